Context: an optimization exercise on an open-source flow, tuned for small area, a short achievable clock period and few clock cycles per item. The choices shown serve that exercise and are no tape-out recipe. Where RTL was checked, it was by simulation tests only, not by an equivalence proof against the original. Order is by start time. A run may have started before the one above it ended, and the first run may already hold edits. The series may have gaps, and a smaller design here may also do less where the tests do not look. For runs 3 to 8, 21 to 23, 25, 30 and 36, only the layout was checked, not whether the RTL still works. Power figures rest on the tool's default switching activity, not on a simulated workload.

`design.v`:
```
module rom #(
    parameter   NUM_TAPS   = 8,
                COEFF_WIDTH = 8,
                FILE_NAME  = "fir_coeffs.mem"
)(
    input    [$clog2(NUM_TAPS)-1:0] addr,
    output reg  signed [COEFF_WIDTH-1:0] coeff
);
    reg signed [COEFF_WIDTH-1:0] memory [0:NUM_TAPS-1];
    initial begin
        $readmemh("fir_coeffs.mem", memory);
    end
    always @(*) begin
        coeff <= memory[addr];
    end
endmodule
module shift_register #(
    parameter   DATA_WIDTH = 8,
                NUM_TAPS   = 8
)(
    input                                    clk,
    input                                    rst,
    input                                    shift_en,
    input  signed [DATA_WIDTH-1:0]          data_in,
    output signed [NUM_TAPS*DATA_WIDTH-1:0] taps_out
);
    reg signed [DATA_WIDTH-1:0] reg_mem [0:NUM_TAPS-1];
    integer i;
    always @(posedge clk) begin
        if (rst) begin
            for (i = 0; i < NUM_TAPS; i = i + 1)
                reg_mem[i] <= {DATA_WIDTH{1'b0}};
        end else if (shift_en) begin
            for (i = NUM_TAPS-1; i > 0; i = i - 1)
                reg_mem[i] <= reg_mem[i-1];
            reg_mem[0] <= data_in;  
        end
    end
    genvar k;
    generate
        for (k = 0; k < NUM_TAPS; k = k + 1) begin : gen_taps_out
            assign taps_out[(k+1)*DATA_WIDTH-1 : k*DATA_WIDTH] = reg_mem[k];
        end
    endgenerate
endmodule
module mux_taps #(
    parameter   DATA_WIDTH = 8,
                NUM_TAPS   = 8
)(
    input    [NUM_TAPS*DATA_WIDTH-1:0] taps_in,
    input    [$clog2(NUM_TAPS)-1:0]    tap_index,
    output reg  signed [DATA_WIDTH-1:0]   data_out
);
    always @(*) begin
        data_out = taps_in[(tap_index+1)*DATA_WIDTH-1 -: DATA_WIDTH];
    end
endmodule
module mac #(
    parameter DW = 8,
    parameter CW = 8,
    parameter AW = DW + CW + 4
)(
    input  wire clk,
    input  wire rst,
    input  wire signed [DW-1:0] data_in,
    input  wire signed [CW-1:0] coeff_in,
    input  wire ps,
    input  wire l_acc,
    input  wire signed [AW-1:0] load_value,
    output reg  signed [AW-1:0] acc_out,
    output wire signed [AW-1:0] sum_out
);
    wire signed [DW+CW-1:0] product;
    assign product = data_in * coeff_in;
    wire signed [AW-1:0] product_ext;
    assign product_ext = {{(AW-(DW+CW)){product[DW+CW-1]}}, product};
    wire signed [AW-1:0] sum;
    assign sum = acc_out + product_ext;
    assign sum_out = sum;
    always @(posedge clk or posedge rst) begin
        if (rst)
            acc_out <= 0;
        else if (l_acc)
            acc_out <= 0;
        else if (ps)
            acc_out <= sum;
    end
endmodule
module fir_control #(
    parameter K = 8
  )(
    input  wire clk,
    input  wire rst,
    input  wire start,
    output reg  shift_en,
    output reg  acc_clear,
    output reg  mac_en,
    output reg  data_valid,
    output reg  [$clog2(K)-1:0] tap_index
  );
  localparam IDLE    = 3'd0;
  localparam CAPTURE = 3'd1;
  localparam SHIFT   = 3'd2;
  localparam PROCESS = 3'd3;
  localparam DONE    = 3'd4;
  reg [2:0] state, next_state;
  always @(posedge clk or posedge rst)
  begin
    if (rst)
      state <= IDLE;
    else
      state <= next_state;
  end
  always @(*)
  begin
    next_state = state;
    case (state)
      IDLE:
        if (start)
          next_state = CAPTURE;
      CAPTURE:
        next_state = SHIFT;
      SHIFT:
        next_state = PROCESS;
      PROCESS:
        if (tap_index == K-1)
          next_state = DONE;
      DONE:
        next_state = IDLE;
    endcase
  end
  always @(posedge clk or posedge rst)
  begin
    if (rst)
      tap_index <= 0;
    else
    begin
      case (state)
        CAPTURE: tap_index <= 0;
        PROCESS:
          if (tap_index < K-1)
            tap_index <= tap_index + 1;
        default: ;
      endcase
    end
  end
  always @(state)
  begin
    shift_en   = 1'b0;
    mac_en     = 1'b0;
    acc_clear  = 1'b0;
    data_valid = 1'b0;
    case (state)
      CAPTURE: acc_clear  = 1'b1;
      SHIFT:   shift_en   = 1'b1;
      PROCESS: mac_en     = 1'b1;
      DONE:    data_valid = 1'b1;
      default: ;
    endcase
  end
endmodule
module fir_datapath #(
    parameter K  = 8,
    parameter DW = 8,
    parameter CW = 8
)(
    input  wire clk,
    input  wire rst,
    input  wire shift_en,
    input  wire mac_en,
    input  wire acc_clear,
    input  wire [$clog2(K)-1:0] tap_index,
    input  wire signed [DW-1:0] x_in,
    output reg  signed [DW+CW+$clog2(K):0] y_out
);
    localparam PW = DW + CW;
    localparam AW = PW + $clog2(K) + 1;
    wire signed [K*DW-1:0] taps_bus;
    shift_register #(
        .DATA_WIDTH(DW),
        .NUM_TAPS  (K)
    ) u_shift_register (
        .clk      (clk),
        .rst      (rst),
        .shift_en (shift_en),
        .data_in  (x_in),
        .taps_out (taps_bus)
    );
    wire signed [DW-1:0] sample;
    mux_taps #(
        .DATA_WIDTH(DW),
        .NUM_TAPS  (K)
    ) u_mux_taps (
        .taps_in  (taps_bus),
        .tap_index(tap_index),
        .data_out (sample)
    );
    wire signed [CW-1:0] coeff_rom;
    rom #(
        .NUM_TAPS   (K),
        .COEFF_WIDTH(CW),
        .FILE_NAME  ("fir_coeffs.mem")
    ) u_rom (
        .addr (tap_index),
        .coeff(coeff_rom)
    );
    wire signed [AW-1:0] mac_out;
    wire signed [AW-1:0] mac_sum;
    mac #(
        .DW(DW),
        .CW(CW),
        .AW(AW)
    ) u_mac (
        .clk        (clk),
        .rst        (rst),
        .data_in    (sample),
        .coeff_in   (coeff_rom),
        .ps         (mac_en),      
        .l_acc      (acc_clear),   
        .load_value ({AW{1'b0}}),  
        .acc_out    (mac_out),
        .sum_out    (mac_sum)
    );
    always @(posedge clk or posedge rst) begin
        if (rst)
            y_out <= 0;
        else if (mac_en && (tap_index == K-1))
            y_out <= mac_sum;
    end
endmodule
module fir_top #(
    parameter K  = 8,
    parameter DW = 8,
    parameter CW = 8
)(
    input  wire clk,
    input  wire rst,
    input  wire start,
    input  wire signed [DW-1:0] x_in,
    output wire signed [DW+CW+$clog2(K):0] y_out,
    output wire data_valid
);
    wire shift_en;
    wire mac_en;
    wire acc_clear;
    wire [$clog2(K)-1:0] tap_index;
    fir_control #(
        .K(K)
    ) u_fir_control (
        .clk        (clk),
        .rst        (rst),
        .start      (start),
        .shift_en   (shift_en),
        .acc_clear  (acc_clear),
        .mac_en     (mac_en),
        .tap_index  (tap_index),
        .data_valid (data_valid)
    );
    fir_datapath #(
        .K (K),
        .DW(DW),
        .CW(CW)
    ) u_fir_datapath (
        .clk       (clk),
        .rst       (rst),
        .shift_en  (shift_en),
        .mac_en    (mac_en),
        .acc_clear (acc_clear),
        .x_in      (x_in),
        .tap_index (tap_index),
        .y_out     (y_out)
    );
endmodule
```
`fir_coeffs.mem`:
```
04
01
01
01
01
01
02
05
```
`run.sh`:
```
#!/bin/bash
# synth_recipe.tcl (not shown) runs the flow's synth.tcl, then flattens the netlist and writes it again
# the make line also repeats each setting of config.mk as NAME=value (left out here)
make -C /OpenROAD-flow-scripts/flow DESIGN_CONFIG=/design/flow/config.mk WORK_HOME=/design/flow/orfs CLKGATE_MAP_FILE= SYNTH_SCRIPT=/design/flow/synth_recipe.tcl finish
```
`config.mk`:
```
export PLATFORM = sky130hd
export DESIGN_NAME = fir_top
export DESIGN_NICKNAME = fir_top
export VERILOG_FILES = /design/flow/design.v
export SDC_FILE = /design/flow/constraint.sdc
export NUM_CORES = 4
export LEC_CHECK = 0
export CAP_MARGIN = 20
export CORE_MARGIN = 2
export CORE_UTILIZATION = 40
export SLEW_MARGIN = 20
```
`constraint.sdc`:
```
create_clock -name core_clock -period 6.0 [get_ports {clk}]
set_input_delay 1.2000 -clock core_clock [delete_from_list [all_inputs] [get_ports {clk}]]
set_output_delay 1.2000 -clock core_clock [all_outputs]
set_load 0.01 [all_outputs]
```
==> results of run 1 <==
## cell usage after synthesis (5+ instances only)
master and count:
fa_1 35, clkbuf_1 25, buf_1 7, a21oi_1 78, a22o_1 5, o21ai_0 24
nand3_1 11, dfxtp_1 64, ha_1 60, o22ai_1 10, inv_1 114, mux4_2 13
nor2_1 33, a21o_1 8, xnor2_1 9, nor2b_1 5, xor2_1 10, dfrtp_1 46
mux2_2 5, nand2_1 179
## kinds of logic (layout without fill, tap and decap cells)
| group | after synthesis | in the layout | share of synthesized area (%) |
|---|---|---|---|
| compound gates | 157 | 157 | 13.4 |
| mux | 19 | 19 | 5.12 |
| fa+ha+maj | 95 | 95 | 20.7 |
| simple gates | 251 | 251 | 14.8 |
| xor+xnor | 21 | 21 | 2.93 |
| flops | 110 | 110 | 34.7 |
| buf+inv | 152 | 182 | 8.37 |
## timing repair
action	in CTS	in global routing
buffers inserted	0	1
endpoints found under the setup margin	0	17
gates resized for setup	0	15
## cell usage in the layout (no fill, tap or decap), drive strengths merged, types with 4 or more instances in the layout
cell and count:
dfrtp 46, a21oi 78, ha 60, nor2b 5, xor2 11, a31oi 5, inv 117, o21ai 28
mux2 5, nand3 11, nor2 34, clkdlybuf4s50 30, a21o 8, clkbuf 10, o22ai 10, a22o 5
nand2 179, o21a 4, buf 22, xnor2 9, fa 35, dfxtp 64, o211ai 4, mux4 13
## sequential cells by signal, summed over array words and instances, names as in the netlist
signal	cells
u_fir_datapath.y_out	20
u_fir_control.state	3
u_fir_control.tap_index	3
u_fir_datapath.u_mac.acc_out	20
u_fir_datapath.u_shift_register.reg_mem	64
## power by group through the flow
stage | clock network [uW] | registers [uW] | logic [uW]
after global routing | 727 | 984 | 1710
after global placement | 0 | 976 | 1450
after detailed placement | 0 | 979 | 1460
after floorplan | 0 | 995 | 992
after CTS | 699 | 964 | 1470
final | 678 | 963 | 1500
## through the flow
stage                     instances  utilization (%)  instance area [sq um]  worst slack (ps)  hold WS, ps
after detailed placement       1043             44.1                   7590              51.6          446
after global placement         1043             44.1                   7590               173          440
after CTS                      1059             46.0                   7930              33.6          458
final                          1060             46.4                   8000               360          455
after floorplan                 805                -                   7010               106          433
after global routing           1060             46.4                   8000              6.63          486
## routing by layer
layer	share of wire, %	global-route usage (%)
met5	0	0
met4	1.8	5.21
met3	2.1	3.09
met2	47	26.3
met1	50	22.8
## worst max-delay path, cell delays in order, from the launching register on
cell and delay (ps):
dfrtp_1 410, inv_1 70, ha_1 350, buf_4 190
buf_6 170, mux4_2 550, a22o_1 250, nand2_1 110
nor2_1 70, fa_1 460, ha_1 310, ha_1 280
inv_1 50, fa_1 520, inv_1 40, ha_1 320
o211ai_1 210, a21oi_2 80, o31ai_2 280, a31oi_1 140
a211oi_1 260, xnor3_1 280, o21ai_1 140
## layout make-up
| type | instances | area share [%] |
|---|---|---|
| Timing Repair Buffer | 52 | 5.83 |
| Sequential cell | 110 | 30.4 |
| Multi-Input combinational cell | 543 | 50.7 |
| Clock buffer | 10 | 2.99 |
| Clock inverter | 6 | 1.22 |
| Inverter | 114 | 5.37 |
| Tap cell | 225 | 3.52 |
## worst min-delay path by stage
stage | cells after the start | slack, ps | to | start
floorplan | 2 | 430 | u_fir_datapath.u_shift_register.reg_mem[7][4]$_SDFFE_PP0P_ | u_fir_datapath.u_shift_register.reg_mem[7][4]$_SDFFE_PP0P_
global placement | 2 | 440 | u_fir_datapath.u_shift_register.reg_mem[7][0]$_SDFFE_PP0P_ | u_fir_datapath.u_shift_register.reg_mem[7][0]$_SDFFE_PP0P_
detailed placement | 2 | 450 | u_fir_datapath.u_shift_register.reg_mem[7][5]$_SDFFE_PP0P_ | u_fir_datapath.u_shift_register.reg_mem[7][5]$_SDFFE_PP0P_
CTS | 2 | 460 | u_fir_datapath.u_shift_register.reg_mem[7][5]$_SDFFE_PP0P_ | u_fir_datapath.u_shift_register.reg_mem[7][5]$_SDFFE_PP0P_
global route | 2 | 490 | u_fir_datapath.u_shift_register.reg_mem[7][3]$_SDFFE_PP0P_ | u_fir_datapath.u_shift_register.reg_mem[7][3]$_SDFFE_PP0P_
finish | 2 | 450 | u_fir_datapath.u_shift_register.reg_mem[7][2]$_SDFFE_PP0P_ | u_fir_datapath.u_shift_register.reg_mem[7][2]$_SDFFE_PP0P_
==> impl_metrics.tcl, run 1 <==
set metrics [dict create \
    insertedDiodeCount 0 \
    p_sw_share_pct 38.7 \
    tightest_slew_ps 899 \
    synth-main-ff-cell "dfxtp_1" \
    r2r-end "u_fir_datapath.y_out[19]$_DFFE_PP0P_" \
    ctsHoldBuffers 0 \
    netlist.area_leader.share_pct 18.3 \
    nFillCells 1684 \
    hold_viol 0 \
    status "timing/DRC/antenna clean" \
    hpwl_mm 10.2 \
    rr_worst_depth 22 \
    vias 5123 \
    critPathLaunchType "register" \
    syn_inst 805 \
    synth_top_area_cell "dfxtp_1" \
    detail-route-antenna-nets 0 \
    io_pins 32 \
    crit_required_ps 6260 \
    ir_drop_uv 215 \
    grt_pass1_vias 4901 \
    async_reset_ff_share_pct 41.8 \
    p_sw_uw 1220 \
    die_w_um 136 \
    p_leak_uw 0.00359 \
    power_density_nw_per_um2 393 \
    relSlewSlack_pct 39.9 \
    hp-class "reg2reg" \
    synth.cell_area_sq_um 7010 \
    yosys_warnings 7 \
    drv_cap 0 \
    numCtsBuffers 9 \
    slew_violations 0 \
    die-area_sq_um 18600 \
    clk_path_buf_depth 2 \
    synth.area.top_cells "dfxtp_1 18%, dfrtp_1 16%, ha_1 11%" \
    startpoint "u_fir_control.tap_index[0]$_DFFE_PP0P_" \
    root_buffer "clkbuf_16" \
    power.total_uw 3140 \
    syn_avg_cell_area_sq_um 8.71 \
    num_rows 48 \
    ff_latch_area_sq_um 2430 \
    fin_skew_ps 14.9 \
    combPwrFrac_pct 47.7 \
    io_buffers 31 \
    drtIter0Drc 222 \
    clkSinkCount 110 \
    synth-edff-count 0 \
    synth-seq-area-share_pct 34.7 \
    clkTransAtPathRegs_ps 80 \
    grt_overflow 0 \
    vias_per_cell 4.83 \
    coreArea_sq_um 17200 \
    cp.arrival_ps 5900 \
    firstDrtPassIters 4 \
    gp_congestion 0.866 \
    end_kind "register" \
    ys_ff_latch 110 \
    p_clk_share_pct 21.6 \
    drt_wl_total_mm 14.3 \
    post-route-drc-count 0 \
    setup_viol 0 \
    die_h_um 136 \
    layout_worst_path_cycle_share_pct 94.0 \
    grt_pass1_wl_mm 24.1 \
    reg2reg_from "u_fir_control.tap_index[0]$_DFFE_PP0P_" \
    post-route-min-period_ps 5640 \
    drive_gt1_share_pct 9.34 \
    setup_tns_ps 0 \
    intPower_uw 1920 \
    rsz0062_at_grt "false" \
    cp_max_fo 10 \
    critPathCapture "u_fir_datapath.y_out[19]$_DFFE_PP0P_" \
    yosysUniqueCellTypes 54 \
    multi_input_area_sq_um 4050 \
    insertion_delay_ps 360 \
    antenna_found_initial 0 \
    grt_max_degree 66 \
    max_freq_mhz 177 \
    path_class "reg2reg" \
    cts.htree.levels 3 \
    area_growth_pct 14.1 \
    grt_usage_pct 16.5 \
    tritoncts "done" \
    wire_per_inst_um 13.5 \
    start_util_pct 40.7 \
    pwr-share-seq_pct 30.7 \
    ff2ff_setup_slack_ps 360 \
    finalNetCount 936 \
]
Testbench counts, summed over its fixed seeds: cycles 96,000, items 8,000.
==> run 2, diff against run 1 <==
==> design.v (replaced) <==
module fir_top #(
    parameter K  = 8,
    parameter DW = 8,
    parameter CW = 8
)(
    input  wire clk,
    input  wire rst,
    input  wire start,
    input  wire signed [DW-1:0] x_in,
    output wire signed [DW+CW+$clog2(K):0] y_out,
    output wire data_valid
);
    reg [7:0] u1, u2, u3, u4, u5, u6, u7;
    reg [11:0] p;
    reg [11:0] y;
    reg dv;
    wire [7:0]  u_in = {~x_in[7], x_in[6:0]};
    wire [11:0] psum = u1 + u2 + u3 + u4 + u5 + {u6, 1'b0} + {u7, 2'b00} + u7;
    wire [11:0] s    = {u_in, 2'b00} + p;
    wire ld = start & ~rst;
    wire hd = ~start & ~rst;
    always @(posedge clk) begin
        u1 <= ({8{ld}} & u_in) | ({8{hd}} & u1) | {rst, 7'b0};
        u2 <= ({8{ld}} & u1)   | ({8{hd}} & u2) | {rst, 7'b0};
        u3 <= ({8{ld}} & u2)   | ({8{hd}} & u3) | {rst, 7'b0};
        u4 <= ({8{ld}} & u3)   | ({8{hd}} & u4) | {rst, 7'b0};
        u5 <= ({8{ld}} & u4)   | ({8{hd}} & u5) | {rst, 7'b0};
        u6 <= ({8{ld}} & u5)   | ({8{hd}} & u6) | {rst, 7'b0};
        u7 <= ({8{ld}} & u6)   | ({8{hd}} & u7) | {rst, 7'b0};
    end
    always @(posedge clk) begin
        if (rst) p <= 12'd1536;
        else     p <= psum;
    end
    always @(posedge clk)
        y <= {~s[11], s[10:0]};
    always @(posedge clk or posedge rst) begin
        if (rst) dv <= 1'b0;
        else     dv <= start;
    end
    assign y_out = {{8{y[11]}}, y};
    assign data_valid = dv;
endmodule
removed: fir_coeffs.mem
==> impl_metrics.tcl, run 2 <==
set metrics [dict create \
    status "timing/DRC/antenna clean" \
    io_pins 32 \
    detail-route-antenna-nets 0 \
    power_density_nw_per_um2 272 \
    root_buffer "clkbuf_16" \
    hpwl_mm 5.51 \
    clkSinkCount 81 \
    max_freq_mhz 254 \
    clkTransAtPathRegs_ps 60 \
    dp.cells 610 \
    tritoncts "done" \
    grt_pass1_wl_mm 13.3 \
    wl_met3_um 246 \
    fin_area_sq_um 5250 \
    top_layer_used "met4" \
    cp.arrival_ps 4140 \
    wire_per_inst_um 12.0 \
    grt_overflow 0 \
    yosys_warnings 1 \
    ctsHoldBuffers 0 \
    antenna_found_initial 0 \
    ir_drop_uv 229 \
    hp-class "reg2reg" \
    synth-seq-area-share_pct 35.4 \
    insertion_delay_ps 340 \
    end_kind "register" \
    post-route-drc-count 0 \
    die-area_sq_um 12400 \
    die_w_um 111 \
    rr_worst_depth 14 \
    num_rows 39 \
    syn_avg_cell_area_sq_um 10.1 \
    cts.htree.levels 3 \
    drive_gt1_share_pct 5.18 \
    cpPeakStageDelay_ps 530 \
    slew_violations 0 \
    vias_per_cell 4.56 \
    cts-resized-gates 0 \
    synthTopCellsByCount "93 x inv_1, 80 x dfxtp_1, 62 x nor2_1, 54 x mux2i_1, 47 x fa_1" \
    crit_required_ps 6200 \
    combPwrFrac_pct 20.4 \
    p_clk_share_pct 38.0 \
    nFillCells 1053 \
    stdcell_count 626 \
    multi_input_area_sq_um 2490 \
    cp_slowest_cell "fa_1" \
    postCtsSetupBuffers 0 \
    pwr-share-seq_pct 41.6 \
    synth-edff-count 0 \
    wl_met1_mm 3.22 \
    synth_top_area_cell "dfxtp_1" \
    mostFrequentLayoutCell "inv_1" \
    critPathLaunchType "register" \
    path_cells "fa_1 > inv_1 > fa_1 > fa_1 > fa_1 > inv_1 > ha_1 > inv_1 > fa_1 > nor2b_1 > o2111ai_1 > nand4_1 > a21o_1 > a21oi_1" \
    hold_depth 0 \
    ff2ff_setup_slack_ps 2060 \
    syn_inst 457 \
    gp_congestion 0.781 \
    insertedDiodeCount 0 \
    cp_max_fo 3 \
    coreArea_sq_um 11300 \
    grt_usage_pct 13.4 \
    tightest_slew_ps 931 \
    setup_tns_ps 0 \
    p_sw_uw 373 \
    postPlaceCellArea_sq_um 4950 \
    post-route-min-period_ps 3940 \
    yosysMostFrequentCell "inv_1" \
    setup_viol 0 \
    hold_viol 0 \
    start_util_pct 40.6 \
    ff_latch_area_sq_um 1630 \
    drv_cap 0 \
    whs_ps 326 \
    p_leak_uw 0.00239 \
    ys_ff_latch 81 \
    area_growth_pct 14.3 \
    power.total_uw 1430 \
    numCtsBuffers 9 \
    layout_worst_path_cycle_share_pct 65.6 \
    synth.cell_area_sq_um 4590 \
    crit_path_frequent_cell "fa_1" \
    grt_max_degree 62 \
    path_class "reg2reg" \
    rsz0062_at_grt "false" \
    firstDrtPassIters 4 \
    die_h_um 111 \
    p_sw_share_pct 26.0 \
    io_buffers 31 \
    cp_num_cells 14 \
    intPower_uw 1060 \
    synth-main-ff-cell "dfxtp_1" \
    grt_pass1_vias 2932 \
    drtIter0Drc 110 \
    fin_skew_ps 7.15 \
    mostFrequentLayoutCells "93 x inv_1, 80 x dfxtp_1, 62 x nor2_1" \
    netlist.area_leader.share_pct 34.9 \
    critPathBufInv 3 \
    finalNetCount 560 \
    met2_length_mm 3.90 \
    yosysUniqueCellTypes 35 \
    synth.area.top_cells "dfxtp_1 35%, fa_1 20%, mux2i_1 12%" \
    async_reset_ff_share_pct 1.23 \
    clk_path_buf_depth 2 \
    cp_top_family "adder cells" \
    vias 2852 \
    relSlewSlack_pct 37.9 \
    drt_wl_total_mm 7.50 \
]
run 2: changes by cell type after synthesis, moves of 13 or more:
| cell | previous run | this run |
|---|---|---|
| dfrtp_1 | 46 | 1 |
| ha_1 | 60 | 24 |
| nand2_1 | 179 | 14 |
| dfxtp_1 | 64 | 80 |
| mux2i_1 | 1 | 54 |
| o21ai_0 | 24 | 8 |
| a21oi_1 | 78 | 8 |
| nor2_1 | 33 | 62 |
| clkbuf_1 | 25 | 5 |
| inv_1 | 114 | 93 |
| mux4_2 | 13 | 0 |
run 2: power by group through the flow:
stage / Clock (uW) / Combinational [uW] / Sequential (uW)
finish: 544 / 292 / 595
global route: 582 / 327 / 599
CTS: 562 / 297 / 596
detailed placement: 0 / 295 / 608
global placement: 0 / 291 / 606
floorplan: 0 / 193 / 616
run 2: final timing paths:
check	start	endpoint
setup reg to reg	u1[3]$_DFF_P_	p[11]$_SDFF_PP0_
hold reg to reg	p[0]$_SDFF_PP0_	y[0]$_DFF_P_
setup / recovery	u1[3]$_DFF_P_	p[11]$_SDFF_PP0_
hold / removal	p[0]$_SDFF_PP0_	y[0]$_DFF_P_
min in group asynchronous	rst	dv$_DFF_PP0_
max in group asynchronous	rst	dv$_DFF_PP0_
run 2: per-stage QoR:
step / utilization, % / setup WS (ps)
2_1_floorplan: - / 2210
3_3_place_gp: 43.8 / 2070
3_5_place_dp: 43.8 / 2060
4_1_cts: 46.4 / 2040
5_1_grt: 46.4 / 1760
6_report: 46.4 / 2060
run 2: cell type report:
cell class / instances / area share (%)
repair buffers: 32 / 5.91
multi-input cells: 260 / 47.3
clock inverters: 5 / 1.05
clock buffers: 11 / 4.62
well taps: 143 / 3.41
inverters: 94 / 6.72
flip-flops and latches: 81 / 31.0
run 2: layer usage:
metal	up-vias	track usage (%)
met5	-	0
met3	10	3.50
met1	1361	16.1
met4	0	4.94
li1	1445	-
met2	36	23.3
run 2: kinds of logic (layout without fill, tap and decap cells):
kind of cell / Yosys count / in the layout / synth area share (%)
AOI/OAI and AO/OA: 28 / 28 / 4.25
xor gates and xnor gates: 10 / 10 / 1.91
adders and majority gates: 71 / 71 / 27.0
buffers and inverters: 116 / 142 / 10.5
DFF: 81 / 81 / 35.4
muxes: 54 / 54 / 11.8
and+or+nand+nor: 97 / 97 / 9.18
Testbench counts for the RTL of run 2, summed over its fixed seeds: cycles 16,000, items 8,000.
==> run 3, diff against run 2 <==
==> design.v (replaced) <==
module fa_cell (input wire a, input wire b, input wire c, output wire s, output wire co);
    assign s  = a ^ b ^ c;
    assign co = (a & b) | (a & c) | (b & c);
endmodule
module ha_cell (input wire a, input wire b, output wire s, output wire co);
    assign s  = a ^ b;
    assign co = a & b;
endmodule
module hold_cell (input wire ld, input wire hd, input wire d, input wire q, output wire o);
    assign o = (ld & d) | (hd & q);
endmodule
module hold1_cell (input wire ld, input wire hd, input wire r, input wire d, input wire q, output wire o);
    assign o = (ld & d) | (hd & q) | r;
endmodule
module fir_top #(
    parameter K  = 8,
    parameter DW = 8,
    parameter CW = 8
)(
    input  wire clk,
    input  wire rst,
    input  wire start,
    input  wire signed [DW-1:0] x_in,
    output wire signed [DW+CW+$clog2(K):0] y_out,
    output wire data_valid
);
    reg [7:0] u1, u2, u3, u4, u5, u6, u7;
    reg [11:0] ra, rb;
    reg [11:0] y;
    reg dv;
    wire [7:0]  u_in = {~x_in[7], x_in[6:0]};
    wire s1, c1;
    ha_cell u_ha1 (.a(u1[1]), .b(u2[1]), .s(s1), .co(c1));
    wire s2, c2;
    fa_cell u_fa2 (.a(u1[2]), .b(u2[2]), .c(u3[2]), .s(s2), .co(c2));
    wire s3, c3;
    ha_cell u_ha3 (.a(u4[2]), .b(u5[2]), .s(s3), .co(c3));
    wire s4, c4;
    fa_cell u_fa4 (.a(u1[3]), .b(u2[3]), .c(u3[3]), .s(s4), .co(c4));
    wire s5, c5;
    fa_cell u_fa5 (.a(u4[3]), .b(u5[3]), .c(u6[2]), .s(s5), .co(c5));
    wire s6, c6;
    fa_cell u_fa6 (.a(u1[4]), .b(u2[4]), .c(u3[4]), .s(s6), .co(c6));
    wire s7, c7;
    fa_cell u_fa7 (.a(u4[4]), .b(u5[4]), .c(u6[3]), .s(s7), .co(c7));
    wire s8, c8;
    fa_cell u_fa8 (.a(u1[5]), .b(u2[5]), .c(u3[5]), .s(s8), .co(c8));
    wire s9, c9;
    fa_cell u_fa9 (.a(u4[5]), .b(u5[5]), .c(u6[4]), .s(s9), .co(c9));
    wire s10, c10;
    fa_cell u_fa10 (.a(u1[6]), .b(u2[6]), .c(u3[6]), .s(s10), .co(c10));
    wire s11, c11;
    fa_cell u_fa11 (.a(u4[6]), .b(u5[6]), .c(u6[5]), .s(s11), .co(c11));
    wire s12, c12;
    fa_cell u_fa12 (.a(u1[7]), .b(u2[7]), .c(u3[7]), .s(s12), .co(c12));
    wire s13, c13;
    fa_cell u_fa13 (.a(u4[7]), .b(u5[7]), .c(u6[6]), .s(s13), .co(c13));
    wire s14, c14;
    fa_cell u_fa14 (.a(u1[0]), .b(u2[0]), .c(u3[0]), .s(s14), .co(c14));
    wire s15, c15;
    fa_cell u_fa15 (.a(u3[1]), .b(u4[1]), .c(u5[1]), .s(s15), .co(c15));
    wire s16, c16;
    ha_cell u_ha16 (.a(u6[0]), .b(u7[1]), .s(s16), .co(c16));
    wire s17, c17;
    fa_cell u_fa17 (.a(u6[1]), .b(u7[0]), .c(u7[2]), .s(s17), .co(c17));
    wire s18, c18;
    fa_cell u_fa18 (.a(s2), .b(s3), .c(c1), .s(s18), .co(c18));
    wire s19, c19;
    fa_cell u_fa19 (.a(u7[1]), .b(u7[3]), .c(s4), .s(s19), .co(c19));
    wire s20, c20;
    fa_cell u_fa20 (.a(s5), .b(c2), .c(c3), .s(s20), .co(c20));
    wire s21, c21;
    fa_cell u_fa21 (.a(u7[2]), .b(u7[4]), .c(s6), .s(s21), .co(c21));
    wire s22, c22;
    fa_cell u_fa22 (.a(s7), .b(c4), .c(c5), .s(s22), .co(c22));
    wire s23, c23;
    fa_cell u_fa23 (.a(u7[3]), .b(u7[5]), .c(s8), .s(s23), .co(c23));
    wire s24, c24;
    fa_cell u_fa24 (.a(s9), .b(c6), .c(c7), .s(s24), .co(c24));
    wire s25, c25;
    fa_cell u_fa25 (.a(u7[4]), .b(u7[6]), .c(s10), .s(s25), .co(c25));
    wire s26, c26;
    fa_cell u_fa26 (.a(s11), .b(c8), .c(c9), .s(s26), .co(c26));
    wire s27, c27;
    fa_cell u_fa27 (.a(u7[5]), .b(u7[7]), .c(s12), .s(s27), .co(c27));
    wire s28, c28;
    fa_cell u_fa28 (.a(s13), .b(c10), .c(c11), .s(s28), .co(c28));
    wire s29, c29;
    fa_cell u_fa29 (.a(u6[7]), .b(u7[6]), .c(c12), .s(s29), .co(c29));
    wire s30, c30;
    ha_cell u_ha30 (.a(u4[0]), .b(u5[0]), .s(s30), .co(c30));
    wire s31, c31;
    fa_cell u_fa31 (.a(s1), .b(s15), .c(s16), .s(s31), .co(c31));
    wire s32, c32;
    fa_cell u_fa32 (.a(s17), .b(s18), .c(c15), .s(s32), .co(c32));
    wire s33, c33;
    fa_cell u_fa33 (.a(s19), .b(s20), .c(c17), .s(s33), .co(c33));
    wire s34, c34;
    fa_cell u_fa34 (.a(s21), .b(s22), .c(c19), .s(s34), .co(c34));
    wire s35, c35;
    fa_cell u_fa35 (.a(s23), .b(s24), .c(c21), .s(s35), .co(c35));
    wire s36, c36;
    fa_cell u_fa36 (.a(s25), .b(s26), .c(c23), .s(s36), .co(c36));
    wire s37, c37;
    fa_cell u_fa37 (.a(s27), .b(s28), .c(c25), .s(s37), .co(c37));
    wire s38, c38;
    fa_cell u_fa38 (.a(c13), .b(s29), .c(c27), .s(s38), .co(c38));
    wire s39, c39;
    ha_cell u_ha39 (.a(u7[0]), .b(s14), .s(s39), .co(c39));
    wire s40, c40;
    fa_cell u_fa40 (.a(c14), .b(s31), .c(c30), .s(s40), .co(c40));
    wire s41, c41;
    fa_cell u_fa41 (.a(c16), .b(s32), .c(c31), .s(s41), .co(c41));
    wire s42, c42;
    fa_cell u_fa42 (.a(c18), .b(s33), .c(c32), .s(s42), .co(c42));
    wire s43, c43;
    fa_cell u_fa43 (.a(c20), .b(s34), .c(c33), .s(s43), .co(c43));
    wire s44, c44;
    fa_cell u_fa44 (.a(c22), .b(s35), .c(c34), .s(s44), .co(c44));
    wire s45, c45;
    fa_cell u_fa45 (.a(c24), .b(s36), .c(c35), .s(s45), .co(c45));
    wire s46, c46;
    fa_cell u_fa46 (.a(c26), .b(s37), .c(c36), .s(s46), .co(c46));
    wire s47, c47;
    fa_cell u_fa47 (.a(c28), .b(s38), .c(c37), .s(s47), .co(c47));
    wire s48, c48;
    fa_cell u_fa48 (.a(u7[7]), .b(c29), .c(c38), .s(s48), .co(c48));
    wire [11:0] pr0 = {1'b0, c48, s48, s47, s46, s45, s44, s43, s42, s41, s40, s30};
    wire [11:0] pr1 = {1'b0, 1'b0, c47, c46, c45, c44, c43, c42, c41, c40, c39, s39};
    wire [11:0] p = ra + rb;
    wire [11:0] s = {u_in, 2'b00} + p;
    wire ld = start & ~rst;
    wire hd = ~start & ~rst;
    wire [55:0] hist = {u7, u6, u5, u4, u3, u2, u1};
    wire [55:0] hin  = {u6, u5, u4, u3, u2, u1, u_in};
    wire [55:0] hnx;
    genvar gi;
    generate
        for (gi = 0; gi < 56; gi = gi + 1) begin : g_hist
            if (gi % 8 == 7) begin : g_msb
                hold1_cell u_h (.ld(ld), .hd(hd), .r(rst), .d(hin[gi]), .q(hist[gi]), .o(hnx[gi]));
            end else begin : g_low
                hold_cell u_h (.ld(ld), .hd(hd), .d(hin[gi]), .q(hist[gi]), .o(hnx[gi]));
            end
        end
    endgenerate
    always @(posedge clk)
        {u7, u6, u5, u4, u3, u2, u1} <= hnx;
    always @(posedge clk) begin
        if (rst) begin
            ra <= 12'd1536;
            rb <= 12'd0;
        end else begin
            ra <= pr0;
            rb <= pr1;
        end
    end
    always @(posedge clk)
        y <= {~s[11], s[10:0]};
    always @(posedge clk or posedge rst) begin
        if (rst) dv <= 1'b0;
        else     dv <= start;
    end
    assign y_out = {{8{y[11]}}, y};
    assign data_valid = dv;
endmodule
--- a/config.mk
+++ b/config.mk
@@ -10,2 +10,3 @@
 export CORE_UTILIZATION = 40
 export SLEW_MARGIN = 20
+export SYNTH_HIERARCHICAL = 1
==> impl_metrics.tcl, run 3 <==
set metrics [dict create \
    status "timing/DRC/antenna clean" \
    synthTopCellsByCount "89 x dfxtp_1, 52 x fa_1, 49 x a22o_1, 22 x nor2b_1, 17 x ha_1" \
    num_rows 36 \
    mostFrequentLayoutCells "89 x dfxtp_1, 52 x fa_1, 49 x a22o_1" \
    clk_path_buf_depth 2 \
    clkTransAtPathRegs_ps 80 \
    syn_inst 300 \
    cts-resized-gates 0 \
    layout_worst_path_cycle_share_pct 55.4 \
    slew_violations 0 \
    drive_gt1_share_pct 7.96 \
    io_buffers 31 \
    critPathLaunchType "input port" \
    postCtsSetupBuffers 0 \
    synth.area.top_cells "dfxtp_1 43%, fa_1 25%, a22o_1 10%" \
    netlist.area_leader.share_pct 43.5 \
    tightest_slew_ps 981 \
    whs_ps 465 \
    p_sw_share_pct 26.2 \
    root_buffer "clkbuf_8" \
    path_class "in2reg" \
    relSlewSlack_pct 34.4 \
    tritoncts "done" \
    gp_congestion 0.734 \
    top_register "y" \
    yosys_warnings 7 \
    intPower_uw 1050 \
    rsz0062_at_grt "false" \
    hpwl_mm 4.85 \
    detail-route-antenna-nets 0 \
    ir_drop_uv 179 \
    synth.cell_area_sq_um 4100 \
    grt_max_degree 44 \
    firstDrtPassIters 4 \
    ctsHoldBuffers 0 \
    drt_wl_total_mm 6.65 \
    coreArea_sq_um 9860 \
    die-area_sq_um 11100 \
    finalNetCount 414 \
    clkSinkCount 90 \
    hold_viol 0 \
    wire_per_inst_um 14.1 \
    setup_tns_ps 0 \
    grt_pass1_vias 2520 \
    synth_top_area_cell "dfxtp_1" \
    hold_depth 1 \
    p_leak_uw 0.00208 \
    vias_per_cell 4.98 \
    combPwrFrac_pct 20.9 \
    p_clk_share_pct 31.9 \
    syn_avg_cell_area_sq_um 13.7 \
    cp.arrival_ps 3560 \
    ys_ff_latch 90 \
    yosysMostFrequentCell "dfxtp_1" \
    insertedDiodeCount 0 \
    grt_pass1_wl_mm 12.2 \
    top_usage_layer "met2" \
    crit_required_ps 6240 \
    synth-main-ff-cell "dfxtp_1" \
    area_growth_pct 16.4 \
    fin_skew_ps 9.42 \
    insertion_delay_ps 370 \
    vias 2352 \
    grt_overflow 0 \
    pwr-share-seq_pct 47.2 \
    antenna_found_initial 0 \
    hp-class "reg2reg" \
    drtIter0Drc 73 \
    synth-edff-count 0 \
    post-route-min-period_ps 3320 \
    grt_use_met1_pct 18.4 \
    end_kind "register" \
    p_sw_uw 372 \
    max_freq_mhz 301 \
    power_density_nw_per_um2 297 \
    rr_worst_depth 5 \
    io_pins 32 \
    start_util_pct 41.6 \
    die_w_um 105 \
    yosysUniqueCellTypes 38 \
    use_met2_pct 22.0 \
    synth-seq-area-share_pct 44.1 \
    gr-usage-met3_pct 5.19 \
    die_h_um 105 \
    largest_reg_flops 12 \
    drv_cap 0 \
    setup_viol 0 \
    async_reset_ff_share_pct 1.11 \
    grt_usage_pct 14.1 \
    post-route-drc-count 0 \
    cts.htree.levels 3 \
    cp_max_fo 4 \
    numCtsBuffers 9 \
    mostFrequentLayoutCell "dfxtp_1" \
]
[run 3: path summary, 6_finish.rpt]
kind	start	end	slack, ps
max in group asynchronous	rst	dv$_DFF_PP0_	4660
min in group asynchronous	rst	dv$_DFF_PP0_	1240
worst min-delay path	ra[0]$_SDFF_PP0_	y[0]$_DFF_P_	460
worst max-delay path	x_in[0]	y[9]$_DFF_P_	2680
worst min register to register	ra[0]$_SDFF_PP0_	y[0]$_DFF_P_	460
worst max register to register	u1[2]$_DFF_P_	ra[2]$_SDFF_PP0_	3390
[run 3: per-layer routing]
layer  vias up  share of wire (%)
met5         -                  0
met4         0                1.1
met3        12                4.0
met2        26                 49
met1      1180                 46
li1       1134                  -
[run 3: area by class of cell]
type	instances	area, sq um
clock buffers	11	141
clock inverters	5	77.6
fillers	877	5090
inverters	9	33.8
multi-input cells	190	2200
flip-flops and latches	90	1810
well taps	133	166
repair buffers	34	345
[run 3: through the flow]
step / power, uW / setup slack [ps] / util, % / cell area, sq um / instances
after CTS: 1440 / 2690 / 48.4 / 4770 / 472
after detailed placement: 985 / 2310 / 46.2 / 4550 / 456
after global placement: 981 / 2310 / 46.0 / 4530 / 455
after global routing: 1510 / 2510 / 48.4 / 4770 / 472
after floorplan: 876 / 2310 / - / 4100 / 300
final: 1420 / 2680 / 48.4 / 4770 / 472
[run 3: critical path: stages]
cell             delay [ps]
clkdlybuf4s50_1         480
inv_1                    70
fa_1                    530
inv_1                    70
fa_1                    450
a21o_1                  210
a21oi_2                 220
o221ai_1                170
xor2_1                  170
[run 3: cell families after synthesis]
logic type	Yosys count	share of synthesized area, %
adders and majority gates	69	30.6
AOI/OAI and AO/OA	76	15.9
buffers and inverters	20	2.59
xor gates and xnor gates	6	1.28
and+or+nand+nor	39	5.55
DFF	90	44.1
[run 3: power groups by stage]
stage | clock (uW) | sequential, uW | combinational [uW]
after floorplan | 0 | 691 | 185
after global placement | 0 | 683 | 298
after detailed placement | 0 | 686 | 300
after CTS | 470 | 672 | 302
after global routing | 495 | 678 | 334
final | 452 | 670 | 297
[run 3: per-module statistics from Yosys (local to each module, per instance)]
module	flip-flops and latches	times used	cells	area, sq um
hold1_cell	0	7	1	10.0
fa_cell	0	43	1	20.0
fir_top	90	1	196	2680
ha_cell	0	5	1	12.5
hold_cell	0	49	1	8.76
==> run 4, diff against run 3 <==
--- a/design.v
+++ b/design.v
@@ -12,4 +12,10 @@
 module hold1_cell (input wire ld, input wire hd, input wire r, input wire d, input wire q, output wire o);
     assign o = (ld & d) | (hd & q) | r;
+endmodule
+module add12 (input wire [11:0] a, input wire [11:0] b, output wire [11:0] s);
+    assign s = a + b;
+endmodule
+module add10 (input wire [9:0] a, input wire [7:0] b, output wire [9:0] s);
+    assign s = a + {2'b00, b};
 endmodule
 module fir_top #(
@@ -128,6 +134,8 @@
     wire [11:0] pr0 = {1'b0, c48, s48, s47, s46, s45, s44, s43, s42, s41, s40, s30};
     wire [11:0] pr1 = {1'b0, 1'b0, c47, c46, c45, c44, c43, c42, c41, c40, c39, s39};
-    wire [11:0] p = ra + rb;
-    wire [11:0] s = {u_in, 2'b00} + p;
+    wire [11:0] p, s;
+    add12 u_add_p (.a(ra), .b(rb), .s(p));
+    add10 u_add_s (.a(p[11:2]), .b(u_in), .s(s[11:2]));
+    assign s[1:0] = p[1:0];
     wire ld = start & ~rst;
     wire hd = ~start & ~rst;
==> flow/run.sh (new file) <==
#!/bin/bash
# Standard layout, except that the port buffers are buf_1 cells instead of
# the flow's default pick (clkdlybuf4s50_1, a slow delay cell).
set -euo pipefail
export BUFFER_PORTS_ARGS="-buffer_cell sky130_fd_sc_hd__buf_1"
bash standard.sh > standard.log 2>&1
==> standard.sh (new file) <==
#!/bin/bash
# synth_recipe.tcl (not shown) runs the flow's synth.tcl, then flattens the netlist and writes it again
# the make line also repeats each setting of config.mk as NAME=value (left out here)
make -C /OpenROAD-flow-scripts/flow DESIGN_CONFIG=/design/flow/config.mk WORK_HOME=/design/flow/orfs CLKGATE_MAP_FILE= SYNTH_SCRIPT=/design/flow/synth_recipe.tcl "${@:-finish}"
removed: run.sh
==> impl_metrics.tcl, run 4 <==
set metrics [dict create \
    synth_top_family_by_area "adder cells" \
    numCtsBuffers 9 \
    detail-route-antenna-nets 0 \
    yosysMostFrequentCell "dfxtp_1" \
    synth-edff-count 0 \
    synthMuxAreaShare_pct 0 \
    netlist.area_leader.share_pct 40.8 \
    syn_inst 342 \
    start_util_pct 40.6 \
    mostFrequentLayoutCells "89 x dfxtp_1, 49 x a22o_1, 45 x fa_1" \
    yosys_warnings 7 \
    mostFrequentLayoutCell "dfxtp_1" \
    grt_usage_pct 14.3 \
    syn_avg_cell_area_sq_um 12.8 \
    async_reset_ff_share_pct 1.11 \
    coreArea_sq_um 10700 \
    ir_drop_uv 164 \
    synth-seq-area-share_pct 41.4 \
    ff2ff_setup_slack_ps 2720 \
    slew_violations 0 \
    gr-usage-met3_pct 4.22 \
    crit_required_ps 6260 \
    relSlewSlack_pct 60.5 \
    status "timing/DRC/antenna clean" \
    synth_xor_xnor_area_share_pct 3.41 \
    root_buffer "clkbuf_8" \
    vias_per_cell 5.05 \
    synth-compound-area-share_pct 18.4 \
    postCtsSetupBuffers 0 \
    synth_top_area_cell "dfxtp_1" \
    power_density_nw_per_um2 281 \
    cp.arrival_ps 3540 \
    clkSinkCount 90 \
    setup_tns_ps 0 \
    gp_congestion 0.785 \
    p_leak_uw 0.00211 \
    startpoint "ra[0]$_SDFF_PP0_" \
    die-area_sq_um 11800 \
    drt_wl_total_mm 7.53 \
    max_freq_mhz 305 \
    synth-simple-area-share_pct 6.73 \
    rr_worst_depth 13 \
    reg2reg_from "ra[0]$_SDFF_PP0_" \
    critPathCapture "y[11]$_DFF_P_" \
    top_usage_layer "met2" \
    grt_pass1_wl_mm 13.0 \
    antenna_found_initial 0 \
    vias 2647 \
    die_h_um 108 \
    end_kind "register" \
    use_met2_pct 23.6 \
    cts-resized-gates 0 \
    hp-class "reg2reg" \
    cts.htree.levels 3 \
    wire_per_inst_um 14.4 \
    synthTopCellsByCount "89 x dfxtp_1, 49 x a22o_1, 45 x fa_1, 24 x ha_1, 18 x nor2b_1" \
    synth-adder-area-share_pct 27.5 \
    io_buffers 31 \
    insertedDiodeCount 0 \
    rsz0062_at_grt "false" \
    insertion_delay_ps 360 \
    fin_skew_ps 9.80 \
    finalNetCount 459 \
    nFillCells 1038 \
    area_growth_pct 10.3 \
    largest_reg_flops 12 \
    yosysUniqueCellTypes 46 \
    io_pins 32 \
    num_rows 38 \
    ys_ff_latch 90 \
    ctsHoldBuffers 0 \
    hold_viol 0 \
    cp_max_fo 4 \
    setup_ws_ps 2720 \
    grt_use_met1_pct 18.1 \
    clk_path_buf_depth 2 \
    hpwl_mm 5.49 \
    synth.area.top_cells "dfxtp_1 41%, fa_1 21%, a22o_1 9.8%" \
    path_class "reg2reg" \
    grt_overflow 0 \
    clkTransAtPathRegs_ps 80 \
    tightest_slew_ps 593 \
    grt_pass1_vias 2742 \
    synth-main-ff-cell "dfxtp_1" \
    grt_max_degree 57 \
    post-route-min-period_ps 3280 \
    r2r-end "y[11]$_DFF_P_" \
    synth.cell_area_sq_um 4370 \
    setup_viol 0 \
    die_w_um 108 \
    critPathLaunchType "register" \
    drtIter0Drc 128 \
    top_register "y" \
    drv_cap 0 \
    post-route-drc-count 0 \
    firstDrtPassIters 4 \
    layout_worst_path_cycle_share_pct 54.6 \
    dp_slack_ps 2770 \
    tritoncts "done" \
    drive_gt1_share_pct 7.03 \
]
run 4: changes by cell type in the layout (fill, tap and decap cells not counted), moves of 7 or more:
cell             before  now
xnor2_1               3   12
a21oi_1               2   10
fa_1                 52   45
ha_1                 17   24
clkdlybuf4s50_1      31    0
buf_1                 0   31
run 4: where the power goes:
part	switching [uW]	internal (uW)
clock	207	193
sequential	25.2	644
combinational	164	122
total	396	958
run 4: routing by layer:
layer,up-vias,part of all wire (%)
met5,-,0
met4,0,1.2
met3,7,2.9
met2,36,50
met1,1303,46
li1,1301,-
run 4: how the worst min path moves through the flow:
stage	startpoint	end	slack, ps	depth (start not counted)
floorplan	rb[0]$_SDFF_PP0_	y[0]$_DFF_P_	420	1
global placement	rb[0]$_SDFF_PP0_	y[0]$_DFF_P_	440	1
detailed placement	rb[0]$_SDFF_PP0_	y[0]$_DFF_P_	440	1
CTS	rb[0]$_SDFF_PP0_	y[0]$_DFF_P_	470	1
global route	ra[0]$_SDFF_PP0_	y[0]$_DFF_P_	500	1
finish	rb[0]$_SDFF_PP0_	y[0]$_DFF_P_	460	1
run 4: cell families after synthesis:
logic type / Yosys count
AO/OA/AOI/OAI: 95
flip-flops: 90
adder cells (fa/ha/maj): 69
AND/OR/NAND/NOR: 51
buffers and inverters: 19
XOR/XNOR: 17
other: 1
run 4: worst max-delay path, cell delays in order (launching register included):
cell and delay, ps:
dfxtp_1 310, ha_1 220, fa_1 430, a211oi_1 360
nor2_1 120, o21a_1 200, o41a_1 320, xor2_1 150
ha_1 360, a21oi_2 160, o21ai_0 130, a211o_1 320
o211ai_2 70, inv_1 50
run 4: per-module statistics from Yosys (local to each module, per instance):
module,flip-flops and latches,cells,area [sq um],times used
add10,0,52,399,1
hold_cell,0,1,8.76,49
ha_cell,0,1,12.5,5
hold1_cell,0,1,10.0,7
fa_cell,0,1,20.0,43
fir_top,90,127,2040,1
add12,0,59,503,1
run 4: cell type report:
type / instances / area (sq um) / share of cell area [%]
Clock buffer: 12 / 135 / 2.81
Clock inverter: 4 / 52.6 / 1.09
Sequential cell: 90 / 1810 / 37.5
Timing Repair Buffer: 34 / 139 / 2.88
Multi-Input combinational cell: 235 / 2470 / 51.4
Tap cell: 140 / 175 / 3.64
Inverter: 9 / 33.8 / 0.702
run 4: stage by stage:
stage / instances / total power [uW] / hold WS, ps / area [sq um] / util (%)
global route: 524 / 1440 / 504 / 4810 / 44.8
finish: 524 / 1350 / 463 / 4810 / 44.8
detailed placement: 508 / 972 / 440 / 4630 / 43.1
floorplan: 344 / 925 / 420 / 4370 / -
global placement: 508 / 966 / 440 / 4630 / 43.1
CTS: 524 / 1380 / 466 / 4810 / 44.8
==> run 5, diff against run 4 <==
==> flow/run.sh (replaced) <==
#!/bin/bash
# Standard layout, except: port buffers are buf_1 cells instead of the flow's
# default pick (clkdlybuf4s50_1, a slow delay cell), and synthesis leaves the
# adders to abc (no fa_1/ha_1 extraction), so that they map for speed.
set -euo pipefail
export BUFFER_PORTS_ARGS="-buffer_cell sky130_fd_sc_hd__buf_1"
export ADDER_MAP_FILE=
bash standard.sh > standard.log 2>&1
--- a/config.mk
+++ b/config.mk
@@ -6,7 +6,8 @@
 export NUM_CORES = 4
 export LEC_CHECK = 0
+export ABC_CLOCK_PERIOD_IN_PS = 2000
 export CAP_MARGIN = 20
 export CORE_MARGIN = 2
 export CORE_UTILIZATION = 40
 export SLEW_MARGIN = 20
-export SYNTH_HIERARCHICAL = 1
+export SYNTH_HIERARCHICAL = 0
==> impl_metrics.tcl, run 5 <==
set metrics [dict create \
    relSlewSlack_pct 36.5 \
    critPathCapture "y[11]$_DFF_P_" \
    critPathBufInv 1 \
    vias 3540 \
    largest_reg_flops 12 \
    area_growth_pct 10.3 \
    ctsHoldBuffers 0 \
    setup_viol 0 \
    start_util_pct 41.0 \
    slew_violations 0 \
    drv_cap 0 \
    path_cells "buf_1 > maj3_1 > a21oi_1 > o21ai_0 > o211a_1 > maj3_2 > a221o_1 > o31a_1 > o31a_4 > o21a_1 > o31a_1 > nand2_1" \
    grt_pass1_wl_mm 14.0 \
    postCtsSetupBuffers 0 \
    io_pins 32 \
    vias_per_cell 4.82 \
    path_class "in2reg" \
    max_freq_mhz 266 \
    num_rows 40 \
    insertedDiodeCount 0 \
    end_kind "register" \
    cp_num_cells 12 \
    drt_wl_total_mm 8.22 \
    syn_avg_cell_area_sq_um 8.99 \
    yosysMostFrequentCell "dfxtp_1" \
    cp_max_fo 8 \
    top_register "y" \
    grt_max_degree 70 \
    grt_overflow 0 \
    ir_drop_uv 158 \
    hpwl_mm 5.91 \
    die-area_sq_um 13300 \
    synth-edff-count 0 \
    post-route-drc-count 0 \
    cts.htree.levels 3 \
    stdcell_count 734 \
    async_reset_ff_share_pct 1.11 \
    hold_viol 0 \
    wire_per_inst_um 11.2 \
    status "timing/DRC/antenna clean" \
    crit_path_frequent_cell "o31a_1" \
    die_w_um 115 \
    grt_pass1_vias 3157 \
    r2r-end "y[11]$_DFF_P_" \
    power_density_nw_per_um2 258 \
    crit_required_ps 6280 \
    fin_skew_ps 7.83 \
    cp_top_family "compound AO/OA/AOI/OAI gates" \
    tritoncts "done" \
    setup_ws_ps 2240 \
    post-route-min-period_ps 3760 \
    dp_slack_ps 1920 \
    die_h_um 115 \
    cts-resized-gates 0 \
    drtIter0Drc 164 \
    synth-seq-area-share_pct 36.5 \
    detail-route-antenna-nets 0 \
    critPathLaunchType "input port" \
    reg2reg_from "rb[1]$_SDFF_PP0_" \
    netlist.area_leader.share_pct 36.0 \
    gp_congestion 0.819 \
    layout_worst_path_cycle_share_pct 62.7 \
    rr_worst_depth 11 \
    antenna_found_initial 0 \
    cp.arrival_ps 4050 \
    insertion_delay_ps 340 \
    drive_gt1_share_pct 4.95 \
    ff2ff_setup_slack_ps 2700 \
    yosys_warnings 1 \
    synth.cell_area_sq_um 4940 \
    syn_inst 550 \
    setup_tns_ps 0 \
    nFillCells 1145 \
    mostFrequentLayoutCell "dfxtp_1" \
    clkTransAtPathRegs_ps 60 \
    dp.cells 718 \
    whs_ps 481 \
    grt_usage_pct 13.2 \
    ys_ff_latch 90 \
    synthTopCellsByCount "89 x dfxtp_1, 87 x nor2_1, 84 x xnor2_1, 55 x mux2i_1, 41 x nand2_1" \
    finalNetCount 572 \
    io_buffers 31 \
    power.total_uw 1410 \
    hp-class "reg2reg" \
    coreArea_sq_um 12100 \
    root_buffer "clkbuf_16" \
    synth.area.top_cells "dfxtp_1 36%, xnor2_1 15%, mux2i_1 11%" \
    numCtsBuffers 9 \
    startpoint "x_in[0]" \
    synth-main-ff-cell "dfxtp_1" \
    yosysUniqueCellTypes 44 \
    clk_path_buf_depth 2 \
    tightest_slew_ps 953 \
    clkSinkCount 90 \
    firstDrtPassIters 4 \
    cpPeakStageDelay_ps 410 \
    rsz0062_at_grt "false" \
    cp_slowest_cell "maj3_1" \
    synth_top_area_cell "dfxtp_1" \
    p_leak_uw 0.00217 \
    mostFrequentLayoutCells "89 x dfxtp_1, 87 x nor2_1, 84 x xnor2_1" \
]
[run 5: routing by layer]
| layer | global-route usage, % | vias up | part of all wire [%] |
|---|---|---|---|
| li1 | - | 1855 | - |
| met1 | 16.9 | 1618 | 51 |
| met2 | 20.8 | 54 | 44 |
| met3 | 4.22 | 13 | 3.3 |
| met4 | 4.66 | 0 | 1.8 |
| met5 | 0 | - | 0 |
[run 5: how the worst min path moves through the flow]
stage / start / end / slack (ps) / depth (start not counted)
floorplan: ra[10]$_SDFF_PP1_ / y[10]$_DFF_P_ / 430 / 1
global placement: ra[10]$_SDFF_PP1_ / y[10]$_DFF_P_ / 460 / 1
detailed placement: ra[10]$_SDFF_PP1_ / y[10]$_DFF_P_ / 480 / 1
CTS: ra[10]$_SDFF_PP1_ / y[10]$_DFF_P_ / 480 / 1
global route: ra[10]$_SDFF_PP1_ / y[10]$_DFF_P_ / 500 / 1
finish: ra[10]$_SDFF_PP1_ / y[10]$_DFF_P_ / 480 / 1
[run 5: area by class of cell]
| class | instances | area (sq um) | area share [%] |
|---|---|---|---|
| multi-input combinational | 423 | 2970 | 54.4 |
| sequential | 90 | 1810 | 33.1 |
| clock buffer | 11 | 243 | 4.45 |
| tap | 168 | 210 | 3.85 |
| timing repair buffer | 33 | 134 | 2.46 |
| clock inverter | 5 | 77.6 | 1.42 |
| inverter | 4 | 15.0 | 0.275 |
[run 5: cells by family (layout without fill, tap and decap cells)]
| kind of cell | Yosys count | count (layout) | synth area share [%] |
|---|---|---|---|
| multiplexers | 55 | 55 | 11.1 |
| adder cells (fa/ha/maj) | 26 | 26 | 5.31 |
| AO/OA/AOI/OAI | 69 | 69 | 9.36 |
| buffers and inverters | 37 | 53 | 3.47 |
| AND/OR/NAND/NOR | 150 | 150 | 12.4 |
| XOR/XNOR | 123 | 123 | 21.8 |
| flip-flops | 90 | 90 | 36.5 |
[run 5: stage by stage]
| stage | utilization, % | area (sq um) |
|---|---|---|
| floorplan | - | 4940 |
| global placement | 42.6 | 5130 |
| detailed placement | 42.6 | 5130 |
| CTS | 45.2 | 5450 |
| global route | 45.2 | 5450 |
| finish | 45.2 | 5450 |
[run 5: power by group]
part	internal, uW	total [uW]	switching [uW]
clock	375	602	227
sequential	624	643	18.9
combinational	73.6	164	90.4
==> run 6, diff against run 5 <==
==> flow/run.sh (replaced) <==
#!/bin/bash
# Standard layout, except that the port buffers are buf_1 cells instead of
# the flow's default pick (clkdlybuf4s50_1, a slow delay cell).
set -euo pipefail
export BUFFER_PORTS_ARGS="-buffer_cell sky130_fd_sc_hd__buf_1"
bash standard.sh > standard.log 2>&1
--- a/config.mk
+++ b/config.mk
@@ -6,8 +6,8 @@
 export NUM_CORES = 4
 export LEC_CHECK = 0
-export ABC_CLOCK_PERIOD_IN_PS = 2000
 export CAP_MARGIN = 20
 export CORE_MARGIN = 2
 export CORE_UTILIZATION = 40
+export SETUP_SLACK_MARGIN = 3.6
 export SLEW_MARGIN = 20
-export SYNTH_HIERARCHICAL = 0
+export SYNTH_HIERARCHICAL = 1
==> impl_metrics.tcl, run 6 <==
set metrics [dict create \
    status "timing/DRC/antenna clean" \
    die-area_sq_um 11800 \
    num_rows 38 \
    netlist.area_leader.share_pct 40.8 \
    io_buffers 31 \
    cts.htree.levels 3 \
    rsz0062_at_grt "true" \
    ir_drop_uv 192 \
    hp-class "reg2reg" \
    setup_tns_ps 0 \
    syn_avg_cell_area_sq_um 12.8 \
    relSlewSlack_pct 61.7 \
    power_density_nw_per_um2 262 \
    gp_congestion 0.781 \
    slew_violations 0 \
    area_growth_pct 18.3 \
    tightest_slew_ps 574 \
    synth_top_area_cell "dfxtp_1" \
    cp.arrival_ps 3250 \
    post-route-drc-count 0 \
    root_buffer "clkbuf_8" \
    setup_viol 0 \
    post-route-min-period_ps 2990 \
    yosys_warnings 7 \
    mostFrequentLayoutCells "68 x dfxtp_1, 49 x a22o_1, 31 x buf_1" \
    critPathLaunchType "register" \
    p_leak_uw 0.00223 \
    tritoncts "done" \
    firstDrtPassIters 4 \
    drtIter0Drc 121 \
    numCtsBuffers 9 \
    detail-route-antenna-nets 0 \
    clkTransAtPathRegs_ps 90 \
    hold_viol 0 \
    clk_path_buf_depth 2 \
    io_pins 32 \
    async_reset_ff_share_pct 1.11 \
    die_w_um 108 \
    drt_wl_total_mm 8.08 \
    synth-main-ff-cell "dfxtp_1" \
    die_h_um 108 \
    max_freq_mhz 335 \
    hpwl_mm 5.46 \
    ys_ff_latch 90 \
    synth-edff-count 0 \
    synthTopCellsByCount "89 x dfxtp_1, 49 x a22o_1, 45 x fa_1, 24 x ha_1, 18 x nor2b_1" \
    grt_pass1_wl_mm 13.6 \
    power.total_uw 1350 \
    synth.area.top_cells "dfxtp_1 41%, fa_1 21%, a22o_1 9.8%" \
    crit_required_ps 6270 \
    yosysMostFrequentCell "dfxtp_1" \
    end_kind "register" \
    path_class "reg2reg" \
    top_register "y" \
    largest_reg_flops 12 \
    wire_per_inst_um 14.8 \
    vias_per_cell 5.06 \
    cp_max_fo 4 \
    grt_usage_pct 15.0 \
    fin_skew_ps 12.3 \
    insertion_delay_ps 370 \
    mostFrequentLayoutCell "dfxtp_1" \
    grt_pass1_vias 2906 \
    start_util_pct 40.6 \
    grt_max_degree 57 \
    layout_worst_path_cycle_share_pct 49.8 \
    grt_overflow 0 \
    ctsHoldBuffers 0 \
    drv_cap 0 \
    syn_inst 342 \
    antenna_found_initial 0 \
    drive_gt1_share_pct 25.0 \
    synth.cell_area_sq_um 4370 \
    synth-seq-area-share_pct 41.4 \
    coreArea_sq_um 10700 \
    yosysUniqueCellTypes 46 \
    vias 2771 \
    insertedDiodeCount 0 \
    clkSinkCount 90 \
    finalNetCount 483 \
]
## run 6: cell count changes after synthesis, sizes merged, moves of 17 or more
cell	delta
nor2	-77
nand2	-38
o21ai	-17
xnor2	-72
maj3	-26
a22o	+48
xor2	-34
nor2b	+18
ha	+24
clkbuf	-19
mux2i	-55
fa	+45
## run 6: layout make-up
cell class / instances / area, sq um
fillers: 991 / 5580
clock inverters: 6 / 43.8
inverters: 9 / 33.8
multi-input cells: 235 / 2610
well taps: 140 / 175
flip-flops and latches: 90 / 1830
clock buffers: 10 / 128
repair buffers: 58 / 338
## run 6: logic make-up (layout without fill, tap and decap cells)
kind of cell	Yosys count	count (layout)	synth area share, %
other	1	3	0.0859
DFF	90	90	41.4
adders and majority gates	69	69	27.5
buffers and inverters	19	83	2.52
xor gates and xnor gates	17	17	3.41
AOI/OAI and AO/OA	95	95	18.4
and+or+nand+nor	51	51	6.73
## run 6: per-module statistics from Yosys (local to each module, per instance)
module,flops+latches,copies in the design,cells
ha_cell,0,5,1
hold_cell,0,49,1
hold1_cell,0,7,1
fir_top,90,1,127
add10,0,1,52
add12,0,1,59
fa_cell,0,43,1
## run 6: power by group
part	switching, uW	internal (uW)
Sequential	25.7	645
Combinational	173	142
Clock	218	151
## run 6: timing repair
| item | in CTS | in global routing |
|---|---|---|
| buffers inserted | 21 | 3 |
| endpoints found under the hold margin | 0 | 0 |
| resized for setup | 35 | 16 |
| setup endpoints to repair | 21 | 22 |
| pin swaps | 17 | 10 |
## run 6: worst max-delay path: stages (launching register included)
cell and delay [ps]:
dfxtp_2 340, ha_4 160, fa_2 370, a211oi_4 260, nor2_2 80, o21a_1 190, o41a_1 320, xor2_1 150
ha_1 330, a21oi_2 160, o211ai_1 120, a211o_1 290, o211ai_2 70, inv_1 50
## run 6: metal layers
layer  routed length, um  part of all wire (%)  vias to the layer above  GRT usage, %
li1                    -                     -                     1343             -
met1                3580                    44                     1394          18.3
met2                4170                    52                       26          25.1
met3                 220                   2.7                        8          4.16
met4                 115                   1.4                        0          5.95
met5                   0                     0                        -             0
## run 6: path summary, 6_finish.rpt
check	slack, ps	end	cells past startpoint	startpoint
hold reg to reg	500	y[0]$_DFF_P_	1	ra[0]$_SDFF_PP0_
setup / recovery	3010	y[11]$_DFF_P_	13	rb[0]$_SDFF_PP0_
hold / removal	500	y[0]$_DFF_P_	1	ra[0]$_SDFF_PP0_
setup reg to reg	3010	y[11]$_DFF_P_	13	rb[0]$_SDFF_PP0_
max in group asynchronous	4990	dv$_DFF_PP0_	3	rst
min in group asynchronous	910	dv$_DFF_PP0_	3	rst
## run 6: stage by stage
step	cells	setup slack [ps]	cell area (sq um)	hold WS (ps)	util, %
2_1_floorplan	344	3160	4410	446	-
3_3_place_gp	508	3070	4650	464	43.3
3_5_place_dp	508	2950	4650	465	43.3
4_1_cts	545	2980	5080	490	47.3
5_1_grt	548	2860	5160	508	48.1
6_report	548	3010	5160	502	48.1
==> run 7, diff against run 6 <==
--- a/design.v
+++ b/design.v
@@ -12,10 +12,4 @@
 module hold1_cell (input wire ld, input wire hd, input wire r, input wire d, input wire q, output wire o);
     assign o = (ld & d) | (hd & q) | r;
-endmodule
-module add12 (input wire [11:0] a, input wire [11:0] b, output wire [11:0] s);
-    assign s = a + b;
-endmodule
-module add10 (input wire [9:0] a, input wire [7:0] b, output wire [9:0] s);
-    assign s = a + {2'b00, b};
 endmodule
 module fir_top #(
@@ -132,10 +126,9 @@
     wire s48, c48;
     fa_cell u_fa48 (.a(u7[7]), .b(c29), .c(c38), .s(s48), .co(c48));
+    localparam [11:0] RA0 = 12'd1536;
+    localparam [11:0] RB0 = 12'd0;
     wire [11:0] pr0 = {1'b0, c48, s48, s47, s46, s45, s44, s43, s42, s41, s40, s30};
     wire [11:0] pr1 = {1'b0, 1'b0, c47, c46, c45, c44, c43, c42, c41, c40, c39, s39};
-    wire [11:0] p, s;
-    add12 u_add_p (.a(ra), .b(rb), .s(p));
-    add10 u_add_s (.a(p[11:2]), .b(u_in), .s(s[11:2]));
-    assign s[1:0] = p[1:0];
+    wire [11:0] s = ra + rb + {2'b00, u_in, 2'b00};
     wire ld = start & ~rst;
     wire hd = ~start & ~rst;
@@ -157,6 +150,6 @@
     always @(posedge clk) begin
         if (rst) begin
-            ra <= 12'd1536;
-            rb <= 12'd0;
+            ra <= RA0;
+            rb <= RB0;
         end else begin
             ra <= pr0;
==> flow/run.sh (replaced) <==
#!/bin/bash
# The standard layout (standard.sh) with two changes:
#  - port buffers are buf_1 cells instead of the flow's default pick
#    (clkdlybuf4s50_1, a slow delay cell);
#  - synthesis is the standard flow's script, except that Yosys's full/half adder
#    extraction runs only inside the fa_cell and ha_cell modules, so that the
#    final adder is left to abc as plain gates (the extracted fa_1/ha_1 cells
#    are slow on its carry path). Registers are untouched.
set -euo pipefail
W=$(pwd)
export BUFFER_PORTS_ARGS="-buffer_cell sky130_fd_sc_hd__buf_1"
sed 's|extract_fa {\*}\[dont_use_extract_fa_args\]|extract_fa {*}[dont_use_extract_fa_args] fa_cell ha_cell|' \
    "$FLOW_HOME/scripts/synth.tcl" > "$W/flow_synth_core.tcl"
grep -q 'dont_use_extract_fa_args\] fa_cell ha_cell' "$W/flow_synth_core.tcl"
sed "s|source \$::env(SCRIPTS_DIR)/synth.tcl|source $W/flow_synth_core.tcl|" synth_recipe.tcl > "$W/flow_synth.tcl"
grep -q "flow_synth_core.tcl" "$W/flow_synth.tcl"
sed "s|SYNTH_SCRIPT=[^ ]*|SYNTH_SCRIPT=$W/flow_synth.tcl|" standard.sh > "$W/flow_standard.sh"
grep -q "SYNTH_SCRIPT=$W/flow_synth.tcl" "$W/flow_standard.sh"
bash "$W/flow_standard.sh" > "$W/standard.log" 2>&1
--- a/config.mk
+++ b/config.mk
@@ -9,5 +9,4 @@
 export CORE_MARGIN = 2
 export CORE_UTILIZATION = 40
-export SETUP_SLACK_MARGIN = 3.6
 export SLEW_MARGIN = 20
 export SYNTH_HIERARCHICAL = 1
==> impl_metrics.tcl, run 7 <==
set metrics [dict create \
    status "timing/DRC/antenna clean" \
    mostFrequentLayoutCell "dfxtp_1" \
    drt_wl_total_mm 7.94 \
    grt_usage_pct 13.4 \
    grt_max_degree 57 \
    vias 2896 \
    slew_violations 0 \
    yosys_warnings 7 \
    yosysMostFrequentCell "dfxtp_1" \
    ff2ff_setup_slack_ps 3390 \
    cp_max_fo 8 \
    dp_slack_ps 2750 \
    critPathLaunchType "input port" \
    top_register "y" \
    post-route-drc-count 0 \
    setup_tns_ps 0 \
    setup_viol 0 \
    grt_overflow 0 \
    fin_skew_ps 5.77 \
    hold_viol 0 \
    power_density_nw_per_um2 307 \
    die_w_um 111 \
    end_kind "register" \
    async_reset_ff_share_pct 1.11 \
    insertion_delay_ps 340 \
    synth.area.top_cells "dfxtp_1 39%, fa_1 19%, a22o_1 9.6%" \
    hp-class "reg2reg" \
    root_buffer "clkbuf_16" \
    clk_path_buf_depth 2 \
    syn_inst 382 \
    vias_per_cell 5.23 \
    cts.htree.levels 3 \
    synthTopCellsByCount "89 x dfxtp_1, 50 x a22o_1, 43 x fa_1, 20 x nor2b_1, 17 x xnor2_1" \
    die_h_um 111 \
    io_pins 32 \
    ir_drop_uv 176 \
    gp_congestion 0.873 \
    synth-main-ff-cell "dfxtp_1" \
    wire_per_inst_um 14.3 \
    synth.cell_area_sq_um 4580 \
    clkTransAtPathRegs_ps 60 \
    synth-edff-count 0 \
    die-area_sq_um 12300 \
    top_layer_used "met4" \
    netlist.area_leader.share_pct 38.9 \
    syn_avg_cell_area_sq_um 12.0 \
    relSlewSlack_pct 60.6 \
    setup_ws_ps 3090 \
    max_freq_mhz 343 \
    post-route-min-period_ps 2910 \
    detail-route-antenna-nets 0 \
    cts-resized-gates 0 \
    num_rows 39 \
    cp.arrival_ps 3140 \
    ctsHoldBuffers 0 \
    wl_met1_mm 4.11 \
    hpwl_mm 5.72 \
    yosysUniqueCellTypes 48 \
    drv_cap 0 \
    layout_worst_path_cycle_share_pct 48.5 \
    drtIter0Drc 106 \
    antenna_found_initial 0 \
    numCtsBuffers 9 \
    nFillCells 1028 \
    largest_reg_flops 12 \
    wl_met3_um 223 \
    firstDrtPassIters 4 \
    crit_required_ps 6230 \
    synth_top_area_cell "dfxtp_1" \
    grt_pass1_vias 2770 \
    start_util_pct 40.6 \
    tritoncts "done" \
    area_growth_pct 11.0 \
    grt_pass1_wl_mm 13.3 \
    synth-seq-area-share_pct 39.5 \
    insertedDiodeCount 0 \
    met2_length_mm 3.49 \
    path_class "in2reg" \
    drive_gt1_share_pct 8.52 \
    stdcell_count 554 \
    p_leak_uw 0.00214 \
    ys_ff_latch 90 \
    postCtsSetupBuffers 0 \
    post-route-util_pct 45.1 \
    rsz0062_at_grt "false" \
    coreArea_sq_um 11300 \
    mostFrequentLayoutCells "89 x dfxtp_1, 50 x a22o_1, 43 x fa_1" \
    clkSinkCount 90 \
    tightest_slew_ps 591 \
    finalNetCount 465 \
    io_buffers 31 \
    dp.cells 538 \
]
## run 7: modules after synthesis (local to each module, per instance)
module / cells / copies in the design
fir_top: 278 / 1
fa_cell: 1 / 43
ha_cell: 1 / 5
hold1_cell: 1 / 7
hold_cell: 1 / 49
## run 7: final cells by class
cell class	count	area, sq um	area share, %
Clock buffer	15	288	5.66
Timing Repair Buffer	34	139	2.73
Sequential cell	90	1810	35.5
Inverter	6	22.5	0.443
Clock inverter	1	30.0	0.591
Multi-Input combinational cell	265	2620	51.5
Tap cell	143	179	3.52
## run 7: worst paths after layout
check,from,endpoint,cells past startpoint
min in group asynchronous,rst,dv$_DFF_PP0_,3
hold / removal,u5[2]$_DFF_P_,u5[2]$_DFF_P_,1
max in group asynchronous,rst,dv$_DFF_PP0_,3
setup / recovery,x_in[1],y[9]$_DFF_P_,8
hold reg to reg,u5[2]$_DFF_P_,u5[2]$_DFF_P_,1
setup reg to reg,u1[2]$_DFF_P_,ra[2]$_SDFF_PP0_,5
## run 7: metal layers
| metal | up-vias | track usage, % |
|---|---|---|
| met5 | - | 0 |
| met4 | 0 | 5.00 |
| met3 | 8 | 3.50 |
| met1 | 1422 | 19.4 |
| li1 | 1424 | - |
| met2 | 42 | 19.3 |
## run 7: where the power goes
group	total (uW)	internal (uW)	switching, uW
sequential	678	644	34.9
combinational	292	135	158
clock	589	369	220
## run 7: metrics by stage
step / hold slack [ps] / power (uW) / area, sq um
finish: 506 / 1560 / 5080
global route: 528 / 1640 / 5080
CTS: 509 / 1580 / 5080
detailed placement: 489 / 986 / 4770
global placement: 481 / 985 / 4770
floorplan: 464 / 936 / 4580
## run 7: cells by family (layout without fill, tap and decap cells)
| logic type | Yosys count | count (layout) | synth area share, % |
|---|---|---|---|
| buffers and inverters | 27 | 56 | 3.66 |
| DFF | 90 | 90 | 39.5 |
| and+or+nand+nor | 68 | 68 | 7.76 |
| adders and majority gates | 56 | 56 | 22.0 |
| xor gates and xnor gates | 33 | 33 | 8.31 |
| AOI/OAI and AO/OA | 108 | 108 | 18.8 |
## run 7: worst max-delay path: stages
cell      delay [ps]
buf_1            340
xor3_1           450
a31oi_1          210
o22ai_1          120
a211oi_1         430
o21ai_0          160
nand4_1          140
xnor2_1           80
==> run 8, diff against run 7 <==
--- a/config.mk
+++ b/config.mk
@@ -6,7 +6,9 @@
 export NUM_CORES = 4
 export LEC_CHECK = 0
+export ABC_AREA = 1
 export CAP_MARGIN = 20
 export CORE_MARGIN = 2
 export CORE_UTILIZATION = 40
+export SETUP_SLACK_MARGIN = 3.6
 export SLEW_MARGIN = 20
 export SYNTH_HIERARCHICAL = 1
==> impl_metrics.tcl, run 8 <==
set metrics [dict create \
    path_cells "fa_1 > fa_1 > fa_1 > fa_1 > inv_1 > nor2_1" \
    async_reset_ff_share_pct 1.11 \
    hold_viol 0 \
    area_growth_pct 14.0 \
    largest_reg_flops 12 \
    critPathLaunchType "register" \
    yosysUniqueCellTypes 30 \
    clkSinkCount 90 \
    die_w_um 110 \
    hp-class "reg2reg" \
    yosysMostFrequentCell "nand2_1" \
    coreArea_sq_um 10900 \
    nFillCells 1067 \
    clkTransAtPathRegs_ps 60 \
    root_buffer "clkbuf_16" \
    die_h_um 110 \
    cts.htree.levels 3 \
    io_pins 32 \
    synth-main-ff-cell "dfxtp_1" \
    layout_worst_path_cycle_share_pct 42.1 \
    finalNetCount 636 \
    ir_drop_uv 166 \
    p_sw_uw 403 \
    crit_path_frequent_cell "fa_1" \
    cp_max_fo 3 \
    drtIter0Drc 100 \
    yosys_warnings 7 \
    setup_tns_ps 0 \
    netlist.area_leader.share_pct 39.4 \
    tritoncts "done" \
    synth.area.top_cells "dfxtp_1 39%, nand2_1 19%, fa_1 19%" \
    min-delay-start "u6[3]$_DFF_P_" \
    post-route-util_pct 47.2 \
    hpwl_mm 5.85 \
    setup_viol 0 \
    drv_cap 0 \
    reg2reg_from "u4[3]$_DFF_P_" \
    drt_wl_total_mm 7.80 \
    wire_per_inst_um 10.8 \
    antenna_found_initial 0 \
    firstDrtPassIters 4 \
    synthTopCellsByCount "233 x nand2_1, 89 x dfxtp_1, 58 x inv_1, 43 x fa_1, 29 x nor2_1" \
    cp_slowest_cell "fa_1" \
    syn_inst 541 \
    rsz0062_at_grt "true" \
    synth-edff-count 0 \
    num_rows 38 \
    startpoint "u4[3]$_DFF_P_" \
    top_register "y" \
    numCtsBuffers 9 \
    syn_avg_cell_area_sq_um 8.37 \
    gp_congestion 0.785 \
    vias 3201 \
    start_util_pct 41.4 \
    relSlewSlack_pct 66.3 \
    drive_gt1_share_pct 14.8 \
    combPwrFrac_pct 17.1 \
    path_class "reg2reg" \
    insertion_delay_ps 340 \
    synth-seq-area-share_pct 39.9 \
    crit_required_ps 6210 \
    intPower_uw 1090 \
    grt_overflow 0 \
    io_buffers 31 \
    synth.cell_area_sq_um 4530 \
    cpPeakStageDelay_ps 560 \
    cp.arrival_ps 2740 \
    detail-route-antenna-nets 0 \
    vias_per_cell 4.43 \
    synth_top_area_cell "dfxtp_1" \
    max_freq_mhz 396 \
    grt_pass1_wl_mm 14.6 \
    grt_max_degree 47 \
    slew_violations 0 \
    pwr-share-seq_pct 44.4 \
    p_sw_share_pct 26.9 \
    post-route-min-period_ps 2530 \
    grt_usage_pct 15.5 \
    end_kind "register" \
    ys_ff_latch 90 \
    clk_path_buf_depth 2 \
    die-area_sq_um 12200 \
    tightest_slew_ps 504 \
    mostFrequentLayoutCells "233 x nand2_1, 75 x dfxtp_1, 56 x inv_1" \
    power.total_uw 1500 \
    power_density_nw_per_um2 290 \
    insertedDiodeCount 0 \
    p_leak_uw 0.00258 \
    post-route-drc-count 0 \
    fin_skew_ps 4.46 \
    p_clk_share_pct 38.6 \
    grt_pass1_vias 3351 \
    mostFrequentLayoutCell "nand2_1" \
    status "timing/DRC/antenna clean" \
]
-- run 8: Yosys stat by module (local to each module, per instance) --
module      flip-flops and latches  copies in the design  cells
fa_cell                          0                    43      1
fir_top                         90                     1    318
ha_cell                          0                     5      1
hold1_cell                       0                     7      4
hold_cell                        0                    49      3
-- run 8: layer usage --
metal / GRT usage [%] / vias to the layer above / part of all wire [%]
met5: 0 / - / 0
met4: 5.98 / 0 / 1.9
met2: 27.4 / 42 / 50
met1: 17.9 / 1463 / 45
met3: 4.00 / 12 / 3.2
li1: - / 1684 / -
-- run 8: repair_timing --
item	4_1_cts	5_1_grt
endpoints found under the hold margin	0	0
hold buffers	0	0
endpoints found under the setup margin	14	17
buffers inserted	0	1
gates resized for setup	7	13
pin swaps	3	2
-- run 8: cell families (layout without fill, tap and decap cells) --
kind of cell	after synthesis	after routing	share of synthesized area (%)
AND/OR/NAND/NOR	313	313	30.1
flip-flops	90	90	39.9
buffers and inverters	72	113	6.64
adder cells (fa/ha/maj)	48	48	20.4
AO/OA/AOI/OAI	12	12	1.77
XOR/XNOR	6	6	1.16
-- run 8: power by group through the flow --
| stage | Clock, uW | Sequential [uW] | Combinational, uW |
|---|---|---|---|
| 6_report | 577 | 664 | 255 |
| 3_5_place_dp | 0 | 678 | 258 |
| 4_1_cts | 593 | 665 | 260 |
| 5_1_grt | 613 | 671 | 301 |
| 3_3_place_gp | 0 | 676 | 253 |
| 2_1_floorplan | 0 | 685 | 203 |
-- run 8: stage by stage --
stage	cell area [sq um]	setup WS (ps)	hold WS [ps]	std cells
floorplan	4550	3580	432	541
global placement	4790	3210	446	704
detailed placement	4810	3400	458	705
CTS	5130	3480	464	721
global route	5160	3390	486	722
finish	5160	3470	462	722
-- run 8: cell type report --
| class | count | area, sq um | share of cell area [%] |
|---|---|---|---|
| Multi-Input combinational cell | 379 | 2450 | 47.6 |
| Timing Repair Buffer | 35 | 160 | 3.11 |
| Sequential cell | 90 | 1830 | 35.4 |
| Clock buffer | 14 | 274 | 5.31 |
| Inverter | 62 | 233 | 4.51 |
| Clock inverter | 2 | 35.0 | 0.679 |
| Tap cell | 140 | 175 | 3.40 |
-- run 8: final timing paths --
path | endpoint | slack [ps] | cells past startpoint
hold reg to reg | u6[3]$_DFF_P_ | 460 | 2
setup / recovery | ra[3]$_SDFF_PP0_ | 3470 | 6
hold / removal | u6[3]$_DFF_P_ | 460 | 2
setup reg to reg | ra[3]$_SDFF_PP0_ | 3470 | 6
max in group asynchronous | dv$_DFF_PP0_ | 4960 | 3
min in group asynchronous | dv$_DFF_PP0_ | 940 | 3
-- run 8: critical path, delay by kind of cell (launching register included) --
kind / cells / cell delay (ps)
fa+ha+maj: 4 / 1960
simple gates: 1 / 40
flops: 1 / 330
buf+inv: 1 / 70
==> run 9, diff against run 8 <==
==> design.v (replaced) <==
module fa_cell (input wire a, input wire b, input wire c, output wire s, output wire co);
    assign s  = a ^ b ^ c;
    assign co = (a & b) | (a & c) | (b & c);
endmodule
module ha_cell (input wire a, input wire b, output wire s, output wire co);
    assign s  = a ^ b;
    assign co = a & b;
endmodule
module hold_cell (input wire ld, input wire hd, input wire d, input wire q, output wire o);
    assign o = (ld & d) | (hd & q);
endmodule
module hold1_cell (input wire ld, input wire hd, input wire r, input wire d, input wire q, output wire o);
    assign o = (ld & d) | (hd & q) | r;
endmodule
module fir_top #(
    parameter K  = 8,
    parameter DW = 8,
    parameter CW = 8
)(
    input  wire clk,
    input  wire rst,
    input  wire start,
    input  wire signed [DW-1:0] x_in,
    output wire signed [DW+CW+$clog2(K):0] y_out,
    output wire data_valid
);
    reg [7:0] u1, u2, u3, u4, u5, u6;
    reg [10:0] w;
    reg [11:0] ra, rb;
    reg [11:0] y;
    reg dv;
    wire [7:0] u_in = {~x_in[7], x_in[6:0]};
    wire [10:0] w_nx = {2'b00, u5, 1'b0} + {1'b0, u6, 2'b00} + {3'b000, u6};
    wire ld = start & ~rst;
    wire hd = ~start & ~rst;
    wire [58:0] hist = {w, u6, u5, u4, u3, u2, u1};
    wire [58:0] hin  = {w_nx, u5, u4, u3, u2, u1, u_in};
    localparam [58:0] RST1 = {11'd896, {6{8'h80}}};
    wire [58:0] hnx;
    genvar gi;
    generate
        for (gi = 0; gi < 59; gi = gi + 1) begin : g_hist
            if (RST1[gi]) begin : g_one
                hold1_cell u_h (.ld(ld), .hd(hd), .r(rst), .d(hin[gi]), .q(hist[gi]), .o(hnx[gi]));
            end else begin : g_zero
                hold_cell u_h (.ld(ld), .hd(hd), .d(hin[gi]), .q(hist[gi]), .o(hnx[gi]));
            end
        end
    endgenerate
    always @(posedge clk)
        {w, u6, u5, u4, u3, u2, u1} <= hnx;
    wire s1, c1;
    fa_cell u_fa1 (.a(u1[0]), .b(u2[0]), .c(u3[0]), .s(s1), .co(c1));
    wire s2, c2;
    fa_cell u_fa2 (.a(u1[1]), .b(u2[1]), .c(u3[1]), .s(s2), .co(c2));
    wire s3, c3;
    ha_cell u_ha3 (.a(u4[1]), .b(u5[1]), .s(s3), .co(c3));
    wire s4, c4;
    fa_cell u_fa4 (.a(u1[2]), .b(u2[2]), .c(u3[2]), .s(s4), .co(c4));
    wire s5, c5;
    fa_cell u_fa5 (.a(u4[2]), .b(u5[2]), .c(w[2]), .s(s5), .co(c5));
    wire s6, c6;
    fa_cell u_fa6 (.a(u1[3]), .b(u2[3]), .c(u3[3]), .s(s6), .co(c6));
    wire s7, c7;
    fa_cell u_fa7 (.a(u4[3]), .b(u5[3]), .c(w[3]), .s(s7), .co(c7));
    wire s8, c8;
    fa_cell u_fa8 (.a(u1[4]), .b(u2[4]), .c(u3[4]), .s(s8), .co(c8));
    wire s9, c9;
    fa_cell u_fa9 (.a(u4[4]), .b(u5[4]), .c(w[4]), .s(s9), .co(c9));
    wire s10, c10;
    fa_cell u_fa10 (.a(u1[5]), .b(u2[5]), .c(u3[5]), .s(s10), .co(c10));
    wire s11, c11;
    fa_cell u_fa11 (.a(u4[5]), .b(u5[5]), .c(w[5]), .s(s11), .co(c11));
    wire s12, c12;
    fa_cell u_fa12 (.a(u1[6]), .b(u2[6]), .c(u3[6]), .s(s12), .co(c12));
    wire s13, c13;
    fa_cell u_fa13 (.a(u4[6]), .b(u5[6]), .c(w[6]), .s(s13), .co(c13));
    wire s14, c14;
    fa_cell u_fa14 (.a(u1[7]), .b(u2[7]), .c(u3[7]), .s(s14), .co(c14));
    wire s15, c15;
    fa_cell u_fa15 (.a(u4[7]), .b(u5[7]), .c(w[7]), .s(s15), .co(c15));
    wire s16, c16;
    ha_cell u_ha16 (.a(u4[0]), .b(u5[0]), .s(s16), .co(c16));
    wire s17, c17;
    fa_cell u_fa17 (.a(w[1]), .b(s2), .c(s3), .s(s17), .co(c17));
    wire s18, c18;
    fa_cell u_fa18 (.a(s4), .b(s5), .c(c2), .s(s18), .co(c18));
    wire s19, c19;
    fa_cell u_fa19 (.a(s6), .b(s7), .c(c4), .s(s19), .co(c19));
    wire s20, c20;
    fa_cell u_fa20 (.a(s8), .b(s9), .c(c6), .s(s20), .co(c20));
    wire s21, c21;
    fa_cell u_fa21 (.a(s10), .b(s11), .c(c8), .s(s21), .co(c21));
    wire s22, c22;
    fa_cell u_fa22 (.a(s12), .b(s13), .c(c10), .s(s22), .co(c22));
    wire s23, c23;
    fa_cell u_fa23 (.a(s14), .b(s15), .c(c12), .s(s23), .co(c23));
    wire s24, c24;
    ha_cell u_ha24 (.a(w[8]), .b(c14), .s(s24), .co(c24));
    wire s25, c25;
    ha_cell u_ha25 (.a(w[0]), .b(s1), .s(s25), .co(c25));
    wire s26, c26;
    fa_cell u_fa26 (.a(c1), .b(s17), .c(c16), .s(s26), .co(c26));
    wire s27, c27;
    fa_cell u_fa27 (.a(c3), .b(s18), .c(c17), .s(s27), .co(c27));
    wire s28, c28;
    fa_cell u_fa28 (.a(c5), .b(s19), .c(c18), .s(s28), .co(c28));
    wire s29, c29;
    fa_cell u_fa29 (.a(c7), .b(s20), .c(c19), .s(s29), .co(c29));
    wire s30, c30;
    fa_cell u_fa30 (.a(c9), .b(s21), .c(c20), .s(s30), .co(c30));
    wire s31, c31;
    fa_cell u_fa31 (.a(c11), .b(s22), .c(c21), .s(s31), .co(c31));
    wire s32, c32;
    fa_cell u_fa32 (.a(c13), .b(s23), .c(c22), .s(s32), .co(c32));
    wire s33, c33;
    fa_cell u_fa33 (.a(c15), .b(s24), .c(c23), .s(s33), .co(c33));
    wire s34, c34;
    ha_cell u_ha34 (.a(w[9]), .b(c24), .s(s34), .co(c34));
    wire [11:0] pr0 = {1'b0, w[10], s34, s33, s32, s31, s30, s29, s28, s27, s26, s16};
    wire [11:0] pr1 = {1'b0, c34, c33, c32, c31, c30, c29, c28, c27, c26, c25, s25};
    localparam [11:0] RA0 = 12'd0;
    localparam [11:0] RB0 = 12'd1536;
    always @(posedge clk) begin
        if (rst) begin
            ra <= RA0;
            rb <= RB0;
        end else begin
            ra <= pr0;
            rb <= pr1;
        end
    end
    wire [11:0] s = ra + rb + {2'b00, u_in, 2'b00};
    always @(posedge clk)
        y <= {~s[11], s[10:0]};
    always @(posedge clk or posedge rst) begin
        if (rst) dv <= 1'b0;
        else     dv <= start;
    end
    assign y_out = {{8{y[11]}}, y};
    assign data_valid = dv;
endmodule
--- a/config.mk
+++ b/config.mk
@@ -10,5 +10,5 @@
 export CORE_MARGIN = 2
 export CORE_UTILIZATION = 40
-export SETUP_SLACK_MARGIN = 3.6
+export SETUP_SLACK_MARGIN = 3.5
 export SLEW_MARGIN = 20
 export SYNTH_HIERARCHICAL = 1
==> impl_metrics.tcl, run 9 <==
set metrics [dict create \
    hold_viol 0 \
    tightest_slew_ps 632 \
    clkSinkCount 94 \
    vias 4089 \
    gp_congestion 0.908 \
    drt_wl_total_mm 9.37 \
    wire_per_inst_um 10.0 \
    hpwl_mm 6.81 \
    grt_overflow 0 \
    drive_gt1_share_pct 7.74 \
    io_pins 32 \
    start_util_pct 40.8 \
    die_h_um 117 \
    combPwrFrac_pct 14.2 \
    relSlewSlack_pct 57.9 \
    grt_max_degree 60 \
    dp_slack_ps 3460 \
    cts.htree.levels 3 \
    antenna_found_initial 0 \
    area_growth_pct 13.5 \
    crit_path_frequent_cell "nand2_1" \
    pwr-share-seq_pct 41.4 \
    vias_per_cell 4.38 \
    power_density_nw_per_um2 287 \
    p_leak_uw 0.00305 \
    path_cells "buf_1 > inv_1 > nand2_1 > nand2_1 > nand2_1 > nand3_1 > nand2_1 > nor2_1 > nand2_1 > nand2_1 > nand2_1 > nand2_1 > nand2_1 > nand2_1" \
    synthMuxAreaShare_pct 0 \
    synth_top_family_by_area "simple AND/OR/NAND/NOR gates" \
    insertedDiodeCount 0 \
    ir_drop_uv 132 \
    syn_avg_cell_area_sq_um 7.06 \
    coreArea_sq_um 12500 \
    cp_slowest_cell "buf_1" \
    num_rows 41 \
    mostFrequentLayoutCell "nand2_1" \
    mostFrequentLayoutCells "325 x nand2_1, 95 x inv_1, 93 x dfxtp_1" \
    post-route-min-period_ps 2200 \
    synthTopCellsByCount "325 x nand2_1, 95 x inv_1, 93 x dfxtp_1, 54 x nor2_1, 34 x nand3_1" \
    clkTransAtPathRegs_ps 70 \
    grt_usage_pct 14.9 \
    hp-class "reg2reg" \
    yosys_warnings 7 \
    synth-compound-area-share_pct 2.38 \
    tritoncts "done" \
    clk_path_buf_depth 2 \
    intPower_uw 1240 \
    power.total_uw 1660 \
    synth-main-ff-cell "dfxtp_1" \
    fin_skew_ps 8.60 \
    yosysUniqueCellTypes 29 \
    root_buffer "clkbuf_16" \
    post-route-drc-count 0 \
    ctsHoldBuffers 0 \
    netlist.area_leader.share_pct 36.5 \
    synth.area.top_cells "dfxtp_1 36%, nand2_1 24%, fa_1 11%" \
    yosysMostFrequentCell "nand2_1" \
    max_freq_mhz 455 \
    largest_reg_flops 12 \
    p_sw_share_pct 25.2 \
    status "timing/DRC/antenna clean" \
    p_sw_uw 418 \
    finalNetCount 802 \
    synth_xor_xnor_area_share_pct 1.89 \
    firstDrtPassIters 6 \
    io_buffers 31 \
    cp_max_fo 4 \
    detail-route-antenna-nets 0 \
    synth.cell_area_sq_um 5100 \
    end_kind "register" \
    ys_ff_latch 94 \
    synth_top_area_cell "dfxtp_1" \
    postCtsSetupBuffers 0 \
    syn_inst 723 \
    grt_pass1_vias 3727 \
    synth-adder-area-share_pct 12.6 \
    die_w_um 117 \
    rsz0062_at_grt "false" \
    drv_cap 0 \
    insertion_delay_ps 340 \
    setup_tns_ps 0 \
    setup_ws_ps 3800 \
    slew_violations 0 \
    synth-simple-area-share_pct 37.5 \
    setup_viol 0 \
    p_clk_share_pct 44.4 \
    synth-edff-count 0 \
    cp.arrival_ps 2420 \
    cpPeakStageDelay_ps 180 \
    async_reset_ff_share_pct 1.06 \
    crit_required_ps 6230 \
    synth-seq-area-share_pct 37.0 \
    grt_pass1_wl_mm 16.3 \
    path_class "in2reg" \
    drtIter0Drc 232 \
    top_register "y" \
    cts-resized-gates 0 \
    die-area_sq_um 13700 \
    critPathLaunchType "input port" \
    numCtsBuffers 9 \
    layout_worst_path_cycle_share_pct 36.6 \
]
run 9: cell count changes in the layout (fill, tap and decap cells not counted), sizes merged, moves of 6 or more:
cell    delta
clkbuf     -6
fa        -14
inv       +38
nand2     +86
nand3     +28
nor2      +26
o21ai     +10
run 9: final cells by class:
class	instances	area (sq um)
fillers	1252	6730
multi-input cells	519	2790
flip-flops and latches	94	1890
inverters	99	372
clock buffers	9	225
well taps	172	215
clock inverters	7	168
repair buffers	34	139
run 9: metrics by stage:
stage                     area [sq um]  util [%]  std cells  hold slack (ps)
after CTS                         5790      46.3        934              441
after global placement            5400      43.1        918              430
after detailed placement          5400      43.1        918              432
final                             5790      46.3        934              442
after floorplan                   5130         -        723              403
after global routing              5790      46.3        934              459
run 9: critical path, delay by kind of cell:
family                 cells  cell delay, ps
buffers and inverters      2             240
and+or+nand+nor           12             980
run 9: per-layer routing:
metal	up-vias	wire length [um]	GRT usage, %	share of wire, %
met2	48	4110	23.2	44
met5	-	0	0	0
met1	1785	4780	20.1	51
met4	0	227	6.90	2.4
li1	2238	-	-	-
met3	18	255	2.94	2.7
run 9: power groups by stage:
stage          registers [uW]  logic (uW)  clock network (uW)
2_1_floorplan             708         185                   0
3_3_place_gp              701         235                   0
3_5_place_dp              702         237                   0
4_1_cts                   688         239                 751
5_1_grt                   694         276                 783
6_report                  687         235                 737
run 9: worst paths after layout:
| kind | endpoint | slack [ps] | from | depth (start not counted) |
|---|---|---|---|---|
| max | y[9]$_DFF_P_ | 3800 | x_in[2] | 14 |
| min | w[10]$_DFF_P_ | 440 | w[10]$_DFF_P_ | 2 |
| max reg2reg | rb[9]$_SDFF_PP1_ | 3840 | u5[7]$_DFF_P_ | 4 |
| min reg2reg | w[10]$_DFF_P_ | 440 | w[10]$_DFF_P_ | 2 |
| max in group asynchronous | dv$_DFF_PP0_ | 4950 | rst | 3 |
| min in group asynchronous | dv$_DFF_PP0_ | 950 | rst | 3 |
run 9: logic make-up after synthesis:
group	after synthesis
simple gates	452
buf+inv	110
compound gates	22
xor+xnor	11
flops	94
fa+ha+maj	34
run 9: per-module statistics from Yosys, one instance, submodules excluded:
module / cell area (sq um) / copies in the design
hold1_cell: 21.3 / 9
ha_cell: 12.5 / 5
fir_top: 3700 / 1
fa_cell: 20.0 / 29
hold_cell: 11.3 / 50
Testbench counts for the RTL of run 9, summed over its fixed seeds: cycles 16,000, items 8,000.
==> run 10, diff against run 9 <==
--- a/config.mk
+++ b/config.mk
@@ -6,9 +6,8 @@
 export NUM_CORES = 4
 export LEC_CHECK = 0
-export ABC_AREA = 1
 export CAP_MARGIN = 20
 export CORE_MARGIN = 2
 export CORE_UTILIZATION = 40
-export SETUP_SLACK_MARGIN = 3.5
+export SETUP_SLACK_MARGIN = 3.6
 export SLEW_MARGIN = 20
 export SYNTH_HIERARCHICAL = 1
==> impl_metrics.tcl, run 10 <==
set metrics [dict create \
    status "timing/DRC/antenna clean" \
    path_cells "buf_8 > maj3_4 > xor2_1 > nor2_4 > o211ai_1 > a21oi_2 > a21oi_2 > maj3_2 > xnor2_1" \
    grt_pass1_wl_mm 16.6 \
    ff2ff_setup_slack_ps 3670 \
    syn_avg_cell_area_sq_um 10.7 \
    r2r-end "w[9]$_DFF_P_" \
    hp-class "reg2reg" \
    whs_ps 479 \
    grt_max_degree 60 \
    tritoncts "done" \
    finalNetCount 557 \
    max_freq_mhz 382 \
    num_rows 40 \
    end_kind "register" \
    cp.arrival_ps 2850 \
    synth-seq-area-share_pct 38.3 \
    coreArea_sq_um 12000 \
    cts.htree.levels 3 \
    nFillCells 1062 \
    synth-edff-count 0 \
    synth_top_area_cell "dfxtp_1" \
    grt_pass1_vias 3381 \
    layout_worst_path_cycle_share_pct 43.6 \
    power.total_uw 1620 \
    gp_congestion 0.809 \
    path_class "in2reg" \
    crit_required_ps 6230 \
    ir_drop_uv 158 \
    drive_gt1_share_pct 22.2 \
    reg2reg_from "u5[2]$_DFF_P_" \
    hold_path_end "w[10]$_DFF_P_" \
    post-route-drc-count 0 \
    synth.cell_area_sq_um 4920 \
    setup_viol 0 \
    top_register "y" \
    drv_cap 0 \
    area_growth_pct 22.0 \
    critPathBufInv 1 \
    vias_per_cell 5.37 \
    insertion_delay_ps 340 \
    grt_overflow 0 \
    vias 3566 \
    antenna_found_initial 0 \
    yosysUniqueCellTypes 57 \
    root_buffer "clkbuf_16" \
    setup_ws_ps 3380 \
    p_sw_share_pct 27.2 \
    tightest_slew_ps 639 \
    yosys_warnings 7 \
    setup_tns_ps 0 \
    post-route-util_pct 50.0 \
    numCtsBuffers 9 \
    p_clk_share_pct 38.4 \
    start_util_pct 41.0 \
    netlist.area_leader.share_pct 37.8 \
    async_reset_ff_share_pct 1.06 \
    drtIter0Drc 246 \
    slew_violations 0 \
    post-route-min-period_ps 2620 \
    synth.area.top_cells "dfxtp_1 38%, fa_1 12%, a22o_1 9.1%" \
    power_density_nw_per_um2 270 \
    clk_path_buf_depth 2 \
    mostFrequentLayoutCell "dfxtp_1" \
    hold_depth 1 \
    pwr-share-seq_pct 43.1 \
    hpwl_mm 6.35 \
    synth-main-ff-cell "dfxtp_1" \
    cpPeakStageDelay_ps 380 \
    synthTopCellsByCount "93 x dfxtp_1, 51 x a22o_1, 36 x xnor2_1, 29 x fa_1, 26 x nand2_1" \
    wire_per_inst_um 14.8 \
    hold_viol 0 \
    yosysMostFrequentCell "dfxtp_1" \
    clkTransAtPathRegs_ps 70 \
    critPathLaunchType "input port" \
    die_w_um 115 \
    firstDrtPassIters 4 \
    drt_wl_total_mm 9.81 \
    intPower_uw 1180 \
    die-area_sq_um 13200 \
    io_pins 32 \
    combPwrFrac_pct 18.5 \
    p_leak_uw 0.00242 \
    io_buffers 31 \
    rsz0062_at_grt "true" \
    rr_worst_depth 9 \
    grt_usage_pct 15.7 \
    cp_max_fo 9 \
    fin_skew_ps 6.99 \
    syn_inst 459 \
    p_sw_uw 442 \
    min-delay-start "w[10]$_DFF_P_" \
    insertedDiodeCount 0 \
    largest_reg_flops 12 \
    crit_path_frequent_cell "a21oi_2" \
    dp_slack_ps 2810 \
    cp_slowest_cell "maj3_4" \
    ys_ff_latch 94 \
    cp_top_family "adder cells" \
    mostFrequentLayoutCells "83 x dfxtp_1, 51 x a22o_1, 32 x xnor2_1" \
    clkSinkCount 94 \
    relSlewSlack_pct 57.4 \
    ctsHoldBuffers 0 \
    die_h_um 115 \
    detail-route-antenna-nets 0 \
]
run 10: cell count changes after synthesis, sizes merged, moves of 12 or more:
| cell | before | now |
|---|---|---|
| a21oi | 6 | 24 |
| xnor2 | 5 | 36 |
| inv | 99 | 9 |
| a22o | 0 | 51 |
| nor2 | 58 | 20 |
| nor2b | 0 | 22 |
| nand2 | 335 | 26 |
| maj3 | 0 | 12 |
| nand3 | 51 | 6 |
run 10: kinds of logic (layout without fill, tap and decap cells):
| group | Yosys count | after routing | synth area share [%] |
|---|---|---|---|
| compound gates | 137 | 137 | 21.2 |
| simple gates | 92 | 92 | 9.38 |
| mux | 1 | 1 | 0.203 |
| buf+inv | 30 | 88 | 2.95 |
| flops | 94 | 94 | 38.3 |
| fa+ha+maj | 46 | 46 | 15.6 |
| xor+xnor | 59 | 59 | 12.4 |
run 10: final cells by class:
cell class	instances	area, sq um	area share (%)
timing repair buffer	63	415	6.92
sequential	94	1910	31.8
multi-input combinational	335	3130	52.2
clock buffer	9	225	3.75
tap	147	184	3.06
clock inverter	7	103	1.71
inverter	9	33.8	0.563
run 10: power by group through the flow:
stage	Sequential, uW	Combinational, uW	Clock (uW)
6_report	700	300	624
3_3_place_gp	714	254	0
5_1_grt	707	334	667
4_1_cts	701	289	638
2_1_floorplan	720	200	0
3_5_place_dp	715	257	0
run 10: worst max path at each step:
| stage | cells past startpoint | end | start | slack [ps] |
|---|---|---|---|---|
| 6_report | 9 | y[10]$_DFF_P_ | x_in[4] | 3380 |
| 2_1_floorplan | 8 | y[10]$_DFF_P_ | x_in[4] | 3230 |
| 5_1_grt | 9 | y[11]$_DFF_P_ | x_in[1] | 3320 |
| 3_5_place_dp | 9 | y[10]$_DFF_P_ | x_in[3] | 2810 |
| 3_3_place_gp | 9 | y[11]$_DFF_P_ | x_in[1] | 2910 |
| 4_1_cts | 9 | y[10]$_DFF_P_ | x_in[3] | 3340 |
run 10: repair_timing:
item                       in CTS  in global routing
gates resized for setup        49                 24
hold endpoints to repair        0                  0
pin swaps                      29                 24
setup endpoints to repair      10                 14
buffers inserted               15                 14
run 10: stage by stage:
step,cells,area [sq um]
2_1_floorplan,459,4970
3_3_place_gp,619,5180
3_5_place_dp,619,5180
4_1_cts,650,5810
5_1_grt,664,6000
6_report,664,6000
run 10: per-module statistics from Yosys, one instance, submodules excluded:
module	cells inside	times used
hold1_cell	1	9
fir_top	366	1
ha_cell	1	5
fa_cell	1	29
hold_cell	1	50
run 10: per-layer routing:
layer	vias up	routed length [um]	global-route usage [%]
met2	54	4580	24.4
li1	1758	-	-
met5	-	0	0
met1	1741	4850	21.9
met3	13	177	2.53
met4	0	201	6.51
==> run 11, diff against run 10 <==
--- a/config.mk
+++ b/config.mk
@@ -9,5 +9,5 @@
 export CORE_MARGIN = 2
 export CORE_UTILIZATION = 40
-export SETUP_SLACK_MARGIN = 3.6
+export SETUP_SLACK_MARGIN = 3.8
 export SLEW_MARGIN = 20
 export SYNTH_HIERARCHICAL = 1
==> impl_metrics.tcl, run 11 <==
set metrics [dict create \
    syn_inst 459 \
    synth_top_area_cell "dfxtp_1" \
    yosysMostFrequentCell "dfxtp_1" \
    firstDrtPassIters 4 \
    nFillCells 1047 \
    clk_path_buf_depth 2 \
    postPlaceCellArea_sq_um 5180 \
    detail-route-antenna-nets 0 \
    ys_ff_latch 94 \
    post-route-drc-count 0 \
    end_kind "register" \
    io_buffers 31 \
    synth.area.top_cells "dfxtp_1 38%, fa_1 12%, a22o_1 9.1%" \
    start_util_pct 41.0 \
    yosys_warnings 7 \
    vias_per_cell 5.38 \
    post-route-min-period_ps 2680 \
    drt_wl_total_mm 9.72 \
    hpwl_mm 6.31 \
    post-route-util_pct 50.1 \
    synth-edff-count 0 \
    cp.arrival_ps 2890 \
    num_rows 40 \
    drv_cap 0 \
    cp_slowest_cell "xor3_2" \
    top_register "y" \
    synth-seq-area-share_pct 38.3 \
    mostFrequentLayoutCell "dfxtp_1" \
    io_pins 32 \
    vias 3575 \
    setup_viol 0 \
    synth-main-ff-cell "dfxtp_1" \
    root_buffer "clkbuf_16" \
    netlist.area_leader.share_pct 37.8 \
    drive_gt1_share_pct 23.0 \
    die_h_um 115 \
    insertion_delay_ps 330 \
    antenna_found_initial 0 \
    setup_tns_ps 0 \
    clkSinkCount 94 \
    power_density_nw_per_um2 267 \
    crit_required_ps 6210 \
    hp-class "reg2reg" \
    rsz0062_at_grt "true" \
    die-area_sq_um 13200 \
    status "timing/DRC/antenna clean" \
    p_leak_uw 0.00243 \
    path_class "in2reg" \
    grt_usage_pct 15.4 \
    yosysUniqueCellTypes 57 \
    synth.cell_area_sq_um 4920 \
    power.total_uw 1610 \
    area_growth_pct 22.3 \
    synthTopCellsByCount "93 x dfxtp_1, 51 x a22o_1, 36 x xnor2_1, 29 x fa_1, 26 x nand2_1" \
    multi_input_area_sq_um 3130 \
    grt_max_degree 60 \
    syn_avg_cell_area_sq_um 10.7 \
    largest_reg_flops 12 \
    grt_pass1_wl_mm 16.3 \
    path_cells "buf_6 > xor3_2 > xnor2_4 > nor2_4 > o211ai_1 > a21oi_1 > a21oi_2 > maj3_2 > xnor2_1" \
    tightest_slew_ps 521 \
    relSlewSlack_pct 65.3 \
    drtIter0Drc 244 \
    ir_drop_uv 116 \
    cts.htree.levels 3 \
    async_reset_ff_share_pct 1.06 \
    critPathLaunchType "input port" \
    slew_violations 0 \
    fin_area_sq_um 6020 \
    tritoncts "done" \
    clkTransAtPathRegs_ps 60 \
    finalNetCount 557 \
    insertedDiodeCount 0 \
    cpPeakStageDelay_ps 470 \
    gp_congestion 0.787 \
    ff_latch_area_sq_um 1920 \
    max_freq_mhz 373 \
    numCtsBuffers 9 \
    grt_pass1_vias 3401 \
    cp_max_fo 5 \
    mostFrequentLayoutCells "80 x dfxtp_1, 51 x a22o_1, 32 x xnor2_1" \
    wire_per_inst_um 14.6 \
    whs_ps 486 \
    fin_skew_ps 7.88 \
    die_w_um 115 \
    grt_overflow 0 \
    hold_viol 0 \
    layout_worst_path_cycle_share_pct 44.7 \
    coreArea_sq_um 12000 \
]
## run 11: what timing repair did
item	CTS	global route
gates resized for setup	48	36
setup endpoints to repair	27	80
gates cloned	0	0
pin swaps	25	24
hold endpoints to repair	0	0
setup buffers	16	13
hold buffers	0	0
## run 11: modules after synthesis, one instance, submodules excluded
module / flops+latches / area, sq um
fir_top: 94 / 3750
hold1_cell: 0 / 10.0
ha_cell: 0 / 12.5
fa_cell: 0 / 20.0
hold_cell: 0 / 8.76
## run 11: report_power, final
group | internal, uW | leakage, uW | switching [uW]
logic | 146 | 0.00149 | 155
clock network | 366 | 0.000156 | 241
registers | 667 | 0.000780 | 32.4
total | 1180 | 0.00243 | 428
## run 11: worst paths after layout
kind	startpoint	depth (start not counted)	slack (ps)	endpoint
worst max-delay path	x_in[4]	9	3320	y[10]$_DFF_P_
max in group asynchronous	rst	3	4940	dv$_DFF_PP0_
worst min-delay path	w[10]$_DFF_P_	1	490	w[10]$_DFF_P_
min in group asynchronous	rst	3	960	dv$_DFF_PP0_
worst max register to register	u5[2]$_DFF_P_	10	3710	w[9]$_DFF_P_
worst min register to register	w[10]$_DFF_P_	1	490	w[10]$_DFF_P_
## run 11: final cells by class
cell class,count,area share (%)
Sequential cell,94,31.9
Clock buffer,9,3.74
Inverter,9,0.561
Tap cell,147,3.05
Timing Repair Buffer,63,7.11
Multi-Input combinational cell,335,52.0
Clock inverter,7,1.64
## run 11: worst max-delay path, delay by kind of cell
family          cells  cell delay (ps)
xor+xnor            3              780
simple gates        1              110
compound gates      3              390
fa+ha+maj           1              310
buf+inv             1              100
## run 11: through the flow
stage,std cells,worst slack [ps]
global route,664,3260
floorplan,459,3230
finish,664,3320
global placement,619,2910
detailed placement,619,2830
CTS,651,3290
## run 11: metal layers
metal,track usage [%],vias up,part of all wire (%)
li1,-,1767,-
met1,21.1,1743,50
met2,24.5,50,46
met3,2.69,15,2.5
met4,5.62,0,1.8
met5,0,-,0
## run 11: logic make-up (layout without fill, tap and decap cells)
logic type                 count (synthesis)  after routing  synth area share, %
AOI/OAI and AO/OA                        137            137                 21.2
buffers and inverters                     30             88                 2.95
and+or+nand+nor                           92             92                 9.38
muxes                                      1              1                0.203
adders and majority gates                 46             46                 15.6
xor gates and xnor gates                  59             59                 12.4
DFF                                       94             94                 38.3
==> run 12, diff against run 11 <==
--- a/config.mk
+++ b/config.mk
@@ -6,4 +6,6 @@
 export NUM_CORES = 4
 export LEC_CHECK = 0
+export ABC_AREA = 1
+export ABC_CLOCK_PERIOD_IN_PS = 1000
 export CAP_MARGIN = 20
 export CORE_MARGIN = 2
==> impl_metrics.tcl, run 12 <==
set metrics [dict create \
    status "timing/DRC/antenna clean" \
    die-area_sq_um 13700 \
    io_pins 32 \
    relSlewSlack_pct 70.0 \
    power.total_uw 1460 \
    async_reset_ff_share_pct 1.06 \
    ctsHoldBuffers 0 \
    root_buffer "clkbuf_16" \
    power_density_nw_per_um2 250 \
    antenna_found_initial 0 \
    mostFrequentLayoutCell "nand2_1" \
    grt_max_degree 60 \
    cp_top_family "simple AND/OR/NAND/NOR gates" \
    grt_usage_pct 14.7 \
    cp_max_fo 4 \
    yosys_warnings 7 \
    cp.arrival_ps 2360 \
    cts.htree.levels 3 \
    largest_reg_flops 12 \
    synth_top_area_cell "dfxtp_1" \
    wire_per_inst_um 10.3 \
    clkTransAtPathRegs_ps 60 \
    firstDrtPassIters 4 \
    p_sw_uw 414 \
    clkSinkCount 94 \
    coreArea_sq_um 12500 \
    mostFrequentLayoutCells "299 x nand2_1, 94 x inv_1, 92 x dfxtp_1" \
    combPwrFrac_pct 17.6 \
    io_buffers 31 \
    synth-seq-area-share_pct 37.0 \
    clk_path_buf_depth 2 \
    start_util_pct 40.8 \
    whs_ps 452 \
    top_register "y" \
    setup_viol 0 \
    numCtsBuffers 9 \
    synthTopCellsByCount "325 x nand2_1, 95 x inv_1, 93 x dfxtp_1, 54 x nor2_1, 34 x nand3_1" \
    p_leak_uw 0.00304 \
    p_sw_share_pct 28.3 \
    synth.area.top_cells "dfxtp_1 36%, nand2_1 24%, fa_1 11%" \
    drt_wl_total_mm 9.69 \
    tightest_slew_ps 449 \
    hpwl_mm 7.00 \
    area_growth_pct 14.7 \
    hold_viol 0 \
    die_w_um 117 \
    crit_path_frequent_cell "nand2_1" \
    drv_cap 0 \
    insertion_delay_ps 330 \
    drive_gt1_share_pct 14.8 \
    path_class "in2reg" \
    yosysUniqueCellTypes 29 \
    netlist.area_leader.share_pct 36.5 \
    ys_ff_latch 94 \
    grt_pass1_vias 3750 \
    die_h_um 117 \
    slew_violations 0 \
    post-route-min-period_ps 2130 \
    synth-main-ff-cell "dfxtp_1" \
    post-route-drc-count 0 \
    insertedDiodeCount 0 \
    finalNetCount 806 \
    vias 4180 \
    rsz0062_at_grt "true" \
    vias_per_cell 4.46 \
    grt_overflow 0 \
    max_freq_mhz 469 \
    layout_worst_path_cycle_share_pct 35.5 \
    intPower_uw 1050 \
    fin_skew_ps 5.89 \
    synth.cell_area_sq_um 5100 \
    syn_inst 723 \
    ir_drop_uv 157 \
    setup_tns_ps 0 \
    tritoncts "done" \
    pwr-share-seq_pct 47.1 \
    gp_congestion 0.872 \
    detail-route-antenna-nets 0 \
    synth-edff-count 0 \
    drtIter0Drc 199 \
    crit_required_ps 6230 \
    critPathLaunchType "input port" \
    path_cells "clkbuf_2 > inv_1 > nand2_1 > nand2_1 > nand2_1 > nand3_2 > nand2_2 > nor2_2 > nand2_1 > nand3_2 > nand2_2 > nand2_1 > nand2_1 > nand2_1" \
    syn_avg_cell_area_sq_um 7.06 \
    grt_pass1_wl_mm 16.1 \
    cp_slowest_cell "nand3_2" \
    hp-class "reg2reg" \
    num_rows 41 \
    cpPeakStageDelay_ps 150 \
    critPathBufInv 2 \
    yosysMostFrequentCell "nand2_1" \
    end_kind "register" \
    p_clk_share_pct 35.3 \
]
[run 12: cell types whose count changed after synthesis, sizes merged, moves of 12 or more]
cell / delta
nor2: +38
xnor2: -31
maj3: -12
nand3: +45
inv: +90
a21oi: -18
a22o: -51
nor2b: -22
nand2: +309
[run 12: layout make-up]
| class | instances | area (sq um) |
|---|---|---|
| Clock buffer | 12 | 246 |
| Clock inverter | 4 | 22.5 |
| Fill cell | 1259 | 6660 |
| Inverter | 99 | 372 |
| Multi-Input combinational cell | 519 | 2920 |
| Sequential cell | 94 | 1890 |
| Tap cell | 172 | 215 |
| Timing Repair Buffer | 38 | 185 |
[run 12: cells by family after synthesis]
kind of cell	Yosys count	share of synthesized area, %
AO/OA/AOI/OAI	22	2.38
flip-flops	94	37.0
adder cells (fa/ha/maj)	34	12.6
buffers and inverters	110	8.68
XOR/XNOR	11	1.89
AND/OR/NAND/NOR	452	37.5
[run 12: repair_timing]
action / in CTS / in global routing
gates resized for setup: 0 / 56
setup endpoints to repair: 0 / 44
setup buffers: 0 / 4
[run 12: worst paths after layout]
path                       slack, ps          endpoint  cells past startpoint           from
max                             3870     y[10]$_DFF_P_                     14        x_in[3]
min                              450     w[10]$_DFF_P_                      2  w[10]$_DFF_P_
max reg2reg                     3890  rb[9]$_SDFF_PP1_                      4  u5[7]$_DFF_P_
min reg2reg                      450     w[10]$_DFF_P_                      2  w[10]$_DFF_P_
max in group asynchronous       4950      dv$_DFF_PP0_                      3            rst
min in group asynchronous        950      dv$_DFF_PP0_                      3            rst
[run 12: power by group through the flow]
stage / clock network (uW) / logic (uW) / registers, uW
after detailed placement: 0 / 239 / 703
final: 516 / 258 / 690
after global routing: 558 / 299 / 697
after floorplan: 0 / 188 / 709
after CTS: 532 / 240 / 689
after global placement: 0 / 235 / 702
[run 12: per-stage QoR]
stage,instance area [sq um],util [%],worst slack [ps],std cells
floorplan,5150,-,3580,723
global placement,5410,43.2,3480,918
detailed placement,5410,43.2,3440,918
CTS,5680,45.3,3800,934
global route,5850,46.8,3720,938
finish,5850,46.8,3870,938
[run 12: worst min-delay path, delay by kind of cell, from the launching register on]
family           cells  cell delay, ps
flip-flops           1             310
AND/OR/NAND/NOR      2             100
[run 12: layer usage]
metal / vias up / global-route usage, % / routed length, um
met5: - / 0 / 0
met4: 0 / 5.73 / 189
met3: 16 / 2.78 / 248
met2: 53 / 23.5 / 4410
met1: 1865 / 19.7 / 4840
li1: 2246 / - / -
[run 12: modules after synthesis (local to each module, per instance)]
module / flip-flops and latches / cell area, sq um / cells / copies in the design
fir_top: 94 / 3700 / 503 / 1
fa_cell: 0 / 20.0 / 1 / 29
ha_cell: 0 / 12.5 / 1 / 5
hold_cell: 0 / 11.3 / 3 / 50
hold1_cell: 0 / 21.3 / 4 / 9
==> run 13, diff against run 12 <==
--- a/config.mk
+++ b/config.mk
@@ -7,5 +7,5 @@
 export LEC_CHECK = 0
 export ABC_AREA = 1
-export ABC_CLOCK_PERIOD_IN_PS = 1000
+export ABC_CLOCK_PERIOD_IN_PS = 1600
 export CAP_MARGIN = 20
 export CORE_MARGIN = 2
==> impl_metrics.tcl, run 13 <==
set metrics [dict create \
    status "timing/DRC/antenna clean" \
    io_pins 32 \
    cp_max_fo 4 \
    io_buffers 31 \
    synth.cell_area_sq_um 5100 \
    setup_tns_ps 0 \
    clk_path_buf_depth 2 \
    synth.area.top_cells "dfxtp_1 36%, nand2_1 24%, fa_1 11%" \
    ctsHoldBuffers 0 \
    min-delay-start "w[10]$_DFF_P_" \
    vias 4180 \
    wire_per_inst_um 10.3 \
    netlist.area_leader.share_pct 36.5 \
    num_rows 41 \
    path_class "in2reg" \
    coreArea_sq_um 12500 \
    root_buffer "clkbuf_16" \
    r2r-end "rb[9]$_SDFF_PP1_" \
    firstDrtPassIters 4 \
    tightest_slew_ps 449 \
    grt_pass1_vias 3750 \
    layout_worst_path_cycle_share_pct 35.5 \
    post-route-drc-count 0 \
    grt_usage_pct 14.7 \
    cp.arrival_ps 2360 \
    hold_depth 2 \
    cp_top_family "simple AND/OR/NAND/NOR gates" \
    drtIter0Drc 199 \
    clkTransAtPathRegs_ps 60 \
    reg2reg_from "u5[7]$_DFF_P_" \
    synth-main-ff-cell "dfxtp_1" \
    drive_gt1_share_pct 14.8 \
    hp-class "reg2reg" \
    end_kind "register" \
    syn_avg_cell_area_sq_um 7.06 \
    ir_drop_uv 157 \
    hold_viol 0 \
    start_util_pct 40.8 \
    numCtsBuffers 9 \
    crit_required_ps 6230 \
    relSlewSlack_pct 70.0 \
    path_cells "clkbuf_2 > inv_1 > nand2_1 > nand2_1 > nand2_1 > nand3_2 > nand2_2 > nor2_2 > nand2_1 > nand3_2 > nand2_2 > nand2_1 > nand2_1 > nand2_1" \
    rsz0062_at_grt "true" \
    mostFrequentLayoutCell "nand2_1" \
    detail-route-antenna-nets 0 \
    max_freq_mhz 469 \
    synth_top_area_cell "dfxtp_1" \
    power.total_uw 1460 \
    synth-edff-count 0 \
    gp_congestion 0.872 \
    ff2ff_setup_slack_ps 3890 \
    critPathLaunchType "input port" \
    antenna_found_initial 0 \
    critPathBufInv 2 \
    yosys_warnings 7 \
    drt_wl_total_mm 9.69 \
    clkSinkCount 94 \
    power_density_nw_per_um2 250 \
    post-route-min-period_ps 2130 \
    synth-seq-area-share_pct 37.0 \
    rr_worst_depth 4 \
    cp_slowest_cell "nand3_2" \
    vias_per_cell 4.46 \
    cts.htree.levels 3 \
    p_leak_uw 0.00304 \
    synthTopCellsByCount "325 x nand2_1, 95 x inv_1, 93 x dfxtp_1, 54 x nor2_1, 34 x nand3_1" \
    drv_cap 0 \
    hpwl_mm 7.00 \
    die-area_sq_um 13700 \
    crit_path_frequent_cell "nand2_1" \
    insertedDiodeCount 0 \
    yosysMostFrequentCell "nand2_1" \
    slew_violations 0 \
    insertion_delay_ps 330 \
    hold_path_end "w[10]$_DFF_P_" \
    grt_max_degree 60 \
    die_w_um 117 \
    syn_inst 723 \
    grt_pass1_wl_mm 16.1 \
    cpPeakStageDelay_ps 150 \
    area_growth_pct 14.7 \
    finalNetCount 806 \
    tritoncts "done" \
    top_register "y" \
    mostFrequentLayoutCells "299 x nand2_1, 94 x inv_1, 92 x dfxtp_1" \
    largest_reg_flops 12 \
    fin_skew_ps 5.89 \
    ys_ff_latch 94 \
    setup_viol 0 \
    async_reset_ff_share_pct 1.06 \
    yosysUniqueCellTypes 29 \
    die_h_um 117 \
    grt_overflow 0 \
]
## run 13: cell counts after synthesis
Identical to the previous run, type by type.
## run 13: per-stage QoR
| step | setup WS (ps) | instances | hold WS, ps | instance area [sq um] | util [%] |
|---|---|---|---|---|---|
| after floorplan | 3580 | 723 | 403 | 5150 | - |
| after global routing | 3720 | 938 | 473 | 5850 | 46.8 |
| after CTS | 3800 | 934 | 454 | 5680 | 45.3 |
| final | 3870 | 938 | 452 | 5850 | 46.8 |
| after global placement | 3480 | 918 | 434 | 5410 | 43.2 |
| after detailed placement | 3440 | 918 | 443 | 5410 | 43.2 |
## run 13: cells by family (layout without fill, tap and decap cells)
logic type,Yosys count,count (layout),share of synthesized area [%]
buffers and inverters,110,153,8.68
adder cells (fa/ha/maj),34,34,12.6
AND/OR/NAND/NOR,452,452,37.5
XOR/XNOR,11,11,1.89
flip-flops,94,94,37.0
AO/OA/AOI/OAI,22,22,2.38
## run 13: layout make-up
| cell class | count | area, sq um |
|---|---|---|
| multi-input cells | 519 | 2920 |
| repair buffers | 38 | 185 |
| inverters | 99 | 372 |
| fillers | 1259 | 6660 |
| flip-flops and latches | 94 | 1890 |
| clock inverters | 4 | 22.5 |
| well taps | 172 | 215 |
| clock buffers | 12 | 246 |
## run 13: tightest hold or removal path, stage by stage (launching register included)
cell     delay [ps]
dfxtp_1         310
nand2_1          60
nand2_1          40
## run 13: how the worst max path moves through the flow
stage,start,end,slack [ps],cells after the start
after floorplan,rst,u1[7]$_DFF_P_,3580,5
after global placement,x_in[4],y[10]$_DFF_P_,3480,12
after detailed placement,x_in[2],y[8]$_DFF_P_,3440,12
after CTS,x_in[2],y[8]$_DFF_P_,3800,12
after global routing,x_in[2],y[9]$_DFF_P_,3720,14
final,x_in[3],y[10]$_DFF_P_,3870,14
## run 13: modules after synthesis (local to each module, per instance)
module      area [sq um]  times used  flip-flops and latches  cells
fir_top             3700           1                      94    503
hold1_cell          21.3           9                       0      4
fa_cell             20.0          29                       0      1
ha_cell             12.5           5                       0      1
hold_cell           11.3          50                       0      3
## run 13: timing repair
action,CTS,global route
gates resized for setup,0,56
buffers inserted,0,4
endpoints found under the setup margin,0,44
## run 13: power by group
part | internal, uW | switching (uW) | leakage, uW
registers | 665 | 25.0 | 0.000772
logic | 95.0 | 163 | 0.00214
clock network | 290 | 226 | 0.000132
## run 13: per-layer routing
metal / track usage (%) / up-vias / wire, um
li1: - / 2246 / -
met1: 19.7 / 1865 / 4840
met2: 23.5 / 53 / 4410
met3: 2.78 / 16 / 248
met4: 5.73 / 0 / 189
met5: 0 / - / 0
==> run 14, diff against run 13 <==
--- a/config.mk
+++ b/config.mk
@@ -7,5 +7,4 @@
 export LEC_CHECK = 0
 export ABC_AREA = 1
-export ABC_CLOCK_PERIOD_IN_PS = 1600
 export CAP_MARGIN = 20
 export CORE_MARGIN = 2
==> impl_metrics.tcl, run 14 <==
set metrics [dict create \
    mostFrequentLayoutCell "nand2_1" \
    post-route-min-period_ps 2130 \
    hp-class "reg2reg" \
    insertion_delay_ps 330 \
    path_class "in2reg" \
    gp_congestion 0.872 \
    p_leak_uw 0.00304 \
    antenna_found_initial 0 \
    async_reset_ff_share_pct 1.06 \
    synth-main-ff-cell "dfxtp_1" \
    grt_pass1_wl_mm 16.1 \
    root_buffer "clkbuf_16" \
    status "timing/DRC/antenna clean" \
    syn_inst 723 \
    vias 4180 \
    mostFrequentLayoutCells "299 x nand2_1, 94 x inv_1, 92 x dfxtp_1" \
    drtIter0Drc 199 \
    relSlewSlack_pct 70.0 \
    end_kind "register" \
    setup_viol 0 \
    synth-edff-count 0 \
    io_pins 32 \
    dp_slack_ps 3440 \
    reg2reg_from "u5[7]$_DFF_P_" \
    firstDrtPassIters 4 \
    grt_pass1_vias 3750 \
    hold_depth 2 \
    numCtsBuffers 9 \
    rr_worst_depth 4 \
    area_growth_pct 14.7 \
    power_density_nw_per_um2 250 \
    finalNetCount 806 \
    tritoncts "done" \
    insertedDiodeCount 0 \
    ys_ff_latch 94 \
    nFillCells 1259 \
    post-route-drc-count 0 \
    syn_avg_cell_area_sq_um 7.06 \
    die_w_um 117 \
    clk_path_buf_depth 2 \
    dp.cells 918 \
    critPathLaunchType "input port" \
    netlist.area_leader.share_pct 36.5 \
    yosysUniqueCellTypes 29 \
    drv_cap 0 \
    setup_ws_ps 3870 \
    vias_per_cell 4.46 \
    hold_path_end "w[10]$_DFF_P_" \
    drive_gt1_share_pct 14.8 \
    layout_worst_path_cycle_share_pct 35.5 \
    r2r-end "rb[9]$_SDFF_PP1_" \
    largest_reg_flops 12 \
    grt_max_degree 60 \
    min-delay-start "w[10]$_DFF_P_" \
    cp_max_fo 4 \
    ctsHoldBuffers 0 \
    rsz0062_at_grt "true" \
    max_freq_mhz 469 \
    io_buffers 31 \
    yosys_warnings 7 \
    clkSinkCount 94 \
    fin_skew_ps 5.89 \
    top_register "y" \
    synth-seq-area-share_pct 37.0 \
    detail-route-antenna-nets 0 \
    num_rows 41 \
    tightest_slew_ps 449 \
    hold_viol 0 \
    grt_usage_pct 14.7 \
    post-route-util_pct 46.8 \
    ir_drop_uv 157 \
    crit_required_ps 6230 \
    cts.htree.levels 3 \
    hpwl_mm 7.00 \
    cp.arrival_ps 2360 \
    stdcell_count 938 \
    drt_wl_total_mm 9.69 \
    die-area_sq_um 13700 \
    clkTransAtPathRegs_ps 60 \
    grt_overflow 0 \
    ff2ff_setup_slack_ps 3890 \
    synthTopCellsByCount "325 x nand2_1, 95 x inv_1, 93 x dfxtp_1, 54 x nor2_1, 34 x nand3_1" \
    synth.cell_area_sq_um 5100 \
    yosysMostFrequentCell "nand2_1" \
    synth.area.top_cells "dfxtp_1 36%, nand2_1 24%, fa_1 11%" \
    whs_ps 452 \
    wire_per_inst_um 10.3 \
    setup_tns_ps 0 \
    die_h_um 117 \
    start_util_pct 40.8 \
    synth_top_area_cell "dfxtp_1" \
    slew_violations 0 \
    coreArea_sq_um 12500 \
]
run 14: cell counts in the layout (fill, tap and decap cells not counted):
Identical to the previous run, type by type.
run 14: cells by family after synthesis:
group,count (synthesis),synth area share [%]
xor gates and xnor gates,11,1.89
and+or+nand+nor,452,37.5
adders and majority gates,34,12.6
AOI/OAI and AO/OA,22,2.38
DFF,94,37.0
buffers and inverters,110,8.68
run 14: layer usage:
layer | wire length (um) | GRT usage (%)
met2 | 4410 | 23.5
met3 | 248 | 2.78
met4 | 189 | 5.73
met5 | 0 | 0
met1 | 4840 | 19.7
run 14: report_power, final:
group / switching (uW) / internal, uW
Combinational: 163 / 95.0
Sequential: 25.0 / 665
Clock: 226 / 290
run 14: through the flow:
stage          power, uW  cell area [sq um]
2_1_floorplan        896               5150
3_3_place_gp         937               5410
3_5_place_dp         942               5410
4_1_cts             1460               5680
5_1_grt             1550               5850
6_report            1460               5850
run 14: critical path, stage by stage:
cell and delay [ps]:
clkbuf_2 120, inv_1 40, nand2_1 80, nand2_1 50, nand2_1 90, nand3_2 130
nand2_2 120, nor2_2 50, nand2_1 70, nand3_2 150, nand2_2 110, nand2_1 50
nand2_1 50, nand2_1 50
run 14: what timing repair did:
action | in CTS | in global routing
hold endpoints to repair | 0 | 0
resized for setup | 0 | 56
buffers inserted | 0 | 4
endpoints found under the setup margin | 0 | 44
run 14: worst max path at each step:
stage | startpoint | end | depth (start not counted) | slack, ps
after floorplan | rst | u1[7]$_DFF_P_ | 5 | 3580
after global placement | x_in[4] | y[10]$_DFF_P_ | 12 | 3480
after detailed placement | x_in[2] | y[8]$_DFF_P_ | 12 | 3440
after CTS | x_in[2] | y[8]$_DFF_P_ | 12 | 3800
after global routing | x_in[2] | y[9]$_DFF_P_ | 14 | 3720
final | x_in[3] | y[10]$_DFF_P_ | 14 | 3870
run 14: Yosys stat by module, one instance, submodules excluded:
module,copies in the design,cell area [sq um]
hold1_cell,9,21.3
fa_cell,29,20.0
hold_cell,50,11.3
fir_top,1,3700
ha_cell,5,12.5
run 14: area by class of cell:
cell class                      count  area, sq um  share of cell area, %
Clock buffer                       12          246                   4.21
Clock inverter                      4         22.5                  0.385
Multi-Input combinational cell    519         2920                   50.0
Sequential cell                    94         1890                   32.3
Inverter                           99          372                   6.35
Tap cell                          172          215                   3.68
Timing Repair Buffer               38          185                   3.16
==> run 15, diff against run 14 <==
==> flow/run.sh (replaced) <==
#!/bin/bash
# The standard layout (standard.sh) with these changes:
#  - port buffers are buf_1 cells instead of the flow's default pick
#    (clkdlybuf4s50_1, a slow delay cell);
#  - synthesis is the standard flow's script, except that
#    - Yosys's full/half adder extraction runs only inside the fa_cell and
#      ha_cell modules, so the final adder is left to abc as plain gates (the
#      extracted fa_1/ha_1 cells are slow on its carry path);
#    - abc maps the top module with ORFS's abc_area.script (it builds the
#      final adder from fast NAND gates) and the small cell modules with the
#      default abc_speed.script (which keeps the history muxes as a22o).
#  Registers are untouched.
set -euo pipefail
W=$(pwd)
export BUFFER_PORTS_ARGS="-buffer_cell sky130_fd_sc_hd__buf_1"
sed -e 's|extract_fa {\*}\[dont_use_extract_fa_args\]|extract_fa {*}[dont_use_extract_fa_args] fa_cell ha_cell|' \
    -e 's|^  log_cmd abc {\*}\$abc_args$|  log_cmd abc {*}$abc_args fir_top %n\n  log_cmd abc {*}[lreplace $abc_args 1 1 $::env(SCRIPTS_DIR)/abc_area.script] fir_top|' \
    "$FLOW_HOME/scripts/synth.tcl" > "$W/flow_synth_core.tcl"
grep -q 'dont_use_extract_fa_args\] fa_cell ha_cell' "$W/flow_synth_core.tcl"
grep -q 'abc_area.script\] fir_top' "$W/flow_synth_core.tcl"
sed "s|source \$::env(SCRIPTS_DIR)/synth.tcl|source $W/flow_synth_core.tcl|" synth_recipe.tcl > "$W/flow_synth.tcl"
grep -q "flow_synth_core.tcl" "$W/flow_synth.tcl"
sed "s|SYNTH_SCRIPT=[^ ]*|SYNTH_SCRIPT=$W/flow_synth.tcl|" standard.sh > "$W/flow_standard.sh"
grep -q "SYNTH_SCRIPT=$W/flow_synth.tcl" "$W/flow_standard.sh"
bash "$W/flow_standard.sh" > "$W/standard.log" 2>&1
--- a/config.mk
+++ b/config.mk
@@ -6,5 +6,4 @@
 export NUM_CORES = 4
 export LEC_CHECK = 0
-export ABC_AREA = 1
 export CAP_MARGIN = 20
 export CORE_MARGIN = 2
==> impl_metrics.tcl, run 15 <==
set metrics [dict create \
    area_growth_pct 15.1 \
    stdcell_count 783 \
    synth_top_area_cell "dfxtp_1" \
    hold_depth 1 \
    detail-route-antenna-nets 0 \
    rr_worst_depth 4 \
    clkSinkCount 94 \
    critPathLaunchType "input port" \
    grt_max_degree 60 \
    coreArea_sq_um 12000 \
    num_rows 40 \
    drtIter0Drc 221 \
    io_buffers 31 \
    wire_per_inst_um 12.0 \
    netlist.area_leader.share_pct 38.2 \
    top_register "y" \
    clk_path_buf_depth 2 \
    yosys_warnings 7 \
    ctsHoldBuffers 0 \
    p_leak_uw 0.00272 \
    slew_violations 0 \
    clkTransAtPathRegs_ps 60 \
    drv_cap 0 \
    relSlewSlack_pct 69.8 \
    die_w_um 114 \
    synth-seq-area-share_pct 38.7 \
    max_freq_mhz 465 \
    largest_reg_flops 12 \
    dp_slack_ps 3420 \
    crit_required_ps 6230 \
    rsz0062_at_grt "true" \
    dp.cells 766 \
    synth-compound-area-share_pct 13.3 \
    tightest_slew_ps 453 \
    setup_viol 0 \
    path_class "in2reg" \
    ys_ff_latch 94 \
    synth-simple-area-share_pct 24.4 \
    mostFrequentLayoutCells "135 x nand2_1, 88 x dfxtp_1, 86 x inv_1" \
    io_pins 32 \
    synthTopCellsByCount "157 x nand2_1, 93 x dfxtp_1, 86 x inv_1, 54 x nor2_1, 50 x a22o_1" \
    synthMuxAreaShare_pct 0 \
    start_util_pct 40.8 \
    layout_worst_path_cycle_share_pct 35.9 \
    end_kind "register" \
    synth.cell_area_sq_um 4870 \
    status "timing/DRC/antenna clean" \
    synth-main-ff-cell "dfxtp_1" \
    power.total_uw 1530 \
    antenna_found_initial 0 \
    insertedDiodeCount 0 \
    drt_wl_total_mm 9.37 \
    synth-edff-count 0 \
    die_h_um 114 \
    setup_tns_ps 0 \
    grt_pass1_vias 3558 \
    crit_path_frequent_cell "nand2_1" \
    cp.arrival_ps 2380 \
    vias_per_cell 4.80 \
    tritoncts "done" \
    firstDrtPassIters 4 \
    hpwl_mm 6.66 \
    nFillCells 1165 \
    finalNetCount 676 \
    synth-adder-area-share_pct 13.2 \
    synth.area.top_cells "dfxtp_1 38%, nand2_1 12%, fa_1 12%" \
    cp_slowest_cell "nand2_1" \
    gp_congestion 0.781 \
    mostFrequentLayoutCell "nand2_1" \
    cp_max_fo 4 \
    setup_ws_ps 3850 \
    grt_overflow 0 \
    hp-class "reg2reg" \
    async_reset_ff_share_pct 1.06 \
    synth_top_family_by_area "simple AND/OR/NAND/NOR gates" \
    cpPeakStageDelay_ps 130 \
    whs_ps 479 \
    cts.htree.levels 3 \
    fin_skew_ps 4.86 \
    post-route-drc-count 0 \
    numCtsBuffers 9 \
    grt_pass1_wl_mm 16.0 \
    synth_xor_xnor_area_share_pct 1.98 \
    path_cells "buf_2 > inv_1 > nand2_2 > nand2_2 > nand2_1 > nand2_1 > nor2_2 > inv_1 > nand2_1 > nand2_2 > nand2_1 > nand2_2 > nand3_1 > nand2_1" \
    root_buffer "clkbuf_16" \
    grt_usage_pct 15.2 \
    yosysMostFrequentCell "nand2_1" \
    drive_gt1_share_pct 15.7 \
    syn_inst 596 \
    insertion_delay_ps 340 \
    power_density_nw_per_um2 274 \
    ir_drop_uv 151 \
    yosysUniqueCellTypes 31 \
    syn_avg_cell_area_sq_um 8.18 \
    vias 3756 \
    die-area_sq_um 13100 \
    post-route-min-period_ps 2150 \
    hold_viol 0 \
]
==> run 15: cell count changes after synthesis, sizes merged <==
cell | previous run | this run
a221o | 0 | 9
inv | 99 | 90
nand3 | 51 | 42
a22o | 0 | 50
nand2 | 335 | 167
==> run 15: logic make-up after synthesis <==
group           Yosys count
simple gates            275
compound gates           81
fa+ha+maj                34
buf+inv                 101
flops                    94
xor+xnor                 11
==> run 15: modules after synthesis (local to each module, per instance) <==
module	copies in the design	cell area [sq um]	cells
fa_cell	29	20.0	1
hold1_cell	9	10.0	1
hold_cell	50	8.76	1
ha_cell	5	12.5	1
fir_top	1	3700	503
==> run 15: report_power, final <==
group          total (uW)  switching (uW)  internal, uW
sequential            690            25.2           665
clock                 596             229           367
combinational         249             156          93.1
==> run 15: timing repair <==
action / in CTS / in global routing
pin swaps: 0 / 14
buffers inserted: 0 / 1
setup endpoints to repair: 3 / 28
resized for setup: 3 / 48
==> run 15: area by class of cell <==
class / count / area (sq um) / area share, %
clock buffer: 13 / 280 / 5.00
clock inverter: 3 / 40.0 / 0.714
inverter: 90 / 338 / 6.02
multi-input combinational: 401 / 2710 / 48.3
sequential: 94 / 1890 / 33.7
tap: 147 / 184 / 3.28
timing repair buffer: 35 / 165 / 2.94
==> run 15: final timing paths <==
check / start / to / slack [ps]
setup / recovery: x_in[0] / y[9]$_DFF_P_ / 3850
hold / removal: w[10]$_DFF_P_ / w[10]$_DFF_P_ / 480
setup reg to reg: u1[7]$_DFF_P_ / rb[9]$_SDFF_PP1_ / 3890
hold reg to reg: w[10]$_DFF_P_ / w[10]$_DFF_P_ / 480
max in group asynchronous: rst / dv$_DFF_PP0_ / 4960
min in group asynchronous: rst / dv$_DFF_PP0_ / 940
==> run 15: through the flow <==
stage | utilization [%] | instance area (sq um)
finish | 46.9 | 5610
global route | 46.9 | 5610
CTS | 45.8 | 5470
detailed placement | 43.0 | 5150
global placement | 43.0 | 5150
floorplan | - | 4930
==> run 15: worst max-delay path, delay by kind of cell <==
| kind | cells | cell delay (ps) |
|---|---|---|
| buf+inv | 3 | 230 |
| simple gates | 11 | 950 |
==> run 15: metal layers <==
layer  up-vias  share of wire, %  track usage (%)
met4         0               1.6             6.26
met5         -                 0                0
met2        53                46             23.6
met3        14               2.7             3.81
met1      1707                50             20.4
li1       1982                 -                -
==> run 16, diff against run 15 <==
--- a/config.mk
+++ b/config.mk
@@ -9,4 +9,6 @@
 export CORE_MARGIN = 2
 export CORE_UTILIZATION = 40
+export CTS_BUF_LIST = sky130_fd_sc_hd__clkbuf_4 sky130_fd_sc_hd__clkbuf_8
+export CTS_CLUSTER_SIZE = 20
 export SETUP_SLACK_MARGIN = 3.8
 export SLEW_MARGIN = 20
==> impl_metrics.tcl, run 16 <==
set metrics [dict create \
    status "timing/DRC/antenna clean" \
    hold_path_end "w[10]$_DFF_P_" \
    ir_drop_uv 108 \
    pwr-share-seq_pct 50.0 \
    grt_pass1_wl_mm 15.8 \
    critPathLaunchType "input port" \
    slew_violations 0 \
    yosysMostFrequentCell "nand2_1" \
    combPwrFrac_pct 17.4 \
    tightest_slew_ps 631 \
    cp_max_fo 4 \
    crit_path_frequent_cell "nand2_1" \
    largest_reg_flops 12 \
    synth.area.top_cells "dfxtp_1 38%, nand2_1 12%, fa_1 12%" \
    layout_worst_path_cycle_share_pct 35.4 \
    grt_usage_pct 15.1 \
    antenna_found_initial 0 \
    vias 3741 \
    clkTransAtPathRegs_ps 90 \
    p_leak_uw 0.00266 \
    synth_top_area_cell "dfxtp_1" \
    finalNetCount 676 \
    drtIter0Drc 190 \
    end_kind "register" \
    netlist.area_leader.share_pct 38.2 \
    path_class "in2reg" \
    min-delay-start "w[10]$_DFF_P_" \
    intPower_uw 991 \
    relSlewSlack_pct 57.9 \
    crit_required_ps 6270 \
    grt_max_degree 60 \
    die_w_um 114 \
    drv_cap 0 \
    hold_viol 0 \
    coreArea_sq_um 12000 \
    fin_skew_ps 7.55 \
    ff2ff_setup_slack_ps 3890 \
    post-route-drc-count 0 \
    cp.arrival_ps 2390 \
    p_sw_uw 387 \
    grt_overflow 0 \
    ys_ff_latch 94 \
    hold_depth 1 \
    io_buffers 31 \
    insertion_delay_ps 360 \
    area_growth_pct 11.4 \
    io_pins 32 \
    hp-class "reg2reg" \
    reg2reg_from "u1[7]$_DFF_P_" \
    die-area_sq_um 13100 \
    ff_latch_area_sq_um 1890 \
    syn_inst 596 \
    insertedDiodeCount 0 \
    yosysUniqueCellTypes 31 \
    wire_per_inst_um 11.7 \
    post-route-util_pct 45.4 \
    rr_worst_depth 4 \
    multi_input_area_sq_um 2640 \
    async_reset_ff_share_pct 1.06 \
    rsz0062_at_grt "true" \
    grt_pass1_vias 3505 \
    tritoncts "done" \
    drt_wl_total_mm 9.15 \
    setup_tns_ps 0 \
    wl_met3_um 296 \
    cts.htree.levels 3 \
    cp_slowest_cell "nor2_1" \
    ctsHoldBuffers 0 \
    max_freq_mhz 470 \
    p_sw_share_pct 28.1 \
    wl_met1_mm 4.66 \
    synth-main-ff-cell "dfxtp_1" \
    clkSinkCount 94 \
    path_cells "clkbuf_2 > inv_1 > nand2_1 > nand2_1 > nand2_1 > nand2_1 > nand4_1 > nor2_1 > nand2_1 > nand3_2 > nand2_1 > nand3_1 > nand2_1" \
    detail-route-antenna-nets 0 \
    num_rows 40 \
    clk_path_buf_depth 2 \
    vias_per_cell 4.78 \
    nFillCells 1181 \
    root_buffer "clkbuf_8" \
    start_util_pct 40.8 \
    setup_viol 0 \
    synth-seq-area-share_pct 38.7 \
    r2r-end "rb[9]$_SDFF_PP1_" \
    met2_length_mm 3.99 \
    post-route-min-period_ps 2130 \
    numCtsBuffers 9 \
    cpPeakStageDelay_ps 180 \
    top_register "y" \
    firstDrtPassIters 4 \
    gp_congestion 0.781 \
    synth-edff-count 0 \
    hpwl_mm 6.66 \
    mostFrequentLayoutCell "nand2_1" \
    die_h_um 114 \
    power_density_nw_per_um2 254 \
    mostFrequentLayoutCells "149 x nand2_1, 87 x dfxtp_1, 86 x inv_1" \
    synthTopCellsByCount "157 x nand2_1, 93 x dfxtp_1, 86 x inv_1, 54 x nor2_1, 50 x a22o_1" \
    syn_avg_cell_area_sq_um 8.18 \
    yosys_warnings 7 \
    drive_gt1_share_pct 12.4 \
    p_clk_share_pct 32.6 \
    synth.cell_area_sq_um 4870 \
    top_layer_used "met4" \
]
==> run 16: cells by family (layout without fill, tap and decap cells) <==
family / Yosys count / after routing / share of synthesized area, %
buffers and inverters: 101 / 141 / 8.39
adders and majority gates: 34 / 34 / 13.2
and+or+nand+nor: 275 / 275 / 24.4
AOI/OAI and AO/OA: 81 / 81 / 13.3
xor gates and xnor gates: 11 / 11 / 1.98
DFF: 94 / 94 / 38.7
==> run 16: metal layers <==
metal	GRT usage (%)	vias to the layer above
li1	-	1980
met1	20.4	1691
met2	22.8	52
met3	4.45	18
met4	5.53	0
met5	0	-
==> run 16: per-module statistics from Yosys (local to each module, per instance) <==
module      times used  cells inside  cell area [sq um]
hold_cell           50             1               8.76
hold1_cell           9             1               10.0
fa_cell             29             1               20.0
ha_cell              5             1               12.5
fir_top              1           503               3700
==> run 16: worst max path at each step <==
stage	from	end	slack, ps
after global placement	x_in[2]	y[10]$_DFF_P_	3460
after global routing	x_in[0]	y[11]$_DFF_P_	3760
after floorplan	rst	u1[7]$_DFF_P_	3530
after CTS	x_in[2]	y[9]$_DFF_P_	3830
final	x_in[0]	y[10]$_DFF_P_	3870
after detailed placement	x_in[1]	y[9]$_DFF_P_	3420
==> run 16: area by class of cell <==
class,count,share of cell area (%)
clock buffer,13,3.29
clock inverter,3,0.737
inverter,90,6.22
multi-input combinational,401,48.6
sequential,94,34.9
tap,147,3.39
timing repair buffer,35,2.88
==> run 16: power groups by stage <==
stage	Combinational (uW)	Clock (uW)	Sequential (uW)
floorplan	184	0	709
global placement	230	0	701
detailed placement	232	0	703
CTS	233	467	689
global route	278	493	695
finish	240	449	688
==> run 16: worst max-delay path: cells and delay by family <==
kind / cells / cell delay [ps]
simple gates: 11 / 1020
buf+inv: 2 / 160
==> run 16: what timing repair did <==
item | in CTS | in global routing
setup endpoints to repair | 9 | 19
gates resized for setup | 1 | 26
buffers inserted | 0 | 1
pin swaps | 0 | 3
==> run 16: through the flow <==
| stage | instances | hold WS [ps] | power, uW | area [sq um] | setup WS [ps] |
|---|---|---|---|---|---|
| floorplan | 596 | 403 | 893 | 4930 | 3530 |
| global placement | 766 | 461 | 931 | 5150 | 3460 |
| detailed placement | 766 | 460 | 935 | 5150 | 3420 |
| CTS | 782 | 480 | 1390 | 5370 | 3830 |
| global route | 783 | 483 | 1470 | 5430 | 3760 |
| finish | 783 | 484 | 1380 | 5430 | 3870 |
==> run 17, diff against run 16 <==
--- a/flow/run.sh
+++ b/flow/run.sh
@@ -7,6 +7,6 @@
 #      ha_cell modules, so the final adder is left to abc as plain gates (the
 #      extracted fa_1/ha_1 cells are slow on its carry path);
-#    - abc maps the top module with ORFS's abc_area.script (it builds the
-#      final adder from fast NAND gates) and the small cell modules with the
+#    - abc maps the top module with flow/abc_top.script (delay-constrained
+#      mapping with area recovery) and the small cell modules with the
 #      default abc_speed.script (which keeps the history muxes as a22o).
 #  Registers are untouched.
@@ -14,9 +14,10 @@
 W=$(pwd)
 export BUFFER_PORTS_ARGS="-buffer_cell sky130_fd_sc_hd__buf_1"
+TOPSCRIPT="$W/flow/abc_top.script"
 sed -e 's|extract_fa {\*}\[dont_use_extract_fa_args\]|extract_fa {*}[dont_use_extract_fa_args] fa_cell ha_cell|' \
-    -e 's|^  log_cmd abc {\*}\$abc_args$|  log_cmd abc {*}$abc_args fir_top %n\n  log_cmd abc {*}[lreplace $abc_args 1 1 $::env(SCRIPTS_DIR)/abc_area.script] fir_top|' \
+    -e "s|^  log_cmd abc {\\*}\\\$abc_args\$|  log_cmd abc {*}\$abc_args fir_top %n\\n  log_cmd abc {*}[lreplace \$abc_args 1 1 $TOPSCRIPT] fir_top|" \
     "$FLOW_HOME/scripts/synth.tcl" > "$W/flow_synth_core.tcl"
 grep -q 'dont_use_extract_fa_args\] fa_cell ha_cell' "$W/flow_synth_core.tcl"
-grep -q 'abc_area.script\] fir_top' "$W/flow_synth_core.tcl"
+grep -q "abc_top.script\] fir_top" "$W/flow_synth_core.tcl"
 sed "s|source \$::env(SCRIPTS_DIR)/synth.tcl|source $W/flow_synth_core.tcl|" synth_recipe.tcl > "$W/flow_synth.tcl"
 grep -q "flow_synth_core.tcl" "$W/flow_synth.tcl"
==> flow/abc_top.script (new file) <==
strash
dch
map -D 1000
topo
stime -c
buffer -c
upsize -c
dnsize -c
--- a/config.mk
+++ b/config.mk
@@ -9,6 +9,5 @@
 export CORE_MARGIN = 2
 export CORE_UTILIZATION = 40
-export CTS_BUF_LIST = sky130_fd_sc_hd__clkbuf_4 sky130_fd_sc_hd__clkbuf_8
-export CTS_CLUSTER_SIZE = 20
+export CTS_BUF_LIST = sky130_fd_sc_hd__clkbuf_8
 export SETUP_SLACK_MARGIN = 3.8
 export SLEW_MARGIN = 20
==> impl_metrics.tcl, run 17 <==
set metrics [dict create \
    p_sw_uw 431 \
    syn_inst 550 \
    root_buffer "clkbuf_8" \
    max_freq_mhz 428 \
    yosys_warnings 7 \
    grt_overflow 0 \
    ys_ff_latch 94 \
    vias_per_cell 5.21 \
    drive_gt1_share_pct 25.0 \
    post-route-drc-count 0 \
    synth.cell_area_sq_um 4920 \
    top_register "y" \
    cp.arrival_ps 2640 \
    hp-class "reg2reg" \
    insertion_delay_ps 360 \
    coreArea_sq_um 12000 \
    drtIter0Drc 189 \
    rsz0062_at_grt "true" \
    intPower_uw 1020 \
    p_leak_uw 0.00257 \
    cp_max_fo 3 \
    dp_slack_ps 3290 \
    clkSinkCount 94 \
    tightest_slew_ps 620 \
    die-area_sq_um 13200 \
    path_class "in2reg" \
    mostFrequentLayoutCell "dfxtp_1" \
    path_cells "buf_8 > nor2_4 > nand3b_1 > buf_4 > nand3_4 > nand4_1 > nor3_4 > nand4_1 > nand3_1 > nand2_1 > nand2_1" \
    finalNetCount 647 \
    synthTopCellsByCount "93 x dfxtp_1, 74 x nand2_1, 63 x nor2_1, 62 x inv_1, 50 x a22o_1" \
    hpwl_mm 6.93 \
    synth-edff-count 0 \
    pwr-share-seq_pct 47.5 \
    yosysUniqueCellTypes 42 \
    fin_skew_ps 13.0 \
    mostFrequentLayoutCells "82 x dfxtp_1, 58 x inv_1, 58 x nand2_1" \
    synth.area.top_cells "dfxtp_1 38%, fa_1 12%, a22o_1 8.9%" \
    insertedDiodeCount 0 \
    whs_ps 473 \
    grt_max_degree 60 \
    cts.htree.levels 3 \
    grt_usage_pct 15.5 \
    firstDrtPassIters 4 \
    grt_pass1_vias 3723 \
    ctsHoldBuffers 0 \
    setup_viol 0 \
    synth_top_area_cell "dfxtp_1" \
    end_kind "register" \
    grt_pass1_wl_mm 16.6 \
    drv_cap 0 \
    vias 3927 \
    num_rows 40 \
    numCtsBuffers 9 \
    p_sw_share_pct 29.7 \
    netlist.area_leader.share_pct 37.8 \
    clkTransAtPathRegs_ps 100 \
    cp_slowest_cell "nand3b_1" \
    syn_avg_cell_area_sq_um 8.94 \
    critPathLaunchType "input port" \
    slew_violations 0 \
    combPwrFrac_pct 21.3 \
    tritoncts "done" \
    synth-seq-area-share_pct 38.4 \
    clk_path_buf_depth 2 \
    drt_wl_total_mm 9.80 \
    gp_congestion 0.895 \
    status "timing/DRC/antenna clean" \
    area_growth_pct 19.9 \
    antenna_found_initial 0 \
    layout_worst_path_cycle_share_pct 38.9 \
    setup_ws_ps 3660 \
    largest_reg_flops 12 \
    io_buffers 31 \
    crit_required_ps 6300 \
    power_density_nw_per_um2 246 \
    yosysMostFrequentCell "dfxtp_1" \
    cpPeakStageDelay_ps 220 \
    relSlewSlack_pct 58.6 \
    async_reset_ff_share_pct 1.06 \
    start_util_pct 41.0 \
    wire_per_inst_um 13.0 \
    setup_tns_ps 0 \
    detail-route-antenna-nets 0 \
    io_pins 32 \
    post-route-min-period_ps 2340 \
    synth-main-ff-cell "dfxtp_1" \
    die_w_um 115 \
    ir_drop_uv 92.9 \
    die_h_um 115 \
    p_clk_share_pct 31.3 \
    hold_viol 0 \
]
run 17: what timing repair did:
item                       CTS  global route
pin swaps                   14            31
resized for setup           17            67
setup endpoints to repair    9            19
cloned                       0             0
buffers inserted             9             9
run 17: logic make-up after synthesis:
| logic type | share of synthesized area (%) |
|---|---|
| AO/OA/AOI/OAI | 19.8 |
| flip-flops | 38.4 |
| AND/OR/NAND/NOR | 19.7 |
| adder cells (fa/ha/maj) | 13.1 |
| XOR/XNOR | 2.67 |
| buffers and inverters | 6.41 |
run 17: routing by layer:
metal | part of all wire, % | track usage, % | vias to the layer above
li1 | - | - | 1967
met1 | 49 | 20.4 | 1874
met2 | 46 | 25.1 | 65
met3 | 2.7 | 1.79 | 21
met4 | 2.7 | 8.03 | 0
met5 | 0 | 0 | -
run 17: worst paths after layout:
| kind | start | endpoint | slack [ps] | cells after the start |
|---|---|---|---|---|
| min | ra[0]$_SDFF_PP0_ | y[0]$_DFF_P_ | 470 | 2 |
| min reg2reg | ra[0]$_SDFF_PP0_ | y[0]$_DFF_P_ | 470 | 2 |
| max in group asynchronous | rst | dv$_DFF_PP0_ | 4990 | 3 |
| max | x_in[6] | y[11]$_DFF_P_ | 3660 | 11 |
| min in group asynchronous | rst | dv$_DFF_PP0_ | 910 | 3 |
| max reg2reg | u5[7]$_DFF_P_ | ra[7]$_SDFF_PP0_ | 3860 | 5 |
run 17: cell type report:
class                           instances  area, sq um
Fill cell                            1118         6110
Multi-Input combinational cell        380         3030
Sequential cell                        94         1910
Timing Repair Buffer                   52          327
Inverter                               65          244
Tap cell                              147          184
Clock buffer                            9          124
Clock inverter                          7         90.1
run 17: modules after synthesis, one instance, submodules excluded:
module | cells | flops+latches | copies in the design
fir_top | 457 | 94 | 1
fa_cell | 1 | 0 | 29
ha_cell | 1 | 0 | 5
hold1_cell | 1 | 0 | 9
hold_cell | 1 | 0 | 50
run 17: power groups by stage:
stage | combinational, uW | clock [uW] | sequential, uW
floorplan | 204 | 0 | 710
global placement | 256 | 0 | 703
detailed placement | 259 | 0 | 704
CTS | 280 | 466 | 691
global route | 345 | 490 | 697
finish | 309 | 455 | 690
run 17: critical path: cells and delay by family:
kind          cells  cell delay (ps)
buf+inv           2              270
simple gates      9             1180
run 17: through the flow:
| stage | cells | area [sq um] | total power, uW | utilization, % |
|---|---|---|---|---|
| after floorplan | 550 | 5070 | 914 | - |
| after global placement | 720 | 5290 | 959 | 44.0 |
| after detailed placement | 720 | 5290 | 963 | 44.0 |
| after CTS | 745 | 5620 | 1440 | 46.8 |
| after global routing | 754 | 5900 | 1530 | 49.1 |
| final | 754 | 5900 | 1450 | 49.1 |
==> run 18, diff against run 17 <==
--- a/flow/run.sh
+++ b/flow/run.sh
@@ -7,6 +7,6 @@
 #      ha_cell modules, so the final adder is left to abc as plain gates (the
 #      extracted fa_1/ha_1 cells are slow on its carry path);
-#    - abc maps the top module with flow/abc_top.script (delay-constrained
-#      mapping with area recovery) and the small cell modules with the
+#    - abc maps the top module with ORFS's abc_area.script (it builds the
+#      final adder from fast NAND gates) and the small cell modules with the
 #      default abc_speed.script (which keeps the history muxes as a22o).
 #  Registers are untouched.
@@ -14,10 +14,9 @@
 W=$(pwd)
 export BUFFER_PORTS_ARGS="-buffer_cell sky130_fd_sc_hd__buf_1"
-TOPSCRIPT="$W/flow/abc_top.script"
 sed -e 's|extract_fa {\*}\[dont_use_extract_fa_args\]|extract_fa {*}[dont_use_extract_fa_args] fa_cell ha_cell|' \
-    -e "s|^  log_cmd abc {\\*}\\\$abc_args\$|  log_cmd abc {*}\$abc_args fir_top %n\\n  log_cmd abc {*}[lreplace \$abc_args 1 1 $TOPSCRIPT] fir_top|" \
+    -e 's|^  log_cmd abc {\*}\$abc_args$|  log_cmd abc {*}$abc_args fir_top %n\n  log_cmd abc {*}[lreplace $abc_args 1 1 $::env(SCRIPTS_DIR)/abc_area.script] fir_top|' \
     "$FLOW_HOME/scripts/synth.tcl" > "$W/flow_synth_core.tcl"
 grep -q 'dont_use_extract_fa_args\] fa_cell ha_cell' "$W/flow_synth_core.tcl"
-grep -q "abc_top.script\] fir_top" "$W/flow_synth_core.tcl"
+grep -q 'abc_area.script\] fir_top' "$W/flow_synth_core.tcl"
 sed "s|source \$::env(SCRIPTS_DIR)/synth.tcl|source $W/flow_synth_core.tcl|" synth_recipe.tcl > "$W/flow_synth.tcl"
 grep -q "flow_synth_core.tcl" "$W/flow_synth.tcl"
--- a/config.mk
+++ b/config.mk
@@ -10,5 +10,5 @@
 export CORE_UTILIZATION = 40
 export CTS_BUF_LIST = sky130_fd_sc_hd__clkbuf_8
-export SETUP_SLACK_MARGIN = 3.8
+export SETUP_SLACK_MARGIN = 4.0
 export SLEW_MARGIN = 20
 export SYNTH_HIERARCHICAL = 1
removed: flow/abc_top.script
==> impl_metrics.tcl, run 18 <==
set metrics [dict create \
    yosysMostFrequentCell "nand2_1" \
    synth-main-ff-cell "dfxtp_1" \
    area_growth_pct 29.5 \
    ctsHoldBuffers 0 \
    whs_ps 431 \
    crit_required_ps 4800 \
    ys_ff_latch 94 \
    tritoncts "done" \
    dp_slack_ps 3220 \
    mostFrequentLayoutCells "88 x nand2_1, 77 x inv_1, 57 x dfxtp_1" \
    detail-route-antenna-nets 0 \
    fin_skew_ps 5.64 \
    hp-class "reg2reg" \
    p_leak_uw 0.00301 \
    cp_slowest_cell "dfxtp_4" \
    synthTopCellsByCount "157 x nand2_1, 93 x dfxtp_1, 86 x inv_1, 54 x nor2_1, 50 x a22o_1" \
    syn_avg_cell_area_sq_um 8.18 \
    gp_congestion 0.817 \
    nFillCells 1076 \
    syn_inst 596 \
    path_class "reg2out" \
    grt_overflow 0 \
    synth_top_area_cell "dfxtp_1" \
    insertedDiodeCount 0 \
    cpPeakStageDelay_ps 380 \
    yosys_warnings 7 \
    firstDrtPassIters 4 \
    vias_per_cell 4.85 \
    ir_drop_uv 85.3 \
    die_w_um 114 \
    coreArea_sq_um 12000 \
    tightest_slew_ps 451 \
    synth-seq-area-share_pct 38.7 \
    drtIter0Drc 206 \
    end_kind "output port" \
    post-route-drc-count 0 \
    slew_violations 0 \
    netlist.area_leader.share_pct 38.2 \
    clkTransAtPathRegs_ps 80 \
    power_density_nw_per_um2 220 \
    yosysUniqueCellTypes 31 \
    drv_cap 0 \
    cp_max_fo 9 \
    clkSinkCount 94 \
    root_buffer "clkbuf_8" \
    synth-edff-count 0 \
    hpwl_mm 6.60 \
    finalNetCount 702 \
    insertion_delay_ps 360 \
    clk_path_buf_depth 2 \
    num_rows 40 \
    hold_viol 0 \
    setup_ws_ps 3940 \
    path_cells "buf_2" \
    synth.area.top_cells "dfxtp_1 38%, nand2_1 12%, fa_1 12%" \
    grt_pass1_wl_mm 16.3 \
    io_pins 32 \
    critPathLaunchType "register" \
    grt_max_degree 60 \
    synth.cell_area_sq_um 4870 \
    numCtsBuffers 9 \
    setup_viol 0 \
    start_util_pct 40.8 \
    critPathBufInv 1 \
    die-area_sq_um 13100 \
    async_reset_ff_share_pct 1.06 \
    antenna_found_initial 0 \
    drt_wl_total_mm 9.90 \
    mostFrequentLayoutCell "nand2_1" \
    io_buffers 31 \
    layout_worst_path_cycle_share_pct 34.3 \
    top_register "y" \
    cp.arrival_ps 860 \
    largest_reg_flops 12 \
    drive_gt1_share_pct 40.8 \
    rsz0062_at_grt "true" \
    relSlewSlack_pct 69.9 \
    max_freq_mhz 485 \
    grt_usage_pct 15.5 \
    grt_pass1_vias 3690 \
    vias 3918 \
    status "timing/DRC/antenna clean" \
    cts.htree.levels 3 \
    cp_top_family "flip-flops" \
    wire_per_inst_um 12.3 \
    setup_tns_ps 0 \
    power.total_uw 1390 \
    die_h_um 114 \
    post-route-min-period_ps 2060 \
]
run 18: cell types whose count changed in the layout (fill, tap and decap cells not counted), sizes merged, moves of 7 or more:
cell / before / now
o21a: 7 / 0
o21ai: 25 / 13
nand2: 79 / 167
inv: 66 / 93
a21oi: 15 / 6
buf: 50 / 60
nor2: 69 / 58
nand3: 23 / 42
nand3b: 16 / 1
run 18: power by group:
part | switching (uW) | internal (uW) | total (uW)
clock | 208 | 141 | 349
combinational | 201 | 151 | 352
sequential | 26.4 | 663 | 690
run 18: routing by layer:
layer | GRT usage (%) | up-vias | wire length [um]
met5 | 0 | - | 0
met4 | 7.97 | 0 | 173
met3 | 2.12 | 11 | 227
met2 | 25.1 | 49 | 4700
met1 | 20.3 | 1823 | 4800
li1 | - | 2035 | -
run 18: per-module statistics from Yosys (local to each module, per instance):
module | cells inside | cell area, sq um | flip-flops and latches
fir_top | 503 | 3700 | 94
fa_cell | 1 | 20.0 | 0
ha_cell | 1 | 12.5 | 0
hold1_cell | 1 | 10.0 | 0
hold_cell | 1 | 8.76 | 0
run 18: repair_timing:
item / in CTS / in global routing
pin swaps: 35 / 64
buffers inserted: 14 / 13
gates resized for setup: 74 / 146
endpoints found under the setup margin: 102 / 48
run 18: final timing paths:
| kind | start | to | slack (ps) | cells past startpoint |
|---|---|---|---|---|
| max | y[11]$_DFF_P_ | y_out[14] | 3940 | 1 |
| min | w[10]$_DFF_P_ | ra[10]$_SDFF_PP0_ | 430 | 2 |
| max reg2reg | u5[2]$_DFF_P_ | ra[2]$_SDFF_PP0_ | 3980 | 5 |
| min reg2reg | w[10]$_DFF_P_ | ra[10]$_SDFF_PP0_ | 430 | 2 |
| max in group asynchronous | rst | dv$_DFF_PP0_ | 5060 | 3 |
| min in group asynchronous | rst | dv$_DFF_PP0_ | 850 | 3 |
run 18: cell families (layout without fill, tap and decap cells):
| logic type | count (synthesis) | after routing | synth area share [%] |
|---|---|---|---|
| DFF | 94 | 94 | 38.7 |
| AOI/OAI and AO/OA | 81 | 81 | 13.3 |
| xor gates and xnor gates | 11 | 11 | 1.98 |
| buffers and inverters | 101 | 166 | 8.39 |
| and+or+nand+nor | 275 | 275 | 24.4 |
| adders and majority gates | 34 | 34 | 13.2 |
run 18: cell type report:
| class | count | area, sq um | share of cell area [%] |
|---|---|---|---|
| Multi-Input combinational cell | 401 | 3180 | 50.3 |
| Sequential cell | 94 | 1950 | 30.9 |
| Timing Repair Buffer | 61 | 488 | 7.73 |
| Inverter | 90 | 363 | 5.75 |
| Tap cell | 147 | 184 | 2.91 |
| Clock buffer | 9 | 124 | 1.96 |
| Clock inverter | 6 | 25.0 | 0.396 |
run 18: stage by stage:
step	instances	area (sq um)	util [%]
6_report	808	6310	52.8
5_1_grt	808	6310	52.8
4_1_cts	795	5720	47.8
3_5_place_dp	766	5310	44.4
3_3_place_gp	766	5310	44.4
2_1_floorplan	596	5090	-
==> run 19, diff against run 18 <==
--- a/config.mk
+++ b/config.mk
@@ -10,5 +10,6 @@
 export CORE_UTILIZATION = 40
 export CTS_BUF_LIST = sky130_fd_sc_hd__clkbuf_8
-export SETUP_SLACK_MARGIN = 4.0
+export CTS_CLUSTER_SIZE = 30
+export SETUP_SLACK_MARGIN = 3.8
 export SLEW_MARGIN = 20
 export SYNTH_HIERARCHICAL = 1
==> impl_metrics.tcl, run 19 <==
set metrics [dict create \
    critPathLaunchType "input port" \
    ir_drop_uv 108 \
    synth-seq-area-share_pct 38.7 \
    intPower_uw 991 \
    finalNetCount 676 \
    p_sw_uw 387 \
    cts.htree.levels 3 \
    async_reset_ff_share_pct 1.06 \
    dp.cells 766 \
    numCtsBuffers 9 \
    wl_met1_mm 4.66 \
    wire_per_inst_um 11.7 \
    io_pins 32 \
    cp_max_fo 4 \
    grt_overflow 0 \
    rr_worst_depth 4 \
    relSlewSlack_pct 57.9 \
    grt_usage_pct 15.1 \
    crit_required_ps 6270 \
    synth.cell_area_sq_um 4870 \
    ys_ff_latch 94 \
    area_growth_pct 11.4 \
    largest_reg_flops 12 \
    gp_congestion 0.781 \
    vias_per_cell 4.78 \
    critPathBufInv 2 \
    path_class "in2reg" \
    hpwl_mm 6.66 \
    post-route-drc-count 0 \
    clkSinkCount 94 \
    start_util_pct 40.8 \
    grt_pass1_vias 3505 \
    synth-edff-count 0 \
    drtIter0Drc 190 \
    hold_viol 0 \
    drt_wl_total_mm 9.15 \
    tightest_slew_ps 631 \
    setup_viol 0 \
    fin_skew_ps 7.55 \
    die-area_sq_um 13100 \
    firstDrtPassIters 4 \
    top_layer_used "met4" \
    stdcell_count 783 \
    cp_num_cells 13 \
    top_register "y" \
    vias 3741 \
    p_leak_uw 0.00266 \
    post-route-min-period_ps 2130 \
    synth-main-ff-cell "dfxtp_1" \
    mostFrequentLayoutCells "149 x nand2_1, 87 x dfxtp_1, 86 x inv_1" \
    ctsHoldBuffers 0 \
    hp-class "reg2reg" \
    root_buffer "clkbuf_8" \
    synthTopCellsByCount "157 x nand2_1, 93 x dfxtp_1, 86 x inv_1, 54 x nor2_1, 50 x a22o_1" \
    insertion_delay_ps 360 \
    crit_path_frequent_cell "nand2_1" \
    status "timing/DRC/antenna clean" \
    syn_inst 596 \
    cpPeakStageDelay_ps 180 \
    grt_max_degree 60 \
    rsz0062_at_grt "true" \
    antenna_found_initial 0 \
    slew_violations 0 \
    num_rows 40 \
    cp.arrival_ps 2390 \
    met2_length_mm 3.99 \
    clk_path_buf_depth 2 \
    yosysUniqueCellTypes 31 \
    yosys_warnings 7 \
    drive_gt1_share_pct 12.4 \
    p_clk_share_pct 32.6 \
    yosysMostFrequentCell "nand2_1" \
    end_kind "register" \
    layout_worst_path_cycle_share_pct 35.4 \
    wl_met3_um 296 \
    path_cells "clkbuf_2 > inv_1 > nand2_1 > nand2_1 > nand2_1 > nand2_1 > nand4_1 > nor2_1 > nand2_1 > nand3_2 > nand2_1 > nand3_1 > nand2_1" \
    die_h_um 114 \
    synth.area.top_cells "dfxtp_1 38%, nand2_1 12%, fa_1 12%" \
    power_density_nw_per_um2 254 \
    die_w_um 114 \
    mostFrequentLayoutCell "nand2_1" \
    pwr-share-seq_pct 50.0 \
    cp_top_family "simple AND/OR/NAND/NOR gates" \
    cp_slowest_cell "nor2_1" \
    grt_pass1_wl_mm 15.8 \
    hold_depth 1 \
    netlist.area_leader.share_pct 38.2 \
    coreArea_sq_um 12000 \
    io_buffers 31 \
    nFillCells 1181 \
    syn_avg_cell_area_sq_um 8.18 \
    insertedDiodeCount 0 \
    tritoncts "done" \
    detail-route-antenna-nets 0 \
    setup_tns_ps 0 \
    synth_top_area_cell "dfxtp_1" \
    combPwrFrac_pct 17.4 \
    clkTransAtPathRegs_ps 90 \
    max_freq_mhz 470 \
    drv_cap 0 \
    p_sw_share_pct 28.1 \
]
-- run 19: changes by cell type in the layout (fill, tap and decap cells not counted), sizes merged --
| cell | previous run | this run |
|---|---|---|
| buf | 60 | 27 |
| bufinv | 0 | 1 |
| clkbuf | 10 | 21 |
| clkinv | 3 | 2 |
| inv | 93 | 90 |
-- run 19: final timing paths --
| check | slack (ps) | endpoint | start |
|---|---|---|---|
| max | 3870 | y[10]$_DFF_P_ | x_in[0] |
| min reg2reg | 480 | w[10]$_DFF_P_ | w[10]$_DFF_P_ |
| min in group asynchronous | 910 | dv$_DFF_PP0_ | rst |
| max in group asynchronous | 4990 | dv$_DFF_PP0_ | rst |
| min | 480 | w[10]$_DFF_P_ | w[10]$_DFF_P_ |
| max reg2reg | 3890 | rb[9]$_SDFF_PP1_ | u1[7]$_DFF_P_ |
-- run 19: worst reg2reg max path: cells and delay by family (launching register included) --
family                   cells  cell delay, ps
flip-flops                   1             360
AND/OR/NAND/NOR              1             280
adder cells (fa/ha/maj)      3            1360
-- run 19: layout make-up --
type | count | area (sq um) | share of cell area, %
Clock buffer | 13 | 179 | 3.29
Tap cell | 147 | 184 | 3.39
Inverter | 90 | 338 | 6.22
Clock inverter | 3 | 40.0 | 0.737
Sequential cell | 94 | 1890 | 34.9
Timing Repair Buffer | 35 | 156 | 2.88
Multi-Input combinational cell | 401 | 2640 | 48.6
-- run 19: power by group through the flow --
stage               logic, uW  registers, uW  clock network [uW]
global route              278            695                 493
CTS                       233            689                 467
global placement          230            701                   0
finish                    240            688                 449
detailed placement        232            703                   0
floorplan                 184            709                   0
-- run 19: per-module statistics from Yosys, one instance, submodules excluded --
module | cell area, sq um | copies in the design
fir_top | 3700 | 1
fa_cell | 20.0 | 29
ha_cell | 12.5 | 5
hold1_cell | 10.0 | 9
hold_cell | 8.76 | 50
-- run 19: timing repair --
| item | 4_1_cts | 5_1_grt |
|---|---|---|
| buffers inserted | 0 | 1 |
| setup endpoints to repair | 9 | 19 |
| pin swaps | 0 | 3 |
| resized for setup | 1 | 26 |
-- run 19: per-stage QoR --
stage	instance area (sq um)	utilization [%]	setup slack [ps]	hold slack (ps)	power (uW)
final	5430	45.4	3870	484	1380
after global routing	5430	45.4	3760	483	1470
after CTS	5370	44.9	3830	480	1390
after detailed placement	5150	43.0	3420	460	935
after global placement	5150	43.0	3460	461	931
after floorplan	4930	-	3530	403	893
-- run 19: cell families (layout without fill, tap and decap cells) --
kind of cell	after synthesis	in the layout	share of synthesized area [%]
and+or+nand+nor	275	275	24.4
buffers and inverters	101	141	8.39
xor gates and xnor gates	11	11	1.98
DFF	94	94	38.7
adders and majority gates	34	34	13.2
AOI/OAI and AO/OA	81	81	13.3
-- run 19: metal layers --
metal | vias to the layer above | GRT usage, %
met5 | - | 0
met4 | 0 | 5.53
met3 | 18 | 4.45
met2 | 52 | 22.8
met1 | 1691 | 20.4
li1 | 1980 | -
==> run 20, diff against run 19 <==
--- a/config.mk
+++ b/config.mk
@@ -11,5 +11,5 @@
 export CTS_BUF_LIST = sky130_fd_sc_hd__clkbuf_8
 export CTS_CLUSTER_SIZE = 30
-export SETUP_SLACK_MARGIN = 3.8
+export SETUP_SLACK_MARGIN = 3.65
 export SLEW_MARGIN = 20
 export SYNTH_HIERARCHICAL = 1
==> impl_metrics.tcl, run 20 <==
set metrics [dict create \
    hp-class "reg2reg" \
    grt_pass1_wl_mm 15.7 \
    yosysMostFrequentCell "nand2_1" \
    path_cells "buf_1" \
    num_rows 40 \
    p_leak_uw 0.00263 \
    rsz0062_at_grt "true" \
    top_usage_layer "met2" \
    fin_skew_ps 9.44 \
    netlist.area_leader.share_pct 38.2 \
    synthTopCellsByCount "157 x nand2_1, 93 x dfxtp_1, 86 x inv_1, 54 x nor2_1, 50 x a22o_1" \
    synth.area.top_cells "dfxtp_1 38%, nand2_1 12%, fa_1 12%" \
    die_h_um 114 \
    clkTransAtPathRegs_ps 90 \
    p_sw_uw 375 \
    setup_tns_ps 0 \
    clk_path_buf_depth 2 \
    mostFrequentLayoutCell "nand2_1" \
    grt_pass1_vias 3499 \
    postCtsSetupBuffers 0 \
    synth-main-ff-cell "dfxtp_1" \
    combPwrFrac_pct 17.1 \
    area_growth_pct 9.63 \
    largest_reg_flops 12 \
    synth-edff-count 0 \
    hpwl_mm 6.56 \
    stdcell_count 782 \
    p_clk_share_pct 31.5 \
    top_register "y" \
    cp_top_family "flip-flops" \
    ir_drop_uv 90.7 \
    cts.htree.levels 3 \
    max_freq_mhz 459 \
    grt_overflow 0 \
    io_buffers 31 \
    synth-seq-area-share_pct 38.7 \
    tritoncts "done" \
    drive_gt1_share_pct 8.03 \
    cp_max_fo 9 \
    vias 3737 \
    wire_per_inst_um 11.3 \
    slew_violations 0 \
    p_sw_share_pct 28.1 \
    whs_ps 489 \
    post-route-drc-count 0 \
    die_w_um 114 \
    critPathBufInv 1 \
    finalNetCount 675 \
    layout_worst_path_cycle_share_pct 36.3 \
    drtIter0Drc 187 \
    insertion_delay_ps 360 \
    cts-resized-gates 0 \
    io_pins 32 \
    drt_wl_total_mm 8.85 \
    detail-route-antenna-nets 0 \
    yosys_warnings 7 \
    relSlewSlack_pct 58.9 \
    nFillCells 1168 \
    drv_cap 0 \
    insertedDiodeCount 0 \
    cpPeakStageDelay_ps 440 \
    syn_avg_cell_area_sq_um 8.18 \
    power_density_nw_per_um2 250 \
    status "timing/DRC/antenna clean" \
    mostFrequentLayoutCells "157 x nand2_1, 93 x dfxtp_1, 87 x inv_1" \
    critPathLaunchType "register" \
    post-route-min-period_ps 2180 \
    cp.arrival_ps 980 \
    gr-usage-met3_pct 3.12 \
    pwr-share-seq_pct 51.5 \
    grt_use_met1_pct 20.1 \
    end_kind "output port" \
    syn_inst 596 \
    antenna_found_initial 0 \
    dp.cells 766 \
    vias_per_cell 4.78 \
    numCtsBuffers 9 \
    start_util_pct 40.8 \
    intPower_uw 960 \
    synth_top_area_cell "dfxtp_1" \
    grt_max_degree 60 \
    use_met2_pct 23.2 \
    root_buffer "clkbuf_8" \
    power.total_uw 1340 \
    grt_usage_pct 14.9 \
    hold_viol 0 \
    ctsHoldBuffers 0 \
    ys_ff_latch 94 \
    firstDrtPassIters 4 \
    tightest_slew_ps 616 \
    die-area_sq_um 13100 \
    cp_slowest_cell "dfxtp_1" \
    crit_required_ps 4800 \
    path_class "reg2out" \
    coreArea_sq_um 12000 \
    clkSinkCount 94 \
    synth.cell_area_sq_um 4870 \
    setup_viol 0 \
    yosysUniqueCellTypes 31 \
    async_reset_ff_share_pct 1.06 \
    gp_congestion 0.779 \
]
==> run 20: changes by cell type in the layout (fill, tap and decap cells not counted), moves of 5 or more <==
cell      previous run  this run
nand2_1            149       157
nand3_2             13         8
nand3_1             29        34
nand2_2             16         8
dfxtp_2              6         0
dfxtp_1             87        93
clkbuf_2             8         2
buf_1               23        29
==> run 20: logic make-up (layout without fill, tap and decap cells) <==
kind of cell,after synthesis,count (layout),synth area share [%]
buf+inv,101,140,8.39
compound gates,81,81,13.3
simple gates,275,275,24.4
flops,94,94,38.7
fa+ha+maj,34,34,13.2
xor+xnor,11,11,1.98
==> run 20: area by class of cell <==
class                   instances  area, sq um  share of cell area (%)
clock buffers                  11          151                    2.83
clock inverters                 5         48.8                   0.913
inverters                      90          338                    6.32
multi-input cells             401         2590                    48.5
flip-flops and latches         94         1890                    35.3
well taps                     147          184                    3.44
repair buffers                 34          141                    2.65
==> run 20: Yosys stat by module, one instance, submodules excluded <==
module | cells | flip-flops and latches | times used | area [sq um]
hold_cell | 1 | 0 | 50 | 8.76
fir_top | 503 | 94 | 1 | 3700
hold1_cell | 1 | 0 | 9 | 10.0
ha_cell | 1 | 0 | 5 | 12.5
fa_cell | 1 | 0 | 29 | 20.0
==> run 20: power by group through the flow <==
stage,Clock (uW),Combinational [uW],Sequential [uW]
after floorplan,0,183,708
after global placement,0,228,701
after detailed placement,0,231,703
after CTS,437,232,688
after global routing,461,270,693
final,420,228,687
==> run 20: metrics by stage <==
step	setup slack, ps	util, %	cell area (sq um)
after CTS	3790	44.7	5340
after detailed placement	3420	43.0	5140
after global placement	3470	43.0	5140
final	3820	44.7	5340
after floorplan	3530	-	4920
after global routing	3650	44.7	5340
==> run 20: final timing paths <==
kind,slack (ps),endpoint,depth (start not counted),startpoint
setup / recovery,3820,y_out[13],1,y[11]$_DFF_P_
setup reg to reg,3870,rb[9]$_SDFF_PP1_,4,u5[7]$_DFF_P_
hold / removal,490,w[10]$_DFF_P_,1,w[10]$_DFF_P_
hold reg to reg,490,w[10]$_DFF_P_,1,w[10]$_DFF_P_
max in group asynchronous,4980,dv$_DFF_PP0_,3,rst
min in group asynchronous,930,dv$_DFF_PP0_,3,rst
==> run 20: layer usage <==
metal  up-vias  part of all wire (%)
li1       1975                     -
met4         0                   2.2
met2        49                    45
met3        14                   2.7
met1      1699                    50
met5         -                     0
==> run 21, diff against run 20 <==
--- a/design.v
+++ b/design.v
@@ -31,5 +31,5 @@
     reg dv;
     wire [7:0] u_in = {~x_in[7], x_in[6:0]};
-    wire [10:0] w_nx = {2'b00, u5, 1'b0} + {1'b0, u6, 2'b00} + {3'b000, u6};
+    wire [10:0] w_nx;                         
     wire ld = start & ~rst;
     wire hd = ~start & ~rst;
@@ -122,4 +122,21 @@
     localparam [11:0] RA0 = 12'd0;
     localparam [11:0] RB0 = 12'd1536;
+    wire s35, c35;
+    fa_cell u_fa35 (.a(u6[0]), .b(u5[1]), .c(u6[2]), .s(s35), .co(c35));
+    wire s36, c36;
+    fa_cell u_fa36 (.a(u6[1]), .b(u5[2]), .c(u6[3]), .s(s36), .co(c36));
+    wire s37, c37;
+    fa_cell u_fa37 (.a(u6[2]), .b(u5[3]), .c(u6[4]), .s(s37), .co(c37));
+    wire s38, c38;
+    fa_cell u_fa38 (.a(u6[3]), .b(u5[4]), .c(u6[5]), .s(s38), .co(c38));
+    wire s39, c39;
+    fa_cell u_fa39 (.a(u6[4]), .b(u5[5]), .c(u6[6]), .s(s39), .co(c39));
+    wire s40, c40;
+    fa_cell u_fa40 (.a(u6[5]), .b(u5[6]), .c(u6[7]), .s(s40), .co(c40));
+    wire s41, c41;
+    ha_cell u_ha41 (.a(u6[6]), .b(u5[7]), .s(s41), .co(c41));
+    wire [10:0] wr0 = {1'b0, u6[7], s41, s40, s39, s38, s37, s36, s35, u5[0], u6[0]};
+    wire [10:0] wr1 = {1'b0, c41, c40, c39, c38, c37, c36, c35, 1'b0, u6[1], 1'b0};
+    assign w_nx = wr0 + wr1;                  
     always @(posedge clk) begin
         if (rst) begin
@@ -131,5 +148,11 @@
         end
     end
-    wire [11:0] s = ra + rb + {2'b00, u_in, 2'b00};
+    wire [11:0] uu = {2'b00, u_in, 2'b00};
+    wire [11:0] sx = ra ^ rb;
+    wire [11:0] sg = ra & rb;
+    wire [11:0] so = ra | rb;
+    wire [11:0] ss = sx ^ uu;
+    wire [11:0] sk = sg | (uu & so);
+    wire [11:0] s  = ss + {sk[10:0], 1'b0};
     always @(posedge clk)
         y <= {~s[11], s[10:0]};
--- a/flow/run.sh
+++ b/flow/run.sh
@@ -7,4 +7,6 @@
 #      ha_cell modules, so the final adder is left to abc as plain gates (the
 #      extracted fa_1/ha_1 cells are slow on its carry path);
+#    - the adders use Yosys's default carry-lookahead map, not ORFS's
+#      Kogge-Stone one (abc makes them smaller and as fast from it);
 #    - abc maps the top module with ORFS's abc_area.script (it builds the
 #      final adder from fast NAND gates) and the small cell modules with the
@@ -15,7 +17,9 @@
 export BUFFER_PORTS_ARGS="-buffer_cell sky130_fd_sc_hd__buf_1"
 sed -e 's|extract_fa {\*}\[dont_use_extract_fa_args\]|extract_fa {*}[dont_use_extract_fa_args] fa_cell ha_cell|' \
+    -e 's|"-extra-map \$::env(FLOW_HOME)/platforms/common/lcu_kogge_stone.v"|""|' \
     -e 's|^  log_cmd abc {\*}\$abc_args$|  log_cmd abc {*}$abc_args fir_top %n\n  log_cmd abc {*}[lreplace $abc_args 1 1 $::env(SCRIPTS_DIR)/abc_area.script] fir_top|' \
     "$FLOW_HOME/scripts/synth.tcl" > "$W/flow_synth_core.tcl"
 grep -q 'dont_use_extract_fa_args\] fa_cell ha_cell' "$W/flow_synth_core.tcl"
+! grep -q 'lcu_kogge_stone' "$W/flow_synth_core.tcl"
 grep -q 'abc_area.script\] fir_top' "$W/flow_synth_core.tcl"
 sed "s|source \$::env(SCRIPTS_DIR)/synth.tcl|source $W/flow_synth_core.tcl|" synth_recipe.tcl > "$W/flow_synth.tcl"
--- a/config.mk
+++ b/config.mk
@@ -11,5 +11,5 @@
 export CTS_BUF_LIST = sky130_fd_sc_hd__clkbuf_8
 export CTS_CLUSTER_SIZE = 30
-export SETUP_SLACK_MARGIN = 3.65
+export SETUP_SLACK_MARGIN = 3.8
 export SLEW_MARGIN = 20
 export SYNTH_HIERARCHICAL = 1
==> impl_metrics.tcl, run 21 <==
set metrics [dict create \
    status "timing/DRC/antenna clean" \
    power.total_uw 1310 \
    syn_avg_cell_area_sq_um 9.33 \
    drive_gt1_share_pct 15.1 \
    layout_worst_path_cycle_share_pct 37.7 \
    syn_inst 489 \
    async_reset_ff_share_pct 1.06 \
    num_rows 38 \
    yosysMostFrequentCell "nand2_1" \
    die_w_um 111 \
    rr_worst_depth 13 \
    p_sw_share_pct 27.7 \
    top_register "y" \
    rsz0062_at_grt "true" \
    hpwl_mm 5.50 \
    insertedDiodeCount 0 \
    grt_usage_pct 14.0 \
    grt_max_degree 60 \
    hp-class "reg2reg" \
    synth-main-ff-cell "dfxtp_1" \
    detail-route-antenna-nets 0 \
    antenna_found_initial 0 \
    die_h_um 111 \
    grt_overflow 0 \
    clkTransAtPathRegs_ps 80 \
    combPwrFrac_pct 16.9 \
    yosysUniqueCellTypes 29 \
    drv_cap 0 \
    path_class "reg2reg" \
    hold_viol 0 \
    drtIter0Drc 212 \
    multi_input_area_sq_um 2420 \
    clk_path_buf_depth 2 \
    grt_pass1_wl_mm 14.1 \
    cp_max_fo 2 \
    critPathLaunchType "register" \
    synthTopCellsByCount "95 x nand2_1, 93 x dfxtp_1, 66 x inv_1, 50 x a22o_1, 47 x nor2_1" \
    p_clk_share_pct 30.4 \
    stdcell_count 676 \
    p_leak_uw 0.00249 \
    dp.cells 652 \
    p_sw_uw 362 \
    pwr-share-seq_pct 52.6 \
    insertion_delay_ps 350 \
    intPower_uw 945 \
    relSlewSlack_pct 57.7 \
    power_density_nw_per_um2 253 \
    synth_top_area_cell "dfxtp_1" \
    numCtsBuffers 9 \
    setup_viol 0 \
    netlist.area_leader.share_pct 40.8 \
    synth-seq-area-share_pct 41.4 \
    ff_latch_area_sq_um 1900 \
    root_buffer "clkbuf_8" \
    io_pins 32 \
    mostFrequentLayoutCells "91 x nand2_1, 85 x dfxtp_1, 68 x inv_1" \
    tightest_slew_ps 635 \
    setup_tns_ps 0 \
    ys_ff_latch 94 \
    vias_per_cell 4.65 \
    synth.area.top_cells "dfxtp_1 41%, fa_1 15%, a22o_1 9.6%" \
    ir_drop_uv 111 \
    yosys_warnings 7 \
    hold_depth 2 \
    start_util_pct 41.5 \
    largest_reg_flops 12 \
    clkSinkCount 94 \
    wire_per_inst_um 11.7 \
    gp_congestion 0.747 \
    post-route-drc-count 0 \
    postPlaceCellArea_sq_um 4820 \
    nFillCells 1040 \
    tritoncts "done" \
    ctsHoldBuffers 0 \
    crit_required_ps 6250 \
    io_buffers 31 \
    cp.arrival_ps 2510 \
    synth.cell_area_sq_um 4560 \
    mostFrequentLayoutCell "nand2_1" \
    end_kind "register" \
    fin_area_sq_um 5160 \
    fin_skew_ps 7.68 \
    drt_wl_total_mm 7.93 \
    max_freq_mhz 442 \
    slew_violations 0 \
    grt_pass1_vias 3052 \
    post-route-min-period_ps 2260 \
    vias 3141 \
    finalNetCount 584 \
    firstDrtPassIters 5 \
    coreArea_sq_um 11000 \
    synth-edff-count 0 \
    die-area_sq_um 12300 \
    area_growth_pct 13.1 \
    cts.htree.levels 3 \
]
run 21: cell count changes after synthesis, sizes merged, moves of 6 or more:
cell,previous run,this run
fa,29,35
nand3,42,21
nand2,167,107
inv,90,69
o21ai,13,3
nor2,58,50
xor2,6,15
run 21: worst paths after layout:
kind / slack [ps] / startpoint / endpoint
max in group asynchronous: 5030 / rst / dv$_DFF_PP0_
min in group asynchronous: 870 / rst / dv$_DFF_PP0_
setup reg to reg: 3740 / u6[1]$_DFF_P_ / w[4]$_DFF_P_
hold / removal: 450 / w[10]$_DFF_P_ / ra[10]$_SDFF_PP0_
setup / recovery: 3740 / u6[1]$_DFF_P_ / w[4]$_DFF_P_
hold reg to reg: 450 / w[10]$_DFF_P_ / ra[10]$_SDFF_PP0_
run 21: per-module statistics from Yosys (local to each module, per instance):
module	cell area (sq um)	cells inside
fa_cell	20.0	1
hold1_cell	10.0	1
ha_cell	12.5	1
hold_cell	8.76	1
fir_top	3260	389
run 21: what timing repair did:
item                                    in CTS  in global routing
gates resized for setup                     10                 27
endpoints found under the setup margin      12                 38
setup buffers                                9                  0
pin swaps                                    7                  9
run 21: worst max-delay path, stage by stage (launching register included):
cell,delay [ps]
dfxtp_4,360
fa_1,570
nand2_2,80
inv_2,50
nor2_2,30
nand2_1,70
nand2_2,70
buf_6,110
buf_4,110
buf_4,120
buf_4,120
buf_6,100
xor2_1,130
a22o_1,230
run 21: routing by layer:
metal | part of all wire [%] | up-vias | track usage [%]
met5 | 0 | - | 0
met4 | 1.6 | 0 | 6.75
met3 | 2.4 | 8 | 2.24
met2 | 44 | 25 | 20.7
met1 | 52 | 1449 | 19.9
li1 | - | 1659 | -
run 21: kinds of logic after synthesis:
logic type	Yosys count	synth area share, %
fa+ha+maj	41	17.0
flops	94	41.4
compound gates	72	13.8
xor+xnor	18	3.46
buf+inv	80	7.24
simple gates	184	17.1
run 21: final cells by class:
class | instances | area share, %
clock buffers | 10 | 2.67
multi-input cells | 315 | 46.8
clock inverters | 5 | 0.873
flip-flops and latches | 94 | 36.8
well taps | 140 | 3.39
repair buffers | 43 | 4.39
inverters | 69 | 5.02
run 21: power by group through the flow:
stage               clock network, uW  registers (uW)  logic [uW]
floorplan                           0             710         175
global placement                    0             703         218
detailed placement                  0             703         221
CTS                               416             688         222
global route                      440             694         257
finish                            398             688         221
run 21: stage by stage:
step / worst slack (ps) / util (%) / hold slack, ps
3_5_place_dp: 3480 / 43.9 / 446
2_1_floorplan: 3530 / - / 403
4_1_cts: 3750 / 46.4 / 454
6_report: 3740 / 47.0 / 446
5_1_grt: 3650 / 47.0 / 479
3_3_place_gp: 3500 / 43.9 / 451
==> run 22, diff against run 21 <==
--- a/config.mk
+++ b/config.mk
@@ -8,7 +8,8 @@
 export CAP_MARGIN = 20
 export CORE_MARGIN = 2
-export CORE_UTILIZATION = 40
+export CORE_UTILIZATION = 65
 export CTS_BUF_LIST = sky130_fd_sc_hd__clkbuf_8
 export CTS_CLUSTER_SIZE = 30
+export PLACE_DENSITY = 0.75
 export SETUP_SLACK_MARGIN = 3.8
 export SLEW_MARGIN = 20
==> impl_metrics.tcl, run 22 <==
set metrics [dict create \
    status "timing/DRC/antenna clean" \
    top_register "y" \
    hold_viol 0 \
    crit_path_frequent_cell "nand2_1" \
    hpwl_mm 5.33 \
    slew_violations 0 \
    syn_inst 489 \
    cpPeakStageDelay_ps 560 \
    grt_pass1_vias 2852 \
    insertedDiodeCount 0 \
    synth.area.top_cells "dfxtp_1 41%, fa_1 15%, a22o_1 9.6%" \
    cp_max_fo 3 \
    grt_usage_pct 21.7 \
    drt_wl_total_mm 7.60 \
    die_h_um 87.8 \
    max_freq_mhz 429 \
    largest_reg_flops 12 \
    cp_slowest_cell "fa_1" \
    root_buffer "clkbuf_8" \
    io_buffers 31 \
    clkSinkCount 94 \
    synth.cell_area_sq_um 4560 \
    die-area_sq_um 7700 \
    hp-class "reg2reg" \
    detail-route-antenna-nets 0 \
    start_util_pct 67.1 \
    crit_required_ps 6240 \
    clk_path_buf_depth 2 \
    rsz0062_at_grt "true" \
    critPathBufInv 1 \
    insertion_delay_ps 350 \
    grt_pass1_wl_mm 13.0 \
    relSlewSlack_pct 59.4 \
    ir_drop_uv 186 \
    layout_worst_path_cycle_share_pct 38.9 \
    power.total_uw 1280 \
    antenna_found_initial 0 \
    async_reset_ff_share_pct 1.06 \
    grt_max_degree 60 \
    critPathLaunchType "register" \
    tightest_slew_ps 609 \
    setup_viol 0 \
    synth-seq-area-share_pct 41.4 \
    netlist.area_leader.share_pct 40.8 \
    yosys_warnings 7 \
    synthTopCellsByCount "95 x nand2_1, 93 x dfxtp_1, 66 x inv_1, 50 x a22o_1, 47 x nor2_1" \
    yosysMostFrequentCell "nand2_1" \
    drive_gt1_share_pct 16.4 \
    die_w_um 87.8 \
    numCtsBuffers 9 \
    path_cells "fa_1 > nand2_1 > inv_1 > nor2_2 > nand2_1 > nand2_2 > nand2_2 > nand2_2 > a21o_2 > nand2_1 > nand2_1 > xor2_1 > a221o_1" \
    path_class "reg2reg" \
    clkTransAtPathRegs_ps 90 \
    end_kind "register" \
    fin_skew_ps 10.2 \
    area_growth_pct 11.8 \
    synth_top_area_cell "dfxtp_1" \
    syn_avg_cell_area_sq_um 9.33 \
    wire_per_inst_um 12.0 \
    ys_ff_latch 94 \
    cp.arrival_ps 2570 \
    grt_overflow 0 \
    synth-main-ff-cell "dfxtp_1" \
    drtIter0Drc 130 \
    tritoncts "done" \
    gp_congestion 0.768 \
    io_pins 32 \
    mostFrequentLayoutCell "nand2_1" \
    p_leak_uw 0.00248 \
    drv_cap 0 \
    cp_top_family "adder cells" \
    vias_per_cell 5.03 \
    cts.htree.levels 3 \
    mostFrequentLayoutCells "89 x nand2_1, 83 x dfxtp_1, 66 x inv_1" \
    vias 3181 \
    post-route-drc-count 0 \
    yosysUniqueCellTypes 29 \
    power_density_nw_per_um2 251 \
    firstDrtPassIters 4 \
    coreArea_sq_um 6790 \
    post-route-min-period_ps 2330 \
    setup_tns_ps 0 \
    synth-edff-count 0 \
    num_rows 30 \
    whs_ps 464 \
    finalNetCount 585 \
]
## run 22: cell counts after synthesis
No cell type changed its count.
## run 22: cell families (layout without fill, tap and decap cells)
logic type      Yosys count  in the layout  synth area share, %
xor+xnor                 18             18                 3.46
simple gates            184            184                 17.1
flops                    94             94                 41.4
buf+inv                  80            128                 7.24
compound gates           72             72                 13.8
fa+ha+maj                41             41                 17.0
## run 22: path summary, 6_finish.rpt
check | startpoint | endpoint | slack [ps] | cells after the start
worst max-delay path | u5[2]$_DFF_P_ | w[8]$_DFF_P_ | 3670 | 13
worst min-delay path | w[10]$_DFF_P_ | ra[10]$_SDFF_PP0_ | 460 | 2
worst max register to register | u5[2]$_DFF_P_ | w[8]$_DFF_P_ | 3670 | 13
worst min register to register | w[10]$_DFF_P_ | ra[10]$_SDFF_PP0_ | 460 | 2
max in group asynchronous | rst | dv$_DFF_PP0_ | 4980 | 3
min in group asynchronous | rst | dv$_DFF_PP0_ | 930 | 3
## run 22: layer usage
metal	wire length, um	vias to the layer above	track usage (%)	share of wire (%)
met2	3330	61	30.6	44
met1	3910	1451	33.3	51
met3	276	6	4.43	3.6
met5	0	-	0	0
li1	-	1663	-	-
met4	89	0	7.55	1.2
## run 22: per-module statistics from Yosys, one instance, submodules excluded
module,flip-flops and latches,cells
fir_top,94,389
fa_cell,0,1
ha_cell,0,1
hold1_cell,0,1
hold_cell,0,1
## run 22: metrics by stage
stage	utilization, %	setup slack (ps)	cells	cell area, sq um
after detailed placement	70.1	3500	608	4760
final	75.1	3670	633	5100
after CTS	74.0	3780	631	5030
after floorplan	-	3530	489	4610
after global routing	75.1	3570	633	5100
after global placement	70.1	3520	608	4760
## run 22: repair_timing
| action | 4_1_cts | 5_1_grt |
|---|---|---|
| hold buffers | 0 | 0 |
| buffers inserted | 8 | 2 |
| gates resized for setup | 12 | 24 |
| pin swaps | 2 | 10 |
| endpoints found under the setup margin | 12 | 10 |
## run 22: cell type report
| class | instances | area (sq um) |
|---|---|---|
| clock buffers | 11 | 151 |
| clock inverters | 4 | 23.8 |
| fillers | 489 | 1690 |
| inverters | 69 | 259 |
| multi-input cells | 315 | 2410 |
| flip-flops and latches | 94 | 1900 |
| well taps | 96 | 120 |
| repair buffers | 44 | 231 |
## run 22: tightest hold or removal path, stage by stage, from the launching register on
cell and delay, ps:
dfxtp_1 320, inv_1 60, nor2_1 50
## run 22: power by group
group / internal, uW / total, uW / switching [uW]
clock network: 169 / 372 / 203
logic: 84.9 / 220 / 135
registers: 664 / 688 / 23.9
total: 918 / 1280 / 363
==> run 23, diff against run 22 <==
--- a/config.mk
+++ b/config.mk
@@ -8,8 +8,8 @@
 export CAP_MARGIN = 20
 export CORE_MARGIN = 2
-export CORE_UTILIZATION = 65
+export CORE_UTILIZATION = 55
 export CTS_BUF_LIST = sky130_fd_sc_hd__clkbuf_8
 export CTS_CLUSTER_SIZE = 30
-export PLACE_DENSITY = 0.75
+export PLACE_DENSITY = 0.65
 export SETUP_SLACK_MARGIN = 3.8
 export SLEW_MARGIN = 20
==> impl_metrics.tcl, run 23 <==
set metrics [dict create \
    status "timing/DRC/antenna clean" \
    ir_drop_uv 120 \
    synthTopCellsByCount "95 x nand2_1, 93 x dfxtp_1, 66 x inv_1, 50 x a22o_1, 47 x nor2_1" \
    io_pins 32 \
    stdcell_count 644 \
    tightest_slew_ps 629 \
    hpwl_mm 5.36 \
    clk_path_buf_depth 2 \
    hold_viol 0 \
    p_leak_uw 0.00251 \
    synth_top_family_by_area "simple AND/OR/NAND/NOR gates" \
    die_h_um 95.1 \
    hp-class "reg2reg" \
    dp.cells 617 \
    grt_max_degree 60 \
    r2r-end "w[8]$_DFF_P_" \
    crit_required_ps 6250 \
    async_reset_ff_share_pct 1.06 \
    rr_worst_depth 13 \
    synth.cell_area_sq_um 4560 \
    post-route-drc-count 0 \
    setup_viol 0 \
    start_util_pct 56.1 \
    top_register "y" \
    crit_path_frequent_cell "nand2_2" \
    grt_usage_pct 18.8 \
    wl_met1_mm 4.18 \
    synth-edff-count 0 \
    postPlaceCellArea_sq_um 4780 \
    tritoncts "done" \
    die_w_um 95.1 \
    synth-seq-area-share_pct 41.4 \
    ctsHoldBuffers 0 \
    clkTransAtPathRegs_ps 90 \
    clkSinkCount 94 \
    max_freq_mhz 435 \
    fin_area_sq_um 5200 \
    cp_top_family "adder cells" \
    synth-compound-area-share_pct 13.8 \
    mostFrequentLayoutCells "87 x nand2_1, 84 x dfxtp_1, 63 x inv_1" \
    firstDrtPassIters 4 \
    synth.area.top_cells "dfxtp_1 41%, fa_1 15%, a22o_1 9.6%" \
    insertedDiodeCount 0 \
    yosysUniqueCellTypes 29 \
    yosysMostFrequentCell "nand2_1" \
    largest_reg_flops 12 \
    post-route-min-period_ps 2300 \
    io_buffers 31 \
    numCtsBuffers 9 \
    cts.htree.levels 3 \
    num_rows 33 \
    top_layer_used "met4" \
    critPathCapture "w[8]$_DFF_P_" \
    syn_avg_cell_area_sq_um 9.33 \
    root_buffer "clkbuf_8" \
    drt_wl_total_mm 7.63 \
    rsz0062_at_grt "true" \
    grt_overflow 0 \
    startpoint "u6[1]$_DFF_P_" \
    netlist.area_leader.share_pct 40.8 \
    post-route-util_pct 64.0 \
    gp_congestion 0.739 \
    ys_ff_latch 94 \
    die-area_sq_um 9040 \
    yosys_warnings 7 \
    synth-adder-area-share_pct 17.0 \
    critPathLaunchType "register" \
    path_class "reg2reg" \
    critPathBufInv 1 \
    drive_gt1_share_pct 17.3 \
    detail-route-antenna-nets 0 \
    setup_tns_ps 0 \
    layout_worst_path_cycle_share_pct 38.4 \
    wire_per_inst_um 11.8 \
    drv_cap 0 \
    area_growth_pct 14.0 \
    synth-main-ff-cell "dfxtp_1" \
    syn_inst 489 \
    grt_pass1_vias 2871 \
    grt_pass1_wl_mm 13.2 \
    cp_num_cells 13 \
    slew_violations 0 \
    synth-simple-area-share_pct 17.1 \
    met2_length_mm 3.19 \
    vias 3134 \
    finalNetCount 586 \
    end_kind "register" \
    power_density_nw_per_um2 272 \
    coreArea_sq_um 8130 \
    cp_max_fo 3 \
    insertion_delay_ps 360 \
    drtIter0Drc 116 \
    relSlewSlack_pct 58.1 \
    reg2reg_from "u6[1]$_DFF_P_" \
    fin_skew_ps 9.24 \
    ff2ff_setup_slack_ps 3700 \
    synth_top_area_cell "dfxtp_1" \
    antenna_found_initial 0 \
    cp_slowest_cell "fa_1" \
    cpPeakStageDelay_ps 590 \
    vias_per_cell 4.87 \
    synthMuxAreaShare_pct 0 \
    synth_xor_xnor_area_share_pct 3.46 \
    path_cells "fa_1 > nand2_2 > inv_2 > nor2_2 > nand2_1 > nand2_2 > nand2_2 > nand2_4 > a21o_4 > nand2_2 > nand2_2 > xor2_2 > a221o_1" \
    cp.arrival_ps 2560 \
    wl_met3_um 171 \
    mostFrequentLayoutCell "nand2_1" \
]
run 23: cell count changes in the layout (fill, tap and decap cells not counted), sizes merged:
cell / delta
bufinv: +3
clkinvlp: -1
buf: +2
clkbuf: -3
inv: +1
run 23: per-stage QoR:
step / hold WS, ps / total power [uW] / setup WS [ps]
after floorplan: 403 / 885 / 3530
after global placement: 455 / 917 / 3530
after detailed placement: 453 / 922 / 3510
after CTS: 460 / 1430 / 3710
after global routing: 483 / 1500 / 3530
final: 459 / 1420 / 3700
run 23: logic make-up after synthesis:
kind of cell,count (synthesis)
and+or+nand+nor,184
DFF,94
xor gates and xnor gates,18
adders and majority gates,41
buffers and inverters,80
AOI/OAI and AO/OA,72
run 23: how the worst min path moves through the flow:
stage,startpoint,end,slack (ps),depth (start not counted)
after floorplan,w[10]$_DFF_P_,ra[10]$_SDFF_PP0_,400,2
after global placement,ra[0]$_SDFF_PP0_,y[0]$_DFF_P_,460,2
after detailed placement,w[10]$_DFF_P_,ra[10]$_SDFF_PP0_,450,2
after CTS,w[10]$_DFF_P_,ra[10]$_SDFF_PP0_,460,2
after global routing,w[10]$_DFF_P_,ra[10]$_SDFF_PP0_,480,2
final,w[10]$_DFF_P_,ra[10]$_SDFF_PP0_,460,2
run 23: final cells by class:
| cell class | count | area [sq um] |
|---|---|---|
| multi-input combinational | 315 | 2430 |
| tap | 105 | 131 |
| fill | 699 | 2930 |
| sequential | 94 | 1910 |
| inverter | 69 | 259 |
| clock inverter | 7 | 120 |
| timing repair buffer | 45 | 230 |
| clock buffer | 9 | 124 |
run 23: metal layers:
layer  GRT usage [%]  vias to the layer above
li1                -                     1666
met5               0                        -
met3            3.87                        7
met4            6.88                        0
met2            25.8                       30
met1            29.2                     1431
run 23: where the power goes:
part / switching (uW) / internal [uW] / leakage, uW
clock network: 230 / 279 / 0.000120
logic: 135 / 84.7 / 0.00161
registers: 23.2 / 664 / 0.000777
total: 388 / 1030 / 0.00251
run 23: what timing repair did:
action | 4_1_cts | 5_1_grt
resized for setup | 9 | 31
gates cloned | 0 | 0
buffers inserted | 9 | 2
setup endpoints to repair | 12 | 15
pin swaps | 7 | 13
run 23: per-module statistics from Yosys, one instance, submodules excluded:
module / cell area [sq um] / copies in the design / cells / flip-flops and latches
ha_cell: 12.5 / 6 / 1 / 0
fa_cell: 20.0 / 35 / 1 / 0
hold_cell: 8.76 / 50 / 1 / 0
hold1_cell: 10.0 / 9 / 1 / 0
fir_top: 3260 / 1 / 389 / 94
run 23: worst min-delay path: stages, from the launching register on:
cell and delay, ps:
dfxtp_1 330, inv_1 60, nor2_1 30
==> run 24, diff against run 23 <==
--- a/design.v
+++ b/design.v
@@ -139,5 +139,5 @@
     wire [10:0] wr1 = {1'b0, c41, c40, c39, c38, c37, c36, c35, 1'b0, u6[1], 1'b0};
     assign w_nx = wr0 + wr1;                  
-    always @(posedge clk) begin
+    always @(posedge clk or posedge rst) begin
         if (rst) begin
             ra <= RA0;
--- a/config.mk
+++ b/config.mk
@@ -8,8 +8,7 @@
 export CAP_MARGIN = 20
 export CORE_MARGIN = 2
-export CORE_UTILIZATION = 55
+export CORE_UTILIZATION = 40
 export CTS_BUF_LIST = sky130_fd_sc_hd__clkbuf_8
 export CTS_CLUSTER_SIZE = 30
-export PLACE_DENSITY = 0.65
 export SETUP_SLACK_MARGIN = 3.8
 export SLEW_MARGIN = 20
==> impl_metrics.tcl, run 24 <==
set metrics [dict create \
    start_util_pct 41.3 \
    min-delay-start "w[10]$_DFF_P_" \
    cts.htree.levels 3 \
    vias 2973 \
    synth_top_area_cell "dfxtp_1" \
    numCtsBuffers 9 \
    synth-seq-area-share_pct 44.5 \
    pwr-share-seq_pct 49.2 \
    rsz0062_at_grt "true" \
    p_clk_share_pct 30.8 \
    grt_usage_pct 13.7 \
    critPathLaunchType "register" \
    layout_worst_path_cycle_share_pct 37.2 \
    startpoint "u6[1]$_DFF_P_" \
    syn_avg_cell_area_sq_um 10.2 \
    rr_worst_depth 13 \
    largest_reg_flops 12 \
    grt_overflow 0 \
    drive_gt1_share_pct 16.8 \
    tightest_slew_ps 844 \
    antenna_found_initial 0 \
    hold_path_end "ra[10]$_DFF_PP0_" \
    synthTopCellsByCount "98 x nand2_1, 71 x dfxtp_1, 50 x a22o_1, 45 x inv_1, 35 x fa_1" \
    intPower_uw 1030 \
    cp_slowest_cell "fa_1" \
    path_cells "fa_1 > nand2_1 > inv_1 > nor2_2 > nand2_1 > nand2_1 > nand2_1 > nand2_2 > a21o_1 > nand2_1 > nand2_1 > xor2_1 > a221o_1" \
    cp.arrival_ps 2470 \
    ff_latch_area_sq_um 2010 \
    synth_xor_xnor_area_share_pct 3.70 \
    io_pins 32 \
    multi_input_area_sq_um 2310 \
    root_buffer "clkbuf_8" \
    synth-edff-count 0 \
    post-route-min-period_ps 2230 \
    post-route-drc-count 0 \
    max_freq_mhz 448 \
    power_density_nw_per_um2 280 \
    synth-compound-area-share_pct 14.1 \
    hold_viol 0 \
    setup_viol 0 \
    ys_ff_latch 94 \
    fin_area_sq_um 5180 \
    postPlaceCellArea_sq_um 4770 \
    die-area_sq_um 12100 \
    gp_congestion 0.737 \
    drt_wl_total_mm 7.31 \
    clkTransAtPathRegs_ps 80 \
    yosysUniqueCellTypes 30 \
    r2r-end "w[8]$_DFF_P_" \
    synth.area.top_cells "dfxtp_1 32%, fa_1 16%, dfrtp_1 12%" \
    drtIter0Drc 139 \
    p_sw_share_pct 29.0 \
    insertion_delay_ps 350 \
    reg2reg_from "u6[1]$_DFF_P_" \
    synth_top_family_by_area "adder cells" \
    combPwrFrac_pct 20.0 \
    area_growth_pct 15.2 \
    num_rows 38 \
    io_buffers 31 \
    ir_drop_uv 147 \
    slew_violations 0 \
    async_reset_ff_share_pct 24.5 \
    path_class "reg2reg" \
    vias_per_cell 4.65 \
    grt_pass1_wl_mm 12.8 \
    crit_path_frequent_cell "nand2_1" \
    mostFrequentLayoutCells "95 x nand2_1, 64 x dfxtp_1, 50 x a22o_1" \
    setup_ws_ps 3770 \
    coreArea_sq_um 10900 \
    cpPeakStageDelay_ps 560 \
    setup_tns_ps 0 \
    detail-route-antenna-nets 0 \
    clkSinkCount 94 \
    yosysMostFrequentCell "nand2_1" \
    clk_path_buf_depth 2 \
    grt_pass1_vias 2804 \
    dp_slack_ps 3460 \
    drv_cap 0 \
    hp-class "reg2reg" \
    firstDrtPassIters 4 \
    relSlewSlack_pct 43.7 \
    whs_ps 364 \
    tritoncts "done" \
    synth-simple-area-share_pct 15.2 \
    mostFrequentLayoutCell "nand2_1" \
    cp_top_family "adder cells" \
    ctsHoldBuffers 0 \
    fin_skew_ps 8.57 \
    crit_required_ps 6240 \
    critPathBufInv 1 \
    cp_max_fo 3 \
    finalNetCount 546 \
    status "timing/DRC/antenna clean" \
    hpwl_mm 5.32 \
    synth.cell_area_sq_um 4500 \
    synthMuxAreaShare_pct 0 \
    nFillCells 996 \
    p_leak_uw 0.00256 \
    top_register "y" \
    end_kind "register" \
    wire_per_inst_um 11.4 \
    grt_max_degree 60 \
    p_sw_uw 420 \
    hold_depth 0 \
    yosys_warnings 7 \
    ff2ff_setup_slack_ps 3770 \
    post-route-util_pct 47.6 \
    insertedDiodeCount 0 \
    netlist.area_leader.share_pct 31.6 \
    synth-adder-area-share_pct 17.3 \
    synth-main-ff-cell "dfxtp_1" \
    die_w_um 110 \
    syn_inst 443 \
    die_h_um 110 \
]
-- run 24: cell count changes in the layout (fill, tap and decap cells not counted), moves of 3 or more --
cell	before	now
buf_4	14	11
nand2_1	87	95
nand2_2	19	13
dfxtp_1	84	64
dfrtp_1	1	21
inv_1	63	43
nor2_1	43	20
buf_6	0	6
inv_2	6	3
clkbuf_8	9	13
-- run 24: repair_timing --
| item | 4_1_cts | 5_1_grt |
|---|---|---|
| endpoints found under the setup margin | 12 | 54 |
| gates cloned | 0 | 0 |
| pin swaps | 6 | 5 |
| setup buffers | 15 | 0 |
| gates resized for setup | 12 | 21 |
| endpoints found under the hold margin | 0 | 0 |
-- run 24: routing by layer --
metal / wire [um] / vias up / GRT usage (%)
met3: 216 / 8 / 3.59
met5: 0 / - / 0
met1: 3780 / 1373 / 19.7
met4: 123 / 0 / 5.42
met2: 3190 / 34 / 19.5
li1: - / 1558 / -
-- run 24: worst max-delay path by stage --
stage,endpoint,cells past startpoint,slack (ps)
finish,w[8]$_DFF_P_,13,3770
global placement,u3[7]$_DFF_P_,5,3510
CTS,w[8]$_DFF_P_,13,3770
floorplan,u1[7]$_DFF_P_,3,3770
global route,w[8]$_DFF_P_,13,3620
detailed placement,u2[7]$_DFF_P_,4,3460
-- run 24: cells by family (layout without fill, tap and decap cells) --
logic type,after synthesis,in the layout
and+or+nand+nor,160,160
DFF,94,94
AOI/OAI and AO/OA,73,73
buffers and inverters,56,112
adders and majority gates,41,41
xor gates and xnor gates,19,19
-- run 24: area by class of cell --
type	instances	share of cell area (%)
multi-input cells	293	44.5
flip-flops and latches	94	38.8
repair buffers	48	5.34
inverters	48	3.72
clock buffers	13	3.45
well taps	140	3.38
clock inverters	3	0.773
-- run 24: stage by stage --
stage	instances	power, uW
2_1_floorplan	443	969
3_3_place_gp	608	1010
3_5_place_dp	608	1020
4_1_cts	639	1460
5_1_grt	639	1560
6_report	639	1450
-- run 24: modules after synthesis, one instance, submodules excluded --
module / cells inside / cell area (sq um) / flops+latches / copies in the design
fir_top: 343 / 3190 / 94 / 1
ha_cell: 1 / 12.5 / 0 / 6
hold_cell: 1 / 8.76 / 0 / 50
fa_cell: 1 / 20.0 / 0 / 35
hold1_cell: 1 / 10.0 / 0 / 9
-- run 24: power by group through the flow --
| stage | combinational [uW] | sequential (uW) | clock, uW |
|---|---|---|---|
| 2_1_floorplan | 231 | 739 | 0 |
| 3_3_place_gp | 285 | 727 | 0 |
| 3_5_place_dp | 289 | 729 | 0 |
| 4_1_cts | 290 | 714 | 461 |
| 5_1_grt | 343 | 725 | 490 |
| 6_report | 289 | 713 | 447 |
Testbench counts for the RTL of run 24, summed over its fixed seeds: cycles 16,000, items 8,000.
==> run 25, diff against run 24 <==
==> design.v (replaced) <==
module fa_cell (input wire a, input wire b, input wire c, output wire s, output wire co);
    assign s  = a ^ b ^ c;
    assign co = (a & b) | (a & c) | (b & c);
endmodule
module ha_cell (input wire a, input wire b, output wire s, output wire co);
    assign s  = a ^ b;
    assign co = a & b;
endmodule
module hold_cell (input wire ld, input wire hd, input wire d, input wire q, output wire o);
    assign o = (ld & d) | (hd & q);
endmodule
module hold1_cell (input wire ld, input wire hd, input wire r, input wire d, input wire q, output wire o);
    assign o = (ld & d) | (hd & q) | r;
endmodule
module fir_top #(
    parameter K  = 8,
    parameter DW = 8,
    parameter CW = 8
)(
    input  wire clk,
    input  wire rst,
    input  wire start,
    input  wire signed [DW-1:0] x_in,
    output wire signed [DW+CW+$clog2(K):0] y_out,
    output wire data_valid
);
    reg [7:0] u1, u2, u3, u4, u5, u6;
    reg [10:0] w;
    reg [10:0] r;
    reg [11:0] y;
    reg dv;
    wire [7:0] u_in = {~x_in[7], x_in[6:0]};
    wire [7:0] u6n = ~u6;                     
    wire s1, c1;
    fa_cell u_fa1 (.a(u5[1]), .b(u6[0]), .c(u6[2]), .s(s1), .co(c1));
    wire s2, c2;
    fa_cell u_fa2 (.a(u5[2]), .b(u6[1]), .c(u6[3]), .s(s2), .co(c2));
    wire s3, c3;
    fa_cell u_fa3 (.a(u5[3]), .b(u6[2]), .c(u6[4]), .s(s3), .co(c3));
    wire s4, c4;
    fa_cell u_fa4 (.a(u5[4]), .b(u6[3]), .c(u6[5]), .s(s4), .co(c4));
    wire s5, c5;
    fa_cell u_fa5 (.a(u5[5]), .b(u6[4]), .c(u6[6]), .s(s5), .co(c5));
    wire s6, c6;
    fa_cell u_fa6 (.a(u5[6]), .b(u6[5]), .c(u6[7]), .s(s6), .co(c6));
    wire s7, c7;
    ha_cell u_ha7 (.a(u5[7]), .b(u6[6]), .s(s7), .co(c7));
    wire [10:0] wr0 = {1'b0, u6[7], s7, s6, s5, s4, s3, s2, s1, u5[0], u6[0]};
    wire [10:0] wr1 = {1'b0, c7, c6, c5, c4, c3, c2, c1, 1'b0, u6[1], 1'b0};
    wire s8, c8;
    fa_cell u_fa8 (.a(r[0]), .b(u1[0]), .c(u6n[0]), .s(s8), .co(c8));
    wire s9, c9;
    fa_cell u_fa9 (.a(r[1]), .b(u1[1]), .c(u6n[1]), .s(s9), .co(c9));
    wire s10, c10;
    fa_cell u_fa10 (.a(r[2]), .b(u1[2]), .c(u6n[2]), .s(s10), .co(c10));
    wire s11, c11;
    fa_cell u_fa11 (.a(r[3]), .b(u1[3]), .c(u6n[3]), .s(s11), .co(c11));
    wire s12, c12;
    fa_cell u_fa12 (.a(r[4]), .b(u1[4]), .c(u6n[4]), .s(s12), .co(c12));
    wire s13, c13;
    fa_cell u_fa13 (.a(r[5]), .b(u1[5]), .c(u6n[5]), .s(s13), .co(c13));
    wire s14, c14;
    fa_cell u_fa14 (.a(r[6]), .b(u1[6]), .c(u6n[6]), .s(s14), .co(c14));
    wire s15, c15;
    fa_cell u_fa15 (.a(r[7]), .b(u1[7]), .c(u6n[7]), .s(s15), .co(c15));
    wire [10:0] rr0 = {r[10], r[9], r[8], s15, s14, s13, s12, s11, s10, s9, s8};
    wire [10:0] rr1 = {1'b0, 1'b0, c15, c14, c13, c12, c11, c10, c9, c8, 1'b0};
    wire [10:0] w_nx = wr0 + wr1;             
    wire [10:0] r_nx = rr0 + rr1 + 11'd1793;  
    wire ld = start & ~rst;
    wire hd = ~start & ~rst;
    wire ldr = dv & ~rst;
    wire hdr = ~dv & ~rst;
    wire [69:0] st   = {r, w, u6, u5, u4, u3, u2, u1};
    wire [69:0] sin  = {r_nx, w_nx, u5, u4, u3, u2, u1, u_in};
    wire [69:0] sld  = {{11{ldr}}, {59{ld}}};
    wire [69:0] shd  = {{11{hdr}}, {59{hd}}};
    localparam [69:0] RST1 = {11'd640, 11'd896, {6{8'h80}}};
    wire [69:0] snx;
    genvar gi;
    generate
        for (gi = 0; gi < 70; gi = gi + 1) begin : g_st
            if (RST1[gi]) begin : g_one
                hold1_cell u_h (.ld(sld[gi]), .hd(shd[gi]), .r(rst), .d(sin[gi]), .q(st[gi]), .o(snx[gi]));
            end else begin : g_zero
                hold_cell u_h (.ld(sld[gi]), .hd(shd[gi]), .d(sin[gi]), .q(st[gi]), .o(snx[gi]));
            end
        end
    endgenerate
    always @(posedge clk)
        {r, w, u6, u5, u4, u3, u2, u1} <= snx;
    wire [11:0] ra = {1'b0, r};
    wire [11:0] rb = {1'b0, w};
    wire [11:0] uu = {2'b00, u_in, 2'b00};
    wire [11:0] sx = ra ^ rb;
    wire [11:0] sg = ra & rb;
    wire [11:0] so = ra | rb;
    wire [11:0] ss = sx ^ uu;
    wire [11:0] sk = sg | (uu & so);
    wire [11:0] s  = ss + {sk[10:0], 1'b0};
    always @(posedge clk)
        y <= {~s[11], s[10:0]};
    always @(posedge clk or posedge rst) begin
        if (rst) dv <= 1'b0;
        else     dv <= start;
    end
    assign y_out = {{8{y[11]}}, y};
    assign data_valid = dv;
endmodule
--- a/flow/run.sh
+++ b/flow/run.sh
@@ -12,8 +12,11 @@
 #      final adder from fast NAND gates) and the small cell modules with the
 #      default abc_speed.script (which keeps the history muxes as a22o).
+#  - clock tree synthesis inserts no dummy loads (they only add area here).
 #  Registers are untouched.
 set -euo pipefail
 W=$(pwd)
 export BUFFER_PORTS_ARGS="-buffer_cell sky130_fd_sc_hd__buf_1"
+# ORFS's clock tree settings (as config.mk would set them), without dummy loads
+export CTS_ARGS="-sink_clustering_enable -repair_clock_nets -sink_clustering_size 30 -buf_list sky130_fd_sc_hd__clkbuf_8 -dont_use_dummy_load"
 sed -e 's|extract_fa {\*}\[dont_use_extract_fa_args\]|extract_fa {*}[dont_use_extract_fa_args] fa_cell ha_cell|' \
     -e 's|"-extra-map \$::env(FLOW_HOME)/platforms/common/lcu_kogge_stone.v"|""|' \
==> impl_metrics.tcl, run 25 <==
set metrics [dict create \
    grt_overflow 0 \
    vias 3533 \
    critPathLaunchType "register" \
    synthTopCellsByCount "141 x nand2_1, 82 x dfxtp_1, 73 x inv_1, 59 x a22o_1, 44 x nor2_1" \
    die_w_um 107 \
    detail-route-antenna-nets 0 \
    coreArea_sq_um 10400 \
    insertion_delay_ps 360 \
    hold_viol 0 \
    p_leak_uw 0.00243 \
    synth_top_area_cell "dfxtp_1" \
    die-area_sq_um 11600 \
    drtIter0Drc 166 \
    num_rows 37 \
    yosysUniqueCellTypes 31 \
    antenna_found_initial 0 \
    tightest_slew_ps 671 \
    die_h_um 107 \
    synth-edff-count 0 \
    drt_wl_total_mm 8.69 \
    io_pins 32 \
    wl_met1_mm 4.34 \
    synth.cell_area_sq_um 4280 \
    path_class "reg2reg" \
    syn_inst 533 \
    area_growth_pct 17.1 \
    post-route-min-period_ps 2390 \
    layout_worst_path_cycle_share_pct 39.8 \
    setup_ws_ps 3610 \
    clkSinkCount 83 \
    grt_usage_pct 15.7 \
    cts.htree.levels 3 \
    crit_required_ps 6240 \
    dp_slack_ps 3300 \
    fin_skew_ps 41.5 \
    whs_ps 476 \
    io_buffers 31 \
    vias_per_cell 4.91 \
    grt_max_degree 60 \
    insertedDiodeCount 0 \
    yosysMostFrequentCell "nand2_1" \
    setup_tns_ps 0 \
    grt_pass1_wl_mm 14.4 \
    start_util_pct 41.3 \
    numCtsBuffers 9 \
    post-route-util_pct 48.3 \
    mostFrequentLayoutCells "125 x nand2_1, 68 x inv_1, 67 x dfxtp_1" \
    top_layer_used "met4" \
    cp_max_fo 4 \
    met2_length_mm 3.99 \
    synth.area.top_cells "dfxtp_1 38%, nand2_1 12%, a22o_1 12%" \
    cp.arrival_ps 2620 \
    grt_pass1_vias 3251 \
    power.total_uw 1700 \
    drv_cap 0 \
    gp_congestion 0.819 \
    yosys_warnings 7 \
    max_freq_mhz 419 \
    async_reset_ff_share_pct 1.20 \
    rsz0062_at_grt "true" \
    top_register "y" \
    firstDrtPassIters 4 \
    slew_violations 0 \
    hpwl_mm 6.02 \
    clk_path_buf_depth 2 \
    mostFrequentLayoutCell "nand2_1" \
    relSlewSlack_pct 55.1 \
    largest_reg_flops 12 \
    drive_gt1_share_pct 20.2 \
    tritoncts "done" \
    clkTransAtPathRegs_ps 100 \
    finalNetCount 611 \
    ir_drop_uv 131 \
    setup_viol 0 \
    status "timing/DRC/antenna clean" \
    root_buffer "clkbuf_8" \
    ys_ff_latch 83 \
    power_density_nw_per_um2 339 \
    netlist.area_leader.share_pct 38.3 \
    end_kind "register" \
    syn_avg_cell_area_sq_um 8.04 \
    post-route-drc-count 0 \
    wl_met3_um 219 \
    synth-main-ff-cell "dfxtp_1" \
    hp-class "reg2reg" \
    synth-seq-area-share_pct 38.9 \
    wire_per_inst_um 12.1 \
]
==> run 25: layout make-up <==
type	count	area, sq um
fillers	1016	5360
multi-input cells	366	2440
flip-flops and latches	83	1710
inverters	76	298
repair buffers	49	277
well taps	136	170
clock buffers	9	124
==> run 25: power by group <==
part	leakage, uW	total [uW]	internal, uW	switching, uW
registers	0.000692	671	616	55.5
logic	0.00167	714	289	424
clock network	0.0000647	314	134	180
==> run 25: path summary, 6_finish.rpt <==
check                              start            end  slack, ps  cells past startpoint
hold reg to reg            u4[4]$_DFF_P_  u4[4]$_DFF_P_        480                      1
setup reg to reg           u6[1]$_DFF_P_   r[9]$_DFF_P_       3610                     16
min in group asynchronous            rst   dv$_DFF_PP0_        840                      2
hold / removal             u4[4]$_DFF_P_  u4[4]$_DFF_P_        480                      1
max in group asynchronous            rst   dv$_DFF_PP0_       5060                      2
setup / recovery           u6[1]$_DFF_P_   r[9]$_DFF_P_       3610                     16
==> run 25: modules after synthesis, one instance, submodules excluded <==
module      cells  cell area, sq um  times used
hold1_cell      1              10.0          11
fa_cell         1              20.0          14
ha_cell         1              12.5           1
fir_top       448              3360           1
hold_cell       1              8.76          59
==> run 25: kinds of logic after synthesis <==
kind of cell / synth area share, %
AO/OA/AOI/OAI: 17.6
XOR/XNOR: 5.32
adder cells (fa/ha/maj): 6.84
buffers and inverters: 8.06
flip-flops: 38.9
AND/OR/NAND/NOR: 23.3
==> run 25: per-layer routing <==
metal,vias up,track usage [%]
met5,-,0
met4,0,5.68
met3,12,3.33
met2,40,25.5
met1,1638,20.6
li1,1843,-
==> run 25: critical path, cell delays in order, from the launching register on <==
cell and delay, ps:
dfxtp_4 370, inv_2 30, fa_1 440, or2_1 240, nand2_1 80, nor2_2 40, nor2_1 110, nor2_2 60
nand2_1 60, nand2_2 80, nand3_2 80, nand2_2 80, nand2_1 90, nand2_1 60, nand2_1 70, nand2_1 60
a221o_1 310
==> run 25: timing repair <==
| item | CTS | global route |
|---|---|---|
| gates cloned | 0 | 0 |
| endpoints found under the setup margin | 42 | 46 |
| hold buffers | 0 | 0 |
| gates resized for setup | 27 | 51 |
| buffers inserted | 10 | 6 |
| pin swaps | 12 | 17 |
==> run 25: through the flow <==
step                instance area (sq um)  std cells
global route                         5010        719
finish                               5010        719
floorplan                            4320        533
global placement                     4560        694
CTS                                  4830        713
detailed placement                   4560        694
==> run 26, diff against run 25 <==
==> design.v: back to that of run 24 <==
==> impl_metrics.tcl, run 26 <==
set metrics [dict create \
    hp-class "reg2reg" \
    synthTopCellsByCount "98 x nand2_1, 71 x dfxtp_1, 50 x a22o_1, 45 x inv_1, 35 x fa_1" \
    num_rows 38 \
    detail-route-antenna-nets 0 \
    grt_usage_pct 13.5 \
    clkSinkCount 94 \
    path_class "reg2reg" \
    slew_violations 0 \
    cp.arrival_ps 2460 \
    clkTransAtPathRegs_ps 70 \
    vias_per_cell 4.71 \
    crit_path_frequent_cell "nand2_1" \
    hpwl_mm 5.32 \
    dp.cells 608 \
    crit_required_ps 6240 \
    insertion_delay_ps 360 \
    cpPeakStageDelay_ps 560 \
    netlist.area_leader.share_pct 31.6 \
    drv_cap 0 \
    setup_tns_ps 0 \
    die_w_um 110 \
    firstDrtPassIters 5 \
    die_h_um 110 \
    critPathLaunchType "register" \
    post-route-min-period_ps 2220 \
    yosys_warnings 7 \
    grt_pass1_wl_mm 12.6 \
    yosysMostFrequentCell "nand2_1" \
    ys_ff_latch 94 \
    mostFrequentLayoutCells "95 x nand2_1, 64 x dfxtp_1, 50 x a22o_1" \
    synth-seq-area-share_pct 44.5 \
    cp_max_fo 3 \
    stdcell_count 627 \
    insertedDiodeCount 0 \
    fin_skew_ps 14.4 \
    top_usage_layer "met1" \
    layout_worst_path_cycle_share_pct 37.0 \
    synth.area.top_cells "dfxtp_1 32%, fa_1 16%, dfrtp_1 12%" \
    async_reset_ff_share_pct 24.5 \
    gp_congestion 0.737 \
    hold_viol 0 \
    drive_gt1_share_pct 14.8 \
    syn_avg_cell_area_sq_um 10.2 \
    root_buffer "clkbuf_8" \
    max_freq_mhz 451 \
    io_pins 32 \
    drtIter0Drc 141 \
    rsz0062_at_grt "true" \
    cts.htree.levels 3 \
    coreArea_sq_um 10900 \
    end_kind "register" \
    gr-usage-met3_pct 2.88 \
    status "timing/DRC/antenna clean" \
    synth_top_area_cell "dfxtp_1" \
    antenna_found_initial 0 \
    yosysUniqueCellTypes 30 \
    mostFrequentLayoutCell "nand2_1" \
    relSlewSlack_pct 43.8 \
    finalNetCount 541 \
    power.total_uw 1330 \
    power_density_nw_per_um2 264 \
    tightest_slew_ps 843 \
    use_met2_pct 19.1 \
    path_cells "fa_1 > nand2_1 > inv_1 > nor2_2 > nand2_1 > nand2_1 > nand2_1 > nand2_2 > a21o_1 > nand2_1 > nand2_1 > xor2_1 > a221o_1" \
    ir_drop_uv 130 \
    tritoncts "done" \
    vias 2953 \
    p_leak_uw 0.00248 \
    grt_max_degree 60 \
    grt_pass1_vias 2762 \
    top_register "y" \
    io_buffers 31 \
    grt_use_met1_pct 19.4 \
    syn_inst 443 \
    setup_viol 0 \
    synth-edff-count 0 \
    die-area_sq_um 12100 \
    post-route-drc-count 0 \
    whs_ps 362 \
    start_util_pct 41.3 \
    largest_reg_flops 12 \
    area_growth_pct 12.0 \
    cp_slowest_cell "fa_1" \
    clk_path_buf_depth 2 \
    synth-main-ff-cell "dfxtp_1" \
    numCtsBuffers 9 \
    grt_overflow 0 \
    drt_wl_total_mm 7.27 \
    wire_per_inst_um 11.6 \
    synth.cell_area_sq_um 4500 \
]
run 26: cell count changes in the layout (fill, tap and decap cells not counted), sizes merged, moves of 11 or more:
cell	previous run	this run
fa	14	35
dfxtp	82	71
inv	76	47
nor2	49	29
nand2	150	108
dfrtp	1	21
run 26: cells by family after synthesis:
family	count (synthesis)	share of synthesized area (%)
flip-flops	94	44.5
adder cells (fa/ha/maj)	41	17.3
XOR/XNOR	19	3.70
AND/OR/NAND/NOR	160	15.2
AO/OA/AOI/OAI	73	14.1
buffers and inverters	56	5.34
run 26: worst paths after layout:
path / startpoint / to / slack, ps / cells after the start
worst max-delay path: u5[2]$_DFF_P_ / w[8]$_DFF_P_ / 3780 / 13
worst min-delay path: w[10]$_DFF_P_ / ra[10]$_DFF_PP0_ / 360 / 0
worst max register to register: u5[2]$_DFF_P_ / w[8]$_DFF_P_ / 3780 / 13
worst min register to register: w[10]$_DFF_P_ / ra[10]$_DFF_PP0_ / 360 / 0
max in group asynchronous: rst / ra[2]$_DFF_PP0_ / 4290 / 2
min in group asynchronous: rst / dv$_DFF_PP0_ / 1190 / 2
run 26: per-module statistics from Yosys, one instance, submodules excluded:
module      cells inside  times used
ha_cell                1           6
fir_top              343           1
hold1_cell             1           9
fa_cell                1          35
hold_cell              1          50
run 26: what timing repair did:
item                                    in CTS  in global routing
hold buffers                                 0                  0
buffers inserted                             7                  3
pin swaps                                    5                  3
endpoints found under the setup margin       6                 61
gates resized for setup                     10                 19
run 26: per-stage QoR:
step           area (sq um)  utilization [%]  setup slack, ps
2_1_floorplan          4520                -             3770
3_3_place_gp           4770             43.8             3510
3_5_place_dp           4770             43.8             3460
4_1_cts                4970             45.7             3770
5_1_grt                5040             46.3             3630
6_report               5040             46.3             3780
run 26: cell type report:
cell class / count / area [sq um]
inverter: 48 / 193
sequential: 94 / 2010
timing repair buffer: 43 / 223
clock buffer: 9 / 124
fill: 1014 / 5850
tap: 140 / 175
multi-input combinational: 293 / 2310
run 26: metal layers:
metal | share of wire, % | wire (um) | up-vias
li1 | - | - | 1541
met1 | 51 | 3720 | 1373
met2 | 44 | 3240 | 29
met3 | 2.4 | 171 | 10
met4 | 2.0 | 148 | 0
met5 | 0 | 0 | -
run 26: power by group:
group	total [uW]	leakage [uW]	switching (uW)	internal, uW
Combinational	294	0.00153	182	112
Clock	322	0.0000647	187	135
Sequential	713	0.000883	30.3	683
Total	1330	0.00248	399	929
run 26: worst max-delay path: cells and delay by family, from the launching register on:
family | cells | cell delay (ps)
fa+ha+maj | 1 | 560
buf+inv | 1 | 70
xor+xnor | 1 | 150
compound gates | 2 | 490
simple gates | 8 | 490
flops | 1 | 350
Testbench counts for the RTL of run 26, summed over its fixed seeds: cycles 16,000, items 8,000.
==> run 27, diff against run 26 <==
--- a/design.v
+++ b/design.v
@@ -26,5 +26,6 @@
 );
     reg [7:0] u1, u2, u3, u4, u5, u6;
-    reg [10:0] w;
+    reg [10:0] wi;                            
+    wire [10:0] w = wi ^ 11'h380;
     reg [11:0] ra, rb;
     reg [11:0] y;
@@ -34,7 +35,7 @@
     wire ld = start & ~rst;
     wire hd = ~start & ~rst;
-    wire [58:0] hist = {w, u6, u5, u4, u3, u2, u1};
-    wire [58:0] hin  = {w_nx, u5, u4, u3, u2, u1, u_in};
-    localparam [58:0] RST1 = {11'd896, {6{8'h80}}};
+    wire [58:0] hist = {wi, u6, u5, u4, u3, u2, u1};
+    wire [58:0] hin  = {w_nx ^ 11'h380, u5, u4, u3, u2, u1, u_in};
+    localparam [58:0] RST1 = {11'd0, {6{8'h80}}};
     wire [58:0] hnx;
     genvar gi;
@@ -49,5 +50,5 @@
     endgenerate
     always @(posedge clk)
-        {w, u6, u5, u4, u3, u2, u1} <= hnx;
+        {wi, u6, u5, u4, u3, u2, u1} <= hnx;
     wire s1, c1;
     fa_cell u_fa1 (.a(u1[0]), .b(u2[0]), .c(u3[0]), .s(s1), .co(c1));
==> impl_metrics.tcl, run 27 <==
set metrics [dict create \
    synth-edff-count 0 \
    finalNetCount 534 \
    synth.area.top_cells "dfxtp_1 32%, fa_1 16%, dfrtp_1 12%" \
    antenna_found_initial 0 \
    grt_max_degree 60 \
    clk_path_buf_depth 2 \
    path_class "reg2reg" \
    status "timing/DRC/antenna clean" \
    p_leak_uw 0.00244 \
    power.total_uw 1330 \
    synth_xor_xnor_area_share_pct 3.89 \
    synth-adder-area-share_pct 17.2 \
    post-route-drc-count 0 \
    ys_ff_latch 94 \
    nFillCells 1018 \
    cp_max_fo 4 \
    wire_per_inst_um 12.0 \
    yosys_warnings 7 \
    start_util_pct 41.3 \
    post-route-util_pct 46.3 \
    yosysMostFrequentCell "nand2_1" \
    cp_top_family "simple AND/OR/NAND/NOR gates" \
    tightest_slew_ps 848 \
    synth_top_family_by_area "adder cells" \
    grt_pass1_wl_mm 12.6 \
    multi_input_area_sq_um 2360 \
    synth-main-ff-cell "dfxtp_1" \
    hp-class "reg2reg" \
    largest_reg_flops 12 \
    drive_gt1_share_pct 15.6 \
    cp_slowest_cell "fa_1" \
    crit_required_ps 6250 \
    tritoncts "done" \
    clkTransAtPathRegs_ps 80 \
    syn_avg_cell_area_sq_um 10.2 \
    io_buffers 31 \
    synth_top_area_cell "dfxtp_1" \
    hold_viol 0 \
    fin_skew_ps 32.7 \
    yosysUniqueCellTypes 30 \
    root_buffer "clkbuf_8" \
    synthTopCellsByCount "95 x nand2_1, 71 x dfxtp_1, 53 x a22o_1, 44 x inv_1, 35 x fa_1" \
    cts.htree.levels 3 \
    synth.cell_area_sq_um 4500 \
    num_rows 38 \
    insertion_delay_ps 360 \
    ir_drop_uv 115 \
    end_kind "register" \
    vias 2965 \
    rsz0062_at_grt "true" \
    crit_path_frequent_cell "nand2_2" \
    clkSinkCount 94 \
    firstDrtPassIters 6 \
    setup_tns_ps 0 \
    ff_latch_area_sq_um 2010 \
    grt_overflow 0 \
    synthMuxAreaShare_pct 0 \
    setup_viol 0 \
    power_density_nw_per_um2 263 \
    vias_per_cell 4.78 \
    insertedDiodeCount 0 \
    top_register "y" \
    hpwl_mm 5.34 \
    synth-seq-area-share_pct 44.4 \
    relSlewSlack_pct 43.4 \
    ctsHoldBuffers 0 \
    synth-compound-area-share_pct 14.2 \
    detail-route-antenna-nets 0 \
    cp.arrival_ps 2370 \
    grt_pass1_vias 2713 \
    grt_usage_pct 13.6 \
    synth-simple-area-share_pct 14.8 \
    drt_wl_total_mm 7.44 \
    layout_worst_path_cycle_share_pct 35.4 \
    drtIter0Drc 191 \
    die_h_um 110 \
    cpPeakStageDelay_ps 510 \
    critPathLaunchType "register" \
    dp.cells 607 \
    async_reset_ff_share_pct 24.5 \
    slew_violations 0 \
    post-route-min-period_ps 2120 \
    area_growth_pct 12.1 \
    io_pins 32 \
    netlist.area_leader.share_pct 31.6 \
    whs_ps 354 \
    numCtsBuffers 9 \
    syn_inst 442 \
    gp_congestion 0.804 \
    drv_cap 0 \
    mostFrequentLayoutCell "nand2_1" \
    critPathBufInv 1 \
    die-area_sq_um 12100 \
    mostFrequentLayoutCells "88 x nand2_1, 65 x dfxtp_1, 53 x a22o_1" \
    die_w_um 110 \
    path_cells "fa_1 > nand2_2 > inv_1 > nor2_2 > nand2_1 > nand2_2 > nand2_2 > nand2_4 > a21o_1 > a21boi_2 > xnor2_1 > a22o_1" \
    max_freq_mhz 471 \
    coreArea_sq_um 10900 \
    stdcell_count 620 \
]
run 27: routing by layer:
layer / global-route usage (%) / wire (um) / share of wire [%]
met4: 6.96 / 149 / 2.0
met5: 0 / 0 / 0
met2: 19.4 / 3270 / 44
met1: 19.8 / 3740 / 50
met3: 2.47 / 286 / 3.8
run 27: path summary, 6_finish.rpt:
path                                start               end  slack (ps)  cells after the start
max                         u5[2]$_DFF_P_     wi[8]$_DFF_P_        3880                     12
min                        wi[10]$_DFF_P_  ra[10]$_DFF_PP0_         350                      0
max reg2reg                 u5[2]$_DFF_P_     wi[8]$_DFF_P_        3880                     12
min reg2reg                wi[10]$_DFF_P_  ra[10]$_DFF_PP0_         350                      0
max in group asynchronous             rst   ra[4]$_DFF_PP0_        4230                      2
min in group asynchronous             rst   rb[4]$_DFF_PP0_        1210                      2
run 27: cell type report:
cell class | instances | area share (%)
flip-flops and latches | 94 | 40.0
inverters | 49 | 3.90
multi-input cells | 291 | 46.8
clock buffers | 9 | 2.46
well taps | 140 | 3.47
repair buffers | 37 | 3.42
run 27: per-module statistics from Yosys, one instance, submodules excluded:
module / area [sq um] / cells / flops+latches / times used
fa_cell: 20.0 / 1 / 0 / 35
fir_top: 3200 / 342 / 94 / 1
hold1_cell: 10.0 / 1 / 0 / 6
hold_cell: 8.76 / 1 / 0 / 53
ha_cell: 12.5 / 1 / 0 / 6
run 27: cell families (layout without fill, tap and decap cells):
family	after synthesis	after routing
fa+ha+maj	41	41
compound gates	74	74
buf+inv	57	95
xor+xnor	20	20
flops	94	94
simple gates	156	156
run 27: what timing repair did:
| item | 4_1_cts | 5_1_grt |
|---|---|---|
| setup endpoints to repair | 10 | 67 |
| gates resized for setup | 2 | 35 |
| pin swaps | 0 | 9 |
| buffers inserted | 0 | 4 |
run 27: per-stage QoR:
stage	cell area [sq um]	setup slack (ps)
after global placement	4770	3480
after floorplan	4530	3770
after detailed placement	4770	3440
final	5040	3880
after CTS	4900	3790
after global routing	5040	3680
run 27: worst register-to-register path: stages, from the launching register on:
cell	delay [ps]
dfxtp_4	360
fa_1	510
nand2_2	110
inv_1	50
nor2_2	120
nand2_1	90
nand2_2	90
nand2_2	60
nand2_4	90
a21o_1	160
a21boi_2	70
xnor2_1	120
a22o_1	210
run 27: power breakdown:
| group | internal [uW] | total [uW] | leakage (uW) | switching (uW) |
|---|---|---|---|---|
| clock | 135 | 321 | 0.0000647 | 186 |
| sequential | 684 | 714 | 0.000882 | 30.0 |
| combinational | 109 | 292 | 0.00149 | 183 |
| total | 928 | 1330 | 0.00244 | 399 |
Testbench counts for the RTL of run 27, summed over its fixed seeds: cycles 16,000, items 8,000.
==> run 28, diff against run 27 <==
--- a/config.mk
+++ b/config.mk
@@ -11,5 +11,5 @@
 export CTS_BUF_LIST = sky130_fd_sc_hd__clkbuf_8
 export CTS_CLUSTER_SIZE = 30
-export SETUP_SLACK_MARGIN = 3.8
+export SETUP_SLACK_MARGIN = 4.0
 export SLEW_MARGIN = 20
 export SYNTH_HIERARCHICAL = 1
==> impl_metrics.tcl, run 28 <==
set metrics [dict create \
    critPathLaunchType "register" \
    synth.cell_area_sq_um 4500 \
    die_h_um 110 \
    syn_inst 442 \
    vias 3105 \
    hold_depth 0 \
    grt_pass1_wl_mm 13.1 \
    mostFrequentLayoutCells "59 x nand2_1, 53 x a22o_1, 44 x dfxtp_1" \
    drtIter0Drc 187 \
    ir_drop_uv 156 \
    tritoncts "done" \
    fin_skew_ps 14.9 \
    rsz0062_at_grt "true" \
    p_leak_uw 0.00269 \
    hp-class "reg2reg" \
    synth-main-ff-cell "dfxtp_1" \
    status "timing/DRC/antenna clean" \
    grt_pass1_vias 2820 \
    drive_gt1_share_pct 39.2 \
    die-area_sq_um 12100 \
    nFillCells 948 \
    hpwl_mm 5.33 \
    async_reset_ff_share_pct 24.5 \
    cp_max_fo 1 \
    clkSinkCount 94 \
    top_register "y" \
    coreArea_sq_um 10900 \
    path_class "reg2out" \
    antenna_found_initial 0 \
    detail-route-antenna-nets 0 \
    synthTopCellsByCount "95 x nand2_1, 71 x dfxtp_1, 53 x a22o_1, 44 x inv_1, 35 x fa_1" \
    critPathBufInv 1 \
    io_pins 32 \
    clkTransAtPathRegs_ps 80 \
    yosysUniqueCellTypes 30 \
    yosys_warnings 7 \
    fin_area_sq_um 5610 \
    gp_congestion 0.749 \
    num_rows 38 \
    post-route-drc-count 0 \
    rr_worst_depth 8 \
    setup_tns_ps 0 \
    r2r-end "wi[8]$_DFF_P_" \
    synth_top_area_cell "dfxtp_1" \
    layout_worst_path_cycle_share_pct 34.2 \
    finalNetCount 549 \
    grt_max_degree 60 \
    io_buffers 31 \
    tightest_slew_ps 855 \
    cp.arrival_ps 850 \
    wire_per_inst_um 12.8 \
    path_cells "clkbuf_2" \
    start_util_pct 41.3 \
    vias_per_cell 4.89 \
    min-delay-start "wi[10]$_DFF_P_" \
    post-route-min-period_ps 2050 \
    postPlaceCellArea_sq_um 4820 \
    grt_usage_pct 14.0 \
    reg2reg_from "u6[2]$_DFF_P_" \
    cpPeakStageDelay_ps 380 \
    relSlewSlack_pct 43.0 \
    mostFrequentLayoutCell "nand2_1" \
    ys_ff_latch 94 \
    grt_overflow 0 \
    cp_top_family "flip-flops" \
    numCtsBuffers 9 \
    netlist.area_leader.share_pct 31.6 \
    hold_viol 0 \
    die_w_um 110 \
    end_kind "output port" \
    crit_required_ps 4800 \
    firstDrtPassIters 4 \
    area_growth_pct 24.6 \
    synth-seq-area-share_pct 44.4 \
    power_density_nw_per_um2 261 \
    max_freq_mhz 487 \
    ff2ff_setup_slack_ps 3970 \
    cts.htree.levels 3 \
    root_buffer "clkbuf_8" \
    clk_path_buf_depth 2 \
    power.total_uw 1460 \
    syn_avg_cell_area_sq_um 10.2 \
    cp_slowest_cell "dfrtp_1" \
    hold_path_end "ra[10]$_DFF_PP0_" \
    setup_viol 0 \
    largest_reg_flops 12 \
    synth.area.top_cells "dfxtp_1 32%, fa_1 16%, dfrtp_1 12%" \
    slew_violations 0 \
    insertedDiodeCount 0 \
    yosysMostFrequentCell "nand2_1" \
    synth-edff-count 0 \
    drv_cap 0 \
    insertion_delay_ps 350 \
    drt_wl_total_mm 8.12 \
]
## run 28: cell count changes in the layout (fill, tap and decap cells not counted), moves of 9 or more
cell,previous run,this run
buf_6,1,12
dfxtp_1,65,44
nand3_2,4,13
inv_1,42,32
buf_4,5,19
nand3_1,15,4
buf_2,0,17
nand2_1,88,59
buf_1,25,0
dfxtp_2,3,20
nand2_4,1,14
nand2_2,17,33
## run 28: per-stage QoR
stage | hold WS (ps) | instances | setup WS, ps | utilization [%]
after floorplan | 332 | 442 | 3800 | -
after global placement | 342 | 607 | 3350 | 44.3
after detailed placement | 344 | 607 | 3280 | 44.3
after CTS | 353 | 626 | 3910 | 47.4
after global routing | 368 | 635 | 3860 | 51.5
final | 353 | 635 | 3950 | 51.5
## run 28: per-module statistics from Yosys (local to each module, per instance)
module / copies in the design / flops+latches / area (sq um)
ha_cell: 6 / 0 / 12.5
fir_top: 1 / 94 / 3200
hold_cell: 53 / 0 / 8.76
hold1_cell: 6 / 0 / 10.0
fa_cell: 35 / 0 / 20.0
## run 28: how the worst max path moves through the flow
stage / start / end / cells after the start
2_1_floorplan: start / u1[7]$_DFF_P_ / 3
3_3_place_gp: x_in[0] / y[10]$_DFF_P_ / 14
3_5_place_dp: x_in[0] / y[10]$_DFF_P_ / 14
4_1_cts: u6[3]$_DFF_P_ / wi[8]$_DFF_P_ / 12
5_1_grt: u6[2]$_DFF_P_ / wi[8]$_DFF_P_ / 8
6_report: dv$_DFF_PP0_ / data_valid / 1
## run 28: cells by family (layout without fill, tap and decap cells)
group	Yosys count	in the layout	share of synthesized area (%)
flops	94	94	44.4
buf+inv	57	110	5.42
compound gates	74	74	14.2
fa+ha+maj	41	41	17.2
simple gates	156	156	14.9
xor+xnor	20	20	3.89
## run 28: layout make-up
| cell class | instances | area [sq um] | area share, % |
|---|---|---|---|
| Multi-Input combinational cell | 291 | 2630 | 46.9 |
| Timing Repair Buffer | 52 | 408 | 7.28 |
| Inverter | 49 | 220 | 3.93 |
| Clock buffer | 9 | 124 | 2.21 |
| Sequential cell | 94 | 2050 | 36.6 |
| Tap cell | 140 | 175 | 3.12 |
## run 28: power by group
| group | leakage [uW] | total [uW] | switching, uW | internal, uW |
|---|---|---|---|---|
| logic | 0.00173 | 415 | 233 | 182 |
| clock network | 0.0000647 | 328 | 193 | 135 |
| registers | 0.000890 | 719 | 33.0 | 686 |
| total | 0.00269 | 1460 | 459 | 1000 |
## run 28: layer usage
metal  up-vias  global-route usage [%]  share of wire [%]
met1      1506                    20.5                 48
met5         -                       0                  0
li1       1554                       -                  -
met2        32                    19.5                 48
met4         0                    7.05                2.0
met3        13                    2.65                2.2
## run 28: what timing repair did
action | in CTS | in global routing
pin swaps | 27 | 60
hold buffers | 0 | 0
setup buffers | 10 | 9
setup endpoints to repair | 94 | 42
endpoints found under the hold margin | 0 | 0
gates resized for setup | 66 | 119
==> run 29, diff against run 28 <==
--- a/config.mk
+++ b/config.mk
@@ -6,10 +6,10 @@
 export NUM_CORES = 4
 export LEC_CHECK = 0
-export CAP_MARGIN = 20
+export CAP_MARGIN = 5
 export CORE_MARGIN = 2
 export CORE_UTILIZATION = 40
 export CTS_BUF_LIST = sky130_fd_sc_hd__clkbuf_8
 export CTS_CLUSTER_SIZE = 30
-export SETUP_SLACK_MARGIN = 4.0
-export SLEW_MARGIN = 20
+export SETUP_SLACK_MARGIN = 3.8
+export SLEW_MARGIN = 5
 export SYNTH_HIERARCHICAL = 1
==> impl_metrics.tcl, run 29 <==
set metrics [dict create \
    antenna_found_initial 0 \
    fin_area_sq_um 5040 \
    status "timing/DRC/antenna clean" \
    synth_top_area_cell "dfxtp_1" \
    dp_slack_ps 3440 \
    postPlaceCellArea_sq_um 4770 \
    area_growth_pct 12.1 \
    clkTransAtPathRegs_ps 80 \
    synth-edff-count 0 \
    yosysMostFrequentCell "nand2_1" \
    post-route-min-period_ps 2120 \
    die_h_um 110 \
    max_freq_mhz 471 \
    yosys_warnings 7 \
    setup_viol 0 \
    ys_ff_latch 94 \
    critPathCapture "wi[8]$_DFF_P_" \
    vias 2965 \
    slew_violations 0 \
    top_register "y" \
    grt_overflow 0 \
    setup_tns_ps 0 \
    netlist.area_leader.share_pct 31.6 \
    synth-seq-area-share_pct 44.4 \
    r2r-end "wi[8]$_DFF_P_" \
    grt_max_degree 60 \
    detail-route-antenna-nets 0 \
    finalNetCount 534 \
    coreArea_sq_um 10900 \
    yosysUniqueCellTypes 30 \
    hp-class "reg2reg" \
    root_buffer "clkbuf_8" \
    crit_required_ps 6250 \
    mostFrequentLayoutCell "nand2_1" \
    power.total_uw 1330 \
    ir_drop_uv 115 \
    start_util_pct 41.3 \
    drive_gt1_share_pct 15.6 \
    relSlewSlack_pct 43.4 \
    end_kind "register" \
    cp.arrival_ps 2370 \
    hold_viol 0 \
    hpwl_mm 5.34 \
    path_class "reg2reg" \
    io_buffers 31 \
    cts.htree.levels 3 \
    synth.area.top_cells "dfxtp_1 32%, fa_1 16%, dfrtp_1 12%" \
    synth.cell_area_sq_um 4500 \
    syn_inst 442 \
    num_rows 38 \
    layout_worst_path_cycle_share_pct 35.4 \
    mostFrequentLayoutCells "88 x nand2_1, 65 x dfxtp_1, 53 x a22o_1" \
    rsz0062_at_grt "true" \
    drt_wl_total_mm 7.44 \
    die_w_um 110 \
    drv_cap 0 \
    async_reset_ff_share_pct 24.5 \
    gp_congestion 0.804 \
    clk_path_buf_depth 2 \
    vias_per_cell 4.78 \
    drtIter0Drc 191 \
    cp_max_fo 4 \
    setup_ws_ps 3880 \
    clkSinkCount 94 \
    grt_pass1_wl_mm 12.6 \
    tightest_slew_ps 848 \
    die-area_sq_um 12100 \
    synthTopCellsByCount "95 x nand2_1, 71 x dfxtp_1, 53 x a22o_1, 44 x inv_1, 35 x fa_1" \
    fin_skew_ps 32.7 \
    io_pins 32 \
    largest_reg_flops 12 \
    ff2ff_setup_slack_ps 3880 \
    startpoint "u5[2]$_DFF_P_" \
    grt_usage_pct 13.6 \
    insertion_delay_ps 360 \
    wire_per_inst_um 12.0 \
    synth-main-ff-cell "dfxtp_1" \
    p_leak_uw 0.00244 \
    power_density_nw_per_um2 263 \
    rr_worst_depth 12 \
    numCtsBuffers 9 \
    tritoncts "done" \
    insertedDiodeCount 0 \
    critPathLaunchType "register" \
    reg2reg_from "u5[2]$_DFF_P_" \
    post-route-drc-count 0 \
    firstDrtPassIters 6 \
    syn_avg_cell_area_sq_um 10.2 \
    grt_pass1_vias 2713 \
]
run 29: cell types whose count changed in the layout (fill, tap and decap cells not counted), sizes merged:
cell,delta
buf,-19
clkbuf,+4
run 29: stage by stage:
stage	util (%)	hold slack (ps)	std cells
after floorplan	-	332	442
after global placement	43.8	341	607
after detailed placement	43.8	340	607
after CTS	45.0	357	616
after global routing	46.3	362	620
final	46.3	354	620
run 29: power by group:
part / total (uW) / switching (uW) / internal [uW]
Sequential: 714 / 30.0 / 684
Clock: 321 / 186 / 135
Combinational: 292 / 183 / 109
run 29: layout make-up:
type                    count  area, sq um
clock buffers               9          124
fillers                  1018         5850
inverters                  49          196
multi-input cells         291         2360
flip-flops and latches     94         2010
well taps                 140          175
repair buffers             37          173
run 29: per-layer routing:
layer / track usage, % / part of all wire (%)
met1: 19.8 / 50
met2: 19.4 / 44
met3: 2.47 / 3.8
met4: 6.96 / 2.0
met5: 0 / 0
run 29: kinds of logic after synthesis:
kind of cell | after synthesis | synth area share (%)
adders and majority gates | 41 | 17.2
and+or+nand+nor | 156 | 14.9
AOI/OAI and AO/OA | 74 | 14.2
DFF | 94 | 44.4
buffers and inverters | 57 | 5.42
xor gates and xnor gates | 20 | 3.89
run 29: worst min-delay path by stage:
| stage | from | to | slack (ps) | cells past startpoint |
|---|---|---|---|---|
| 5_1_grt | wi[10]$_DFF_P_ | ra[10]$_DFF_PP0_ | 360 | 0 |
| 3_3_place_gp | wi[10]$_DFF_P_ | ra[10]$_DFF_PP0_ | 340 | 0 |
| 6_report | wi[10]$_DFF_P_ | ra[10]$_DFF_PP0_ | 350 | 0 |
| 2_1_floorplan | wi[10]$_DFF_P_ | ra[10]$_DFF_PP0_ | 330 | 0 |
| 3_5_place_dp | wi[10]$_DFF_P_ | ra[10]$_DFF_PP0_ | 340 | 0 |
| 4_1_cts | wi[10]$_DFF_P_ | ra[10]$_DFF_PP0_ | 360 | 0 |
run 29: Yosys stat by module, one instance, submodules excluded:
module / cells inside / copies in the design / area (sq um) / flip-flops and latches
ha_cell: 1 / 6 / 12.5 / 0
hold1_cell: 1 / 6 / 10.0 / 0
fa_cell: 1 / 35 / 20.0 / 0
fir_top: 342 / 1 / 3200 / 94
hold_cell: 1 / 53 / 8.76 / 0
run 29: timing repair:
| action | 4_1_cts | 5_1_grt |
|---|---|---|
| hold buffers | 0 | 0 |
| resized for setup | 2 | 35 |
| setup endpoints to repair | 10 | 67 |
| pin swaps | 0 | 9 |
| buffers inserted | 0 | 4 |
run 29: worst max-delay path, cell delays in order, from the launching register on:
cell	delay (ps)
dfxtp_4	360
fa_1	510
nand2_2	110
inv_1	50
nor2_2	120
nand2_1	90
nand2_2	90
nand2_2	60
nand2_4	90
a21o_1	160
a21boi_2	60
xnor2_1	120
a22o_1	210
==> run 30, diff against run 29 <==
==> design.v (replaced) <==
module fa_cell (input wire a, input wire b, input wire c, output wire s, output wire co);
    assign s  = a ^ b ^ c;
    assign co = (a & b) | (a & c) | (b & c);
endmodule
module ha_cell (input wire a, input wire b, output wire s, output wire co);
    assign s  = a ^ b;
    assign co = a & b;
endmodule
module hold_cell (input wire ld, input wire hd, input wire d, input wire q, output wire o);
    assign o = (ld & d) | (hd & q);
endmodule
module hold1_cell (input wire ld, input wire hd, input wire r, input wire d, input wire q, output wire o);
    assign o = (ld & d) | (hd & q) | r;
endmodule
module fir_top #(
    parameter K  = 8,
    parameter DW = 8,
    parameter CW = 8
)(
    input  wire clk,
    input  wire rst,
    input  wire start,
    input  wire signed [DW-1:0] x_in,
    output wire signed [DW+CW+$clog2(K):0] y_out,
    output wire data_valid
);
    reg [7:0] u1, u2, u3, u4, u5, u6, u7;
    reg [11:0] ra, rb;
    reg [11:0] y;
    reg dv;
    wire [7:0] u_in = {~x_in[7], x_in[6:0]};
    wire ld = start & ~rst;
    wire hd = ~start & ~rst;
    wire [55:0] hist = {u7, u6, u5, u4, u3, u2, u1};
    wire [55:0] hin  = {u6, u5, u4, u3, u2, u1, u_in};
    localparam [55:0] RST1 = {7{8'h80}};
    wire [55:0] hnx;
    genvar gi;
    generate
        for (gi = 0; gi < 56; gi = gi + 1) begin : g_hist
            if (RST1[gi]) begin : g_one
                hold1_cell u_h (.ld(ld), .hd(hd), .r(rst), .d(hin[gi]), .q(hist[gi]), .o(hnx[gi]));
            end else begin : g_zero
                hold_cell u_h (.ld(ld), .hd(hd), .d(hin[gi]), .q(hist[gi]), .o(hnx[gi]));
            end
        end
    endgenerate
    always @(posedge clk)
        {u7, u6, u5, u4, u3, u2, u1} <= hnx;
    wire s1, c1;
    ha_cell u_ha1 (.a(u1[1]), .b(u2[1]), .s(s1), .co(c1));
    wire s2, c2;
    fa_cell u_fa2 (.a(u1[2]), .b(u2[2]), .c(u3[2]), .s(s2), .co(c2));
    wire s3, c3;
    ha_cell u_ha3 (.a(u4[2]), .b(u5[2]), .s(s3), .co(c3));
    wire s4, c4;
    fa_cell u_fa4 (.a(u1[3]), .b(u2[3]), .c(u3[3]), .s(s4), .co(c4));
    wire s5, c5;
    fa_cell u_fa5 (.a(u4[3]), .b(u5[3]), .c(u6[2]), .s(s5), .co(c5));
    wire s6, c6;
    fa_cell u_fa6 (.a(u1[4]), .b(u2[4]), .c(u3[4]), .s(s6), .co(c6));
    wire s7, c7;
    fa_cell u_fa7 (.a(u4[4]), .b(u5[4]), .c(u6[3]), .s(s7), .co(c7));
    wire s8, c8;
    fa_cell u_fa8 (.a(u1[5]), .b(u2[5]), .c(u3[5]), .s(s8), .co(c8));
    wire s9, c9;
    fa_cell u_fa9 (.a(u4[5]), .b(u5[5]), .c(u6[4]), .s(s9), .co(c9));
    wire s10, c10;
    fa_cell u_fa10 (.a(u1[6]), .b(u2[6]), .c(u3[6]), .s(s10), .co(c10));
    wire s11, c11;
    fa_cell u_fa11 (.a(u4[6]), .b(u5[6]), .c(u6[5]), .s(s11), .co(c11));
    wire s12, c12;
    fa_cell u_fa12 (.a(u1[7]), .b(u2[7]), .c(u3[7]), .s(s12), .co(c12));
    wire s13, c13;
    fa_cell u_fa13 (.a(u4[7]), .b(u5[7]), .c(u6[6]), .s(s13), .co(c13));
    wire s14, c14;
    fa_cell u_fa14 (.a(u1[0]), .b(u2[0]), .c(u3[0]), .s(s14), .co(c14));
    wire s15, c15;
    fa_cell u_fa15 (.a(u3[1]), .b(u4[1]), .c(u5[1]), .s(s15), .co(c15));
    wire s16, c16;
    ha_cell u_ha16 (.a(u6[0]), .b(u7[1]), .s(s16), .co(c16));
    wire s17, c17;
    fa_cell u_fa17 (.a(u6[1]), .b(u7[0]), .c(u7[2]), .s(s17), .co(c17));
    wire s18, c18;
    fa_cell u_fa18 (.a(s2), .b(s3), .c(c1), .s(s18), .co(c18));
    wire s19, c19;
    fa_cell u_fa19 (.a(u7[1]), .b(u7[3]), .c(s4), .s(s19), .co(c19));
    wire s20, c20;
    fa_cell u_fa20 (.a(s5), .b(c2), .c(c3), .s(s20), .co(c20));
    wire s21, c21;
    fa_cell u_fa21 (.a(u7[2]), .b(u7[4]), .c(s6), .s(s21), .co(c21));
    wire s22, c22;
    fa_cell u_fa22 (.a(s7), .b(c4), .c(c5), .s(s22), .co(c22));
    wire s23, c23;
    fa_cell u_fa23 (.a(u7[3]), .b(u7[5]), .c(s8), .s(s23), .co(c23));
    wire s24, c24;
    fa_cell u_fa24 (.a(s9), .b(c6), .c(c7), .s(s24), .co(c24));
    wire s25, c25;
    fa_cell u_fa25 (.a(u7[4]), .b(u7[6]), .c(s10), .s(s25), .co(c25));
    wire s26, c26;
    fa_cell u_fa26 (.a(s11), .b(c8), .c(c9), .s(s26), .co(c26));
    wire s27, c27;
    fa_cell u_fa27 (.a(u7[5]), .b(u7[7]), .c(s12), .s(s27), .co(c27));
    wire s28, c28;
    fa_cell u_fa28 (.a(s13), .b(c10), .c(c11), .s(s28), .co(c28));
    wire s29, c29;
    fa_cell u_fa29 (.a(u6[7]), .b(u7[6]), .c(c12), .s(s29), .co(c29));
    wire s30, c30;
    ha_cell u_ha30 (.a(u4[0]), .b(u5[0]), .s(s30), .co(c30));
    wire s31, c31;
    fa_cell u_fa31 (.a(s1), .b(s15), .c(s16), .s(s31), .co(c31));
    wire s32, c32;
    fa_cell u_fa32 (.a(s17), .b(s18), .c(c15), .s(s32), .co(c32));
    wire s33, c33;
    fa_cell u_fa33 (.a(s19), .b(s20), .c(c17), .s(s33), .co(c33));
    wire s34, c34;
    fa_cell u_fa34 (.a(s21), .b(s22), .c(c19), .s(s34), .co(c34));
    wire s35, c35;
    fa_cell u_fa35 (.a(s23), .b(s24), .c(c21), .s(s35), .co(c35));
    wire s36, c36;
    fa_cell u_fa36 (.a(s25), .b(s26), .c(c23), .s(s36), .co(c36));
    wire s37, c37;
    fa_cell u_fa37 (.a(s27), .b(s28), .c(c25), .s(s37), .co(c37));
    wire s38, c38;
    fa_cell u_fa38 (.a(c13), .b(s29), .c(c27), .s(s38), .co(c38));
    wire s39, c39;
    ha_cell u_ha39 (.a(u7[0]), .b(s14), .s(s39), .co(c39));
    wire s40, c40;
    fa_cell u_fa40 (.a(c14), .b(s31), .c(c30), .s(s40), .co(c40));
    wire s41, c41;
    fa_cell u_fa41 (.a(c16), .b(s32), .c(c31), .s(s41), .co(c41));
    wire s42, c42;
    fa_cell u_fa42 (.a(c18), .b(s33), .c(c32), .s(s42), .co(c42));
    wire s43, c43;
    fa_cell u_fa43 (.a(c20), .b(s34), .c(c33), .s(s43), .co(c43));
    wire s44, c44;
    fa_cell u_fa44 (.a(c22), .b(s35), .c(c34), .s(s44), .co(c44));
    wire s45, c45;
    fa_cell u_fa45 (.a(c24), .b(s36), .c(c35), .s(s45), .co(c45));
    wire s46, c46;
    fa_cell u_fa46 (.a(c26), .b(s37), .c(c36), .s(s46), .co(c46));
    wire s47, c47;
    fa_cell u_fa47 (.a(c28), .b(s38), .c(c37), .s(s47), .co(c47));
    wire s48, c48;
    fa_cell u_fa48 (.a(u7[7]), .b(c29), .c(c38), .s(s48), .co(c48));
    wire [11:0] pr0 = {1'b0, c48, s48, s47, s46, s45, s44, s43, s42, s41, s40, s30};
    wire [11:0] pr1 = {1'b0, 1'b0, c47, c46, c45, c44, c43, c42, c41, c40, c39, s39};
    localparam [11:0] RA0 = 12'd1536;
    localparam [11:0] RB0 = 12'd0;
    always @(posedge clk or posedge rst) begin
        if (rst) begin
            ra <= RA0;
            rb <= RB0;
        end else begin
            ra <= pr0;
            rb <= pr1;
        end
    end
    wire [11:0] uu = {2'b00, u_in, 2'b00};
    wire [11:0] sx = ra ^ rb;
    wire [11:0] sg = ra & rb;
    wire [11:0] so = ra | rb;
    wire [11:0] ss = sx ^ uu;
    wire [11:0] sk = sg | (uu & so);
    wire [11:0] s  = ss + {sk[10:0], 1'b0};
    always @(posedge clk)
        y <= {~s[11], s[10:0]};
    always @(posedge clk or posedge rst) begin
        if (rst) dv <= 1'b0;
        else     dv <= start;
    end
    assign y_out = {{8{y[11]}}, y};
    assign data_valid = dv;
endmodule
--- a/config.mk
+++ b/config.mk
@@ -6,5 +6,5 @@
 export NUM_CORES = 4
 export LEC_CHECK = 0
-export CAP_MARGIN = 5
+export CAP_MARGIN = 20
 export CORE_MARGIN = 2
 export CORE_UTILIZATION = 40
@@ -12,4 +12,4 @@
 export CTS_CLUSTER_SIZE = 30
 export SETUP_SLACK_MARGIN = 3.8
-export SLEW_MARGIN = 5
+export SLEW_MARGIN = 20
 export SYNTH_HIERARCHICAL = 1
==> impl_metrics.tcl, run 30 <==
set metrics [dict create \
    num_rows 37 \
    synth.area.top_cells "dfxtp_1 32%, fa_1 20%, dfrtp_1 12%" \
    cp_top_family "adder cells" \
    cts.htree.levels 3 \
    fin_skew_ps 29.7 \
    top_register "y" \
    critPathLaunchType "register" \
    start_util_pct 41.0 \
    area_growth_pct 12.1 \
    io_buffers 31 \
    hpwl_mm 5.26 \
    status "timing/DRC/antenna clean" \
    syn_inst 378 \
    postPlaceCellArea_sq_um 4510 \
    drt_wl_total_mm 7.28 \
    path_class "reg2reg" \
    p_sw_uw 409 \
    grt_pass1_vias 2691 \
    dp_slack_ps 3430 \
    ys_ff_latch 90 \
    end_kind "register" \
    firstDrtPassIters 4 \
    p_leak_uw 0.00225 \
    post-route-drc-count 0 \
    setup_viol 0 \
    gp_congestion 0.710 \
    combPwrFrac_pct 23.7 \
    numCtsBuffers 9 \
    rr_worst_depth 4 \
    yosys_warnings 7 \
    ctsHoldBuffers 0 \
    drv_cap 0 \
    stdcell_count 557 \
    synth.cell_area_sq_um 4240 \
    root_buffer "clkbuf_8" \
    setup_tns_ps 0 \
    synth_top_area_cell "dfxtp_1" \
    cp.arrival_ps 2670 \
    insertedDiodeCount 0 \
    largest_reg_flops 12 \
    synth-edff-count 0 \
    synthTopCellsByCount "68 x dfxtp_1, 67 x nand2_1, 49 x a22o_1, 43 x fa_1, 34 x inv_1" \
    drive_gt1_share_pct 22.3 \
    synth-main-ff-cell "dfxtp_1" \
    synth-seq-area-share_pct 45.2 \
    yosysMostFrequentCell "dfxtp_1" \
    clkSinkCount 90 \
    die-area_sq_um 11400 \
    tightest_slew_ps 841 \
    tritoncts "done" \
    grt_usage_pct 14.1 \
    vias_per_cell 4.79 \
    p_clk_share_pct 24.1 \
    critPathBufInv 0 \
    layout_worst_path_cycle_share_pct 40.6 \
    fin_area_sq_um 4750 \
    top_usage_layer "met2" \
    hold_depth 1 \
    cpPeakStageDelay_ps 570 \
    drtIter0Drc 91 \
    dp.cells 539 \
    io_pins 32 \
    mostFrequentLayoutCells "66 x nand2_1, 49 x a22o_1, 46 x dfxtp_1" \
    post-route-util_pct 46.0 \
    grt_max_degree 57 \
    grt_pass1_wl_mm 12.6 \
    die_h_um 107 \
    coreArea_sq_um 10300 \
    cp_max_fo 2 \
    mostFrequentLayoutCell "nand2_1" \
    vias 2666 \
    crit_required_ps 6240 \
    clkTransAtPathRegs_ps 80 \
    ir_drop_uv 149 \
    relSlewSlack_pct 43.8 \
    finalNetCount 482 \
    intPower_uw 913 \
    cp_num_cells 4 \
    insertion_delay_ps 370 \
    hold_viol 0 \
    max_freq_mhz 410 \
    hp-class "reg2reg" \
    rsz0062_at_grt "true" \
    async_reset_ff_share_pct 24.4 \
    wire_per_inst_um 13.1 \
    grt_overflow 0 \
    netlist.area_leader.share_pct 32.1 \
    yosysUniqueCellTypes 29 \
    syn_avg_cell_area_sq_um 11.2 \
    post-route-min-period_ps 2440 \
    pwr-share-seq_pct 52.2 \
    p_sw_share_pct 30.9 \
    clk_path_buf_depth 2 \
    gr-usage-met3_pct 3.65 \
    detail-route-antenna-nets 0 \
    die_w_um 107 \
    grt_use_met1_pct 17.9 \
    antenna_found_initial 0 \
    power_density_nw_per_um2 278 \
    path_cells "fa_2 > fa_1 > fa_1 > fa_2" \
    cp_slowest_cell "fa_2" \
    use_met2_pct 23.3 \
    setup_ws_ps 3560 \
    slew_violations 0 \
]
[run 30: changes by cell type in the layout (fill, tap and decap cells not counted), sizes merged, moves of 7 or more]
cell   change
inv        -8
fa         +8
nand2     -22
buf        +7
nor2      -12
[run 30: layout make-up]
type                    instances  area [sq um]
clock buffers                   9           124
fillers                       978          5570
inverters                      41           156
multi-input cells             239          2150
flip-flops and latches         90          1950
well taps                     136           170
repair buffers                 42           205
[run 30: logic make-up after synthesis]
logic type,count (synthesis),synth area share [%]
flops,90,45.2
buf+inv,49,5.05
simple gates,116,12.3
compound gates,65,13.4
fa+ha+maj,48,21.8
xor+xnor,10,2.25
[run 30: worst paths after layout]
check                               from               to  slack [ps]
setup / recovery           u6[2]$_DFF_P_  ra[3]$_DFF_PP0_        3560
hold / removal             u4[5]$_DFF_P_    u4[5]$_DFF_P_         490
setup reg to reg           u6[2]$_DFF_P_  ra[3]$_DFF_PP0_        3560
hold reg to reg            u4[5]$_DFF_P_    u4[5]$_DFF_P_         490
max in group asynchronous            rst  rb[6]$_DFF_PP0_        4290
min in group asynchronous            rst  rb[0]$_DFF_PP0_        1150
[run 30: power by group through the flow]
stage | logic (uW) | registers [uW] | clock network, uW
after floorplan | 239 | 714 | 0
after global placement | 302 | 703 | 0
after detailed placement | 310 | 704 | 0
after CTS | 312 | 691 | 332
after global routing | 357 | 699 | 352
final | 313 | 691 | 319
[run 30: modules after synthesis (local to each module, per instance)]
module / cells inside / area (sq um) / flip-flops and latches / times used
hold1_cell: 1 / 10.0 / 0 / 7
hold_cell: 1 / 8.76 / 0 / 49
ha_cell: 1 / 12.5 / 0 / 5
fa_cell: 1 / 20.0 / 0 / 43
fir_top: 274 / 2810 / 90 / 1
[run 30: worst register-to-register path, cell delays in order, from the launching register on]
cell and delay, ps:
dfxtp_2 340, fa_2 570, fa_1 450, fa_1 540, fa_2 430
[run 30: metal layers]
| layer | share of wire (%) | wire, um |
|---|---|---|
| met1 | 47 | 3420 |
| met2 | 49 | 3570 |
| met3 | 2.4 | 178 |
| met4 | 1.5 | 110 |
| met5 | 0 | 0 |
[run 30: timing repair]
item,CTS,global route
endpoints found under the setup margin,16,33
pin swaps,0,9
buffers inserted,4,5
resized for setup,7,23
[run 30: through the flow]
step,power (uW),hold slack (ps)
6_report,1320,490
5_1_grt,1410,506
4_1_cts,1330,494
3_5_place_dp,1010,483
3_3_place_gp,1000,477
2_1_floorplan,953,466
==> run 31, diff against run 30 <==
==> design.v: back to that of run 27 <==
--- a/flow/run.sh
+++ b/flow/run.sh
@@ -18,5 +18,5 @@
 export BUFFER_PORTS_ARGS="-buffer_cell sky130_fd_sc_hd__buf_1"
 # ORFS's clock tree settings (as config.mk would set them), without dummy loads
-export CTS_ARGS="-sink_clustering_enable -repair_clock_nets -sink_clustering_size 30 -buf_list sky130_fd_sc_hd__clkbuf_8 -dont_use_dummy_load"
+export CTS_ARGS="-sink_clustering_enable -repair_clock_nets -sink_clustering_size 30 -sink_clustering_max_diameter 200 -sink_buffer_max_cap_derate 1.0 -buf_list sky130_fd_sc_hd__clkbuf_8 -dont_use_dummy_load"
 sed -e 's|extract_fa {\*}\[dont_use_extract_fa_args\]|extract_fa {*}[dont_use_extract_fa_args] fa_cell ha_cell|' \
     -e 's|"-extra-map \$::env(FLOW_HOME)/platforms/common/lcu_kogge_stone.v"|""|' \
==> impl_metrics.tcl, run 31 <==
set metrics [dict create \
    cp.arrival_ps 2370 \
    startpoint "u5[2]$_DFF_P_" \
    netlist.area_leader.share_pct 31.6 \
    area_growth_pct 12.1 \
    synthTopCellsByCount "95 x nand2_1, 71 x dfxtp_1, 53 x a22o_1, 44 x inv_1, 35 x fa_1" \
    r2r-end "wi[8]$_DFF_P_" \
    synthMuxAreaShare_pct 0 \
    reg2reg_from "u5[2]$_DFF_P_" \
    crit_required_ps 6250 \
    yosysMostFrequentCell "nand2_1" \
    mostFrequentLayoutCells "88 x nand2_1, 65 x dfxtp_1, 53 x a22o_1" \
    io_buffers 31 \
    top_register "y" \
    status "timing/DRC/antenna clean" \
    cp_max_fo 4 \
    wl_met3_um 286 \
    synth.area.top_cells "dfxtp_1 32%, fa_1 16%, dfrtp_1 12%" \
    critPathBufInv 1 \
    ff2ff_setup_slack_ps 3880 \
    tightest_slew_ps 848 \
    drtIter0Drc 191 \
    rsz0062_at_grt "true" \
    layout_worst_path_cycle_share_pct 35.4 \
    yosysUniqueCellTypes 30 \
    synth-edff-count 0 \
    grt_pass1_wl_mm 12.6 \
    synth-simple-area-share_pct 14.8 \
    async_reset_ff_share_pct 24.5 \
    relSlewSlack_pct 43.4 \
    cp_num_cells 12 \
    end_kind "register" \
    dp_slack_ps 3440 \
    crit_path_frequent_cell "nand2_2" \
    synth-adder-area-share_pct 17.2 \
    synth_xor_xnor_area_share_pct 3.89 \
    setup_ws_ps 3880 \
    num_rows 38 \
    finalNetCount 534 \
    root_buffer "clkbuf_8" \
    setup_viol 0 \
    drive_gt1_share_pct 15.6 \
    path_cells "fa_1 > nand2_2 > inv_1 > nor2_2 > nand2_1 > nand2_2 > nand2_2 > nand2_4 > a21o_1 > a21boi_2 > xnor2_1 > a22o_1" \
    hold_viol 0 \
    nFillCells 1018 \
    fin_skew_ps 32.7 \
    firstDrtPassIters 6 \
    numCtsBuffers 9 \
    post-route-drc-count 0 \
    drv_cap 0 \
    hpwl_mm 5.34 \
    synth_top_area_cell "dfxtp_1" \
    synth-main-ff-cell "dfxtp_1" \
    combPwrFrac_pct 22.0 \
    grt_max_degree 60 \
    die-area_sq_um 12100 \
    synth-seq-area-share_pct 44.4 \
    grt_pass1_vias 2713 \
    synth_top_family_by_area "adder cells" \
    clkTransAtPathRegs_ps 80 \
    synth-compound-area-share_pct 14.2 \
    intPower_uw 928 \
    synth.cell_area_sq_um 4500 \
    p_leak_uw 0.00244 \
    gp_congestion 0.804 \
    power_density_nw_per_um2 263 \
    met2_length_mm 3.27 \
    coreArea_sq_um 10900 \
    setup_tns_ps 0 \
    die_w_um 110 \
    multi_input_area_sq_um 2360 \
    antenna_found_initial 0 \
    die_h_um 110 \
    p_sw_share_pct 30.0 \
    wl_met1_mm 3.74 \
    ff_latch_area_sq_um 2010 \
    path_class "reg2reg" \
    p_sw_uw 399 \
    cp_top_family "simple AND/OR/NAND/NOR gates" \
    vias_per_cell 4.78 \
    detail-route-antenna-nets 0 \
    cp_slowest_cell "fa_1" \
    critPathLaunchType "register" \
    insertion_delay_ps 360 \
    largest_reg_flops 12 \
    vias 2965 \
    slew_violations 0 \
    clkSinkCount 94 \
    cpPeakStageDelay_ps 510 \
    start_util_pct 41.3 \
    post-route-min-period_ps 2120 \
    grt_overflow 0 \
    yosys_warnings 7 \
    insertedDiodeCount 0 \
    drt_wl_total_mm 7.44 \
    p_clk_share_pct 24.2 \
    hp-class "reg2reg" \
    grt_usage_pct 13.6 \
    syn_avg_cell_area_sq_um 10.2 \
    cts.htree.levels 3 \
    io_pins 32 \
    ir_drop_uv 115 \
    clk_path_buf_depth 2 \
    syn_inst 442 \
    wire_per_inst_um 12.0 \
    max_freq_mhz 471 \
    pwr-share-seq_pct 53.8 \
    mostFrequentLayoutCell "nand2_1" \
    rr_worst_depth 12 \
    tritoncts "done" \
    ys_ff_latch 94 \
    top_layer_used "met4" \
    critPathCapture "wi[8]$_DFF_P_" \
]
## run 31: cell count changes in the layout (fill, tap and decap cells not counted), moves of 6 or more
| cell | delta |
|---|---|
| nand2_1 | +22 |
| dfxtp_1 | +19 |
| dfxtp_2 | -17 |
| inv_1 | +9 |
| nor2_1 | +8 |
| fa_2 | -7 |
| buf_4 | -6 |
| xor2_1 | +6 |
## run 31: kinds of logic after synthesis
group	after synthesis
xor+xnor	20
compound gates	74
fa+ha+maj	41
buf+inv	57
simple gates	156
flops	94
## run 31: through the flow
stage / total power, uW / instances / cell area (sq um) / hold slack (ps) / util, %
after floorplan: 972 / 442 / 4530 / 332 / -
after global placement: 1010 / 607 / 4770 / 341 / 43.8
after detailed placement: 1020 / 607 / 4770 / 340 / 43.8
after CTS: 1340 / 616 / 4900 / 357 / 45.0
after global routing: 1430 / 620 / 5040 / 362 / 46.3
final: 1330 / 620 / 5040 / 354 / 46.3
## run 31: worst min path at each step
stage,startpoint,cells past startpoint,end,slack [ps]
after floorplan,wi[10]$_DFF_P_,0,ra[10]$_DFF_PP0_,330
after global placement,wi[10]$_DFF_P_,0,ra[10]$_DFF_PP0_,340
after detailed placement,wi[10]$_DFF_P_,0,ra[10]$_DFF_PP0_,340
after CTS,wi[10]$_DFF_P_,0,ra[10]$_DFF_PP0_,360
after global routing,wi[10]$_DFF_P_,0,ra[10]$_DFF_PP0_,360
final,wi[10]$_DFF_P_,0,ra[10]$_DFF_PP0_,350
## run 31: timing repair
| action | 4_1_cts | 5_1_grt |
|---|---|---|
| hold buffers | 0 | 0 |
| gates cloned | 0 | 0 |
| setup endpoints to repair | 10 | 67 |
| gates resized for setup | 2 | 35 |
| pin swaps | 0 | 9 |
| setup buffers | 0 | 4 |
## run 31: modules after synthesis, one instance, submodules excluded
module,cells inside,times used
fir_top,342,1
fa_cell,1,35
ha_cell,1,6
hold1_cell,1,6
hold_cell,1,53
## run 31: metal layers
layer,track usage (%),vias up
met2,19.4,42
met1,19.8,1386
met3,2.47,12
met4,6.96,0
met5,0,-
li1,-,1525
## run 31: worst reg2reg max path, stage by stage (launching register included)
cell	delay (ps)
dfxtp_4	360
fa_1	510
nand2_2	110
inv_1	50
nor2_2	120
nand2_1	90
nand2_2	90
nand2_2	60
nand2_4	90
a21o_1	160
a21boi_2	70
xnor2_1	120
a22o_1	210
## run 31: layout make-up
type                            instances  area share (%)
Multi-Input combinational cell        291            46.8
Sequential cell                        94            40.0
Inverter                               49            3.90
Tap cell                              140            3.47
Timing Repair Buffer                   37            3.42
Clock buffer                            9            2.46
## run 31: power groups by stage
stage | Clock, uW | Sequential [uW] | Combinational, uW
floorplan | 0 | 738 | 234
global placement | 0 | 726 | 288
detailed placement | 0 | 727 | 292
CTS | 336 | 714 | 292
global route | 362 | 726 | 341
finish | 321 | 714 | 292
Testbench counts for the RTL of run 31, summed over its fixed seeds: cycles 16,000, items 8,000.
==> run 32, diff against run 31 <==
--- a/flow/run.sh
+++ b/flow/run.sh
@@ -18,5 +18,5 @@
 export BUFFER_PORTS_ARGS="-buffer_cell sky130_fd_sc_hd__buf_1"
 # ORFS's clock tree settings (as config.mk would set them), without dummy loads
-export CTS_ARGS="-sink_clustering_enable -repair_clock_nets -sink_clustering_size 30 -sink_clustering_max_diameter 200 -sink_buffer_max_cap_derate 1.0 -buf_list sky130_fd_sc_hd__clkbuf_8 -dont_use_dummy_load"
+export CTS_ARGS="-repair_clock_nets -buf_list sky130_fd_sc_hd__clkbuf_8 -dont_use_dummy_load"
 sed -e 's|extract_fa {\*}\[dont_use_extract_fa_args\]|extract_fa {*}[dont_use_extract_fa_args] fa_cell ha_cell|' \
     -e 's|"-extra-map \$::env(FLOW_HOME)/platforms/common/lcu_kogge_stone.v"|""|' \
==> impl_metrics.tcl, run 32 <==
set metrics [dict create \
    cts.htree.levels 3 \
    yosysUniqueCellTypes 30 \
    setup_ws_ps 3880 \
    io_pins 32 \
    cp_max_fo 4 \
    coreArea_sq_um 10900 \
    die_h_um 110 \
    grt_pass1_wl_mm 12.6 \
    cp.arrival_ps 2370 \
    critPathLaunchType "register" \
    mostFrequentLayoutCell "nand2_1" \
    syn_avg_cell_area_sq_um 10.2 \
    drv_cap 0 \
    insertedDiodeCount 0 \
    async_reset_ff_share_pct 24.5 \
    intPower_uw 928 \
    synth-edff-count 0 \
    synth.cell_area_sq_um 4500 \
    die_w_um 110 \
    grt_pass1_vias 2713 \
    vias 2965 \
    top_register "y" \
    mostFrequentLayoutCells "88 x nand2_1, 65 x dfxtp_1, 53 x a22o_1" \
    rr_worst_depth 12 \
    num_rows 38 \
    cp_slowest_cell "fa_1" \
    die-area_sq_um 12100 \
    clkTransAtPathRegs_ps 80 \
    grt_max_degree 60 \
    netlist.area_leader.share_pct 31.6 \
    ir_drop_uv 115 \
    crit_required_ps 6250 \
    max_freq_mhz 471 \
    cpPeakStageDelay_ps 510 \
    dp_slack_ps 3440 \
    hpwl_mm 5.34 \
    p_sw_share_pct 30.0 \
    postPlaceCellArea_sq_um 4770 \
    drtIter0Drc 191 \
    tightest_slew_ps 848 \
    p_sw_uw 399 \
    wire_per_inst_um 12.0 \
    hold_depth 0 \
    largest_reg_flops 12 \
    insertion_delay_ps 360 \
    combPwrFrac_pct 22.0 \
    clkSinkCount 94 \
    grt_overflow 0 \
    rsz0062_at_grt "true" \
    area_growth_pct 12.1 \
    relSlewSlack_pct 43.4 \
    firstDrtPassIters 6 \
    critPathBufInv 1 \
    gp_congestion 0.804 \
    power.total_uw 1330 \
    reg2reg_from "u5[2]$_DFF_P_" \
    ys_ff_latch 94 \
    start_util_pct 41.3 \
    hold_path_end "ra[10]$_DFF_PP0_" \
    p_clk_share_pct 24.2 \
    post-route-min-period_ps 2120 \
    ctsHoldBuffers 0 \
    slew_violations 0 \
    syn_inst 442 \
    grt_usage_pct 13.6 \
    clk_path_buf_depth 2 \
    post-route-drc-count 0 \
    vias_per_cell 4.78 \
    path_class "reg2reg" \
    path_cells "fa_1 > nand2_2 > inv_1 > nor2_2 > nand2_1 > nand2_2 > nand2_2 > nand2_4 > a21o_1 > a21boi_2 > xnor2_1 > a22o_1" \
    startpoint "u5[2]$_DFF_P_" \
    drive_gt1_share_pct 15.6 \
    crit_path_frequent_cell "nand2_2" \
    finalNetCount 534 \
    layout_worst_path_cycle_share_pct 35.4 \
    p_leak_uw 0.00244 \
    synth-main-ff-cell "dfxtp_1" \
    fin_area_sq_um 5040 \
    pwr-share-seq_pct 53.8 \
    setup_viol 0 \
    synth_top_area_cell "dfxtp_1" \
    io_buffers 31 \
    fin_skew_ps 32.7 \
    detail-route-antenna-nets 0 \
    tritoncts "done" \
    setup_tns_ps 0 \
    end_kind "register" \
    min-delay-start "wi[10]$_DFF_P_" \
    power_density_nw_per_um2 263 \
    synth.area.top_cells "dfxtp_1 32%, fa_1 16%, dfrtp_1 12%" \
    r2r-end "wi[8]$_DFF_P_" \
    hp-class "reg2reg" \
    yosysMostFrequentCell "nand2_1" \
    yosys_warnings 7 \
    hold_viol 0 \
    root_buffer "clkbuf_8" \
    ff2ff_setup_slack_ps 3880 \
    drt_wl_total_mm 7.44 \
    synth-seq-area-share_pct 44.4 \
    status "timing/DRC/antenna clean" \
    synthTopCellsByCount "95 x nand2_1, 71 x dfxtp_1, 53 x a22o_1, 44 x inv_1, 35 x fa_1" \
    antenna_found_initial 0 \
    numCtsBuffers 9 \
    cp_top_family "simple AND/OR/NAND/NOR gates" \
]
run 32: cell counts after synthesis:
Identical to the previous run, type by type.
run 32: final cells by class:
type / count / area [sq um]
Tap cell: 140 / 175
Sequential cell: 94 / 2010
Timing Repair Buffer: 37 / 173
Clock buffer: 9 / 124
Inverter: 49 / 196
Multi-Input combinational cell: 291 / 2360
Fill cell: 1018 / 5850
run 32: per-module statistics from Yosys, one instance, submodules excluded:
module      cells inside  flops+latches
fir_top              342             94
fa_cell                1              0
hold1_cell             1              0
ha_cell                1              0
hold_cell              1              0
run 32: power groups by stage:
stage	Sequential [uW]	Combinational (uW)	Clock (uW)
2_1_floorplan	738	234	0
3_3_place_gp	726	288	0
3_5_place_dp	727	292	0
4_1_cts	714	292	336
5_1_grt	726	341	362
6_report	714	292	321
run 32: worst max path at each step:
stage / slack (ps) / to / cells after the start
after floorplan: 3770 / u1[7]$_DFF_P_ / 3
after CTS: 3790 / wi[8]$_DFF_P_ / 12
after global placement: 3480 / u4[7]$_DFF_P_ / 5
final: 3880 / wi[8]$_DFF_P_ / 12
after detailed placement: 3440 / u5[7]$_DFF_P_ / 5
after global routing: 3680 / wi[8]$_DFF_P_ / 12
run 32: logic make-up after synthesis:
group | after synthesis | synth area share [%]
AO/OA/AOI/OAI | 74 | 14.2
XOR/XNOR | 20 | 3.89
adder cells (fa/ha/maj) | 41 | 17.2
buffers and inverters | 57 | 5.42
flip-flops | 94 | 44.4
AND/OR/NAND/NOR | 156 | 14.9
run 32: layer usage:
metal | vias up | routed length, um | global-route usage (%)
li1 | 1525 | - | -
met1 | 1386 | 3740 | 19.8
met2 | 42 | 3270 | 19.4
met3 | 12 | 286 | 2.47
met4 | 0 | 149 | 6.96
met5 | - | 0 | 0
run 32: through the flow:
| stage | hold WS, ps | utilization [%] | std cells |
|---|---|---|---|
| floorplan | 332 | - | 442 |
| global placement | 341 | 43.8 | 607 |
| detailed placement | 340 | 43.8 | 607 |
| CTS | 357 | 45.0 | 616 |
| global route | 362 | 46.3 | 620 |
| finish | 354 | 46.3 | 620 |
run 32: worst reg2reg max path: cells and delay by family, from the launching register on:
| kind | cells | cell delay, ps |
|---|---|---|
| xor+xnor | 1 | 120 |
| compound gates | 3 | 440 |
| simple gates | 6 | 560 |
| buf+inv | 1 | 50 |
| fa+ha+maj | 1 | 510 |
| flops | 1 | 360 |
run 32: repair_timing:
action / CTS / global route
hold endpoints to repair: 0 / 0
setup endpoints to repair: 10 / 67
pin swaps: 0 / 9
resized for setup: 2 / 35
buffers inserted: 0 / 4
==> run 33, diff against run 32 <==
--- a/flow/run.sh
+++ b/flow/run.sh
@@ -18,5 +18,5 @@
 export BUFFER_PORTS_ARGS="-buffer_cell sky130_fd_sc_hd__buf_1"
 # ORFS's clock tree settings (as config.mk would set them), without dummy loads
-export CTS_ARGS="-repair_clock_nets -buf_list sky130_fd_sc_hd__clkbuf_8 -dont_use_dummy_load"
+export CTS_ARGS="-sink_clustering_enable -repair_clock_nets -sink_clustering_size 30 -buf_list sky130_fd_sc_hd__clkbuf_8 -dont_use_dummy_load"
 sed -e 's|extract_fa {\*}\[dont_use_extract_fa_args\]|extract_fa {*}[dont_use_extract_fa_args] fa_cell ha_cell|' \
     -e 's|"-extra-map \$::env(FLOW_HOME)/platforms/common/lcu_kogge_stone.v"|""|' \
--- a/config.mk
+++ b/config.mk
@@ -11,5 +11,5 @@
 export CTS_BUF_LIST = sky130_fd_sc_hd__clkbuf_8
 export CTS_CLUSTER_SIZE = 30
-export SETUP_SLACK_MARGIN = 3.8
+export SETUP_SLACK_MARGIN = 3.7
 export SLEW_MARGIN = 20
 export SYNTH_HIERARCHICAL = 1
==> impl_metrics.tcl, run 33 <==
set metrics [dict create \
    mostFrequentLayoutCell "nand2_1" \
    async_reset_ff_share_pct 24.5 \
    stdcell_count 616 \
    synth-adder-area-share_pct 17.2 \
    cp.arrival_ps 2430 \
    crit_required_ps 6240 \
    post-route-min-period_ps 2190 \
    drt_wl_total_mm 7.33 \
    die_w_um 110 \
    p_leak_uw 0.00239 \
    nFillCells 1013 \
    clk_path_buf_depth 2 \
    ys_ff_latch 94 \
    path_class "in2reg" \
    die-area_sq_um 12100 \
    relSlewSlack_pct 43.6 \
    gp_congestion 0.732 \
    fin_area_sq_um 4900 \
    combPwrFrac_pct 21.7 \
    start_util_pct 41.3 \
    synthMuxAreaShare_pct 0 \
    power_density_nw_per_um2 270 \
    drive_gt1_share_pct 10.3 \
    vias 2944 \
    drv_cap 0 \
    cts.htree.levels 3 \
    synthTopCellsByCount "95 x nand2_1, 71 x dfxtp_1, 53 x a22o_1, 44 x inv_1, 35 x fa_1" \
    grt_overflow 0 \
    grt_pass1_wl_mm 12.9 \
    die_h_um 110 \
    largest_reg_flops 12 \
    detail-route-antenna-nets 0 \
    post-route-util_pct 45.0 \
    synth-main-ff-cell "dfxtp_1" \
    fin_skew_ps 17.7 \
    postCtsSetupBuffers 0 \
    root_buffer "clkbuf_8" \
    synth-compound-area-share_pct 14.2 \
    clkSinkCount 94 \
    top_register "y" \
    pwr-share-seq_pct 53.8 \
    status "timing/DRC/antenna clean" \
    synth.area.top_cells "dfxtp_1 32%, fa_1 16%, dfrtp_1 12%" \
    vias_per_cell 4.78 \
    grt_max_degree 60 \
    antenna_found_initial 0 \
    cts-resized-gates 0 \
    clkTransAtPathRegs_ps 80 \
    cp_max_fo 59 \
    hpwl_mm 5.36 \
    end_kind "register" \
    ir_drop_uv 177 \
    finalNetCount 530 \
    layout_worst_path_cycle_share_pct 36.5 \
    yosys_warnings 7 \
    firstDrtPassIters 4 \
    insertion_delay_ps 360 \
    intPower_uw 925 \
    area_growth_pct 8.84 \
    syn_avg_cell_area_sq_um 10.2 \
    io_pins 32 \
    grt_pass1_vias 2778 \
    synth.cell_area_sq_um 4500 \
    power.total_uw 1320 \
    wire_per_inst_um 11.9 \
    yosysUniqueCellTypes 30 \
    drtIter0Drc 263 \
    tritoncts "done" \
    p_clk_share_pct 24.5 \
    synth_top_area_cell "dfxtp_1" \
    slew_violations 0 \
    mostFrequentLayoutCells "94 x nand2_1, 68 x dfxtp_1, 53 x a22o_1" \
    synth-seq-area-share_pct 44.4 \
    synth_top_family_by_area "adder cells" \
    io_buffers 31 \
    postPlaceCellArea_sq_um 4760 \
    tightest_slew_ps 845 \
    critPathLaunchType "input port" \
    hold_viol 0 \
    ctsHoldBuffers 0 \
    synth_xor_xnor_area_share_pct 3.89 \
    syn_inst 442 \
    dp.cells 607 \
    setup_tns_ps 0 \
    synth-simple-area-share_pct 14.8 \
    p_sw_uw 400 \
    p_sw_share_pct 30.2 \
    num_rows 38 \
    synth-edff-count 0 \
    coreArea_sq_um 10900 \
    setup_viol 0 \
    yosysMostFrequentCell "nand2_1" \
    hp-class "reg2reg" \
    rsz0062_at_grt "true" \
    numCtsBuffers 9 \
    post-route-drc-count 0 \
    netlist.area_leader.share_pct 31.6 \
    max_freq_mhz 457 \
    insertedDiodeCount 0 \
    grt_usage_pct 13.9 \
]
[run 33: cell counts after synthesis]
Identical to the previous run, type by type.
[run 33: logic make-up (layout without fill, tap and decap cells)]
| group | count (synthesis) | in the layout |
|---|---|---|
| XOR/XNOR | 20 | 20 |
| adder cells (fa/ha/maj) | 41 | 41 |
| AO/OA/AOI/OAI | 74 | 74 |
| AND/OR/NAND/NOR | 156 | 156 |
| buffers and inverters | 57 | 91 |
| flip-flops | 94 | 94 |
[run 33: worst paths after layout]
path                       slack [ps]  cells past startpoint            from          endpoint
setup / recovery                 3810                      4             rst     u4[7]$_DFF_P_
hold / removal                    380                      0  wi[10]$_DFF_P_  ra[10]$_DFF_PP0_
setup reg to reg                 3880                      7   u5[5]$_DFF_P_     wi[8]$_DFF_P_
hold reg to reg                   380                      0  wi[10]$_DFF_P_  ra[10]$_DFF_PP0_
max in group asynchronous        4240                      2             rst   rb[6]$_DFF_PP0_
min in group asynchronous        1230                      2             rst   ra[9]$_DFF_PP0_
[run 33: cell type report]
type	count	area (sq um)	area share [%]
inverter	49	184	3.76
clock buffer	9	124	2.53
timing repair buffer	33	135	2.76
tap	140	175	3.58
sequential	94	2000	40.9
multi-input combinational	291	2280	46.5
[run 33: Yosys stat by module, one instance, submodules excluded]
module      cells  cell area [sq um]
fa_cell         1               20.0
hold_cell       1               8.76
fir_top       342               3200
hold1_cell      1               10.0
ha_cell         1               12.5
[run 33: through the flow]
stage / setup slack (ps) / hold WS [ps]
5_1_grt: 3710 / 391
3_5_place_dp: 3460 / 380
6_report: 3810 / 382
2_1_floorplan: 3770 / 332
4_1_cts: 3790 / 383
3_3_place_gp: 3490 / 380
[run 33: metal layers]
| layer | up-vias | global-route usage (%) | wire (um) |
|---|---|---|---|
| li1 | 1522 | - | - |
| met1 | 1375 | 20.3 | 3780 |
| met2 | 38 | 19.7 | 3140 |
| met3 | 9 | 2.82 | 241 |
| met4 | 0 | 6.51 | 164 |
| met5 | - | 0 | 0 |
[run 33: critical path, cell delays in order]
cell and delay [ps]:
buf_1 400, nor2_4 60, buf_4 320, a221o_1 420
[run 33: power by group through the flow]
stage	sequential [uW]	clock [uW]	combinational (uW)
global route	723	360	344
detailed placement	727	0	292
finish	712	325	288
CTS	713	334	292
floorplan	738	0	234
global placement	727	0	287
==> run 34, diff against run 33 <==
--- a/config.mk
+++ b/config.mk
@@ -11,5 +11,5 @@
 export CTS_BUF_LIST = sky130_fd_sc_hd__clkbuf_8
 export CTS_CLUSTER_SIZE = 30
-export SETUP_SLACK_MARGIN = 3.7
+export SETUP_SLACK_MARGIN = 3.9
 export SLEW_MARGIN = 20
 export SYNTH_HIERARCHICAL = 1
==> impl_metrics.tcl, run 34 <==
set metrics [dict create \
    status "timing/DRC/antenna clean" \
    ir_drop_uv 146 \
    yosys_warnings 7 \
    vias 3008 \
    grt_max_degree 60 \
    hpwl_mm 5.37 \
    start_util_pct 41.3 \
    die_w_um 110 \
    combPwrFrac_pct 24.6 \
    insertion_delay_ps 360 \
    largest_reg_flops 12 \
    pwr-share-seq_pct 51.8 \
    nFillCells 1027 \
    io_pins 32 \
    root_buffer "clkbuf_8" \
    synth-seq-area-share_pct 44.4 \
    synth.area.top_cells "dfxtp_1 32%, fa_1 16%, dfrtp_1 12%" \
    crit_required_ps 6250 \
    mostFrequentLayoutCell "nand2_1" \
    p_sw_share_pct 30.9 \
    synth_top_area_cell "dfxtp_1" \
    netlist.area_leader.share_pct 31.6 \
    tritoncts "done" \
    p_clk_share_pct 23.6 \
    top_register "y" \
    yosysMostFrequentCell "nand2_1" \
    num_rows 38 \
    yosysUniqueCellTypes 30 \
    ys_ff_latch 94 \
    insertedDiodeCount 0 \
    dp_slack_ps 3270 \
    post-route-drc-count 0 \
    syn_avg_cell_area_sq_um 10.2 \
    synth.cell_area_sq_um 4500 \
    synth-main-ff-cell "dfxtp_1" \
    grt_pass1_vias 2844 \
    cp_max_fo 4 \
    post-route-min-period_ps 2190 \
    die_h_um 110 \
    relSlewSlack_pct 40.5 \
    cts.htree.levels 3 \
    grt_overflow 0 \
    gp_congestion 0.763 \
    end_kind "register" \
    grt_pass1_wl_mm 13.1 \
    fin_skew_ps 20.9 \
    wire_per_inst_um 12.8 \
    power_density_nw_per_um2 266 \
    numCtsBuffers 9 \
    antenna_found_initial 0 \
    path_class "reg2reg" \
    firstDrtPassIters 4 \
    max_freq_mhz 456 \
    rr_worst_depth 12 \
    multi_input_area_sq_um 2420 \
    ff_latch_area_sq_um 2010 \
    hold_depth 0 \
    hold_viol 0 \
    layout_worst_path_cycle_share_pct 36.5 \
    p_leak_uw 0.00251 \
    die-area_sq_um 12100 \
    area_growth_pct 15.0 \
    clkSinkCount 94 \
    grt_usage_pct 14.1 \
    async_reset_ff_share_pct 24.5 \
    slew_violations 0 \
    rsz0062_at_grt "true" \
    setup_ws_ps 3810 \
    detail-route-antenna-nets 0 \
    cp.arrival_ps 2440 \
    io_buffers 31 \
    syn_inst 442 \
    drv_cap 0 \
    vias_per_cell 4.82 \
    p_sw_uw 425 \
    setup_viol 0 \
    drtIter0Drc 169 \
    clkTransAtPathRegs_ps 80 \
    setup_tns_ps 0 \
    mostFrequentLayoutCells "75 x nand2_1, 65 x dfxtp_1, 53 x a22o_1" \
    clk_path_buf_depth 2 \
    drt_wl_total_mm 8.00 \
    hp-class "reg2reg" \
    coreArea_sq_um 10900 \
    synth-edff-count 0 \
    finalNetCount 538 \
    drive_gt1_share_pct 23.3 \
    tightest_slew_ps 892 \
    intPower_uw 952 \
    synthTopCellsByCount "95 x nand2_1, 71 x dfxtp_1, 53 x a22o_1, 44 x inv_1, 35 x fa_1" \
    critPathLaunchType "register" \
]
[run 34: cell families (layout without fill, tap and decap cells)]
kind of cell | count (synthesis) | count (layout) | synth area share, %
and+or+nand+nor | 156 | 156 | 14.9
DFF | 94 | 94 | 44.4
AOI/OAI and AO/OA | 74 | 74 | 14.2
buffers and inverters | 57 | 99 | 5.42
adders and majority gates | 41 | 41 | 17.2
xor gates and xnor gates | 20 | 20 | 3.89
[run 34: final timing paths]
kind | to | slack (ps) | from
min reg2reg | ra[10]$_DFF_PP0_ | 350 | wi[10]$_DFF_P_
max in group asynchronous | rb[3]$_DFF_PP0_ | 4270 | rst
max | wi[8]$_DFF_P_ | 3810 | u6[3]$_DFF_P_
min | ra[10]$_DFF_PP0_ | 350 | wi[10]$_DFF_P_
min in group asynchronous | ra[7]$_DFF_PP0_ | 1170 | rst
max reg2reg | wi[8]$_DFF_P_ | 3810 | u6[3]$_DFF_P_
[run 34: metrics by stage]
stage | instance area [sq um] | total power (uW) | utilization (%) | cells | hold WS (ps)
after floorplan | 4570 | 976 | - | 442 | 332
after global placement | 4820 | 1020 | 44.3 | 607 | 341
after detailed placement | 4820 | 1030 | 44.3 | 607 | 344
after CTS | 4990 | 1360 | 45.8 | 616 | 355
after global routing | 5180 | 1480 | 47.5 | 624 | 376
final | 5180 | 1380 | 47.5 | 624 | 354
[run 34: timing repair]
item                                    in CTS  in global routing
hold buffers                                 0                  0
setup buffers                                0                  8
endpoints found under the setup margin      74                 55
resized for setup                           23                 51
pin swaps                                    1                 25
[run 34: layout make-up]
class,count,share of cell area (%)
multi-input combinational,291,46.8
sequential,94,38.9
inverter,49,4.16
tap,140,3.38
clock buffer,9,2.39
timing repair buffer,41,4.38
[run 34: power by group through the flow]
stage               combinational (uW)  clock (uW)  sequential [uW]
finish                             339         325              713
global route                       391         362              723
CTS                                307         342              714
detailed placement                 298           0              727
global placement                   292           0              727
floorplan                          238           0              738
[run 34: critical path, stage by stage, from the launching register on]
cell,delay (ps)
dfxtp_4,360
fa_1,600
nand2_2,90
inv_2,70
nor2_4,40
nand2_2,60
nand2_2,70
nand2_2,80
nand2_4,60
a21o_1,190
a21boi_2,180
xnor2_1,80
a22o_1,200
[run 34: Yosys stat by module, one instance, submodules excluded]
module | cells inside | flops+latches | copies in the design
hold1_cell | 1 | 0 | 6
hold_cell | 1 | 0 | 53
fir_top | 342 | 94 | 1
ha_cell | 1 | 0 | 6
fa_cell | 1 | 0 | 35
[run 34: metal layers]
metal / wire length [um] / vias to the layer above / track usage (%)
met5: 0 / - / 0
met4: 133 / 0 / 6.24
met3: 220 / 11 / 3.64
met2: 3630 / 35 / 20.4
met1: 4010 / 1425 / 19.9
li1: - / 1537 / -
==> run 35, diff against run 34 <==
--- a/config.mk
+++ b/config.mk
@@ -11,5 +11,6 @@
 export CTS_BUF_LIST = sky130_fd_sc_hd__clkbuf_8
 export CTS_CLUSTER_SIZE = 30
-export SETUP_SLACK_MARGIN = 3.9
+export SETUP_SLACK_MARGIN = 3.8
 export SLEW_MARGIN = 20
 export SYNTH_HIERARCHICAL = 1
+export TNS_END_PERCENT = 10
==> impl_metrics.tcl, run 35 <==
set metrics [dict create \
    synth-edff-count 0 \
    io_pins 32 \
    drv_cap 0 \
    tritoncts "done" \
    rsz0062_at_grt "true" \
    die-area_sq_um 12100 \
    top_register "y" \
    synth.cell_area_sq_um 4500 \
    clkTransAtPathRegs_ps 80 \
    post-route-drc-count 0 \
    mostFrequentLayoutCells "83 x nand2_1, 65 x dfxtp_1, 53 x a22o_1" \
    insertedDiodeCount 0 \
    cpPeakStageDelay_ps 390 \
    synth-seq-area-share_pct 44.4 \
    grt_overflow 0 \
    gp_congestion 0.770 \
    relSlewSlack_pct 42.8 \
    die_w_um 110 \
    synth-main-ff-cell "dfxtp_1" \
    critPathBufInv 1 \
    firstDrtPassIters 4 \
    hold_viol 0 \
    yosysMostFrequentCell "nand2_1" \
    largest_reg_flops 12 \
    vias_per_cell 4.82 \
    num_rows 38 \
    start_util_pct 41.3 \
    drtIter0Drc 167 \
    cp_slowest_cell "dfxtp_2" \
    grt_pass1_vias 2757 \
    critPathLaunchType "register" \
    fin_area_sq_um 5070 \
    yosysUniqueCellTypes 30 \
    die_h_um 110 \
    vias 2991 \
    insertion_delay_ps 360 \
    synth_top_area_cell "dfxtp_1" \
    root_buffer "clkbuf_8" \
    yosys_warnings 7 \
    cp_top_family "flip-flops" \
    cp.arrival_ps 920 \
    max_freq_mhz 472 \
    ctsHoldBuffers 0 \
    coreArea_sq_um 10900 \
    setup_viol 0 \
    setup_tns_ps 0 \
    synthTopCellsByCount "95 x nand2_1, 71 x dfxtp_1, 53 x a22o_1, 44 x inv_1, 35 x fa_1" \
    numCtsBuffers 9 \
    status "timing/DRC/antenna clean" \
    drive_gt1_share_pct 17.9 \
    hp-class "reg2reg" \
    slew_violations 0 \
    syn_inst 442 \
    detail-route-antenna-nets 0 \
    path_cells "buf_1" \
    post-route-min-period_ps 2120 \
    mostFrequentLayoutCell "nand2_1" \
    grt_max_degree 60 \
    clkSinkCount 94 \
    fin_skew_ps 16.8 \
    tightest_slew_ps 856 \
    syn_avg_cell_area_sq_um 10.2 \
    netlist.area_leader.share_pct 31.6 \
    layout_worst_path_cycle_share_pct 35.3 \
    area_growth_pct 12.6 \
    postPlaceCellArea_sq_um 4770 \
    p_leak_uw 0.00244 \
    antenna_found_initial 0 \
    cp_max_fo 9 \
    crit_required_ps 4800 \
    wire_per_inst_um 12.3 \
    clk_path_buf_depth 2 \
    ir_drop_uv 117 \
    hpwl_mm 5.25 \
    end_kind "output port" \
    cts.htree.levels 3 \
    ys_ff_latch 94 \
    path_class "reg2out" \
    power_density_nw_per_um2 266 \
    grt_usage_pct 13.9 \
    finalNetCount 535 \
    drt_wl_total_mm 7.66 \
    async_reset_ff_share_pct 24.5 \
    synth.area.top_cells "dfxtp_1 32%, fa_1 16%, dfrtp_1 12%" \
    io_buffers 31 \
    grt_pass1_wl_mm 13.0 \
]
[run 35: cell count changes in the layout (fill, tap and decap cells not counted), moves of 2 or more]
cell / delta
buf_1: +12
nand2_1: +8
buf_2: -12
nand2_2: -2
buf_4: -5
nand2_4: -6
clkbuf_2: +2
inv_1: +3
[run 35: kinds of logic (layout without fill, tap and decap cells)]
logic type / count (synthesis) / count (layout) / synth area share (%)
AO/OA/AOI/OAI: 74 / 74 / 14.2
AND/OR/NAND/NOR: 156 / 156 / 14.9
adder cells (fa/ha/maj): 41 / 41 / 17.2
buffers and inverters: 57 / 96 / 5.42
XOR/XNOR: 20 / 20 / 3.89
flip-flops: 94 / 94 / 44.4
[run 35: per-module statistics from Yosys, one instance, submodules excluded]
module,cells inside,flip-flops and latches,times used,area (sq um)
hold_cell,1,0,53,8.76
fir_top,342,94,1,3200
fa_cell,1,0,35,20.0
hold1_cell,1,0,6,10.0
ha_cell,1,0,6,12.5
[run 35: power by group]
part / switching [uW] / total [uW] / internal [uW]
clock network: 199 / 334 / 135
logic: 189 / 302 / 112
registers: 29.8 / 712 / 683
total: 418 / 1350 / 930
[run 35: cell type report]
class / instances / area [sq um]
clock buffer: 9 / 124
fill: 1014 / 5820
inverter: 49 / 196
multi-input combinational: 291 / 2370
sequential: 94 / 2010
tap: 140 / 175
timing repair buffer: 38 / 184
[run 35: path summary, 6_finish.rpt]
check | startpoint | endpoint | slack (ps) | cells after the start
worst max-delay path | y[11]$_DFF_P_ | y_out[17] | 3880 | 1
worst min-delay path | wi[10]$_DFF_P_ | ra[10]$_DFF_PP0_ | 350 | 0
worst max register to register | u6[5]$_DFF_P_ | wi[10]$_DFF_P_ | 3880 | 8
worst min register to register | wi[10]$_DFF_P_ | ra[10]$_DFF_PP0_ | 350 | 0
max in group asynchronous | rst | rb[0]$_DFF_PP0_ | 4240 | 2
min in group asynchronous | rst | dv$_DFF_PP0_ | 1220 | 2
[run 35: layer usage]
metal  routed length, um  global-route usage, %
met4                 129                   5.33
met2                3260                   19.0
met1                3980                   20.2
met3                 289                   4.59
met5                   0                      0
[run 35: through the flow]
stage / worst slack, ps / std cells / power (uW) / hold slack [ps] / util (%)
after floorplan: 3770 / 442 / 972 / 332 / -
after global placement: 3480 / 607 / 1010 / 341 / 43.8
after detailed placement: 3440 / 607 / 1020 / 345 / 43.8
after CTS: 3790 / 616 / 1350 / 356 / 45.0
after global routing: 3740 / 621 / 1450 / 362 / 46.5
final: 3880 / 621 / 1350 / 352 / 46.5
[run 35: what timing repair did]
item | 4_1_cts | 5_1_grt
buffers inserted | 0 | 5
setup endpoints to repair | 10 | 62
resized for setup | 1 | 46
pin swaps | 0 | 11
cloned | 0 | 0
[run 35: worst reg2reg max path, stage by stage (launching register included)]
cell	delay [ps]
dfxtp_1	350
fa_1	460
xnor2_1	400
nor2_1	140
nand2_1	160
o2111ai_4	140
nand2_1	80
nand2_1	80
a22o_1	210
==> run 36, diff against run 35 <==
--- a/design.v
+++ b/design.v
@@ -121,4 +121,6 @@
     wire [11:0] pr0 = {1'b0, w[10], s34, s33, s32, s31, s30, s29, s28, s27, s26, s16};
     wire [11:0] pr1 = {1'b0, c34, c33, c32, c31, c30, c29, c28, c27, c26, c25, s25};
+    wire [11:0] pa = {ra[11], w[10], ra[9], ra[8], ra[7], ra[6], ra[5], ra[4], ra[3], ra[2], ra[1], ra[0]};
+    wire [11:0] pb = {rb[11], rb[10], rb[9], rb[8], rb[7], rb[6], rb[5], rb[4], rb[3], rb[2], rb[1], rb[0]};
     localparam [11:0] RA0 = 12'd0;
     localparam [11:0] RB0 = 12'd1536;
@@ -150,7 +152,7 @@
     end
     wire [11:0] uu = {2'b00, u_in, 2'b00};
-    wire [11:0] sx = ra ^ rb;
-    wire [11:0] sg = ra & rb;
-    wire [11:0] so = ra | rb;
+    wire [11:0] sx = pa ^ pb;
+    wire [11:0] sg = pa & pb;
+    wire [11:0] so = pa | pb;
     wire [11:0] ss = sx ^ uu;
     wire [11:0] sk = sg | (uu & so);
--- a/config.mk
+++ b/config.mk
@@ -11,5 +11,5 @@
 export CTS_BUF_LIST = sky130_fd_sc_hd__clkbuf_8
 export CTS_CLUSTER_SIZE = 30
-export SETUP_SLACK_MARGIN = 3.8
+export SETUP_SLACK_MARGIN = 3.9
 export SLEW_MARGIN = 20
 export SYNTH_HIERARCHICAL = 1
==> impl_metrics.tcl, run 36 <==
set metrics [dict create \
    status "timing/DRC/antenna clean" \
    insertedDiodeCount 0 \
    power_density_nw_per_um2 265 \
    antenna_found_initial 0 \
    max_freq_mhz 474 \
    largest_reg_flops 12 \
    hp-class "reg2reg" \
    top_register "y" \
    root_buffer "clkbuf_8" \
    crit_required_ps 6240 \
    cp_max_fo 59 \
    die_w_um 110 \
    synth-edff-count 0 \
    drv_cap 0 \
    coreArea_sq_um 10900 \
    clkSinkCount 93 \
    synth-main-ff-cell "dfxtp_1" \
    mostFrequentLayoutCell "nand2_1" \
    tritoncts "done" \
    syn_avg_cell_area_sq_um 10.1 \
    finalNetCount 537 \
    synthTopCellsByCount "95 x nand2_1, 71 x dfxtp_1, 53 x a22o_1, 44 x inv_1, 35 x fa_1" \
    drtIter0Drc 156 \
    dp.cells 606 \
    grt_pass1_wl_mm 12.9 \
    netlist.area_leader.share_pct 31.8 \
    grt_pass1_vias 2806 \
    grt_overflow 0 \
    firstDrtPassIters 4 \
    clkTransAtPathRegs_ps 80 \
    post-route-drc-count 0 \
    path_class "in2reg" \
    hpwl_mm 5.34 \
    detail-route-antenna-nets 0 \
    async_reset_ff_share_pct 23.7 \
    yosys_warnings 7 \
    num_rows 38 \
    tightest_slew_ps 859 \
    insertion_delay_ps 350 \
    die_h_um 110 \
    synth_top_area_cell "dfxtp_1" \
    grt_max_degree 60 \
    wire_per_inst_um 12.0 \
    synth.cell_area_sq_um 4470 \
    post-route-min-period_ps 2110 \
    grt_usage_pct 13.8 \
    clk_path_buf_depth 2 \
    p_leak_uw 0.00246 \
    stdcell_count 623 \
    numCtsBuffers 9 \
    setup_viol 0 \
    io_pins 32 \
    io_buffers 31 \
    vias_per_cell 4.86 \
    end_kind "register" \
    cts.htree.levels 3 \
    cp.arrival_ps 2350 \
    syn_inst 441 \
    mostFrequentLayoutCells "79 x nand2_1, 64 x dfxtp_1, 53 x a22o_1" \
    drt_wl_total_mm 7.48 \
    hold_viol 0 \
    ys_ff_latch 93 \
    synth.area.top_cells "dfxtp_1 32%, fa_1 16%, dfrtp_1 11%" \
    layout_worst_path_cycle_share_pct 35.1 \
    yosysUniqueCellTypes 30 \
    critPathLaunchType "input port" \
    rsz0062_at_grt "true" \
    fin_skew_ps 23.2 \
    relSlewSlack_pct 42.7 \
    vias 3028 \
    start_util_pct 41.1 \
    gp_congestion 0.769 \
    synth-seq-area-share_pct 44.1 \
    yosysMostFrequentCell "nand2_1" \
    slew_violations 0 \
    die-area_sq_um 12000 \
    setup_tns_ps 0 \
    drive_gt1_share_pct 20.7 \
    ir_drop_uv 107 \
    area_growth_pct 13.5 \
]
==> run 36: final timing paths <==
| kind | cells after the start | slack, ps | end | from |
|---|---|---|---|---|
| max in group asynchronous | 2 | 4220 | ra[6]$_DFF_PP0_ | rst |
| worst max-delay path | 4 | 3890 | u1[7]$_DFF_P_ | rst |
| min in group asynchronous | 2 | 1240 | dv$_DFF_PP0_ | rst |
| worst min-delay path | 1 | 480 | wi[7]$_DFF_P_ | wi[7]$_DFF_P_ |
| worst min register to register | 1 | 480 | wi[7]$_DFF_P_ | wi[7]$_DFF_P_ |
| worst max register to register | 12 | 3890 | wi[7]$_DFF_P_ | u6[3]$_DFF_P_ |
==> run 36: power by group <==
group	internal [uW]	switching (uW)
clock	135	191
sequential	677	28.9
combinational	121	194
==> run 36: layer usage <==
metal | global-route usage, % | routed length [um] | up-vias
met4 | 5.70 | 109 | 0
met5 | 0 | 0 | -
met3 | 3.02 | 219 | 11
met2 | 20.2 | 3310 | 37
li1 | - | - | 1529
met1 | 19.8 | 3830 | 1451
==> run 36: worst max-delay path, stage by stage <==
cell     delay, ps
buf_1          400
nor2_4          30
buf_4          310
a221o_1        390
==> run 36: Yosys stat by module, one instance, submodules excluded <==
module      flip-flops and latches  area (sq um)
hold_cell                        0          8.76
fa_cell                          0          20.0
ha_cell                          0          12.5
hold1_cell                       0          10.0
fir_top                         93          3170
==> run 36: logic make-up (layout without fill, tap and decap cells) <==
family | after synthesis | in the layout | share of synthesized area (%)
compound gates | 74 | 74 | 14.2
xor+xnor | 20 | 20 | 3.92
fa+ha+maj | 41 | 41 | 17.3
buf+inv | 57 | 99 | 5.45
flops | 93 | 93 | 44.1
simple gates | 156 | 156 | 14.9
==> run 36: cell type report <==
type / count / area, sq um
clock buffer: 9 / 124
fill: 1003 / 5810
inverter: 49 / 196
multi-input combinational: 291 / 2380
sequential: 93 / 1990
tap: 140 / 175
timing repair buffer: 41 / 208
==> run 36: stage by stage <==
step | worst slack, ps | util (%) | total power, uW | area, sq um | hold WS, ps
after global placement | 3470 | 43.6 | 1010 | 4750 | 462
after floorplan | 3770 | - | 965 | 4500 | 439
after CTS | 3870 | 45.0 | 1350 | 4900 | 486
final | 3890 | 46.7 | 1350 | 5080 | 480
after detailed placement | 3450 | 43.6 | 1010 | 4750 | 459
after global routing | 3800 | 46.7 | 1450 | 5080 | 511
==> run 36: what timing repair did <==
action                     CTS  global route
setup endpoints to repair   71            47
setup buffers                0             8
hold endpoints to repair     0             0
hold buffers                 0             0
resized for setup           11            48
pin swaps                    1            20
==> run 37, diff against run 36 <==
--- a/design.v
+++ b/design.v
@@ -121,6 +121,4 @@
     wire [11:0] pr0 = {1'b0, w[10], s34, s33, s32, s31, s30, s29, s28, s27, s26, s16};
     wire [11:0] pr1 = {1'b0, c34, c33, c32, c31, c30, c29, c28, c27, c26, c25, s25};
-    wire [11:0] pa = {ra[11], w[10], ra[9], ra[8], ra[7], ra[6], ra[5], ra[4], ra[3], ra[2], ra[1], ra[0]};
-    wire [11:0] pb = {rb[11], rb[10], rb[9], rb[8], rb[7], rb[6], rb[5], rb[4], rb[3], rb[2], rb[1], rb[0]};
     localparam [11:0] RA0 = 12'd0;
     localparam [11:0] RB0 = 12'd1536;
@@ -152,7 +150,7 @@
     end
     wire [11:0] uu = {2'b00, u_in, 2'b00};
-    wire [11:0] sx = pa ^ pb;
-    wire [11:0] sg = pa & pb;
-    wire [11:0] so = pa | pb;
+    wire [11:0] sx = ra ^ rb;
+    wire [11:0] sg = ra & rb;
+    wire [11:0] so = ra | rb;
     wire [11:0] ss = sx ^ uu;
     wire [11:0] sk = sg | (uu & so);
==> impl_metrics.tcl, run 37 <==
set metrics [dict create \
    numCtsBuffers 9 \
    pwr-share-seq_pct 53.7 \
    critPathLaunchType "register" \
    layout_worst_path_cycle_share_pct 35.1 \
    grt_overflow 0 \
    cts.htree.levels 3 \
    area_growth_pct 11.2 \
    netlist.area_leader.share_pct 31.6 \
    synth_top_area_cell "dfxtp_1" \
    post-route-min-period_ps 2100 \
    path_cells "fa_1 > nand2_2 > inv_2 > nor2_4 > nand2_2 > nand2_2 > nand2_2 > nand2_2 > a21o_1 > a21boi_2 > xnor2_1 > a22o_1" \
    syn_avg_cell_area_sq_um 10.2 \
    syn_inst 442 \
    die_h_um 110 \
    clkSinkCount 94 \
    r2r-end "wi[8]$_DFF_P_" \
    post-route-drc-count 0 \
    firstDrtPassIters 4 \
    max_freq_mhz 475 \
    critPathCapture "wi[8]$_DFF_P_" \
    p_sw_share_pct 29.9 \
    hold_viol 0 \
    ir_drop_uv 115 \
    cp_num_cells 12 \
    finalNetCount 533 \
    synth.area.top_cells "dfxtp_1 32%, fa_1 16%, dfrtp_1 12%" \
    clk_path_buf_depth 2 \
    start_util_pct 41.3 \
    ff2ff_setup_slack_ps 3900 \
    synthTopCellsByCount "95 x nand2_1, 71 x dfxtp_1, 53 x a22o_1, 44 x inv_1, 35 x fa_1" \
    dp.cells 607 \
    drtIter0Drc 191 \
    gp_congestion 0.804 \
    cp_top_family "adder cells" \
    die_w_um 110 \
    setup_viol 0 \
    cp_slowest_cell "fa_1" \
    vias 2948 \
    path_class "reg2reg" \
    synth-main-ff-cell "dfxtp_1" \
    io_pins 32 \
    yosys_warnings 7 \
    tritoncts "done" \
    cp_max_fo 4 \
    io_buffers 31 \
    vias_per_cell 4.76 \
    num_rows 38 \
    slew_violations 0 \
    relSlewSlack_pct 43.4 \
    wire_per_inst_um 11.9 \
    setup_tns_ps 0 \
    async_reset_ff_share_pct 24.5 \
    insertion_delay_ps 370 \
    power_density_nw_per_um2 266 \
    antenna_found_initial 0 \
    p_clk_share_pct 24.2 \
    grt_max_degree 60 \
    post-route-util_pct 46.0 \
    die-area_sq_um 12100 \
    yosysMostFrequentCell "nand2_1" \
    stdcell_count 619 \
    mostFrequentLayoutCell "nand2_1" \
    grt_pass1_wl_mm 12.7 \
    hp-class "reg2reg" \
    crit_path_frequent_cell "nand2_2" \
    drt_wl_total_mm 7.39 \
    insertedDiodeCount 0 \
    drive_gt1_share_pct 15.7 \
    p_sw_uw 398 \
    detail-route-antenna-nets 0 \
    synth-seq-area-share_pct 44.4 \
    combPwrFrac_pct 22.1 \
    drv_cap 0 \
    root_buffer "clkbuf_8" \
    hpwl_mm 5.34 \
    end_kind "register" \
    dp_slack_ps 3440 \
    reg2reg_from "u5[2]$_DFF_P_" \
    intPower_uw 932 \
    rr_worst_depth 12 \
    cpPeakStageDelay_ps 580 \
    setup_ws_ps 3900 \
    tightest_slew_ps 848 \
    yosysUniqueCellTypes 30 \
    mostFrequentLayoutCells "89 x nand2_1, 65 x dfxtp_1, 53 x a22o_1" \
    coreArea_sq_um 10900 \
    ys_ff_latch 94 \
    status "timing/DRC/antenna clean" \
    startpoint "u5[2]$_DFF_P_" \
    clkTransAtPathRegs_ps 80 \
    grt_usage_pct 13.7 \
    fin_skew_ps 32.7 \
    rsz0062_at_grt "true" \
    crit_required_ps 6250 \
    cp.arrival_ps 2360 \
    synth.cell_area_sq_um 4500 \
    grt_pass1_vias 2721 \
    p_leak_uw 0.00243 \
    synth-edff-count 0 \
    top_register "y" \
    largest_reg_flops 12 \
    critPathBufInv 1 \
]
run 37: changes by cell type in the layout (fill, tap and decap cells not counted), sizes merged:
cell	before	now
buf	34	33
clkbuf	16	12
dfrtp	20	21
run 37: metal layers:
metal	vias up	global-route usage, %	wire length [um]
met5	-	0	0
met4	0	6.96	149
met3	12	2.47	235
met2	31	19.5	3230
met1	1384	19.8	3780
li1	1521	-	-
run 37: timing repair:
action | 4_1_cts | 5_1_grt
hold buffers | 0 | 0
resized for setup | 17 | 19
pin swaps | 1 | 7
setup endpoints to repair | 71 | 33
setup buffers | 0 | 3
run 37: how the worst min path moves through the flow:
stage	from	to	slack, ps	depth (start not counted)
finish	wi[10]$_DFF_P_	ra[10]$_DFF_PP0_	350	0
global route	wi[10]$_DFF_P_	ra[10]$_DFF_PP0_	360	0
CTS	wi[10]$_DFF_P_	ra[10]$_DFF_PP0_	360	0
detailed placement	wi[10]$_DFF_P_	ra[10]$_DFF_PP0_	340	0
global placement	wi[10]$_DFF_P_	ra[10]$_DFF_PP0_	340	0
floorplan	wi[10]$_DFF_P_	ra[10]$_DFF_PP0_	330	0
run 37: power by group through the flow:
| stage | logic (uW) | registers (uW) | clock network, uW |
|---|---|---|---|
| finish | 294 | 713 | 322 |
| detailed placement | 292 | 727 | 0 |
| global route | 343 | 725 | 362 |
| floorplan | 234 | 738 | 0 |
| CTS | 297 | 715 | 336 |
| global placement | 288 | 726 | 0 |
run 37: per-module statistics from Yosys, one instance, submodules excluded:
module | cell area (sq um) | flops+latches | cells inside | times used
hold1_cell | 10.0 | 0 | 1 | 6
fir_top | 3200 | 94 | 342 | 1
fa_cell | 20.0 | 0 | 1 | 35
ha_cell | 12.5 | 0 | 1 | 6
hold_cell | 8.76 | 0 | 1 | 53
run 37: worst register-to-register path: cells and delay by family (launching register included):
kind | cells | cell delay (ps)
adders and majority gates | 1 | 580
AOI/OAI and AO/OA | 3 | 550
and+or+nand+nor | 6 | 380
DFF | 1 | 360
buffers and inverters | 1 | 70
xor gates and xnor gates | 1 | 70
run 37: kinds of logic after synthesis:
| group | Yosys count | share of synthesized area, % |
|---|---|---|
| AO/OA/AOI/OAI | 74 | 14.2 |
| XOR/XNOR | 20 | 3.89 |
| adder cells (fa/ha/maj) | 41 | 17.2 |
| buffers and inverters | 57 | 5.42 |
| flip-flops | 94 | 44.4 |
| AND/OR/NAND/NOR | 156 | 14.9 |
run 37: final cells by class:
class | instances | area, sq um
fillers | 1014 | 5880
multi-input cells | 291 | 2320
flip-flops and latches | 94 | 2010
inverters | 49 | 196
well taps | 140 | 175
repair buffers | 36 | 170
clock buffers | 9 | 124
run 37: stage by stage:
stage                     instance area (sq um)  hold WS [ps]  total power, uW
final                                      5000           354             1330
after global routing                       5000           362             1430
after CTS                                  4930           357             1350
after detailed placement                   4770           340             1020
after global placement                     4770           341             1010
after floorplan                            4530           332              972
Testbench counts for the RTL of run 37, summed over its fixed seeds: cycles 16,000, items 8,000.
==> run 38, diff against run 37 <==
--- a/flow/run.sh
+++ b/flow/run.sh
@@ -9,7 +9,9 @@
 #    - the adders use Yosys's default carry-lookahead map, not ORFS's
 #      Kogge-Stone one (abc makes them smaller and as fast from it);
-#    - abc maps the top module with ORFS's abc_area.script (it builds the
-#      final adder from fast NAND gates) and the small cell modules with the
-#      default abc_speed.script (which keeps the history muxes as a22o).
+#    - abc maps the top module with flow/abc_top.script, which is ORFS's
+#      abc_area.script (it builds the adders from fast NAND gates) without
+#      its buffering and upsizing (the layout's repair sizes the gates), and
+#      the small cell modules with the default abc_speed.script (which keeps
+#      the history muxes as a22o).
 #  - clock tree synthesis inserts no dummy loads (they only add area here).
 #  Registers are untouched.
@@ -21,9 +23,9 @@
 sed -e 's|extract_fa {\*}\[dont_use_extract_fa_args\]|extract_fa {*}[dont_use_extract_fa_args] fa_cell ha_cell|' \
     -e 's|"-extra-map \$::env(FLOW_HOME)/platforms/common/lcu_kogge_stone.v"|""|' \
-    -e 's|^  log_cmd abc {\*}\$abc_args$|  log_cmd abc {*}$abc_args fir_top %n\n  log_cmd abc {*}[lreplace $abc_args 1 1 $::env(SCRIPTS_DIR)/abc_area.script] fir_top|' \
+    -e "s|^  log_cmd abc {\\*}\\\$abc_args\$|  log_cmd abc {*}\$abc_args fir_top %n\\n  log_cmd abc {*}[lreplace \$abc_args 1 1 $W/flow/abc_top.script] fir_top|" \
     "$FLOW_HOME/scripts/synth.tcl" > "$W/flow_synth_core.tcl"
 grep -q 'dont_use_extract_fa_args\] fa_cell ha_cell' "$W/flow_synth_core.tcl"
 ! grep -q 'lcu_kogge_stone' "$W/flow_synth_core.tcl"
-grep -q 'abc_area.script\] fir_top' "$W/flow_synth_core.tcl"
+grep -q 'abc_top.script\] fir_top' "$W/flow_synth_core.tcl"
 sed "s|source \$::env(SCRIPTS_DIR)/synth.tcl|source $W/flow_synth_core.tcl|" synth_recipe.tcl > "$W/flow_synth.tcl"
 grep -q "flow_synth_core.tcl" "$W/flow_synth.tcl"
==> flow/abc_top.script (new file) <==
strash
dch
map -B 0.9
topo
stime -c
dnsize -c
==> impl_metrics.tcl, run 38 <==
set metrics [dict create \
    grt_max_degree 60 \
    yosysUniqueCellTypes 21 \
    critPathBufInv 2 \
    drtIter0Drc 211 \
    min-delay-start "wi[10]$_DFF_P_" \
    path_class "reg2reg" \
    syn_avg_cell_area_sq_um 10.0 \
    p_sw_uw 417 \
    max_freq_mhz 474 \
    setup_viol 0 \
    wire_per_inst_um 12.5 \
    synth-main-ff-cell "dfxtp_1" \
    tritoncts "done" \
    cp_slowest_cell "fa_1" \
    largest_reg_flops 12 \
    grt_pass1_vias 2877 \
    combPwrFrac_pct 23.1 \
    detail-route-antenna-nets 0 \
    hpwl_mm 5.40 \
    drive_gt1_share_pct 20.5 \
    clkTransAtPathRegs_ps 80 \
    die-area_sq_um 11900 \
    drt_wl_total_mm 7.78 \
    pwr-share-seq_pct 52.6 \
    ff_latch_area_sq_um 2020 \
    synth_top_area_cell "dfxtp_1" \
    multi_input_area_sq_um 2350 \
    firstDrtPassIters 4 \
    crit_required_ps 6250 \
    post-route-drc-count 0 \
    mostFrequentLayoutCell "nand2_1" \
    synth-seq-area-share_pct 45.2 \
    grt_overflow 0 \
    cts.htree.levels 3 \
    intPower_uw 938 \
    layout_worst_path_cycle_share_pct 35.2 \
    power_density_nw_per_um2 267 \
    grt_pass1_wl_mm 13.3 \
    root_buffer "clkbuf_8" \
    rsz0062_at_grt "true" \
    die_w_um 109 \
    synth.cell_area_sq_um 4420 \
    netlist.area_leader.share_pct 32.2 \
    drv_cap 0 \
    vias 3020 \
    fin_skew_ps 8.83 \
    clk_path_buf_depth 2 \
    gp_congestion 0.751 \
    area_growth_pct 15.0 \
    critPathLaunchType "register" \
    vias_per_cell 4.85 \
    setup_tns_ps 0 \
    cp_max_fo 3 \
    insertedDiodeCount 0 \
    synth-edff-count 0 \
    reg2reg_from "u6[3]$_DFF_P_" \
    insertion_delay_ps 350 \
    p_sw_share_pct 30.8 \
    p_clk_share_pct 24.3 \
    ys_ff_latch 94 \
    top_register "y" \
    crit_path_frequent_cell "nand2_2" \
    coreArea_sq_um 10800 \
    end_kind "register" \
    io_pins 32 \
    io_buffers 31 \
    p_leak_uw 0.00235 \
    clkSinkCount 94 \
    die_h_um 109 \
    antenna_found_initial 0 \
    cp.arrival_ps 2360 \
    cpPeakStageDelay_ps 570 \
    grt_usage_pct 14.4 \
    synthTopCellsByCount "106 x nand2_1, 71 x dfxtp_1, 53 x a22o_1, 49 x clkinv_1, 35 x fa_1" \
    relSlewSlack_pct 44.5 \
    yosys_warnings 7 \
    cp_top_family "adder cells" \
    tightest_slew_ps 828 \
    async_reset_ff_share_pct 24.5 \
    path_cells "fa_1 > nand2_2 > inv_2 > nor2_2 > nand2_1 > nand2_2 > nand2_2 > nand2_2 > a21o_1 > buf_6 > xor2_1 > a22o_1" \
    startpoint "u6[3]$_DFF_P_" \
    yosysMostFrequentCell "nand2_1" \
    slew_violations 0 \
    status "timing/DRC/antenna clean" \
    num_rows 38 \
    finalNetCount 537 \
    post-route-min-period_ps 2110 \
    nFillCells 1003 \
    numCtsBuffers 9 \
    hold_viol 0 \
    ir_drop_uv 148 \
    post-route-util_pct 47.1 \
    syn_inst 442 \
    synth.area.top_cells "dfxtp_1 32%, fa_1 16%, dfrtp_1 12%" \
    start_util_pct 41.0 \
    mostFrequentLayoutCells "84 x nand2_1, 60 x dfxtp_1, 53 x a22o_1" \
    hp-class "reg2reg" \
]
-- run 38: changes by cell type in the layout (fill, tap and decap cells not counted), sizes merged --
cell | before | now
clkbuf | 12 | 10
clkinv | 0 | 43
inv | 49 | 6
buf | 33 | 39
-- run 38: cell type report --
type                    count  area share [%]
multi-input cells         291            46.2
clock buffers               9            2.44
flip-flops and latches     94            39.7
inverters                  49            3.99
well taps                 140            3.45
repair buffers             40            4.18
-- run 38: worst paths after layout --
kind / endpoint / slack [ps] / cells past startpoint
max in group asynchronous: rb[4]$_DFF_PP0_ / 4590 / 2
hold reg to reg: ra[10]$_DFF_PP0_ / 360 / 0
setup / recovery: wi[7]$_DFF_P_ / 3890 / 12
setup reg to reg: wi[7]$_DFF_P_ / 3890 / 12
hold / removal: ra[10]$_DFF_PP0_ / 360 / 0
min in group asynchronous: dv$_DFF_PP0_ / 1000 / 2
-- run 38: modules after synthesis, one instance, submodules excluded --
module / flip-flops and latches / area [sq um] / copies in the design / cells inside
hold_cell: 0 / 8.76 / 53 / 1
fa_cell: 0 / 20.0 / 35 / 1
ha_cell: 0 / 12.5 / 6 / 1
fir_top: 94 / 3120 / 1 / 342
hold1_cell: 0 / 10.0 / 6 / 1
-- run 38: worst register-to-register path: cells and delay by family (launching register included) --
family,cells,cell delay [ps]
AO/OA/AOI/OAI,2,390
XOR/XNOR,1,130
adder cells (fa/ha/maj),1,570
buffers and inverters,2,180
flip-flops,1,370
AND/OR/NAND/NOR,6,390
-- run 38: stage by stage --
step | power, uW | instance area (sq um) | cells | hold WS [ps] | setup WS (ps)
after global routing | 1460 | 5080 | 623 | 382 | 3760
after floorplan | 966 | 4470 | 442 | 332 | 3760
after global placement | 1010 | 4720 | 607 | 340 | 3460
after detailed placement | 1020 | 4720 | 607 | 350 | 3410
final | 1360 | 5080 | 623 | 359 | 3890
after CTS | 1360 | 4910 | 617 | 362 | 3890
-- run 38: cell families after synthesis --
logic type                 share of synthesized area, %
AOI/OAI and AO/OA                                  13.8
xor gates and xnor gates                           3.96
adders and majority gates                          17.5
buffers and inverters                              5.52
DFF                                                45.2
and+or+nand+nor                                    13.9
-- run 38: what timing repair did --
action	CTS	global route
hold endpoints to repair	0	0
setup buffers	1	6
hold buffers	0	0
pin swaps	3	20
gates resized for setup	31	45
setup endpoints to repair	72	25
-- run 38: metal layers --
| metal | vias up | part of all wire, % | track usage (%) |
|---|---|---|---|
| li1 | 1541 | - | - |
| met1 | 1434 | 50 | 20.7 |
| met2 | 35 | 45 | 21.0 |
| met3 | 10 | 3.1 | 3.41 |
| met4 | 0 | 1.8 | 5.77 |
| met5 | - | 0 | 0 |
-- run 38: power groups by stage --
stage          Clock (uW)  Combinational [uW]  Sequential, uW
6_report              330                 313             713
5_1_grt               370                 362             723
3_5_place_dp            0                 288             728
4_1_cts               345                 297             715
2_1_floorplan           0                 228             739
3_3_place_gp            0                 283             728
==> run 39, diff against run 38 <==
--- a/flow/run.sh
+++ b/flow/run.sh
@@ -9,9 +9,7 @@
 #    - the adders use Yosys's default carry-lookahead map, not ORFS's
 #      Kogge-Stone one (abc makes them smaller and as fast from it);
-#    - abc maps the top module with flow/abc_top.script, which is ORFS's
-#      abc_area.script (it builds the adders from fast NAND gates) without
-#      its buffering and upsizing (the layout's repair sizes the gates), and
-#      the small cell modules with the default abc_speed.script (which keeps
-#      the history muxes as a22o).
+#    - abc maps the top module with ORFS's abc_area.script (it builds the
+#      final adder from fast NAND gates) and the small cell modules with the
+#      default abc_speed.script (which keeps the history muxes as a22o).
 #  - clock tree synthesis inserts no dummy loads (they only add area here).
 #  Registers are untouched.
@@ -23,9 +21,9 @@
 sed -e 's|extract_fa {\*}\[dont_use_extract_fa_args\]|extract_fa {*}[dont_use_extract_fa_args] fa_cell ha_cell|' \
     -e 's|"-extra-map \$::env(FLOW_HOME)/platforms/common/lcu_kogge_stone.v"|""|' \
-    -e "s|^  log_cmd abc {\\*}\\\$abc_args\$|  log_cmd abc {*}\$abc_args fir_top %n\\n  log_cmd abc {*}[lreplace \$abc_args 1 1 $W/flow/abc_top.script] fir_top|" \
+    -e 's|^  log_cmd abc {\*}\$abc_args$|  log_cmd abc {*}$abc_args fir_top %n\n  log_cmd abc {*}[lreplace $abc_args 1 1 $::env(SCRIPTS_DIR)/abc_area.script] fir_top|' \
     "$FLOW_HOME/scripts/synth.tcl" > "$W/flow_synth_core.tcl"
 grep -q 'dont_use_extract_fa_args\] fa_cell ha_cell' "$W/flow_synth_core.tcl"
 ! grep -q 'lcu_kogge_stone' "$W/flow_synth_core.tcl"
-grep -q 'abc_top.script\] fir_top' "$W/flow_synth_core.tcl"
+grep -q 'abc_area.script\] fir_top' "$W/flow_synth_core.tcl"
 sed "s|source \$::env(SCRIPTS_DIR)/synth.tcl|source $W/flow_synth_core.tcl|" synth_recipe.tcl > "$W/flow_synth.tcl"
 grep -q "flow_synth_core.tcl" "$W/flow_synth.tcl"
--- a/config.mk
+++ b/config.mk
@@ -11,6 +11,6 @@
 export CTS_BUF_LIST = sky130_fd_sc_hd__clkbuf_8
 export CTS_CLUSTER_SIZE = 30
-export SETUP_SLACK_MARGIN = 3.9
+export SETUP_SLACK_MARGIN = 3.95
 export SLEW_MARGIN = 20
 export SYNTH_HIERARCHICAL = 1
-export TNS_END_PERCENT = 10
+export TNS_END_PERCENT = 5
removed: flow/abc_top.script
==> impl_metrics.tcl, run 39 <==
set metrics [dict create \
    cp.arrival_ps 2350 \
    layout_worst_path_cycle_share_pct 35.0 \
    tritoncts "done" \
    p_leak_uw 0.00246 \
    path_cells "buf_1 > nor2_4 > buf_4 > a221o_1" \
    grt_pass1_wl_mm 12.5 \
    grt_usage_pct 13.6 \
    fin_skew_ps 10.3 \
    drv_cap 0 \
    synth.cell_area_sq_um 4500 \
    power_density_nw_per_um2 266 \
    die_h_um 110 \
    tightest_slew_ps 851 \
    async_reset_ff_share_pct 24.5 \
    cp_max_fo 59 \
    hold_viol 0 \
    synth_top_area_cell "dfxtp_1" \
    io_pins 32 \
    firstDrtPassIters 6 \
    yosys_warnings 7 \
    synth.area.top_cells "dfxtp_1 32%, fa_1 16%, dfrtp_1 12%" \
    use_met2_pct 18.8 \
    root_buffer "clkbuf_8" \
    num_rows 38 \
    grt_pass1_vias 2721 \
    drtIter0Drc 164 \
    cp_slowest_cell "buf_1" \
    critPathLaunchType "input port" \
    status "timing/DRC/antenna clean" \
    rsz0062_at_grt "true" \
    setup_tns_ps 0 \
    detail-route-antenna-nets 0 \
    setup_viol 0 \
    io_buffers 31 \
    clkSinkCount 94 \
    synthTopCellsByCount "95 x nand2_1, 71 x dfxtp_1, 53 x a22o_1, 44 x inv_1, 35 x fa_1" \
    vias 2944 \
    die-area_sq_um 12100 \
    clkTransAtPathRegs_ps 80 \
    yosysMostFrequentCell "nand2_1" \
    top_usage_layer "met1" \
    hp-class "reg2reg" \
    yosysUniqueCellTypes 30 \
    syn_inst 442 \
    synth-seq-area-share_pct 44.4 \
    largest_reg_flops 12 \
    numCtsBuffers 9 \
    drive_gt1_share_pct 20.9 \
    end_kind "register" \
    grt_max_degree 60 \
    cp_top_family "buffers and inverters" \
    wire_per_inst_um 11.9 \
    drt_wl_total_mm 7.44 \
    vias_per_cell 4.73 \
    slew_violations 0 \
    insertedDiodeCount 0 \
    finalNetCount 537 \
    post-route-min-period_ps 2100 \
    post-route-drc-count 0 \
    ir_drop_uv 122 \
    hpwl_mm 5.25 \
    gr-usage-met3_pct 4.23 \
    mostFrequentLayoutCells "83 x nand2_1, 61 x dfxtp_1, 53 x a22o_1" \
    power.total_uw 1350 \
    insertion_delay_ps 360 \
    netlist.area_leader.share_pct 31.6 \
    area_growth_pct 12.8 \
    relSlewSlack_pct 43.2 \
    synth-main-ff-cell "dfxtp_1" \
    synth-edff-count 0 \
    ys_ff_latch 94 \
    antenna_found_initial 0 \
    path_class "in2reg" \
    grt_overflow 0 \
    cpPeakStageDelay_ps 400 \
    max_freq_mhz 476 \
    gp_congestion 0.753 \
    dp_slack_ps 3450 \
    crit_required_ps 6250 \
    die_w_um 110 \
    ff2ff_setup_slack_ps 3910 \
    critPathBufInv 2 \
    setup_ws_ps 3900 \
    top_register "y" \
    clk_path_buf_depth 2 \
    syn_avg_cell_area_sq_um 10.2 \
    cts.htree.levels 3 \
    grt_use_met1_pct 19.8 \
    mostFrequentLayoutCell "nand2_1" \
    start_util_pct 41.3 \
    coreArea_sq_um 10900 \
]
run 39: final timing paths:
| check | startpoint | end | cells after the start |
|---|---|---|---|
| max in group asynchronous | rst | rb[8]$_DFF_PP0_ | 2 |
| hold / removal | wi[10]$_DFF_P_ | ra[10]$_DFF_PP0_ | 0 |
| hold reg to reg | wi[10]$_DFF_P_ | ra[10]$_DFF_PP0_ | 0 |
| setup / recovery | rst | u3[7]$_DFF_P_ | 4 |
| setup reg to reg | u6[5]$_DFF_P_ | wi[10]$_DFF_P_ | 9 |
| min in group asynchronous | rst | dv$_DFF_PP0_ | 2 |
run 39: repair_timing:
action,4_1_cts,5_1_grt
pin swaps,6,14
gates cloned,0,0
hold buffers,0,0
setup endpoints to repair,73,87
buffers inserted,5,2
resized for setup,30,31
run 39: per-layer routing:
layer | vias to the layer above | part of all wire, %
met5 | - | 0
met4 | 0 | 1.9
met3 | 10 | 3.8
met2 | 34 | 42
met1 | 1368 | 52
li1 | 1532 | -
run 39: worst register-to-register path, cell delays in order, from the launching register on:
cell and delay (ps):
dfxtp_2 350, fa_1 500, or2_2 320, nand2_1 100, nor2_1 60, nand3_1 120, o2111ai_2 140, nand2_1 90
nand2_1 80, a22o_1 210
run 39: cell families (layout without fill, tap and decap cells):
logic type	count (synthesis)	count (layout)	share of synthesized area, %
DFF	94	94	44.4
buffers and inverters	57	98	5.42
xor gates and xnor gates	20	20	3.89
and+or+nand+nor	156	156	14.9
adders and majority gates	41	41	17.2
AOI/OAI and AO/OA	74	74	14.2
run 39: modules after synthesis, one instance, submodules excluded:
module | cells inside | flip-flops and latches
hold_cell | 1 | 0
hold1_cell | 1 | 0
ha_cell | 1 | 0
fa_cell | 1 | 0
fir_top | 342 | 94
run 39: layout make-up:
type                    instances  area (sq um)
fillers                      1013          5810
multi-input cells             291          2350
flip-flops and latches         94          2020
repair buffers                 40           210
inverters                      49           196
well taps                     140           175
clock buffers                   9           124
run 39: metrics by stage:
stage / area (sq um) / instances / hold slack (ps) / util, %
2_1_floorplan: 4530 / 442 / 332 / -
3_3_place_gp: 4770 / 607 / 341 / 43.8
3_5_place_dp: 4770 / 607 / 350 / 43.8
4_1_cts: 5000 / 621 / 361 / 45.9
5_1_grt: 5080 / 623 / 370 / 46.6
6_report: 5080 / 623 / 359 / 46.6
run 39: where the power goes:
part,internal [uW],switching [uW],total [uW]
logic,120,189,310
registers,684,29.5,713
clock network,135,195,330
total,939,414,1350
==> run 40, diff against run 39 <==
--- a/config.mk
+++ b/config.mk
@@ -11,6 +11,6 @@
 export CTS_BUF_LIST = sky130_fd_sc_hd__clkbuf_8
 export CTS_CLUSTER_SIZE = 30
-export SETUP_SLACK_MARGIN = 3.95
+export SETUP_SLACK_MARGIN = 4.0
 export SLEW_MARGIN = 20
 export SYNTH_HIERARCHICAL = 1
-export TNS_END_PERCENT = 5
+export TNS_END_PERCENT = 10
==> impl_metrics.tcl, run 40 <==
set metrics [dict create \
    status "timing/DRC/antenna clean" \
    rsz0062_at_grt "true" \
    setup_viol 0 \
    crit_path_frequent_cell "nand2_2" \
    synth-seq-area-share_pct 44.4 \
    antenna_found_initial 0 \
    fin_skew_ps 32.3 \
    cp_num_cells 12 \
    vias_per_cell 4.86 \
    gr-usage-met3_pct 2.47 \
    die-area_sq_um 12100 \
    cp_top_family "adder cells" \
    gp_congestion 0.804 \
    top_usage_layer "met1" \
    clkTransAtPathRegs_ps 90 \
    synth.cell_area_sq_um 4500 \
    relSlewSlack_pct 43.2 \
    root_buffer "clkbuf_8" \
    post-route-min-period_ps 2140 \
    syn_avg_cell_area_sq_um 10.2 \
    setup_tns_ps 0 \
    path_cells "fa_1 > nand2_2 > inv_2 > nor2_4 > nand2_2 > nand2_2 > nand2_2 > nand2_4 > a21o_1 > buf_4 > xor2_1 > a22o_1" \
    ff_latch_area_sq_um 2010 \
    num_rows 38 \
    yosysMostFrequentCell "nand2_1" \
    grt_overflow 0 \
    yosysUniqueCellTypes 30 \
    tightest_slew_ps 852 \
    firstDrtPassIters 4 \
    setup_ws_ps 3860 \
    grt_pass1_wl_mm 12.8 \
    slew_violations 0 \
    critPathBufInv 2 \
    hold_viol 0 \
    synth-main-ff-cell "dfxtp_1" \
    min-delay-start "wi[10]$_DFF_P_" \
    critPathLaunchType "register" \
    rr_worst_depth 12 \
    tritoncts "done" \
    p_leak_uw 0.00258 \
    clk_path_buf_depth 2 \
    drv_cap 0 \
    multi_input_area_sq_um 2530 \
    crit_required_ps 6250 \
    async_reset_ff_share_pct 24.5 \
    path_class "reg2reg" \
    wire_per_inst_um 12.4 \
    detail-route-antenna-nets 0 \
    max_freq_mhz 468 \
    top_register "y" \
    synth-edff-count 0 \
    insertion_delay_ps 370 \
    clkSinkCount 94 \
    post-route-drc-count 0 \
    largest_reg_flops 12 \
    nFillCells 985 \
    numCtsBuffers 9 \
    coreArea_sq_um 10900 \
    mostFrequentLayoutCells "65 x dfxtp_1, 63 x nand2_1, 53 x a22o_1" \
    end_kind "register" \
    drtIter0Drc 164 \
    drt_wl_total_mm 7.80 \
    drive_gt1_share_pct 29.2 \
    synth.area.top_cells "dfxtp_1 32%, fa_1 16%, dfrtp_1 12%" \
    ys_ff_latch 94 \
    area_growth_pct 18.7 \
    hold_depth 0 \
    reg2reg_from "u6[1]$_DFF_P_" \
    ir_drop_uv 131 \
    vias 3058 \
    netlist.area_leader.share_pct 31.6 \
    use_met2_pct 19.8 \
    startpoint "u6[1]$_DFF_P_" \
    synth_top_area_cell "dfxtp_1" \
    hpwl_mm 5.34 \
    start_util_pct 41.3 \
    grt_max_degree 60 \
    cpPeakStageDelay_ps 580 \
    io_buffers 31 \
    dp_slack_ps 3440 \
    hp-class "reg2reg" \
    layout_worst_path_cycle_share_pct 35.6 \
    synthTopCellsByCount "95 x nand2_1, 71 x dfxtp_1, 53 x a22o_1, 44 x inv_1, 35 x fa_1" \
    io_pins 32 \
    cts.htree.levels 3 \
    finalNetCount 543 \
    syn_inst 442 \
    cp.arrival_ps 2390 \
    grt_use_met1_pct 20.0 \
    die_h_um 110 \
    cp_slowest_cell "fa_1" \
    die_w_um 110 \
    insertedDiodeCount 0 \
    mostFrequentLayoutCell "dfxtp_1" \
    power_density_nw_per_um2 263 \
    grt_pass1_vias 2751 \
    grt_usage_pct 13.8 \
    cp_max_fo 4 \
    yosys_warnings 7 \
]
[run 40: cell counts after synthesis]
Identical to the previous run, type by type.
[run 40: area by class of cell]
cell class	instances	area share [%]
Multi-Input combinational cell	291	47.4
Sequential cell	94	37.7
Timing Repair Buffer	46	5.29
Inverter	49	3.96
Tap cell	140	3.28
Clock buffer	9	2.32
[run 40: power by group]
group | internal (uW) | total, uW | switching, uW | leakage [uW]
logic | 148 | 367 | 220 | 0.00163
clock network | 135 | 324 | 189 | 0.0000647
registers | 684 | 713 | 29.2 | 0.000882
total | 966 | 1400 | 438 | 0.00258
[run 40: through the flow]
step | instances | instance area, sq um | util (%) | power, uW | hold slack (ps)
after CTS | 620 | 5000 | 45.9 | 1350 | 357
after detailed placement | 607 | 4770 | 43.8 | 1020 | 340
after floorplan | 442 | 4530 | - | 972 | 332
after global routing | 629 | 5340 | 49.1 | 1500 | 362
final | 629 | 5340 | 49.1 | 1400 | 354
after global placement | 607 | 4770 | 43.8 | 1010 | 341
[run 40: cells by family (layout without fill, tap and decap cells)]
family                   count (synthesis)  after routing  share of synthesized area (%)
flip-flops                              94             94                           44.4
AO/OA/AOI/OAI                           74             74                           14.2
XOR/XNOR                                20             20                           3.89
AND/OR/NAND/NOR                        156            156                           14.9
buffers and inverters                   57            104                           5.42
adder cells (fa/ha/maj)                 41             41                           17.2
[run 40: worst paths after layout]
| path | endpoint | slack, ps |
|---|---|---|
| hold / removal | ra[10]$_DFF_PP0_ | 350 |
| setup / recovery | wi[7]$_DFF_P_ | 3860 |
| hold reg to reg | ra[10]$_DFF_PP0_ | 350 |
| min in group asynchronous | rb[4]$_DFF_PP0_ | 1100 |
| max in group asynchronous | ra[4]$_DFF_PP0_ | 4340 |
| setup reg to reg | wi[7]$_DFF_P_ | 3860 |
[run 40: timing repair]
item                                    in CTS  in global routing
cloned                                       0                  0
endpoints found under the setup margin      88                 43
hold buffers                                 0                  0
setup buffers                                4                  9
pin swaps                                    5                 34
resized for setup                           33                 95
[run 40: per-layer routing]
layer  vias up  wire (um)
met4         0        149
met1      1463       3860
met5         -          0
met3        12        216
li1       1545          -
met2        38       3580
[run 40: modules after synthesis, one instance, submodules excluded]
module	copies in the design	area, sq um	cells	flops+latches
fir_top	1	3200	342	94
hold_cell	53	8.76	1	0
hold1_cell	6	10.0	1	0
ha_cell	6	12.5	1	0
fa_cell	35	20.0	1	0
==> run 41, diff against run 40 <==
--- a/flow/run.sh
+++ b/flow/run.sh
@@ -18,5 +18,5 @@
 export BUFFER_PORTS_ARGS="-buffer_cell sky130_fd_sc_hd__buf_1"
 # ORFS's clock tree settings (as config.mk would set them), without dummy loads
-export CTS_ARGS="-sink_clustering_enable -repair_clock_nets -sink_clustering_size 30 -buf_list sky130_fd_sc_hd__clkbuf_8 -dont_use_dummy_load"
+export CTS_ARGS="-sink_clustering_enable -repair_clock_nets -sink_clustering_size 10 -sink_clustering_max_diameter 50 -buf_list {sky130_fd_sc_hd__clkbuf_4 sky130_fd_sc_hd__clkbuf_8} -root_buf sky130_fd_sc_hd__clkbuf_8 -dont_use_dummy_load"
 sed -e 's|extract_fa {\*}\[dont_use_extract_fa_args\]|extract_fa {*}[dont_use_extract_fa_args] fa_cell ha_cell|' \
     -e 's|"-extra-map \$::env(FLOW_HOME)/platforms/common/lcu_kogge_stone.v"|""|' \
--- a/config.mk
+++ b/config.mk
@@ -11,5 +11,5 @@
 export CTS_BUF_LIST = sky130_fd_sc_hd__clkbuf_8
 export CTS_CLUSTER_SIZE = 30
-export SETUP_SLACK_MARGIN = 4.0
+export SETUP_SLACK_MARGIN = 3.9
 export SLEW_MARGIN = 20
 export SYNTH_HIERARCHICAL = 1
==> impl_metrics.tcl, run 41 <==
set metrics [dict create \
    cts.htree.levels 3 \
    yosysUniqueCellTypes 30 \
    ff2ff_setup_slack_ps 3900 \
    crit_required_ps 6250 \
    yosysMostFrequentCell "nand2_1" \
    fin_skew_ps 32.7 \
    cp_max_fo 4 \
    insertion_delay_ps 370 \
    clkTransAtPathRegs_ps 80 \
    rsz0062_at_grt "true" \
    coreArea_sq_um 10900 \
    grt_pass1_wl_mm 12.7 \
    path_cells "fa_1 > nand2_2 > inv_2 > nor2_4 > nand2_2 > nand2_2 > nand2_2 > nand2_2 > a21o_1 > a21boi_2 > xnor2_1 > a22o_1" \
    setup_viol 0 \
    p_leak_uw 0.00243 \
    synthTopCellsByCount "95 x nand2_1, 71 x dfxtp_1, 53 x a22o_1, 44 x inv_1, 35 x fa_1" \
    critPathBufInv 1 \
    hold_viol 0 \
    crit_path_frequent_cell "nand2_2" \
    finalNetCount 533 \
    die-area_sq_um 12100 \
    yosys_warnings 7 \
    syn_inst 442 \
    end_kind "register" \
    top_register "y" \
    hpwl_mm 5.34 \
    gp_congestion 0.804 \
    max_freq_mhz 475 \
    wire_per_inst_um 11.9 \
    tritoncts "done" \
    status "timing/DRC/antenna clean" \
    ys_ff_latch 94 \
    critPathLaunchType "register" \
    fin_area_sq_um 5000 \
    grt_overflow 0 \
    detail-route-antenna-nets 0 \
    multi_input_area_sq_um 2320 \
    ir_drop_uv 115 \
    grt_usage_pct 13.7 \
    firstDrtPassIters 4 \
    synth-seq-area-share_pct 44.4 \
    hp-class "reg2reg" \
    power_density_nw_per_um2 266 \
    netlist.area_leader.share_pct 31.6 \
    synth.area.top_cells "dfxtp_1 32%, fa_1 16%, dfrtp_1 12%" \
    synth.cell_area_sq_um 4500 \
    postPlaceCellArea_sq_um 4770 \
    cp_slowest_cell "fa_1" \
    synth-main-ff-cell "dfxtp_1" \
    cp_top_family "adder cells" \
    cpPeakStageDelay_ps 580 \
    largest_reg_flops 12 \
    vias 2948 \
    grt_pass1_vias 2721 \
    power.total_uw 1330 \
    async_reset_ff_share_pct 24.5 \
    mostFrequentLayoutCells "89 x nand2_1, 65 x dfxtp_1, 53 x a22o_1" \
    die_h_um 110 \
    cp.arrival_ps 2360 \
    mostFrequentLayoutCell "nand2_1" \
    syn_avg_cell_area_sq_um 10.2 \
    synth-edff-count 0 \
    whs_ps 354 \
    die_w_um 110 \
    io_buffers 31 \
    slew_violations 0 \
    num_rows 38 \
    drive_gt1_share_pct 15.7 \
    numCtsBuffers 9 \
    setup_tns_ps 0 \
    tightest_slew_ps 848 \
    insertedDiodeCount 0 \
    layout_worst_path_cycle_share_pct 35.1 \
    post-route-drc-count 0 \
    synth_top_area_cell "dfxtp_1" \
    post-route-min-period_ps 2100 \
    grt_max_degree 60 \
    antenna_found_initial 0 \
    clk_path_buf_depth 2 \
    clkSinkCount 94 \
    area_growth_pct 11.2 \
    vias_per_cell 4.76 \
    drtIter0Drc 191 \
    drt_wl_total_mm 7.39 \
    relSlewSlack_pct 43.4 \
    ff_latch_area_sq_um 2010 \
    path_class "reg2reg" \
    nFillCells 1014 \
    root_buffer "clkbuf_8" \
    start_util_pct 41.3 \
    io_pins 32 \
    drv_cap 0 \
]
==> run 41: what timing repair did <==
item | in CTS | in global routing
pin swaps | 1 | 7
hold buffers | 0 | 0
cloned | 0 | 0
endpoints found under the setup margin | 71 | 33
buffers inserted | 0 | 3
resized for setup | 17 | 19
==> run 41: kinds of logic after synthesis <==
family          count (synthesis)  share of synthesized area, %
fa+ha+maj                      41                          17.2
buf+inv                        57                          5.42
xor+xnor                       20                          3.89
compound gates                 74                          14.2
simple gates                  156                          14.9
flops                          94                          44.4
==> run 41: path summary, 6_finish.rpt <==
path                       depth (start not counted)               end            from
max reg2reg                                       12     wi[8]$_DFF_P_   u5[2]$_DFF_P_
min                                                0  ra[10]$_DFF_PP0_  wi[10]$_DFF_P_
min reg2reg                                        0  ra[10]$_DFF_PP0_  wi[10]$_DFF_P_
max                                               12     wi[8]$_DFF_P_   u5[2]$_DFF_P_
max in group asynchronous                          2   ra[4]$_DFF_PP0_             rst
min in group asynchronous                          2   rb[4]$_DFF_PP0_             rst
==> run 41: final cells by class <==
| class | instances | share of cell area, % |
|---|---|---|
| flip-flops and latches | 94 | 40.3 |
| repair buffers | 36 | 3.40 |
| multi-input cells | 291 | 46.4 |
| well taps | 140 | 3.50 |
| inverters | 49 | 3.93 |
| clock buffers | 9 | 2.48 |
==> run 41: per-module statistics from Yosys, one instance, submodules excluded <==
module      flip-flops and latches  cells  area (sq um)  copies in the design
fa_cell                          0      1          20.0                    35
fir_top                         94    342          3200                     1
ha_cell                          0      1          12.5                     6
hold1_cell                       0      1          10.0                     6
hold_cell                        0      1          8.76                    53
==> run 41: layer usage <==
metal / part of all wire (%) / up-vias / track usage [%] / wire, um
met5: 0 / - / 0 / 0
met4: 2.0 / 0 / 6.96 / 149
met3: 3.2 / 12 / 2.47 / 235
met2: 44 / 31 / 19.5 / 3230
met1: 51 / 1384 / 19.8 / 3780
li1: - / 1521 / - / -
==> run 41: power breakdown <==
| group | internal [uW] | switching (uW) |
|---|---|---|
| combinational | 113 | 181 |
| clock | 135 | 187 |
| sequential | 684 | 29.3 |
==> run 41: through the flow <==
step	std cells	setup WS (ps)	utilization [%]
final	619	3900	46.0
after global routing	619	3740	46.0
after CTS	616	3880	45.3
after detailed placement	607	3440	43.8
after global placement	607	3480	43.8
after floorplan	442	3770	-
==> run 42, diff against run 41 <==
--- a/flow/run.sh
+++ b/flow/run.sh
@@ -18,5 +18,5 @@
 export BUFFER_PORTS_ARGS="-buffer_cell sky130_fd_sc_hd__buf_1"
 # ORFS's clock tree settings (as config.mk would set them), without dummy loads
-export CTS_ARGS="-sink_clustering_enable -repair_clock_nets -sink_clustering_size 10 -sink_clustering_max_diameter 50 -buf_list {sky130_fd_sc_hd__clkbuf_4 sky130_fd_sc_hd__clkbuf_8} -root_buf sky130_fd_sc_hd__clkbuf_8 -dont_use_dummy_load"
+export CTS_ARGS="-sink_clustering_enable -repair_clock_nets -sink_clustering_size 30 -buf_list sky130_fd_sc_hd__clkbuf_8 -dont_use_dummy_load"
 sed -e 's|extract_fa {\*}\[dont_use_extract_fa_args\]|extract_fa {*}[dont_use_extract_fa_args] fa_cell ha_cell|' \
     -e 's|"-extra-map \$::env(FLOW_HOME)/platforms/common/lcu_kogge_stone.v"|""|' \
--- a/config.mk
+++ b/config.mk
@@ -14,3 +14,3 @@
 export SLEW_MARGIN = 20
 export SYNTH_HIERARCHICAL = 1
-export TNS_END_PERCENT = 10
+export TNS_END_PERCENT = 5
==> impl_metrics.tcl, run 42 <==
set metrics [dict create \
    status "timing/DRC/antenna clean" \
    detail-route-antenna-nets 0 \
    numCtsBuffers 9 \
    path_class "reg2reg" \
    synthMuxAreaShare_pct 0 \
    slew_violations 0 \
    synth-adder-area-share_pct 17.2 \
    area_growth_pct 12.4 \
    stdcell_count 622 \
    rr_worst_depth 12 \
    cts.htree.levels 3 \
    tritoncts "done" \
    vias_per_cell 4.76 \
    syn_avg_cell_area_sq_um 10.2 \
    ir_drop_uv 120 \
    drtIter0Drc 204 \
    drv_cap 0 \
    synth-edff-count 0 \
    yosysMostFrequentCell "nand2_1" \
    ys_ff_latch 94 \
    ctsHoldBuffers 0 \
    fin_skew_ps 11.2 \
    cpPeakStageDelay_ps 590 \
    die_h_um 110 \
    post-route-drc-count 0 \
    tightest_slew_ps 860 \
    top_register "y" \
    finalNetCount 536 \
    yosysUniqueCellTypes 30 \
    gp_congestion 0.753 \
    setup_tns_ps 0 \
    whs_ps 358 \
    synth-compound-area-share_pct 14.2 \
    synth-main-ff-cell "dfxtp_1" \
    netlist.area_leader.share_pct 31.6 \
    coreArea_sq_um 10900 \
    die-area_sq_um 12100 \
    power_density_nw_per_um2 264 \
    clkTransAtPathRegs_ps 80 \
    crit_required_ps 6260 \
    dp_slack_ps 3450 \
    path_cells "fa_1 > nand2_2 > inv_2 > nor2_4 > nand2_2 > nand2_2 > nand2_2 > nand2_4 > a21o_1 > a21boi_2 > xnor2_1 > a22o_1" \
    rsz0062_at_grt "true" \
    dp.cells 607 \
    cp_max_fo 4 \
    antenna_found_initial 0 \
    die_w_um 110 \
    synth_top_area_cell "dfxtp_1" \
    firstDrtPassIters 4 \
    largest_reg_flops 12 \
    grt_pass1_wl_mm 12.5 \
    insertion_delay_ps 360 \
    async_reset_ff_share_pct 24.5 \
    hold_depth 0 \
    synth-seq-area-share_pct 44.4 \
    synth.area.top_cells "dfxtp_1 32%, fa_1 16%, dfrtp_1 12%" \
    syn_inst 442 \
    drt_wl_total_mm 7.51 \
    end_kind "register" \
    drive_gt1_share_pct 17.6 \
    vias 2960 \
    setup_ws_ps 3880 \
    root_buffer "clkbuf_8" \
    io_buffers 31 \
    hp-class "reg2reg" \
    mostFrequentLayoutCell "nand2_1" \
    grt_usage_pct 13.7 \
    grt_overflow 0 \
    start_util_pct 41.3 \
    wire_per_inst_um 12.1 \
    cp_slowest_cell "fa_1" \
    synth.cell_area_sq_um 4500 \
    grt_max_degree 60 \
    clk_path_buf_depth 2 \
    hold_viol 0 \
    post-route-min-period_ps 2120 \
    synthTopCellsByCount "95 x nand2_1, 71 x dfxtp_1, 53 x a22o_1, 44 x inv_1, 35 x fa_1" \
    ff2ff_setup_slack_ps 3880 \
    insertedDiodeCount 0 \
    critPathLaunchType "register" \
    cp.arrival_ps 2380 \
    relSlewSlack_pct 42.6 \
    synth-simple-area-share_pct 14.8 \
    layout_worst_path_cycle_share_pct 35.4 \
    io_pins 32 \
    num_rows 38 \
    synth_top_family_by_area "adder cells" \
    max_freq_mhz 471 \
    synth_xor_xnor_area_share_pct 3.89 \
    crit_path_frequent_cell "nand2_2" \
    setup_viol 0 \
    mostFrequentLayoutCells "87 x nand2_1, 62 x dfxtp_1, 53 x a22o_1" \
    clkSinkCount 94 \
    post-route-util_pct 46.5 \
    yosys_warnings 7 \
    hpwl_mm 5.25 \
    grt_pass1_vias 2703 \
    p_leak_uw 0.00244 \
]
run 42: worst paths after layout:
path | from | end
max in group asynchronous | rst | rb[8]$_DFF_PP0_
min in group asynchronous | rst | ra[7]$_DFF_PP0_
worst max register to register | u6[3]$_DFF_P_ | wi[8]$_DFF_P_
worst max-delay path | u6[3]$_DFF_P_ | wi[8]$_DFF_P_
worst min register to register | wi[10]$_DFF_P_ | ra[10]$_DFF_PP0_
worst min-delay path | wi[10]$_DFF_P_ | ra[10]$_DFF_PP0_
run 42: layer usage:
layer  vias up  part of all wire, %  track usage, %
li1       1531                    -               -
met1      1384                   51            19.9
met2        31                   43            18.8
met3        14                  3.3            4.23
met4         0                  2.3            5.70
met5         -                    0               0
run 42: stage by stage:
| step | cell area [sq um] | power (uW) |
|---|---|---|
| after floorplan | 4530 | 972 |
| after global placement | 4770 | 1020 |
| after detailed placement | 4770 | 1020 |
| after CTS | 4920 | 1350 |
| after global routing | 5060 | 1440 |
| final | 5060 | 1340 |
run 42: timing repair:
item	CTS	global route
setup buffers	0	6
resized for setup	10	36
endpoints found under the setup margin	70	30
pin swaps	0	13
endpoints found under the hold margin	0	0
run 42: critical path, delay by kind of cell (launching register included):
| kind | cells | cell delay, ps |
|---|---|---|
| AO/OA/AOI/OAI | 3 | 550 |
| XOR/XNOR | 1 | 80 |
| adder cells (fa/ha/maj) | 1 | 590 |
| buffers and inverters | 1 | 70 |
| flip-flops | 1 | 350 |
| AND/OR/NAND/NOR | 6 | 370 |
run 42: cell families (layout without fill, tap and decap cells):
kind of cell / count (synthesis) / in the layout
xor+xnor: 20 / 20
simple gates: 156 / 156
flops: 94 / 94
fa+ha+maj: 41 / 41
buf+inv: 57 / 97
compound gates: 74 / 74
run 42: power breakdown:
part	internal (uW)	total, uW	switching [uW]	leakage (uW)
clock	135	329	194	0.0000647
sequential	683	713	29.8	0.000884
combinational	111	295	184	0.00150
total	929	1340	408	0.00244
run 42: final cells by class:
class                      instances  area (sq um)
tap                              140           175
timing repair buffer              39           190
clock buffer                       9           124
inverter                          49           196
fill                            1016          5830
sequential                        94          2020
multi-input combinational        291          2350
run 42: per-module statistics from Yosys (local to each module, per instance):
| module | flops+latches | cells | times used | cell area (sq um) |
|---|---|---|---|---|
| hold_cell | 0 | 1 | 53 | 8.76 |
| hold1_cell | 0 | 1 | 6 | 10.0 |
| fa_cell | 0 | 1 | 35 | 20.0 |
| ha_cell | 0 | 1 | 6 | 12.5 |
| fir_top | 94 | 342 | 1 | 3200 |
==> run 43, diff against run 42 <==
--- a/config.mk
+++ b/config.mk
@@ -14,3 +14,3 @@
 export SLEW_MARGIN = 20
 export SYNTH_HIERARCHICAL = 1
-export TNS_END_PERCENT = 5
+export TNS_END_PERCENT = 20
==> impl_metrics.tcl, run 43 <==
set metrics [dict create \
    reg2reg_from "u5[2]$_DFF_P_" \
    end_kind "register" \
    cp_max_fo 4 \
    num_rows 38 \
    power.total_uw 1340 \
    p_leak_uw 0.00246 \
    max_freq_mhz 475 \
    post-route-min-period_ps 2110 \
    ys_ff_latch 94 \
    largest_reg_flops 12 \
    drv_cap 0 \
    firstDrtPassIters 4 \
    finalNetCount 536 \
    hpwl_mm 5.29 \
    tritoncts "done" \
    power_density_nw_per_um2 264 \
    r2r-end "wi[7]$_DFF_P_" \
    clkSinkCount 94 \
    post-route-drc-count 0 \
    syn_avg_cell_area_sq_um 10.2 \
    hold_viol 0 \
    grt_pass1_vias 2754 \
    gp_congestion 0.803 \
    nFillCells 1047 \
    mostFrequentLayoutCell "nand2_1" \
    grt_overflow 0 \
    start_util_pct 41.3 \
    vias_per_cell 4.73 \
    crit_required_ps 6240 \
    insertion_delay_ps 350 \
    die_h_um 110 \
    p_clk_share_pct 24.2 \
    grt_max_degree 60 \
    whs_ps 351 \
    top_register "y" \
    insertedDiodeCount 0 \
    wire_per_inst_um 12.0 \
    path_cells "fa_1 > nand2_2 > inv_2 > nor2_4 > nand2_2 > nand2_2 > nand2_2 > nand2_2 > a21o_1 > buf_6 > xor2_2 > a22o_1" \
    die-area_sq_um 12100 \
    critPathLaunchType "register" \
    startpoint "u5[2]$_DFF_P_" \
    drt_wl_total_mm 7.44 \
    fin_skew_ps 20.9 \
    grt_pass1_wl_mm 12.8 \
    clkTransAtPathRegs_ps 80 \
    tightest_slew_ps 863 \
    synth-main-ff-cell "dfxtp_1" \
    synth.area.top_cells "dfxtp_1 32%, fa_1 16%, dfrtp_1 12%" \
    ff2ff_setup_slack_ps 3890 \
    antenna_found_initial 0 \
    setup_viol 0 \
    cts.htree.levels 3 \
    status "timing/DRC/antenna clean" \
    hp-class "reg2reg" \
    setup_tns_ps 0 \
    syn_inst 442 \
    pwr-share-seq_pct 53.0 \
    combPwrFrac_pct 22.8 \
    crit_path_frequent_cell "nand2_2" \
    relSlewSlack_pct 42.4 \
    synthTopCellsByCount "95 x nand2_1, 71 x dfxtp_1, 53 x a22o_1, 44 x inv_1, 35 x fa_1" \
    synth.cell_area_sq_um 4500 \
    grt_usage_pct 13.5 \
    critPathCapture "wi[7]$_DFF_P_" \
    layout_worst_path_cycle_share_pct 35.1 \
    numCtsBuffers 9 \
    synth-seq-area-share_pct 44.4 \
    critPathBufInv 2 \
    rr_worst_depth 12 \
    p_sw_uw 411 \
    yosys_warnings 7 \
    die_w_um 110 \
    rsz0062_at_grt "true" \
    yosysMostFrequentCell "nand2_1" \
    cpPeakStageDelay_ps 580 \
    io_buffers 31 \
    async_reset_ff_share_pct 24.5 \
    root_buffer "clkbuf_8" \
    ir_drop_uv 136 \
    io_pins 32 \
    netlist.area_leader.share_pct 31.6 \
    slew_violations 0 \
    detail-route-antenna-nets 0 \
    area_growth_pct 13.2 \
    coreArea_sq_um 10900 \
    cp.arrival_ps 2350 \
    drtIter0Drc 158 \
    mostFrequentLayoutCells "79 x nand2_1, 64 x dfxtp_1, 53 x a22o_1" \
    clk_path_buf_depth 2 \
    intPower_uw 934 \
    p_sw_share_pct 30.5 \
    cp_top_family "adder cells" \
    cp_num_cells 12 \
    yosysUniqueCellTypes 30 \
    synth_top_area_cell "dfxtp_1" \
    path_class "reg2reg" \
    synth-edff-count 0 \
    min-delay-start "wi[10]$_DFF_P_" \
    cp_slowest_cell "fa_1" \
    drive_gt1_share_pct 21.0 \
    vias 2941 \
]
==> run 43: cell count changes in the layout (fill, tap and decap cells not counted), sizes merged <==
| cell | change |
|---|---|
| buf | +1 |
| clkbuf | -1 |
==> run 43: stage by stage <==
| stage | worst slack (ps) | utilization, % | instances | instance area (sq um) |
|---|---|---|---|---|
| 3_5_place_dp | 3450 | 43.8 | 607 | 4770 |
| 4_1_cts | 3840 | 45.2 | 616 | 4920 |
| 2_1_floorplan | 3780 | - | 442 | 4530 |
| 3_3_place_gp | 3490 | 43.8 | 607 | 4770 |
| 6_report | 3890 | 46.8 | 622 | 5090 |
| 5_1_grt | 3770 | 46.8 | 622 | 5090 |
==> run 43: kinds of logic after synthesis <==
| kind of cell | synth area share, % |
|---|---|
| and+or+nand+nor | 14.9 |
| AOI/OAI and AO/OA | 14.2 |
| adders and majority gates | 17.2 |
| buffers and inverters | 5.42 |
| DFF | 44.4 |
| xor gates and xnor gates | 3.89 |
==> run 43: how the worst min path moves through the flow <==
stage / to / slack [ps] / cells past startpoint
6_report: ra[10]$_DFF_PP0_ / 350 / 0
5_1_grt: ra[10]$_DFF_PP0_ / 360 / 0
4_1_cts: ra[10]$_DFF_PP0_ / 350 / 0
3_5_place_dp: ra[10]$_DFF_PP0_ / 340 / 0
3_3_place_gp: ra[10]$_DFF_PP0_ / 340 / 0
2_1_floorplan: ra[10]$_DFF_PP0_ / 330 / 0
==> run 43: power groups by stage <==
stage | Combinational (uW) | Clock [uW] | Sequential, uW
5_1_grt | 356 | 359 | 725
4_1_cts | 297 | 336 | 715
3_3_place_gp | 288 | 0 | 726
3_5_place_dp | 293 | 0 | 727
2_1_floorplan | 234 | 0 | 738
6_report | 307 | 325 | 713
==> run 43: area by class of cell <==
class | count | area, sq um | share of cell area [%]
tap | 140 | 175 | 3.44
inverter | 49 | 196 | 3.86
clock buffer | 9 | 124 | 2.43
sequential | 94 | 2020 | 39.6
multi-input combinational | 291 | 2380 | 46.7
timing repair buffer | 39 | 201 | 3.96
==> run 43: modules after synthesis (local to each module, per instance) <==
| module | cells inside | times used |
|---|---|---|
| fa_cell | 1 | 35 |
| hold1_cell | 1 | 6 |
| ha_cell | 1 | 6 |
| fir_top | 342 | 1 |
| hold_cell | 1 | 53 |
==> run 43: worst register-to-register path, stage by stage (launching register included) <==
cell and delay (ps):
dfxtp_4 360, fa_1 580, nand2_2 80, inv_2 70
nor2_4 40, nand2_2 60, nand2_2 60, nand2_2 50
nand2_2 70, a21o_1 190, buf_6 120, xor2_2 130
a22o_1 200
==> run 43: metal layers <==
metal	vias to the layer above	track usage [%]	wire, um
li1	1533	-	-
met1	1380	19.9	3950
met2	23	19.3	3240
met3	5	2.35	152
met4	0	6.06	90
met5	-	0	0
==> run 43: timing repair <==
| action | in CTS | in global routing |
|---|---|---|
| pin swaps | 0 | 14 |
| hold buffers | 0 | 0 |
| setup buffers | 0 | 6 |
| setup endpoints to repair | 71 | 20 |
| gates resized for setup | 12 | 52 |
==> run 44, diff against run 43 <==
==> design.v (replaced) <==
module fa_cell (input wire a, input wire b, input wire c, output wire s, output wire co);
    assign s  = a ^ b ^ c;
    assign co = (a & b) | (a & c) | (b & c);
endmodule
module ha_cell (input wire a, input wire b, output wire s, output wire co);
    assign s  = a ^ b;
    assign co = a & b;
endmodule
module hold_cell (input wire ld, input wire hd, input wire d, input wire q, output wire o);
    assign o = (ld & d) | (hd & q);
endmodule
module hold1_cell (input wire ld, input wire hd, input wire r, input wire d, input wire q, output wire o);
    assign o = (ld & d) | (hd & q) | r;
endmodule
module fir_top #(
    parameter K  = 8,
    parameter DW = 8,
    parameter CW = 8
)(
    input  wire clk,
    input  wire rst,
    input  wire start,
    input  wire signed [DW-1:0] x_in,
    output wire signed [DW+CW+$clog2(K):0] y_out,
    output wire data_valid
);
    reg [7:0] u1, u2, u3, u4, u5, u6, u7;
    reg [11:0] ra, rb, rc;
    reg [11:0] y;
    reg dv;
    wire [7:0] u_in = {~x_in[7], x_in[6:0]};
    wire ld = start & ~rst;
    wire hd = ~start & ~rst;
    wire [55:0] hist = {u7, u6, u5, u4, u3, u2, u1};
    wire [55:0] hin  = {u6, u5, u4, u3, u2, u1, u_in};
    localparam [55:0] RST1 = {7{8'h80}};
    wire [55:0] hnx;
    genvar gi;
    generate
        for (gi = 0; gi < 56; gi = gi + 1) begin : g_hist
            if (RST1[gi]) begin : g_one
                hold1_cell u_h (.ld(ld), .hd(hd), .r(rst), .d(hin[gi]), .q(hist[gi]), .o(hnx[gi]));
            end else begin : g_zero
                hold_cell u_h (.ld(ld), .hd(hd), .d(hin[gi]), .q(hist[gi]), .o(hnx[gi]));
            end
        end
    endgenerate
    always @(posedge clk)
        {u7, u6, u5, u4, u3, u2, u1} <= hnx;
    wire s1, c1;
    ha_cell u_ha1 (.a(u1[1]), .b(u2[1]), .s(s1), .co(c1));
    wire s2, c2;
    fa_cell u_fa2 (.a(u1[2]), .b(u2[2]), .c(u3[2]), .s(s2), .co(c2));
    wire s3, c3;
    ha_cell u_ha3 (.a(u4[2]), .b(u5[2]), .s(s3), .co(c3));
    wire s4, c4;
    fa_cell u_fa4 (.a(u1[3]), .b(u2[3]), .c(u3[3]), .s(s4), .co(c4));
    wire s5, c5;
    fa_cell u_fa5 (.a(u4[3]), .b(u5[3]), .c(u6[2]), .s(s5), .co(c5));
    wire s6, c6;
    fa_cell u_fa6 (.a(u1[4]), .b(u2[4]), .c(u3[4]), .s(s6), .co(c6));
    wire s7, c7;
    fa_cell u_fa7 (.a(u4[4]), .b(u5[4]), .c(u6[3]), .s(s7), .co(c7));
    wire s8, c8;
    fa_cell u_fa8 (.a(u1[5]), .b(u2[5]), .c(u3[5]), .s(s8), .co(c8));
    wire s9, c9;
    fa_cell u_fa9 (.a(u4[5]), .b(u5[5]), .c(u6[4]), .s(s9), .co(c9));
    wire s10, c10;
    fa_cell u_fa10 (.a(u1[6]), .b(u2[6]), .c(u3[6]), .s(s10), .co(c10));
    wire s11, c11;
    fa_cell u_fa11 (.a(u4[6]), .b(u5[6]), .c(u6[5]), .s(s11), .co(c11));
    wire s12, c12;
    fa_cell u_fa12 (.a(u1[7]), .b(u2[7]), .c(u3[7]), .s(s12), .co(c12));
    wire s13, c13;
    fa_cell u_fa13 (.a(u4[7]), .b(u5[7]), .c(u6[6]), .s(s13), .co(c13));
    wire s14, c14;
    fa_cell u_fa14 (.a(u1[0]), .b(u2[0]), .c(u3[0]), .s(s14), .co(c14));
    wire s15, c15;
    fa_cell u_fa15 (.a(u3[1]), .b(u4[1]), .c(u5[1]), .s(s15), .co(c15));
    wire s16, c16;
    ha_cell u_ha16 (.a(u6[0]), .b(u7[1]), .s(s16), .co(c16));
    wire s17, c17;
    fa_cell u_fa17 (.a(u6[1]), .b(u7[0]), .c(u7[2]), .s(s17), .co(c17));
    wire s18, c18;
    fa_cell u_fa18 (.a(s2), .b(s3), .c(c1), .s(s18), .co(c18));
    wire s19, c19;
    fa_cell u_fa19 (.a(u7[1]), .b(u7[3]), .c(s4), .s(s19), .co(c19));
    wire s20, c20;
    fa_cell u_fa20 (.a(s5), .b(c2), .c(c3), .s(s20), .co(c20));
    wire s21, c21;
    fa_cell u_fa21 (.a(u7[2]), .b(u7[4]), .c(s6), .s(s21), .co(c21));
    wire s22, c22;
    fa_cell u_fa22 (.a(s7), .b(c4), .c(c5), .s(s22), .co(c22));
    wire s23, c23;
    fa_cell u_fa23 (.a(u7[3]), .b(u7[5]), .c(s8), .s(s23), .co(c23));
    wire s24, c24;
    fa_cell u_fa24 (.a(s9), .b(c6), .c(c7), .s(s24), .co(c24));
    wire s25, c25;
    fa_cell u_fa25 (.a(u7[4]), .b(u7[6]), .c(s10), .s(s25), .co(c25));
    wire s26, c26;
    fa_cell u_fa26 (.a(s11), .b(c8), .c(c9), .s(s26), .co(c26));
    wire s27, c27;
    fa_cell u_fa27 (.a(u7[5]), .b(u7[7]), .c(s12), .s(s27), .co(c27));
    wire s28, c28;
    fa_cell u_fa28 (.a(s13), .b(c10), .c(c11), .s(s28), .co(c28));
    wire s29, c29;
    fa_cell u_fa29 (.a(u6[7]), .b(u7[6]), .c(c12), .s(s29), .co(c29));
    wire s30, c30;
    ha_cell u_ha30 (.a(u4[0]), .b(u5[0]), .s(s30), .co(c30));
    wire s31, c31;
    fa_cell u_fa31 (.a(s1), .b(s15), .c(s16), .s(s31), .co(c31));
    wire s32, c32;
    fa_cell u_fa32 (.a(s17), .b(s18), .c(c15), .s(s32), .co(c32));
    wire s33, c33;
    fa_cell u_fa33 (.a(s19), .b(s20), .c(c17), .s(s33), .co(c33));
    wire s34, c34;
    fa_cell u_fa34 (.a(s21), .b(s22), .c(c19), .s(s34), .co(c34));
    wire s35, c35;
    fa_cell u_fa35 (.a(s23), .b(s24), .c(c21), .s(s35), .co(c35));
    wire s36, c36;
    fa_cell u_fa36 (.a(s25), .b(s26), .c(c23), .s(s36), .co(c36));
    wire s37, c37;
    fa_cell u_fa37 (.a(s27), .b(s28), .c(c25), .s(s37), .co(c37));
    wire s38, c38;
    fa_cell u_fa38 (.a(c13), .b(s29), .c(c27), .s(s38), .co(c38));
    wire [11:0] pr0 = {1'b0, 1'b0, u7[7], c28, c26, c24, c22, c20, c18, c16, c14, u7[0]};
    localparam [11:0] R00 = 12'd512;
    wire [11:0] pr1 = {1'b0, 1'b0, c29, s38, s37, s36, s35, s34, s33, s32, s31, s14};
    localparam [11:0] R10 = 12'd512;
    wire [11:0] pr2 = {1'b0, 1'b0, c38, c37, c36, c35, c34, c33, c32, c31, c30, s30};
    localparam [11:0] R20 = 12'd512;
    wire s39, c39;
    fa_cell u_fa39 (.a(u7[0]), .b(rb[0]), .c(rc[0]), .s(s39), .co(c39));
    wire s40, c40;
    fa_cell u_fa40 (.a(ra[1]), .b(rb[1]), .c(rc[1]), .s(s40), .co(c40));
    wire s41, c41;
    fa_cell u_fa41 (.a(ra[2]), .b(rb[2]), .c(rc[2]), .s(s41), .co(c41));
    wire s42, c42;
    fa_cell u_fa42 (.a(ra[3]), .b(rb[3]), .c(rc[3]), .s(s42), .co(c42));
    wire s43, c43;
    fa_cell u_fa43 (.a(ra[4]), .b(rb[4]), .c(rc[4]), .s(s43), .co(c43));
    wire s44, c44;
    fa_cell u_fa44 (.a(ra[5]), .b(rb[5]), .c(rc[5]), .s(s44), .co(c44));
    wire s45, c45;
    fa_cell u_fa45 (.a(ra[6]), .b(rb[6]), .c(rc[6]), .s(s45), .co(c45));
    wire s46, c46;
    fa_cell u_fa46 (.a(ra[7]), .b(rb[7]), .c(rc[7]), .s(s46), .co(c46));
    wire s47, c47;
    fa_cell u_fa47 (.a(ra[8]), .b(rb[8]), .c(rc[8]), .s(s47), .co(c47));
    wire s48, c48;
    fa_cell u_fa48 (.a(u7[7]), .b(rb[9]), .c(rc[9]), .s(s48), .co(c48));
    wire [11:0] pa = {1'b0, 1'b0, s48, s47, s46, s45, s44, s43, s42, s41, s40, s39};
    wire [11:0] pb = {1'b0, c48, c47, c46, c45, c44, c43, c42, c41, c40, c39, 1'b0};
    always @(posedge clk or posedge rst) begin
        if (rst) begin
            ra <= R00;
            rb <= R10;
            rc <= R20;
        end else begin
            ra <= pr0;
            rb <= pr1;
            rc <= pr2;
        end
    end
    wire [11:0] uu = {2'b00, u_in, 2'b00};
    wire [11:0] sx = pa ^ pb;
    wire [11:0] sg = pa & pb;
    wire [11:0] so = pa | pb;
    wire [11:0] ss = sx ^ uu;
    wire [11:0] sk = sg | (uu & so);
    wire [11:0] s  = ss + {sk[10:0], 1'b0};
    always @(posedge clk)
        y <= {~s[11], s[10:0]};
    always @(posedge clk or posedge rst) begin
        if (rst) dv <= 1'b0;
        else     dv <= start;
    end
    assign y_out = {{8{y[11]}}, y};
    assign data_valid = dv;
endmodule
--- a/config.mk
+++ b/config.mk
@@ -11,6 +11,5 @@
 export CTS_BUF_LIST = sky130_fd_sc_hd__clkbuf_8
 export CTS_CLUSTER_SIZE = 30
-export SETUP_SLACK_MARGIN = 3.9
+export SETUP_SLACK_MARGIN = 3.8
 export SLEW_MARGIN = 20
 export SYNTH_HIERARCHICAL = 1
-export TNS_END_PERCENT = 20
==> impl_metrics.tcl, run 44 <==
set metrics [dict create \
    status "timing/DRC/antenna clean" \
    end_kind "register" \
    cts.htree.levels 3 \
    ff_latch_area_sq_um 2090 \
    yosysMostFrequentCell "dfxtp_1" \
    finalNetCount 465 \
    slew_violations 0 \
    cp_max_fo 4 \
    netlist.area_leader.share_pct 30.9 \
    synthTopCellsByCount "68 x dfxtp_1, 51 x nand2_1, 49 x a22o_1, 44 x fa_1, 37 x inv_1" \
    clkSinkCount 97 \
    detail-route-antenna-nets 0 \
    hold_depth 1 \
    setup_ws_ps 3800 \
    mostFrequentLayoutCells "67 x dfxtp_1, 49 x a22o_1, 48 x nand2_1" \
    antenna_found_initial 0 \
    synth-simple-area-share_pct 11.4 \
    syn_inst 365 \
    vias 2675 \
    numCtsBuffers 9 \
    tritoncts "done" \
    die_h_um 109 \
    grt_max_degree 28 \
    rr_worst_depth 16 \
    yosys_warnings 7 \
    yosysUniqueCellTypes 28 \
    ctsHoldBuffers 0 \
    path_class "in2reg" \
    mostFrequentLayoutCell "dfxtp_1" \
    power_density_nw_per_um2 286 \
    nFillCells 985 \
    rsz0062_at_grt "true" \
    coreArea_sq_um 10800 \
    postPlaceCellArea_sq_um 4730 \
    ys_ff_latch 97 \
    relSlewSlack_pct 49.4 \
    drtIter0Drc 114 \
    grt_overflow 0 \
    io_buffers 31 \
    hpwl_mm 5.42 \
    post-route-drc-count 0 \
    async_reset_ff_share_pct 29.9 \
    firstDrtPassIters 4 \
    top_register "y" \
    clk_path_buf_depth 2 \
    wl_met1_mm 3.42 \
    vias_per_cell 4.92 \
    synth_xor_xnor_area_share_pct 2.95 \
    largest_reg_flops 12 \
    drt_wl_total_mm 7.58 \
    setup_viol 0 \
    drv_cap 0 \
    die_w_um 109 \
    wire_per_inst_um 13.9 \
    layout_worst_path_cycle_share_pct 36.6 \
    synth-adder-area-share_pct 21.1 \
    synth_top_family_by_area "adder cells" \
    insertion_delay_ps 370 \
    p_leak_uw 0.00232 \
    multi_input_area_sq_um 2190 \
    clkTransAtPathRegs_ps 80 \
    num_rows 38 \
    whs_ps 519 \
    ff2ff_setup_slack_ps 3820 \
    root_buffer "clkbuf_8" \
    cp.arrival_ps 2440 \
    synthMuxAreaShare_pct 0 \
    tightest_slew_ps 758 \
    critPathLaunchType "input port" \
    r2r-end "y[9]$_DFF_P_" \
    met2_length_mm 3.83 \
    fin_skew_ps 20.4 \
    insertedDiodeCount 0 \
    ir_drop_uv 168 \
    synth.cell_area_sq_um 4410 \
    min-delay-start "u2[1]$_DFF_P_" \
    gp_congestion 0.737 \
    power.total_uw 1410 \
    wl_met3_um 225 \
    synth_top_area_cell "dfxtp_1" \
    hold_viol 0 \
    setup_tns_ps 0 \
    hold_path_end "u2[1]$_DFF_P_" \
    synth.area.top_cells "dfxtp_1 31%, fa_1 20%, dfrtp_1 15%" \
    drive_gt1_share_pct 15.1 \
    fin_area_sq_um 4930 \
    dp_slack_ps 3400 \
    reg2reg_from "rc[5]$_DFF_PP0_" \
    grt_pass1_vias 2701 \
    die-area_sq_um 11900 \
    synth-seq-area-share_pct 47.4 \
    start_util_pct 40.9 \
    top_layer_used "met4" \
    synth-main-ff-cell "dfxtp_1" \
    max_freq_mhz 455 \
    post-route-min-period_ps 2200 \
    syn_avg_cell_area_sq_um 12.1 \
    io_pins 32 \
    hp-class "reg2reg" \
    grt_usage_pct 14.3 \
    grt_pass1_wl_mm 12.7 \
    synth-compound-area-share_pct 12.5 \
    synth-edff-count 0 \
    crit_required_ps 6250 \
    area_growth_pct 11.7 \
]
-- run 44: cell types whose count changed after synthesis, moves of 4 or more --
cell     change
a21oi_1      -4
a22o_1       -4
dfrtp_1      +6
fa_1         +9
inv_1        -7
nand2_1     -44
nand2_2      +9
nand3_1      -8
nor2_1      -18
xor2_1       -4
-- run 44: worst max-delay path: stages --
cell and delay, ps:
buf_1 260, inv_1 130, nand2_4 100, nand2_2 60
nand2_2 80, nand2_4 70, nor2_4 80, nand2_2 70
nand2_4 90, nand2_2 60, nand2_2 80, nand2_2 50
nand3_1 60, nand2_1 50
-- run 44: kinds of logic after synthesis --
| kind of cell | Yosys count |
|---|---|
| compound gates | 63 |
| xor+xnor | 14 |
| buf+inv | 47 |
| flops | 97 |
| simple gates | 96 |
| fa+ha+maj | 48 |
-- run 44: where the power goes --
part / internal (uW) / switching (uW)
sequential: 703 / 29.0
clock: 135 / 197
combinational: 134 / 212
total: 972 / 438
-- run 44: what timing repair did --
item | in CTS | in global routing
cloned | 2 | 0
resized for setup | 1 | 11
pin swaps | 2 | 14
setup endpoints to repair | 9 | 29
endpoints found under the hold margin | 0 | 0
buffers inserted | 0 | 2
-- run 44: worst max-delay path by stage --
stage                     slack [ps]             from            end  cells past startpoint
after floorplan                 3800            start  u1[7]$_DFF_P_                      3
after global placement          3220              rst  u1[7]$_DFF_P_                      3
after detailed placement        3400              rst  u3[1]$_DFF_P_                      4
after CTS                       3800          x_in[3]   y[9]$_DFF_P_                     14
after global routing            3670  rc[5]$_DFF_PP0_   y[9]$_DFF_P_                     17
final                           3800          x_in[3]   y[9]$_DFF_P_                     14
-- run 44: final cells by class --
cell class,count,share of cell area [%]
Multi-Input combinational cell,223,44.4
Sequential cell,97,42.4
Inverter,39,3.02
Timing Repair Buffer,36,4.11
Tap cell,140,3.55
Clock buffer,9,2.51
-- run 44: Yosys stat by module (local to each module, per instance) --
module,copies in the design,cells,cell area [sq um]
fa_cell,44,1,20.0
fir_top,1,261,2980
ha_cell,4,1,12.5
hold_cell,49,1,8.76
hold1_cell,7,1,10.0
-- run 44: layer usage --
layer,up-vias,GRT usage [%]
li1,1289,-
met1,1345,17.2
met2,31,24.9
met3,10,3.83
met4,0,4.67
met5,-,0
-- run 44: through the flow --
step           instances  utilization, %
5_1_grt              544            45.7
6_report             544            45.7
3_5_place_dp         531            43.8
4_1_cts              542            45.1
2_1_floorplan        365               -
3_3_place_gp         528            43.2
Testbench counts for the RTL of run 44, summed over its fixed seeds: cycles 16,000, items 8,000.
==> run 45, diff against run 44 <==
--- a/config.mk
+++ b/config.mk
@@ -11,5 +11,6 @@
 export CTS_BUF_LIST = sky130_fd_sc_hd__clkbuf_8
 export CTS_CLUSTER_SIZE = 30
-export SETUP_SLACK_MARGIN = 3.8
+export SETUP_SLACK_MARGIN = 3.9
 export SLEW_MARGIN = 20
 export SYNTH_HIERARCHICAL = 1
+export TNS_END_PERCENT = 10
==> impl_metrics.tcl, run 45 <==
set metrics [dict create \
    status "timing/DRC/antenna clean" \
    grt_pass1_vias 2731 \
    synth.area.top_cells "dfxtp_1 31%, fa_1 20%, dfrtp_1 15%" \
    synth-main-ff-cell "dfxtp_1" \
    syn_inst 365 \
    hold_path_end "u4[0]$_DFF_P_" \
    power_density_nw_per_um2 288 \
    yosys_warnings 7 \
    yosysMostFrequentCell "dfxtp_1" \
    crit_path_frequent_cell "nand2_2" \
    drtIter0Drc 72 \
    power.total_uw 1410 \
    grt_overflow 0 \
    drv_cap 0 \
    relSlewSlack_pct 58.1 \
    grt_usage_pct 13.9 \
    cp.arrival_ps 2370 \
    cpPeakStageDelay_ps 580 \
    finalNetCount 463 \
    insertion_delay_ps 370 \
    num_rows 38 \
    ctsHoldBuffers 0 \
    insertedDiodeCount 0 \
    root_buffer "clkbuf_8" \
    crit_required_ps 6240 \
    tightest_slew_ps 628 \
    hp-class "reg2reg" \
    rr_worst_depth 16 \
    die-area_sq_um 11900 \
    post-route-drc-count 0 \
    grt_pass1_wl_mm 12.6 \
    drive_gt1_share_pct 18.2 \
    clkTransAtPathRegs_ps 90 \
    mostFrequentLayoutCell "dfxtp_1" \
    top_usage_layer "met2" \
    ir_drop_uv 228 \
    synthTopCellsByCount "68 x dfxtp_1, 51 x nand2_1, 49 x a22o_1, 44 x fa_1, 37 x inv_1" \
    numCtsBuffers 9 \
    synth-seq-area-share_pct 47.4 \
    rsz0062_at_grt "true" \
    min-delay-start "u4[0]$_DFF_P_" \
    post-route-min-period_ps 2130 \
    fin_area_sq_um 4910 \
    gp_congestion 0.716 \
    postPlaceCellArea_sq_um 4700 \
    synth-edff-count 0 \
    drt_wl_total_mm 7.11 \
    path_class "reg2reg" \
    clkSinkCount 97 \
    yosysUniqueCellTypes 28 \
    whs_ps 515 \
    hold_depth 1 \
    reg2reg_from "ra[4]$_DFF_PP0_" \
    r2r-end "y[9]$_DFF_P_" \
    grt_use_met1_pct 16.9 \
    path_cells "fa_1 > inv_1 > nand2_2 > nand2_2 > nand2_2 > nand2_1 > nand2_2 > nand2_4 > nor2_4 > nand2_2 > nand2_4 > nand2_2 > nand2_2 > nand2_2 > nand3_1 > nand2_1" \
    start_util_pct 40.9 \
    detail-route-antenna-nets 0 \
    top_register "y" \
    synth_top_area_cell "dfxtp_1" \
    coreArea_sq_um 10800 \
    cts.htree.levels 3 \
    grt_max_degree 57 \
    cp_top_family "simple AND/OR/NAND/NOR gates" \
    use_met2_pct 23.5 \
    clk_path_buf_depth 2 \
    slew_violations 0 \
    critPathLaunchType "register" \
    setup_viol 0 \
    tritoncts "done" \
    die_w_um 109 \
    die_h_um 109 \
    netlist.area_leader.share_pct 30.9 \
    wire_per_inst_um 13.1 \
    vias 2618 \
    mostFrequentLayoutCells "67 x dfxtp_1, 49 x a22o_1, 44 x fa_1" \
    async_reset_ff_share_pct 29.9 \
    hpwl_mm 5.26 \
    end_kind "register" \
    cp_slowest_cell "fa_1" \
    ff2ff_setup_slack_ps 3870 \
    ys_ff_latch 97 \
    largest_reg_flops 12 \
    io_pins 32 \
    p_leak_uw 0.00232 \
    synth.cell_area_sq_um 4410 \
    post-route-util_pct 45.5 \
    max_freq_mhz 470 \
    layout_worst_path_cycle_share_pct 35.5 \
    area_growth_pct 11.3 \
    nFillCells 977 \
    hold_viol 0 \
    fin_skew_ps 27.0 \
    firstDrtPassIters 4 \
    io_buffers 31 \
    cp_max_fo 4 \
    syn_avg_cell_area_sq_um 12.1 \
    multi_input_area_sq_um 2190 \
    vias_per_cell 4.83 \
    antenna_found_initial 0 \
    gr-usage-met3_pct 4.30 \
    setup_tns_ps 0 \
    ff_latch_area_sq_um 2090 \
    critPathBufInv 1 \
]
[run 45: cell counts after synthesis]
No cell type changed its count.
[run 45: worst max path at each step]
stage | cells after the start | slack, ps | start | end
3_3_place_gp | 3 | 3270 | start | u2[7]$_DFF_P_
4_1_cts | 16 | 3840 | rc[4]$_DFF_PP0_ | y[9]$_DFF_P_
3_5_place_dp | 14 | 3440 | x_in[3] | y[9]$_DFF_P_
5_1_grt | 16 | 3720 | ra[5]$_DFF_PP0_ | y[9]$_DFF_P_
6_report | 16 | 3870 | ra[4]$_DFF_PP0_ | y[9]$_DFF_P_
2_1_floorplan | 3 | 3810 | start | u1[7]$_DFF_P_
[run 45: repair_timing]
item	CTS	global route
pin swaps	17	16
gates resized for setup	12	12
endpoints found under the setup margin	32	72
endpoints found under the hold margin	0	0
buffers inserted	2	1
cloned	0	0
[run 45: layout make-up]
type                            count  share of cell area, %
Multi-Input combinational cell    221                   44.5
Sequential cell                    97                   42.6
Timing Repair Buffer               36                   3.57
Tap cell                          140                   3.57
Inverter                           39                   3.24
Clock buffer                        9                   2.52
[run 45: kinds of logic after synthesis]
family | synth area share, %
buf+inv | 4.68
flops | 47.4
fa+ha+maj | 21.1
xor+xnor | 2.95
compound gates | 12.5
simple gates | 11.4
[run 45: Yosys stat by module (local to each module, per instance)]
module      cell area, sq um  times used  flops+latches
fa_cell                 20.0          44              0
fir_top                 2980           1             97
ha_cell                 12.5           4              0
hold1_cell              10.0           7              0
hold_cell               8.76          49              0
[run 45: where the power goes]
part           internal (uW)  switching [uW]
registers                704            28.6
clock network            135             195
logic                    136             214
[run 45: metrics by stage]
| stage | cells | setup WS [ps] |
|---|---|---|
| after global routing | 542 | 3720 |
| final | 542 | 3870 |
| after CTS | 541 | 3840 |
| after global placement | 529 | 3270 |
| after detailed placement | 530 | 3440 |
| after floorplan | 365 | 3810 |
[run 45: routing by layer]
layer	wire (um)	part of all wire, %
met4	93	1.3
met2	3620	51
met5	0	0
met1	3150	44
met3	238	3.3

[static timing again, ports no longer ideal]
In the flow no input, the clock included, has a driving cell. The finished layouts below were timed again as built, in two steps. Step 1 (the two cells are an assumption about what drives the block):
set clk [get_ports {clk}]
set_driving_cell -lib_cell sky130_fd_sc_hd__clkbuf_16 $clk
set_driving_cell -lib_cell sky130_fd_sc_hd__buf_2 [delete_from_list [all_inputs] $clk]
Step 2 also shifts input and output timing later by t, the mid clock arrival at the registers, as if the neighbouring blocks saw the same clock. Slacks: no drivers / after step 1 / after step 2; pairs: no drivers / after step 1.
run	t, ns	setup slack, ns	hold WS [ns]	slew at the worst register clock pin (ns)	worst data-port slew with drivers (ns)
run 1	0.398	0.360 / 0.360 / 0.360	0.455 / 0.455 / 0.455	0.08 / 0.08	0.03
run 2	0.374	2.063 / 2.063 / 2.063	0.326 / 0.326 / 0.326	0.06 / 0.06	0.03
run 3	0.391	2.679 / 2.684 / 2.293	0.465 / 0.465 / 0.465	0.09 / 0.09	0.04
run 4	0.384	2.722 / 2.722 / 2.722	0.463 / 0.463 / 0.463	0.09 / 0.09	0.03
run 5	0.374	2.236 / 2.255 / 1.881	0.481 / 0.481 / 0.481	0.07 / 0.07	0.03
run 6	0.395	3.012 / 3.012 / 3.012	0.502 / 0.502 / 0.502	0.09 / 0.09	0.04
run 7	0.368	3.088 / 3.088 / 2.720	0.506 / 0.506 / 0.506	0.06 / 0.06	0.05
run 8	0.369	3.473 / 3.473 / 3.406	0.462 / 0.462 / 0.462	0.06 / 0.06	0.03
run 9	0.371	3.804 / 3.791 / 3.447	0.442 / 0.442 / 0.442	0.07 / 0.07	0.03
run 10	0.376	3.385 / 3.381 / 3.005	0.479 / 0.479 / 0.479	0.07 / 0.07	0.05
run 11	0.367	3.316 / 3.321 / 2.954	0.486 / 0.486 / 0.486	0.07 / 0.07	0.05
run 12	0.363	3.868 / 3.876 / 3.515	0.452 / 0.452 / 0.452	0.06 / 0.06	0.03
run 13	0.363	3.868 / 3.876 / 3.515	0.452 / 0.452 / 0.452	0.06 / 0.06	0.03
run 14	0.363	3.868 / 3.876 / 3.515	0.452 / 0.452 / 0.452	0.06 / 0.06	0.03
run 15	0.376	3.848 / 3.867 / 3.491	0.479 / 0.479 / 0.479	0.06 / 0.06	0.04
run 16	0.394	3.873 / 3.840 / 3.493	0.484 / 0.484 / 0.484	0.09 / 0.09	0.04
run 17	0.388	3.664 / 3.643 / 3.255	0.473 / 0.473 / 0.473	0.10 / 0.10	0.05
run 18	0.390	3.939 / 3.906 / 3.543	0.431 / 0.431 / 0.431	0.08 / 0.08	0.06
run 19	0.394	3.873 / 3.840 / 3.493	0.484 / 0.484 / 0.484	0.09 / 0.09	0.04
run 20	0.390	3.822 / 3.785 / 3.462	0.489 / 0.489 / 0.489	0.09 / 0.09	0.03
run 21	0.383	3.739 / 3.739 / 3.532	0.446 / 0.446 / 0.446	0.09 / 0.09	0.03
run 22	0.374	3.669 / 3.669 / 3.490	0.464 / 0.464 / 0.464	0.09 / 0.09	0.03
run 23	0.391	3.699 / 3.699 / 3.491	0.459 / 0.459 / 0.459	0.10 / 0.10	0.04
run 24	0.383	3.768 / 3.768 / 3.540	0.364 / 0.364 / 0.364	0.09 / 0.09	0.03
run 25	0.378	3.614 / 3.614 / 3.542	0.476 / 0.476 / 0.476	0.10 / 0.10	0.03
run 26	0.383	3.781 / 3.781 / 3.540	0.362 / 0.362 / 0.362	0.09 / 0.09	0.03
run 27	0.383	3.877 / 3.867 / 3.518	0.354 / 0.354 / 0.354	0.10 / 0.10	0.03
run 28	0.379	3.949 / 3.913 / 3.615	0.353 / 0.353 / 0.353	0.08 / 0.08	0.07
run 29	0.383	3.877 / 3.867 / 3.518	0.354 / 0.354 / 0.354	0.10 / 0.10	0.03
run 30	0.384	3.563 / 3.563 / 3.541	0.490 / 0.490 / 0.490	0.10 / 0.10	0.03
run 31	0.383	3.877 / 3.867 / 3.518	0.354 / 0.354 / 0.354	0.10 / 0.10	0.03
run 32	0.383	3.877 / 3.867 / 3.518	0.354 / 0.354 / 0.354	0.10 / 0.10	0.03
run 33	0.384	3.812 / 3.795 / 3.434	0.382 / 0.382 / 0.382	0.09 / 0.09	0.03
run 34	0.380	3.809 / 3.809 / 3.547	0.354 / 0.354 / 0.354	0.09 / 0.09	0.04
run 35	0.387	3.881 / 3.847 / 3.524	0.352 / 0.352 / 0.352	0.09 / 0.09	0.03
run 36	0.374	3.891 / 3.894 / 3.525	0.480 / 0.480 / 0.480	0.09 / 0.09	0.03
run 37	0.384	3.896 / 3.879 / 3.527	0.354 / 0.354 / 0.354	0.10 / 0.10	0.03
run 38	0.382	3.888 / 3.887 / 3.538	0.359 / 0.359 / 0.359	0.08 / 0.08	0.03
run 39	0.393	3.898 / 3.901 / 3.517	0.359 / 0.359 / 0.359	0.08 / 0.08	0.03
run 40	0.385	3.862 / 3.862 / 3.590	0.354 / 0.354 / 0.354	0.10 / 0.10	0.05
run 41	0.384	3.896 / 3.879 / 3.527	0.354 / 0.354 / 0.354	0.10 / 0.10	0.03
run 42	0.393	3.879 / 3.879 / 3.528	0.358 / 0.358 / 0.358	0.08 / 0.08	0.03
run 43	0.373	3.893 / 3.888 / 3.614	0.351 / 0.351 / 0.351	0.09 / 0.09	0.03
run 44	0.390	3.804 / 3.817 / 3.427	0.519 / 0.519 / 0.519	0.09 / 0.09	0.04
run 45	0.386	3.872 / 3.872 / 3.522	0.515 / 0.515 / 0.515	0.09 / 0.09	0.04
After both steps setup and hold are still met in every run listed. For run 17, which loses most, drivers alone change the setup slack by -0.021 ns; drivers and shift together by -0.409 ns.
